What follows belongs to an exercise in optimizing a design on an open flow for small area, a short achievable clock period and few clock cycles per item; a production flow would make more cautious choices.
At most, simulation tests tie the RTL to the original design; equivalence was not proved.
Order is by start time. A run may have started before the one above it ended, and the first run may already hold edits.
Some runs may be left out. An edit can pass the tests and still lose a function that they never use.
For runs 3 to 6 and 23 to 26, only the layout was checked, not whether the RTL still works.
The clock cells of runs 15 to 21, 23 and 25 to 42 come from the design's own scripts or RTL, not from TritonCTS.
The clock input has no modelled driver; a real chip could not lean on it and would need a root buffer or a full tree.
Power and IR drop assume default switching activity.

--- run.sh ---
#!/bin/bash
# synth_recipe.tcl (not shown) runs the flow's synth.tcl, then flattens the netlist and writes it again
# the make line also repeats each setting of config.mk as NAME=value (left out here)
make -C /OpenROAD-flow-scripts/flow DESIGN_CONFIG=/design/flow/config.mk WORK_HOME=/design/flow/orfs CLKGATE_MAP_FILE= SYNTH_SCRIPT=/design/flow/synth_recipe.tcl finish
--- design.v ---
module s_box (
    input [3:0] i_sb, output [3:0] o_sb
);
    assign o_sb[0] = (!i_sb[3]&!i_sb[2]&i_sb[1]) | (!i_sb[2]&i_sb[1]&i_sb[0]) 
    | (!i_sb[3]&i_sb[2]&!i_sb[1]) | (i_sb[2]&!i_sb[1]&i_sb[0]) | 
    (i_sb[3]&!i_sb[2]&!i_sb[1]&!i_sb[0]) | (i_sb[3]&i_sb[2]&i_sb[1]&!i_sb[0]);
    assign o_sb[1] = (!i_sb[3]&!i_sb[2]&!i_sb[0]) | (!i_sb[3]&!i_sb[1]&!i_sb[0]) | (i_sb[2]&i_sb[1]&i_sb[0]) 
| (i_sb[3]&!i_sb[2]&i_sb[0]) | (i_sb[3]&i_sb[2]&i_sb[1]);
    assign o_sb[2] = (!i_sb[3]&!i_sb[2]&!i_sb[1]) | (!i_sb[2]&!i_sb[1]&!i_sb[0]) | (!i_sb[3]&i_sb[2]&!i_sb[0]) 
| (i_sb[3]&i_sb[1]&i_sb[0]) | (i_sb[3]&i_sb[2]&i_sb[0]);
    assign o_sb[3] = (!i_sb[3]&!i_sb[2]&!i_sb[0]) | (!i_sb[3]&i_sb[1]&!i_sb[0]) | (!i_sb[3]&i_sb[2]&i_sb[0]) 
| (i_sb[3]&!i_sb[1]&!i_sb[0]) | (i_sb[3]&!i_sb[2]&i_sb[1]&i_sb[0]);
endmodule
module block_shuffle (
    input [15:0] i_bs, output [15:0] o_bs
);
    assign o_bs = {i_bs[7:4], i_bs[3:0], i_bs[15:12], i_bs[11:8]};
endmodule
module round_permutation #(
    parameter [5:0] shift = 5'b0000,
    parameter [7:0] data_length = 8'd16
)(
    input [data_length - 1:0] i_rp,  output [data_length - 1:0] o_rp
); 
assign o_rp = (i_rp << shift) | (i_rp >> (data_length - shift));
endmodule
module XOR_layer (
    input [63:0] i_xor, output [63:0] o_xor
);
    assign o_xor = {(i_xor[63:48]^i_xor[47:32]^i_xor[15:0]), (i_xor[47:32]^i_xor[15:0]),(i_xor[63:48]^i_xor[31:16]), (i_xor[63:48]^i_xor[31:16]^i_xor[15:0])};
endmodule
module permutation_layer (
    input [63:0] i_pl, output [63:0] o_pl
);
    wire [63:0] bs2rp;
    wire [63:0] rp2xor;
    genvar i;
    generate
        for (i = 0; i < 4; i = i +1 ) begin
            block_shuffle bs(.i_bs(i_pl[(16*i + 15):16*i]), .o_bs(bs2rp[(16*i + 15):16*i]));
        end
    endgenerate
            round_permutation #(.shift(1), .data_length(16)) rp0(.i_rp(bs2rp[(16*0 + 15):16*0]), .o_rp(rp2xor[15:0]));
            round_permutation #(.shift(4), .data_length(16)) rp1(.i_rp(bs2rp[(16*1 + 15):16*1]), .o_rp(rp2xor[(16 + 15):16*1]));
            round_permutation #(.shift(7), .data_length(16)) rp2(.i_rp(bs2rp[(16*2 + 15):16*2]), .o_rp(rp2xor[(16*2 + 15):16*2]));
            round_permutation #(.shift(9), .data_length(16)) rp3(.i_rp(bs2rp[(16*3 + 15):16*3]), .o_rp(rp2xor[(16*3 + 15):16*3]));
    XOR_layer xl(.i_xor(rp2xor), .o_xor(o_pl));
endmodule
module add_round_key (
    input [63:0] i_ark_msg, input [63:0] i_ark_key,
    output [63:0] o_ark_cipher
);
    wire [63:0] xor_msg_key;
    wire [63:0] sb2pl;
    assign xor_msg_key = i_ark_key ^ i_ark_msg;
    genvar j;
    generate    
    for(j=0; j < 16; j = j + 1) begin
            s_box sb(.i_sb(xor_msg_key[(4*j + 3):4*j]), .o_sb(sb2pl[(4*j + 3):4*j]));
        end
    endgenerate
    permutation_layer pl(.i_pl(sb2pl), .o_pl(o_ark_cipher));
endmodule
module key_scheduler (
    input clk, rst, input [4:0] round_counter, input [79:0] i_ks_oldkey, output [79:0] o_ks_newkey 
);
    wire [79:0] level_shift;
    wire [79:0] level_sbox;
    wire [4:0] xor_rc;
    round_permutation #(.shift(13), .data_length(80)) rp (.i_rp(i_ks_oldkey), .o_rp(level_shift));
    s_box sb(.i_sb(level_shift[3:0]), .o_sb(level_sbox[3:0]));
    assign level_sbox[79:4] = level_shift[79:4];
    assign xor_rc = level_sbox[63:59]^(round_counter -1);
    assign o_ks_newkey = {level_sbox[79:64], xor_rc, level_sbox[58:0]};
endmodule
module boron_enc (
    input  clk, rst, start, input [63:0] plain_text, input [79:0] master_key,
    output reg done, output reg [63:0] cipher_text
);
    parameter IDLE = 3'b000, ROUND = 3'b001, FINAL = 3'b010;
    reg [2:0] reg_sm_main;
    reg [4:0] reg_round_counter;
    reg [63:0] reg_plaintext;
    wire [63:0] reg_nextplaintext;
    reg [79:0] reg_key;
    wire [79:0] reg_nextkey;
    key_scheduler ks(.clk(clk), .rst(rst), .round_counter(reg_round_counter), .i_ks_oldkey(reg_key), .o_ks_newkey(reg_nextkey));
    add_round_key ark(.i_ark_msg(reg_plaintext), .i_ark_key(reg_key[63:0]), .o_ark_cipher(reg_nextplaintext));
    always @(posedge clk ) begin
        if(!rst) begin
            reg_sm_main <= IDLE;
            done <= 1'b0;
        end
        else begin
            done <= 1'b0;
            case (reg_sm_main)
                IDLE:  
                    if(start) begin
                        reg_plaintext <= plain_text;
                        reg_key <= master_key;
                        reg_sm_main <= ROUND;
                    end
                    else
                        reg_sm_main <= IDLE;
                ROUND:
                    if(reg_round_counter < 25) begin
                        reg_plaintext <= reg_nextplaintext;
                        reg_key <= reg_nextkey;
                        reg_sm_main <= ROUND;
                    end
                    else
                        reg_sm_main <= FINAL;
                FINAL:
                begin
                    cipher_text <=(reg_nextkey[63:0] ^ reg_nextplaintext);
                    done <= 1'b1;
                    reg_sm_main <= IDLE;
                end
                default:
                    reg_sm_main <= IDLE;
            endcase
        end
    end
    always @(posedge clk ) begin
        if(!rst) begin
            reg_round_counter <= 5'd0;
        end
        else if(reg_sm_main == IDLE) begin
            if(start)
                reg_round_counter <= 5'd1;
        end
        else if(reg_sm_main == ROUND && reg_round_counter < 25) begin
            reg_round_counter <= reg_round_counter + 1;
        end
    end
endmodule
--- constraint.sdc ---
create_clock -name core_clock -period 5.0 [get_ports {clk}]
set_input_delay 1.0000 -clock core_clock [delete_from_list [all_inputs] [get_ports {clk}]]
set_output_delay 1.0000 -clock core_clock [all_outputs]
set_load 0.01 [all_outputs]
--- config.mk ---
export PLATFORM = sky130hd
export DESIGN_NAME = boron_enc
export DESIGN_NICKNAME = boron_enc
export VERILOG_FILES = /design/flow/design.v
export SDC_FILE = /design/flow/constraint.sdc
export NUM_CORES = 4
export LEC_CHECK = 0
export CAP_MARGIN = 20
export CORE_MARGIN = 2
export CORE_UTILIZATION = 40
export SLEW_MARGIN = 20
==> run summary, run 1 <==
- Status: timing/DRC/antenna clean
- CP Launch Type: flop
- Worst Hold Depth: 2
- Clk sinks: 216
- Hold_sp: reg_round_counter[4]
- RR Startpoint: reg_key[56]
- Minimum hold slack: 0.510 ns
- # setup viols final: 0
- R2R setup slack: ~2.3 ns
- Slew Limit Fails: 0
- Worst Reg-to-Reg Cells: 7
- Vias in the first global route: 8321
- Met1 Track Usage GR: 26.9%
- CTS Root Cell: clkbuf_16
- Ys flop type: edfxtp_1
- Area leader, netlist: edfxtp_1
- Final Hold Fails: 0
- Core Util, Final: around 53%
- Num CTS Buffers: 26
- P_leak: about 5.3 nW
- Clock-pin slew on the worst setup and hold paths: 0.06 ns
- Sequential fraction of the synthesis area: about 53%
- NumNets Final: about 1400
- Routed wire per std cell: approximately 19 um
- Grt total ovfl: 0
- Design area: about 16000 um^2
- Die extent in y: ~180 um
- Port Buffers: approximately 210
- RSZ-0062 raised after global routing: no
- # resized after CTS: 0
- GRT met3 Usage: 3.39%
- Slew of the pin with the lowest slew margin: 0.850 ns
- Dpl ws: 1.87 ns
- Initial antenna violation count: 0
- H-Tree Depth: 1
- DRC Markers: 0
- First-pass GRT wire length: approximately 47000 um
- Vias: about 8300
- Synth top area share: between 50% and 60%
- Iteration-0 DRC Markers: 590
- Synthesized area: about 12000 um^2
- Io pins: between 200 and 250
- Crit path required time: around 5.3 ns
- Row count: 63
- CTS tree: done
- Maxcap violations: 0
- DRT antenna net count: 0
- Core area: about 30000 um^2
- CP arrival: around 3.0 ns
- Gr usage total: 19.7%
- Largest net degree at the start of global routing: approximately 150
- Pwr dens: ~500 nW/um^2
- Tcrit/Tclk final: about 55%
- Top-count cell post-synth: edfxtp_1
- CTS max path bufs: 3
- Final setup TNS: 0 ns
- Reg-to-Reg End: reg_plaintext[10]
- Syn Nets: 1169
- Die width: ~180 um
- Finished Layout Cells: roughly 1600
- Hold EP: reg_sm_main[1]
- Most Crowded Layer GR: met2
- Post-Syn Instances: about 1000
- Die area: 31700 um^2
- F_max: approximately 0.36 GHz
- Yosys reg bits: roughly 220
- Endpoint type of the worst setup path: flop
- Worst Skew: ~0.0082 ns
- Largest cells by area after synthesis: edfxtp_1 52%, xnor2_1 14%, mux2_2 6.7%
- Post-DP HPWL: approximately 23000 um
- FFs w/ async S/R, synth: 0%
- Worst min-delay path category: flop to flop
- Post-synth top cells: 208 x edfxtp_1, 191 x xnor2_1, 124 x nand2_1, 90 x o21ai_0, 74 x xor2_1
- Area Overhead vs Synth: 28.9%
- Final worst setup slack: around 2.3 ns
- Final total power: around 7.8 mW
- Tmin final: about 2.7 ns
- Antenna diodes: 0
- Gpl congestion: 0.830
- Yosys cell types: 50
- Clk Latency, worst-skew pair: approximately 0.52 ns
- Hold Buf Count CTS: 0
- Postcts setup bufs: 0
- Syn_area_per_cell: roughly 12 um^2
- DRT Wirelength: 31500 um
- Worst slew margin: 43.1%
- Post-synth EDFFs: 208
- Post-DP Area: ~15000 um^2
- Worst vdd ir: 266 uV
- Crit Path Class: flop to flop
- Max FO, Critical Path: 9
- Initial Util: between 40% and 50%
- Layout cells sized above 1: between 10% and 20%
- DR vias/cell: ~5
- Yosys warning count: 1
- First-pass DRT Iterations: 5
- Placed cell count: 1600
- GR Util met2: between 30% and 40%
-- critical path: stages (launching register included) --
cell,delay [ns]
edfxtp_1,0.40
xor2_1,0.51
nor2_1,0.11
xnor2_1,0.15
a31oi_1,0.31
xor2_1,0.40
xor2_1,0.44
o21ai_0,0.14
-- per-layer routing --
metal / part of all wire (%) / up-vias
met3: 5.6 / 52
met1: 45 / 3954
met5: 0 / -
met2: 46 / 228
li1: - / 4083
met4: 2.7 / 0
-- registers in the layout, indices dropped and copies added, names as in the netlist --
name,cells
reg_sm_main,2
reg_round_counter,5
reg_plaintext,64
reg_key,80
done,1
cipher_text,64
-- worst max path at each step --
| stage | startpoint | cells past startpoint | to | slack, ns |
|---|---|---|---|---|
| 2_1_floorplan | rst | 2 | reg_key[0] | -1.41 |
| 3_3_place_gp | rst | 4 | cipher_text[55] | 1.91 |
| 3_5_place_dp | rst | 4 | reg_key[54] | 1.87 |
| 4_1_cts | reg_key[56] | 7 | reg_plaintext[10] | 2.23 |
| 5_1_grt | reg_key[56] | 7 | reg_plaintext[10] | 1.99 |
| 6_report | reg_key[56] | 7 | reg_plaintext[10] | 2.26 |
-- layout make-up --
class,count,area (um^2)
clock inverter,17,213
sequential,216,6410
tap,390,488
timing repair buffer,217,2190
fill,2647,14100
clock buffer,29,683
inverter,4,15.0
multi-input combinational,773,5630
-- report_power, final --
part / switching, mW / internal [mW] / total (mW)
Clock: 0.750 / 1.23 / 1.98
Combinational: 1.94 / 1.36 / 3.31
Sequential: 0.128 / 2.42 / 2.54
Total: 2.82 / 5.01 / 7.83
-- placed cells by master, fill, tap and decap left out, drive strengths merged, types with 10 or more instances in the layout --
cell type | synthesis | routed
mux2 | 72 | 72
xnor2 | 205 | 205
xor2 | 82 | 82
a31oi | 10 | 10
o211ai | 15 | 15
a21oi | 21 | 21
nand2 | 124 | 124
o21ai | 101 | 101
edfxtp | 208 | 208
nor3 | 15 | 15
nand3 | 12 | 12
clkbuf | 26 | 29
clkdlybuf4s50 | 0 | 211
clkinv | 0 | 10
nor2 | 57 | 57
-- kinds of logic (layout without fill, tap and decap cells) --
family / count (synthesis) / in the layout / synth area share (%)
DFF: 216 / 216 / 52.8
and+or+nand+nor: 228 / 228 / 7.84
xor gates and xnor gates: 287 / 287 / 22.2
buffers and inverters: 31 / 267 / 0.970
adders and majority gates: 2 / 2 / 0.206
AOI/OAI and AO/OA: 180 / 180 / 8.92
muxes: 76 / 76 / 7.02
Testbench counts, summed over its fixed seeds: cycles 10,376, items 384.
==> run 2, diff against run 1 <==
--- a/design.v
+++ b/design.v
@@ -77,60 +77,32 @@
     input  clk, rst, start, input [63:0] plain_text, input [79:0] master_key,
-    output reg done, output reg [63:0] cipher_text
+    output reg done, output [63:0] cipher_text
 );
-    parameter IDLE = 3'b000, ROUND = 3'b001, FINAL = 3'b010;
-    reg [2:0] reg_sm_main;
-    reg [4:0] reg_round_counter;
-    reg [63:0] reg_plaintext;
-    wire [63:0] reg_nextplaintext;
-    reg [79:0] reg_key;
-    wire [79:0] reg_nextkey;
-    key_scheduler ks(.clk(clk), .rst(rst), .round_counter(reg_round_counter), .i_ks_oldkey(reg_key), .o_ks_newkey(reg_nextkey));
-    add_round_key ark(.i_ark_msg(reg_plaintext), .i_ark_key(reg_key[63:0]), .o_ark_cipher(reg_nextplaintext));
-    always @(posedge clk ) begin
-        if(!rst) begin
-            reg_sm_main <= IDLE;
+    reg        busy;
+    reg [4:0]  rc;           
+    reg [63:0] x;
+    reg [79:0] k;
+    wire [63:0] sp;
+    wire [79:0] k_upd;
+    add_round_key ark(.i_ark_msg(x), .i_ark_key(64'd0), .o_ark_cipher(sp));
+    key_scheduler ks(.clk(clk), .rst(rst), .round_counter(rc + 5'd1), .i_ks_oldkey(k), .o_ks_newkey(k_upd));
+    wire [79:0] k_next = busy ? k_upd : master_key;
+    wire [63:0] x_next = (busy ? sp : plain_text) ^ k_next[63:0];
+    always @(posedge clk) begin
+        x <= x_next;
+        k <= k_next;
+        rc <= busy ? rc + 5'd1 : 5'd0;
+    end
+    always @(posedge clk) begin
+        if (!rst) begin
+            busy <= 1'b0;
             done <= 1'b0;
-        end
-        else begin
-            done <= 1'b0;
-            case (reg_sm_main)
-                IDLE:  
-                    if(start) begin
-                        reg_plaintext <= plain_text;
-                        reg_key <= master_key;
-                        reg_sm_main <= ROUND;
-                    end
-                    else
-                        reg_sm_main <= IDLE;
-                ROUND:
-                    if(reg_round_counter < 25) begin
-                        reg_plaintext <= reg_nextplaintext;
-                        reg_key <= reg_nextkey;
-                        reg_sm_main <= ROUND;
-                    end
-                    else
-                        reg_sm_main <= FINAL;
-                FINAL:
-                begin
-                    cipher_text <=(reg_nextkey[63:0] ^ reg_nextplaintext);
-                    done <= 1'b1;
-                    reg_sm_main <= IDLE;
-                end
-                default:
-                    reg_sm_main <= IDLE;
-            endcase
+        end else begin
+            done <= busy && rc == 5'd24;
+            if (!busy)
+                busy <= start;
+            else if (rc == 5'd24)
+                busy <= 1'b0;
         end
     end
-    always @(posedge clk ) begin
-        if(!rst) begin
-            reg_round_counter <= 5'd0;
-        end
-        else if(reg_sm_main == IDLE) begin
-            if(start)
-                reg_round_counter <= 5'd1;
-        end
-        else if(reg_sm_main == ROUND && reg_round_counter < 25) begin
-            reg_round_counter <= reg_round_counter + 1;
-        end
-    end
+    assign cipher_text = x;
 endmodule
==> run 2 against run 1 <==
  * Synthesized area is 31% lower
  * Worst setup slack better by 0.10 ns
  * Hold slack got worse by 0.057 ns
  * Sequential share of layout area fell by 14 points
  * Synthesized cell count decreased by 14%
  * Critical endpoint is now cipher_text[7]
  * Largest cell class is now multi-input gates
==> run summary, run 2 <==
- Clock-pin slew on the worst setup and hold paths: ~0.06 ns
- Worst Reg-to-Reg Cells: 4
- DR WL met2: around 11000 um
- CP arrival: ~1.6 ns
- Area leader, netlist: dfxtp_1
- WP depth: 1
- Synth top area share: a little over a third
- Die area: between 20000 and 25000 um^2
- Largest cells by area after synthesis: dfxtp_1 36%, xnor2_1 12%, mux2_2 10%
- Hold Buf Count CTS: 0
- FF+latch area: approximately 3000 um^2
- Largest net degree at the start of global routing: between 70 and 80
- Post-Syn Instances: ~880
- Routed wire per std cell: approximately 18 um
- Most frequent cells in the layout: 211 x clkdlybuf4s50_1, 150 x dfxtp_1, 118 x xnor2_1
- H-Tree Depth: 4
- Top sig layer: met4
- Core area: 20400 um^2
- CP top delay family: buffers and inverters
- Endpoint type of the worst setup path: output port
- Crit path required time: roughly 4.0 ns
- Ys flop type: dfxtp_1
- Post-DP HPWL: roughly 19000 um
- First-pass DRT Iterations: 5
- Final Hold Fails: 0
- Maxcap violations: 0
- Yosys cell types: 57
- Port Buffers: between 200 and 250
- Met3 Wirelength: 1240 um
- Syn_area_per_cell: 9.49 um^2
- F_max: between 0.3 and 0.4 GHz
- Area Overhead vs Synth: 32.7%
- Clk sinks: 151
- CP max stage delay: 0.63 ns
- Gr usage total: between 20% and 30%
- Tmin final: between 2 and 3 ns
- Final setup TNS: 0 ns
- Die width: roughly 150 um
- CTS max path bufs: 2
- Initial Util: slightly above 40%
- Die extent in y: 149 um
- Worst Skew: roughly 0.0097 ns
- # setup viols final: 0
- Iteration-0 DRC Markers: 484
- Gpl congestion: just over 0.8
- DRC Markers: 0
- Bufs and invs on worst path: 1
- DRT Wirelength: between 20000 and 25000 um
- FFs w/ async S/R, synth: 0%
- Clk Latency, worst-skew pair: between 0.4 and 0.5 ns
- Vias in the first global route: a little over 6000
- # resized after CTS: 0
- Row count: 52
- DRT antenna net count: 0
- Yosys warning count: 1
- Largest register FFs: 80
- Layout cells sized above 1: 12.5%
- Initial antenna violation count: 1
- RSZ-0062 raised after global routing: no
- CTS Root Cell: clkbuf_16
- Fillcell total: roughly 1900
- Syn Nets: between 1000 and 1500
- Status: timing/DRC/antenna clean
- Yosys reg bits: 151
- Tcrit/Tclk final: between 50% and 60%
- Largest Register: k
- Vias: 6529
- Worst path slowest cell: clkdlybuf4s50_1
- Commonest non-fill, non-tap cell in the layout: clkdlybuf4s50_1
- Worst min-delay path category: flop to flop
- Worst Hold Depth: 1
- Synthesized area: between 8000 and 9000 um^2
- Post-synth EDFFs: 0
- Max FO, Critical Path: 9
- Postcts setup bufs: 0
- Io pins: ~210
- Worst slew margin: 38.6%
- CTS tree: done
- NumNets Final: 1187
- DR vias/cell: roughly 5
- First-pass GRT wire length: 35800 um
- Area occupied by multi-input gates: a little under 5000 um^2
- Sequential fraction of the synthesis area: between 30% and 40%
- M1 wire length: 11600 um
- Post-synth top cells: 151 x dfxtp_1, 118 x xnor2_1, 74 x mux2_2, 72 x xor2_1, 39 x nor2_1
- Top-count cell post-synth: dfxtp_1
- Grt total ovfl: 0
- Crit Path Class: flop to output port
- Crit path cell chain: clkdlybuf4s50_1
- Num CTS Buffers: 17
- CP Launch Type: flop
- Slew Limit Fails: 0
- Slew of the pin with the lowest slew margin: 0.909 ns
==> run 2: cell count changes after synthesis, sizes merged, moves of 17 or more <==
cell,previous run,this run
edfxtp,208,0
o211ai,15,36
nor2b,0,18
nor2,57,39
mux2i,4,38
buf,1,35
o21ai,101,39
xnor2,205,118
dfxtp,8,151
nand2,124,34
clkbuf,26,43
==> run 2: final timing paths <==
path / to / slack (ns) / start
hold / removal: k[79] / 0.45 / k[66]
hold reg to reg: k[79] / 0.45 / k[66]
setup / recovery: cipher_text[7] / 2.36 / x[7]
setup reg to reg: x[18] / 2.61 / busy
==> run 2: final cells by class <==
| type | count | share of cell area, % |
|---|---|---|
| multi-input cells | 634 | 44.3 |
| flip-flops and latches | 151 | 27.3 |
| repair buffers | 215 | 19.3 |
| clock buffers | 18 | 3.87 |
| well taps | 270 | 3.04 |
| clock inverters | 12 | 1.61 |
| inverters | 18 | 0.609 |
| diodes | 1 | 0.0225 |
==> run 2: per-layer routing <==
metal | up-vias | track usage, %
met5 | - | 0
met4 | 0 | 6.52
met3 | 19 | 4.48
met2 | 172 | 33.7
met1 | 3015 | 30.5
li1 | 3323 | -
==> run 2: kinds of logic after synthesis <==
group | count (synthesis) | synth area share [%]
xor+xnor | 191 | 20.1
fa+ha+maj | 3 | 0.449
mux | 112 | 14.5
simple gates | 160 | 10.0
buf+inv | 96 | 5.07
compound gates | 168 | 13.7
flops | 151 | 36.2
==> run 2: stage by stage <==
stage	cells	utilization [%]	hold WS, ns	cell area, um^2	setup WS [ns]
final	1319	54.5	0.453	11100	2.36
after global routing	1319	54.5	0.467	11100	2.30
after CTS	1318	54.5	0.455	11100	2.35
after detailed placement	1288	51.5	0.440	10500	2.61
after global placement	1288	51.5	0.437	10500	2.65
after floorplan	881	-	0.433	8360	3.09
Testbench counts for the RTL of run 2, summed over its fixed seeds: cycles 9,992, items 384.
Power of run 2 is not shown: the default activity estimate is doubtful for this run.
==> run 3, diff against run 2 <==
--- a/design.v
+++ b/design.v
@@ -1,13 +1,11 @@
 module s_box (
-    input [3:0] i_sb, output [3:0] o_sb
+    input [3:0] i_sb, output reg [3:0] o_sb
 );
-    assign o_sb[0] = (!i_sb[3]&!i_sb[2]&i_sb[1]) | (!i_sb[2]&i_sb[1]&i_sb[0]) 
-    | (!i_sb[3]&i_sb[2]&!i_sb[1]) | (i_sb[2]&!i_sb[1]&i_sb[0]) | 
-    (i_sb[3]&!i_sb[2]&!i_sb[1]&!i_sb[0]) | (i_sb[3]&i_sb[2]&i_sb[1]&!i_sb[0]);
-    assign o_sb[1] = (!i_sb[3]&!i_sb[2]&!i_sb[0]) | (!i_sb[3]&!i_sb[1]&!i_sb[0]) | (i_sb[2]&i_sb[1]&i_sb[0]) 
-| (i_sb[3]&!i_sb[2]&i_sb[0]) | (i_sb[3]&i_sb[2]&i_sb[1]);
-    assign o_sb[2] = (!i_sb[3]&!i_sb[2]&!i_sb[1]) | (!i_sb[2]&!i_sb[1]&!i_sb[0]) | (!i_sb[3]&i_sb[2]&!i_sb[0]) 
-| (i_sb[3]&i_sb[1]&i_sb[0]) | (i_sb[3]&i_sb[2]&i_sb[0]);
-    assign o_sb[3] = (!i_sb[3]&!i_sb[2]&!i_sb[0]) | (!i_sb[3]&i_sb[1]&!i_sb[0]) | (!i_sb[3]&i_sb[2]&i_sb[0]) 
-| (i_sb[3]&!i_sb[1]&!i_sb[0]) | (i_sb[3]&!i_sb[2]&i_sb[1]&i_sb[0]);
+    always @(*)
+        case (i_sb)
+            4'h0: o_sb = 4'hE; 4'h1: o_sb = 4'h4; 4'h2: o_sb = 4'hB; 4'h3: o_sb = 4'h1;
+            4'h4: o_sb = 4'h7; 4'h5: o_sb = 4'h9; 4'h6: o_sb = 4'hC; 4'h7: o_sb = 4'hA;
+            4'h8: o_sb = 4'hD; 4'h9: o_sb = 4'h2; 4'hA: o_sb = 4'h0; 4'hB: o_sb = 4'hF;
+            4'hC: o_sb = 4'h8; 4'hD: o_sb = 4'h5; 4'hE: o_sb = 4'h3; default: o_sb = 4'h6;
+        endcase
 endmodule
@@ -79,16 +77,37 @@
 );
+    localparam R = 3;
+    localparam [4:0] LAST = 25 - R;      
     reg        busy;
-    reg [4:0]  rc;           
+    reg [4:0]  c;            
     reg [63:0] x;
     reg [79:0] k;
-    wire [63:0] sp;
-    wire [79:0] k_upd;
-    add_round_key ark(.i_ark_msg(x), .i_ark_key(64'd0), .o_ark_cipher(sp));
-    key_scheduler ks(.clk(clk), .rst(rst), .round_counter(rc + 5'd1), .i_ks_oldkey(k), .o_ks_newkey(k_upd));
-    wire [79:0] k_next = busy ? k_upd : master_key;
-    wire [63:0] x_next = (busy ? sp : plain_text) ^ k_next[63:0];
+    wire [63:0] y  [0:R];
+    wire [79:0] kk [0:R];
+    wire [63:0] sp [0:R-1];
+    assign y[0]  = x;
+    assign kk[0] = k;
+    genvar t;
+    generate
+        for (t = 0; t < R; t = t + 1) begin : rnd
+            wire [63:0] s_in;
+            wire [79:0] k_in;
+            wire [4:0]  rc;
+            if (t == R - 1) begin : entry
+                assign k_in = busy ? kk[t] : master_key;
+                assign s_in = t == 0 ? (busy ? x : plain_text ^ master_key[63:0])
+                                     : ((busy ? sp[t-1] : plain_text) ^ k_in[63:0]);
+                assign rc   = busy ? c + t : 5'd0;
+            end else begin : mid
+                assign k_in = kk[t];
+                assign s_in = t == 0 ? x : (sp[t-1] ^ k_in[63:0]);
+                assign rc   = c + t;
+            end
+            add_round_key ark(.i_ark_msg(s_in), .i_ark_key(64'd0), .o_ark_cipher(sp[t]));
+            key_scheduler ks(.clk(clk), .rst(rst), .round_counter(rc + 5'd1), .i_ks_oldkey(k_in), .o_ks_newkey(kk[t+1]));
+        end
+    endgenerate
     always @(posedge clk) begin
-        x <= x_next;
-        k <= k_next;
-        rc <= busy ? rc + 5'd1 : 5'd0;
+        x <= sp[R-1] ^ kk[R][63:0];
+        k <= kk[R];
+        c <= busy ? c + R : 5'd1;
     end
@@ -99,6 +118,6 @@
         end else begin
-            done <= busy && rc == 5'd24;
+            done <= busy && c == LAST;
             if (!busy)
                 busy <= start;
-            else if (rc == 5'd24)
+            else if (c == LAST)
                 busy <= 1'b0;
==> run 3 against run 2 <==
  * Worst setup slack worse by 2.3 ns
  * Critical path depth is 17 higher
  * Sequential share of layout area is 9.5 points lower
  * Core utilization is 0.37 points higher
  * Flip-flop and latch count is 64 higher
  * Count of clock-buffer cells in the layout is 21 higher
  * Critical path type is now flop to flop
  * Largest cell class unchanged
==> run summary, run 3 <==
- Most frequent cells in the layout: 303 x xnor2_1, 297 x buf_4, 211 x clkdlybuf4s50_1
- RSZ-0062 raised after global routing: yes
- First-pass GRT wire length: between 90000 and 100000 um
- Hold EP: k[23]
- Slew Limit Fails: 0
- Tcrit/Tclk final: roughly 98%
- Crit path cell chain: xor2_2, xnor2_2, inv_1, ha_1, mux4_2, xor2_2, xnor2_1, xor2_1, a21oi_1, ha_1, or4_1, o21ai_1, nor4_2, mux2_2, xnor3_1, and2_1, mux2_2, mux2i_1
- Iteration-0 DRC Markers: roughly 1300
- Post-DP HPWL: 56200 um
- Synth top area share: 23.9%
- Yosys warning count: 2
- Area Overhead vs Synth: 35.1%
- Die extent in y: approximately 220 um
- Yosys cell types: 75
- Endpoint type of the worst setup path: flop
- Area leader, netlist: dfxtp_1
- Initial antenna violation count: 0
- Synthesized area: roughly 18000 um^2
- F_max: around 0.20 GHz
- Largest cells by area after synthesis: dfxtp_1 24%, xnor2_1 16%, mux2i_1 10%
- FF+latch area: approximately 4300 um^2
- R2R setup slack: 0.08 ns
- Post-synth EDFFs: 0
- Area occupied by multi-input gates: between 10000 and 15000 um^2
- DR vias/cell: roughly 5.3
- Io pins: 212
- CP max stage delay: 0.56 ns
- Grt total ovfl: 0
- Worst Skew: 0.0172 ns
- Reg-to-Reg End: rnd[0].ark.genblk1[14].sb.o_sb[3]
- Post-synth top cells: 330 x xnor2_1, 215 x dfxtp_1, 184 x mux2i_1, 122 x xor2_1
- RR Startpoint: rnd[0].ark.genblk1[3].sb.o_sb[3]
- CTS max path bufs: 3
- Core area: 44400 um^2
- Gpl congestion: about 0.98
- Syn Nets: 2115
- Clk Latency, worst-skew pair: ~0.58 ns
- Worst slew margin: ~46%
- Routed wire per std cell: roughly 22 um
- Layout cells sized above 1: ~23%
- Row count: between 70 and 80
- Clock-pin slew on the worst setup and hold paths: about 0.06 ns
- Final Hold Fails: 0
- Hold Buf Count CTS: 0
- Maxcap violations: 0
- Worst path slowest cell: mux4_2
- Status: timing/DRC/antenna clean
- H-Tree Depth: 1
- CP arrival: about 5.4 ns
- DRT Wirelength: just under 70000 um
- Worst Reg-to-Reg Cells: 18
- Commonest non-fill, non-tap cell in the layout: xnor2_1
- NumNets Final: between 2000 and 3000
- Worst min-delay path category: flop to flop
- Top-count cell post-synth: xnor2_1
- CTS tree: done
- Crit Path Class: flop to flop
- Die area: ~47000 um^2
- First-pass DRT Iterations: 7
- Gr usage total: between 20% and 30%
- Vias in the first global route: approximately 15000
- FFs w/ async S/R, synth: 0%
- Ys flop type: dfxtp_1
- DRT antenna net count: 0
- Antenna diodes: 0
- Final worst setup slack: 0.0837 ns
- Largest Register: k
- Syn_area_per_cell: 9.42 um^2
- CP Launch Type: flop
- Die width: approximately 220 um
- Largest register FFs: 80
- Num CTS Buffers: 28
- Max FO, Critical Path: 4
- Hold_sp: k[64]
- Slew of the pin with the lowest slew margin: 0.788 ns
- # setup viols final: 0
- DRC Markers: 0
- Dpl ws: -0.161 ns
- Initial Util: 40.6%
- Vias: 15900
- Tmin final: a little under 5 ns
- Worst Hold Depth: 2
- Sequential fraction of the synthesis area: a little under a quarter
- Crit path required time: between 5 and 6 ns
- Clk sinks: between 200 and 250
- Largest net degree at the start of global routing: 62
- Post-Syn Instances: 1914
- Yosys reg bits: about 220
- Port Buffers: approximately 210
- CTS Root Cell: clkbuf_16
- Fillcell total: between 3000 and 4000
## run 3: cell count changes in the layout (fill, tap and decap cells not counted), sizes merged, moves of 64 or more
cell and delta:
nor2 +78, buf +296, xnor2 +220, inv +101, mux2i +148, dfxtp +64
## run 3: layer usage
metal	track usage (%)	share of wire, %
met1	37.1	43
met2	43.8	44
met3	4.38	7.2
met4	14.7	6.0
met5	0	0
## run 3: repair_timing
action / in CTS / in global routing
endpoints found under the setup margin: 16 / 58
setup buffers: 0 / 8
pin swaps: 1 / 7
gates resized for setup: 11 / 72
## run 3: cells by family (layout without fill, tap and decap cells)
family,count (synthesis),in the layout,synth area share [%]
compound gates,314,314,11.6
xor+xnor,523,523,30.5
fa+ha+maj,54,54,3.75
buf+inv,165,683,3.59
flops,215,215,23.9
mux,283,283,17.2
simple gates,360,360,9.50
## run 3: final cells by class
cell class,instances,area share (%)
multi-input cells,1534,55.4
repair buffers,511,18.1
flip-flops and latches,215,17.7
clock buffers,39,3.38
well taps,592,3.04
inverters,120,1.85
clock inverters,13,0.555
## run 3: critical path: cells and delay by family, from the launching register on
family,cells,cell delay [ns]
xor+xnor,6,1.46
flops,1,0.40
buf+inv,1,0.11
simple gates,3,0.77
mux,4,1.25
compound gates,2,0.26
fa+ha+maj,2,0.57
## run 3: worst max path at each step
| stage | startpoint | end | cells past startpoint | slack [ns] |
|---|---|---|---|---|
| 2_1_floorplan | busy | rnd[0].ark.genblk1[14].sb.o_sb[3] | 18 | 0.11 |
| 3_3_place_gp | k[47] | rnd[0].ark.genblk1[0].sb.o_sb[3] | 17 | 0.006 |
| 3_5_place_dp | rnd[0].ark.genblk1[3].sb.o_sb[3] | rnd[0].ark.genblk1[2].sb.o_sb[2] | 19 | -0.16 |
| 4_1_cts | rnd[0].ark.genblk1[10].sb.o_sb[1] | rnd[0].ark.genblk1[2].sb.o_sb[2] | 18 | 0.002 |
| 5_1_grt | k[67] | rnd[0].ark.genblk1[14].sb.o_sb[3] | 18 | -0.07 |
| 6_report | rnd[0].ark.genblk1[3].sb.o_sb[3] | rnd[0].ark.genblk1[14].sb.o_sb[3] | 18 | 0.08 |
## run 3: metrics by stage
step           TNS, ns  hold slack [ns]  util (%)  cells  area [um^2]
6_report             0            0.537      54.9   3024        24400
5_1_grt         -0.371            0.571      54.9   3024        24400
4_1_cts              0            0.545      53.9   3016        24000
3_5_place_dp     -1.10            0.520      51.6   2964        22900
3_3_place_gp         0            0.501      51.6   2964        22900
2_1_floorplan        0            0.449         -   1914        18000
Power of run 3 is left out: the tool's default activity adds up to more than one toggle a clock period on the data nets, which glitch-free logic cannot reach.
==> run 4, diff against run 3 <==
--- a/design.v
+++ b/design.v
@@ -77,3 +77,3 @@
 );
-    localparam R = 3;
+    localparam R = 2;
     localparam [4:0] LAST = 25 - R;      
==> run 4 against run 3 <==
  * Synthesized cell count down 26%
  * Design area down 27%
  * Worst setup slack better by 0.36 ns
==> run summary, run 4 <==
- Sequential fraction of the synthesis area: between 30% and 40%
- Clock-pin slew on the worst setup and hold paths: around 0.06 ns
- First-pass GRT wire length: ~63000 um
- CP max stage delay: between 0.6 and 0.7 ns
- Post-synth top cells: 214 x dfxtp_1, 187 x xnor2_1, 110 x nor2_1, 108 x mux2i_1, 89 x xor2_1
- Yosys reg bits: between 200 and 250
- Ys flop type: dfxtp_1
- Crit Path Class: flop to flop
- Crit path cell chain: buf_12, mux2i_1, inv_1, xnor2_2, inv_1, ha_1, inv_1, mux4_2, xnor2_2, xnor2_2, nand2b_1, nor2_1, a311o_1
- # resized after CTS: 0
- Syn_area_per_cell: a little over 10 um^2
- Max FO, Critical Path: 58
- Hold Buf Count CTS: 0
- First-pass DRT Iterations: 7
- RSZ-0062 raised after global routing: no
- Port Buffers: about 210
- Yosys warning count: 2
- CP Launch Type: flop
- RR Startpoint: busy
- Maxcap violations: 0
- Slew of the pin with the lowest slew margin: approximately 0.92 ns
- Vias in the first global route: 10200
- Clk sinks: 214
- Initial antenna violation count: 1
- CP arrival: between 4 and 5 ns
- F_max: approximately 0.22 GHz
- Worst slew margin: 38.3%
- Area Overhead vs Synth: 24.1%
- Post-Syn Instances: ~1400
- Largest Register: k
- Slew Limit Fails: 0
- # setup viols final: 0
- Row count: between 60 and 70
- Synthesized area: approximately 14000 um^2
- Status: timing/DRC/antenna clean
- Worst Hold Depth: 1
- NumNets Final: 1811
- Postcts setup bufs: 0
- Initial Util: a little over 40%
- Tcrit/Tclk final: between 90 and 100%
- Vias: 10700
- Worst Reg-to-Reg Cells: 13
- Clk Latency, worst-skew pair: between 0.5 and 0.6 ns
- FFs w/ async S/R, synth: 0%
- Yosys cell types: approximately 80
- Hold_sp: k[52]
- Routed wire per std cell: approximately 20 um
- Tmin final: about 4.6 ns
- Iteration-0 DRC Markers: between 600 and 700
- Worst path slowest cell: dfxtp_4
- Synth top area share: between 30% and 40%
- Reg-to-Reg End: rnd[0].ark.genblk1[11].sb.o_sb[2]
- CTS max path bufs: 3
- Final setup TNS: 0 ns
- Design area: 17700 um^2
- Worst min-delay path category: flop to flop
- Post-synth EDFFs: 0
- Largest net degree at the start of global routing: roughly 60
- DR vias/cell: roughly 5.1
- Area leader, netlist: dfxtp_1
- Worst Skew: ~0.011 ns
- Crit path required time: 5.42 ns
- Gr usage total: 23.3%
- Bufs and invs on worst path: 4
- Grt total ovfl: 0
- DRC Markers: 0
- Final Hold Fails: 0
- Fillcell total: roughly 3200
- Gpl congestion: 0.904
- Die width: roughly 190 um
- Hold EP: k[78]
- Die area: approximately 37000 um^2
- CP top delay family: XOR/XNOR gates
- Layout cells sized above 1: roughly 15%
- CTS Root Cell: clkbuf_16
- Core area: 35300 um^2
- Die extent in y: 193 um
- Endpoint type of the worst setup path: flop
- Commonest non-fill, non-tap cell in the layout: dfxtp_1
- Post-DP Area: 16900 um^2
- Largest register FFs: 80
- Top-count cell post-synth: dfxtp_1
- R2R setup slack: approximately 0.44 ns
- Io pins: ~210
- H-Tree Depth: 1
- Num CTS Buffers: 26
- Most frequent cells in the layout: 213 x dfxtp_1, 211 x clkdlybuf4s50_1, 187 x xnor2_1
- Largest cells by area after synthesis: dfxtp_1 30%, xnor2_1 11%, mux2i_1 7.6%
- Syn Nets: about 1600
- DRT antenna net count: 0
- Post-DP HPWL: around 35000 um
- DRT Wirelength: between 40000 and 50000 um
- CTS tree: done
==> run 4: changes by cell type after synthesis, sizes merged, moves of 22 or more <==
cell,change
mux2i,-63
xor2,-30
xnor2,-109
inv,-31
xnor3,-26
o21ai,-27
clkbuf,-22
mux2,-22
ha,-30
o211ai,-28
==> run 4: layer usage <==
layer | routed length, um | GRT usage, %
met5 | 0 | 0
met4 | 895 | 5.46
met3 | 2900 | 3.73
met2 | 19900 | 38.1
met1 | 19800 | 32.2
==> run 4: final cells by class <==
cell class              instances  area [um^2]  area share (%)
flip-flops and latches        214         4290            24.2
multi-input cells            1077         9410            53.1
diodes                          1         2.50          0.0141
clock inverters                 9         51.3           0.290
inverters                      88          330            1.86
repair buffers                233         2290            12.9
clock buffers                  39          771            4.35
well taps                     461          577            3.26
==> run 4: metrics by stage <==
stage          util (%)  std cells  setup WS [ns]  hold WS (ns)
2_1_floorplan         -       1408          0.720         0.431
3_3_place_gp       47.8       2073          0.335         0.438
3_5_place_dp       47.8       2073          0.328         0.445
4_1_cts            50.2       2121          0.497         0.459
5_1_grt            50.2       2121          0.324         0.478
6_report           50.2       2122          0.445         0.454
==> run 4: worst max path at each step <==
stage                    from  slack [ns]  cells after the start                                end
6_report                 busy        0.44                     13  rnd[0].ark.genblk1[11].sb.o_sb[2]
4_1_cts                  busy        0.50                     13  rnd[0].ark.genblk1[11].sb.o_sb[2]
3_3_place_gp   master_key[44]        0.33                     13  rnd[0].ark.genblk1[11].sb.o_sb[2]
2_1_floorplan            busy        0.72                     19  rnd[0].ark.genblk1[12].sb.o_sb[3]
5_1_grt                  busy        0.32                     13  rnd[0].ark.genblk1[11].sb.o_sb[2]
3_5_place_dp   master_key[44]        0.33                     13  rnd[0].ark.genblk1[11].sb.o_sb[2]
==> run 4: cell families after synthesis <==
logic type	share of synthesized area, %
simple gates	9.15
buf+inv	4.06
mux	15.6
xor+xnor	28.2
flops	30.0
fa+ha+maj	2.10
compound gates	10.9
Power of run 4 is left out for the same reason.
==> run 5, diff against run 4 <==
--- a/design.v
+++ b/design.v
@@ -1,11 +1,13 @@
 module s_box (
-    input [3:0] i_sb, output reg [3:0] o_sb
+    input [3:0] i_sb, output [3:0] o_sb
 );
-    always @(*)
-        case (i_sb)
-            4'h0: o_sb = 4'hE; 4'h1: o_sb = 4'h4; 4'h2: o_sb = 4'hB; 4'h3: o_sb = 4'h1;
-            4'h4: o_sb = 4'h7; 4'h5: o_sb = 4'h9; 4'h6: o_sb = 4'hC; 4'h7: o_sb = 4'hA;
-            4'h8: o_sb = 4'hD; 4'h9: o_sb = 4'h2; 4'hA: o_sb = 4'h0; 4'hB: o_sb = 4'hF;
-            4'hC: o_sb = 4'h8; 4'hD: o_sb = 4'h5; 4'hE: o_sb = 4'h3; default: o_sb = 4'h6;
-        endcase
+    assign o_sb[0] = (!i_sb[3]&!i_sb[2]&i_sb[1]) | (!i_sb[2]&i_sb[1]&i_sb[0]) 
+    | (!i_sb[3]&i_sb[2]&!i_sb[1]) | (i_sb[2]&!i_sb[1]&i_sb[0]) | 
+    (i_sb[3]&!i_sb[2]&!i_sb[1]&!i_sb[0]) | (i_sb[3]&i_sb[2]&i_sb[1]&!i_sb[0]);
+    assign o_sb[1] = (!i_sb[3]&!i_sb[2]&!i_sb[0]) | (!i_sb[3]&!i_sb[1]&!i_sb[0]) | (i_sb[2]&i_sb[1]&i_sb[0]) 
+| (i_sb[3]&!i_sb[2]&i_sb[0]) | (i_sb[3]&i_sb[2]&i_sb[1]);
+    assign o_sb[2] = (!i_sb[3]&!i_sb[2]&!i_sb[1]) | (!i_sb[2]&!i_sb[1]&!i_sb[0]) | (!i_sb[3]&i_sb[2]&!i_sb[0]) 
+| (i_sb[3]&i_sb[1]&i_sb[0]) | (i_sb[3]&i_sb[2]&i_sb[0]);
+    assign o_sb[3] = (!i_sb[3]&!i_sb[2]&!i_sb[0]) | (!i_sb[3]&i_sb[1]&!i_sb[0]) | (!i_sb[3]&i_sb[2]&i_sb[0]) 
+| (i_sb[3]&!i_sb[1]&!i_sb[0]) | (i_sb[3]&!i_sb[2]&i_sb[1]&i_sb[0]);
 endmodule
@@ -77,3 +79,3 @@
 );
-    localparam R = 2;
+    localparam R = 3;
     localparam [4:0] LAST = 25 - R;      
==> run 5 against run 4 <==
  * Register-to-register slack worse by 0.32 ns
  * Critical path type unchanged
  * Largest cell class unchanged
  * Final cell count is 30% higher
  * Hold slack better by 0.059 ns
  * Maximum frequency is 6.5% lower
  * Still clean on timing, DRC and antenna
==> run summary, run 5 <==
- Status: timing/DRC/antenna clean
- Area leader, netlist: xnor2_1
- CP endpoint: x[12]
- Worst Skew: roughly 0.010 ns
- Die extent in y: 211 um
- Synth top area share: roughly 18%
- Final setup TNS: 0 ns
- Post-synth EDFFs: 0
- Iteration-0 DRC Markers: 1421
- Clk sinks: between 150 and 200
- CTS Root Cell: clkbuf_16
- Post-DP HPWL: roughly 56000 um
- Worst min-delay path category: flop to flop
- Row count: between 70 and 80
- Syn Nets: ~2100
- Fillcell total: ~4000
- Crit Path Class: flop to flop
- DRT Wirelength: 67200 um
- Tcrit/Tclk final: 97.5%
- Final Hold Fails: 0
- Commonest non-fill, non-tap cell in the layout: xnor2_1
- Post-Syn Instances: around 2000
- Clk Latency, worst-skew pair: 0.46 ns
- FFs w/ async S/R, synth: 0%
- Worst Hold Depth: 1
- Tmin final: around 4.9 ns
- Maxcap violations: 0
- NumNets Final: about 2400
- Largest Register: k
- Grt total ovfl: 0
- CP max stage delay: between 0.4 and 0.5 ns
- Routed wire per std cell: between 20 and 25 um
- Crit path required time: ~5.3 ns
- DRT antenna net count: 0
- Max FO, Critical Path: 11
- FF+latch area: just over 3000 um^2
- Synthesized area: 17100 um^2
- Layout cells sized above 1: around 14%
- Area occupied by multi-input gates: around 14000 um^2
- F_max: around 0.21 GHz
- Crit path cell chain: nor4b_2, a211oi_4, buf_12, xnor2_2, xnor3_1, xnor3_1, a221oi_2, buf_4, xnor2_1, xor2_1, mux2i_4, xor2_2, a311oi_1, a21oi_2, xnor2_1, xor3_1
- Slew Limit Fails: 0
- Core area: between 40000 and 50000 um^2
- CP Launch Point: x[63]
- Vias: around 16000
- Vias in the first global route: around 15000
- # setup viols final: 0
- R2R setup slack: about 0.13 ns
- Endpoint type of the worst setup path: flop
- RR Startpoint: x[63]
- CP arrival: between 5 and 6 ns
- Io pins: roughly 210
- CTS tree: done
- Die width: ~210 um
- Largest register FFs: 80
- Port Buffers: 211
- Reg-to-Reg End: x[12]
- Initial Util: 40.7%
- CTS max path bufs: 2
- Top-count cell post-synth: xnor2_1
- First-pass DRT Iterations: 6
- Core Util, Final: between 40 and 50%
- Yosys cell types: 102
- Gr usage total: a little under 30%
- Syn_area_per_cell: 8.68 um^2
- H-Tree Depth: 4
- DRC Markers: 0
- Largest cells by area after synthesis: xnor2_1 18%, dfxtp_1 18%, xor2_1 6.8%
- Hold Buf Count CTS: 0
- Die area: approximately 45000 um^2
- Largest net degree at the start of global routing: 74
- First-pass GRT wire length: roughly 95000 um
- Worst path slowest cell: a221oi_2
- Worst slew margin: between 30 and 40%
- Worst Reg-to-Reg Cells: 16
- Clock-pin slew on the worst setup and hold paths: 0.07 ns
- Area Overhead vs Synth: 22.0%
- Yosys reg bits: between 150 and 200
- Slew of the pin with the lowest slew margin: around 1 ns
- Yosys warning count: 1
- Most frequent cells in the layout: 340 x xnor2_1, 211 x clkdlybuf4s50_1, 147 x nor2_1
- Gpl congestion: approximately 1
- Sequential fraction of the synthesis area: 17.6%
- Antenna diodes: 0
- Initial antenna violation count: 1
- CP Launch Type: flop
- Num CTS Buffers: 17
- DR vias/cell: between 5 and 6
- Post-synth top cells: 347 x xnor2_1, 151 x dfxtp_1, 148 x nor2_1, 133 x xor2_1, 93 x nand2_1
- Ys flop type: dfxtp_1
[run 5: final cells by class]
class,count,share of cell area [%]
multi-input cells,1672,65.0
well taps,539,3.22
inverters,62,1.11
clock inverters,11,0.586
flip-flops and latches,151,14.5
clock buffers,20,2.28
repair buffers,296,13.3
[run 5: cells by family after synthesis]
group,count (synthesis),synth area share (%)
AND/OR/NAND/NOR,549,16.6
XOR/XNOR,569,34.9
flip-flops,151,17.6
multiplexers,135,8.42
buffers and inverters,153,3.93
adder cells (fa/ha/maj),5,0.365
AO/OA/AOI/OAI,414,18.2
[run 5: metrics by stage]
step | setup slack (ns) | instance area, um^2 | cells | hold slack (ns)
2_1_floorplan | 0.943 | 17100 | 1976 | 0.456
3_3_place_gp | -0.0487 | 20100 | 2716 | 0.489
3_5_place_dp | -0.0841 | 20100 | 2716 | 0.494
4_1_cts | 0.00716 | 20700 | 2747 | 0.513
5_1_grt | -0.0240 | 20900 | 2751 | 0.525
6_report | 0.127 | 20900 | 2751 | 0.513
[run 5: how the worst min path moves through the flow]
stage / slack, ns / to / from
2_1_floorplan: 0.46 / k[12] / k[53]
3_3_place_gp: 0.49 / k[67] / k[28]
3_5_place_dp: 0.49 / k[78] / k[39]
4_1_cts: 0.51 / k[78] / k[39]
5_1_grt: 0.52 / k[78] / k[39]
6_report: 0.51 / k[67] / k[28]
[run 5: worst max-delay path: cells and delay by family (launching register included)]
family                 cells  cell delay [ns]
XOR/XNOR                   8             2.35
AO/OA/AOI/OAI              4             0.99
flip-flops                 1             0.45
AND/OR/NAND/NOR            1             0.43
buffers and inverters      2             0.38
multiplexers               1             0.13
[run 5: layer usage]
layer	GRT usage [%]	wire, um
met1	39.2	28200
met2	47.6	30500
met3	4.46	5300
met4	13.7	3170
met5	0	0
[run 5: repair_timing]
item                                    in CTS  in global routing
pin swaps                                    0                  3
endpoints found under the setup margin       5                 30
endpoints found under the hold margin        0                  0
setup buffers                                0                  4
gates resized for setup                      1                 28
Power of run 5 is left out for the same reason.
==> run 6, diff against run 5 <==
--- a/design.v
+++ b/design.v
@@ -79,3 +79,3 @@
 );
-    localparam R = 3;
+    localparam R = 2;
     localparam [4:0] LAST = 25 - R;      
==> run 6 against run 5 <==
  * Still clean on timing, DRC and antenna
  * Register-to-register slack better by 0.95 ns
  * Via count decreased by 31%
  * Final cell count shrank 29%
  * Synthesized area decreased by 25%
  * Routed wire length shrank 35%
  * Critical path type unchanged
==> run summary, run 6 <==
- Layout cells sized above 1: 8.69%
- First-pass DRT Iterations: 5
- F_max: 0.255 GHz
- Port Buffers: 211
- Antenna diodes: 0
- Final worst setup slack: between 1 and 1.5 ns
- Post-synth EDFFs: 0
- Top-count cell post-synth: xnor2_1
- Design area: between 15000 and 20000 um^2
- # resized after CTS: 0
- Clk sinks: 150
- Status: timing/DRC/antenna clean
- Largest Register: k
- Io pins: 212
- Crit path cell chain: mux2_2, o211ai_1, xor3_1, a21oi_1, xor2_1, nor2_1, a21o_1, a221oi_2, xnor3_1
- Sequential fraction of the synthesis area: between 20% and 30%
- Iteration-0 DRC Markers: slightly below 900
- H-Tree Depth: 4
- Area leader, netlist: dfxtp_1
- Postcts setup bufs: 0
- Initial antenna violation count: 0
- Post-synth top cells: 233 x xnor2_1, 150 x dfxtp_1, 74 x xor2_1, 71 x nor2_1, 67 x mux2i_1
- Yosys reg bits: 150
- Largest net degree at the start of global routing: 67
- NumNets Final: 1688
- Die width: approximately 180 um
- CP arrival: 4.23 ns
- RSZ-0062 raised after global routing: no
- Grt total ovfl: 0
- Area Overhead vs Synth: 22.5%
- Dpl ws: 1.09 ns
- FFs w/ async S/R, synth: 0%
- CP max stage delay: 0.54 ns
- Max FO, Critical Path: 11
- CTS Root Cell: clkbuf_16
- Post-DP HPWL: around 36000 um
- DRC Markers: 0
- Maxcap violations: 0
- DRT Wirelength: 43900 um
- First-pass GRT wire length: roughly 63000 um
- Tcrit/Tclk final: 78.6%
- Yosys warning count: 1
- Final setup TNS: 0 ns
- Die extent in y: 183 um
- Num CTS Buffers: 17
- Vias: 10900
- Most frequent cells in the layout: 233 x xnor2_1, 211 x clkdlybuf4s50_1, 149 x dfxtp_1
- Tmin final: between 3 and 4 ns
- Vias in the first global route: slightly above 10000
- Worst path slowest cell: dfxtp_1
- Initial Util: a little over 40%
- Slew Limit Fails: 0
- Routed wire per std cell: about 22 um
- CTS max path bufs: 2
- CTS tree: done
- Final Hold Fails: 0
- Largest register FFs: 80
- Yosys cell types: 78
- Worst Skew: 0.0103 ns
- Crit path required time: 5.30 ns
- Hold Buf Count CTS: 0
- Row count: between 60 and 70
- Syn_area_per_cell: roughly 9.3 um^2
- DR vias/cell: 5.58
- Synth top area share: approximately a quarter
- Commonest non-fill, non-tap cell in the layout: xnor2_1
- Synthesized area: 12800 um^2
- Endpoint type of the worst setup path: flop
- Syn Nets: 1532
- Worst min-delay path category: flop to flop
- # setup viols final: 0
- Worst slew margin: 38.5%
- Crit Path Class: flop to flop
- Gr usage total: between 20 and 30%
- Largest cells by area after synthesis: dfxtp_1 23%, xnor2_1 16%, xnor3_1 6.7%
- CP Launch Type: flop
- Clk Latency, worst-skew pair: 0.44 ns
- Slew of the pin with the lowest slew margin: 0.923 ns
- Core area: roughly 32000 um^2
- Gpl congestion: between 0.9 and 1
- Die area: between 30000 and 40000 um^2
- Post-DP Area: 15100 um^2
- Core Util, Final: between 40% and 50%
- DRT antenna net count: 0
- Clock-pin slew on the worst setup and hold paths: about 0.07 ns
- Ys flop type: dfxtp_1
- Post-Syn Instances: ~1400
[run 6: cell count changes after synthesis, sizes merged, moves of 10 or more]
| cell | previous run | this run |
|---|---|---|
| and2 | 22 | 5 |
| nand2 | 93 | 45 |
| xnor2 | 375 | 236 |
| xor2 | 146 | 74 |
| o21ai | 50 | 23 |
| nor3 | 50 | 21 |
| mux2i | 81 | 68 |
| inv | 62 | 52 |
| a21oi | 95 | 39 |
| nor2 | 149 | 71 |
| nand3 | 53 | 32 |
| nand2b | 27 | 13 |
| nor3b | 21 | 8 |
[run 6: per-stage QoR]
step | hold slack, ns | cells
6_report | 0.462 | 1955
5_1_grt | 0.476 | 1955
4_1_cts | 0.467 | 1955
3_5_place_dp | 0.446 | 1923
3_3_place_gp | 0.439 | 1923
2_1_floorplan | 0.431 | 1384
[run 6: path summary, 6_finish.rpt]
check         from     to  slack (ns)  cells after the start
max          x[22]  x[11]        1.07                      9
min          k[51]  k[77]        0.46                      1
max reg2reg  x[22]  x[11]        1.07                      9
min reg2reg  k[51]  k[77]        0.46                      1
[run 6: logic make-up (layout without fill, tap and decap cells)]
kind of cell | count (synthesis) | after routing | share of synthesized area (%)
DFF | 150 | 150 | 23.4
buffers and inverters | 137 | 306 | 4.78
and+or+nand+nor | 315 | 315 | 13.4
adders and majority gates | 1 | 1 | 0.0975
muxes | 126 | 126 | 10.5
AOI/OAI and AO/OA | 297 | 297 | 18.0
xor gates and xnor gates | 358 | 358 | 29.9
[run 6: per-layer routing]
metal  share of wire (%)  vias to the layer above  GRT usage (%)
met1                  45                     5223           34.9
met2                  45                      359           40.3
li1                    -                     5263              -
met5                   0                        -              0
met4                 3.8                        0           10.9
met3                 6.2                       70           4.05
[run 6: final cells by class]
class	count	area [um^2]
clock buffers	19	453
inverters	52	195
clock inverters	13	133
multi-input cells	1097	9220
well taps	402	503
repair buffers	222	2210
fillers	2972	15800
flip-flops and latches	150	3010
[run 6: worst max-delay path, delay by kind of cell (launching register included)]
family,cells,cell delay (ns)
compound gates,4,1.34
mux,1,0.38
flops,1,0.54
simple gates,1,0.18
xor+xnor,3,1.35
Power of run 6 is left out for the same reason.
==> run 7, diff against run 6 <==
--- a/design.v
+++ b/design.v
@@ -79,37 +79,16 @@
 );
-    localparam R = 2;
-    localparam [4:0] LAST = 25 - R;      
     reg        busy;
-    reg [4:0]  c;            
+    reg [4:0]  rc;           
     reg [63:0] x;
     reg [79:0] k;
-    wire [63:0] y  [0:R];
-    wire [79:0] kk [0:R];
-    wire [63:0] sp [0:R-1];
-    assign y[0]  = x;
-    assign kk[0] = k;
-    genvar t;
-    generate
-        for (t = 0; t < R; t = t + 1) begin : rnd
-            wire [63:0] s_in;
-            wire [79:0] k_in;
-            wire [4:0]  rc;
-            if (t == R - 1) begin : entry
-                assign k_in = busy ? kk[t] : master_key;
-                assign s_in = t == 0 ? (busy ? x : plain_text ^ master_key[63:0])
-                                     : ((busy ? sp[t-1] : plain_text) ^ k_in[63:0]);
-                assign rc   = busy ? c + t : 5'd0;
-            end else begin : mid
-                assign k_in = kk[t];
-                assign s_in = t == 0 ? x : (sp[t-1] ^ k_in[63:0]);
-                assign rc   = c + t;
-            end
-            add_round_key ark(.i_ark_msg(s_in), .i_ark_key(64'd0), .o_ark_cipher(sp[t]));
-            key_scheduler ks(.clk(clk), .rst(rst), .round_counter(rc + 5'd1), .i_ks_oldkey(k_in), .o_ks_newkey(kk[t+1]));
-        end
-    endgenerate
+    wire [63:0] sp;
+    wire [79:0] k_upd;
+    add_round_key ark(.i_ark_msg(x), .i_ark_key(64'd0), .o_ark_cipher(sp));
+    key_scheduler ks(.clk(clk), .rst(rst), .round_counter(rc + 5'd1), .i_ks_oldkey(k), .o_ks_newkey(k_upd));
+    wire [79:0] k_next = busy ? k_upd : master_key;
+    wire [63:0] x_next = (busy ? sp : plain_text) ^ k_next[63:0];
     always @(posedge clk) begin
-        x <= sp[R-1] ^ kk[R][63:0];
-        k <= kk[R];
-        c <= busy ? c + R : 5'd1;
+        x <= x_next;
+        k <= k_next;
+        rc <= busy ? rc + 5'd1 : 5'd0;
     end
@@ -120,6 +99,6 @@
         end else begin
-            done <= busy && c == LAST;
+            done <= busy && rc == 5'd24;
             if (!busy)
                 busy <= start;
-            else if (c == LAST)
+            else if (rc == 5'd24)
                 busy <= 1'b0;
==> flow/run.sh (new file) <==
#!/bin/bash
# Standard layout, with the port buffers made from buf_2 cells instead of the
# cell buffer_ports picks by default.
set -euo pipefail
bash standard.sh "BUFFER_PORTS_ARGS=-buffer_cell sky130_fd_sc_hd__buf_2" finish > standard.log 2>&1
==> standard.sh (new file) <==
#!/bin/bash
# synth_recipe.tcl (not shown) runs the flow's synth.tcl, then flattens the netlist and writes it again
# the make line also repeats each setting of config.mk as NAME=value (left out here)
make -C /OpenROAD-flow-scripts/flow DESIGN_CONFIG=/design/flow/config.mk WORK_HOME=/design/flow/orfs CLKGATE_MAP_FILE= SYNTH_SCRIPT=/design/flow/synth_recipe.tcl "${@:-finish}"
removed: run.sh
==> run 7 against run 6 <==
  * Critical path depth is 8 lower
  * Synthesized area is 35% lower
  * Hold slack lost 0.011 ns
  * Count of clock-buffer cells in the layout rose by 2
  * Sequential share of layout area rose by 11 points
  * Non-clock buffer count shrank 8
  * Global-route usage shrank 4.1 points
  * Register-to-register slack better by 1.8 ns
==> run summary, run 7 <==
- Status: timing/DRC/antenna clean
- Slew Limit Fails: 0
- Postcts setup bufs: 0
- First-pass GRT wire length: 35300 um
- RR Startpoint: x[51]
- Synthesized area: ~8400 um^2
- Area Overhead vs Synth: 19.3%
- CP max stage delay: between 0.5 and 0.6 ns
- Slew of the pin with the lowest slew margin: around 0.97 ns
- Port Buffers: around 210
- Row count: 52
- Clock-pin slew on the worst setup and hold paths: about 0.060 ns
- Routed wire per std cell: roughly 18 um
- # resized after CTS: 0
- Gr usage total: 21.5%
- CTS Root Cell: clkbuf_16
- CP Launch Type: flop
- Bufs and invs on worst path: 1
- Commonest non-fill, non-tap cell in the layout: buf_2
- Crit Path Class: flop to output port
- Syn_area_per_cell: 9.49 um^2
- Io pins: around 210
- Worst path slowest cell: dfxtp_1
- Core area: between 20000 and 25000 um^2
- Synth top area share: 36.2%
- Most frequent cells in the layout: 211 x buf_2, 150 x dfxtp_1, 118 x xnor2_1
- Iteration-0 DRC Markers: ~410
- Reg-to-Reg End: x[3]
- Die extent in y: 149 um
- Die width: 149 um
- Num CTS Buffers: 17
- Vias: 6600
- Worst Reg-to-Reg Cells: 6
- Yosys warning count: 1
- Max FO, Critical Path: 8
- Top-count cell post-synth: dfxtp_1
- DRT Wirelength: 23700 um
- Maxcap violations: 0
- DR vias/cell: between 5 and 6
- Fillcell total: ~1900
- CP arrival: 1.20 ns
- Ys flop type: dfxtp_1
- Post-synth EDFFs: 0
- RSZ-0062 raised after global routing: no
- Vias in the first global route: 6121
- CTS tree: done
- Antenna diodes: 0
- Tmin final: between 2 and 2.5 ns
- R2R setup slack: approximately 2.9 ns
- First-pass DRT Iterations: 5
- Largest Register: k
- Area leader, netlist: dfxtp_1
- Worst slew margin: around 36%
- DRC Markers: 0
- F_max: approximately 0.45 GHz
- Worst Skew: ~0.0076 ns
- Final worst setup slack: 2.80 ns
- WP depth: 1
- Yosys cell types: 57
- Core Util, Final: just under 50%
- Initial antenna violation count: 0
- NumNets Final: 1186
- DRT antenna net count: 0
- CP Launch Point: x[2]
- Final setup TNS: 0 ns
- Post-Syn Instances: approximately 880
- Tcrit/Tclk final: 44.1%
- Die area: 22100 um^2
- Dpl ws: ~2.9 ns
- Initial Util: between 40 and 50%
- H-Tree Depth: 4
- CP endpoint: cipher_text[2]
- Clk Latency, worst-skew pair: between 0.4 and 0.5 ns
- FFs w/ async S/R, synth: 0%
- Syn Nets: 1031
- Gpl congestion: around 0.8
- # setup viols final: 0
- CTS max path bufs: 2
- Post-synth top cells: 151 x dfxtp_1, 118 x xnor2_1, 74 x mux2_2, 72 x xor2_1, 39 x nor2_1
- Clk sinks: 151
- Worst min-delay path category: flop to flop
- Yosys reg bits: 151
- Largest register FFs: 80
- Crit path required time: 4.00 ns
- Final Hold Fails: 0
- Crit path cell chain: buf_2
- Hold Buf Count CTS: 0
- Sequential fraction of the synthesis area: a little over a third
- Layout cells sized above 1: between 30% and 40%
- Grt total ovfl: 0
- Largest cells by area after synthesis: dfxtp_1 36%, xnor2_1 12%, mux2_2 10%
- Largest net degree at the start of global routing: 80
- Post-DP HPWL: between 15000 and 20000 um
- Endpoint type of the worst setup path: output port
- CP top delay family: flip-flops
==> run 7: routing by layer <==
layer  up-vias  global-route usage [%]  wire length (um)
li1       3322                       -                 -
met1      3055                    30.2             11200
met2       203                    33.7             10600
met3        20                    4.23              1450
met4         0                    6.10               371
met5         -                       0                 0
==> run 7: layout make-up <==
type	count	area [um^2]	share of cell area [%]
multi-input cells	634	4910	49.2
flip-flops and latches	151	3030	30.3
repair buffers	214	1080	10.8
clock buffers	21	450	4.51
well taps	270	338	3.39
clock inverters	9	103	1.03
inverters	18	67.6	0.677
==> run 7: cell families after synthesis <==
kind of cell	count (synthesis)	share of synthesized area (%)
xor+xnor	191	20.1
buf+inv	96	5.07
compound gates	168	13.7
fa+ha+maj	3	0.449
simple gates	160	10.0
mux	112	14.5
flops	151	36.2
==> run 7: worst min-delay path by stage <==
stage                from  endpoint  slack (ns)  cells after the start
floorplan           k[51]     k[64]        0.43                      1
global placement    k[63]     k[76]        0.44                      1
detailed placement  k[57]     k[70]        0.44                      1
CTS                 k[59]     k[72]        0.45                      1
global route        k[62]     k[75]        0.46                      1
finish              k[59]     k[72]        0.45                      1
==> run 7: per-stage QoR <==
step	instances	hold slack [ns]	area, um^2
finish	1317	0.451	9980
global route	1317	0.457	9980
CTS	1317	0.454	9980
detailed placement	1287	0.438	9420
global placement	1287	0.438	9420
floorplan	881	0.433	8360
Testbench counts for the RTL of run 7, summed over its fixed seeds: cycles 9,992, items 384.
Power of run 7 is not shown: the default activity estimate is doubtful for this run.
==> run 8, diff against run 7 <==
==> run.sh (new file) <==
#!/bin/bash
# synth_recipe.tcl (not shown) runs the flow's synth.tcl, then flattens the netlist and writes it again
# the make line also repeats each setting of config.mk as NAME=value (left out here)
make -C /OpenROAD-flow-scripts/flow DESIGN_CONFIG=/design/flow/config.mk WORK_HOME=/design/flow/orfs CLKGATE_MAP_FILE= SYNTH_SCRIPT=/design/flow/synth_recipe.tcl finish
--- a/config.mk
+++ b/config.mk
@@ -10,2 +10,3 @@
 export CORE_UTILIZATION = 40
+export SETUP_SLACK_MARGIN = 3.2
 export SLEW_MARGIN = 20
removed: flow/run.sh
removed: standard.sh
==> run 8 against run 7 <==
  * Synthesized cell count did not move
  * Final cell count rose by 10%
  * Synthesized area did not move
  * Count of clock-buffer cells in the layout fell by 2
  * Critical path depth rose by 6
  * First-iteration DRC count fell by 21%
  * Global-route usage rose by 3.2 points
  * Die area did not move
  * Via count rose by 10%
  * Flip-flop and latch count did not move
  * Sequential share of layout area fell by 6.3 points
  * Core utilization rose by 18 points
  * Critical path type is now flop to flop
  * Largest cell class unchanged
==> run summary, run 8 <==
- CTS tree: done
- Hold_sp: k[62]
- Core area: a little over 20000 um^2
- Num CTS Buffers: 17
- CTS max path bufs: 2
- CTS Root Cell: clkbuf_16
- Top-count cell post-synth: dfxtp_1
- # setup viols final: 0
- DRT antenna net count: 0
- Worst Reg-to-Reg Cells: 7
- Endpoint type of the worst setup path: flop
- Sequential fraction of the synthesis area: between 30% and 40%
- Tmin final: between 1.5 and 2 ns
- Worst min-delay path category: flop to flop
- Row count: 52
- Layout cells sized above 1: 43.4%
- Status: timing/DRC/antenna clean
- Io pins: between 200 and 250
- Commonest non-fill, non-tap cell in the layout: clkdlybuf4s50_1
- Maxcap violations: 0
- Vias: between 7000 and 8000
- Most frequent cells in the layout: 146 x clkdlybuf4s50_1, 100 x buf_4, 85 x buf_6
- Crit Path Class: flop to flop
- First-pass DRT Iterations: 5
- Iteration-0 DRC Markers: 322
- Syn Nets: 1031
- DR vias/cell: 5.01
- Largest cells by area after synthesis: dfxtp_1 36%, xnor2_1 12%, mux2_2 10%
- Max FO, Critical Path: 5
- Crit path required time: between 5 and 6 ns
- Post-synth EDFFs: 0
- Tcrit/Tclk final: between 30% and 40%
- Worst Hold Depth: 1
- Routed wire per std cell: slightly below 20 um
- CP arrival: roughly 2.3 ns
- Post-DP HPWL: roughly 19000 um
- CP Launch Type: flop
- Port Buffers: 211
- Gpl congestion: between 0.8 and 0.9
- Area leader, netlist: dfxtp_1
- Syn_area_per_cell: 9.49 um^2
- Hold EP: k[75]
- Synth top area share: 36.2%
- DRT Wirelength: ~28000 um
- Area Overhead vs Synth: 62.6%
- Grt total ovfl: 0
- Ys flop type: dfxtp_1
- First-pass GRT wire length: slightly above 40000 um
- Initial antenna violation count: 3
- FFs w/ async S/R, synth: 0%
- Clock-pin slew on the worst setup and hold paths: approximately 0.070 ns
- RR Startpoint: x[7]
- Synthesized area: about 8400 um^2
- Largest Register: k
- Die width: 149 um
- Worst slew margin: 62.9%
- Post-Syn Instances: about 880
- Slew Limit Fails: 0
- Largest register FFs: 80
- NumNets Final: roughly 1300
- Gr usage total: ~25%
- Die extent in y: roughly 150 um
- Worst Skew: around 0.0085 ns
- DRC Markers: 0
- Yosys cell types: 57
- Slew of the pin with the lowest slew margin: ~0.56 ns
- H-Tree Depth: 4
- RSZ-0062 raised after global routing: yes
- Yosys warning count: 1
- Die area: approximately 22000 um^2
- Clk sinks: 151
- Post-synth top cells: 151 x dfxtp_1, 118 x xnor2_1, 74 x mux2_2, 72 x xor2_1, 39 x nor2_1
- Initial Util: about two fifths
- Final Hold Fails: 0
- R2R setup slack: ~3.0 ns
- F_max: 0.510 GHz
- Clk Latency, worst-skew pair: about 0.43 ns
- Reg-to-Reg End: x[62]
- Final setup TNS: 0 ns
- Vias in the first global route: 7152
- Yosys reg bits: 151
- Largest net degree at the start of global routing: 65
[run 8: cells by family after synthesis]
family | Yosys count | share of synthesized area (%)
xor+xnor | 191 | 20.1
compound gates | 168 | 13.7
simple gates | 160 | 10.0
flops | 151 | 36.2
mux | 112 | 14.5
buf+inv | 96 | 5.07
fa+ha+maj | 3 | 0.449
[run 8: worst max path at each step]
stage / start / to / slack, ns / cells after the start
floorplan: x[46] / x[62] / 3.17 / 7
finish: x[7] / x[62] / 3.04 / 7
global placement: busy / x[60] / 2.71 / 6
global route: x[7] / x[62] / 3.00 / 7
detailed placement: busy / x[60] / 2.71 / 6
CTS: x[59] / cipher_text[59] / 2.96 / 1
[run 8: metrics by stage]
| stage | std cells | hold WS [ns] | worst slack, ns | utilization [%] | area, um^2 |
|---|---|---|---|---|---|
| after CTS | 1419 | 0.455 | 2.96 | 62.4 | 12700 |
| after global placement | 1287 | 0.441 | 2.71 | 51.5 | 10500 |
| after detailed placement | 1287 | 0.440 | 2.71 | 51.5 | 10500 |
| final | 1453 | 0.452 | 3.04 | 66.8 | 13600 |
| after floorplan | 881 | 0.433 | 3.17 | - | 8390 |
| after global routing | 1452 | 0.468 | 3.00 | 66.8 | 13600 |
[run 8: metal layers]
layer,routed length (um),share of wire [%],GRT usage [%]
met1,12600,45,33.0
met2,13300,47,40.7
met3,1480,5.3,5.61
met4,731,2.6,6.38
met5,11,0.039,0
[run 8: final cells by class]
type                            count  area [um^2]
Sequential cell                   151         3270
Clock inverter                     13          196
Multi-Input combinational cell    634         5840
Timing Repair Buffer              346         3450
Clock buffer                       19          433
Inverter                           18         67.6
Fill cell                        1583         6770
Antenna cell                        2         5.00
Tap cell                          270          338
[run 8: critical path, cell delays in order (launching register included)]
cell	delay, ns
dfxtp_4	0.36
buf_12	0.14
o211ai_1	0.25
o221ai_4	0.17
or3_4	0.35
and2_4	0.15
a221o_1	0.29
xor2_1	0.14
[run 8: timing repair]
action	4_1_cts	5_1_grt
buffers inserted	100	31
pin swaps	37	74
hold buffers	0	0
endpoints found under the setup margin	173	118
cloned	0	1
gates resized for setup	547	125
endpoints found under the hold margin	0	0
Power of run 8 is not shown: the default activity estimate is doubtful for this run.
==> run 9, diff against run 8 <==
==> flow/run.sh (new file) <==
#!/bin/bash
set -euo pipefail
here=$(pwd)
args=("PRE_GLOBAL_PLACE_TCL=$here/flow/ports.tcl")
if [[ -f flow/cts_args.txt ]]; then args+=("CTS_ARGS=$(cat flow/cts_args.txt)"); fi
if [[ -f flow/extra.txt ]]; then while read -r l; do [[ -n "$l" ]] && args+=("$l"); done < flow/extra.txt; fi
bash standard.sh "${args[@]}" finish > standard.log 2>&1
==> flow/ports.tcl (new file) <==
# Port buffers: buf_1 on the inputs, buf_2 on the outputs (which drive the
# output load), in place of the single buffer_ports call global placement makes.
rename buffer_ports std_buffer_ports
proc buffer_ports {args} {
  std_buffer_ports -inputs -buffer_cell sky130_fd_sc_hd__buf_1
  std_buffer_ports -outputs -buffer_cell sky130_fd_sc_hd__buf_2
}
==> standard.sh (new file) <==
#!/bin/bash
# synth_recipe.tcl (not shown) runs the flow's synth.tcl, then flattens the netlist and writes it again
# the make line also repeats each setting of config.mk as NAME=value (left out here)
make -C /OpenROAD-flow-scripts/flow DESIGN_CONFIG=/design/flow/config.mk WORK_HOME=/design/flow/orfs CLKGATE_MAP_FILE= SYNTH_SCRIPT=/design/flow/synth_recipe.tcl "${@:-finish}"
--- a/config.mk
+++ b/config.mk
@@ -10,3 +10,2 @@
 export CORE_UTILIZATION = 40
-export SETUP_SLACK_MARGIN = 3.2
 export SLEW_MARGIN = 20
removed: run.sh
==> run 9 against run 8 <==
  * Die area unchanged
  * Global-route usage fell by 3.5 points
  * Register-to-register slack worse by 0.29 ns
  * Routed wire length shrank 17%
  * Core utilization decreased by 18 points
==> run summary, run 9 <==
- Syn Nets: a little over 1000
- Mux contribution to synthesized area: about 15%
- Clk Latency, worst-skew pair: around 0.42 ns
- Crit path required time: 5.35 ns
- Largest net degree at the start of global routing: 55
- Adder-cell share of the synthesized area: less than 1%
- Io pins: roughly 210
- Synthesized area: between 8000 and 9000 um^2
- H-Tree Depth: 4
- Post-synth top cells: 151 x dfxtp_1, 118 x xnor2_1, 74 x mux2_2, 72 x xor2_1, 39 x nor2_1
- Die extent in y: around 150 um
- Num CTS Buffers: 17
- Sequential fraction of the synthesis area: approximately 36%
- Crit Path Class: flop to flop
- Gpl congestion: ~0.83
- DRT antenna net count: 0
- Slew Limit Fails: 0
- Clock-pin slew on the worst setup and hold paths: roughly 0.07 ns
- Area Overhead vs Synth: 18.1%
- First-pass GRT wire length: about 35000 um
- Top-count cell post-synth: dfxtp_1
- DRT Wirelength: approximately 23000 um
- CTS tree: done
- Grt total ovfl: 0
- Initial Util: about two fifths
- CP Launch Type: flop
- Iteration-0 DRC Markers: between 300 and 400
- Most frequent cells in the layout: 150 x dfxtp_1, 146 x buf_1, 118 x xnor2_1
- Worst Skew: 0.0124 ns
- Largest Register: k
- Ys flop type: dfxtp_1
- Antenna diodes: 0
- Area leader, netlist: dfxtp_1
- Maxcap violations: 0
- Largest register FFs: 80
- Final setup TNS: 0 ns
- CTS max path bufs: 2
- Die width: 149 um
- Post-DP HPWL: about 18000 um
- GRT met3 Usage: 4.39%
- Slew of the pin with the lowest slew margin: between 0.8 and 0.9 ns
- Core area: roughly 20000 um^2
- Syn_area_per_cell: approximately 9.5 um^2
- Postcts setup bufs: 0
- Worst slew margin: between 30% and 40%
- Simple-gate share of the synthesized area: about a tenth
- Synth top area share: between 30% and 40%
- Layout cells sized above 1: a little under a fifth
- Largest cells by area after synthesis: dfxtp_1 36%, xnor2_1 12%, mux2_2 10%
- Tmin final: around 2.3 ns
- Met1 Track Usage GR: 29.9%
- Fillcell total: 1969
- # setup viols final: 0
- # resized after CTS: 0
- Post-Syn Instances: 881
- DRC Markers: 0
- DR vias/cell: about 5.0
- Gr usage total: around a fifth
- RSZ-0062 raised after global routing: no
- Clk sinks: 151
- Hold Buf Count CTS: 0
- Row count: 52
- Vias: approximately 6600
- Post-Synth XOR/XNOR Area: 20.1%
- Routed wire per std cell: between 15 and 20 um
- Yosys cell types: 57
- Port Buffers: ~210
- Placed cell count: roughly 1300
- Finished Layout Cells: approximately 1300
- Final Hold Fails: 0
- Post-synth EDFFs: 0
- Max FO, Critical Path: 54
- GR Util met2: 33.2%
- Vias in the first global route: between 6000 and 7000
- Tcrit/Tclk final: between 40% and 50%
- CTS Root Cell: clkbuf_16
- FFs w/ async S/R, synth: 0%
- Largest family of logic cells by synthesized area: XOR/XNOR gates
- Yosys warning count: 1
- Die area: ~22000 um^2
- Yosys reg bits: 151
- Most Crowded Layer GR: met2
- First-pass DRT Iterations: 5
- Status: timing/DRC/antenna clean
- Worst min-delay path category: flop to flop
- F_max: between 0.4 and 0.5 GHz
- Endpoint type of the worst setup path: flop
- NumNets Final: 1187
- Compound-Gate Fraction of Synth Area: a little over an eighth
- Initial antenna violation count: 0
- Commonest non-fill, non-tap cell in the layout: dfxtp_1
- CP arrival: ~2.6 ns
## run 9: cell counts after synthesis
No cell type changed its count.
## run 9: per-stage QoR
step	cell area (um^2)	util (%)	setup slack (ns)	hold slack, ns
after floorplan	8360	-	3.09	0.433
after global placement	9250	45.4	2.87	0.434
after detailed placement	9250	45.4	2.84	0.441
after CTS	9880	48.5	2.72	0.456
after global routing	9880	48.5	2.64	0.468
final	9880	48.5	2.74	0.456
## run 9: kinds of logic (layout without fill, tap and decap cells)
| logic type | Yosys count | after routing |
|---|---|---|
| xor+xnor | 191 | 191 |
| compound gates | 168 | 168 |
| simple gates | 160 | 160 |
| flops | 151 | 151 |
| mux | 112 | 112 |
| buf+inv | 96 | 265 |
| fa+ha+maj | 3 | 3 |
## run 9: cell type report
class	instances	area, um^2	area share, %
Timing Repair Buffer	215	903	9.15
Sequential cell	151	3030	30.6
Inverter	18	67.6	0.684
Clock inverter	10	143	1.44
Clock buffer	22	484	4.90
Multi-Input combinational cell	634	4910	49.8
Tap cell	270	338	3.42
## run 9: path summary, 6_finish.rpt
kind / from / to / slack [ns] / cells past startpoint
max: busy / x[3] / 2.74 / 4
min: k[59] / k[72] / 0.46 / 1
max reg2reg: busy / x[3] / 2.74 / 4
min reg2reg: k[59] / k[72] / 0.46 / 1
## run 9: worst max-delay path, cell delays in order, from the launching register on
cell and delay (ns):
dfxtp_4 0.81, buf_4 0.56, nor2b_1 0.12, a31oi_1 0.47
xnor2_1 0.17
## run 9: metal layers
metal | vias to the layer above | wire length, um
met5 | - | 0
met2 | 198 | 10600
met4 | 0 | 276
met1 | 3027 | 11200
li1 | 3336 | -
met3 | 15 | 1380
Power of run 9 is not shown: the default activity estimate is doubtful for this run.
==> run 10, diff against run 9 <==
==> flow/cts_args.txt (new file) <==
-sink_clustering_enable -repair_clock_nets -sink_clustering_size 40 -sink_clustering_max_diameter 200 -dont_use_dummy_load
==> run 10 against run 9 <==
  * Still clean
  * Clock skew up 0.0062 ns
  * Global-route usage about the same
  * Final cell count shrank 1.1%
  * Die area stayed put
  * Flip-flop and latch count unchanged
  * Critical endpoint unchanged
  * Highest routed layer unchanged
==> run summary, run 10 <==
- Antenna diodes: 0
- First-pass GRT wire length: approximately 35000 um
- Routed wire per std cell: between 15 and 20 um
- Area occupied by multi-input gates: approximately 4900 um^2
- DRT Wirelength: ~23000 um
- # setup viols final: 0
- CTS tree: done
- CP arrival: ~2.6 ns
- FFs w/ async S/R, synth: 0%
- Max FO, Critical Path: 54
- Syn_area_per_cell: ~9.5 um^2
- Clock-pin slew on the worst setup and hold paths: ~0.060 ns
- Finished Layout Cells: 1305
- Hold Buf Count CTS: 0
- Tcrit/Tclk final: roughly 46%
- Maxcap violations: 0
- Largest Register: k
- DR vias/cell: about 5.0
- Worst slew margin: a little over a third
- Initial Util: roughly two fifths
- FF+latch area: approximately 3000 um^2
- Layout cells sized above 1: roughly 18%
- Yosys reg bits: roughly 150
- Worst Skew: between 0.015 and 0.02 ns
- Design area: 9670 um^2
- Yosys cell types: between 50 and 60
- Minimum hold slack: about 0.45 ns
- Top-count cell post-synth: dfxtp_1
- Ys flop type: dfxtp_1
- H-Tree Depth: 4
- Endpoint type of the worst setup path: flop
- Die area: 22100 um^2
- Row count: 52
- Commonest non-fill, non-tap cell in the layout: dfxtp_1
- Slew of the pin with the lowest slew margin: approximately 0.95 ns
- Sequential fraction of the synthesis area: between 30% and 40%
- CTS Root Cell: clkbuf_16
- Final setup TNS: 0 ns
- Crit Path Class: flop to flop
- Post-synth EDFFs: 0
- Tmin final: 2.28 ns
- Area leader, netlist: dfxtp_1
- F_max: roughly 0.44 GHz
- Crit path required time: 5.34 ns
- RR Startpoint: busy
- Largest cells by area after synthesis: dfxtp_1 36%, xnor2_1 12%, mux2_2 10%
- Vias in the first global route: slightly above 6000
- Post-synth top cells: 151 x dfxtp_1, 118 x xnor2_1, 74 x mux2_2, 72 x xor2_1, 39 x nor2_1
- Post-DP Area: roughly 9000 um^2
- Area Overhead vs Synth: 15.7%
- Core area: a little over 20000 um^2
- Iteration-0 DRC Markers: about 350
- Syn Nets: 1031
- Synthesized area: between 8000 and 9000 um^2
- Slew Limit Fails: 0
- Most frequent cells in the layout: 150 x dfxtp_1, 146 x buf_1, 118 x xnor2_1
- NumNets Final: between 1000 and 1500
- Vias: 6577
- Port Buffers: 211
- Worst min-delay path category: flop to flop
- CP Launch Point: busy
- Grt total ovfl: 0
- Placed cell count: ~1300
- DRC Markers: 0
- Io pins: 212
- Die extent in y: 149 um
- Post-DP HPWL: around 18000 um
- Clk Latency, worst-skew pair: approximately 0.41 ns
- CP Launch Type: flop
- Largest register FFs: 80
- CTS max path bufs: 2
- Hold_sp: k[56]
- # resized after CTS: 0
- Final Hold Fails: 0
- Post-Syn Instances: between 800 and 900
- Yosys warning count: 1
- RSZ-0062 raised after global routing: no
- First-pass DRT Iterations: 5
- Largest net degree at the start of global routing: between 50 and 60
- Status: timing/DRC/antenna clean
- Initial antenna violation count: 0
- Gr usage total: a little over a fifth
- Postcts setup bufs: 0
- Num CTS Buffers: 17
- Synth top area share: between 30 and 40%
- Fillcell total: 1987
- Clk sinks: 151
- DRT antenna net count: 0
- Gpl congestion: around 0.83
- Die width: 149 um
[run 10: cell counts after synthesis]
Identical to the previous run, type by type.
[run 10: logic make-up (layout without fill, tap and decap cells)]
family / Yosys count / count (layout) / share of synthesized area [%]
adders and majority gates: 3 / 3 / 0.449
DFF: 151 / 151 / 36.2
AOI/OAI and AO/OA: 168 / 168 / 13.7
muxes: 112 / 112 / 14.5
buffers and inverters: 96 / 250 / 5.07
and+or+nand+nor: 160 / 160 / 10.0
xor gates and xnor gates: 191 / 191 / 20.1
[run 10: final cells by class]
class / count / area share [%]
repair buffers: 215 / 9.34
multi-input cells: 634 / 50.8
flip-flops and latches: 151 / 31.3
inverters: 18 / 0.698
well taps: 270 / 3.49
clock buffers: 17 / 4.40
[run 10: worst max-delay path, cell delays in order, from the launching register on]
cell and delay [ns]:
dfxtp_4 0.82, buf_4 0.56, nor2b_1 0.13, a31oi_1 0.48, xnor2_1 0.18
[run 10: path summary, 6_finish.rpt]
path,endpoint,slack [ns],cells after the start
worst max-delay path,x[3],2.72,4
worst min-delay path,k[69],0.45,1
worst max register to register,x[3],2.72,4
worst min register to register,k[69],0.45,1
[run 10: stage by stage]
stage	util, %	setup slack [ns]
after floorplan	-	3.09
after CTS	47.5	2.74
after global routing	47.5	2.65
final	47.5	2.72
after global placement	45.4	2.87
after detailed placement	45.4	2.84
[run 10: routing by layer]
layer,routed length (um),GRT usage [%],part of all wire (%)
met4,176,4.76,0.75
met2,10800,33.6,46
met1,11300,29.8,48
met3,1240,4.45,5.3
met5,0,0,0
Power of run 10 is not shown: the default activity estimate is doubtful for this run.
==> run 11, diff against run 10 <==
--- a/config.mk
+++ b/config.mk
@@ -10,2 +10,3 @@
 export CORE_UTILIZATION = 40
+export SETUP_SLACK_MARGIN = 2.6
 export SLEW_MARGIN = 20
==> run 11 against run 10 <==
  * Count of clock-buffer cells in the layout is the same
  * Final cell count is the same
  * Register-to-register slack is essentially flat
  * Synthesized area is the same
  * Non-clock buffer count is the same
  * Synthesized cell count is the same
  * Critical path type unchanged
  * Critical endpoint unchanged
==> run summary, run 11 <==
- Initial antenna violation count: 0
- Top-count cell post-synth: dfxtp_1
- Area Overhead vs Synth: 15.7%
- CP endpoint: x[3]
- Largest net degree at the start of global routing: between 50 and 60
- Sequential fraction of the synthesis area: approximately 36%
- Synth top area share: 36.2%
- NumNets Final: between 1000 and 1500
- R2R setup slack: between 2 and 3 ns
- Reg-to-Reg End: x[3]
- Clk Latency, worst-skew pair: 0.41 ns
- Status: timing/DRC/antenna clean
- F_max: around 0.44 GHz
- Tcrit/Tclk final: approximately 46%
- Post-synth EDFFs: 0
- Final setup TNS: 0 ns
- Postcts setup bufs: 0
- Gpl congestion: 0.826
- Largest cells by area after synthesis: dfxtp_1 36%, xnor2_1 12%, mux2_2 10%
- Iteration-0 DRC Markers: approximately 350
- CP Launch Type: flop
- Hold Buf Count CTS: 0
- Commonest non-fill, non-tap cell in the layout: dfxtp_1
- DRT antenna net count: 0
- Post-Syn Instances: ~880
- CP arrival: 2.62 ns
- Port Buffers: between 200 and 250
- Layout cells sized above 1: roughly 18%
- Post-DP HPWL: about 18000 um
- Num CTS Buffers: 17
- Worst Reg-to-Reg Cells: 4
- Most frequent cells in the layout: 150 x dfxtp_1, 146 x buf_1, 118 x xnor2_1
- CTS tree: done
- Worst min-delay path category: flop to flop
- Synthesized area: between 8000 and 9000 um^2
- Yosys reg bits: around 150
- Slew Limit Fails: 0
- Crit Path Class: flop to flop
- Syn_area_per_cell: between 9 and 10 um^2
- First-pass GRT wire length: ~35000 um
- Final Hold Fails: 0
- Gr usage total: between 20% and 30%
- Io pins: about 210
- Tmin final: around 2.3 ns
- FFs w/ async S/R, synth: 0%
- Ys flop type: dfxtp_1
- Yosys cell types: 57
- Yosys warning count: 1
- CTS max path bufs: 2
- First-pass DRT Iterations: 5
- Die width: around 150 um
- Endpoint type of the worst setup path: flop
- # resized after CTS: 0
- Worst Skew: ~0.019 ns
- Worst slew margin: 35.6%
- Antenna diodes: 0
- Largest register FFs: 80
- Clk sinks: between 150 and 200
- DR vias/cell: about 5.0
- Core area: around 20000 um^2
- Syn Nets: between 1000 and 1500
- H-Tree Depth: 4
- RSZ-0062 raised after global routing: no
- Grt total ovfl: 0
- Maxcap violations: 0
- CTS Root Cell: clkbuf_16
- Area leader, netlist: dfxtp_1
- Crit path required time: between 5 and 6 ns
- Post-synth top cells: 151 x dfxtp_1, 118 x xnor2_1, 74 x mux2_2, 72 x xor2_1, 39 x nor2_1
- DRT Wirelength: 23400 um
- Routed wire per std cell: 18.0 um
- Vias: 6577
- Initial Util: 41.1%
- Row count: 52
- Clock-pin slew on the worst setup and hold paths: ~0.060 ns
- Vias in the first global route: 6082
- CP Launch Point: busy
- Max FO, Critical Path: 54
- Die area: between 20000 and 25000 um^2
- RR Startpoint: busy
- DRC Markers: 0
- Die extent in y: 149 um
- # setup viols final: 0
- Largest Register: k
- Slew of the pin with the lowest slew margin: approximately 0.95 ns
run 11: cell families (layout without fill, tap and decap cells):
| logic type | count (synthesis) | after routing | synth area share, % |
|---|---|---|---|
| muxes | 112 | 112 | 14.5 |
| DFF | 151 | 151 | 36.2 |
| and+or+nand+nor | 160 | 160 | 10.0 |
| AOI/OAI and AO/OA | 168 | 168 | 13.7 |
| adders and majority gates | 3 | 3 | 0.449 |
| xor gates and xnor gates | 191 | 191 | 20.1 |
| buffers and inverters | 96 | 250 | 5.07 |
run 11: metrics by stage:
| stage | utilization [%] | instances | setup slack, ns | hold slack, ns | cell area [um^2] |
|---|---|---|---|---|---|
| final | 47.5 | 1305 | 2.72 | 0.452 | 9670 |
| after global routing | 47.5 | 1305 | 2.65 | 0.463 | 9670 |
| after CTS | 47.5 | 1305 | 2.74 | 0.452 | 9670 |
| after detailed placement | 45.4 | 1288 | 2.84 | 0.441 | 9250 |
| after global placement | 45.4 | 1288 | 2.87 | 0.434 | 9250 |
| after floorplan | - | 881 | 3.09 | 0.433 | 8360 |
run 11: worst min-delay path by stage:
stage	startpoint	endpoint	cells past startpoint
6_report	k[56]	k[69]	1
3_3_place_gp	k[66]	k[79]	1
4_1_cts	k[56]	k[69]	1
3_5_place_dp	k[52]	k[65]	1
2_1_floorplan	k[51]	k[64]	1
5_1_grt	k[56]	k[69]	1
run 11: layer usage:
metal | track usage, % | vias to the layer above | wire length [um]
li1 | - | 3320 | -
met1 | 29.8 | 3051 | 11300
met2 | 33.6 | 198 | 10800
met3 | 4.45 | 8 | 1240
met4 | 4.76 | 0 | 176
met5 | 0 | - | 0
run 11: final cells by class:
cell class	count	area, um^2
Fill cell	1987	10700
Multi-Input combinational cell	634	4910
Sequential cell	151	3030
Timing Repair Buffer	215	903
Clock buffer	17	425
Tap cell	270	338
Inverter	18	67.6
run 11: critical path, stage by stage (launching register included):
cell and delay [ns]:
dfxtp_4 0.82, buf_4 0.56, nor2b_1 0.13, a31oi_1 0.48, xnor2_1 0.18
Power of run 11 is not shown: the default activity estimate is doubtful for this run.
==> run 12, diff against run 11 <==
--- a/config.mk
+++ b/config.mk
@@ -10,3 +10,3 @@
 export CORE_UTILIZATION = 40
-export SETUP_SLACK_MARGIN = 2.6
+export SETUP_SLACK_MARGIN = 3.0
 export SLEW_MARGIN = 20
==> run 12 against run 11 <==
  * Via count is 1.3% higher
  * Non-clock buffer count is 13 higher
  * Global-route usage is 0.40 points higher
  * Highest routed layer unchanged
  * Largest cell class unchanged
  * Final cell count is 1.0% higher
  * Count of clock-buffer cells in the layout stayed put
  * Sequential share of layout area is 1.1 points higher
  * Critical path type is now flop to output port
  * Synthesized area stayed put
  * First-iteration DRC count is 11% lower
  * Flip-flop and latch count stayed put
  * Maximum frequency is 14% higher
  * Die area stayed put
==> run summary, run 12 <==
- Post-DP HPWL: about 18000 um
- Antenna diodes: 0
- CP arrival: a little under 1 ns
- Area Overhead vs Synth: 20.6%
- # setup viols final: 0
- Layout cells sized above 1: 25.6%
- Worst slew margin: between 40% and 50%
- Worst Skew: between 0.015 and 0.02 ns
- Routed wire per std cell: roughly 18 um
- Die width: between 100 and 150 um
- CP top delay family: flip-flops
- F_max: 0.502 GHz
- Io pins: between 200 and 250
- Largest cells by area after synthesis: dfxtp_1 36%, xnor2_1 12%, mux2_2 10%
- Fillcell total: between 1500 and 2000
- Largest register FFs: 80
- Crit path required time: around 4.0 ns
- Status: timing/DRC/antenna clean
- Worst path slowest cell: dfxtp_2
- Final setup TNS: 0 ns
- CTS tree: done
- Area leader, netlist: dfxtp_1
- Post-synth EDFFs: 0
- NumNets Final: 1200
- GR Util met2: between 30% and 40%
- First-pass GRT wire length: around 36000 um
- Syn_area_per_cell: approximately 9.5 um^2
- Clock-pin slew on the worst setup and hold paths: 0.06 ns
- Core area: approximately 20000 um^2
- Yosys reg bits: roughly 150
- Top-count cell post-synth: dfxtp_1
- R2R setup slack: between 3 and 4 ns
- H-Tree Depth: 4
- Commonest non-fill, non-tap cell in the layout: buf_1
- Most Crowded Layer GR: met2
- Minimum hold slack: between 0.4 and 0.5 ns
- Num CTS Buffers: 17
- Maxcap violations: 0
- Crit path cell chain: buf_2
- Die area: about 22000 um^2
- CP Launch Type: flop
- Iteration-0 DRC Markers: ~310
- Ys flop type: dfxtp_1
- FFs w/ async S/R, synth: 0%
- Hold Buf Count CTS: 0
- Synthesized area: around 8400 um^2
- Most frequent cells in the layout: 146 x buf_1, 118 x xnor2_1, 85 x dfxtp_1
- DRT antenna net count: 0
- Max FO, Critical Path: 8
- Syn Nets: around 1000
- Initial antenna violation count: 0
- Vias in the first global route: between 6000 and 7000
- First-pass DRT Iterations: 5
- CP max stage delay: around 0.41 ns
- Vias: about 6700
- GRT met3 Usage: 4.54%
- Tcrit/Tclk final: between 30% and 40%
- Bufs and invs on worst path: 1
- Core Util, Final: between 40% and 50%
- Tmin final: ~2.0 ns
- Sequential fraction of the synthesis area: 36.2%
- Worst min-delay path category: flop to flop
- Final Hold Fails: 0
- Post-Syn Instances: 881
- Synth top area share: a little over a third
- Crit Path Class: flop to output port
- Row count: 52
- DR vias/cell: between 5 and 6
- CTS Root Cell: clkbuf_16
- Largest net degree at the start of global routing: 42
- Endpoint type of the worst setup path: output port
- DRC Markers: 0
- Yosys warning count: 1
- DRT Wirelength: roughly 24000 um
- Slew Limit Fails: 0
- Post-synth top cells: 151 x dfxtp_1, 118 x xnor2_1, 74 x mux2_2, 72 x xor2_1, 39 x nor2_1
- Gpl congestion: about 0.83
- Yosys cell types: 57
- Largest Register: k
- Slew of the pin with the lowest slew margin: just under 0.9 ns
- Met1 Track Usage GR: a little under a third
- Grt total ovfl: 0
- Gr usage total: a little over a fifth
- Clk Latency, worst-skew pair: ~0.42 ns
- Die extent in y: approximately 150 um
- Port Buffers: 211
- Clk sinks: 151
- CTS max path bufs: 2
- Initial Util: 41.1%
- RSZ-0062 raised after global routing: yes
run 12: path summary, 6_finish.rpt:
path                             from         endpoint  cells past startpoint
worst max-delay path            x[30]  cipher_text[30]                      1
worst min-delay path            k[56]            k[69]                      1
worst max register to register  x[56]            x[10]                      7
worst min register to register  k[56]            k[69]                      1
run 12: cell type report:
type / instances / area (um^2) / share of cell area (%)
flip-flops and latches: 151 / 3260 / 32.4
multi-input cells: 634 / 4940 / 49.0
clock buffers: 17 / 425 / 4.22
well taps: 270 / 338 / 3.35
repair buffers: 228 / 1050 / 10.4
inverters: 18 / 67.6 / 0.670
run 12: cell families after synthesis:
| group | synth area share [%] |
|---|---|
| muxes | 14.5 |
| DFF | 36.2 |
| buffers and inverters | 5.07 |
| AOI/OAI and AO/OA | 13.7 |
| adders and majority gates | 0.449 |
| xor gates and xnor gates | 20.1 |
| and+or+nand+nor | 10.0 |
run 12: what timing repair did:
item	in CTS	in global routing
endpoints found under the setup margin	104	50
resized for setup	105	39
setup buffers	2	11
run 12: per-stage QoR:
stage | worst slack, ns | instances | cell area [um^2]
after floorplan | 3.09 | 881 | 8360
after global placement | 2.87 | 1288 | 9250
after detailed placement | 2.84 | 1288 | 9250
after CTS | 2.91 | 1307 | 9890
after global routing | 2.96 | 1318 | 10100
final | 3.01 | 1318 | 10100
run 12: per-layer routing:
layer,share of wire [%],vias up
met5,0,-
met1,48,3108
met2,46,187
met3,5.1,14
li1,-,3351
met4,0.92,0
Power of run 12 is not shown: the default activity estimate is doubtful for this run.
==> run 13, diff against run 12 <==
--- a/config.mk
+++ b/config.mk
@@ -10,3 +10,3 @@
 export CORE_UTILIZATION = 40
-export SETUP_SLACK_MARGIN = 3.0
+export SETUP_SLACK_MARGIN = 3.2
 export SLEW_MARGIN = 20
==> run 13 against run 12 <==
  * Via count up 8.8%
  * Critical path depth unchanged
  * Worst setup slack better by 0.044 ns
  * Die area unchanged
  * Flip-flop and latch count unchanged
  * Core utilization up 9.4 points
  * Register-to-register slack better by 0.03 ns
  * Synthesized area unchanged
  * First-iteration DRC count up 31%
  * Critical path type unchanged
  * Largest cell class unchanged
==> run summary, run 13 <==
- Slew of the pin with the lowest slew margin: between 0.5 and 0.6 ns
- Clk sinks: between 150 and 200
- Gr usage total: around a quarter
- Io pins: approximately 210
- Routed wire per std cell: approximately 19 um
- Worst min-delay path category: flop to flop
- Area occupied by multi-input gates: ~5600 um^2
- Vias in the first global route: between 7000 and 8000
- Post-DP HPWL: roughly 18000 um
- Worst slew margin: around three fifths
- CTS tree: done
- Yosys warning count: 1
- Final Hold Fails: 0
- DR vias/cell: between 5 and 6
- First-pass DRT Iterations: 5
- H-Tree Depth: 4
- Largest Register: k
- Area Overhead vs Synth: 43.5%
- Top-count cell post-synth: dfxtp_1
- Vias: between 7000 and 8000
- Worst path slowest cell: dfxtp_4
- Ys flop type: dfxtp_1
- Clk Latency, worst-skew pair: about 0.42 ns
- CP max stage delay: approximately 0.41 ns
- Yosys cell types: between 50 and 60
- Area leader, netlist: dfxtp_1
- Die area: roughly 22000 um^2
- CTS Root Cell: clkbuf_16
- DRT antenna net count: 0
- Hold Buf Count CTS: 0
- Syn Nets: just over 1000
- Largest register FFs: 80
- Fillcell total: between 1500 and 2000
- Post-Syn Instances: 881
- Die extent in y: 149 um
- Final setup TNS: 0 ns
- Row count: 52
- Die width: about 150 um
- Largest net degree at the start of global routing: 82
- DRT Wirelength: approximately 27000 um
- NumNets Final: 1300
- F_max: around 0.5 GHz
- CP top delay family: flip-flops
- Bufs and invs on worst path: 1
- Initial antenna violation count: 0
- Tmin final: roughly 1.9 ns
- Syn_area_per_cell: 9.49 um^2
- Synth top area share: a little over a third
- FF+latch area: 3270 um^2
- Gpl congestion: about 0.85
- Num CTS Buffers: 17
- FFs w/ async S/R, synth: 0%
- Tcrit/Tclk final: about two fifths
- DRC Markers: 0
- Iteration-0 DRC Markers: ~400
- Post-synth top cells: 151 x dfxtp_1, 118 x xnor2_1, 74 x mux2_2, 72 x xor2_1, 39 x nor2_1
- First-pass GRT wire length: between 30000 and 40000 um
- # setup viols final: 0
- Core area: 20400 um^2
- Slew Limit Fails: 0
- Synthesized area: 8360 um^2
- Crit path cell chain: buf_6
- Layout cells sized above 1: roughly two fifths
- Crit path required time: approximately 4 ns
- Clock-pin slew on the worst setup and hold paths: approximately 0.060 ns
- Antenna diodes: 0
- Commonest non-fill, non-tap cell in the layout: buf_1
- Most frequent cells in the layout: 146 x buf_1, 99 x buf_4, 89 x xnor2_1
- CTS max path bufs: 2
- Status: timing/DRC/antenna clean
- RSZ-0062 raised after global routing: yes
- Port Buffers: roughly 210
- Worst Skew: about 0.018 ns
- Max FO, Critical Path: 6
- Endpoint type of the worst setup path: output port
- Yosys reg bits: between 150 and 200
- CP Launch Type: flop
- CP arrival: approximately 0.95 ns
- Post-synth EDFFs: 0
- Largest cells by area after synthesis: dfxtp_1 36%, xnor2_1 12%, mux2_2 10%
- Sequential fraction of the synthesis area: around 36%
- Grt total ovfl: 0
- Crit Path Class: flop to output port
- Initial Util: roughly two fifths
- Maxcap violations: 0
## run 13: cell counts after synthesis
No cell type changed its count.
## run 13: worst paths after layout
| path | cells after the start | from | endpoint | slack (ns) |
|---|---|---|---|---|
| max | 1 | x[63] | cipher_text[63] | 3.05 |
| min | 1 | k[66] | k[79] | 0.46 |
| min reg2reg | 1 | k[66] | k[79] | 0.46 |
| max reg2reg | 7 | x[47] | x[62] | 3.06 |
## run 13: repair_timing
action,CTS,global route
pin swaps,26,52
endpoints found under the hold margin,0,0
gates cloned,1,0
buffers inserted,92,22
resized for setup,248,94
endpoints found under the setup margin,106,113
## run 13: per-stage QoR
stage / setup WS, ns / hold WS [ns] / std cells / util, % / instance area (um^2)
after floorplan: 3.17 / 0.433 / 881 / - / 8390
after global placement: 2.91 / 0.438 / 1286 / 45.4 / 9250
after detailed placement: 2.89 / 0.443 / 1286 / 45.4 / 9250
after CTS: 3.05 / 0.457 / 1396 / 55.7 / 11300
after global routing: 3.00 / 0.471 / 1418 / 58.9 / 12000
final: 3.05 / 0.456 / 1418 / 58.9 / 12000
## run 13: logic make-up after synthesis
group	after synthesis	share of synthesized area (%)
simple gates	160	10.0
mux	112	14.5
flops	151	36.2
fa+ha+maj	3	0.449
compound gates	168	13.7
xor+xnor	191	20.1
buf+inv	96	5.07
## run 13: layout make-up
type | count | share of cell area, %
repair buffers | 328 | 19.3
clock buffers | 17 | 3.55
well taps | 270 | 2.82
flip-flops and latches | 151 | 27.2
inverters | 18 | 0.574
multi-input cells | 634 | 46.5
## run 13: routing by layer
metal | track usage (%) | up-vias | share of wire, %
met4 | 7.67 | 0 | 2.1
met3 | 4.39 | 31 | 5.4
met5 | 0 | - | 0
li1 | - | 3529 | -
met1 | 31.8 | 3446 | 45
met2 | 38.6 | 240 | 47
## run 13: worst register-to-register path: cells and delay by family, from the launching register on
| kind | cells | cell delay [ns] |
|---|---|---|
| AND/OR/NAND/NOR | 3 | 0.68 |
| AO/OA/AOI/OAI | 2 | 0.50 |
| buffers and inverters | 1 | 0.13 |
| flip-flops | 1 | 0.36 |
| XOR/XNOR | 1 | 0.15 |
Power of run 13 is not shown: the default activity estimate is doubtful for this run.
==> run 14, diff against run 13 <==
--- a/config.mk
+++ b/config.mk
@@ -10,3 +10,3 @@
 export CORE_UTILIZATION = 40
-export SETUP_SLACK_MARGIN = 3.2
+export SETUP_SLACK_MARGIN = 3.4
 export SLEW_MARGIN = 20
==> run 14 against run 13 <==
  * Count of clock-buffer cells in the layout is the same
  * Design area grew 12%
  * Core utilization grew 6.9 points
  * Routed wire length grew 8.0%
  * Register-to-register slack gained 0.04 ns
  * Critical path type unchanged
  * Die area is the same
  * Flip-flop and latch count is the same
  * Non-clock buffer count grew 59
  * Final cell count grew 4.2%
  * Worst setup slack lost 0.0015 ns
  * First-iteration DRC count grew 8.0%
  * Sequential share of layout area shrank 2.8 points
==> run summary, run 14 <==
- First-pass GRT wire length: between 40000 and 50000 um
- R2R setup slack: roughly 3.1 ns
- Endpoint type of the worst setup path: output port
- CP max stage delay: slightly above 0.4 ns
- Port Buffers: between 200 and 250
- Bufs and invs on worst path: 1
- Core area: approximately 20000 um^2
- Yosys warning count: 1
- Routed wire per std cell: just under 20 um
- Vias in the first global route: approximately 7500
- Syn_area_per_cell: around 9.5 um^2
- Final Hold Fails: 0
- Maxcap violations: 0
- Yosys reg bits: about 150
- DRT Wirelength: roughly 29000 um
- Die extent in y: roughly 150 um
- # setup viols final: 0
- Slew Limit Fails: 0
- Slew of the pin with the lowest slew margin: ~0.44 ns
- CP Launch Type: flop
- CP top delay family: flip-flops
- Gpl congestion: ~0.83
- Vias: around 7600
- Post-Syn Instances: 881
- Hold Buf Count CTS: 0
- Initial antenna violation count: 0
- F_max: 0.513 GHz
- CTS Root Cell: clkbuf_16
- Sequential fraction of the synthesis area: between 30% and 40%
- Clk Latency, worst-skew pair: approximately 0.42 ns
- RSZ-0062 raised after global routing: yes
- Antenna diodes: 0
- Most frequent cells in the layout: 146 x buf_1, 128 x buf_6, 100 x buf_4
- NumNets Final: roughly 1400
- Yosys cell types: 57
- CTS max path bufs: 2
- Tcrit/Tclk final: around two fifths
- FFs w/ async S/R, synth: 0%
- Num CTS Buffers: 17
- CP arrival: roughly 0.95 ns
- Top-count cell post-synth: dfxtp_1
- Largest cells by area after synthesis: dfxtp_1 36%, xnor2_1 12%, mux2_2 10%
- H-Tree Depth: 4
- Post-synth top cells: 151 x dfxtp_1, 118 x xnor2_1, 74 x mux2_2, 72 x xor2_1, 39 x nor2_1
- Post-synth EDFFs: 0
- Iteration-0 DRC Markers: between 400 and 500
- Largest Register: k
- Largest net degree at the start of global routing: 64
- Fillcell total: between 1500 and 2000
- Worst Skew: about 0.016 ns
- Row count: 52
- Syn Nets: just over 1000
- Die area: about 22000 um^2
- Synth top area share: 36.2%
- Clock-pin slew on the worst setup and hold paths: approximately 0.060 ns
- Ys flop type: dfxtp_1
- Clk sinks: 151
- Synthesized area: 8360 um^2
- Layout cells sized above 1: between 40% and 50%
- Initial Util: around two fifths
- Crit Path Class: flop to output port
- Post-DP HPWL: around 18000 um
- Grt total ovfl: 0
- DRC Markers: 0
- Worst min-delay path category: flop to flop
- First-pass DRT Iterations: 5
- DR vias/cell: 5.16
- Crit path cell chain: buf_6
- Status: timing/DRC/antenna clean
- CTS tree: done
- Area leader, netlist: dfxtp_1
- Commonest non-fill, non-tap cell in the layout: buf_1
- Gr usage total: 24.9%
- Tmin final: 1.95 ns
- DRT antenna net count: 0
- Io pins: roughly 210
- Final setup TNS: 0 ns
- Worst path slowest cell: dfxtp_4
- Largest register FFs: 80
- Worst slew margin: 70.4%
- Die width: between 100 and 150 um
- Max FO, Critical Path: 5
- Crit path required time: approximately 4.0 ns
- Area Overhead vs Synth: 60.3%
==> run 14: layout make-up <==
| class | instances | area, um^2 | area share [%] |
|---|---|---|---|
| multi-input cells | 634 | 6320 | 47.2 |
| inverters | 18 | 71.3 | 0.532 |
| clock buffers | 17 | 425 | 3.17 |
| repair buffers | 387 | 2980 | 22.2 |
| well taps | 270 | 338 | 2.52 |
| flip-flops and latches | 151 | 3270 | 24.4 |
==> run 14: cell families after synthesis <==
family / Yosys count / synth area share, %
xor+xnor: 191 / 20.1
compound gates: 168 / 13.7
simple gates: 160 / 10.0
flops: 151 / 36.2
mux: 112 / 14.5
buf+inv: 96 / 5.07
fa+ha+maj: 3 / 0.449
==> run 14: per-stage QoR <==
stage	hold WS, ns	setup WS (ns)	cells	utilization (%)	cell area [um^2]
after floorplan	0.433	3.17	881	-	8640
after global placement	0.437	2.86	1287	46.1	9380
after detailed placement	0.440	2.81	1287	46.1	9380
after CTS	0.454	3.04	1440	61.0	12400
after global routing	0.467	2.96	1477	65.8	13400
final	0.450	3.05	1477	65.8	13400
==> run 14: worst paths after layout <==
| path | from | to | cells past startpoint |
|---|---|---|---|
| min reg2reg | k[51] | k[64] | 1 |
| min | k[51] | k[64] | 1 |
| max | x[51] | cipher_text[51] | 1 |
| max reg2reg | x[24] | x[5] | 8 |
==> run 14: metal layers <==
layer / vias up / part of all wire [%] / GRT usage (%)
li1: 3651 / - / -
met1: 3656 / 43 / 32.8
met2: 278 / 48 / 41.2
met3: 35 / 6.5 / 5.12
met4: 0 / 2.4 / 7.62
met5: - / 0 / 0
==> run 14: timing repair <==
item | CTS | global route
resized for setup | 376 | 129
setup endpoints to repair | 191 | 130
pin swaps | 96 | 125
gates cloned | 1 | 0
buffers inserted | 135 | 37
Power of run 14 is not shown: the default activity estimate is doubtful for this run.
==> run 15, diff against run 14 <==
==> flow/run.sh (replaced) <==
#!/bin/bash
# Standard layout with two changes: smaller port buffers (ports.tcl) and a
# one-level clock tree (cts.tcl).
set -euo pipefail
here=$(pwd)
args=("PRE_GLOBAL_PLACE_TCL=$here/flow/ports.tcl" "PRE_CTS_TCL=$here/flow/cts.tcl")
if [[ -f flow/extra.txt ]]; then while read -r l; do [[ -n "$l" ]] && args+=("$l"); done < flow/extra.txt; fi
bash standard.sh "${args[@]}" finish > standard.log 2>&1
==> flow/cts.tcl (new file) <==
# Clock tree built here instead of by TritonCTS. The flip-flops are split into
# 2^LEAF_LEVELS groups of equal size (alternately by median x and median y);
# each group gets a clkbuf_16 leaf buffer at its centre. With ROOT_LEVELS > 0
# the leaf buffers are themselves split the same way into 2^ROOT_LEVELS groups,
# each driven by a clkbuf_16 root buffer; the clock port drives the roots (or
# the leaves). Every register sees the same number of buffers from the port.
set ::cts_leaf_levels [expr {[info exists ::env(CTS_LEAF_LEVELS)] ? $::env(CTS_LEAF_LEVELS) : 2}]
set ::cts_root_levels [expr {[info exists ::env(CTS_ROOT_LEVELS)] ? $::env(CTS_ROOT_LEVELS) : 0}]
rename clock_tree_synthesis std_clock_tree_synthesis
proc split_sinks {sinks axis levels} {
  if {$levels == 0} { return [list $sinks] }
  set sorted [lsort -integer -index $axis $sinks]
  set half [expr {[llength $sorted] / 2}]
  set out {}
  foreach part [list [lrange $sorted 0 [expr {$half - 1}]] [lrange $sorted $half end]] {
    lappend out {*}[split_sinks $part [expr {1 - $axis}] [expr {$levels - 1}]]
  }
  return $out
}
proc drive_group {block master net_in g name} {
  set sx 0; set sy 0
  foreach s $g { incr sx [lindex $s 0]; incr sy [lindex $s 1] }
  set cnt [llength $g]
  set x [expr {$sx / $cnt}]
  set y [expr {$sy / $cnt}]
  set net [odb::dbNet_create $block "clknet_$name"]
  $net setSigType CLOCK
  set buf [odb::dbInst_create $block $master "clkbuf_$name"]
  $buf setLocation $x $y
  $buf setPlacementStatus PLACED
  [$buf findITerm A] connect $net_in
  [$buf findITerm X] connect $net
  foreach s $g {
    set it [lindex $s 2]
    $it disconnect
    $it connect $net
  }
  puts "clock buffer $name: $cnt sinks"
  return [list $x $y [$buf findITerm A]]
}
proc clock_tree_synthesis {args} {
  set block [ord::get_db_block]
  set master [[ord::get_db] findMaster sky130_fd_sc_hd__clkbuf_16]
  set clk_net [$block findNet clk]
  set sinks {}
  foreach it [$clk_net getITerms] {
    set loc [[$it getInst] getLocation]
    lappend sinks [list [lindex $loc 0] [lindex $loc 1] $it]
  }
  set leaves {}
  set n 0
  foreach g [split_sinks $sinks 0 $::cts_leaf_levels] {
    lappend leaves [drive_group $block $master $clk_net $g "leaf_$n"]
    incr n
  }
  if {$::cts_root_levels > 0} {
    set n 0
    foreach g [split_sinks $leaves 0 $::cts_root_levels] {
      drive_group $block $master $clk_net $g "root_$n"
      incr n
    }
  }
  set_propagated_clock [all_clocks]
}
==> flow/extra.txt (new file) <==
CTS_LEAF_LEVELS=3
CTS_ROOT_LEVELS=1
--- a/config.mk
+++ b/config.mk
@@ -10,3 +10,3 @@
 export CORE_UTILIZATION = 40
-export SETUP_SLACK_MARGIN = 3.4
+export SETUP_SLACK_MARGIN = 3.0
 export SLEW_MARGIN = 20
removed: flow/cts_args.txt
==> run 15 against run 14 <==
  * Die area unchanged
  * Routed wire length is 18% lower
  * Via count shrank 14%
  * Synthesized cell count is the same
  * Worst setup slack gained 0.0053 ns
  * Core utilization down 18 points
  * Clock skew fell by 0.0066 ns
  * Sequential share of layout area rose by 7.7 points
  * Final cell count decreased by 12%
  * Synthesized area unchanged
  * Global-route usage fell by 4.4 points
  * Critical endpoint is now x[3]
  * Highest routed layer unchanged
==> run summary, run 15 <==
- Status: timing/DRC/antenna clean
- F_max: 0.515 GHz
- FFs w/ async S/R, synth: 0%
- Gr usage total: 20.5%
- Design area: 9710 um^2
- RSZ-0062 raised after global routing: yes
- Largest cells by area after synthesis: dfxtp_1 36%, xnor2_1 12%, mux2_2 10%
- Worst min-delay path category: flop to flop
- Worst path slowest cell: or3_4
- Ys flop type: dfxtp_1
- Crit path required time: 5.24 ns
- Final setup TNS: 0 ns
- CP max stage delay: about 0.4 ns
- Yosys warning count: 1
- Sequential fraction of the synthesis area: 36.2%
- DRC Markers: 0
- Finished Layout Cells: 1300
- Hold Buf Count CTS: 0
- Clock-pin slew on the worst setup and hold paths: 0.08 ns
- Post-DP HPWL: about 18000 um
- Endpoint type of the worst setup path: flop
- Clk Latency, worst-skew pair: around 0.31 ns
- Placed cell count: about 1300
- DR vias/cell: about 5
- Largest net degree at the start of global routing: between 40 and 50
- R2R setup slack: 3.06 ns
- Maxcap violations: 0
- Largest register FFs: 80
- Gpl congestion: between 0.8 and 0.9
- Syn Nets: 1031
- Final Hold Fails: 0
- Layout cells sized above 1: approximately 25%
- Yosys cell types: 57
- Iteration-0 DRC Markers: 350
- Die width: about 150 um
- First-pass DRT Iterations: 5
- Post-DP Area: around 9000 um^2
- DRT antenna net count: 0
- Commonest non-fill, non-tap cell in the layout: buf_1
- Crit Path Class: flop to flop
- Worst Skew: 0.00972 ns
- Worst slew margin: roughly 43%
- Synthesized area: 8360 um^2
- Antenna diodes: 0
- # setup viols final: 0
- Syn_area_per_cell: 9.49 um^2
- Fillcell total: slightly below 2000
- Die area: around 22000 um^2
- Slew Limit Fails: 0
- DRT Wirelength: 23600 um
- NumNets Final: 1182
- Routed wire per std cell: around 18 um
- Tmin final: 1.94 ns
- Synth top area share: 36.2%
- Area leader, netlist: dfxtp_1
- Post-synth top cells: 151 x dfxtp_1, 118 x xnor2_1, 74 x mux2_2, 72 x xor2_1, 39 x nor2_1
- First-pass GRT wire length: approximately 35000 um
- Largest Register: k
- Vias: about 6600
- Area Overhead vs Synth: 16.1%
- Die extent in y: ~150 um
- Slew of the pin with the lowest slew margin: 0.842 ns
- Initial antenna violation count: 0
- Yosys reg bits: about 150
- Post-Syn Instances: around 880
- CP Launch Type: flop
- Top-count cell post-synth: dfxtp_1
- Grt total ovfl: 0
- Tcrit/Tclk final: between 30% and 40%
- Crit path cell chain: a211o_1, o211a_1, or3_4, a21o_1, a31oi_2, xnor2_1
- Io pins: between 200 and 250
- Initial Util: between 40% and 50%
- Vias in the first global route: 6093
- Row count: between 50 and 60
- Core area: approximately 20000 um^2
- CP arrival: 2.18 ns
- Port Buffers: about 210
- Most frequent cells in the layout: 146 x buf_1, 115 x xnor2_1, 86 x dfxtp_1
- Post-synth EDFFs: 0
- Max FO, Critical Path: 10
[run 15: cell families (layout without fill, tap and decap cells)]
kind of cell | after synthesis | in the layout | share of synthesized area [%]
buffers and inverters | 96 | 245 | 5.07
xor gates and xnor gates | 191 | 191 | 20.1
muxes | 112 | 112 | 14.5
DFF | 151 | 151 | 36.2
adders and majority gates | 3 | 3 | 0.449
AOI/OAI and AO/OA | 168 | 168 | 13.7
and+or+nand+nor | 160 | 160 | 10.0
[run 15: critical path: cells and delay by family, from the launching register on]
| family | cells | cell delay [ns] |
|---|---|---|
| and+or+nand+nor | 1 | 0.40 |
| AOI/OAI and AO/OA | 4 | 0.93 |
| DFF | 1 | 0.39 |
| xor gates and xnor gates | 1 | 0.15 |
[run 15: path summary, 6_finish.rpt]
kind	depth (start not counted)	startpoint	to
min reg2reg	1	k[59]	k[72]
max reg2reg	6	x[48]	x[3]
min	1	k[59]	k[72]
max	6	x[48]	x[3]
[run 15: timing repair]
item | 4_1_cts | 5_1_grt
buffers inserted | 1 | 1
setup endpoints to repair | 87 | 36
cloned | 0 | 0
gates resized for setup | 47 | 38
pin swaps | 1 | 2
[run 15: final cells by class]
class	instances	area (um^2)	area share, %
inverters	18	67.6	0.696
flip-flops and latches	151	3110	32.1
repair buffers	217	938	9.67
well taps	270	338	3.48
multi-input cells	634	5000	51.5
plain buffers	10	250	2.58
[run 15: stage by stage]
| step | utilization [%] | setup slack, ns | hold WS (ns) |
|---|---|---|---|
| final | 47.7 | 3.06 | 0.461 |
| after global routing | 47.7 | 2.93 | 0.476 |
| after CTS | 47.1 | 2.96 | 0.461 |
| after detailed placement | 45.4 | 2.84 | 0.441 |
| after global placement | 45.4 | 2.87 | 0.434 |
| after floorplan | - | 3.09 | 0.433 |
[run 15: per-layer routing]
layer | up-vias | wire length, um | track usage, %
met1 | 3053 | 11200 | 29.8
met5 | - | 0 | 0
met4 | 0 | 394 | 2.90
met2 | 190 | 10700 | 33.6
li1 | 3294 | - | -
met3 | 21 | 1300 | 2.24
Power of run 15 is not shown: the default activity estimate is doubtful for this run.
==> run 16, diff against run 15 <==
--- a/config.mk
+++ b/config.mk
@@ -9,3 +9,3 @@
 export CORE_MARGIN = 2
-export CORE_UTILIZATION = 40
+export CORE_UTILIZATION = 65
 export SETUP_SLACK_MARGIN = 3.0
==> run 16 against run 15 <==
  * Still clean on timing, DRC and antenna
  * Design area is 1.1% lower
  * First-iteration DRC count rose by 28%
  * Sequential share of layout area up 0.34 points
  * Critical path type is now flop to output port
  * Critical endpoint is now cipher_text[41]
==> run summary, run 16 <==
- CP max stage delay: 0.46 ns
- Post-Synth XOR/XNOR Area: roughly 20%
- Clock-pin slew on the worst setup and hold paths: around 0.08 ns
- Status: timing/DRC/antenna clean
- Worst slew margin: 49.3%
- Sequential fraction of the synthesis area: 36.2%
- Post-DP HPWL: roughly 16000 um
- Most frequent cells in the layout: 146 x buf_1, 116 x xnor2_1, 86 x dfxtp_1
- Antenna diodes: 0
- Die area: ~14000 um^2
- Syn_area_per_cell: around 9.5 um^2
- Routed wire per std cell: 17.9 um
- RSZ-0062 raised after global routing: yes
- Gr usage total: between 20% and 30%
- DRT antenna net count: 0
- Crit path required time: around 4 ns
- Final setup TNS: 0 ns
- Top-count cell post-synth: dfxtp_1
- Slew Limit Fails: 0
- Clk Latency, worst-skew pair: 0.31 ns
- Post-Syn Instances: approximately 880
- Yosys cell types: 57
- Worst Skew: between 0.008 and 0.009 ns
- Commonest non-fill, non-tap cell in the layout: buf_1
- Area leader, netlist: dfxtp_1
- Tmin final: slightly below 2 ns
- Final Hold Fails: 0
- Ys flop type: dfxtp_1
- Post-synth EDFFs: 0
- Crit path cell chain: buf_2
- Bufs and invs on worst path: 1
- Port Buffers: between 200 and 250
- Adder-cell share of the synthesized area: less than 1%
- Grt total ovfl: 0
- Initial antenna violation count: 0
- CP top delay family: flip-flops
- Layout cells sized above 1: roughly a quarter
- Row count: 41
- Compound-Gate Fraction of Synth Area: between 10% and 20%
- Initial Util: about two thirds
- DRC Markers: 0
- Synth top area share: between 30% and 40%
- Largest Register: k
- Fillcell total: ~1000
- # setup viols final: 0
- Core Util, Final: 76.4%
- First-pass DRT Iterations: 5
- Largest family of logic cells by synthesized area: XOR/XNOR gates
- Design area: roughly 9600 um^2
- Io pins: between 200 and 250
- Dpl ws: around 2.9 ns
- First-pass GRT wire length: 32800 um
- Worst min-delay path category: flop to flop
- Area Overhead vs Synth: 14.8%
- Synthesized area: around 8400 um^2
- Iteration-0 DRC Markers: roughly 450
- R2R setup slack: just over 3 ns
- Maxcap violations: 0
- Vias in the first global route: 6175
- Gpl congestion: ~0.88
- Yosys reg bits: around 150
- Syn Nets: 1031
- Yosys warning count: 1
- DR vias/cell: about 5.6
- Worst path slowest cell: dfxtp_1
- Crit Path Class: flop to output port
- F_max: about 0.51 GHz
- Tcrit/Tclk final: just under 40%
- Die extent in y: roughly 120 um
- Largest register FFs: 80
- Endpoint type of the worst setup path: output port
- FFs w/ async S/R, synth: 0%
- Largest net degree at the start of global routing: 101
- Die width: 117 um
- NumNets Final: approximately 1200
- CP Launch Type: flop
- Largest cells by area after synthesis: dfxtp_1 36%, xnor2_1 12%, mux2_2 10%
- CP arrival: around 0.95 ns
- Post-DP Area: a little over 9000 um^2
- DRT Wirelength: ~21000 um
- Simple-gate share of the synthesized area: 10.0%
- Vias: about 6700
- Max FO, Critical Path: 8
- Mux contribution to synthesized area: about 15%
- Core area: around 13000 um^2
- Post-synth top cells: 151 x dfxtp_1, 118 x xnor2_1, 74 x mux2_2, 72 x xor2_1, 39 x nor2_1
- Final worst setup slack: 3.05 ns
- Slew of the pin with the lowest slew margin: 0.751 ns
==> run 16: final cells by class <==
type | instances | area, um^2 | area share [%]
Sequential cell | 151 | 3110 | 32.4
Timing Repair Buffer | 215 | 953 | 9.93
Inverter | 18 | 67.6 | 0.704
Multi-Input combinational cell | 634 | 5000 | 52.1
Tap cell | 172 | 215 | 2.24
Buffer | 10 | 250 | 2.61
==> run 16: cells by family after synthesis <==
group | after synthesis
muxes | 112
and+or+nand+nor | 160
DFF | 151
xor gates and xnor gates | 191
buffers and inverters | 96
adders and majority gates | 3
AOI/OAI and AO/OA | 168
==> run 16: stage by stage <==
step	instances	hold WS, ns
floorplan	881	0.433
CTS	1199	0.459
finish	1200	0.457
global placement	1188	0.437
global route	1200	0.474
detailed placement	1188	0.441
==> run 16: repair_timing <==
action | 4_1_cts | 5_1_grt
endpoints found under the setup margin | 66 | 55
cloned | 0 | 1
gates resized for setup | 34 | 52
hold buffers | 0 | 0
pin swaps | 1 | 3
buffers inserted | 1 | 0
==> run 16: worst reg2reg max path, cell delays in order, from the launching register on <==
cell      delay, ns
dfxtp_2        0.39
or2_2          0.33
o221ai_1       0.33
xor2_2         0.27
xnor2_1        0.21
a21oi_1        0.13
xor2_1         0.16
==> run 16: layer usage <==
layer,global-route usage (%),part of all wire [%],vias to the layer above
met4,4.97,1.9,0
met5,0,0,-
met3,3.60,6.8,28
met2,49.0,46,228
met1,42.0,45,3116
li1,-,-,3303
==> run 16: path summary, 6_finish.rpt <==
check,start,endpoint,cells past startpoint
setup / recovery,x[41],cipher_text[41],1
hold / removal,k[51],k[64],1
setup reg to reg,x[28],x[9],6
hold reg to reg,k[51],k[64],1
Power of run 16 is not shown: the default activity estimate is doubtful for this run.
==> run 17, diff against run 16 <==
--- a/config.mk
+++ b/config.mk
@@ -10,3 +10,3 @@
 export CORE_UTILIZATION = 65
-export SETUP_SLACK_MARGIN = 3.0
+export SETUP_SLACK_MARGIN = 3.15
 export SLEW_MARGIN = 20
==> run 17 against run 16 <==
  * Still clean on timing, DRC and antenna
  * Die area unchanged
  * Worst setup slack gained 0.072 ns
  * Synthesized area unchanged
  * Register-to-register slack improved by 0.04 ns
  * Critical path depth grew 6
  * Core utilization grew 10 points
  * Synthesized cell count stayed put
  * Hold slack better by 0.0048 ns
  * Critical path type is now flop to flop
==> run summary, run 17 <==
- Most frequent cells in the layout: 147 x buf_1, 107 x buf_4, 99 x xnor2_1
- Final Hold Fails: 0
- Row count: 41
- RSZ-0062 raised after global routing: yes
- Largest cells by area after synthesis: dfxtp_1 36%, xnor2_1 12%, mux2_2 10%
- Slew of the pin with the lowest slew margin: between 0.6 and 0.7 ns
- Worst Skew: approximately 0.0088 ns
- Core area: roughly 13000 um^2
- WP depth: 7
- DR vias/cell: 5.67
- Final setup TNS: 0 ns
- FFs w/ async S/R, synth: 0%
- Layout cells sized above 1: 35.0%
- Grt total ovfl: 0
- Vias: about 7400
- Syn_area_per_cell: about 9.5 um^2
- Largest Register: k
- R2R setup slack: around 3.1 ns
- FF+latch area: around 3300 um^2
- Post-Synth XOR/XNOR Area: about a fifth
- Area occupied by multi-input gates: 5240 um^2
- CP top delay family: XOR/XNOR gates
- Worst slew margin: 57.3%
- CP max stage delay: approximately 0.38 ns
- Routed wire per std cell: between 15 and 20 um
- NumNets Final: around 1300
- Largest family of logic cells by synthesized area: XOR/XNOR gates
- Post-synth EDFFs: 0
- Die width: ~120 um
- Design area: between 10000 and 15000 um^2
- Worst min-delay path category: flop to flop
- Yosys reg bits: about 150
- CP arrival: ~2.1 ns
- First-pass GRT wire length: between 30000 and 40000 um
- Io pins: 212
- Crit path required time: approximately 5.2 ns
- Tcrit/Tclk final: between 30 and 40%
- Commonest non-fill, non-tap cell in the layout: buf_1
- Reg-to-Reg End: x[5]
- Tmin final: 1.88 ns
- Ys flop type: dfxtp_1
- DRT antenna net count: 0
- CP Launch Point: x[24]
- Largest net degree at the start of global routing: 66
- Post-Syn Instances: slightly below 900
- Die area: about 14000 um^2
- CP Launch Type: flop
- Sequential fraction of the synthesis area: between 30% and 40%
- DRT Wirelength: ~25000 um
- Initial antenna violation count: 0
- CP endpoint: x[5]
- RR Startpoint: x[24]
- First-pass DRT Iterations: 5
- Iteration-0 DRC Markers: about 520
- Port Buffers: approximately 210
- Bufs and invs on worst path: 1
- Synthesized area: roughly 8400 um^2
- Post-DP Area: 9120 um^2
- # setup viols final: 0
- Slew Limit Fails: 0
- Gpl congestion: 0.864
- Clock-pin slew on the worst setup and hold paths: around 0.080 ns
- Crit Path Class: flop to flop
- Gr usage total: between 30% and 40%
- Max FO, Critical Path: 6
- DRC Markers: 0
- Endpoint type of the worst setup path: flop
- Initial Util: between 60% and 70%
- Post-synth top cells: 151 x dfxtp_1, 118 x xnor2_1, 74 x mux2_2, 72 x xor2_1, 39 x nor2_1
- Adder-cell share of the synthesized area: less than 1%
- Largest register FFs: 80
- Vias in the first global route: 6497
- Yosys warning count: 1
- Area Overhead vs Synth: 30.4%
- Area leader, netlist: dfxtp_1
- Maxcap violations: 0
- Fillcell total: between 600 and 700
- Die extent in y: around 120 um
- Mux contribution to synthesized area: 14.5%
- Worst path slowest cell: dfxtp_4
- F_max: about 0.53 GHz
- Worst Reg-to-Reg Cells: 7
- Status: timing/DRC/antenna clean
- Syn Nets: around 1000
- Top-count cell post-synth: dfxtp_1
- Compound-Gate Fraction of Synth Area: ~14%
- Yosys cell types: between 50 and 60
- Clk Latency, worst-skew pair: 0.31 ns
- Synth top area share: 36.2%
- Post-DP HPWL: approximately 16000 um
- Antenna diodes: 0
- Simple-gate share of the synthesized area: 10.0%
- Crit path top cell by count: xor2_1
- Crit path cell chain: or2_2, o221ai_2, xor2_1, buf_4, xnor2_1, a21oi_2, xor2_1
-- run 17: cell counts after synthesis --
No cell type changed its count.
-- run 17: what timing repair did --
item                                    in CTS  in global routing
resized for setup                          153                 75
endpoints found under the setup margin     186                101
buffers inserted                            48                 59
hold buffers                                 0                  0
pin swaps                                    4                 20
-- run 17: metrics by stage --
stage	cells	setup WS [ns]	util, %	hold slack, ns
floorplan	881	3.15	-	0.433
global placement	1189	2.90	72.6	0.439
detailed placement	1189	2.82	72.6	0.443
CTS	1247	3.08	80.3	0.462
global route	1306	3.04	86.7	0.479
finish	1306	3.12	86.7	0.461
-- run 17: how the worst min path moves through the flow --
stage	slack [ns]	depth (start not counted)	startpoint	end
2_1_floorplan	0.43	1	k[51]	k[64]
3_3_place_gp	0.44	1	k[51]	k[64]
3_5_place_dp	0.44	1	k[51]	k[64]
4_1_cts	0.46	1	k[51]	k[64]
5_1_grt	0.48	1	k[55]	k[68]
6_report	0.46	1	k[51]	k[64]
-- run 17: layout make-up --
| class | instances | share of cell area [%] |
|---|---|---|
| multi-input cells | 634 | 48.1 |
| flip-flops and latches | 151 | 30.0 |
| repair buffers | 321 | 17.0 |
| plain buffers | 10 | 2.30 |
| well taps | 172 | 1.97 |
| inverters | 18 | 0.631 |
-- run 17: cells by family (layout without fill, tap and decap cells) --
group	Yosys count	count (layout)
and+or+nand+nor	160	160
xor gates and xnor gates	191	191
muxes	112	112
AOI/OAI and AO/OA	168	168
buffers and inverters	96	349
adders and majority gates	3	3
DFF	151	151
-- run 17: layer usage --
metal	part of all wire, %	vias up	track usage [%]
li1	-	3505	-
met1	42	3493	42.7
met2	47	351	49.6
met3	7.7	57	4.52
met4	3.2	0	7.98
met5	0	-	0
Power of run 17 is not shown: the default activity estimate is doubtful for this run.
==> run 18, diff against run 17 <==
--- a/config.mk
+++ b/config.mk
@@ -9,4 +9,4 @@
 export CORE_MARGIN = 2
-export CORE_UTILIZATION = 65
-export SETUP_SLACK_MARGIN = 3.15
+export CORE_UTILIZATION = 80
+export SETUP_SLACK_MARGIN = 3.0
 export SLEW_MARGIN = 20
==> run 18 against run 17 <==
  * Flip-flop and latch count stayed put
  * First-iteration DRC count grew 110%
  * Synthesized area unchanged
  * Design area decreased by 12%
  * Clock skew fell by 0.0027 ns
  * Synthesized cell count unchanged
==> run summary, run 18 <==
- Status: timing/DRC/antenna clean
- Minimum hold slack: 0.462 ns
- Area leader, netlist: dfxtp_1
- Final worst setup slack: ~2.9 ns
- Largest register FFs: 80
- Max FO, Critical Path: 9
- Syn Nets: 1031
- Top-count cell post-synth: dfxtp_1
- Final setup TNS: 0 ns
- Tmin final: around 2.1 ns
- Gpl congestion: 0.918
- Vias: 7943
- R2R setup slack: between 2 and 3 ns
- Sequential fraction of the synthesis area: between 30% and 40%
- Die width: ~110 um
- Reg-to-Reg End: x[14]
- Hold EP: k[73]
- Clk Latency, worst-skew pair: just over 0.3 ns
- Largest cells by area after synthesis: dfxtp_1 36%, xnor2_1 12%, mux2_2 10%
- Routed wire per std cell: 24.3 um
- Worst slew margin: about half
- First-pass DRT Iterations: 6
- Slew Limit Fails: 0
- CP arrival: approximately 2.3 ns
- Yosys cell types: 57
- Worst Hold Depth: 1
- Yosys warning count: 1
- Crit path required time: roughly 5.2 ns
- Slew of the pin with the lowest slew margin: between 0.7 and 0.8 ns
- Initial antenna violation count: 0
- DRT Wirelength: approximately 28000 um
- Largest net degree at the start of global routing: slightly above 40
- DR vias/cell: roughly 6.8
- Yosys reg bits: 151
- Gr usage total: 42.3%
- Ys flop type: dfxtp_1
- Initial Util: 81.7%
- Die extent in y: between 100 and 150 um
- Worst Reg-to-Reg Cells: 6
- First-pass GRT wire length: around 38000 um
- Row count: 37
- Crit Path Class: flop to flop
- RSZ-0062 raised after global routing: no
- Io pins: about 210
- Commonest non-fill, non-tap cell in the layout: buf_1
- Final Hold Fails: 0
- Dpl ws: 2.78 ns
- Core area: approximately 10000 um^2
- Tcrit/Tclk final: a little over two fifths
- Area Overhead vs Synth: 14.9%
- DRC Markers: 0
- Grt total ovfl: 0
- Maxcap violations: 0
- Vias in the first global route: roughly 7100
- Post-DP HPWL: 16900 um
- CP Launch Type: flop
- Post-synth EDFFs: 0
- Most frequent cells in the layout: 146 x buf_1, 111 x xnor2_1, 88 x dfxtp_1
- Iteration-0 DRC Markers: around 1100
- Antenna diodes: 0
- Die area: approximately 11000 um^2
- Port Buffers: ~210
- RR Startpoint: x[60]
- Post-Syn Instances: 881
- Synthesized area: approximately 8400 um^2
- Hold_sp: k[60]
- Post-synth top cells: 151 x dfxtp_1, 118 x xnor2_1, 74 x mux2_2, 72 x xor2_1, 39 x nor2_1
- Clock-pin slew on the worst setup and hold paths: ~0.080 ns
- NumNets Final: about 1200
- DRT antenna net count: 0
- Endpoint type of the worst setup path: flop
- Syn_area_per_cell: 9.49 um^2
- Largest Register: k
- Worst Skew: around 0.0061 ns
- Synth top area share: a little over a third
- Layout cells sized above 1: roughly 26%
- FFs w/ async S/R, synth: 0%
- F_max: approximately 0.48 GHz
- Worst min-delay path category: flop to flop
- # setup viols final: 0
-- run 18: cell counts after synthesis --
No cell type changed its count.
-- run 18: worst max-delay path, cell delays in order, from the launching register on --
cell	delay [ns]
dfxtp_2	0.37
xor2_1	0.18
o211ai_1	0.47
xnor2_1	0.25
xnor2_1	0.34
mux2i_1	0.21
xnor2_1	0.16
-- run 18: layer usage --
metal	vias up	part of all wire, %	wire length (um)	GRT usage (%)
li1	3311	-	-	-
met5	-	0	0	0
met2	797	45	12900	75.0
met1	3593	34	9640	52.0
met4	0	9.1	2570	17.4
met3	242	11	3260	5.03
-- run 18: per-stage QoR --
step | util (%) | cells | area, um^2
5_1_grt | 93.9 | 1170 | 9600
3_3_place_gp | 88.8 | 1154 | 9080
6_report | 93.9 | 1170 | 9600
2_1_floorplan | - | 881 | 8360
4_1_cts | 92.2 | 1166 | 9430
3_5_place_dp | 88.8 | 1154 | 9080
-- run 18: final cells by class --
class	count	area, um^2
fillers	337	628
well taps	136	170
repair buffers	221	978
inverters	18	67.6
flip-flops and latches	151	3110
plain buffers	10	250
multi-input cells	634	5030
-- run 18: how the worst max path moves through the flow --
stage	from	to	slack (ns)	cells past startpoint
6_report	x[60]	x[14]	2.91	6
4_1_cts	x[48]	x[2]	3.00	6
2_1_floorplan	x[4]	x[62]	3.09	7
5_1_grt	x[15]	x[53]	2.89	6
3_5_place_dp	busy	x[46]	2.78	3
3_3_place_gp	busy	x[22]	2.82	3
-- run 18: cells by family (layout without fill, tap and decap cells) --
family,Yosys count,in the layout,synth area share (%)
XOR/XNOR,191,191,20.1
AO/OA/AOI/OAI,168,168,13.7
AND/OR/NAND/NOR,160,160,10.0
flip-flops,151,151,36.2
multiplexers,112,112,14.5
buffers and inverters,96,249,5.07
adder cells (fa/ha/maj),3,3,0.449
-- run 18: timing repair --
action,CTS,global route
resized for setup,44,46
buffers inserted,2,4
setup endpoints to repair,97,44
pin swaps,0,2
hold buffers,0,0
Power of run 18 is not shown: the default activity estimate is doubtful for this run.
==> run 19, diff against run 18 <==
--- a/config.mk
+++ b/config.mk
@@ -9,4 +9,4 @@
 export CORE_MARGIN = 2
-export CORE_UTILIZATION = 80
-export SETUP_SLACK_MARGIN = 3.0
+export CORE_UTILIZATION = 65
+export SETUP_SLACK_MARGIN = 3.07
 export SLEW_MARGIN = 20
==> run 19 against run 18 <==
  * Still clean
  * Synthesized cell count unchanged
  * Maximum frequency grew 9.1%
  * Global-route usage down 13 points
  * Worst setup slack better by 0.17 ns
==> run summary, run 19 <==
- DRC Markers: 0
- Grt total ovfl: 0
- Post-DP HPWL: around 16000 um
- Bufs and invs on worst path: 1
- Ys flop type: dfxtp_1
- Post-synth EDFFs: 0
- Worst path slowest cell: dfxtp_2
- Worst Skew: ~0.0086 ns
- Iteration-0 DRC Markers: 446
- Crit path required time: roughly 4.0 ns
- R2R setup slack: around 3.1 ns
- First-pass GRT wire length: around 33000 um
- Largest net degree at the start of global routing: ~100
- Reg-to-Reg End: x[62]
- Syn Nets: 1031
- Gr usage total: between 20% and 30%
- Slew Limit Fails: 0
- # setup viols final: 0
- Crit path cell chain: buf_2
- CP Launch Point: x[46]
- Yosys cell types: 57
- Die area: between 10000 and 15000 um^2
- Port Buffers: about 210
- Largest cells by area after synthesis: dfxtp_1 36%, xnor2_1 12%, mux2_2 10%
- NumNets Final: approximately 1200
- Tcrit/Tclk final: 38.3%
- CP top delay family: flip-flops
- CP max stage delay: between 0.4 and 0.5 ns
- Vias: roughly 6700
- Antenna diodes: 0
- Maxcap violations: 0
- Die extent in y: 117 um
- Yosys reg bits: 151
- RSZ-0062 raised after global routing: yes
- Initial Util: between 60% and 70%
- Top-count cell post-synth: dfxtp_1
- Clk Latency, worst-skew pair: 0.31 ns
- Crit Path Class: flop to output port
- Syn_area_per_cell: between 9 and 10 um^2
- Hold EP: k[72]
- Sequential fraction of the synthesis area: about 36%
- Vias in the first global route: 6202
- Commonest non-fill, non-tap cell in the layout: buf_1
- Io pins: approximately 210
- CP arrival: slightly above 0.9 ns
- Largest Register: k
- RR Startpoint: x[7]
- Routed wire per std cell: about 18 um
- First-pass DRT Iterations: 5
- F_max: between 0.5 and 0.6 GHz
- Core area: roughly 13000 um^2
- Clock-pin slew on the worst setup and hold paths: roughly 0.08 ns
- Post-Syn Instances: roughly 900
- Hold_sp: k[59]
- Worst min-delay path category: flop to flop
- Largest register FFs: 80
- Most frequent cells in the layout: 146 x buf_1, 116 x xnor2_1, 85 x dfxtp_1
- FFs w/ async S/R, synth: 0%
- Tmin final: 1.92 ns
- Area Overhead vs Synth: 15.8%
- Gpl congestion: roughly 0.88
- Yosys warning count: 1
- Endpoint type of the worst setup path: output port
- Final setup TNS: 0 ns
- Max FO, Critical Path: 10
- Initial antenna violation count: 0
- DRT antenna net count: 0
- Row count: 41
- Worst Reg-to-Reg Cells: 6
- Status: timing/DRC/antenna clean
- Area leader, netlist: dfxtp_1
- Final Hold Fails: 0
- DR vias/cell: around 5.6
- Worst slew margin: 48.0%
- Synthesized area: about 8400 um^2
- Worst Hold Depth: 1
- CP Launch Type: flop
- Post-synth top cells: 151 x dfxtp_1, 118 x xnor2_1, 74 x mux2_2, 72 x xor2_1, 39 x nor2_1
- Slew of the pin with the lowest slew margin: 0.770 ns
- DRT Wirelength: roughly 22000 um
- Layout cells sized above 1: approximately a quarter
- Synth top area share: between 30 and 40%
- Die width: ~120 um
[run 19: worst max-delay path by stage]
stage                                 end  slack, ns  depth (start not counted)
after floorplan                     x[62]       3.09                          7
after global placement              x[53]       2.91                          4
after detailed placement            x[53]       2.86                          4
after CTS                  cipher_text[4]       3.07                          1
after global routing                x[62]       2.99                          6
final                     cipher_text[46]       3.08                          1
[run 19: kinds of logic (layout without fill, tap and decap cells)]
| kind of cell | after synthesis | after routing | synth area share (%) |
|---|---|---|---|
| AND/OR/NAND/NOR | 160 | 160 | 10.0 |
| AO/OA/AOI/OAI | 168 | 168 | 13.7 |
| flip-flops | 151 | 151 | 36.2 |
| XOR/XNOR | 191 | 191 | 20.1 |
| multiplexers | 112 | 112 | 14.5 |
| adder cells (fa/ha/maj) | 3 | 3 | 0.449 |
| buffers and inverters | 96 | 244 | 5.07 |
[run 19: area by class of cell]
cell class | instances | area [um^2]
buffer | 10 | 250
inverter | 18 | 67.6
fill | 958 | 2890
sequential | 151 | 3170
timing repair buffer | 216 | 961
multi-input combinational | 634 | 5020
tap | 172 | 215
[run 19: timing repair]
item / in CTS / in global routing
gates cloned: 0 / 1
hold buffers: 0 / 0
pin swaps: 2 / 2
gates resized for setup: 79 / 34
setup endpoints to repair: 113 / 49
hold endpoints to repair: 0 / 0
setup buffers: 2 / 0
[run 19: per-stage QoR]
step	instance area [um^2]	util [%]	setup slack, ns	hold WS, ns	std cells
4_1_cts	9540	75.9	3.07	0.459	1200
5_1_grt	9680	77.0	2.99	0.474	1201
6_report	9680	77.0	3.08	0.458	1201
2_1_floorplan	8360	-	3.09	0.433	881
3_5_place_dp	9120	72.6	2.86	0.441	1188
3_3_place_gp	9120	72.6	2.91	0.437	1188
[run 19: per-layer routing]
| metal | vias to the layer above | part of all wire [%] | track usage (%) |
|---|---|---|---|
| li1 | 3302 | - | - |
| met4 | 0 | 2.0 | 5.20 |
| met1 | 3130 | 46 | 42.0 |
| met2 | 223 | 46 | 49.3 |
| met5 | - | 0 | 0 |
| met3 | 30 | 6.7 | 3.60 |
Power of run 19 is not shown: the default activity estimate is doubtful for this run.
==> run 20, diff against run 19 <==
--- a/design.v
+++ b/design.v
@@ -83,8 +83,6 @@
     reg [79:0] k;
-    wire [63:0] sp;
-    wire [79:0] k_upd;
-    add_round_key ark(.i_ark_msg(x), .i_ark_key(64'd0), .o_ark_cipher(sp));
-    key_scheduler ks(.clk(clk), .rst(rst), .round_counter(rc + 5'd1), .i_ks_oldkey(k), .o_ks_newkey(k_upd));
-    wire [79:0] k_next = busy ? k_upd : master_key;
-    wire [63:0] x_next = (busy ? sp : plain_text) ^ k_next[63:0];
+    wire [63:0] x_next;
+    wire [79:0] k_next;
+    boron_dp dp(.busy(busy), .rc(rc), .x(x), .k(k), .pt(plain_text), .mk(master_key),
+                .x_next(x_next), .k_next(k_next));
     always @(posedge clk) begin
@@ -108 +106,13 @@
 endmodule
+module boron_dp (
+    input busy, input [4:0] rc, input [63:0] x, input [79:0] k,
+    input [63:0] pt, input [79:0] mk,
+    output [63:0] x_next, output [79:0] k_next
+);
+    wire [63:0] sp;
+    wire [79:0] k_upd;
+    add_round_key ark(.i_ark_msg(x), .i_ark_key(64'd0), .o_ark_cipher(sp));
+    key_scheduler ks(.clk(1'b0), .rst(1'b0), .round_counter(rc + 5'd1), .i_ks_oldkey(k), .o_ks_newkey(k_upd));
+    assign k_next = busy ? k_upd : mk;
+    assign x_next = (busy ? sp : pt) ^ k_next[63:0];
+endmodule
==> flow/run.sh (replaced) <==
#!/bin/bash
# Standard layout with three changes:
#  - the design's boron_dp module (the round's next-state logic) is replaced by
#    the same function mapped by hand to cells (dp_mapped.v, from gen/mkdp.py);
#    the registers and the rest of the design go through the standard synthesis;
#  - smaller port buffers (ports.tcl);
#  - a clock tree with the same number of buffers to every register (cts.tcl).
set -euo pipefail
here=$(pwd)
python3 flow/subst.py design.v flow/dp_mapped.v > design_mapped.v 2> subst.log
args=("VERILOG_FILES=$here/design_mapped.v" "PRE_GLOBAL_PLACE_TCL=$here/flow/ports.tcl" "PRE_CTS_TCL=$here/flow/cts.tcl")
if [[ -f flow/extra.txt ]]; then while read -r l; do [[ -n "$l" ]] && args+=("$l"); done < flow/extra.txt; fi
bash standard.sh "${args[@]}" finish > standard.log 2>&1
==> flow/dp_mapped.v (new file) <==
// boron_dp mapped to sky130_fd_sc_hd cells; written by gen/mkdp.py
module boron_sbox_m (input [3:0] i, output [3:0] o);
  wire n00;
  wire n01;
  wire n02;
  wire n03;
  wire n04;
  wire n05;
  wire n06;
  wire n07;
  wire n08;
  wire n09;
  wire n10;
  wire n11;
  wire n12;
  sky130_fd_sc_hd__inv_1 g0 (.A(i[2]), .Y(n12));
  sky130_fd_sc_hd__nor2_1 g1 (.A(i[1]), .B(i[2]), .Y(n00));
  sky130_fd_sc_hd__nand2b_1 g2 (.A_N(i[0]), .B(i[3]), .Y(n01));
  sky130_fd_sc_hd__nor2_1 g3 (.A(n12), .B(i[0]), .Y(n02));
  sky130_fd_sc_hd__o21ai_1 g4 (.A1(i[3]), .A2(n02), .B1(n01), .Y(n03));
  sky130_fd_sc_hd__nand2_1 g5 (.A(n00), .B(n03), .Y(n04));
  sky130_fd_sc_hd__o21ai_1 g6 (.A1(n00), .A2(n03), .B1(n04), .Y(o[2]));
  sky130_fd_sc_hd__nor2_1 g7 (.A(i[0]), .B(i[3]), .Y(n05));
  sky130_fd_sc_hd__nor2b_1 g8 (.A(n12), .B_N(i[1]), .Y(n06));
  sky130_fd_sc_hd__and3_1 g9 (.A(n12), .B(i[0]), .C(i[3]), .X(n07));
  sky130_fd_sc_hd__nor3_1 g10 (.A(n05), .B(n06), .C(n07), .Y(n08));
  sky130_fd_sc_hd__a21oi_1 g11 (.A1(n05), .A2(n06), .B1(n08), .Y(o[1]));
  sky130_fd_sc_hd__nor2_1 g12 (.A(n00), .B(n06), .Y(n09));
  sky130_fd_sc_hd__nand2_1 g13 (.A(n01), .B(n09), .Y(n10));
  sky130_fd_sc_hd__o21ai_1 g14 (.A1(n01), .A2(n09), .B1(n10), .Y(o[0]));
  sky130_fd_sc_hd__a22oi_1 g15 (.A1(n12), .A2(i[0]), .B1(i[1]), .B2(i[3]), .Y(n11));
  sky130_fd_sc_hd__o22a_1 g16 (.A1(i[1]), .A2(n03), .B1(n07), .B2(n11), .X(o[3]));
endmodule

module boron_dp (
    input busy, input [4:0] rc, input [63:0] x, input [79:0] k,
    input [63:0] pt, input [79:0] mk,
    output [63:0] x_next, output [79:0] k_next
);
  wire [63:0] s;
  wire [3:0] ks_o;
  boron_sbox_m sb0 (.i(x[3:0]), .o(s[3:0]));
  boron_sbox_m sb1 (.i(x[7:4]), .o(s[7:4]));
  boron_sbox_m sb2 (.i(x[11:8]), .o(s[11:8]));
  boron_sbox_m sb3 (.i(x[15:12]), .o(s[15:12]));
  boron_sbox_m sb4 (.i(x[19:16]), .o(s[19:16]));
  boron_sbox_m sb5 (.i(x[23:20]), .o(s[23:20]));
  boron_sbox_m sb6 (.i(x[27:24]), .o(s[27:24]));
  boron_sbox_m sb7 (.i(x[31:28]), .o(s[31:28]));
  boron_sbox_m sb8 (.i(x[35:32]), .o(s[35:32]));
  boron_sbox_m sb9 (.i(x[39:36]), .o(s[39:36]));
  boron_sbox_m sb10 (.i(x[43:40]), .o(s[43:40]));
  boron_sbox_m sb11 (.i(x[47:44]), .o(s[47:44]));
  boron_sbox_m sb12 (.i(x[51:48]), .o(s[51:48]));
  boron_sbox_m sb13 (.i(x[55:52]), .o(s[55:52]));
  boron_sbox_m sb14 (.i(x[59:56]), .o(s[59:56]));
  boron_sbox_m sb15 (.i(x[63:60]), .o(s[63:60]));
  boron_sbox_m ksb (.i({k[70], k[69], k[68], k[67]}), .o(ks_o));
  wire kx0;
  wire kx1;
  wire kx2;
  wire kx3;
  wire kx4;
  wire p32;
  wire p16;
  wire p48;
  wire p0;
  wire p33;
  wire p17;
  wire p49;
  wire p1;
  wire p34;
  wire p18;
  wire p50;
  wire p2;
  wire p35;
  wire p19;
  wire p51;
  wire p3;
  wire p36;
  wire p20;
  wire p52;
  wire p4;
  wire p37;
  wire p21;
  wire p53;
  wire p5;
  wire p38;
  wire p22;
  wire p54;
  wire p6;
  wire p39;
  wire p23;
  wire p55;
  wire p7;
  wire p40;
  wire p24;
  wire p56;
  wire p8;
  wire p41;
  wire p25;
  wire p57;
  wire p9;
  wire p42;
  wire p26;
  wire p58;
  wire p10;
  wire p43;
  wire p27;
  wire p59;
  wire p11;
  wire p44;
  wire p28;
  wire p60;
  wire p12;
  wire p45;
  wire p29;
  wire p61;
  wire p13;
  wire p46;
  wire p30;
  wire p62;
  wire p14;
  wire p47;
  wire p31;
  wire p63;
  wire p15;
  wire mi0;
  wire mi1;
  wire mi2;
  wire mi3;
  wire mi4;
  wire mi5;
  wire mi6;
  wire mi7;
  wire mi8;
  wire mi9;
  wire mi10;
  wire mi11;
  wire mi12;
  wire mi13;
  wire mi14;
  wire mi15;
  wire mi16;
  wire mi17;
  wire mi18;
  wire mi19;
  wire mi20;
  wire mi21;
  wire mi22;
  wire mi23;
  wire mi24;
  wire mi25;
  wire mi26;
  wire mi27;
  wire mi28;
  wire mi29;
  wire mi30;
  wire mi31;
  wire mi32;
  wire mi33;
  wire mi34;
  wire mi35;
  wire mi36;
  wire mi37;
  wire mi38;
  wire mi39;
  wire mi40;
  wire mi41;
  wire mi42;
  wire mi43;
  wire mi44;
  wire mi45;
  wire mi46;
  wire mi47;
  wire mi48;
  wire mi49;
  wire mi50;
  wire mi51;
  wire mi52;
  wire mi53;
  wire mi54;
  wire mi55;
  wire mi56;
  wire mi57;
  wire mi58;
  wire mi59;
  wire mi60;
  wire mi61;
  wire mi62;
  wire mi63;
  sky130_fd_sc_hd__xor2_1 c0 (.A(k[46]), .B(rc[0]), .X(kx0));
  sky130_fd_sc_hd__xor2_1 c1 (.A(k[47]), .B(rc[1]), .X(kx1));
  sky130_fd_sc_hd__xor2_1 c2 (.A(k[48]), .B(rc[2]), .X(kx2));
  sky130_fd_sc_hd__xor2_1 c3 (.A(k[49]), .B(rc[3]), .X(kx3));
  sky130_fd_sc_hd__xor2_1 c4 (.A(k[50]), .B(rc[4]), .X(kx4));
  sky130_fd_sc_hd__mux2_1 c5 (.A0(mk[0]), .A1(ks_o[0]), .S(busy), .X(k_next[0]));
  sky130_fd_sc_hd__mux2_1 c6 (.A0(mk[1]), .A1(ks_o[1]), .S(busy), .X(k_next[1]));
  sky130_fd_sc_hd__mux2_1 c7 (.A0(mk[2]), .A1(ks_o[2]), .S(busy), .X(k_next[2]));
  sky130_fd_sc_hd__mux2_1 c8 (.A0(mk[3]), .A1(ks_o[3]), .S(busy), .X(k_next[3]));
  sky130_fd_sc_hd__mux2_1 c9 (.A0(mk[4]), .A1(k[71]), .S(busy), .X(k_next[4]));
  sky130_fd_sc_hd__mux2_1 c10 (.A0(mk[5]), .A1(k[72]), .S(busy), .X(k_next[5]));
  sky130_fd_sc_hd__mux2_1 c11 (.A0(mk[6]), .A1(k[73]), .S(busy), .X(k_next[6]));
  sky130_fd_sc_hd__mux2_1 c12 (.A0(mk[7]), .A1(k[74]), .S(busy), .X(k_next[7]));
  sky130_fd_sc_hd__mux2_1 c13 (.A0(mk[8]), .A1(k[75]), .S(busy), .X(k_next[8]));
  sky130_fd_sc_hd__mux2_1 c14 (.A0(mk[9]), .A1(k[76]), .S(busy), .X(k_next[9]));
  sky130_fd_sc_hd__mux2_1 c15 (.A0(mk[10]), .A1(k[77]), .S(busy), .X(k_next[10]));
  sky130_fd_sc_hd__mux2_1 c16 (.A0(mk[11]), .A1(k[78]), .S(busy), .X(k_next[11]));
  sky130_fd_sc_hd__mux2_1 c17 (.A0(mk[12]), .A1(k[79]), .S(busy), .X(k_next[12]));
  sky130_fd_sc_hd__mux2_1 c18 (.A0(mk[13]), .A1(k[0]), .S(busy), .X(k_next[13]));
  sky130_fd_sc_hd__mux2_1 c19 (.A0(mk[14]), .A1(k[1]), .S(busy), .X(k_next[14]));
  sky130_fd_sc_hd__mux2_1 c20 (.A0(mk[15]), .A1(k[2]), .S(busy), .X(k_next[15]));
  sky130_fd_sc_hd__mux2_1 c21 (.A0(mk[16]), .A1(k[3]), .S(busy), .X(k_next[16]));
  sky130_fd_sc_hd__mux2_1 c22 (.A0(mk[17]), .A1(k[4]), .S(busy), .X(k_next[17]));
  sky130_fd_sc_hd__mux2_1 c23 (.A0(mk[18]), .A1(k[5]), .S(busy), .X(k_next[18]));
  sky130_fd_sc_hd__mux2_1 c24 (.A0(mk[19]), .A1(k[6]), .S(busy), .X(k_next[19]));
  sky130_fd_sc_hd__mux2_1 c25 (.A0(mk[20]), .A1(k[7]), .S(busy), .X(k_next[20]));
  sky130_fd_sc_hd__mux2_1 c26 (.A0(mk[21]), .A1(k[8]), .S(busy), .X(k_next[21]));
  sky130_fd_sc_hd__mux2_1 c27 (.A0(mk[22]), .A1(k[9]), .S(busy), .X(k_next[22]));
  sky130_fd_sc_hd__mux2_1 c28 (.A0(mk[23]), .A1(k[10]), .S(busy), .X(k_next[23]));
  sky130_fd_sc_hd__mux2_1 c29 (.A0(mk[24]), .A1(k[11]), .S(busy), .X(k_next[24]));
  sky130_fd_sc_hd__mux2_1 c30 (.A0(mk[25]), .A1(k[12]), .S(busy), .X(k_next[25]));
  sky130_fd_sc_hd__mux2_1 c31 (.A0(mk[26]), .A1(k[13]), .S(busy), .X(k_next[26]));
  sky130_fd_sc_hd__mux2_1 c32 (.A0(mk[27]), .A1(k[14]), .S(busy), .X(k_next[27]));
  sky130_fd_sc_hd__mux2_1 c33 (.A0(mk[28]), .A1(k[15]), .S(busy), .X(k_next[28]));
  sky130_fd_sc_hd__mux2_1 c34 (.A0(mk[29]), .A1(k[16]), .S(busy), .X(k_next[29]));
  sky130_fd_sc_hd__mux2_1 c35 (.A0(mk[30]), .A1(k[17]), .S(busy), .X(k_next[30]));
  sky130_fd_sc_hd__mux2_1 c36 (.A0(mk[31]), .A1(k[18]), .S(busy), .X(k_next[31]));
  sky130_fd_sc_hd__mux2_1 c37 (.A0(mk[32]), .A1(k[19]), .S(busy), .X(k_next[32]));
  sky130_fd_sc_hd__mux2_1 c38 (.A0(mk[33]), .A1(k[20]), .S(busy), .X(k_next[33]));
  sky130_fd_sc_hd__mux2_1 c39 (.A0(mk[34]), .A1(k[21]), .S(busy), .X(k_next[34]));
  sky130_fd_sc_hd__mux2_1 c40 (.A0(mk[35]), .A1(k[22]), .S(busy), .X(k_next[35]));
  sky130_fd_sc_hd__mux2_1 c41 (.A0(mk[36]), .A1(k[23]), .S(busy), .X(k_next[36]));
  sky130_fd_sc_hd__mux2_1 c42 (.A0(mk[37]), .A1(k[24]), .S(busy), .X(k_next[37]));
  sky130_fd_sc_hd__mux2_1 c43 (.A0(mk[38]), .A1(k[25]), .S(busy), .X(k_next[38]));
  sky130_fd_sc_hd__mux2_1 c44 (.A0(mk[39]), .A1(k[26]), .S(busy), .X(k_next[39]));
  sky130_fd_sc_hd__mux2_1 c45 (.A0(mk[40]), .A1(k[27]), .S(busy), .X(k_next[40]));
  sky130_fd_sc_hd__mux2_1 c46 (.A0(mk[41]), .A1(k[28]), .S(busy), .X(k_next[41]));
  sky130_fd_sc_hd__mux2_1 c47 (.A0(mk[42]), .A1(k[29]), .S(busy), .X(k_next[42]));
  sky130_fd_sc_hd__mux2_1 c48 (.A0(mk[43]), .A1(k[30]), .S(busy), .X(k_next[43]));
  sky130_fd_sc_hd__mux2_1 c49 (.A0(mk[44]), .A1(k[31]), .S(busy), .X(k_next[44]));
  sky130_fd_sc_hd__mux2_1 c50 (.A0(mk[45]), .A1(k[32]), .S(busy), .X(k_next[45]));
  sky130_fd_sc_hd__mux2_1 c51 (.A0(mk[46]), .A1(k[33]), .S(busy), .X(k_next[46]));
  sky130_fd_sc_hd__mux2_1 c52 (.A0(mk[47]), .A1(k[34]), .S(busy), .X(k_next[47]));
  sky130_fd_sc_hd__mux2_1 c53 (.A0(mk[48]), .A1(k[35]), .S(busy), .X(k_next[48]));
  sky130_fd_sc_hd__mux2_1 c54 (.A0(mk[49]), .A1(k[36]), .S(busy), .X(k_next[49]));
  sky130_fd_sc_hd__mux2_1 c55 (.A0(mk[50]), .A1(k[37]), .S(busy), .X(k_next[50]));
  sky130_fd_sc_hd__mux2_1 c56 (.A0(mk[51]), .A1(k[38]), .S(busy), .X(k_next[51]));
  sky130_fd_sc_hd__mux2_1 c57 (.A0(mk[52]), .A1(k[39]), .S(busy), .X(k_next[52]));
  sky130_fd_sc_hd__mux2_1 c58 (.A0(mk[53]), .A1(k[40]), .S(busy), .X(k_next[53]));
  sky130_fd_sc_hd__mux2_1 c59 (.A0(mk[54]), .A1(k[41]), .S(busy), .X(k_next[54]));
  sky130_fd_sc_hd__mux2_1 c60 (.A0(mk[55]), .A1(k[42]), .S(busy), .X(k_next[55]));
  sky130_fd_sc_hd__mux2_1 c61 (.A0(mk[56]), .A1(k[43]), .S(busy), .X(k_next[56]));
  sky130_fd_sc_hd__mux2_1 c62 (.A0(mk[57]), .A1(k[44]), .S(busy), .X(k_next[57]));
  sky130_fd_sc_hd__mux2_1 c63 (.A0(mk[58]), .A1(k[45]), .S(busy), .X(k_next[58]));
  sky130_fd_sc_hd__mux2_1 c64 (.A0(mk[59]), .A1(kx0), .S(busy), .X(k_next[59]));
  sky130_fd_sc_hd__mux2_1 c65 (.A0(mk[60]), .A1(kx1), .S(busy), .X(k_next[60]));
  sky130_fd_sc_hd__mux2_1 c66 (.A0(mk[61]), .A1(kx2), .S(busy), .X(k_next[61]));
  sky130_fd_sc_hd__mux2_1 c67 (.A0(mk[62]), .A1(kx3), .S(busy), .X(k_next[62]));
  sky130_fd_sc_hd__mux2_1 c68 (.A0(mk[63]), .A1(kx4), .S(busy), .X(k_next[63]));
  sky130_fd_sc_hd__mux2_1 c69 (.A0(mk[64]), .A1(k[51]), .S(busy), .X(k_next[64]));
  sky130_fd_sc_hd__mux2_1 c70 (.A0(mk[65]), .A1(k[52]), .S(busy), .X(k_next[65]));
  sky130_fd_sc_hd__mux2_1 c71 (.A0(mk[66]), .A1(k[53]), .S(busy), .X(k_next[66]));
  sky130_fd_sc_hd__mux2_1 c72 (.A0(mk[67]), .A1(k[54]), .S(busy), .X(k_next[67]));
  sky130_fd_sc_hd__mux2_1 c73 (.A0(mk[68]), .A1(k[55]), .S(busy), .X(k_next[68]));
  sky130_fd_sc_hd__mux2_1 c74 (.A0(mk[69]), .A1(k[56]), .S(busy), .X(k_next[69]));
  sky130_fd_sc_hd__mux2_1 c75 (.A0(mk[70]), .A1(k[57]), .S(busy), .X(k_next[70]));
  sky130_fd_sc_hd__mux2_1 c76 (.A0(mk[71]), .A1(k[58]), .S(busy), .X(k_next[71]));
  sky130_fd_sc_hd__mux2_1 c77 (.A0(mk[72]), .A1(k[59]), .S(busy), .X(k_next[72]));
  sky130_fd_sc_hd__mux2_1 c78 (.A0(mk[73]), .A1(k[60]), .S(busy), .X(k_next[73]));
  sky130_fd_sc_hd__mux2_1 c79 (.A0(mk[74]), .A1(k[61]), .S(busy), .X(k_next[74]));
  sky130_fd_sc_hd__mux2_1 c80 (.A0(mk[75]), .A1(k[62]), .S(busy), .X(k_next[75]));
  sky130_fd_sc_hd__mux2_1 c81 (.A0(mk[76]), .A1(k[63]), .S(busy), .X(k_next[76]));
  sky130_fd_sc_hd__mux2_1 c82 (.A0(mk[77]), .A1(k[64]), .S(busy), .X(k_next[77]));
  sky130_fd_sc_hd__mux2_1 c83 (.A0(mk[78]), .A1(k[65]), .S(busy), .X(k_next[78]));
  sky130_fd_sc_hd__mux2_1 c84 (.A0(mk[79]), .A1(k[66]), .S(busy), .X(k_next[79]));
  sky130_fd_sc_hd__xor2_1 c85 (.A(s[33]), .B(s[7]), .X(p32));
  sky130_fd_sc_hd__xor2_1 c86 (.A(s[63]), .B(s[20]), .X(p16));
  sky130_fd_sc_hd__xor2_1 c87 (.A(p32), .B(s[63]), .X(p48));
  sky130_fd_sc_hd__xor2_1 c88 (.A(p16), .B(s[7]), .X(p0));
  sky130_fd_sc_hd__xor2_1 c89 (.A(s[34]), .B(s[8]), .X(p33));
  sky130_fd_sc_hd__xor2_1 c90 (.A(s[48]), .B(s[21]), .X(p17));
  sky130_fd_sc_hd__xor2_1 c91 (.A(p33), .B(s[48]), .X(p49));
  sky130_fd_sc_hd__xor2_1 c92 (.A(p17), .B(s[8]), .X(p1));
  sky130_fd_sc_hd__xor2_1 c93 (.A(s[35]), .B(s[9]), .X(p34));
  sky130_fd_sc_hd__xor2_1 c94 (.A(s[49]), .B(s[22]), .X(p18));
  sky130_fd_sc_hd__xor2_1 c95 (.A(p34), .B(s[49]), .X(p50));
  sky130_fd_sc_hd__xor2_1 c96 (.A(p18), .B(s[9]), .X(p2));
  sky130_fd_sc_hd__xor2_1 c97 (.A(s[36]), .B(s[10]), .X(p35));
  sky130_fd_sc_hd__xor2_1 c98 (.A(s[50]), .B(s[23]), .X(p19));
  sky130_fd_sc_hd__xor2_1 c99 (.A(p35), .B(s[50]), .X(p51));
  sky130_fd_sc_hd__xor2_1 c100 (.A(p19), .B(s[10]), .X(p3));
  sky130_fd_sc_hd__xor2_1 c101 (.A(s[37]), .B(s[11]), .X(p36));
  sky130_fd_sc_hd__xor2_1 c102 (.A(s[51]), .B(s[24]), .X(p20));
  sky130_fd_sc_hd__xor2_1 c103 (.A(p36), .B(s[51]), .X(p52));
  sky130_fd_sc_hd__xor2_1 c104 (.A(p20), .B(s[11]), .X(p4));
  sky130_fd_sc_hd__xor2_1 c105 (.A(s[38]), .B(s[12]), .X(p37));
  sky130_fd_sc_hd__xor2_1 c106 (.A(s[52]), .B(s[25]), .X(p21));
  sky130_fd_sc_hd__xor2_1 c107 (.A(p37), .B(s[52]), .X(p53));
  sky130_fd_sc_hd__xor2_1 c108 (.A(p21), .B(s[12]), .X(p5));
  sky130_fd_sc_hd__xor2_1 c109 (.A(s[39]), .B(s[13]), .X(p38));
  sky130_fd_sc_hd__xor2_1 c110 (.A(s[53]), .B(s[26]), .X(p22));
  sky130_fd_sc_hd__xor2_1 c111 (.A(p38), .B(s[53]), .X(p54));
  sky130_fd_sc_hd__xor2_1 c112 (.A(p22), .B(s[13]), .X(p6));
  sky130_fd_sc_hd__xor2_1 c113 (.A(s[40]), .B(s[14]), .X(p39));
  sky130_fd_sc_hd__xor2_1 c114 (.A(s[54]), .B(s[27]), .X(p23));
  sky130_fd_sc_hd__xor2_1 c115 (.A(p39), .B(s[54]), .X(p55));
  sky130_fd_sc_hd__xor2_1 c116 (.A(p23), .B(s[14]), .X(p7));
  sky130_fd_sc_hd__xor2_1 c117 (.A(s[41]), .B(s[15]), .X(p40));
  sky130_fd_sc_hd__xor2_1 c118 (.A(s[55]), .B(s[28]), .X(p24));
  sky130_fd_sc_hd__xor2_1 c119 (.A(p40), .B(s[55]), .X(p56));
  sky130_fd_sc_hd__xor2_1 c120 (.A(p24), .B(s[15]), .X(p8));
  sky130_fd_sc_hd__xor2_1 c121 (.A(s[42]), .B(s[0]), .X(p41));
  sky130_fd_sc_hd__xor2_1 c122 (.A(s[56]), .B(s[29]), .X(p25));
  sky130_fd_sc_hd__xor2_1 c123 (.A(p41), .B(s[56]), .X(p57));
  sky130_fd_sc_hd__xor2_1 c124 (.A(p25), .B(s[0]), .X(p9));
  sky130_fd_sc_hd__xor2_1 c125 (.A(s[43]), .B(s[1]), .X(p42));
  sky130_fd_sc_hd__xor2_1 c126 (.A(s[57]), .B(s[30]), .X(p26));
  sky130_fd_sc_hd__xor2_1 c127 (.A(p42), .B(s[57]), .X(p58));
  sky130_fd_sc_hd__xor2_1 c128 (.A(p26), .B(s[1]), .X(p10));
  sky130_fd_sc_hd__xor2_1 c129 (.A(s[44]), .B(s[2]), .X(p43));
  sky130_fd_sc_hd__xor2_1 c130 (.A(s[58]), .B(s[31]), .X(p27));
  sky130_fd_sc_hd__xor2_1 c131 (.A(p43), .B(s[58]), .X(p59));
  sky130_fd_sc_hd__xor2_1 c132 (.A(p27), .B(s[2]), .X(p11));
  sky130_fd_sc_hd__xor2_1 c133 (.A(s[45]), .B(s[3]), .X(p44));
  sky130_fd_sc_hd__xor2_1 c134 (.A(s[59]), .B(s[16]), .X(p28));
  sky130_fd_sc_hd__xor2_1 c135 (.A(p44), .B(s[59]), .X(p60));
  sky130_fd_sc_hd__xor2_1 c136 (.A(p28), .B(s[3]), .X(p12));
  sky130_fd_sc_hd__xor2_1 c137 (.A(s[46]), .B(s[4]), .X(p45));
  sky130_fd_sc_hd__xor2_1 c138 (.A(s[60]), .B(s[17]), .X(p29));
  sky130_fd_sc_hd__xor2_1 c139 (.A(p45), .B(s[60]), .X(p61));
  sky130_fd_sc_hd__xor2_1 c140 (.A(p29), .B(s[4]), .X(p13));
  sky130_fd_sc_hd__xor2_1 c141 (.A(s[47]), .B(s[5]), .X(p46));
  sky130_fd_sc_hd__xor2_1 c142 (.A(s[61]), .B(s[18]), .X(p30));
  sky130_fd_sc_hd__xor2_1 c143 (.A(p46), .B(s[61]), .X(p62));
  sky130_fd_sc_hd__xor2_1 c144 (.A(p30), .B(s[5]), .X(p14));
  sky130_fd_sc_hd__xor2_1 c145 (.A(s[32]), .B(s[6]), .X(p47));
  sky130_fd_sc_hd__xor2_1 c146 (.A(s[62]), .B(s[19]), .X(p31));
  sky130_fd_sc_hd__xor2_1 c147 (.A(p47), .B(s[62]), .X(p63));
  sky130_fd_sc_hd__xor2_1 c148 (.A(p31), .B(s[6]), .X(p15));
  sky130_fd_sc_hd__mux2i_1 c149 (.A0(pt[0]), .A1(p0), .S(busy), .Y(mi0));
  sky130_fd_sc_hd__xnor2_1 c150 (.A(mi0), .B(k_next[0]), .Y(x_next[0]));
  sky130_fd_sc_hd__mux2i_1 c151 (.A0(pt[1]), .A1(p1), .S(busy), .Y(mi1));
  sky130_fd_sc_hd__xnor2_1 c152 (.A(mi1), .B(k_next[1]), .Y(x_next[1]));
  sky130_fd_sc_hd__mux2i_1 c153 (.A0(pt[2]), .A1(p2), .S(busy), .Y(mi2));
  sky130_fd_sc_hd__xnor2_1 c154 (.A(mi2), .B(k_next[2]), .Y(x_next[2]));
  sky130_fd_sc_hd__mux2i_1 c155 (.A0(pt[3]), .A1(p3), .S(busy), .Y(mi3));
  sky130_fd_sc_hd__xnor2_1 c156 (.A(mi3), .B(k_next[3]), .Y(x_next[3]));
  sky130_fd_sc_hd__mux2i_1 c157 (.A0(pt[4]), .A1(p4), .S(busy), .Y(mi4));
  sky130_fd_sc_hd__xnor2_1 c158 (.A(mi4), .B(k_next[4]), .Y(x_next[4]));
  sky130_fd_sc_hd__mux2i_1 c159 (.A0(pt[5]), .A1(p5), .S(busy), .Y(mi5));
  sky130_fd_sc_hd__xnor2_1 c160 (.A(mi5), .B(k_next[5]), .Y(x_next[5]));
  sky130_fd_sc_hd__mux2i_1 c161 (.A0(pt[6]), .A1(p6), .S(busy), .Y(mi6));
  sky130_fd_sc_hd__xnor2_1 c162 (.A(mi6), .B(k_next[6]), .Y(x_next[6]));
  sky130_fd_sc_hd__mux2i_1 c163 (.A0(pt[7]), .A1(p7), .S(busy), .Y(mi7));
  sky130_fd_sc_hd__xnor2_1 c164 (.A(mi7), .B(k_next[7]), .Y(x_next[7]));
  sky130_fd_sc_hd__mux2i_1 c165 (.A0(pt[8]), .A1(p8), .S(busy), .Y(mi8));
  sky130_fd_sc_hd__xnor2_1 c166 (.A(mi8), .B(k_next[8]), .Y(x_next[8]));
  sky130_fd_sc_hd__mux2i_1 c167 (.A0(pt[9]), .A1(p9), .S(busy), .Y(mi9));
  sky130_fd_sc_hd__xnor2_1 c168 (.A(mi9), .B(k_next[9]), .Y(x_next[9]));
  sky130_fd_sc_hd__mux2i_1 c169 (.A0(pt[10]), .A1(p10), .S(busy), .Y(mi10));
  sky130_fd_sc_hd__xnor2_1 c170 (.A(mi10), .B(k_next[10]), .Y(x_next[10]));
  sky130_fd_sc_hd__mux2i_1 c171 (.A0(pt[11]), .A1(p11), .S(busy), .Y(mi11));
  sky130_fd_sc_hd__xnor2_1 c172 (.A(mi11), .B(k_next[11]), .Y(x_next[11]));
  sky130_fd_sc_hd__mux2i_1 c173 (.A0(pt[12]), .A1(p12), .S(busy), .Y(mi12));
  sky130_fd_sc_hd__xnor2_1 c174 (.A(mi12), .B(k_next[12]), .Y(x_next[12]));
  sky130_fd_sc_hd__mux2i_1 c175 (.A0(pt[13]), .A1(p13), .S(busy), .Y(mi13));
  sky130_fd_sc_hd__xnor2_1 c176 (.A(mi13), .B(k_next[13]), .Y(x_next[13]));
  sky130_fd_sc_hd__mux2i_1 c177 (.A0(pt[14]), .A1(p14), .S(busy), .Y(mi14));
  sky130_fd_sc_hd__xnor2_1 c178 (.A(mi14), .B(k_next[14]), .Y(x_next[14]));
  sky130_fd_sc_hd__mux2i_1 c179 (.A0(pt[15]), .A1(p15), .S(busy), .Y(mi15));
  sky130_fd_sc_hd__xnor2_1 c180 (.A(mi15), .B(k_next[15]), .Y(x_next[15]));
  sky130_fd_sc_hd__mux2i_1 c181 (.A0(pt[16]), .A1(p16), .S(busy), .Y(mi16));
  sky130_fd_sc_hd__xnor2_1 c182 (.A(mi16), .B(k_next[16]), .Y(x_next[16]));
  sky130_fd_sc_hd__mux2i_1 c183 (.A0(pt[17]), .A1(p17), .S(busy), .Y(mi17));
  sky130_fd_sc_hd__xnor2_1 c184 (.A(mi17), .B(k_next[17]), .Y(x_next[17]));
  sky130_fd_sc_hd__mux2i_1 c185 (.A0(pt[18]), .A1(p18), .S(busy), .Y(mi18));
  sky130_fd_sc_hd__xnor2_1 c186 (.A(mi18), .B(k_next[18]), .Y(x_next[18]));
  sky130_fd_sc_hd__mux2i_1 c187 (.A0(pt[19]), .A1(p19), .S(busy), .Y(mi19));
  sky130_fd_sc_hd__xnor2_1 c188 (.A(mi19), .B(k_next[19]), .Y(x_next[19]));
  sky130_fd_sc_hd__mux2i_1 c189 (.A0(pt[20]), .A1(p20), .S(busy), .Y(mi20));
  sky130_fd_sc_hd__xnor2_1 c190 (.A(mi20), .B(k_next[20]), .Y(x_next[20]));
  sky130_fd_sc_hd__mux2i_1 c191 (.A0(pt[21]), .A1(p21), .S(busy), .Y(mi21));
  sky130_fd_sc_hd__xnor2_1 c192 (.A(mi21), .B(k_next[21]), .Y(x_next[21]));
  sky130_fd_sc_hd__mux2i_1 c193 (.A0(pt[22]), .A1(p22), .S(busy), .Y(mi22));
  sky130_fd_sc_hd__xnor2_1 c194 (.A(mi22), .B(k_next[22]), .Y(x_next[22]));
  sky130_fd_sc_hd__mux2i_1 c195 (.A0(pt[23]), .A1(p23), .S(busy), .Y(mi23));
  sky130_fd_sc_hd__xnor2_1 c196 (.A(mi23), .B(k_next[23]), .Y(x_next[23]));
  sky130_fd_sc_hd__mux2i_1 c197 (.A0(pt[24]), .A1(p24), .S(busy), .Y(mi24));
  sky130_fd_sc_hd__xnor2_1 c198 (.A(mi24), .B(k_next[24]), .Y(x_next[24]));
  sky130_fd_sc_hd__mux2i_1 c199 (.A0(pt[25]), .A1(p25), .S(busy), .Y(mi25));
  sky130_fd_sc_hd__xnor2_1 c200 (.A(mi25), .B(k_next[25]), .Y(x_next[25]));
  sky130_fd_sc_hd__mux2i_1 c201 (.A0(pt[26]), .A1(p26), .S(busy), .Y(mi26));
  sky130_fd_sc_hd__xnor2_1 c202 (.A(mi26), .B(k_next[26]), .Y(x_next[26]));
  sky130_fd_sc_hd__mux2i_1 c203 (.A0(pt[27]), .A1(p27), .S(busy), .Y(mi27));
  sky130_fd_sc_hd__xnor2_1 c204 (.A(mi27), .B(k_next[27]), .Y(x_next[27]));
  sky130_fd_sc_hd__mux2i_1 c205 (.A0(pt[28]), .A1(p28), .S(busy), .Y(mi28));
  sky130_fd_sc_hd__xnor2_1 c206 (.A(mi28), .B(k_next[28]), .Y(x_next[28]));
  sky130_fd_sc_hd__mux2i_1 c207 (.A0(pt[29]), .A1(p29), .S(busy), .Y(mi29));
  sky130_fd_sc_hd__xnor2_1 c208 (.A(mi29), .B(k_next[29]), .Y(x_next[29]));
  sky130_fd_sc_hd__mux2i_1 c209 (.A0(pt[30]), .A1(p30), .S(busy), .Y(mi30));
  sky130_fd_sc_hd__xnor2_1 c210 (.A(mi30), .B(k_next[30]), .Y(x_next[30]));
  sky130_fd_sc_hd__mux2i_1 c211 (.A0(pt[31]), .A1(p31), .S(busy), .Y(mi31));
  sky130_fd_sc_hd__xnor2_1 c212 (.A(mi31), .B(k_next[31]), .Y(x_next[31]));
  sky130_fd_sc_hd__mux2i_1 c213 (.A0(pt[32]), .A1(p32), .S(busy), .Y(mi32));
  sky130_fd_sc_hd__xnor2_1 c214 (.A(mi32), .B(k_next[32]), .Y(x_next[32]));
  sky130_fd_sc_hd__mux2i_1 c215 (.A0(pt[33]), .A1(p33), .S(busy), .Y(mi33));
  sky130_fd_sc_hd__xnor2_1 c216 (.A(mi33), .B(k_next[33]), .Y(x_next[33]));
  sky130_fd_sc_hd__mux2i_1 c217 (.A0(pt[34]), .A1(p34), .S(busy), .Y(mi34));
  sky130_fd_sc_hd__xnor2_1 c218 (.A(mi34), .B(k_next[34]), .Y(x_next[34]));
  sky130_fd_sc_hd__mux2i_1 c219 (.A0(pt[35]), .A1(p35), .S(busy), .Y(mi35));
  sky130_fd_sc_hd__xnor2_1 c220 (.A(mi35), .B(k_next[35]), .Y(x_next[35]));
  sky130_fd_sc_hd__mux2i_1 c221 (.A0(pt[36]), .A1(p36), .S(busy), .Y(mi36));
  sky130_fd_sc_hd__xnor2_1 c222 (.A(mi36), .B(k_next[36]), .Y(x_next[36]));
  sky130_fd_sc_hd__mux2i_1 c223 (.A0(pt[37]), .A1(p37), .S(busy), .Y(mi37));
  sky130_fd_sc_hd__xnor2_1 c224 (.A(mi37), .B(k_next[37]), .Y(x_next[37]));
  sky130_fd_sc_hd__mux2i_1 c225 (.A0(pt[38]), .A1(p38), .S(busy), .Y(mi38));
  sky130_fd_sc_hd__xnor2_1 c226 (.A(mi38), .B(k_next[38]), .Y(x_next[38]));
  sky130_fd_sc_hd__mux2i_1 c227 (.A0(pt[39]), .A1(p39), .S(busy), .Y(mi39));
  sky130_fd_sc_hd__xnor2_1 c228 (.A(mi39), .B(k_next[39]), .Y(x_next[39]));
  sky130_fd_sc_hd__mux2i_1 c229 (.A0(pt[40]), .A1(p40), .S(busy), .Y(mi40));
  sky130_fd_sc_hd__xnor2_1 c230 (.A(mi40), .B(k_next[40]), .Y(x_next[40]));
  sky130_fd_sc_hd__mux2i_1 c231 (.A0(pt[41]), .A1(p41), .S(busy), .Y(mi41));
  sky130_fd_sc_hd__xnor2_1 c232 (.A(mi41), .B(k_next[41]), .Y(x_next[41]));
  sky130_fd_sc_hd__mux2i_1 c233 (.A0(pt[42]), .A1(p42), .S(busy), .Y(mi42));
  sky130_fd_sc_hd__xnor2_1 c234 (.A(mi42), .B(k_next[42]), .Y(x_next[42]));
  sky130_fd_sc_hd__mux2i_1 c235 (.A0(pt[43]), .A1(p43), .S(busy), .Y(mi43));
  sky130_fd_sc_hd__xnor2_1 c236 (.A(mi43), .B(k_next[43]), .Y(x_next[43]));
  sky130_fd_sc_hd__mux2i_1 c237 (.A0(pt[44]), .A1(p44), .S(busy), .Y(mi44));
  sky130_fd_sc_hd__xnor2_1 c238 (.A(mi44), .B(k_next[44]), .Y(x_next[44]));
  sky130_fd_sc_hd__mux2i_1 c239 (.A0(pt[45]), .A1(p45), .S(busy), .Y(mi45));
  sky130_fd_sc_hd__xnor2_1 c240 (.A(mi45), .B(k_next[45]), .Y(x_next[45]));
  sky130_fd_sc_hd__mux2i_1 c241 (.A0(pt[46]), .A1(p46), .S(busy), .Y(mi46));
  sky130_fd_sc_hd__xnor2_1 c242 (.A(mi46), .B(k_next[46]), .Y(x_next[46]));
  sky130_fd_sc_hd__mux2i_1 c243 (.A0(pt[47]), .A1(p47), .S(busy), .Y(mi47));
  sky130_fd_sc_hd__xnor2_1 c244 (.A(mi47), .B(k_next[47]), .Y(x_next[47]));
  sky130_fd_sc_hd__mux2i_1 c245 (.A0(pt[48]), .A1(p48), .S(busy), .Y(mi48));
  sky130_fd_sc_hd__xnor2_1 c246 (.A(mi48), .B(k_next[48]), .Y(x_next[48]));
  sky130_fd_sc_hd__mux2i_1 c247 (.A0(pt[49]), .A1(p49), .S(busy), .Y(mi49));
  sky130_fd_sc_hd__xnor2_1 c248 (.A(mi49), .B(k_next[49]), .Y(x_next[49]));
  sky130_fd_sc_hd__mux2i_1 c249 (.A0(pt[50]), .A1(p50), .S(busy), .Y(mi50));
  sky130_fd_sc_hd__xnor2_1 c250 (.A(mi50), .B(k_next[50]), .Y(x_next[50]));
  sky130_fd_sc_hd__mux2i_1 c251 (.A0(pt[51]), .A1(p51), .S(busy), .Y(mi51));
  sky130_fd_sc_hd__xnor2_1 c252 (.A(mi51), .B(k_next[51]), .Y(x_next[51]));
  sky130_fd_sc_hd__mux2i_1 c253 (.A0(pt[52]), .A1(p52), .S(busy), .Y(mi52));
  sky130_fd_sc_hd__xnor2_1 c254 (.A(mi52), .B(k_next[52]), .Y(x_next[52]));
  sky130_fd_sc_hd__mux2i_1 c255 (.A0(pt[53]), .A1(p53), .S(busy), .Y(mi53));
  sky130_fd_sc_hd__xnor2_1 c256 (.A(mi53), .B(k_next[53]), .Y(x_next[53]));
  sky130_fd_sc_hd__mux2i_1 c257 (.A0(pt[54]), .A1(p54), .S(busy), .Y(mi54));
  sky130_fd_sc_hd__xnor2_1 c258 (.A(mi54), .B(k_next[54]), .Y(x_next[54]));
  sky130_fd_sc_hd__mux2i_1 c259 (.A0(pt[55]), .A1(p55), .S(busy), .Y(mi55));
  sky130_fd_sc_hd__xnor2_1 c260 (.A(mi55), .B(k_next[55]), .Y(x_next[55]));
  sky130_fd_sc_hd__mux2i_1 c261 (.A0(pt[56]), .A1(p56), .S(busy), .Y(mi56));
  sky130_fd_sc_hd__xnor2_1 c262 (.A(mi56), .B(k_next[56]), .Y(x_next[56]));
  sky130_fd_sc_hd__mux2i_1 c263 (.A0(pt[57]), .A1(p57), .S(busy), .Y(mi57));
  sky130_fd_sc_hd__xnor2_1 c264 (.A(mi57), .B(k_next[57]), .Y(x_next[57]));
  sky130_fd_sc_hd__mux2i_1 c265 (.A0(pt[58]), .A1(p58), .S(busy), .Y(mi58));
  sky130_fd_sc_hd__xnor2_1 c266 (.A(mi58), .B(k_next[58]), .Y(x_next[58]));
  sky130_fd_sc_hd__mux2i_1 c267 (.A0(pt[59]), .A1(p59), .S(busy), .Y(mi59));
  sky130_fd_sc_hd__xnor2_1 c268 (.A(mi59), .B(k_next[59]), .Y(x_next[59]));
  sky130_fd_sc_hd__mux2i_1 c269 (.A0(pt[60]), .A1(p60), .S(busy), .Y(mi60));
  sky130_fd_sc_hd__xnor2_1 c270 (.A(mi60), .B(k_next[60]), .Y(x_next[60]));
  sky130_fd_sc_hd__mux2i_1 c271 (.A0(pt[61]), .A1(p61), .S(busy), .Y(mi61));
  sky130_fd_sc_hd__xnor2_1 c272 (.A(mi61), .B(k_next[61]), .Y(x_next[61]));
  sky130_fd_sc_hd__mux2i_1 c273 (.A0(pt[62]), .A1(p62), .S(busy), .Y(mi62));
  sky130_fd_sc_hd__xnor2_1 c274 (.A(mi62), .B(k_next[62]), .Y(x_next[62]));
  sky130_fd_sc_hd__mux2i_1 c275 (.A0(pt[63]), .A1(p63), .S(busy), .Y(mi63));
  sky130_fd_sc_hd__xnor2_1 c276 (.A(mi63), .B(k_next[63]), .Y(x_next[63]));
endmodule
==> flow/subst.py (new file) <==
#!/usr/bin/env python3
"""subst.py DESIGN MAPPED: prints DESIGN with its boron_dp module replaced by the
cell-level modules in MAPPED (the same function, mapped by hand)."""
import re, sys
design = open(sys.argv[1]).read()
mapped = open(sys.argv[2]).read()
out, n = re.subn(r"(?ms)^\s*module\s+boron_dp\b.*?^\s*endmodule\b", "", design)
if n != 1:
    sys.exit("boron_dp not found exactly once in " + sys.argv[1])
sys.stdout.write(out + "\n" + mapped)
--- a/config.mk
+++ b/config.mk
@@ -10,3 +10,3 @@
 export CORE_UTILIZATION = 65
-export SETUP_SLACK_MARGIN = 3.07
+export SETUP_SLACK_MARGIN = 3.0
 export SLEW_MARGIN = 20
==> run 20 against run 19 <==
  * Global-route usage increased by 2.3 points
  * Routed wire length decreased by 6.1%
  * Final cell count decreased by 7.9%
  * Synthesized cell count decreased by 16%
  * Die area decreased by 12%
  * Design area decreased by 8.1%
  * Via count decreased by 6.9%
  * Sequential share of layout area increased by 1.4 points
  * Hold slack got worse by 0.017 ns
  * Worst setup slack got worse by 0.075 ns
  * Largest cell class unchanged
==> run summary, run 20 <==
- Largest Register: k
- Slew of the pin with the lowest slew margin: about 0.56 ns
- Post-DP Area: roughly 8400 um^2
- Final Hold Fails: 0
- RSZ-0062 raised after global routing: yes
- Largest cells by area after synthesis: dfxtp_1 41%, mux2_1 12%, mux2i_1 9.0%
- DRC Markers: 0
- DRT antenna net count: 0
- NumNets Final: ~1100
- Layout cells sized above 1: around 13%
- Worst Skew: approximately 0.015 ns
- RR Startpoint: x[58]
- CP endpoint: x[12]
- Top sig layer: met5
- F_max: ~0.5 GHz
- Commonest non-fill, non-tap cell in the layout: buf_1
- Port Buffers: ~210
- Vias in the first global route: 6159
- DR WL met2: about 10000 um
- DRT Wirelength: approximately 20000 um
- Post-Synth XOR/XNOR Area: 16.0%
- Yosys cell types: 21
- Worst path slowest cell: dfxtp_1
- Largest net degree at the start of global routing: a little under 100
- Area occupied by multi-input gates: roughly 4400 um^2
- Grt total ovfl: 0
- First-pass GRT wire length: between 30000 and 40000 um
- Routed wire per std cell: roughly 19 um
- Die extent in y: ~110 um
- Post-DP HPWL: 15700 um
- Status: timing/DRC/antenna clean
- CP Launch Point: x[58]
- CP arrival: between 2 and 2.5 ns
- Area leader, netlist: dfxtp_1
- Io pins: between 200 and 250
- FFs w/ async S/R, synth: 0%
- Worst Reg-to-Reg Cells: 8
- Mux contribution to synthesized area: 21.3%
- Largest register FFs: 80
- Crit Path Class: flop to flop
- Post-synth top cells: 151 x dfxtp_1, 80 x mux2_1, 70 x xor2_1, 68 x nor2_1, 66 x mux2i_1
- Most frequent cells in the layout: 146 x buf_1, 143 x dfxtp_1, 80 x mux2_1
- Row count: 38
- Initial Util: between 60 and 70%
- Met3 Wirelength: roughly 1500 um
- Syn Nets: 886
- Compound-Gate Fraction of Synth Area: 8.55%
- Tcrit/Tclk final: 39.8%
- Die width: 110 um
- Slew Limit Fails: 0
- Final setup TNS: 0 ns
- Crit path required time: around 5.2 ns
- Iteration-0 DRC Markers: 485
- Ys flop type: dfxtp_1
- CP max stage delay: 0.39 ns
- Core area: ~11000 um^2
- Die area: between 10000 and 15000 um^2
- Synthesized area: between 7000 and 8000 um^2
- Worst min-delay path category: flop to flop
- M1 wire length: about 8100 um
- Sequential fraction of the synthesis area: 41.2%
- Hold Buf Count CTS: 0
- Clk Latency, worst-skew pair: 0.31 ns
- Area Overhead vs Synth: 21.2%
- Initial antenna violation count: 1
- Post-Syn Instances: 737
- Largest family of logic cells by synthesized area: multiplexers
- Adder-cell share of the synthesized area: less than 1%
- R2R setup slack: around 3.0 ns
- Fillcell total: about 740
- Crit path cell chain: inv_1, nor2_1, o21ai_2, o22a_1, xor2_2, xor2_1, mux2i_1, xnor2_1
- Reg-to-Reg End: x[12]
- Minimum hold slack: around 0.44 ns
- Simple-gate share of the synthesized area: between 10% and 20%
- Tmin final: between 1.5 and 2 ns
- Endpoint type of the worst setup path: flop
- First-pass DRT Iterations: 5
- Syn_area_per_cell: roughly 10 um^2
- Yosys warning count: 1
- Gr usage total: a little under a third
- Maxcap violations: 0
- # setup viols final: 0
- FF+latch area: about 3000 um^2
- Design area: ~8900 um^2
- Clock-pin slew on the worst setup and hold paths: approximately 0.07 ns
- Placed cell count: around 1100
- Yosys reg bits: 151
- Post-synth EDFFs: 0
- Synth top area share: between 40% and 50%
- Worst slew margin: ~63%
- Antenna diodes: 0
- Vias: 6226
- CP Launch Type: flop
- DR vias/cell: 5.63
- Finished Layout Cells: 1106
- Gpl congestion: slightly above 0.9
- Top-count cell post-synth: dfxtp_1
- Max FO, Critical Path: 4
run 20: cell type report:
class                      count  share of cell area, %
multi-input combinational    567                   49.5
buffer                        10                   2.81
timing repair buffer         219                   10.8
sequential                   151                   34.1
inverter                      19                  0.802
tap                          140                   1.97
run 20: worst max-delay path, delay by kind of cell (launching register included):
family / cells / cell delay (ns)
xor gates and xnor gates: 3 / 0.68
buffers and inverters: 1 / 0.10
AOI/OAI and AO/OA: 2 / 0.36
muxes: 1 / 0.17
and+or+nand+nor: 1 / 0.15
DFF: 1 / 0.39
run 20: kinds of logic (layout without fill, tap and decap cells):
logic type,Yosys count,count (layout)
muxes,146,146
DFF,151,151
buffers and inverters,19,248
xor gates and xnor gates,134,134
and+or+nand+nor,181,181
adders and majority gates,2,2
AOI/OAI and AO/OA,104,104
run 20: per-layer routing:
metal | global-route usage [%] | up-vias
li1 | - | 3004
met1 | 39.1 | 2924
met2 | 58.9 | 264
met3 | 4.17 | 32
met4 | 8.13 | 2
met5 | 0 | -
run 20: repair_timing:
action                                 4_1_cts  5_1_grt
gates resized for setup                      3       40
setup endpoints to repair                   78       25
setup buffers                                2        5
pin swaps                                    4       11
endpoints found under the hold margin        0        0
run 20: how the worst min path moves through the flow:
stage	from	end	slack [ns]	depth (start not counted)
floorplan	k[51]	k[64]	0.42	1
global placement	k[58]	k[71]	0.42	1
detailed placement	k[54]	k[67]	0.43	1
CTS	k[54]	k[67]	0.44	1
global route	k[54]	k[67]	0.46	1
finish	k[60]	k[73]	0.44	1
run 20: metrics by stage:
| step | setup slack, ns | util (%) |
|---|---|---|
| global route | 2.86 | 81.3 |
| floorplan | 2.85 | - |
| global placement | 2.89 | 76.9 |
| finish | 3.01 | 81.3 |
| detailed placement | 2.83 | 76.9 |
| CTS | 3.02 | 79.6 |
Testbench counts for the RTL of run 20, summed over its fixed seeds: cycles 9,992, items 384.
Power of run 20 is not shown: the default activity estimate is doubtful for this run.
==> run 21, diff against run 20 <==
--- a/config.mk
+++ b/config.mk
@@ -10,3 +10,3 @@
 export CORE_UTILIZATION = 65
-export SETUP_SLACK_MARGIN = 3.0
+export SETUP_SLACK_MARGIN = 3.1
 export SLEW_MARGIN = 20
==> run 21 against run 20 <==
  * First-iteration DRC count rose by 12%
  * Still clean
  * Flip-flop and latch count did not move
  * Highest routed layer unchanged
  * Routed wire length rose by 6.6%
  * Core utilization rose by 3.9 points
  * Worst setup slack improved by 0.059 ns
  * Design area rose by 4.8%
  * Global-route usage rose by 0.60 points
  * Register-to-register slack improved by 0.09 ns
  * Final cell count rose by 0.99%
  * Critical path depth fell by 7
==> run summary, run 21 <==
- Status: timing/DRC/antenna clean
- F_max: 0.518 GHz
- Final setup TNS: 0 ns
- Row count: 38
- Io pins: about 210
- First-pass DRT Iterations: 7
- Tcrit/Tclk final: between 30 and 40%
- Worst min-delay path category: flop to flop
- Sequential fraction of the synthesis area: around two fifths
- Yosys reg bits: ~150
- Most frequent cells in the layout: 146 x buf_1, 102 x dfxtp_1, 80 x mux2_1
- Vias in the first global route: approximately 6000
- Worst Reg-to-Reg Cells: 8
- DRT Wirelength: roughly 22000 um
- Gr usage total: 32.5%
- Ys flop type: dfxtp_1
- Bufs and invs on worst path: 1
- Worst Skew: 0.0119 ns
- Top-count cell post-synth: dfxtp_1
- Syn_area_per_cell: 9.95 um^2
- Initial antenna violation count: 1
- Port Buffers: between 200 and 250
- Area Overhead vs Synth: 27.0%
- Initial Util: around 67%
- CP endpoint: cipher_text[59]
- RSZ-0062 raised after global routing: yes
- Final Hold Fails: 0
- Iteration-0 DRC Markers: 544
- Largest register FFs: 80
- Max FO, Critical Path: 6
- FFs w/ async S/R, synth: 0%
- Antenna diodes: 0
- Crit path cell chain: buf_2
- Worst slew margin: a little under two thirds
- CP Launch Point: x[59]
- Gpl congestion: 0.889
- Post-synth EDFFs: 0
- CP max stage delay: between 0.4 and 0.5 ns
- Yosys cell types: 21
- Routed wire per std cell: about 20 um
- Vias: 6418
- DRT antenna net count: 0
- First-pass GRT wire length: just over 30000 um
- DR vias/cell: between 5 and 6
- CP arrival: ~0.93 ns
- Crit Path Class: flop to output port
- Hold Buf Count CTS: 0
- Largest cells by area after synthesis: dfxtp_1 41%, mux2_1 12%, mux2i_1 9.0%
- Post-DP HPWL: between 15000 and 20000 um
- Worst path slowest cell: dfxtp_1
- CP top delay family: flip-flops
- Syn Nets: 886
- Clk Latency, worst-skew pair: 0.31 ns
- # setup viols final: 0
- Die area: 12100 um^2
- Yosys warning count: 1
- Endpoint type of the worst setup path: output port
- Largest Register: k
- WP depth: 1
- Die extent in y: about 110 um
- Area leader, netlist: dfxtp_1
- DRC Markers: 0
- Post-synth top cells: 151 x dfxtp_1, 80 x mux2_1, 70 x xor2_1, 68 x nor2_1, 66 x mux2i_1
- Synth top area share: about two fifths
- Grt total ovfl: 0
- Crit path required time: roughly 4.0 ns
- RR Startpoint: x[14]
- Largest net degree at the start of global routing: 97
- Commonest non-fill, non-tap cell in the layout: buf_1
- Synthesized area: ~7300 um^2
- Reg-to-Reg End: x[54]
- NumNets Final: 1128
- Clock-pin slew on the worst setup and hold paths: roughly 0.080 ns
- Maxcap violations: 0
- Tmin final: between 1.5 and 2 ns
- Post-Syn Instances: 737
- Layout cells sized above 1: between 20% and 30%
- R2R setup slack: 3.10 ns
- Core area: around 11000 um^2
- Slew Limit Fails: 0
- Slew of the pin with the lowest slew margin: between 0.5 and 0.6 ns
- Die width: 110 um
- CP Launch Type: flop
## run 21: worst reg2reg max path, cell delays in order (launching register included)
cell	delay (ns)
dfxtp_2	0.36
inv_1	0.09
nor2b_1	0.24
nor3_1	0.10
a21oi_2	0.20
xor2_1	0.32
xor2_1	0.22
mux2i_1	0.12
xnor2_1	0.14
## run 21: kinds of logic (layout without fill, tap and decap cells)
group,after synthesis,in the layout,synth area share (%)
simple gates,181,181,11.6
flops,151,151,41.2
mux,146,146,21.3
xor+xnor,134,134,16.0
compound gates,104,104,8.55
buf+inv,19,259,0.973
fa+ha+maj,2,2,0.341
## run 21: final cells by class
type                            count  area [um^2]
Tap cell                          140          175
Fill cell                         623         1620
Sequential cell                   151         3090
Buffer                             10          250
Multi-Input combinational cell    567         4660
Inverter                           19         71.3
Timing Repair Buffer              230         1070
## run 21: timing repair
action / 4_1_cts / 5_1_grt
hold endpoints to repair: 0 / 0
endpoints found under the setup margin: 118 / 76
pin swaps: 7 / 26
cloned: 0 / 1
buffers inserted: 4 / 13
gates resized for setup: 39 / 107
## run 21: worst min path at each step
| stage | from | end | cells after the start |
|---|---|---|---|
| detailed placement | k[61] | k[74] | 1 |
| global route | k[61] | k[74] | 1 |
| global placement | k[58] | k[71] | 1 |
| floorplan | k[51] | k[64] | 1 |
| finish | k[61] | k[74] | 1 |
| CTS | k[61] | k[74] | 1 |
## run 21: metal layers
metal	track usage (%)	share of wire, %
met1	40.2	39
met2	58.4	49
met3	4.88	8.2
met4	9.82	3.8
met5	0	0.073
## run 21: metrics by stage
step                      setup WS (ns)  area, um^2  hold WS, ns  instances  util, %
final                              3.07        9310        0.443       1117     85.2
after floorplan                    2.85        7340        0.417        737        -
after detailed placement           2.82        8410        0.425       1089     76.9
after global routing               2.96        9310        0.464       1117     85.2
after global placement             2.88        8410        0.420       1089     76.9
after CTS                          3.04        8820        0.444       1103     80.6
Power of run 21 is not shown: the default activity estimate is doubtful for this run.
==> run 22, diff against run 21 <==
--- a/config.mk
+++ b/config.mk
@@ -10,3 +10,3 @@
 export CORE_UTILIZATION = 65
-export SETUP_SLACK_MARGIN = 3.1
+export SETUP_SLACK_MARGIN = 3.2
 export SLEW_MARGIN = 20
==> run 22 against run 21 <==
  * The run now fails in 5_1_grt
  * Synthesized area unchanged
  * Synthesized cell count unchanged
==> run summary, run 22 <==
- Top-count cell post-synth: dfxtp_1
- Post-DP Area: approximately 8400 um^2
- Syn_area_per_cell: around 10 um^2
- Io pins: between 200 and 250
- Sequential fraction of the synthesis area: roughly two fifths
- FFs w/ async S/R, synth: 0%
- Worst endpoint type: output port
- Post-GRT worst EP: cipher_text[59]
- Run Error: [ERROR DPL-0038] Utilization greater than 100%, impossible to legalize
- Syn Nets: slightly below 900
- Post-synth EDFFs: 0
- Yosys cell types: 21
- Adder-cell share of the synthesized area: less than 1%
- Largest family of logic cells by synthesized area: multiplexers
- Yosys warning count: 1
- Mux contribution to synthesized area: between 20% and 30%
- Port Buffers: approximately 210
- Compound-Gate Fraction of Synth Area: between 8 and 9%
- Row count: 38
- Ys flop type: dfxtp_1
- Synth top area share: a little over 40%
- Die width: between 100 and 150 um
- Largest net degree at the start of global routing: between 40 and 50
- Status: stopped before the end
- Post-DP HPWL: 15800 um
- Post-synth top cells: 151 x dfxtp_1, 80 x mux2_1, 70 x xor2_1, 68 x nor2_1, 66 x mux2i_1
- Initial Util: 67.1%
- Area leader, netlist: dfxtp_1
- Synthesized area: roughly 7300 um^2
- Yosys reg bits: about 150
- Post-Syn Instances: 737
- Largest cells by area after synthesis: dfxtp_1 41%, mux2_1 12%, mux2i_1 9.0%
- Simple-gate share of the synthesized area: 11.6%
- Gpl congestion: between 0.9 and 1
- Die extent in y: between 100 and 150 um
- Dpl ws: between 2 and 3 ns
- Post-Synth XOR/XNOR Area: around 16%
- Failing step: 5_1_grt
[run 22: cell counts after synthesis]
Identical to the previous run, type by type.
[run 22: metrics by stage]
step	std cells	util (%)
after detailed placement	1089	76.9
after global placement	1089	76.9
after CTS	1140	88.5
after floorplan	737	-
[run 22: worst max path at each step]
| stage | start | end | slack (ns) | cells after the start |
|---|---|---|---|---|
| floorplan | busy | x[10] | 2.85 | 2 |
| detailed placement | busy | x[24] | 2.84 | 3 |
| CTS | x[0] | cipher_text[0] | 3.16 | 1 |
| global placement | busy | x[18] | 2.90 | 3 |
[run 22: kinds of logic after synthesis]
group,count (synthesis)
AO/OA/AOI/OAI,104
XOR/XNOR,134
flip-flops,151
buffers and inverters,19
multiplexers,146
AND/OR/NAND/NOR,181
adder cells (fa/ha/maj),2
[run 22: what timing repair did]
| item | in CTS |
|---|---|
| pin swaps | 24 |
| hold buffers | 0 |
| hold endpoints to repair | 0 |
| setup endpoints to repair | 163 |
| setup buffers | 40 |
| gates cloned | 1 |
| gates resized for setup | 187 |
--- run 23: outline of the changes from run 22 ---
changed, not shown: flow/dp_mapped.v
--- a/design.v
+++ b/design.v
@@ -80,3 +80,3 @@
     reg        busy;
-    reg [4:0]  rc;           
+    reg [4:0]  c;            
     reg [63:0] x;
@@ -85,4 +85,4 @@
     wire [79:0] k_next;
-    boron_dp dp(.busy(busy), .rc(rc), .x(x), .k(k), .pt(plain_text), .mk(master_key),
-                .x_next(x_next), .k_next(k_next));
+    boron_dp2 dp(.busy(busy), .rc0(c), .rc1(busy ? c + 5'd1 : 5'd0), .x(x), .k(k),
+                 .pt(plain_text), .mk(master_key), .x_next(x_next), .k_next(k_next));
     always @(posedge clk) begin
@@ -90,3 +90,3 @@
         k <= k_next;
-        rc <= busy ? rc + 5'd1 : 5'd0;
+        c <= busy ? c + 5'd2 : 5'd1;
     end
@@ -97,6 +97,6 @@
         end else begin
-            done <= busy && rc == 5'd24;
+            done <= busy && c == 5'd23;
             if (!busy)
                 busy <= start;
-            else if (rc == 5'd24)
+            else if (c == 5'd23)
                 busy <= 1'b0;
@@ -106,4 +106,4 @@
 endmodule
-module boron_dp (
-    input busy, input [4:0] rc, input [63:0] x, input [79:0] k,
+module boron_dp2 (
+    input busy, input [4:0] rc0, input [4:0] rc1, input [63:0] x, input [79:0] k,
     input [63:0] pt, input [79:0] mk,
@@ -111,8 +111,11 @@
 );
-    wire [63:0] sp;
-    wire [79:0] k_upd;
-    add_round_key ark(.i_ark_msg(x), .i_ark_key(64'd0), .o_ark_cipher(sp));
-    key_scheduler ks(.clk(1'b0), .rst(1'b0), .round_counter(rc + 5'd1), .i_ks_oldkey(k), .o_ks_newkey(k_upd));
-    assign k_next = busy ? k_upd : mk;
-    assign x_next = (busy ? sp : pt) ^ k_next[63:0];
+    wire [63:0] sp0, sp1, y;
+    wire [79:0] k_upd, k1;
+    add_round_key ark0(.i_ark_msg(x), .i_ark_key(64'd0), .o_ark_cipher(sp0));
+    key_scheduler ks0(.clk(1'b0), .rst(1'b0), .round_counter(rc0 + 5'd1), .i_ks_oldkey(k), .o_ks_newkey(k_upd));
+    assign k1 = busy ? k_upd : mk;
+    assign y  = (busy ? sp0 : pt) ^ k1[63:0];
+    add_round_key ark1(.i_ark_msg(y), .i_ark_key(64'd0), .o_ark_cipher(sp1));
+    key_scheduler ks1(.clk(1'b0), .rst(1'b0), .round_counter(rc1 + 5'd1), .i_ks_oldkey(k1), .o_ks_newkey(k_next));
+    assign x_next = sp1 ^ k_next[63:0];
 endmodule
--- a/flow/run.sh
+++ b/flow/run.sh
@@ -2,4 +2,4 @@
 # Standard layout with three changes:
-#  - the design's boron_dp module (the round's next-state logic) is replaced by
-#    the same function mapped by hand to cells (dp_mapped.v, from gen/mkdp.py);
+#  - the design's boron_dp2 module (the next-state logic of two rounds) is replaced by
+#    the same function mapped by hand to cells (dp_mapped.v, from gen/mkdp2.py);
 #    the registers and the rest of the design go through the standard synthesis;
==> flow/subst.py (replaced) <==
#!/usr/bin/env python3
"""subst.py DESIGN MAPPED: prints DESIGN with its boron_dp2 module replaced by the
cell-level modules in MAPPED (the same function, mapped by hand)."""
import re, sys
design = open(sys.argv[1]).read()
mapped = open(sys.argv[2]).read()
out, n = re.subn(r"(?ms)^\s*module\s+boron_dp2\b.*?^\s*endmodule\b", "", design)
if n != 1:
    sys.exit("boron_dp2 not found exactly once in " + sys.argv[1])
sys.stdout.write(out + "\n" + mapped)
--- a/config.mk
+++ b/config.mk
@@ -10,3 +10,2 @@
 export CORE_UTILIZATION = 65
-export SETUP_SLACK_MARGIN = 3.2
 export SLEW_MARGIN = 20
==> run 23 against run 22 <==
  * The run now finishes clean
  * Synthesized cell count up 57%
  * Synthesized area up 36%
==> run summary, run 23 <==
- Status: timing/DRC/antenna clean
- Gpl congestion: ~1
- DR vias/cell: between 5 and 6
- Largest Register: k
- Worst slew margin: between 60% and 70%
- RSZ-0062 raised after global routing: no
- DRT Wirelength: between 20000 and 30000 um
- Syn_area_per_cell: 8.59 um^2
- Largest net degree at the start of global routing: ~50
- Worst path slowest cell: dfxtp_1
- Sequential fraction of the synthesis area: between 30% and 40%
- Gr usage total: 35.1%
- Post-synth EDFFs: 0
- FFs w/ async S/R, synth: 0%
- First-pass GRT wire length: 43900 um
- Port Buffers: 211
- Tmin final: ~3.5 ns
- Yosys warning count: 1
- Max FO, Critical Path: 6
- Core area: 15100 um^2
- Routed wire per std cell: around 19 um
- First-pass DRT Iterations: 5
- CP max stage delay: 0.47 ns
- Area leader, netlist: dfxtp_1
- Initial antenna violation count: 0
- Vias in the first global route: roughly 8000
- Hold Buf Count CTS: 0
- Antenna diodes: 0
- Vias: ~9000
- Tcrit/Tclk final: between 70% and 80%
- Worst min-delay path category: flop to flop
- Clock-pin slew on the worst setup and hold paths: around 0.080 ns
- Yosys reg bits: 150
- Iteration-0 DRC Markers: between 600 and 700
- Grt total ovfl: 0
- Crit path cell chain: nand2b_1, o21ai_1, o22a_1, xor2_1, xor2_1, mux2i_1, xnor2_1, nand2b_1, o21ai_1, o22a_1, xor2_1, xor2_1
- Clk Latency, worst-skew pair: roughly 0.31 ns
- Postcts setup bufs: 0
- Fillcell total: 1257
- Row count: 45
- Crit Path Class: flop to flop
- Die area: 16300 um^2
- Syn Nets: about 1300
- Layout cells sized above 1: under 10%
- NumNets Final: around 1500
- Largest register FFs: 80
- Crit path top cell by count: xor2_1
- # resized after CTS: 0
- F_max: between 0.2 and 0.3 GHz
- Initial Util: approximately 66%
- Ys flop type: dfxtp_1
- Endpoint type of the worst setup path: flop
- Final Hold Fails: 0
- Maxcap violations: 0
- Crit path required time: between 5 and 6 ns
- Most frequent cells in the layout: 203 x xor2_1, 149 x dfxtp_1, 146 x buf_1
- Slew Limit Fails: 0
- Commonest non-fill, non-tap cell in the layout: xor2_1
- Final setup TNS: 0 ns
- Yosys cell types: 24
- Die width: 128 um
- Io pins: approximately 210
- Die extent in y: around 130 um
- Largest cells by area after synthesis: dfxtp_1 30%, xor2_1 18%, mux2_1 9.0%
- # setup viols final: 0
- Top-count cell post-synth: xor2_1
- Area Overhead vs Synth: 14.2%
- Worst Skew: ~0.013 ns
- Post-Syn Instances: 1160
- CP arrival: 3.76 ns
- CP Launch Type: flop
- DRT antenna net count: 0
- Post-synth top cells: 203 x xor2_1, 150 x dfxtp_1, 137 x nor2_1, 102 x o21ai_1, 80 x mux2_1
- Synthesized area: between 9000 and 10000 um^2
- Slew of the pin with the lowest slew margin: about 0.59 ns
- Synth top area share: just over 30%
- DRC Markers: 0
- Post-DP HPWL: ~24000 um
## run 23: cell count changes after synthesis, moves of 16 or more
| cell | change |
|---|---|
| nor2b_1 | +18 |
| nor3_1 | +17 |
| inv_1 | +16 |
| o21ai_1 | +51 |
| nand2b_1 | +16 |
| nand2_1 | +34 |
| a21oi_1 | +16 |
| xor2_1 | +133 |
| a22oi_1 | +17 |
| and3_1 | +16 |
| o22a_1 | +17 |
| nor2_1 | +69 |
## run 23: cells by family after synthesis
logic type                 after synthesis  share of synthesized area (%)
AOI/OAI and AO/OA                      206                           12.6
other                                    2                         0.0754
adders and majority gates                1                          0.126
xor gates and xnor gates               267                           23.5
DFF                                    150                           30.2
muxes                                  146                           15.7
and+or+nand+nor                        352                           16.5
buffers and inverters                   36                           1.39
## run 23: worst paths after layout
| check | slack [ns] | endpoint | from | depth (start not counted) |
|---|---|---|---|---|
| hold / removal | 0.46 | k[79] | k[53] | 1 |
| setup reg to reg | 1.48 | x[16] | x[3] | 12 |
| hold reg to reg | 0.46 | k[79] | k[53] | 1 |
| setup / recovery | 1.48 | x[16] | x[3] | 12 |
## run 23: final cells by class
type / count / area, um^2 / share of cell area, %
Sequential cell: 150 / 3010 / 26.4
Tap cell: 188 / 235 / 2.07
Inverter: 35 / 131 / 1.16
Timing Repair Buffer: 215 / 928 / 8.17
Buffer: 10 / 250 / 2.20
Multi-Input combinational cell: 974 / 6820 / 60.0
## run 23: stage by stage
| stage | hold slack (ns) | cell area (um^2) | cells | setup slack [ns] | util [%] |
|---|---|---|---|---|---|
| 5_1_grt | 0.476 | 11400 | 1572 | 1.32 | 75.3 |
| 3_5_place_dp | 0.441 | 11100 | 1562 | 1.66 | 73.7 |
| 4_1_cts | 0.459 | 11400 | 1572 | 1.60 | 75.3 |
| 3_3_place_gp | 0.421 | 11100 | 1562 | 1.59 | 73.7 |
| 6_report | 0.456 | 11400 | 1572 | 1.48 | 75.3 |
| 2_1_floorplan | 0.417 | 9960 | 1160 | 0.980 | - |
## run 23: per-layer routing
layer / global-route usage, % / wire length [um] / part of all wire, %
met5: 0 / 0 / 0
met1: 46.9 / 12400 / 42
met2: 58.1 / 13400 / 45
met3: 4.30 / 2530 / 8.5
met4: 13.7 / 1330 / 4.5
## run 23: critical path: cells and delay by family, from the launching register on
| family | cells | cell delay, ns |
|---|---|---|
| xor gates and xnor gates | 5 | 1.61 |
| AOI/OAI and AO/OA | 4 | 0.84 |
| DFF | 1 | 0.47 |
| and+or+nand+nor | 2 | 0.36 |
| muxes | 1 | 0.15 |
Power of run 23 is left out: the tool's default activity adds up to more than one toggle a clock period on the data nets, which glitch-free logic cannot reach.
==> run 24, diff against run 23 <==
--- a/config.mk
+++ b/config.mk
@@ -10,2 +10,3 @@
 export CORE_UTILIZATION = 65
+export SETUP_SLACK_MARGIN = 2.2
 export SLEW_MARGIN = 20
==> run 24 against run 23 <==
  * The run now fails in 5_1_grt
  * Synthesized cell count unchanged
  * Synthesized area unchanged
==> run summary, run 24 <==
- Compound-Gate Fraction of Synth Area: approximately 13%
- Failing step: 5_1_grt
- Gpl congestion: roughly 0.97
- Syn_area_per_cell: 8.59 um^2
- Synthesized area: approximately 10000 um^2
- Largest cells by area after synthesis: dfxtp_1 30%, xor2_1 18%, mux2_1 9.0%
- Post-synth EDFFs: 0
- Run Error: [ERROR DPL-0038] Utilization greater than 100%, impossible to legalize
- Post-synth top cells: 203 x xor2_1, 150 x dfxtp_1, 137 x nor2_1, 102 x o21ai_1, 80 x mux2_1
- Io pins: between 200 and 250
- Largest net degree at the start of global routing: 31
- Sequential fraction of the synthesis area: a little under a third
- Yosys cell types: 24
- Die width: 128 um
- Worst endpoint type: register data pin
- Yosys warning count: 1
- Post-GRT worst EP: x[10]$_DFF_P_/D
- Ys flop type: dfxtp_1
- Port Buffers: between 200 and 250
- Mux contribution to synthesized area: between 10% and 20%
- Placed cell count: approximately 1600
- Status: stopped before the end
- Largest family of logic cells by synthesized area: XOR/XNOR gates
- Synth top area share: between 30% and 40%
- FFs w/ async S/R, synth: 0%
- Yosys reg bits: 150
- Post-DP Area: around 12000 um^2
- Initial Util: between 60% and 70%
- Area leader, netlist: dfxtp_1
- Post-DP HPWL: around 25000 um
- Post-Syn Instances: around 1200
- Post-Synth XOR/XNOR Area: 23.5%
- Adder-cell share of the synthesized area: less than 1%
- Die extent in y: 128 um
- Syn Nets: around 1300
- Row count: 45
- Top-count cell post-synth: xor2_1
- Simple-gate share of the synthesized area: 16.5%
## run 24: what timing repair did
item,CTS
hold buffers,0
pin swaps,151
endpoints found under the setup margin,64
buffers inserted,87
resized for setup,302
endpoints found under the hold margin,0
## run 24: worst min-delay path by stage
stage | start | end | depth (start not counted)
CTS | k[52] | k[78] | 1
detailed placement | k[51] | k[77] | 1
global placement | k[51] | k[77] | 1
floorplan | k[51] | k[77] | 1
## run 24: metrics by stage
stage               utilization (%)  hold slack, ns  setup slack (ns)
floorplan                         -           0.417              1.94
global placement               77.6           0.420              1.67
detailed placement             77.6           0.432              1.63
CTS                            92.2           0.451              2.18
## run 24: kinds of logic after synthesis
kind of cell,after synthesis
simple gates,352
fa+ha+maj,1
mux,146
other cells,2
compound gates,206
flops,150
xor+xnor,267
buf+inv,36
==> run 25, diff against run 24 <==
--- a/config.mk
+++ b/config.mk
@@ -9,4 +9,4 @@
 export CORE_MARGIN = 2
-export CORE_UTILIZATION = 65
-export SETUP_SLACK_MARGIN = 2.2
+export CORE_UTILIZATION = 50
+export SETUP_SLACK_MARGIN = 2.15
 export SLEW_MARGIN = 20
==> run 25 against run 24 <==
  * The run now finishes clean
  * Synthesized area did not move
  * Synthesized cell count unchanged
==> run summary, run 25 <==
- Grt total ovfl: 0
- Io pins: 212
- Ys flop type: dfxtp_1
- Port Buffers: ~210
- Synth top area share: 30.2%
- CP max stage delay: roughly 0.38 ns
- Hold EP: k[79]
- Crit path required time: between 5 and 6 ns
- Hold Buf Count CTS: 0
- Initial antenna violation count: 1
- Endpoint type of the worst setup path: flop
- Status: timing/DRC/antenna clean
- Vias: a little over 10000
- Bufs and invs on worst path: 3
- NumNets Final: 1674
- Crit Path Class: flop to flop
- Dpl ws: 1.66 ns
- Worst Hold Depth: 1
- FF+latch area: ~3200 um^2
- Yosys cell types: 24
- Post-synth EDFFs: 0
- Largest Register: k
- R2R setup slack: around 1.9 ns
- Max FO, Critical Path: 4
- Gpl congestion: 0.946
- Antenna diodes: 0
- FFs w/ async S/R, synth: 0%
- Yosys warning count: 1
- Reg-to-Reg End: x[60]
- Largest register FFs: 80
- Tcrit/Tclk final: 62.1%
- Worst Reg-to-Reg Cells: 14
- Core area: 19500 um^2
- Post-DP HPWL: 25900 um
- Clock-pin slew on the worst setup and hold paths: around 0.080 ns
- DRT Wirelength: between 30000 and 40000 um
- Die extent in y: approximately 150 um
- Fillcell total: roughly 1200
- DR vias/cell: around 5.7
- Post-Syn Instances: around 1200
- DRT antenna net count: 0
- Slew Limit Fails: 0
- Die area: 21100 um^2
- CP top delay family: XOR/XNOR gates
- DRC Markers: 0
- CP Launch Type: flop
- Area leader, netlist: dfxtp_1
- Routed wire per std cell: ~22 um
- Initial Util: 51.0%
- First-pass DRT Iterations: 5
- Area occupied by multi-input gates: roughly 9900 um^2
- # setup viols final: 0
- Layout cells sized above 1: between 50% and 60%
- Worst min-delay path category: flop to flop
- Clk Latency, worst-skew pair: about 0.32 ns
- Tmin final: just over 3 ns
- Largest cells by area after synthesis: dfxtp_1 30%, xor2_1 18%, mux2_1 9.0%
- Final setup TNS: 0 ns
- Syn Nets: about 1300
- Hold_sp: k[53]
- Post-synth top cells: 203 x xor2_1, 150 x dfxtp_1, 137 x nor2_1, 102 x o21ai_1, 80 x mux2_1
- Vias in the first global route: between 9000 and 10000
- Syn_area_per_cell: 8.59 um^2
- Iteration-0 DRC Markers: between 700 and 800
- Commonest non-fill, non-tap cell in the layout: buf_1
- First-pass GRT wire length: roughly 51000 um
- Final Hold Fails: 0
- Sequential fraction of the synthesis area: slightly above 30%
- Final worst setup slack: around 1.9 ns
- Worst Skew: 0.00925 ns
- Row count: 51
- RSZ-0062 raised after global routing: yes
- Die width: around 150 um
- Synthesized area: approximately 10000 um^2
- Maxcap violations: 0
- RR Startpoint: x[62]
- Placed cell count: about 1600
- Top-count cell post-synth: xor2_1
- Most frequent cells in the layout: 146 x buf_1, 126 x buf_4, 122 x xor2_1
- CP arrival: roughly 3.3 ns
- Area Overhead vs Synth: 60.1%
- Finished Layout Cells: between 1500 and 2000
- F_max: roughly 0.32 GHz
- Largest net degree at the start of global routing: 36
- Gr usage total: 31.2%
- Worst path slowest cell: dfxtp_4
- Yosys reg bits: 150
- Crit path cell chain: inv_4, nor2_2, o21ai_2, o22a_2, xor2_2, xor2_2, mux2i_2, xnor2_2, buf_4, buf_4, a22oi_1, o22a_2, xor2_4, xor2_1
run 25: cell counts after synthesis:
No cell type changed its count.
run 25: how the worst max path moves through the flow:
stage | start | end | slack [ns] | depth (start not counted)
floorplan | busy | x[32] | 1.94 | 7
global placement | x[61] | x[37] | 1.67 | 12
detailed placement | x[61] | x[53] | 1.66 | 12
CTS | x[13] | x[5] | 2.12 | 12
global route | x[62] | x[60] | 1.81 | 14
finish | x[62] | x[60] | 1.90 | 14
run 25: final cells by class:
class                      instances  share of cell area [%]
sequential                       150                    19.9
multi-input combinational        974                    62.1
buffer                            10                    1.57
inverter                          35                    1.07
timing repair buffer             355                    13.2
tap                              265                    2.08
run 25: kinds of logic after synthesis:
group,count (synthesis),synth area share [%]
simple gates,352,16.5
mux,146,15.7
buf+inv,36,1.39
compound gates,206,12.6
xor+xnor,267,23.5
fa+ha+maj,1,0.126
other cells,2,0.0754
flops,150,30.2
run 25: through the flow:
| step | util (%) | hold slack (ns) | instance area (um^2) |
|---|---|---|---|
| after global placement | 60.3 | 0.426 | 11800 |
| after floorplan | - | 0.417 | 10500 |
| after global routing | 81.7 | 0.480 | 15900 |
| after detailed placement | 60.3 | 0.429 | 11800 |
| final | 81.7 | 0.444 | 15900 |
| after CTS | 69.6 | 0.448 | 13600 |
run 25: timing repair:
action | 4_1_cts | 5_1_grt
gates resized for setup | 240 | 408
cloned | 2 | 0
pin swaps | 113 | 178
buffers inserted | 68 | 72
endpoints found under the setup margin | 64 | 64
run 25: per-layer routing:
layer,GRT usage [%],up-vias,share of wire (%)
met5,0,-,0
met4,9.56,0,4.9
met3,4.12,125,6.5
met2,53.3,475,49
met1,41.1,4908,40
li1,-,4666,-
Power of run 25 is left out for the same reason.
==> run 26, diff against run 25 <==
--- a/config.mk
+++ b/config.mk
@@ -10,3 +10,3 @@
 export CORE_UTILIZATION = 50
-export SETUP_SLACK_MARGIN = 2.15
+export SETUP_SLACK_MARGIN = 1.9
 export SLEW_MARGIN = 20
==> run 26 against run 25 <==
  * Still clean
  * Via count is 9.8% lower
  * Global-route usage is 1.8 points lower
  * Design area down 18%
  * Synthesized cell count stayed put
  * Maximum frequency is 0.37% higher
  * Hold slack better by 0.0054 ns
  * Worst setup slack improved by 0.011 ns
  * Synthesized area unchanged
  * Clock skew is 0.0048 ns higher
  * Register-to-register slack about the same
  * Sequential share of layout area grew 3.3 points
  * Core utilization fell by 15 points
==> run summary, run 26 <==
- # setup viols final: 0
- Commonest non-fill, non-tap cell in the layout: buf_1
- Top-count cell post-synth: xor2_1
- Port Buffers: around 210
- Area occupied by multi-input gates: 8020 um^2
- Post-DP Area: 11400 um^2
- GRT met3 Usage: about 3.6%
- RSZ-0062 raised after global routing: yes
- Most frequent cells in the layout: 146 x buf_1, 144 x xor2_1, 133 x nor2_1
- Vias: roughly 9200
- Initial Util: between 50% and 60%
- Post-DP HPWL: ~26000 um
- CP Launch Type: flop
- Maxcap violations: 0
- Gpl congestion: a little under 1
- Area leader, netlist: dfxtp_1
- FF+latch area: between 3000 and 4000 um^2
- Yosys reg bits: 150
- GR Util met2: 49.2%
- Worst min-delay path category: flop to flop
- Largest cells by area after synthesis: dfxtp_1 30%, xor2_1 18%, mux2_1 9.0%
- Slew Limit Fails: 0
- Iteration-0 DRC Markers: 656
- Final Hold Fails: 0
- Die area: about 21000 um^2
- Syn Nets: ~1300
- First-pass DRT Iterations: 5
- Fillcell total: between 1500 and 2000
- Status: timing/DRC/antenna clean
- Synthesized area: approximately 10000 um^2
- Post-Syn Instances: 1160
- Yosys warning count: 1
- Clock-pin slew on the worst setup and hold paths: around 0.090 ns
- Post-synth top cells: 203 x xor2_1, 150 x dfxtp_1, 137 x nor2_1, 102 x o21ai_1, 80 x mux2_1
- Max FO, Critical Path: 5
- Tcrit/Tclk final: about 62%
- Largest Register: k
- Crit path required time: around 5.2 ns
- F_max: between 0.3 and 0.4 GHz
- Largest net degree at the start of global routing: 31
- CP arrival: between 3 and 4 ns
- DRC Markers: 0
- Largest register FFs: 80
- Endpoint type of the worst setup path: flop
- DRT Wirelength: between 30000 and 40000 um
- Design area: ~13000 um^2
- Clk Latency, worst-skew pair: about 0.32 ns
- Routed wire per std cell: around 20 um
- Core Util, Final: roughly two thirds
- Crit Path Class: flop to flop
- First-pass GRT wire length: 47600 um
- Sequential fraction of the synthesis area: 30.2%
- RR Startpoint: x[49]
- CP Launch Point: x[49]
- Gr usage total: 29.3%
- Hold_sp: k[51]
- Io pins: 212
- DR vias/cell: around 5.4
- NumNets Final: between 1500 and 2000
- Most Crowded Layer GR: met2
- FFs w/ async S/R, synth: 0%
- Layout cells sized above 1: between 20% and 30%
- Tmin final: approximately 3.1 ns
- Syn_area_per_cell: between 8 and 9 um^2
- Die extent in y: between 100 and 150 um
- Worst Skew: between 0.01 and 0.015 ns
- Synth top area share: 30.2%
- Die width: between 100 and 150 um
- Initial antenna violation count: 1
- DRT antenna net count: 0
- Grt total ovfl: 0
- Core area: between 15000 and 20000 um^2
- Post-synth EDFFs: 0
- Final setup TNS: 0 ns
- Row count: a little over 50
- Ys flop type: dfxtp_1
- Area Overhead vs Synth: 31.2%
- Vias in the first global route: 8338
- Antenna diodes: 0
- Hold Buf Count CTS: 0
- Met1 Track Usage GR: 40.0%
- Yosys cell types: 24
[run 26: changes by cell type in the layout (fill, tap and decap cells not counted), moves of 30 or more]
cell / change
nor2_1: +62
dfxtp_4: -37
o21ai_1: +33
buf_4: -82
nor2_2: -32
dfxtp_1: +38
nor2_4: -30
o21ai_4: -31
[run 26: worst paths after layout]
check,end,slack (ns),depth (start not counted)
setup / recovery,x[9],1.91,15
hold / removal,k[77],0.45,1
setup reg to reg,x[9],1.91,15
hold reg to reg,k[77],0.45,1
[run 26: stage by stage]
stage                     setup slack [ns]  hold slack (ns)  instances
after global routing                  1.80            0.471       1693
after global placement                1.43            0.425       1644
after CTS                             1.83            0.453       1666
after floorplan                       1.90            0.417       1160
after detailed placement              1.44            0.432       1644
final                                 1.91            0.449       1693
[run 26: layout make-up]
cell class              count  area share (%)
plain buffers              10            1.92
multi-input cells         974            61.4
inverters                  35            1.01
repair buffers            259            9.89
flip-flops and latches    150            23.3
well taps                 265            2.54
[run 26: repair_timing]
action	CTS	global route
setup endpoints to repair	59	64
endpoints found under the hold margin	0	0
resized for setup	65	164
setup buffers	12	27
pin swaps	27	61
[run 26: logic make-up (layout without fill, tap and decap cells)]
family | after synthesis | in the layout | share of synthesized area (%)
buf+inv | 36 | 304 | 1.39
other cells | 2 | 2 | 0.0754
xor+xnor | 267 | 267 | 23.5
fa+ha+maj | 1 | 1 | 0.126
mux | 146 | 146 | 15.7
simple gates | 352 | 352 | 16.5
compound gates | 206 | 206 | 12.6
flops | 150 | 150 | 30.2
[run 26: critical path: stages, from the launching register on]
cell,delay [ns]
dfxtp_1,0.42
nor2b_2,0.26
nor3_1,0.10
a21oi_2,0.20
xor2_1,0.25
xor2_1,0.13
mux2i_1,0.33
xnor2_1,0.15
buf_4,0.15
nor2_1,0.18
nor2_1,0.11
nand2_1,0.10
o21ai_2,0.05
buf_4,0.16
xor2_2,0.19
xor2_2,0.20
[run 26: routing by layer]
layer	vias to the layer above	part of all wire, %
li1	4470	-
met1	4356	44
met2	317	47
met3	38	6.3
met4	0	2.8
met5	-	0
Power of run 26 is left out for the same reason.
==> run 27, diff against run 26 <==
--- a/design.v
+++ b/design.v
@@ -80,3 +80,3 @@
     reg        busy;
-    reg [4:0]  c;            
+    reg [4:0]  rc;           
     reg [63:0] x;
@@ -85,4 +85,4 @@
     wire [79:0] k_next;
-    boron_dp2 dp(.busy(busy), .rc0(c), .rc1(busy ? c + 5'd1 : 5'd0), .x(x), .k(k),
-                 .pt(plain_text), .mk(master_key), .x_next(x_next), .k_next(k_next));
+    boron_dp dp(.busy(busy), .rc(rc), .x(x), .k(k), .pt(plain_text), .mk(master_key),
+                .x_next(x_next), .k_next(k_next));
     always @(posedge clk) begin
@@ -90,3 +90,3 @@
         k <= k_next;
-        c <= busy ? c + 5'd2 : 5'd1;
+        rc <= busy ? rc + 5'd1 : 5'd0;
     end
@@ -97,6 +97,6 @@
         end else begin
-            done <= busy && c == 5'd23;
+            done <= busy && rc == 5'd24;
             if (!busy)
                 busy <= start;
-            else if (c == 5'd23)
+            else if (rc == 5'd24)
                 busy <= 1'b0;
@@ -106,4 +106,4 @@
 endmodule
-module boron_dp2 (
-    input busy, input [4:0] rc0, input [4:0] rc1, input [63:0] x, input [79:0] k,
+module boron_dp (
+    input busy, input [4:0] rc, input [63:0] x, input [79:0] k,
     input [63:0] pt, input [79:0] mk,
@@ -111,11 +111,8 @@
 );
-    wire [63:0] sp0, sp1, y;
-    wire [79:0] k_upd, k1;
-    add_round_key ark0(.i_ark_msg(x), .i_ark_key(64'd0), .o_ark_cipher(sp0));
-    key_scheduler ks0(.clk(1'b0), .rst(1'b0), .round_counter(rc0 + 5'd1), .i_ks_oldkey(k), .o_ks_newkey(k_upd));
-    assign k1 = busy ? k_upd : mk;
-    assign y  = (busy ? sp0 : pt) ^ k1[63:0];
-    add_round_key ark1(.i_ark_msg(y), .i_ark_key(64'd0), .o_ark_cipher(sp1));
-    key_scheduler ks1(.clk(1'b0), .rst(1'b0), .round_counter(rc1 + 5'd1), .i_ks_oldkey(k1), .o_ks_newkey(k_next));
-    assign x_next = sp1 ^ k_next[63:0];
+    wire [63:0] sp;
+    wire [79:0] k_upd;
+    add_round_key ark(.i_ark_msg(x), .i_ark_key(64'd0), .o_ark_cipher(sp));
+    key_scheduler ks(.clk(1'b0), .rst(1'b0), .round_counter(rc + 5'd1), .i_ks_oldkey(k), .o_ks_newkey(k_upd));
+    assign k_next = busy ? k_upd : mk;
+    assign x_next = (busy ? sp : pt) ^ k_next[63:0];
 endmodule
--- a/flow/run.sh
+++ b/flow/run.sh
@@ -2,4 +2,4 @@
 # Standard layout with three changes:
-#  - the design's boron_dp2 module (the next-state logic of two rounds) is replaced by
-#    the same function mapped by hand to cells (dp_mapped.v, from gen/mkdp2.py);
+#  - the design's boron_dp module (the round's next-state logic) is replaced by
+#    the same function mapped by hand to cells (dp_mapped.v, from gen/mkdp.py);
 #    the registers and the rest of the design go through the standard synthesis;
--- a/flow/cts.tcl
+++ b/flow/cts.tcl
@@ -2,3 +2,3 @@
 # 2^LEAF_LEVELS groups of equal size (alternately by median x and median y);
-# each group gets a clkbuf_16 leaf buffer at its centre. With ROOT_LEVELS > 0
+# each group gets a leaf buffer (CTS_LEAF_CELL, clkbuf_16 by default) at its centre. With ROOT_LEVELS > 0
 # the leaf buffers are themselves split the same way into 2^ROOT_LEVELS groups,
@@ -8,2 +8,3 @@
 set ::cts_root_levels [expr {[info exists ::env(CTS_ROOT_LEVELS)] ? $::env(CTS_ROOT_LEVELS) : 0}]
+set ::cts_leaf_cell [expr {[info exists ::env(CTS_LEAF_CELL)] ? $::env(CTS_LEAF_CELL) : "sky130_fd_sc_hd__clkbuf_16"}]
 rename clock_tree_synthesis std_clock_tree_synthesis
@@ -43,2 +44,3 @@
   set master [[ord::get_db] findMaster sky130_fd_sc_hd__clkbuf_16]
+  set leaf_master [[ord::get_db] findMaster $::cts_leaf_cell]
   set clk_net [$block findNet clk]
@@ -52,3 +54,3 @@
   foreach g [split_sinks $sinks 0 $::cts_leaf_levels] {
-    lappend leaves [drive_group $block $master $clk_net $g "leaf_$n"]
+    lappend leaves [drive_group $block $leaf_master $clk_net $g "leaf_$n"]
     incr n
==> flow/dp_mapped.v: back to that of run 20 <==
==> flow/subst.py (replaced) <==
#!/usr/bin/env python3
"""subst.py DESIGN MAPPED: prints DESIGN with its boron_dp module replaced by the
cell-level modules in MAPPED (the same function, mapped by hand)."""
import re, sys
design = open(sys.argv[1]).read()
mapped = open(sys.argv[2]).read()
out, n = re.subn(r"(?ms)^\s*module\s+boron_dp\b.*?^\s*endmodule\b", "", design)
if n != 1:
    sys.exit("boron_dp not found exactly once in " + sys.argv[1])
sys.stdout.write(out + "\n" + mapped)
--- a/config.mk
+++ b/config.mk
@@ -9,4 +9,4 @@
 export CORE_MARGIN = 2
-export CORE_UTILIZATION = 50
-export SETUP_SLACK_MARGIN = 1.9
+export CORE_UTILIZATION = 65
+export SETUP_SLACK_MARGIN = 2.9
 export SLEW_MARGIN = 20
==> run 27 against run 26 <==
  * Sequential share of layout area grew 11 points
  * Worst setup slack improved by 1.0 ns
  * Critical endpoint is now x[12]
  * Design area is 33% lower
  * Still clean on timing, DRC and antenna
  * Routed wire length shrank 40%
  * Final cell count decreased by 35%
  * Critical path depth down 8
  * Core utilization up 13 points
  * Die area shrank 42%
  * Register-to-register slack better by 1.0 ns
==> run summary, run 27 <==
- NumNets Final: 1112
- Port Buffers: 211
- Post-synth EDFFs: 0
- Finished Layout Cells: about 1100
- Io pins: ~210
- Crit Path Class: flop to flop
- Endpoint type of the worst setup path: flop
- DRC Markers: 0
- Die area: around 12000 um^2
- Gr usage total: 31.7%
- Maxcap violations: 0
- Status: timing/DRC/antenna clean
- Iteration-0 DRC Markers: 486
- Reg-to-Reg End: x[12]
- Hold EP: k[73]
- Worst Skew: about 0.014 ns
- Post-DP HPWL: around 16000 um
- Synthesized area: 7330 um^2
- Largest cells by area after synthesis: dfxtp_1 41%, mux2_1 12%, mux2i_1 9.0%
- Compound-Gate Fraction of Synth Area: 8.55%
- RSZ-0062 raised after global routing: yes
- Slew Limit Fails: 0
- Crit path required time: ~5.2 ns
- Core area: 10900 um^2
- Syn_area_per_cell: between 9 and 10 um^2
- Worst Hold Depth: 1
- Placed cell count: ~1100
- Design area: approximately 8700 um^2
- First-pass DRT Iterations: 5
- Adder-cell share of the synthesized area: less than 1%
- Tcrit/Tclk final: between 40% and 50%
- First-pass GRT wire length: 29700 um
- Syn Nets: ~900
- Worst slew margin: 62.5%
- Yosys cell types: 21
- # setup viols final: 0
- DRT antenna net count: 0
- Initial antenna violation count: 1
- Vias in the first global route: 6112
- Die width: approximately 110 um
- Largest net degree at the start of global routing: slightly below 100
- Top-count cell post-synth: dfxtp_1
- Gpl congestion: just over 0.9
- Ys flop type: dfxtp_1
- Post-DP Area: around 8400 um^2
- RR Startpoint: x[56]
- Final setup TNS: 0 ns
- Largest family of logic cells by synthesized area: multiplexers
- Tmin final: roughly 2 ns
- Final Hold Fails: 0
- Clock-pin slew on the worst setup and hold paths: 0.08 ns
- Post-Synth XOR/XNOR Area: ~16%
- R2R setup slack: between 2 and 3 ns
- Synth top area share: about 40%
- Grt total ovfl: 0
- Most frequent cells in the layout: 150 x dfxtp_1, 146 x buf_1, 80 x mux2_1
- Antenna diodes: 0
- Die extent in y: 110 um
- Yosys warning count: 1
- Yosys reg bits: 151
- CP Launch Type: flop
- FFs w/ async S/R, synth: 0%
- F_max: roughly 0.49 GHz
- Vias: approximately 6200
- Largest register FFs: 80
- Mux contribution to synthesized area: roughly a fifth
- CP arrival: approximately 2.2 ns
- Hold_sp: k[60]
- CP Launch Point: x[56]
- Worst Reg-to-Reg Cells: 7
- Initial Util: around two thirds
- Area leader, netlist: dfxtp_1
- Row count: 38
- Clk Latency, worst-skew pair: between 0.3 and 0.4 ns
- DR vias/cell: 5.60
- Post-Syn Instances: ~740
- Routed wire per std cell: 18.3 um
- Worst min-delay path category: flop to flop
- Commonest non-fill, non-tap cell in the layout: dfxtp_1
- Simple-gate share of the synthesized area: a little under an eighth
- Hold Buf Count CTS: 0
- DRT Wirelength: approximately 20000 um
- Max FO, Critical Path: 6
- Post-synth top cells: 151 x dfxtp_1, 80 x mux2_1, 70 x xor2_1, 68 x nor2_1, 66 x mux2i_1
- Largest Register: k
- Sequential fraction of the synthesis area: about two fifths
- Layout cells sized above 1: about 9%
- Slew of the pin with the lowest slew margin: between 0.5 and 0.6 ns
- Area Overhead vs Synth: 18.9%
==> run 27: cell types whose count changed after synthesis, sizes merged, moves of 17 or more <==
cell   change
o22a      -17
a22oi     -17
nor3      -17
nor2      -69
xor2     -133
o21ai     -51
nand2     -34
nor2b     -18
==> run 27: cells by family after synthesis <==
| kind of cell | count (synthesis) |
|---|---|
| buffers and inverters | 19 |
| AOI/OAI and AO/OA | 104 |
| adders and majority gates | 2 |
| and+or+nand+nor | 181 |
| xor gates and xnor gates | 134 |
| DFF | 151 |
| muxes | 146 |
==> run 27: timing repair <==
item,CTS,global route
gates resized for setup,0,7
setup endpoints to repair,38,6
setup buffers,1,1
pin swaps,0,4
==> run 27: through the flow <==
step,hold WS (ns),worst slack [ns],util [%]
floorplan,0.417,2.85,-
global placement,0.418,2.89,76.9
global route,0.457,2.84,79.7
CTS,0.444,2.92,79.3
finish,0.441,2.96,79.7
detailed placement,0.426,2.83,76.9
==> run 27: worst max-delay path by stage <==
stage / end / slack, ns / depth (start not counted)
3_3_place_gp: x[18] / 2.89 / 3
5_1_grt: x[11] / 2.84 / 7
2_1_floorplan: x[10] / 2.85 / 2
3_5_place_dp: x[63] / 2.83 / 3
4_1_cts: x[11] / 2.92 / 7
6_report: x[12] / 2.96 / 7
==> run 27: cell type report <==
cell class / count / area, um^2
sequential: 151 / 3030
inverter: 19 / 71.3
multi-input combinational: 567 / 4280
buffer: 10 / 250
tap: 140 / 175
timing repair buffer: 214 / 921
fill: 785 / 2210
==> run 27: worst max-delay path, cell delays in order (launching register included) <==
cell and delay, ns:
dfxtp_1 0.42, nand2b_1 0.20, o21ai_1 0.13, o22a_1 0.27, xor2_1 0.28, xor2_1 0.29, mux2i_1 0.16, xnor2_1 0.16
==> run 27: routing by layer <==
| layer | up-vias | GRT usage [%] | part of all wire, % | routed length, um |
|---|---|---|---|---|
| met4 | 2 | 8.13 | 2.7 | 541 |
| met1 | 2832 | 38.4 | 40 | 8090 |
| li1 | 2993 | - | - | - |
| met5 | - | 0 | 0.065 | 13 |
| met3 | 44 | 4.53 | 7.7 | 1560 |
| met2 | 299 | 58.7 | 49 | 9930 |
Testbench counts for the RTL of run 27, summed over its fixed seeds: cycles 9,992, items 384.
Power of run 27 is not shown: the default activity estimate is doubtful for this run.
==> run 28, diff against run 27 <==
==> flow/extra.txt (replaced) <==
CTS_LEAF_LEVELS=3
CTS_ROOT_LEVELS=1
CTS_LEAF_CELL=sky130_fd_sc_hd__clkbuf_8
--- a/config.mk
+++ b/config.mk
@@ -10,3 +10,3 @@
 export CORE_UTILIZATION = 65
-export SETUP_SLACK_MARGIN = 2.9
+export SETUP_SLACK_MARGIN = 3.0
 export SLEW_MARGIN = 20
==> run 28 against run 27 <==
  * Core utilization up 0.86 points
  * Clock skew up 0.0028 ns
  * Flip-flop and latch count stayed put
  * Maximum frequency rose by 4.5%
  * Still clean on timing, DRC and antenna
  * Critical path depth decreased by 6
  * Largest cell class unchanged
  * Critical path type is now flop to output port
  * Highest routed layer unchanged
  * Design area is 1.1% higher
  * Die area unchanged
  * First-iteration DRC count is 2.1% lower
  * Global-route usage increased by 0.17 points
  * Final cell count up 0.36%
==> run summary, run 28 <==
- Initial Util: between 60% and 70%
- Largest Register: k
- CP Launch Type: flop
- Post-synth EDFFs: 0
- Vias in the first global route: 6114
- Area leader, netlist: dfxtp_1
- Row count: 38
- Io pins: between 200 and 250
- Ys flop type: dfxtp_1
- Clock-pin slew on the worst setup and hold paths: 0.11 ns
- Fillcell total: 757
- DR vias/cell: ~5.6
- Finished Layout Cells: roughly 1100
- Gr usage total: 31.9%
- Worst Skew: around 0.017 ns
- Routed wire per std cell: 18.4 um
- Maxcap violations: 0
- Area Overhead vs Synth: 20.2%
- Post-synth top cells: 151 x dfxtp_1, 80 x mux2_1, 70 x xor2_1, 68 x nor2_1, 66 x mux2i_1
- Clk Latency, worst-skew pair: roughly 0.32 ns
- Post-DP Area: 8410 um^2
- Yosys cell types: 21
- Post-Syn Instances: between 700 and 800
- Sequential fraction of the synthesis area: between 40% and 50%
- Syn Nets: around 890
- DRT antenna net count: 0
- # setup viols final: 0
- Placed cell count: 1089
- CP top delay family: flip-flops
- R2R setup slack: 3.05 ns
- Largest net degree at the start of global routing: 97
- First-pass DRT Iterations: 6
- Tcrit/Tclk final: between 30% and 40%
- Crit path cell chain: buf_2
- Bufs and invs on worst path: 1
- Top-count cell post-synth: dfxtp_1
- Endpoint type of the worst setup path: output port
- Tmin final: around 2.0 ns
- Minimum hold slack: 0.446 ns
- NumNets Final: 1116
- Yosys reg bits: between 150 and 200
- Yosys warning count: 1
- Worst path slowest cell: dfxtp_1
- Layout cells sized above 1: about 14%
- Crit Path Class: flop to output port
- RR Startpoint: x[50]
- Iteration-0 DRC Markers: about 480
- Crit path required time: approximately 4.0 ns
- Hold EP: k[73]
- FF+latch area: just over 3000 um^2
- Largest cells by area after synthesis: dfxtp_1 41%, mux2_1 12%, mux2i_1 9.0%
- Syn_area_per_cell: approximately 10 um^2
- Worst Hold Depth: 1
- Synth top area share: between 40% and 50%
- Worst min-delay path category: flop to flop
- Synthesized area: between 7000 and 8000 um^2
- Die area: 12100 um^2
- Worst slew margin: between 60% and 70%
- Vias: 6226
- Core area: approximately 11000 um^2
- CP max stage delay: around 0.46 ns
- F_max: roughly 0.5 GHz
- Area occupied by multi-input gates: between 4000 and 5000 um^2
- Status: timing/DRC/antenna clean
- Post-DP HPWL: between 15000 and 20000 um
- Gpl congestion: 0.917
- Antenna diodes: 0
- Hold_sp: k[60]
- Grt total ovfl: 0
- Final Hold Fails: 0
- Max FO, Critical Path: 6
- Design area: 8810 um^2
- Die width: approximately 110 um
- RSZ-0062 raised after global routing: yes
- Initial antenna violation count: 1
- Largest register FFs: 80
- CP arrival: between 0.9 and 1 ns
- Die extent in y: ~110 um
- First-pass GRT wire length: between 30000 and 40000 um
- Slew Limit Fails: 0
- DRT Wirelength: a little over 20000 um
- Port Buffers: roughly 210
- Commonest non-fill, non-tap cell in the layout: buf_1
- Slew of the pin with the lowest slew margin: between 0.5 and 0.6 ns
- FFs w/ async S/R, synth: 0%
- DRC Markers: 0
- Worst Reg-to-Reg Cells: 8
- Most frequent cells in the layout: 146 x buf_1, 137 x dfxtp_1, 80 x mux2_1
- Final setup TNS: 0 ns
- Reg-to-Reg End: x[3]
-- run 28: layer usage --
layer  wire length (um)  track usage (%)  vias to the layer above
met5                 13                0                        -
met4                610             9.46                        2
met3               1610             5.00                       46
met2              10000             57.4                      315
met1               8040             39.1                     2873
li1                   -                -                     2990
-- run 28: worst max-delay path by stage --
| stage | start | slack, ns | cells after the start | endpoint |
|---|---|---|---|---|
| 6_report | x[8] | 3.04 | 1 | cipher_text[8] |
| 5_1_grt | x[2] | 2.96 | 8 | x[60] |
| 4_1_cts | x[50] | 3.01 | 8 | x[3] |
| 3_5_place_dp | busy | 2.83 | 3 | x[63] |
| 3_3_place_gp | busy | 2.89 | 3 | x[18] |
| 2_1_floorplan | busy | 2.85 | 2 | x[10] |
-- run 28: what timing repair did --
item                                    CTS  global route
gates cloned                              0             0
setup buffers                             2             4
pin swaps                                 4             9
resized for setup                         3            49
hold buffers                              0             0
endpoints found under the setup margin   79            32
-- run 28: cell families after synthesis --
family | Yosys count | share of synthesized area, %
mux | 146 | 21.3
fa+ha+maj | 2 | 0.341
buf+inv | 19 | 0.973
xor+xnor | 134 | 16.0
simple gates | 181 | 11.6
flops | 151 | 41.2
compound gates | 104 | 8.55
-- run 28: cell type report --
cell class | count | area share, %
multi-input cells | 567 | 50.0
flip-flops and latches | 151 | 34.5
plain buffers | 10 | 1.82
inverters | 19 | 0.809
repair buffers | 218 | 10.9
well taps | 140 | 1.99
-- run 28: through the flow --
stage / utilization (%) / setup slack (ns)
5_1_grt: 80.6 / 2.96
2_1_floorplan: - / 2.85
6_report: 80.6 / 3.04
3_5_place_dp: 76.9 / 2.83
3_3_place_gp: 76.9 / 2.89
4_1_cts: 78.8 / 3.01
Power of run 28 is not shown: the default activity estimate is doubtful for this run.
==> run 29, diff against run 28 <==
--- a/config.mk
+++ b/config.mk
@@ -10,3 +10,3 @@
 export CORE_UTILIZATION = 65
-export SETUP_SLACK_MARGIN = 3.0
+export SETUP_SLACK_MARGIN = 3.05
 export SLEW_MARGIN = 20
==> run 29 against run 28 <==
  * Final cell count grew 0.90%
  * Critical path depth unchanged
  * Core utilization increased by 1.9 points
  * Global-route usage barely moved
  * Routed wire length increased by 2.7%
  * Hold slack improved by 0.0043 ns
  * Die area is the same
  * First-iteration DRC count fell by 5.9%
  * Synthesized area is the same
  * Flip-flop and latch count did not move
  * Synthesized cell count stayed put
  * Critical endpoint is now cipher_text[59]
  * Largest cell class unchanged
  * Highest routed layer unchanged
==> run summary, run 29 <==
- Syn_area_per_cell: around 10 um^2
- Routed wire per std cell: between 15 and 20 um
- Post-synth top cells: 151 x dfxtp_1, 80 x mux2_1, 70 x xor2_1, 68 x nor2_1, 66 x mux2i_1
- Tcrit/Tclk final: between 30% and 40%
- Die width: 110 um
- Initial antenna violation count: 1
- Layout cells sized above 1: approximately 18%
- Tmin final: ~2 ns
- Worst min-delay path category: flop to flop
- Synthesized area: ~7300 um^2
- DR vias/cell: 5.71
- Top-count cell post-synth: dfxtp_1
- DRT Wirelength: between 20000 and 25000 um
- Clock-pin slew on the worst setup and hold paths: between 0.1 and 0.15 ns
- Antenna diodes: 0
- Clk Latency, worst-skew pair: roughly 0.32 ns
- CP Launch Type: flop
- # setup viols final: 0
- Die extent in y: ~110 um
- Status: timing/DRC/antenna clean
- Largest net degree at the start of global routing: between 90 and 100
- Largest cells by area after synthesis: dfxtp_1 41%, mux2_1 12%, mux2i_1 9.0%
- First-pass DRT Iterations: 7
- Ys flop type: dfxtp_1
- Maxcap violations: 0
- Post-DP HPWL: approximately 16000 um
- Finished Layout Cells: approximately 1100
- Port Buffers: around 210
- Gr usage total: 31.8%
- Worst Skew: around 0.017 ns
- DRC Markers: 0
- Initial Util: ~67%
- Grt total ovfl: 0
- Crit Path Class: flop to output port
- FFs w/ async S/R, synth: 0%
- Largest Register: k
- Post-Syn Instances: between 700 and 800
- First-pass GRT wire length: approximately 30000 um
- Max FO, Critical Path: 6
- CP top delay family: flip-flops
- DRT antenna net count: 0
- Commonest non-fill, non-tap cell in the layout: buf_1
- Io pins: approximately 210
- Final Hold Fails: 0
- Bufs and invs on worst path: 1
- Placed cell count: approximately 1100
- RSZ-0062 raised after global routing: yes
- Yosys warning count: 1
- CP arrival: 0.96 ns
- Die area: 12100 um^2
- Worst path slowest cell: dfxtp_1
- Vias: about 6400
- Largest register FFs: 80
- Hold Buf Count CTS: 0
- Iteration-0 DRC Markers: roughly 450
- Slew of the pin with the lowest slew margin: about 0.53 ns
- Row count: 38
- Area leader, netlist: dfxtp_1
- NumNets Final: between 1000 and 1500
- Slew Limit Fails: 0
- Most frequent cells in the layout: 146 x buf_1, 116 x dfxtp_1, 80 x mux2_1
- Yosys cell types: 21
- Sequential fraction of the synthesis area: between 40% and 50%
- Vias in the first global route: about 6000
- Worst slew margin: between 60% and 70%
- Final setup TNS: 0 ns
- CP max stage delay: between 0.4 and 0.5 ns
- Post-synth EDFFs: 0
- Core area: about 11000 um^2
- Syn Nets: 886
- Area Overhead vs Synth: 23.0%
- Gpl congestion: slightly below 0.9
- Endpoint type of the worst setup path: output port
- F_max: ~0.51 GHz
- Crit path required time: around 4.0 ns
- Synth top area share: 41.2%
- Crit path cell chain: buf_2
- Yosys reg bits: around 150
==> run 29: final timing paths <==
kind              cells past startpoint   from  slack (ns)              end
setup reg to reg                      8  x[58]        3.09            x[10]
setup / recovery                      1  x[59]        3.04  cipher_text[59]
hold / removal                        1  k[61]        0.45            k[74]
hold reg to reg                       1  k[61]        0.45            k[74]
==> run 29: kinds of logic after synthesis <==
| logic type | synth area share (%) |
|---|---|
| AOI/OAI and AO/OA | 8.55 |
| xor gates and xnor gates | 16.0 |
| adders and majority gates | 0.341 |
| buffers and inverters | 0.973 |
| DFF | 41.2 |
| muxes | 21.3 |
| and+or+nand+nor | 11.6 |
==> run 29: stage by stage <==
| stage | cell area (um^2) | hold slack, ns | setup WS, ns | utilization (%) |
|---|---|---|---|---|
| after global placement | 8410 | 0.420 | 2.88 | 76.9 |
| after floorplan | 7340 | 0.417 | 2.85 | - |
| after detailed placement | 8410 | 0.425 | 2.82 | 76.9 |
| after global routing | 9020 | 0.466 | 2.99 | 82.5 |
| after CTS | 8650 | 0.449 | 3.01 | 79.1 |
| final | 9020 | 0.450 | 3.04 | 82.5 |
==> run 29: timing repair <==
item / in CTS / in global routing
pin swaps: 6 / 17
buffers inserted: 4 / 11
resized for setup: 10 / 79
endpoints found under the setup margin: 98 / 73
hold endpoints to repair: 0 / 0
cloned: 0 / 1
==> run 29: layout make-up <==
cell class	count	area, um^2
repair buffers	228	1050
fillers	695	1920
flip-flops and latches	151	3070
inverters	19	71.3
plain buffers	10	160
well taps	140	175
multi-input cells	567	4490
==> run 29: metal layers <==
layer	global-route usage [%]	wire length, um
met1	40.0	8280
met5	0	13
met3	4.06	1690
met2	56.6	10000
met4	10.1	816
Power of run 29 is not shown: the default activity estimate is doubtful for this run.
==> run 30, diff against run 29 <==
--- a/config.mk
+++ b/config.mk
@@ -9,4 +9,4 @@
 export CORE_MARGIN = 2
-export CORE_UTILIZATION = 65
-export SETUP_SLACK_MARGIN = 3.05
+export CORE_UTILIZATION = 58
+export SETUP_SLACK_MARGIN = 3.0
 export SLEW_MARGIN = 20
==> run 30 against run 29 <==
  * Still clean
  * Synthesized area unchanged
  * Global-route usage decreased by 5.1 points
  * Final cell count increased by 2.0%
  * Routed wire length decreased by 5.9%
  * Register-to-register slack about the same
  * Hold slack got worse by 0.0086 ns
  * Design area decreased by 1.9%
  * Clock skew increased by 0.00085 ns
  * Via count decreased by 4.5%
  * Critical path depth unchanged
  * Worst setup slack got worse by 0.052 ns
  * Flip-flop and latch count unchanged
==> run summary, run 30 <==
- Slew Limit Fails: 0
- Core Util, Final: approximately 71%
- Worst min-delay path category: flop to flop
- Top-count cell post-synth: dfxtp_1
- Synth top area share: between 40% and 50%
- Final setup TNS: 0 ns
- Gr usage total: 26.7%
- Vias in the first global route: roughly 5500
- R2R setup slack: 3.08 ns
- CP arrival: approximately 1.0 ns
- Commonest non-fill, non-tap cell in the layout: buf_1
- Hold Buf Count CTS: 0
- Worst slew margin: around two thirds
- Dpl ws: roughly 2.7 ns
- Post-synth top cells: 151 x dfxtp_1, 80 x mux2_1, 70 x xor2_1, 68 x nor2_1, 66 x mux2i_1
- Reg-to-Reg End: x[6]
- Post-synth EDFFs: 0
- Row count: about 40
- Most frequent cells in the layout: 146 x buf_1, 145 x dfxtp_1, 80 x mux2_1
- RSZ-0062 raised after global routing: yes
- Syn_area_per_cell: between 9 and 10 um^2
- Status: timing/DRC/antenna clean
- Die area: approximately 14000 um^2
- DRT antenna net count: 0
- Bufs and invs on worst path: 1
- Die width: around 120 um
- First-pass GRT wire length: around 28000 um
- Hold_sp: k[65]
- Largest register FFs: 80
- Antenna diodes: 0
- Max FO, Critical Path: 6
- Crit path required time: approximately 4.0 ns
- Maxcap violations: 0
- DRT Wirelength: around 20000 um
- Largest cells by area after synthesis: dfxtp_1 41%, mux2_1 12%, mux2i_1 9.0%
- # setup viols final: 0
- Slew of the pin with the lowest slew margin: 0.515 ns
- Post-DP HPWL: about 15000 um
- Core area: between 10000 and 15000 um^2
- Tmin final: between 2 and 2.5 ns
- Clock-pin slew on the worst setup and hold paths: about 0.12 ns
- FFs w/ async S/R, synth: 0%
- DRC Markers: 0
- Synthesized area: roughly 7300 um^2
- Ys flop type: dfxtp_1
- NumNets Final: around 1100
- Worst Hold Depth: 1
- Sequential fraction of the synthesis area: about two fifths
- Crit Path Class: flop to output port
- Die extent in y: roughly 120 um
- Crit path cell chain: buf_2
- Grt total ovfl: 0
- CP Launch Type: flop
- Final worst setup slack: between 2 and 3 ns
- Yosys cell types: 21
- Largest net degree at the start of global routing: between 80 and 90
- Tcrit/Tclk final: approximately 40%
- Post-Syn Instances: 737
- Yosys warning count: 1
- Worst Reg-to-Reg Cells: 7
- Hold EP: k[78]
- Yosys reg bits: between 150 and 200
- Syn Nets: roughly 890
- Layout cells sized above 1: roughly 13%
- Iteration-0 DRC Markers: around 330
- First-pass DRT Iterations: 5
- Vias: between 6000 and 7000
- Gpl congestion: about 0.89
- Initial Util: between 50% and 60%
- CP top delay family: flip-flops
- CP max stage delay: 0.50 ns
- Largest Register: k
- F_max: around 0.50 GHz
- Routed wire per std cell: approximately 17 um
- Area leader, netlist: dfxtp_1
- RR Startpoint: x[24]
- DR vias/cell: about 5.3
- Port Buffers: between 200 and 250
- Io pins: ~210
- Fillcell total: 1049
- Final Hold Fails: 0
- Endpoint type of the worst setup path: output port
- Clk Latency, worst-skew pair: between 0.3 and 0.4 ns
- Worst path slowest cell: dfxtp_1
- Area Overhead vs Synth: 20.7%
- Worst Skew: roughly 0.018 ns
- Initial antenna violation count: 0
==> run 30: cell count changes in the layout (fill, tap and decap cells not counted), sizes merged <==
| cell | change |
|---|---|
| buf | -9 |
| clkbuf | -1 |
==> run 30: worst max path at each step <==
stage,endpoint,cells after the start,slack [ns],from
floorplan,x[10],2,2.85,busy
global placement,x[8],3,2.80,busy
detailed placement,x[24],3,2.74,busy
CTS,cipher_text[43],1,3.01,x[43]
global route,x[6],7,2.93,x[24]
finish,cipher_text[24],1,2.99,x[24]
==> run 30: logic make-up after synthesis <==
family / Yosys count / share of synthesized area [%]
flops: 151 / 41.2
simple gates: 181 / 11.6
buf+inv: 19 / 0.973
fa+ha+maj: 2 / 0.341
mux: 146 / 21.3
xor+xnor: 134 / 16.0
compound gates: 104 / 8.55
==> run 30: per-stage QoR <==
step,cells,cell area [um^2],hold slack [ns]
finish,1137,8850,0.441
detailed placement,1121,8450,0.427
global placement,1121,8450,0.418
floorplan,737,7340,0.417
global route,1137,8850,0.457
CTS,1133,8670,0.454
==> run 30: what timing repair did <==
item | 4_1_cts | 5_1_grt
pin swaps | 3 | 8
setup buffers | 2 | 4
endpoints found under the setup margin | 77 | 26
resized for setup | 5 | 34
==> run 30: cell type report <==
type / count / area [um^2] / area share [%]
multi-input combinational: 567 / 4400 / 49.7
sequential: 151 / 3030 / 34.3
timing repair buffer: 218 / 971 / 11.0
tap: 172 / 215 / 2.43
buffer: 10 / 160 / 1.81
inverter: 19 / 71.3 / 0.806
==> run 30: layer usage <==
layer  track usage, %  routed length [um]
met1             34.1                8130
met2             47.4                9570
met3             4.46                1370
met4             6.43                 546
met5                0                   0
Power of run 30 is not shown: the default activity estimate is doubtful for this run.
==> run 31, diff against run 30 <==
--- a/config.mk
+++ b/config.mk
@@ -9,3 +9,3 @@
 export CORE_MARGIN = 2
-export CORE_UTILIZATION = 58
+export CORE_UTILIZATION = 70
 export SETUP_SLACK_MARGIN = 3.0
==> run 31 against run 30 <==
  * Register-to-register slack got worse by 0.09 ns
  * Via count grew 5.3%
  * Hold slack improved by 0.011 ns
==> run summary, run 31 <==
- Status: timing/DRC/antenna clean
- CP Launch Type: flop
- Post-DP HPWL: 15600 um
- R2R setup slack: 2.99 ns
- Post-synth top cells: 151 x dfxtp_1, 80 x mux2_1, 70 x xor2_1, 68 x nor2_1, 66 x mux2i_1
- DR vias/cell: 5.79
- # setup viols final: 0
- DRC Markers: 0
- Reg-to-Reg End: x[12]
- Synthesized area: ~7300 um^2
- Bufs and invs on worst path: 0
- Vias in the first global route: 6281
- Initial Util: between 70% and 80%
- Hold Buf Count CTS: 0
- Yosys reg bits: 151
- Grt total ovfl: 0
- Die area: approximately 11000 um^2
- Largest Register: k
- Minimum hold slack: roughly 0.45 ns
- Syn_area_per_cell: roughly 10 um^2
- Gpl congestion: slightly above 0.9
- DRT antenna net count: 0
- RSZ-0062 raised after global routing: yes
- Ys flop type: dfxtp_1
- Clk Latency, worst-skew pair: around 0.31 ns
- Gr usage total: around 34%
- Initial antenna violation count: 0
- Endpoint type of the worst setup path: flop
- Most frequent cells in the layout: 146 x buf_1, 144 x dfxtp_1, 80 x mux2_1
- Row count: 37
- Slew of the pin with the lowest slew margin: 0.533 ns
- WP depth: 7
- Worst Reg-to-Reg Cells: 7
- Io pins: ~210
- Largest net degree at the start of global routing: 45
- Die width: 106 um
- Tcrit/Tclk final: 40.2%
- Crit path required time: between 5 and 6 ns
- Final Hold Fails: 0
- RR Startpoint: x[56]
- Slew Limit Fails: 0
- Routed wire per std cell: about 19 um
- Core area: ~10000 um^2
- Antenna diodes: 0
- Crit Path Class: flop to flop
- FFs w/ async S/R, synth: 0%
- Worst slew margin: about 64%
- Area leader, netlist: dfxtp_1
- Vias: approximately 6400
- CP max stage delay: between 0.4 and 0.5 ns
- Largest cells by area after synthesis: dfxtp_1 41%, mux2_1 12%, mux2i_1 9.0%
- F_max: 0.497 GHz
- First-pass DRT Iterations: 7
- Sequential fraction of the synthesis area: 41.2%
- Die extent in y: approximately 110 um
- NumNets Final: approximately 1100
- Tmin final: 2.01 ns
- CP top delay family: XOR/XNOR gates
- Top-count cell post-synth: dfxtp_1
- Hold_sp: k[51]
- Max FO, Critical Path: 6
- CP arrival: 2.22 ns
- Layout cells sized above 1: approximately 14%
- Final setup TNS: 0 ns
- Commonest non-fill, non-tap cell in the layout: buf_1
- Worst path slowest cell: dfxtp_1
- Worst min-delay path category: flop to flop
- Crit path cell chain: nand2b_1, o21ai_1, o22a_1, xor2_2, xor2_1, mux2i_1, xnor2_1
- First-pass GRT wire length: 30600 um
- DRT Wirelength: ~21000 um
- Clock-pin slew on the worst setup and hold paths: 0.12 ns
- Synth top area share: approximately two fifths
- Syn Nets: about 890
- Largest register FFs: 80
- Iteration-0 DRC Markers: 596
- Worst Skew: slightly below 0.009 ns
- Maxcap violations: 0
- Post-synth EDFFs: 0
- Hold EP: k[64]
- Port Buffers: 211
- Area Overhead vs Synth: 20.9%
- Yosys cell types: 21
- Worst Hold Depth: 1
- Yosys warning count: 1
- Post-Syn Instances: between 700 and 800
-- run 31: worst max path at each step --
stage               startpoint     to  slack (ns)
floorplan                 busy  x[10]        2.85
global placement          busy   x[8]        2.80
detailed placement        busy  x[24]        2.72
CTS                      x[57]  x[10]        2.99
global route             x[62]  x[14]        2.91
finish                   x[56]  x[12]        2.99
-- run 31: metal layers --
| layer | track usage [%] | vias to the layer above | routed length [um] |
|---|---|---|---|
| met2 | 60.9 | 352 | 10400 |
| met3 | 4.23 | 63 | 1670 |
| met1 | 41.8 | 2992 | 8070 |
| li1 | - | 2998 | - |
| met5 | 0 | - | 0 |
| met4 | 12.9 | 0 | 794 |
-- run 31: cell families after synthesis --
kind of cell,count (synthesis),synth area share [%]
AOI/OAI and AO/OA,104,8.55
xor gates and xnor gates,134,16.0
adders and majority gates,2,0.341
buffers and inverters,19,0.973
DFF,151,41.2
muxes,146,21.3
and+or+nand+nor,181,11.6
-- run 31: timing repair --
action,in CTS,in global routing
gates resized for setup,7,43
hold endpoints to repair,0,0
pin swaps,5,12
setup buffers,2,7
endpoints found under the setup margin,89,38
-- run 31: final cells by class --
class	count	area [um^2]
inverters	19	71.3
multi-input cells	567	4450
well taps	136	170
fillers	585	1360
flip-flops and latches	151	3030
plain buffers	10	160
repair buffers	223	983
-- run 31: through the flow --
step           setup slack (ns)  area (um^2)  std cells  util, %
2_1_floorplan              2.85         7340        737        -
3_3_place_gp               2.80         8400       1087     82.1
3_5_place_dp               2.72         8400       1087     82.1
4_1_cts                    2.99         8640       1099     84.4
5_1_grt                    2.91         8870       1106     86.7
6_report                   2.99         8870       1106     86.7
Power of run 31 is not shown: the default activity estimate is doubtful for this run.
==> run 32, diff against run 31 <==
==> flow/extra.txt (replaced) <==
CTS_LEAF_LEVELS=3
CTS_ROOT_LEVELS=1
CTS_LEAF_CELL=sky130_fd_sc_hd__clkbuf_8
X_FLOP_CELL=sky130_fd_sc_hd__dfxtp_2
--- a/flow/ports.tcl
+++ b/flow/ports.tcl
@@ -7 +7,9 @@
 }
+
+# The state register drives the cipher_text outputs: give its flip-flops the
+# next drive strength up (same cell type, dfxtp).
+if {[info exists ::env(X_FLOP_CELL)]} {
+  foreach inst [get_cells {x[*]$_DFF_P_}] {
+    replace_cell $inst $::env(X_FLOP_CELL)
+  }
+}
--- a/config.mk
+++ b/config.mk
@@ -9,4 +9,4 @@
 export CORE_MARGIN = 2
-export CORE_UTILIZATION = 70
-export SETUP_SLACK_MARGIN = 3.0
+export CORE_UTILIZATION = 65
+export SETUP_SLACK_MARGIN = 3.1
 export SLEW_MARGIN = 20
==> run 32 against run 31 <==
  * Synthesized cell count is the same
  * Worst setup slack gained 0.081 ns
  * Critical path depth grew 1
  * Final cell count grew 0.81%
  * Maximum frequency grew 4.2%
  * Hold slack lost 0.014 ns
  * First-iteration DRC count shrank 22%
  * Flip-flop and latch count is the same
  * Still clean on timing, DRC and antenna
==> run summary, run 32 <==
- DR vias/cell: 5.72
- Status: timing/DRC/antenna clean
- Worst Skew: around 0.018 ns
- Worst min-delay path category: flop to flop
- Grt total ovfl: 0
- Worst slew margin: 69.6%
- DRC Markers: 0
- Post-Syn Instances: about 740
- Gpl congestion: ~0.9
- Tmin final: roughly 1.9 ns
- NumNets Final: approximately 1100
- Crit Path Class: flop to flop
- Yosys cell types: 21
- Hold Buf Count CTS: 0
- DRT Wirelength: between 20000 and 25000 um
- # setup viols final: 0
- Synth top area share: between 40% and 50%
- RSZ-0062 raised after global routing: yes
- Maxcap violations: 0
- Initial Util: 67.1%
- Area leader, netlist: dfxtp_1
- Slew of the pin with the lowest slew margin: 0.457 ns
- Row count: 38
- Yosys reg bits: about 150
- Gr usage total: 31.9%
- Ys flop type: dfxtp_1
- Endpoint type of the worst setup path: flop
- Area Overhead vs Synth: 25.1%
- First-pass GRT wire length: 29900 um
- F_max: 0.518 GHz
- Clk Latency, worst-skew pair: 0.32 ns
- Most frequent cells in the layout: 146 x buf_1, 86 x dfxtp_1, 80 x mux2_1
- CP max stage delay: approximately 0.35 ns
- Largest Register: k
- Core area: between 10000 and 15000 um^2
- Clock-pin slew on the worst setup and hold paths: approximately 0.12 ns
- Vias: about 6400
- Post-synth top cells: 151 x dfxtp_1, 80 x mux2_1, 70 x xor2_1, 68 x nor2_1, 66 x mux2i_1
- Io pins: around 210
- Final setup TNS: 0 ns
- Sequential fraction of the synthesis area: 41.2%
- Slew Limit Fails: 0
- Die area: about 12000 um^2
- Initial antenna violation count: 0
- Post-DP HPWL: 15600 um
- CP arrival: between 2 and 2.5 ns
- Layout cells sized above 1: 23.9%
- Largest register FFs: 80
- Largest cells by area after synthesis: dfxtp_1 41%, mux2_1 12%, mux2i_1 9.0%
- Syn_area_per_cell: ~10 um^2
- FFs w/ async S/R, synth: 0%
- Die width: ~110 um
- First-pass DRT Iterations: 5
- Port Buffers: ~210
- Crit path required time: approximately 5.2 ns
- Vias in the first global route: between 6000 and 7000
- Top-count cell post-synth: dfxtp_1
- Largest net degree at the start of global routing: 46
- R2R setup slack: between 3 and 4 ns
- Die extent in y: 110 um
- Final Hold Fails: 0
- Tcrit/Tclk final: approximately two fifths
- Worst path slowest cell: dfxtp_2
- Max FO, Critical Path: 4
- Iteration-0 DRC Markers: around 460
- Crit path cell chain: inv_1, nor2_1, o21ai_2, o22a_1, xor2_2, xor2_2, mux2i_1, xnor2_1
- DRT antenna net count: 0
- CP Launch Type: flop
- Commonest non-fill, non-tap cell in the layout: buf_1
- Post-synth EDFFs: 0
- Routed wire per std cell: between 15 and 20 um
- Crit path top cell by count: xor2_2
- Yosys warning count: 1
- Synthesized area: between 7000 and 8000 um^2
- Syn Nets: 886
-- run 32: timing repair --
item,CTS,global route
setup buffers,1,13
pin swaps,5,19
resized for setup,16,74
setup endpoints to repair,93,58
-- run 32: worst paths after layout --
| kind | from | endpoint | cells past startpoint |
|---|---|---|---|
| worst max-delay path | x[58] | x[12] | 8 |
| worst min-delay path | k[65] | k[78] | 1 |
| worst max register to register | x[58] | x[12] | 8 |
| worst min register to register | k[65] | k[78] | 1 |
-- run 32: worst max-delay path: cells and delay by family, from the launching register on --
family	cells	cell delay, ns
flops	1	0.35
buf+inv	1	0.13
xor+xnor	3	0.61
simple gates	1	0.08
compound gates	2	0.50
mux	1	0.14
-- run 32: kinds of logic (layout without fill, tap and decap cells) --
logic type	Yosys count	after routing	synth area share (%)
mux	146	146	21.3
other cells	0	1	0
compound gates	104	104	8.55
buf+inv	19	256	0.973
simple gates	181	181	11.6
flops	151	151	41.2
fa+ha+maj	2	2	0.341
xor+xnor	134	134	16.0
-- run 32: layout make-up --
type                       count  area (um^2)
antenna                        1         2.50
fill                         684         1760
tap                          140          175
buffer                        10          160
timing repair buffer         227         1040
multi-input combinational    567         4600
sequential                   151         3130
inverter                      19         71.3
-- run 32: per-layer routing --
metal,global-route usage [%],share of wire (%),vias up
met3,4.29,7.2,60
met4,11.3,3.9,0
met2,56.2,49,288
li1,-,-,3014
met1,39.9,40,3016
met5,0,0,-
-- run 32: per-stage QoR --
stage	std cells	setup slack [ns]	util (%)	cell area, um^2	hold WS (ns)
after global placement	1090	2.72	77.6	8480	0.418
after CTS	1101	3.03	80.0	8750	0.452
after detailed placement	1090	2.63	77.6	8480	0.428
final	1115	3.07	83.9	9170	0.438
after floorplan	737	2.85	-	7340	0.417
after global routing	1114	3.02	83.9	9170	0.463
Power of run 32 is not shown: the default activity estimate is doubtful for this run.
==> run 33, diff against run 32 <==
--- a/flow/cts.tcl
+++ b/flow/cts.tcl
@@ -43,3 +43,3 @@
   set block [ord::get_db_block]
-  set master [[ord::get_db] findMaster sky130_fd_sc_hd__clkbuf_16]
+  set master [[ord::get_db] findMaster [expr {[info exists ::env(CTS_ROOT_CELL)] ? $::env(CTS_ROOT_CELL) : "sky130_fd_sc_hd__clkbuf_16"}]]
   set leaf_master [[ord::get_db] findMaster $::cts_leaf_cell]
==> flow/extra.txt (replaced) <==
CTS_LEAF_LEVELS=3
CTS_ROOT_LEVELS=1
CTS_LEAF_CELL=sky130_fd_sc_hd__clkbuf_8
CTS_ROOT_CELL=sky130_fd_sc_hd__clkbuf_8
--- a/flow/ports.tcl
+++ b/flow/ports.tcl
@@ -7,9 +7 @@
 }
-
-# The state register drives the cipher_text outputs: give its flip-flops the
-# next drive strength up (same cell type, dfxtp).
-if {[info exists ::env(X_FLOP_CELL)]} {
-  foreach inst [get_cells {x[*]$_DFF_P_}] {
-    replace_cell $inst $::env(X_FLOP_CELL)
-  }
-}
--- a/config.mk
+++ b/config.mk
@@ -10,3 +10,3 @@
 export CORE_UTILIZATION = 65
-export SETUP_SLACK_MARGIN = 3.1
+export SETUP_SLACK_MARGIN = 3.0
 export SLEW_MARGIN = 20
==> run 33 against run 32 <==
  * Sequential share of layout area rose by 0.61 points
  * Synthesized area did not move
  * Worst setup slack got worse by 0.093 ns
  * Routed wire length fell by 4.3%
  * Maximum frequency fell by 4.6%
  * Critical path depth fell by 1
  * Core utilization fell by 3.5 points
==> run summary, run 33 <==
- Sequential fraction of the synthesis area: slightly above 40%
- GRT met3 Usage: between 5 and 6%
- Port Buffers: 211
- Synthesized area: between 7000 and 8000 um^2
- Die area: between 10000 and 15000 um^2
- Tmin final: 2.02 ns
- Hold_sp: k[60]
- F_max: about 0.5 GHz
- Area leader, netlist: dfxtp_1
- Clk Latency, worst-skew pair: roughly 0.33 ns
- Vias: roughly 6200
- Layout cells sized above 1: between 10% and 20%
- DRT Wirelength: between 20000 and 25000 um
- CP Launch Type: flop
- Gpl congestion: slightly above 0.9
- Gr usage total: 31.7%
- Synth top area share: 41.2%
- Syn Nets: ~890
- Most frequent cells in the layout: 146 x buf_1, 133 x dfxtp_1, 80 x mux2_1
- Final setup TNS: 0 ns
- DRT antenna net count: 0
- Tcrit/Tclk final: 40.5%
- Worst Skew: roughly 0.011 ns
- RR Startpoint: x[59]
- Largest net degree at the start of global routing: 97
- Largest cells by area after synthesis: dfxtp_1 41%, mux2_1 12%, mux2i_1 9.0%
- Final Hold Fails: 0
- CP arrival: around 2.2 ns
- Hold Buf Count CTS: 0
- Core area: about 11000 um^2
- GR Util met2: a little under three fifths
- Met1 Track Usage GR: about two fifths
- Vias in the first global route: between 6000 and 7000
- First-pass GRT wire length: between 20000 and 30000 um
- Syn_area_per_cell: between 9 and 10 um^2
- Grt total ovfl: 0
- Yosys warning count: 1
- Post-synth EDFFs: 0
- Slew of the pin with the lowest slew margin: 0.510 ns
- DR vias/cell: about 5.6
- Routed wire per std cell: between 15 and 20 um
- Die extent in y: around 110 um
- Max FO, Critical Path: 6
- Status: timing/DRC/antenna clean
- Iteration-0 DRC Markers: 514
- Worst slew margin: between 60% and 70%
- Post-DP HPWL: approximately 16000 um
- Post-synth top cells: 151 x dfxtp_1, 80 x mux2_1, 70 x xor2_1, 68 x nor2_1, 66 x mux2i_1
- # setup viols final: 0
- Maxcap violations: 0
- Worst min-delay path category: flop to flop
- Most Crowded Layer GR: met2
- Ys flop type: dfxtp_1
- CP Launch Point: x[59]
- Largest register FFs: 80
- Worst path slowest cell: dfxtp_1
- Io pins: ~210
- RSZ-0062 raised after global routing: yes
- Initial Util: approximately 67%
- Post-Syn Instances: 737
- CP max stage delay: roughly 0.49 ns
- Clock-pin slew on the worst setup and hold paths: 0.11 ns
- Yosys reg bits: 151
- Largest Register: k
- Top-count cell post-synth: dfxtp_1
- DRC Markers: 0
- Crit Path Class: flop to flop
- Crit path required time: between 5 and 6 ns
- Row count: 38
- Die width: 110 um
- NumNets Final: between 1000 and 1500
- Antenna diodes: 0
- Commonest non-fill, non-tap cell in the layout: buf_1
- Initial antenna violation count: 1
- Area Overhead vs Synth: 19.8%
- Yosys cell types: 21
- Endpoint type of the worst setup path: flop
- Slew Limit Fails: 0
- Crit path cell chain: nand2b_1, o21ai_2, o22a_1, xor2_2, xor2_1, mux2i_1, xnor2_1
- First-pass DRT Iterations: 5
- FFs w/ async S/R, synth: 0%
[run 33: cell type report]
type | count | area (um^2)
multi-input combinational | 567 | 4390
sequential | 151 | 3050
fill | 759 | 2150
timing repair buffer | 218 | 958
tap | 140 | 175
buffer | 10 | 138
inverter | 19 | 71.3
[run 33: final timing paths]
path	to	slack, ns	cells past startpoint
worst max-delay path	x[12]	2.98	7
worst min-delay path	k[73]	0.44	1
worst max register to register	x[12]	2.98	7
worst min register to register	k[73]	0.44	1
[run 33: critical path: cells and delay by family, from the launching register on]
family	cells	cell delay (ns)
muxes	1	0.17
xor gates and xnor gates	3	0.67
and+or+nand+nor	1	0.19
DFF	1	0.49
AOI/OAI and AO/OA	2	0.39
[run 33: timing repair]
item | in CTS | in global routing
pin swaps | 4 | 9
resized for setup | 3 | 52
setup buffers | 2 | 4
setup endpoints to repair | 80 | 40
[run 33: kinds of logic after synthesis]
family | count (synthesis) | synth area share, %
buf+inv | 19 | 0.973
mux | 146 | 21.3
simple gates | 181 | 11.6
compound gates | 104 | 8.55
xor+xnor | 134 | 16.0
flops | 151 | 41.2
fa+ha+maj | 2 | 0.341
[run 33: per-stage QoR]
step	instances	util [%]	hold WS [ns]	setup slack [ns]	instance area [um^2]
floorplan	737	-	0.417	2.85	7340
global placement	1089	76.9	0.418	2.89	8410
detailed placement	1089	76.9	0.426	2.83	8410
CTS	1101	78.6	0.451	3.00	8590
global route	1105	80.3	0.467	2.93	8780
finish	1105	80.3	0.445	2.98	8780
[run 33: layer usage]
layer	wire length, um	part of all wire, %
met1	8020	39
met2	9880	49
met3	1620	8.0
met4	765	3.8
met5	13	0.064
Power of run 33 is not shown: the default activity estimate is doubtful for this run.
==> run 34, diff against run 33 <==
--- a/flow/cts.tcl
+++ b/flow/cts.tcl
@@ -43,3 +43,3 @@
   set block [ord::get_db_block]
-  set master [[ord::get_db] findMaster [expr {[info exists ::env(CTS_ROOT_CELL)] ? $::env(CTS_ROOT_CELL) : "sky130_fd_sc_hd__clkbuf_16"}]]
+  set master [[ord::get_db] findMaster sky130_fd_sc_hd__clkbuf_16]
   set leaf_master [[ord::get_db] findMaster $::cts_leaf_cell]
--- a/flow/dp_mapped.v
+++ b/flow/dp_mapped.v
@@ -34,2 +34,35 @@
 
+module boron_sbox_n (input [3:0] i, output [3:0] o);
+  wire n00;
+  wire n01;
+  wire n02;
+  wire n03;
+  wire n04;
+  wire n05;
+  wire n06;
+  wire n07;
+  wire n08;
+  wire n09;
+  wire n10;
+  wire n11;
+  wire n12;
+  sky130_fd_sc_hd__inv_1 g0 (.A(i[2]), .Y(n12));
+  sky130_fd_sc_hd__nor2_1 g1 (.A(i[1]), .B(i[2]), .Y(n00));
+  sky130_fd_sc_hd__nand2b_1 g2 (.A_N(i[0]), .B(i[3]), .Y(n01));
+  sky130_fd_sc_hd__nor2_1 g3 (.A(n12), .B(i[0]), .Y(n02));
+  sky130_fd_sc_hd__o21ai_1 g4 (.A1(i[3]), .A2(n02), .B1(n01), .Y(n03));
+  sky130_fd_sc_hd__nand2_1 g5 (.A(n00), .B(n03), .Y(n04));
+  sky130_fd_sc_hd__o21ai_1 g6 (.A1(n00), .A2(n03), .B1(n04), .Y(o[2]));
+  sky130_fd_sc_hd__nor2_1 g7 (.A(i[0]), .B(i[3]), .Y(n05));
+  sky130_fd_sc_hd__nor2b_1 g8 (.A(n12), .B_N(i[1]), .Y(n06));
+  sky130_fd_sc_hd__and3_1 g9 (.A(n12), .B(i[0]), .C(i[3]), .X(n07));
+  sky130_fd_sc_hd__nor3_1 g10 (.A(n05), .B(n06), .C(n07), .Y(n08));
+  sky130_fd_sc_hd__a21oi_1 g11 (.A1(n05), .A2(n06), .B1(n08), .Y(o[1]));
+  sky130_fd_sc_hd__nor2_1 g12 (.A(n00), .B(n06), .Y(n09));
+  sky130_fd_sc_hd__nand2_1 g13 (.A(n01), .B(n09), .Y(n10));
+  sky130_fd_sc_hd__o21ai_1 g14 (.A1(n01), .A2(n09), .B1(n10), .Y(o[0]));
+  sky130_fd_sc_hd__a22oi_1 g15 (.A1(n12), .A2(i[0]), .B1(i[1]), .B2(i[3]), .Y(n11));
+  sky130_fd_sc_hd__o22ai_1 g16 (.A1(i[1]), .A2(n03), .B1(n07), .B2(n11), .Y(o[3]));
+endmodule
+
 module boron_dp (
@@ -41,18 +74,18 @@
   wire [3:0] ks_o;
-  boron_sbox_m sb0 (.i(x[3:0]), .o(s[3:0]));
-  boron_sbox_m sb1 (.i(x[7:4]), .o(s[7:4]));
-  boron_sbox_m sb2 (.i(x[11:8]), .o(s[11:8]));
-  boron_sbox_m sb3 (.i(x[15:12]), .o(s[15:12]));
-  boron_sbox_m sb4 (.i(x[19:16]), .o(s[19:16]));
-  boron_sbox_m sb5 (.i(x[23:20]), .o(s[23:20]));
-  boron_sbox_m sb6 (.i(x[27:24]), .o(s[27:24]));
-  boron_sbox_m sb7 (.i(x[31:28]), .o(s[31:28]));
-  boron_sbox_m sb8 (.i(x[35:32]), .o(s[35:32]));
-  boron_sbox_m sb9 (.i(x[39:36]), .o(s[39:36]));
-  boron_sbox_m sb10 (.i(x[43:40]), .o(s[43:40]));
-  boron_sbox_m sb11 (.i(x[47:44]), .o(s[47:44]));
-  boron_sbox_m sb12 (.i(x[51:48]), .o(s[51:48]));
-  boron_sbox_m sb13 (.i(x[55:52]), .o(s[55:52]));
-  boron_sbox_m sb14 (.i(x[59:56]), .o(s[59:56]));
-  boron_sbox_m sb15 (.i(x[63:60]), .o(s[63:60]));
+  boron_sbox_n sb0 (.i(x[3:0]), .o(s[3:0]));
+  boron_sbox_n sb1 (.i(x[7:4]), .o(s[7:4]));
+  boron_sbox_n sb2 (.i(x[11:8]), .o(s[11:8]));
+  boron_sbox_n sb3 (.i(x[15:12]), .o(s[15:12]));
+  boron_sbox_n sb4 (.i(x[19:16]), .o(s[19:16]));
+  boron_sbox_n sb5 (.i(x[23:20]), .o(s[23:20]));
+  boron_sbox_n sb6 (.i(x[27:24]), .o(s[27:24]));
+  boron_sbox_n sb7 (.i(x[31:28]), .o(s[31:28]));
+  boron_sbox_n sb8 (.i(x[35:32]), .o(s[35:32]));
+  boron_sbox_n sb9 (.i(x[39:36]), .o(s[39:36]));
+  boron_sbox_n sb10 (.i(x[43:40]), .o(s[43:40]));
+  boron_sbox_n sb11 (.i(x[47:44]), .o(s[47:44]));
+  boron_sbox_n sb12 (.i(x[51:48]), .o(s[51:48]));
+  boron_sbox_n sb13 (.i(x[55:52]), .o(s[55:52]));
+  boron_sbox_n sb14 (.i(x[59:56]), .o(s[59:56]));
+  boron_sbox_n sb15 (.i(x[63:60]), .o(s[63:60]));
   boron_sbox_m ksb (.i({k[70], k[69], k[68], k[67]}), .o(ks_o));
@@ -276,6 +309,6 @@
   sky130_fd_sc_hd__mux2_1 c84 (.A0(mk[79]), .A1(k[66]), .S(busy), .X(k_next[79]));
-  sky130_fd_sc_hd__xor2_1 c85 (.A(s[33]), .B(s[7]), .X(p32));
-  sky130_fd_sc_hd__xor2_1 c86 (.A(s[63]), .B(s[20]), .X(p16));
-  sky130_fd_sc_hd__xor2_1 c87 (.A(p32), .B(s[63]), .X(p48));
-  sky130_fd_sc_hd__xor2_1 c88 (.A(p16), .B(s[7]), .X(p0));
+  sky130_fd_sc_hd__xnor2_1 c85 (.A(s[33]), .B(s[7]), .Y(p32));
+  sky130_fd_sc_hd__xnor2_1 c86 (.A(s[63]), .B(s[20]), .Y(p16));
+  sky130_fd_sc_hd__xnor2_1 c87 (.A(p32), .B(s[63]), .Y(p48));
+  sky130_fd_sc_hd__xnor2_1 c88 (.A(p16), .B(s[7]), .Y(p0));
   sky130_fd_sc_hd__xor2_1 c89 (.A(s[34]), .B(s[8]), .X(p33));
@@ -284,3 +317,3 @@
   sky130_fd_sc_hd__xor2_1 c92 (.A(p17), .B(s[8]), .X(p1));
-  sky130_fd_sc_hd__xor2_1 c93 (.A(s[35]), .B(s[9]), .X(p34));
+  sky130_fd_sc_hd__xnor2_1 c93 (.A(s[35]), .B(s[9]), .Y(p34));
   sky130_fd_sc_hd__xor2_1 c94 (.A(s[49]), .B(s[22]), .X(p18));
@@ -289,9 +322,9 @@
   sky130_fd_sc_hd__xor2_1 c97 (.A(s[36]), .B(s[10]), .X(p35));
-  sky130_fd_sc_hd__xor2_1 c98 (.A(s[50]), .B(s[23]), .X(p19));
+  sky130_fd_sc_hd__xnor2_1 c98 (.A(s[50]), .B(s[23]), .Y(p19));
   sky130_fd_sc_hd__xor2_1 c99 (.A(p35), .B(s[50]), .X(p51));
   sky130_fd_sc_hd__xor2_1 c100 (.A(p19), .B(s[10]), .X(p3));
-  sky130_fd_sc_hd__xor2_1 c101 (.A(s[37]), .B(s[11]), .X(p36));
-  sky130_fd_sc_hd__xor2_1 c102 (.A(s[51]), .B(s[24]), .X(p20));
-  sky130_fd_sc_hd__xor2_1 c103 (.A(p36), .B(s[51]), .X(p52));
-  sky130_fd_sc_hd__xor2_1 c104 (.A(p20), .B(s[11]), .X(p4));
+  sky130_fd_sc_hd__xnor2_1 c101 (.A(s[37]), .B(s[11]), .Y(p36));
+  sky130_fd_sc_hd__xnor2_1 c102 (.A(s[51]), .B(s[24]), .Y(p20));
+  sky130_fd_sc_hd__xnor2_1 c103 (.A(p36), .B(s[51]), .Y(p52));
+  sky130_fd_sc_hd__xnor2_1 c104 (.A(p20), .B(s[11]), .Y(p4));
   sky130_fd_sc_hd__xor2_1 c105 (.A(s[38]), .B(s[12]), .X(p37));
@@ -300,3 +333,3 @@
   sky130_fd_sc_hd__xor2_1 c108 (.A(p21), .B(s[12]), .X(p5));
-  sky130_fd_sc_hd__xor2_1 c109 (.A(s[39]), .B(s[13]), .X(p38));
+  sky130_fd_sc_hd__xnor2_1 c109 (.A(s[39]), .B(s[13]), .Y(p38));
   sky130_fd_sc_hd__xor2_1 c110 (.A(s[53]), .B(s[26]), .X(p22));
@@ -305,9 +338,9 @@
   sky130_fd_sc_hd__xor2_1 c113 (.A(s[40]), .B(s[14]), .X(p39));
-  sky130_fd_sc_hd__xor2_1 c114 (.A(s[54]), .B(s[27]), .X(p23));
+  sky130_fd_sc_hd__xnor2_1 c114 (.A(s[54]), .B(s[27]), .Y(p23));
   sky130_fd_sc_hd__xor2_1 c115 (.A(p39), .B(s[54]), .X(p55));
   sky130_fd_sc_hd__xor2_1 c116 (.A(p23), .B(s[14]), .X(p7));
-  sky130_fd_sc_hd__xor2_1 c117 (.A(s[41]), .B(s[15]), .X(p40));
-  sky130_fd_sc_hd__xor2_1 c118 (.A(s[55]), .B(s[28]), .X(p24));
-  sky130_fd_sc_hd__xor2_1 c119 (.A(p40), .B(s[55]), .X(p56));
-  sky130_fd_sc_hd__xor2_1 c120 (.A(p24), .B(s[15]), .X(p8));
+  sky130_fd_sc_hd__xnor2_1 c117 (.A(s[41]), .B(s[15]), .Y(p40));
+  sky130_fd_sc_hd__xnor2_1 c118 (.A(s[55]), .B(s[28]), .Y(p24));
+  sky130_fd_sc_hd__xnor2_1 c119 (.A(p40), .B(s[55]), .Y(p56));
+  sky130_fd_sc_hd__xnor2_1 c120 (.A(p24), .B(s[15]), .Y(p8));
   sky130_fd_sc_hd__xor2_1 c121 (.A(s[42]), .B(s[0]), .X(p41));
@@ -316,3 +349,3 @@
   sky130_fd_sc_hd__xor2_1 c124 (.A(p25), .B(s[0]), .X(p9));
-  sky130_fd_sc_hd__xor2_1 c125 (.A(s[43]), .B(s[1]), .X(p42));
+  sky130_fd_sc_hd__xnor2_1 c125 (.A(s[43]), .B(s[1]), .Y(p42));
   sky130_fd_sc_hd__xor2_1 c126 (.A(s[57]), .B(s[30]), .X(p26));
@@ -321,9 +354,9 @@
   sky130_fd_sc_hd__xor2_1 c129 (.A(s[44]), .B(s[2]), .X(p43));
-  sky130_fd_sc_hd__xor2_1 c130 (.A(s[58]), .B(s[31]), .X(p27));
+  sky130_fd_sc_hd__xnor2_1 c130 (.A(s[58]), .B(s[31]), .Y(p27));
   sky130_fd_sc_hd__xor2_1 c131 (.A(p43), .B(s[58]), .X(p59));
   sky130_fd_sc_hd__xor2_1 c132 (.A(p27), .B(s[2]), .X(p11));
-  sky130_fd_sc_hd__xor2_1 c133 (.A(s[45]), .B(s[3]), .X(p44));
-  sky130_fd_sc_hd__xor2_1 c134 (.A(s[59]), .B(s[16]), .X(p28));
-  sky130_fd_sc_hd__xor2_1 c135 (.A(p44), .B(s[59]), .X(p60));
-  sky130_fd_sc_hd__xor2_1 c136 (.A(p28), .B(s[3]), .X(p12));
+  sky130_fd_sc_hd__xnor2_1 c133 (.A(s[45]), .B(s[3]), .Y(p44));
+  sky130_fd_sc_hd__xnor2_1 c134 (.A(s[59]), .B(s[16]), .Y(p28));
+  sky130_fd_sc_hd__xnor2_1 c135 (.A(p44), .B(s[59]), .Y(p60));
+  sky130_fd_sc_hd__xnor2_1 c136 (.A(p28), .B(s[3]), .Y(p12));
   sky130_fd_sc_hd__xor2_1 c137 (.A(s[46]), .B(s[4]), .X(p45));
@@ -332,3 +365,3 @@
   sky130_fd_sc_hd__xor2_1 c140 (.A(p29), .B(s[4]), .X(p13));
-  sky130_fd_sc_hd__xor2_1 c141 (.A(s[47]), .B(s[5]), .X(p46));
+  sky130_fd_sc_hd__xnor2_1 c141 (.A(s[47]), .B(s[5]), .Y(p46));
   sky130_fd_sc_hd__xor2_1 c142 (.A(s[61]), .B(s[18]), .X(p30));
@@ -337,3 +370,3 @@
   sky130_fd_sc_hd__xor2_1 c145 (.A(s[32]), .B(s[6]), .X(p47));
-  sky130_fd_sc_hd__xor2_1 c146 (.A(s[62]), .B(s[19]), .X(p31));
+  sky130_fd_sc_hd__xnor2_1 c146 (.A(s[62]), .B(s[19]), .Y(p31));
   sky130_fd_sc_hd__xor2_1 c147 (.A(p47), .B(s[62]), .X(p63));
==> flow/extra.txt (replaced) <==
CTS_LEAF_LEVELS=3
CTS_ROOT_LEVELS=1
CTS_LEAF_CELL=sky130_fd_sc_hd__clkbuf_8
==> run 34 against run 33 <==
  * Final cell count decreased by 0.54%
  * Hold slack better by 0.0055 ns
  * Maximum frequency down 1.5%
  * First-iteration DRC count fell by 0.58%
  * Clock skew is 0.0083 ns higher
  * Synthesized area down 0.55%
  * Via count is 0.13% lower
  * Die area fell by 0.53%
==> run summary, run 34 <==
- Status: timing/DRC/antenna clean
- Worst Skew: around 0.020 ns
- Post-DP HPWL: 15500 um
- Largest Register: k
- Routed wire per std cell: around 18 um
- FFs w/ async S/R, synth: 0%
- First-pass GRT wire length: between 20000 and 30000 um
- RSZ-0062 raised after global routing: yes
- Slew of the pin with the lowest slew margin: ~0.95 ns
- Worst Reg-to-Reg Cells: 7
- Post-synth top cells: 151 x dfxtp_1, 88 x xnor2_1, 80 x mux2_1, 68 x nor2_1, 66 x mux2i_1
- Syn_area_per_cell: roughly 9.9 um^2
- Yosys cell types: 22
- Clock-pin slew on the worst setup and hold paths: about 0.11 ns
- RR Startpoint: x[5]
- Crit path required time: 5.21 ns
- Postcts setup bufs: 0
- Most frequent cells in the layout: 146 x buf_1, 145 x dfxtp_1, 86 x xnor2_1
- Ys flop type: dfxtp_1
- Worst min-delay path category: flop to flop
- Hold_sp: k[62]
- Post-Syn Instances: 737
- CP Launch Type: flop
- Die area: 12100 um^2
- Row count: 38
- First-pass DRT Iterations: 5
- Crit path top cell by count: xor2_1
- Final setup TNS: 0 ns
- Top-count cell post-synth: dfxtp_1
- Worst path slowest cell: dfxtp_1
- CP max stage delay: between 0.5 and 0.6 ns
- Worst slew margin: 36.6%
- Sequential fraction of the synthesis area: about two fifths
- Antenna diodes: 0
- Area leader, netlist: dfxtp_1
- Crit Path Class: flop to flop
- Die extent in y: 110 um
- Post-synth EDFFs: 0
- Post-DP Area: 8370 um^2
- Commonest non-fill, non-tap cell in the layout: buf_1
- Syn Nets: ~890
- Yosys reg bits: ~150
- NumNets Final: 1110
- Synth top area share: roughly 41%
- Layout cells sized above 1: 11.3%
- # setup viols final: 0
- Maxcap violations: 0
- Largest register FFs: 80
- Io pins: roughly 210
- DRC Markers: 0
- Grt total ovfl: 0
- Gr usage total: 30.6%
- Vias: a little over 6000
- Crit path cell chain: nor2b_2, nor2_1, o21ai_1, xor2_1, xor2_1, mux2i_1, xnor2_1
- Gpl congestion: just over 0.9
- Hold Buf Count CTS: 0
- Tcrit/Tclk final: approximately two fifths
- Design area: ~8700 um^2
- R2R setup slack: between 2 and 3 ns
- Clk Latency, worst-skew pair: 0.32 ns
- Largest net degree at the start of global routing: 155
- Initial Util: about two thirds
- Vias in the first global route: between 5000 and 6000
- Synthesized area: approximately 7300 um^2
- Largest cells by area after synthesis: dfxtp_1 41%, mux2_1 12%, xnor2_1 11%
- Slew Limit Fails: 0
- Port Buffers: 211
- Die width: 110 um
- CP arrival: between 2 and 2.5 ns
- Iteration-0 DRC Markers: a little over 500
- DR vias/cell: roughly 5.7
- Yosys warning count: 1
- Final Hold Fails: 0
- Area Overhead vs Synth: 18.8%
- DRT Wirelength: approximately 20000 um
- Max FO, Critical Path: 5
- Worst Hold Depth: 1
- Hold EP: k[75]
- Initial antenna violation count: 0
- DRT antenna net count: 0
- Core area: ~11000 um^2
- Reg-to-Reg End: x[61]
- F_max: 0.487 GHz
- Tmin final: 2.05 ns
- Endpoint type of the worst setup path: flop
-- run 34: metrics by stage --
stage	hold WS (ns)	worst slack (ns)	instances	util, %
finish	0.450	2.95	1099	79.6
floorplan	0.417	2.85	737	-
detailed placement	0.428	3.03	1089	76.8
CTS	0.456	3.01	1099	78.4
global route	0.472	2.90	1099	79.6
global placement	0.417	3.08	1089	76.8
-- run 34: routing by layer --
layer | track usage [%] | wire (um) | up-vias | share of wire (%)
met4 | 9.58 | 641 | 0 | 3.3
li1 | - | - | 2993 | -
met5 | 0 | 0 | - | 0
met3 | 4.68 | 1670 | 48 | 8.5
met2 | 54.7 | 9510 | 304 | 48
met1 | 37.5 | 7850 | 2885 | 40
-- run 34: area by class of cell --
class	instances	area (um^2)
sequential	151	3030
fill	768	2230
inverter	19	71.3
multi-input combinational	567	4330
tap	140	175
timing repair buffer	212	893
buffer	10	160
-- run 34: cell families (layout without fill, tap and decap cells) --
group,count (synthesis),count (layout),synth area share (%)
AO/OA/AOI/OAI,104,104,8.05
multiplexers,146,146,21.4
flip-flops,151,151,41.4
XOR/XNOR,134,134,16.1
AND/OR/NAND/NOR,181,181,11.7
adder cells (fa/ha/maj),2,2,0.343
buffers and inverters,19,241,0.978
-- run 34: what timing repair did --
action | CTS | global route
pin swaps | 0 | 6
endpoints found under the hold margin | 0 | 0
endpoints found under the setup margin | 2 | 25
resized for setup | 2 | 29
-- run 34: critical path, delay by kind of cell (launching register included) --
kind             cells  cell delay [ns]
flip-flops           1             0.51
XOR/XNOR             3             0.65
AND/OR/NAND/NOR      2             0.37
AO/OA/AOI/OAI        1             0.29
multiplexers         1             0.13
-- run 34: worst max-delay path by stage --
stage	cells past startpoint	slack, ns	to	from
6_report	7	2.95	x[61]	x[5]
3_5_place_dp	8	3.03	x[53]	x[14]
3_3_place_gp	8	3.08	x[49]	x[10]
4_1_cts	8	3.01	x[11]	x[56]
2_1_floorplan	2	2.85	x[10]	busy
5_1_grt	7	2.90	x[11]	x[56]
Power of run 34 is not shown: the default activity estimate is doubtful for this run.
==> run 35, diff against run 34 <==
--- a/config.mk
+++ b/config.mk
@@ -10,3 +10,3 @@
 export CORE_UTILIZATION = 65
-export SETUP_SLACK_MARGIN = 3.0
+export SETUP_SLACK_MARGIN = 3.05
 export SLEW_MARGIN = 20
==> run 35 against run 34 <==
  * Still clean on timing, DRC and antenna
  * Core utilization increased by 2.1 points
  * Synthesized cell count unchanged
  * Design area increased by 2.7%
  * Register-to-register slack improved by 0.10 ns
  * Synthesized area unchanged
==> run summary, run 35 <==
- Iteration-0 DRC Markers: about 320
- Antenna diodes: 0
- Status: timing/DRC/antenna clean
- Final Hold Fails: 0
- FFs w/ async S/R, synth: 0%
- Tcrit/Tclk final: roughly 39%
- First-pass DRT Iterations: 5
- Clock-pin slew on the worst setup and hold paths: 0.11 ns
- DRT Wirelength: roughly 20000 um
- Routed wire per std cell: ~18 um
- F_max: between 0.5 and 0.6 GHz
- DRC Markers: 0
- Syn_area_per_cell: ~9.9 um^2
- Largest Register: k
- Endpoint type of the worst setup path: flop
- Worst Skew: between 0.015 and 0.02 ns
- Commonest non-fill, non-tap cell in the layout: buf_1
- Syn Nets: between 800 and 900
- DR vias/cell: between 5 and 6
- Met3 Wirelength: 1510 um
- Final setup TNS: 0 ns
- Worst min-delay path category: flop to flop
- Layout cells sized above 1: roughly 17%
- Yosys warning count: 1
- Post-DP HPWL: about 15000 um
- Tmin final: between 1.5 and 2 ns
- Vias: ~6200
- CP arrival: approximately 2.2 ns
- Largest register FFs: 80
- Synthesized area: between 7000 and 8000 um^2
- Area occupied by multi-input gates: ~4500 um^2
- Initial Util: 67.0%
- Top-count cell post-synth: dfxtp_1
- FF+latch area: approximately 3100 um^2
- Max FO, Critical Path: 6
- Die extent in y: 110 um
- Top sig layer: met4
- Synth top area share: between 40% and 50%
- Largest net degree at the start of global routing: 38
- Worst slew margin: approximately two thirds
- Vias in the first global route: roughly 5900
- Yosys cell types: 22
- Maxcap violations: 0
- Ys flop type: dfxtp_1
- Row count: 38
- DRT antenna net count: 0
- Core area: approximately 11000 um^2
- Fillcell total: around 740
- Dpl ws: 2.73 ns
- # setup viols final: 0
- Io pins: 212
- DR WL met2: around 9700 um
- Post-Syn Instances: 737
- Clk Latency, worst-skew pair: about 0.32 ns
- Initial antenna violation count: 0
- Sequential fraction of the synthesis area: 41.4%
- Most frequent cells in the layout: 146 x buf_1, 122 x dfxtp_1, 83 x xnor2_1
- RSZ-0062 raised after global routing: yes
- Area leader, netlist: dfxtp_1
- Die width: between 100 and 150 um
- Port Buffers: about 210
- CP Launch Type: flop
- Post-synth top cells: 151 x dfxtp_1, 88 x xnor2_1, 80 x mux2_1, 68 x nor2_1, 66 x mux2i_1
- Gr usage total: 30.8%
- NumNets Final: 1118
- Largest cells by area after synthesis: dfxtp_1 41%, mux2_1 12%, xnor2_1 11%
- Slew Limit Fails: 0
- Grt total ovfl: 0
- Die area: 12100 um^2
- Final worst setup slack: around 3.0 ns
- M1 wire length: 8020 um
- Gpl congestion: 0.919
- Post-synth EDFFs: 0
- Crit path required time: between 5 and 6 ns
- Crit Path Class: flop to flop
- Yosys reg bits: approximately 150
- Slew of the pin with the lowest slew margin: between 0.5 and 0.6 ns
- First-pass GRT wire length: 28700 um
- Area Overhead vs Synth: 21.9%
run 35: cell counts after synthesis:
No cell type changed its count.
run 35: layout make-up:
class                      instances  area share [%]
tap                              140            1.97
buffer                            10            1.80
timing repair buffer             220            10.8
multi-input combinational        567            50.2
sequential                       151            34.4
inverter                          19           0.802
run 35: per-layer routing:
metal,up-vias,track usage (%)
met4,0,11.4
li1,3002,-
met2,287,54.1
met3,64,4.45
met1,2889,38.2
met5,-,0
run 35: path summary, 6_finish.rpt:
path	from	to	slack, ns	cells after the start
min reg2reg	k[55]	k[68]	0.45	1
min	k[55]	k[68]	0.45	1
max reg2reg	x[0]	x[59]	3.05	7
max	x[0]	x[59]	3.05	7
run 35: metrics by stage:
| stage | utilization, % | cell area (um^2) | hold WS (ns) | instances |
|---|---|---|---|---|
| floorplan | - | 7300 | 0.417 | 737 |
| global placement | 76.9 | 8370 | 0.418 | 1091 |
| detailed placement | 76.9 | 8370 | 0.426 | 1091 |
| CTS | 79.1 | 8610 | 0.451 | 1103 |
| global route | 81.7 | 8890 | 0.463 | 1107 |
| finish | 81.7 | 8890 | 0.449 | 1107 |
run 35: logic make-up (layout without fill, tap and decap cells):
group,after synthesis,after routing,synth area share (%)
muxes,146,146,21.4
and+or+nand+nor,181,181,11.7
adders and majority gates,2,2,0.343
xor gates and xnor gates,134,134,16.1
buffers and inverters,19,249,0.978
AOI/OAI and AO/OA,104,104,8.05
DFF,151,151,41.4
run 35: worst max-delay path, cell delays in order, from the launching register on:
cell and delay, ns:
dfxtp_1 0.45, nand2b_1 0.21, o21ai_1 0.14, o21ai_1 0.39, xor2_1 0.26, xor2_1 0.17, mux2i_1 0.10, xnor2_1 0.13
run 35: what timing repair did:
| item | CTS | global route |
|---|---|---|
| buffers inserted | 2 | 4 |
| endpoints found under the setup margin | 86 | 66 |
| hold buffers | 0 | 0 |
| pin swaps | 2 | 11 |
| resized for setup | 10 | 72 |
Power of run 35 is not shown: the default activity estimate is doubtful for this run.
==> run 36, diff against run 35 <==
==> flow/dp_mapped.v (replaced) <==
// boron_dp mapped to sky130_fd_sc_hd cells; written by gen/mkdp.py
module boron_sbox_m (input [3:0] i, output [3:0] o);
  wire n00;
  wire n01;
  wire n02;
  wire n03;
  wire n04;
  wire n05;
  wire n06;
  wire n07;
  wire n08;
  wire n09;
  wire n10;
  wire n11;
  wire n12;
  sky130_fd_sc_hd__inv_1 g0 (.A(i[2]), .Y(n12));
  sky130_fd_sc_hd__nor2_1 g1 (.A(i[1]), .B(i[2]), .Y(n00));
  sky130_fd_sc_hd__nand2b_1 g2 (.A_N(i[0]), .B(i[3]), .Y(n01));
  sky130_fd_sc_hd__nor2_1 g3 (.A(n12), .B(i[0]), .Y(n02));
  sky130_fd_sc_hd__o21ai_1 g4 (.A1(i[3]), .A2(n02), .B1(n01), .Y(n03));
  sky130_fd_sc_hd__nand2_1 g5 (.A(n00), .B(n03), .Y(n04));
  sky130_fd_sc_hd__o21ai_1 g6 (.A1(n00), .A2(n03), .B1(n04), .Y(o[2]));
  sky130_fd_sc_hd__nor2_1 g7 (.A(i[0]), .B(i[3]), .Y(n05));
  sky130_fd_sc_hd__nor2b_1 g8 (.A(n12), .B_N(i[1]), .Y(n06));
  sky130_fd_sc_hd__and3_1 g9 (.A(n12), .B(i[0]), .C(i[3]), .X(n07));
  sky130_fd_sc_hd__nor3_1 g10 (.A(n05), .B(n06), .C(n07), .Y(n08));
  sky130_fd_sc_hd__a21oi_1 g11 (.A1(n05), .A2(n06), .B1(n08), .Y(o[1]));
  sky130_fd_sc_hd__nor2_1 g12 (.A(n00), .B(n06), .Y(n09));
  sky130_fd_sc_hd__nand2_1 g13 (.A(n01), .B(n09), .Y(n10));
  sky130_fd_sc_hd__o21ai_1 g14 (.A1(n01), .A2(n09), .B1(n10), .Y(o[0]));
  sky130_fd_sc_hd__a22oi_1 g15 (.A1(n12), .A2(i[0]), .B1(i[1]), .B2(i[3]), .Y(n11));
  sky130_fd_sc_hd__o22a_1 g16 (.A1(i[1]), .A2(n03), .B1(n07), .B2(n11), .X(o[3]));
endmodule

module boron_sbox_n (input [3:0] i, output [3:0] o);
  wire n00;
  wire n01;
  wire n02;
  wire n03;
  wire n04;
  wire n05;
  wire n06;
  wire n07;
  wire n08;
  wire n09;
  wire n10;
  wire n11;
  wire n12;
  sky130_fd_sc_hd__inv_1 g0 (.A(i[2]), .Y(n12));
  sky130_fd_sc_hd__nor2_1 g1 (.A(i[1]), .B(i[2]), .Y(n00));
  sky130_fd_sc_hd__nand2b_1 g2 (.A_N(i[0]), .B(i[3]), .Y(n01));
  sky130_fd_sc_hd__nor2_1 g3 (.A(n12), .B(i[0]), .Y(n02));
  sky130_fd_sc_hd__o21ai_1 g4 (.A1(i[3]), .A2(n02), .B1(n01), .Y(n03));
  sky130_fd_sc_hd__nand2_1 g5 (.A(n00), .B(n03), .Y(n04));
  sky130_fd_sc_hd__o21ai_1 g6 (.A1(n00), .A2(n03), .B1(n04), .Y(o[2]));
  sky130_fd_sc_hd__nor2_1 g7 (.A(i[0]), .B(i[3]), .Y(n05));
  sky130_fd_sc_hd__nor2b_1 g8 (.A(n12), .B_N(i[1]), .Y(n06));
  sky130_fd_sc_hd__and3_1 g9 (.A(n12), .B(i[0]), .C(i[3]), .X(n07));
  sky130_fd_sc_hd__nor3_1 g10 (.A(n05), .B(n06), .C(n07), .Y(n08));
  sky130_fd_sc_hd__a21oi_1 g11 (.A1(n05), .A2(n06), .B1(n08), .Y(o[1]));
  sky130_fd_sc_hd__nor2_1 g12 (.A(n00), .B(n06), .Y(n09));
  sky130_fd_sc_hd__nand2_1 g13 (.A(n01), .B(n09), .Y(n10));
  sky130_fd_sc_hd__o21ai_1 g14 (.A1(n01), .A2(n09), .B1(n10), .Y(o[0]));
  sky130_fd_sc_hd__a22oi_1 g15 (.A1(n12), .A2(i[0]), .B1(i[1]), .B2(i[3]), .Y(n11));
  sky130_fd_sc_hd__o22ai_1 g16 (.A1(i[1]), .A2(n03), .B1(n07), .B2(n11), .Y(o[3]));
endmodule

module boron_dp (
    input busy, input [4:0] rc, input [63:0] x, input [79:0] k,
    input [63:0] pt, input [79:0] mk,
    output [63:0] x_next, output [79:0] k_next
);
  wire [63:0] s;
  wire [3:0] ks_o;
  boron_sbox_n sb0 (.i(x[3:0]), .o(s[3:0]));
  boron_sbox_n sb1 (.i(x[7:4]), .o(s[7:4]));
  boron_sbox_n sb2 (.i(x[11:8]), .o(s[11:8]));
  boron_sbox_n sb3 (.i(x[15:12]), .o(s[15:12]));
  boron_sbox_n sb4 (.i(x[19:16]), .o(s[19:16]));
  boron_sbox_n sb5 (.i(x[23:20]), .o(s[23:20]));
  boron_sbox_n sb6 (.i(x[27:24]), .o(s[27:24]));
  boron_sbox_n sb7 (.i(x[31:28]), .o(s[31:28]));
  boron_sbox_n sb8 (.i(x[35:32]), .o(s[35:32]));
  boron_sbox_n sb9 (.i(x[39:36]), .o(s[39:36]));
  boron_sbox_n sb10 (.i(x[43:40]), .o(s[43:40]));
  boron_sbox_n sb11 (.i(x[47:44]), .o(s[47:44]));
  boron_sbox_n sb12 (.i(x[51:48]), .o(s[51:48]));
  boron_sbox_n sb13 (.i(x[55:52]), .o(s[55:52]));
  boron_sbox_n sb14 (.i(x[59:56]), .o(s[59:56]));
  boron_sbox_n sb15 (.i(x[63:60]), .o(s[63:60]));
  boron_sbox_m ksb (.i({k[70], k[69], k[68], k[67]}), .o(ks_o));
  wire kx0;
  wire kx1;
  wire kx2;
  wire kx3;
  wire kx4;
  wire p32;
  wire p16;
  wire mi32;
  wire mi16;
  wire v48;
  wire wn48;
  wire ln48;
  wire v0;
  wire wn0;
  wire ln0;
  wire p33;
  wire p17;
  wire mi33;
  wire mi17;
  wire v49;
  wire wn49;
  wire ln49;
  wire v1;
  wire wn1;
  wire ln1;
  wire p34;
  wire p18;
  wire mi34;
  wire mi18;
  wire v50;
  wire wn50;
  wire ln50;
  wire v2;
  wire wn2;
  wire ln2;
  wire p35;
  wire p19;
  wire mi35;
  wire mi19;
  wire v51;
  wire wn51;
  wire ln51;
  wire v3;
  wire wn3;
  wire ln3;
  wire p36;
  wire p20;
  wire mi36;
  wire mi20;
  wire v52;
  wire wn52;
  wire ln52;
  wire v4;
  wire wn4;
  wire ln4;
  wire p37;
  wire p21;
  wire mi37;
  wire mi21;
  wire v53;
  wire wn53;
  wire ln53;
  wire v5;
  wire wn5;
  wire ln5;
  wire p38;
  wire p22;
  wire mi38;
  wire mi22;
  wire v54;
  wire wn54;
  wire ln54;
  wire v6;
  wire wn6;
  wire ln6;
  wire p39;
  wire p23;
  wire mi39;
  wire mi23;
  wire v55;
  wire wn55;
  wire ln55;
  wire v7;
  wire wn7;
  wire ln7;
  wire p40;
  wire p24;
  wire mi40;
  wire mi24;
  wire v56;
  wire wn56;
  wire ln56;
  wire v8;
  wire wn8;
  wire ln8;
  wire p41;
  wire p25;
  wire mi41;
  wire mi25;
  wire v57;
  wire wn57;
  wire ln57;
  wire v9;
  wire wn9;
  wire ln9;
  wire p42;
  wire p26;
  wire mi42;
  wire mi26;
  wire v58;
  wire wn58;
  wire ln58;
  wire v10;
  wire wn10;
  wire ln10;
  wire p43;
  wire p27;
  wire mi43;
  wire mi27;
  wire v59;
  wire wn59;
  wire ln59;
  wire v11;
  wire wn11;
  wire ln11;
  wire p44;
  wire p28;
  wire mi44;
  wire mi28;
  wire v60;
  wire wn60;
  wire ln60;
  wire v12;
  wire wn12;
  wire ln12;
  wire p45;
  wire p29;
  wire mi45;
  wire mi29;
  wire v61;
  wire wn61;
  wire ln61;
  wire v13;
  wire wn13;
  wire ln13;
  wire p46;
  wire p30;
  wire mi46;
  wire mi30;
  wire v62;
  wire wn62;
  wire ln62;
  wire v14;
  wire wn14;
  wire ln14;
  wire p47;
  wire p31;
  wire mi47;
  wire mi31;
  wire v63;
  wire wn63;
  wire ln63;
  wire v15;
  wire wn15;
  wire ln15;
  sky130_fd_sc_hd__xor2_1 c0 (.A(k[46]), .B(rc[0]), .X(kx0));
  sky130_fd_sc_hd__xor2_1 c1 (.A(k[47]), .B(rc[1]), .X(kx1));
  sky130_fd_sc_hd__xor2_1 c2 (.A(k[48]), .B(rc[2]), .X(kx2));
  sky130_fd_sc_hd__xor2_1 c3 (.A(k[49]), .B(rc[3]), .X(kx3));
  sky130_fd_sc_hd__xor2_1 c4 (.A(k[50]), .B(rc[4]), .X(kx4));
  sky130_fd_sc_hd__mux2_1 c5 (.A0(mk[0]), .A1(ks_o[0]), .S(busy), .X(k_next[0]));
  sky130_fd_sc_hd__mux2_1 c6 (.A0(mk[1]), .A1(ks_o[1]), .S(busy), .X(k_next[1]));
  sky130_fd_sc_hd__mux2_1 c7 (.A0(mk[2]), .A1(ks_o[2]), .S(busy), .X(k_next[2]));
  sky130_fd_sc_hd__mux2_1 c8 (.A0(mk[3]), .A1(ks_o[3]), .S(busy), .X(k_next[3]));
  sky130_fd_sc_hd__mux2_1 c9 (.A0(mk[4]), .A1(k[71]), .S(busy), .X(k_next[4]));
  sky130_fd_sc_hd__mux2_1 c10 (.A0(mk[5]), .A1(k[72]), .S(busy), .X(k_next[5]));
  sky130_fd_sc_hd__mux2_1 c11 (.A0(mk[6]), .A1(k[73]), .S(busy), .X(k_next[6]));
  sky130_fd_sc_hd__mux2_1 c12 (.A0(mk[7]), .A1(k[74]), .S(busy), .X(k_next[7]));
  sky130_fd_sc_hd__mux2_1 c13 (.A0(mk[8]), .A1(k[75]), .S(busy), .X(k_next[8]));
  sky130_fd_sc_hd__mux2_1 c14 (.A0(mk[9]), .A1(k[76]), .S(busy), .X(k_next[9]));
  sky130_fd_sc_hd__mux2_1 c15 (.A0(mk[10]), .A1(k[77]), .S(busy), .X(k_next[10]));
  sky130_fd_sc_hd__mux2_1 c16 (.A0(mk[11]), .A1(k[78]), .S(busy), .X(k_next[11]));
  sky130_fd_sc_hd__mux2_1 c17 (.A0(mk[12]), .A1(k[79]), .S(busy), .X(k_next[12]));
  sky130_fd_sc_hd__mux2_1 c18 (.A0(mk[13]), .A1(k[0]), .S(busy), .X(k_next[13]));
  sky130_fd_sc_hd__mux2_1 c19 (.A0(mk[14]), .A1(k[1]), .S(busy), .X(k_next[14]));
  sky130_fd_sc_hd__mux2_1 c20 (.A0(mk[15]), .A1(k[2]), .S(busy), .X(k_next[15]));
  sky130_fd_sc_hd__mux2_1 c21 (.A0(mk[16]), .A1(k[3]), .S(busy), .X(k_next[16]));
  sky130_fd_sc_hd__mux2_1 c22 (.A0(mk[17]), .A1(k[4]), .S(busy), .X(k_next[17]));
  sky130_fd_sc_hd__mux2_1 c23 (.A0(mk[18]), .A1(k[5]), .S(busy), .X(k_next[18]));
  sky130_fd_sc_hd__mux2_1 c24 (.A0(mk[19]), .A1(k[6]), .S(busy), .X(k_next[19]));
  sky130_fd_sc_hd__mux2_1 c25 (.A0(mk[20]), .A1(k[7]), .S(busy), .X(k_next[20]));
  sky130_fd_sc_hd__mux2_1 c26 (.A0(mk[21]), .A1(k[8]), .S(busy), .X(k_next[21]));
  sky130_fd_sc_hd__mux2_1 c27 (.A0(mk[22]), .A1(k[9]), .S(busy), .X(k_next[22]));
  sky130_fd_sc_hd__mux2_1 c28 (.A0(mk[23]), .A1(k[10]), .S(busy), .X(k_next[23]));
  sky130_fd_sc_hd__mux2_1 c29 (.A0(mk[24]), .A1(k[11]), .S(busy), .X(k_next[24]));
  sky130_fd_sc_hd__mux2_1 c30 (.A0(mk[25]), .A1(k[12]), .S(busy), .X(k_next[25]));
  sky130_fd_sc_hd__mux2_1 c31 (.A0(mk[26]), .A1(k[13]), .S(busy), .X(k_next[26]));
  sky130_fd_sc_hd__mux2_1 c32 (.A0(mk[27]), .A1(k[14]), .S(busy), .X(k_next[27]));
  sky130_fd_sc_hd__mux2_1 c33 (.A0(mk[28]), .A1(k[15]), .S(busy), .X(k_next[28]));
  sky130_fd_sc_hd__mux2_1 c34 (.A0(mk[29]), .A1(k[16]), .S(busy), .X(k_next[29]));
  sky130_fd_sc_hd__mux2_1 c35 (.A0(mk[30]), .A1(k[17]), .S(busy), .X(k_next[30]));
  sky130_fd_sc_hd__mux2_1 c36 (.A0(mk[31]), .A1(k[18]), .S(busy), .X(k_next[31]));
  sky130_fd_sc_hd__mux2_1 c37 (.A0(mk[32]), .A1(k[19]), .S(busy), .X(k_next[32]));
  sky130_fd_sc_hd__mux2_1 c38 (.A0(mk[33]), .A1(k[20]), .S(busy), .X(k_next[33]));
  sky130_fd_sc_hd__mux2_1 c39 (.A0(mk[34]), .A1(k[21]), .S(busy), .X(k_next[34]));
  sky130_fd_sc_hd__mux2_1 c40 (.A0(mk[35]), .A1(k[22]), .S(busy), .X(k_next[35]));
  sky130_fd_sc_hd__mux2_1 c41 (.A0(mk[36]), .A1(k[23]), .S(busy), .X(k_next[36]));
  sky130_fd_sc_hd__mux2_1 c42 (.A0(mk[37]), .A1(k[24]), .S(busy), .X(k_next[37]));
  sky130_fd_sc_hd__mux2_1 c43 (.A0(mk[38]), .A1(k[25]), .S(busy), .X(k_next[38]));
  sky130_fd_sc_hd__mux2_1 c44 (.A0(mk[39]), .A1(k[26]), .S(busy), .X(k_next[39]));
  sky130_fd_sc_hd__mux2_1 c45 (.A0(mk[40]), .A1(k[27]), .S(busy), .X(k_next[40]));
  sky130_fd_sc_hd__mux2_1 c46 (.A0(mk[41]), .A1(k[28]), .S(busy), .X(k_next[41]));
  sky130_fd_sc_hd__mux2_1 c47 (.A0(mk[42]), .A1(k[29]), .S(busy), .X(k_next[42]));
  sky130_fd_sc_hd__mux2_1 c48 (.A0(mk[43]), .A1(k[30]), .S(busy), .X(k_next[43]));
  sky130_fd_sc_hd__mux2_1 c49 (.A0(mk[44]), .A1(k[31]), .S(busy), .X(k_next[44]));
  sky130_fd_sc_hd__mux2_1 c50 (.A0(mk[45]), .A1(k[32]), .S(busy), .X(k_next[45]));
  sky130_fd_sc_hd__mux2_1 c51 (.A0(mk[46]), .A1(k[33]), .S(busy), .X(k_next[46]));
  sky130_fd_sc_hd__mux2_1 c52 (.A0(mk[47]), .A1(k[34]), .S(busy), .X(k_next[47]));
  sky130_fd_sc_hd__mux2_1 c53 (.A0(mk[48]), .A1(k[35]), .S(busy), .X(k_next[48]));
  sky130_fd_sc_hd__mux2_1 c54 (.A0(mk[49]), .A1(k[36]), .S(busy), .X(k_next[49]));
  sky130_fd_sc_hd__mux2_1 c55 (.A0(mk[50]), .A1(k[37]), .S(busy), .X(k_next[50]));
  sky130_fd_sc_hd__mux2_1 c56 (.A0(mk[51]), .A1(k[38]), .S(busy), .X(k_next[51]));
  sky130_fd_sc_hd__mux2_1 c57 (.A0(mk[52]), .A1(k[39]), .S(busy), .X(k_next[52]));
  sky130_fd_sc_hd__mux2_1 c58 (.A0(mk[53]), .A1(k[40]), .S(busy), .X(k_next[53]));
  sky130_fd_sc_hd__mux2_1 c59 (.A0(mk[54]), .A1(k[41]), .S(busy), .X(k_next[54]));
  sky130_fd_sc_hd__mux2_1 c60 (.A0(mk[55]), .A1(k[42]), .S(busy), .X(k_next[55]));
  sky130_fd_sc_hd__mux2_1 c61 (.A0(mk[56]), .A1(k[43]), .S(busy), .X(k_next[56]));
  sky130_fd_sc_hd__mux2_1 c62 (.A0(mk[57]), .A1(k[44]), .S(busy), .X(k_next[57]));
  sky130_fd_sc_hd__mux2_1 c63 (.A0(mk[58]), .A1(k[45]), .S(busy), .X(k_next[58]));
  sky130_fd_sc_hd__mux2_1 c64 (.A0(mk[59]), .A1(kx0), .S(busy), .X(k_next[59]));
  sky130_fd_sc_hd__mux2_1 c65 (.A0(mk[60]), .A1(kx1), .S(busy), .X(k_next[60]));
  sky130_fd_sc_hd__mux2_1 c66 (.A0(mk[61]), .A1(kx2), .S(busy), .X(k_next[61]));
  sky130_fd_sc_hd__mux2_1 c67 (.A0(mk[62]), .A1(kx3), .S(busy), .X(k_next[62]));
  sky130_fd_sc_hd__mux2_1 c68 (.A0(mk[63]), .A1(kx4), .S(busy), .X(k_next[63]));
  sky130_fd_sc_hd__mux2_1 c69 (.A0(mk[64]), .A1(k[51]), .S(busy), .X(k_next[64]));
  sky130_fd_sc_hd__mux2_1 c70 (.A0(mk[65]), .A1(k[52]), .S(busy), .X(k_next[65]));
  sky130_fd_sc_hd__mux2_1 c71 (.A0(mk[66]), .A1(k[53]), .S(busy), .X(k_next[66]));
  sky130_fd_sc_hd__mux2_1 c72 (.A0(mk[67]), .A1(k[54]), .S(busy), .X(k_next[67]));
  sky130_fd_sc_hd__mux2_1 c73 (.A0(mk[68]), .A1(k[55]), .S(busy), .X(k_next[68]));
  sky130_fd_sc_hd__mux2_1 c74 (.A0(mk[69]), .A1(k[56]), .S(busy), .X(k_next[69]));
  sky130_fd_sc_hd__mux2_1 c75 (.A0(mk[70]), .A1(k[57]), .S(busy), .X(k_next[70]));
  sky130_fd_sc_hd__mux2_1 c76 (.A0(mk[71]), .A1(k[58]), .S(busy), .X(k_next[71]));
  sky130_fd_sc_hd__mux2_1 c77 (.A0(mk[72]), .A1(k[59]), .S(busy), .X(k_next[72]));
  sky130_fd_sc_hd__mux2_1 c78 (.A0(mk[73]), .A1(k[60]), .S(busy), .X(k_next[73]));
  sky130_fd_sc_hd__mux2_1 c79 (.A0(mk[74]), .A1(k[61]), .S(busy), .X(k_next[74]));
  sky130_fd_sc_hd__mux2_1 c80 (.A0(mk[75]), .A1(k[62]), .S(busy), .X(k_next[75]));
  sky130_fd_sc_hd__mux2_1 c81 (.A0(mk[76]), .A1(k[63]), .S(busy), .X(k_next[76]));
  sky130_fd_sc_hd__mux2_1 c82 (.A0(mk[77]), .A1(k[64]), .S(busy), .X(k_next[77]));
  sky130_fd_sc_hd__mux2_1 c83 (.A0(mk[78]), .A1(k[65]), .S(busy), .X(k_next[78]));
  sky130_fd_sc_hd__mux2_1 c84 (.A0(mk[79]), .A1(k[66]), .S(busy), .X(k_next[79]));
  sky130_fd_sc_hd__xnor2_1 c85 (.A(s[33]), .B(s[7]), .Y(p32));
  sky130_fd_sc_hd__xnor2_1 c86 (.A(s[63]), .B(s[20]), .Y(p16));
  sky130_fd_sc_hd__mux2i_1 c87 (.A0(pt[32]), .A1(p32), .S(busy), .Y(mi32));
  sky130_fd_sc_hd__xnor2_1 c88 (.A(mi32), .B(k_next[32]), .Y(x_next[32]));
  sky130_fd_sc_hd__mux2i_1 c89 (.A0(pt[16]), .A1(p16), .S(busy), .Y(mi16));
  sky130_fd_sc_hd__xnor2_1 c90 (.A(mi16), .B(k_next[16]), .Y(x_next[16]));
  sky130_fd_sc_hd__xnor2_1 c91 (.A(s[63]), .B(k[35]), .Y(v48));
  sky130_fd_sc_hd__xnor2_1 c92 (.A(p32), .B(v48), .Y(wn48));
  sky130_fd_sc_hd__xnor2_1 c93 (.A(pt[48]), .B(mk[48]), .Y(ln48));
  sky130_fd_sc_hd__mux2i_1 c94 (.A0(ln48), .A1(wn48), .S(busy), .Y(x_next[48]));
  sky130_fd_sc_hd__xnor2_1 c95 (.A(s[7]), .B(ks_o[0]), .Y(v0));
  sky130_fd_sc_hd__xnor2_1 c96 (.A(p16), .B(v0), .Y(wn0));
  sky130_fd_sc_hd__xnor2_1 c97 (.A(pt[0]), .B(mk[0]), .Y(ln0));
  sky130_fd_sc_hd__mux2i_1 c98 (.A0(ln0), .A1(wn0), .S(busy), .Y(x_next[0]));
  sky130_fd_sc_hd__xor2_1 c99 (.A(s[34]), .B(s[8]), .X(p33));
  sky130_fd_sc_hd__xor2_1 c100 (.A(s[48]), .B(s[21]), .X(p17));
  sky130_fd_sc_hd__mux2i_1 c101 (.A0(pt[33]), .A1(p33), .S(busy), .Y(mi33));
  sky130_fd_sc_hd__xnor2_1 c102 (.A(mi33), .B(k_next[33]), .Y(x_next[33]));
  sky130_fd_sc_hd__mux2i_1 c103 (.A0(pt[17]), .A1(p17), .S(busy), .Y(mi17));
  sky130_fd_sc_hd__xnor2_1 c104 (.A(mi17), .B(k_next[17]), .Y(x_next[17]));
  sky130_fd_sc_hd__xor2_1 c105 (.A(s[48]), .B(k[36]), .X(v49));
  sky130_fd_sc_hd__xnor2_1 c106 (.A(p33), .B(v49), .Y(wn49));
  sky130_fd_sc_hd__xnor2_1 c107 (.A(pt[49]), .B(mk[49]), .Y(ln49));
  sky130_fd_sc_hd__mux2i_1 c108 (.A0(ln49), .A1(wn49), .S(busy), .Y(x_next[49]));
  sky130_fd_sc_hd__xor2_1 c109 (.A(s[8]), .B(ks_o[1]), .X(v1));
  sky130_fd_sc_hd__xnor2_1 c110 (.A(p17), .B(v1), .Y(wn1));
  sky130_fd_sc_hd__xnor2_1 c111 (.A(pt[1]), .B(mk[1]), .Y(ln1));
  sky130_fd_sc_hd__mux2i_1 c112 (.A0(ln1), .A1(wn1), .S(busy), .Y(x_next[1]));
  sky130_fd_sc_hd__xnor2_1 c113 (.A(s[35]), .B(s[9]), .Y(p34));
  sky130_fd_sc_hd__xor2_1 c114 (.A(s[49]), .B(s[22]), .X(p18));
  sky130_fd_sc_hd__mux2i_1 c115 (.A0(pt[34]), .A1(p34), .S(busy), .Y(mi34));
  sky130_fd_sc_hd__xnor2_1 c116 (.A(mi34), .B(k_next[34]), .Y(x_next[34]));
  sky130_fd_sc_hd__mux2i_1 c117 (.A0(pt[18]), .A1(p18), .S(busy), .Y(mi18));
  sky130_fd_sc_hd__xnor2_1 c118 (.A(mi18), .B(k_next[18]), .Y(x_next[18]));
  sky130_fd_sc_hd__xor2_1 c119 (.A(s[49]), .B(k[37]), .X(v50));
  sky130_fd_sc_hd__xnor2_1 c120 (.A(p34), .B(v50), .Y(wn50));
  sky130_fd_sc_hd__xnor2_1 c121 (.A(pt[50]), .B(mk[50]), .Y(ln50));
  sky130_fd_sc_hd__mux2i_1 c122 (.A0(ln50), .A1(wn50), .S(busy), .Y(x_next[50]));
  sky130_fd_sc_hd__xor2_1 c123 (.A(s[9]), .B(ks_o[2]), .X(v2));
  sky130_fd_sc_hd__xnor2_1 c124 (.A(p18), .B(v2), .Y(wn2));
  sky130_fd_sc_hd__xnor2_1 c125 (.A(pt[2]), .B(mk[2]), .Y(ln2));
  sky130_fd_sc_hd__mux2i_1 c126 (.A0(ln2), .A1(wn2), .S(busy), .Y(x_next[2]));
  sky130_fd_sc_hd__xor2_1 c127 (.A(s[36]), .B(s[10]), .X(p35));
  sky130_fd_sc_hd__xnor2_1 c128 (.A(s[50]), .B(s[23]), .Y(p19));
  sky130_fd_sc_hd__mux2i_1 c129 (.A0(pt[35]), .A1(p35), .S(busy), .Y(mi35));
  sky130_fd_sc_hd__xnor2_1 c130 (.A(mi35), .B(k_next[35]), .Y(x_next[35]));
  sky130_fd_sc_hd__mux2i_1 c131 (.A0(pt[19]), .A1(p19), .S(busy), .Y(mi19));
  sky130_fd_sc_hd__xnor2_1 c132 (.A(mi19), .B(k_next[19]), .Y(x_next[19]));
  sky130_fd_sc_hd__xor2_1 c133 (.A(s[50]), .B(k[38]), .X(v51));
  sky130_fd_sc_hd__xnor2_1 c134 (.A(p35), .B(v51), .Y(wn51));
  sky130_fd_sc_hd__xnor2_1 c135 (.A(pt[51]), .B(mk[51]), .Y(ln51));
  sky130_fd_sc_hd__mux2i_1 c136 (.A0(ln51), .A1(wn51), .S(busy), .Y(x_next[51]));
  sky130_fd_sc_hd__xor2_1 c137 (.A(s[10]), .B(ks_o[3]), .X(v3));
  sky130_fd_sc_hd__xnor2_1 c138 (.A(p19), .B(v3), .Y(wn3));
  sky130_fd_sc_hd__xnor2_1 c139 (.A(pt[3]), .B(mk[3]), .Y(ln3));
  sky130_fd_sc_hd__mux2i_1 c140 (.A0(ln3), .A1(wn3), .S(busy), .Y(x_next[3]));
  sky130_fd_sc_hd__xnor2_1 c141 (.A(s[37]), .B(s[11]), .Y(p36));
  sky130_fd_sc_hd__xnor2_1 c142 (.A(s[51]), .B(s[24]), .Y(p20));
  sky130_fd_sc_hd__mux2i_1 c143 (.A0(pt[36]), .A1(p36), .S(busy), .Y(mi36));
  sky130_fd_sc_hd__xnor2_1 c144 (.A(mi36), .B(k_next[36]), .Y(x_next[36]));
  sky130_fd_sc_hd__mux2i_1 c145 (.A0(pt[20]), .A1(p20), .S(busy), .Y(mi20));
  sky130_fd_sc_hd__xnor2_1 c146 (.A(mi20), .B(k_next[20]), .Y(x_next[20]));
  sky130_fd_sc_hd__xnor2_1 c147 (.A(s[51]), .B(k[39]), .Y(v52));
  sky130_fd_sc_hd__xnor2_1 c148 (.A(p36), .B(v52), .Y(wn52));
  sky130_fd_sc_hd__xnor2_1 c149 (.A(pt[52]), .B(mk[52]), .Y(ln52));
  sky130_fd_sc_hd__mux2i_1 c150 (.A0(ln52), .A1(wn52), .S(busy), .Y(x_next[52]));
  sky130_fd_sc_hd__xnor2_1 c151 (.A(s[11]), .B(k[71]), .Y(v4));
  sky130_fd_sc_hd__xnor2_1 c152 (.A(p20), .B(v4), .Y(wn4));
  sky130_fd_sc_hd__xnor2_1 c153 (.A(pt[4]), .B(mk[4]), .Y(ln4));
  sky130_fd_sc_hd__mux2i_1 c154 (.A0(ln4), .A1(wn4), .S(busy), .Y(x_next[4]));
  sky130_fd_sc_hd__xor2_1 c155 (.A(s[38]), .B(s[12]), .X(p37));
  sky130_fd_sc_hd__xor2_1 c156 (.A(s[52]), .B(s[25]), .X(p21));
  sky130_fd_sc_hd__mux2i_1 c157 (.A0(pt[37]), .A1(p37), .S(busy), .Y(mi37));
  sky130_fd_sc_hd__xnor2_1 c158 (.A(mi37), .B(k_next[37]), .Y(x_next[37]));
  sky130_fd_sc_hd__mux2i_1 c159 (.A0(pt[21]), .A1(p21), .S(busy), .Y(mi21));
  sky130_fd_sc_hd__xnor2_1 c160 (.A(mi21), .B(k_next[21]), .Y(x_next[21]));
  sky130_fd_sc_hd__xor2_1 c161 (.A(s[52]), .B(k[40]), .X(v53));
  sky130_fd_sc_hd__xnor2_1 c162 (.A(p37), .B(v53), .Y(wn53));
  sky130_fd_sc_hd__xnor2_1 c163 (.A(pt[53]), .B(mk[53]), .Y(ln53));
  sky130_fd_sc_hd__mux2i_1 c164 (.A0(ln53), .A1(wn53), .S(busy), .Y(x_next[53]));
  sky130_fd_sc_hd__xor2_1 c165 (.A(s[12]), .B(k[72]), .X(v5));
  sky130_fd_sc_hd__xnor2_1 c166 (.A(p21), .B(v5), .Y(wn5));
  sky130_fd_sc_hd__xnor2_1 c167 (.A(pt[5]), .B(mk[5]), .Y(ln5));
  sky130_fd_sc_hd__mux2i_1 c168 (.A0(ln5), .A1(wn5), .S(busy), .Y(x_next[5]));
  sky130_fd_sc_hd__xnor2_1 c169 (.A(s[39]), .B(s[13]), .Y(p38));
  sky130_fd_sc_hd__xor2_1 c170 (.A(s[53]), .B(s[26]), .X(p22));
  sky130_fd_sc_hd__mux2i_1 c171 (.A0(pt[38]), .A1(p38), .S(busy), .Y(mi38));
  sky130_fd_sc_hd__xnor2_1 c172 (.A(mi38), .B(k_next[38]), .Y(x_next[38]));
  sky130_fd_sc_hd__mux2i_1 c173 (.A0(pt[22]), .A1(p22), .S(busy), .Y(mi22));
  sky130_fd_sc_hd__xnor2_1 c174 (.A(mi22), .B(k_next[22]), .Y(x_next[22]));
  sky130_fd_sc_hd__xor2_1 c175 (.A(s[53]), .B(k[41]), .X(v54));
  sky130_fd_sc_hd__xnor2_1 c176 (.A(p38), .B(v54), .Y(wn54));
  sky130_fd_sc_hd__xnor2_1 c177 (.A(pt[54]), .B(mk[54]), .Y(ln54));
  sky130_fd_sc_hd__mux2i_1 c178 (.A0(ln54), .A1(wn54), .S(busy), .Y(x_next[54]));
  sky130_fd_sc_hd__xor2_1 c179 (.A(s[13]), .B(k[73]), .X(v6));
  sky130_fd_sc_hd__xnor2_1 c180 (.A(p22), .B(v6), .Y(wn6));
  sky130_fd_sc_hd__xnor2_1 c181 (.A(pt[6]), .B(mk[6]), .Y(ln6));
  sky130_fd_sc_hd__mux2i_1 c182 (.A0(ln6), .A1(wn6), .S(busy), .Y(x_next[6]));
  sky130_fd_sc_hd__xor2_1 c183 (.A(s[40]), .B(s[14]), .X(p39));
  sky130_fd_sc_hd__xnor2_1 c184 (.A(s[54]), .B(s[27]), .Y(p23));
  sky130_fd_sc_hd__mux2i_1 c185 (.A0(pt[39]), .A1(p39), .S(busy), .Y(mi39));
  sky130_fd_sc_hd__xnor2_1 c186 (.A(mi39), .B(k_next[39]), .Y(x_next[39]));
  sky130_fd_sc_hd__mux2i_1 c187 (.A0(pt[23]), .A1(p23), .S(busy), .Y(mi23));
  sky130_fd_sc_hd__xnor2_1 c188 (.A(mi23), .B(k_next[23]), .Y(x_next[23]));
  sky130_fd_sc_hd__xor2_1 c189 (.A(s[54]), .B(k[42]), .X(v55));
  sky130_fd_sc_hd__xnor2_1 c190 (.A(p39), .B(v55), .Y(wn55));
  sky130_fd_sc_hd__xnor2_1 c191 (.A(pt[55]), .B(mk[55]), .Y(ln55));
  sky130_fd_sc_hd__mux2i_1 c192 (.A0(ln55), .A1(wn55), .S(busy), .Y(x_next[55]));
  sky130_fd_sc_hd__xor2_1 c193 (.A(s[14]), .B(k[74]), .X(v7));
  sky130_fd_sc_hd__xnor2_1 c194 (.A(p23), .B(v7), .Y(wn7));
  sky130_fd_sc_hd__xnor2_1 c195 (.A(pt[7]), .B(mk[7]), .Y(ln7));
  sky130_fd_sc_hd__mux2i_1 c196 (.A0(ln7), .A1(wn7), .S(busy), .Y(x_next[7]));
  sky130_fd_sc_hd__xnor2_1 c197 (.A(s[41]), .B(s[15]), .Y(p40));
  sky130_fd_sc_hd__xnor2_1 c198 (.A(s[55]), .B(s[28]), .Y(p24));
  sky130_fd_sc_hd__mux2i_1 c199 (.A0(pt[40]), .A1(p40), .S(busy), .Y(mi40));
  sky130_fd_sc_hd__xnor2_1 c200 (.A(mi40), .B(k_next[40]), .Y(x_next[40]));
  sky130_fd_sc_hd__mux2i_1 c201 (.A0(pt[24]), .A1(p24), .S(busy), .Y(mi24));
  sky130_fd_sc_hd__xnor2_1 c202 (.A(mi24), .B(k_next[24]), .Y(x_next[24]));
  sky130_fd_sc_hd__xnor2_1 c203 (.A(s[55]), .B(k[43]), .Y(v56));
  sky130_fd_sc_hd__xnor2_1 c204 (.A(p40), .B(v56), .Y(wn56));
  sky130_fd_sc_hd__xnor2_1 c205 (.A(pt[56]), .B(mk[56]), .Y(ln56));
  sky130_fd_sc_hd__mux2i_1 c206 (.A0(ln56), .A1(wn56), .S(busy), .Y(x_next[56]));
  sky130_fd_sc_hd__xnor2_1 c207 (.A(s[15]), .B(k[75]), .Y(v8));
  sky130_fd_sc_hd__xnor2_1 c208 (.A(p24), .B(v8), .Y(wn8));
  sky130_fd_sc_hd__xnor2_1 c209 (.A(pt[8]), .B(mk[8]), .Y(ln8));
  sky130_fd_sc_hd__mux2i_1 c210 (.A0(ln8), .A1(wn8), .S(busy), .Y(x_next[8]));
  sky130_fd_sc_hd__xor2_1 c211 (.A(s[42]), .B(s[0]), .X(p41));
  sky130_fd_sc_hd__xor2_1 c212 (.A(s[56]), .B(s[29]), .X(p25));
  sky130_fd_sc_hd__mux2i_1 c213 (.A0(pt[41]), .A1(p41), .S(busy), .Y(mi41));
  sky130_fd_sc_hd__xnor2_1 c214 (.A(mi41), .B(k_next[41]), .Y(x_next[41]));
  sky130_fd_sc_hd__mux2i_1 c215 (.A0(pt[25]), .A1(p25), .S(busy), .Y(mi25));
  sky130_fd_sc_hd__xnor2_1 c216 (.A(mi25), .B(k_next[25]), .Y(x_next[25]));
  sky130_fd_sc_hd__xor2_1 c217 (.A(s[56]), .B(k[44]), .X(v57));
  sky130_fd_sc_hd__xnor2_1 c218 (.A(p41), .B(v57), .Y(wn57));
  sky130_fd_sc_hd__xnor2_1 c219 (.A(pt[57]), .B(mk[57]), .Y(ln57));
  sky130_fd_sc_hd__mux2i_1 c220 (.A0(ln57), .A1(wn57), .S(busy), .Y(x_next[57]));
  sky130_fd_sc_hd__xor2_1 c221 (.A(s[0]), .B(k[76]), .X(v9));
  sky130_fd_sc_hd__xnor2_1 c222 (.A(p25), .B(v9), .Y(wn9));
  sky130_fd_sc_hd__xnor2_1 c223 (.A(pt[9]), .B(mk[9]), .Y(ln9));
  sky130_fd_sc_hd__mux2i_1 c224 (.A0(ln9), .A1(wn9), .S(busy), .Y(x_next[9]));
  sky130_fd_sc_hd__xnor2_1 c225 (.A(s[43]), .B(s[1]), .Y(p42));
  sky130_fd_sc_hd__xor2_1 c226 (.A(s[57]), .B(s[30]), .X(p26));
  sky130_fd_sc_hd__mux2i_1 c227 (.A0(pt[42]), .A1(p42), .S(busy), .Y(mi42));
  sky130_fd_sc_hd__xnor2_1 c228 (.A(mi42), .B(k_next[42]), .Y(x_next[42]));
  sky130_fd_sc_hd__mux2i_1 c229 (.A0(pt[26]), .A1(p26), .S(busy), .Y(mi26));
  sky130_fd_sc_hd__xnor2_1 c230 (.A(mi26), .B(k_next[26]), .Y(x_next[26]));
  sky130_fd_sc_hd__xor2_1 c231 (.A(s[57]), .B(k[45]), .X(v58));
  sky130_fd_sc_hd__xnor2_1 c232 (.A(p42), .B(v58), .Y(wn58));
  sky130_fd_sc_hd__xnor2_1 c233 (.A(pt[58]), .B(mk[58]), .Y(ln58));
  sky130_fd_sc_hd__mux2i_1 c234 (.A0(ln58), .A1(wn58), .S(busy), .Y(x_next[58]));
  sky130_fd_sc_hd__xor2_1 c235 (.A(s[1]), .B(k[77]), .X(v10));
  sky130_fd_sc_hd__xnor2_1 c236 (.A(p26), .B(v10), .Y(wn10));
  sky130_fd_sc_hd__xnor2_1 c237 (.A(pt[10]), .B(mk[10]), .Y(ln10));
  sky130_fd_sc_hd__mux2i_1 c238 (.A0(ln10), .A1(wn10), .S(busy), .Y(x_next[10]));
  sky130_fd_sc_hd__xor2_1 c239 (.A(s[44]), .B(s[2]), .X(p43));
  sky130_fd_sc_hd__xnor2_1 c240 (.A(s[58]), .B(s[31]), .Y(p27));
  sky130_fd_sc_hd__mux2i_1 c241 (.A0(pt[43]), .A1(p43), .S(busy), .Y(mi43));
  sky130_fd_sc_hd__xnor2_1 c242 (.A(mi43), .B(k_next[43]), .Y(x_next[43]));
  sky130_fd_sc_hd__mux2i_1 c243 (.A0(pt[27]), .A1(p27), .S(busy), .Y(mi27));
  sky130_fd_sc_hd__xnor2_1 c244 (.A(mi27), .B(k_next[27]), .Y(x_next[27]));
  sky130_fd_sc_hd__xor2_1 c245 (.A(s[58]), .B(kx0), .X(v59));
  sky130_fd_sc_hd__xnor2_1 c246 (.A(p43), .B(v59), .Y(wn59));
  sky130_fd_sc_hd__xnor2_1 c247 (.A(pt[59]), .B(mk[59]), .Y(ln59));
  sky130_fd_sc_hd__mux2i_1 c248 (.A0(ln59), .A1(wn59), .S(busy), .Y(x_next[59]));
  sky130_fd_sc_hd__xor2_1 c249 (.A(s[2]), .B(k[78]), .X(v11));
  sky130_fd_sc_hd__xnor2_1 c250 (.A(p27), .B(v11), .Y(wn11));
  sky130_fd_sc_hd__xnor2_1 c251 (.A(pt[11]), .B(mk[11]), .Y(ln11));
  sky130_fd_sc_hd__mux2i_1 c252 (.A0(ln11), .A1(wn11), .S(busy), .Y(x_next[11]));
  sky130_fd_sc_hd__xnor2_1 c253 (.A(s[45]), .B(s[3]), .Y(p44));
  sky130_fd_sc_hd__xnor2_1 c254 (.A(s[59]), .B(s[16]), .Y(p28));
  sky130_fd_sc_hd__mux2i_1 c255 (.A0(pt[44]), .A1(p44), .S(busy), .Y(mi44));
  sky130_fd_sc_hd__xnor2_1 c256 (.A(mi44), .B(k_next[44]), .Y(x_next[44]));
  sky130_fd_sc_hd__mux2i_1 c257 (.A0(pt[28]), .A1(p28), .S(busy), .Y(mi28));
  sky130_fd_sc_hd__xnor2_1 c258 (.A(mi28), .B(k_next[28]), .Y(x_next[28]));
  sky130_fd_sc_hd__xnor2_1 c259 (.A(s[59]), .B(kx1), .Y(v60));
  sky130_fd_sc_hd__xnor2_1 c260 (.A(p44), .B(v60), .Y(wn60));
  sky130_fd_sc_hd__xnor2_1 c261 (.A(pt[60]), .B(mk[60]), .Y(ln60));
  sky130_fd_sc_hd__mux2i_1 c262 (.A0(ln60), .A1(wn60), .S(busy), .Y(x_next[60]));
  sky130_fd_sc_hd__xnor2_1 c263 (.A(s[3]), .B(k[79]), .Y(v12));
  sky130_fd_sc_hd__xnor2_1 c264 (.A(p28), .B(v12), .Y(wn12));
  sky130_fd_sc_hd__xnor2_1 c265 (.A(pt[12]), .B(mk[12]), .Y(ln12));
  sky130_fd_sc_hd__mux2i_1 c266 (.A0(ln12), .A1(wn12), .S(busy), .Y(x_next[12]));
  sky130_fd_sc_hd__xor2_1 c267 (.A(s[46]), .B(s[4]), .X(p45));
  sky130_fd_sc_hd__xor2_1 c268 (.A(s[60]), .B(s[17]), .X(p29));
  sky130_fd_sc_hd__mux2i_1 c269 (.A0(pt[45]), .A1(p45), .S(busy), .Y(mi45));
  sky130_fd_sc_hd__xnor2_1 c270 (.A(mi45), .B(k_next[45]), .Y(x_next[45]));
  sky130_fd_sc_hd__mux2i_1 c271 (.A0(pt[29]), .A1(p29), .S(busy), .Y(mi29));
  sky130_fd_sc_hd__xnor2_1 c272 (.A(mi29), .B(k_next[29]), .Y(x_next[29]));
  sky130_fd_sc_hd__xor2_1 c273 (.A(s[60]), .B(kx2), .X(v61));
  sky130_fd_sc_hd__xnor2_1 c274 (.A(p45), .B(v61), .Y(wn61));
  sky130_fd_sc_hd__xnor2_1 c275 (.A(pt[61]), .B(mk[61]), .Y(ln61));
  sky130_fd_sc_hd__mux2i_1 c276 (.A0(ln61), .A1(wn61), .S(busy), .Y(x_next[61]));
  sky130_fd_sc_hd__xor2_1 c277 (.A(s[4]), .B(k[0]), .X(v13));
  sky130_fd_sc_hd__xnor2_1 c278 (.A(p29), .B(v13), .Y(wn13));
  sky130_fd_sc_hd__xnor2_1 c279 (.A(pt[13]), .B(mk[13]), .Y(ln13));
  sky130_fd_sc_hd__mux2i_1 c280 (.A0(ln13), .A1(wn13), .S(busy), .Y(x_next[13]));
  sky130_fd_sc_hd__xnor2_1 c281 (.A(s[47]), .B(s[5]), .Y(p46));
  sky130_fd_sc_hd__xor2_1 c282 (.A(s[61]), .B(s[18]), .X(p30));
  sky130_fd_sc_hd__mux2i_1 c283 (.A0(pt[46]), .A1(p46), .S(busy), .Y(mi46));
  sky130_fd_sc_hd__xnor2_1 c284 (.A(mi46), .B(k_next[46]), .Y(x_next[46]));
  sky130_fd_sc_hd__mux2i_1 c285 (.A0(pt[30]), .A1(p30), .S(busy), .Y(mi30));
  sky130_fd_sc_hd__xnor2_1 c286 (.A(mi30), .B(k_next[30]), .Y(x_next[30]));
  sky130_fd_sc_hd__xor2_1 c287 (.A(s[61]), .B(kx3), .X(v62));
  sky130_fd_sc_hd__xnor2_1 c288 (.A(p46), .B(v62), .Y(wn62));
  sky130_fd_sc_hd__xnor2_1 c289 (.A(pt[62]), .B(mk[62]), .Y(ln62));
  sky130_fd_sc_hd__mux2i_1 c290 (.A0(ln62), .A1(wn62), .S(busy), .Y(x_next[62]));
  sky130_fd_sc_hd__xor2_1 c291 (.A(s[5]), .B(k[1]), .X(v14));
  sky130_fd_sc_hd__xnor2_1 c292 (.A(p30), .B(v14), .Y(wn14));
  sky130_fd_sc_hd__xnor2_1 c293 (.A(pt[14]), .B(mk[14]), .Y(ln14));
  sky130_fd_sc_hd__mux2i_1 c294 (.A0(ln14), .A1(wn14), .S(busy), .Y(x_next[14]));
  sky130_fd_sc_hd__xor2_1 c295 (.A(s[32]), .B(s[6]), .X(p47));
  sky130_fd_sc_hd__xnor2_1 c296 (.A(s[62]), .B(s[19]), .Y(p31));
  sky130_fd_sc_hd__mux2i_1 c297 (.A0(pt[47]), .A1(p47), .S(busy), .Y(mi47));
  sky130_fd_sc_hd__xnor2_1 c298 (.A(mi47), .B(k_next[47]), .Y(x_next[47]));
  sky130_fd_sc_hd__mux2i_1 c299 (.A0(pt[31]), .A1(p31), .S(busy), .Y(mi31));
  sky130_fd_sc_hd__xnor2_1 c300 (.A(mi31), .B(k_next[31]), .Y(x_next[31]));
  sky130_fd_sc_hd__xor2_1 c301 (.A(s[62]), .B(kx4), .X(v63));
  sky130_fd_sc_hd__xnor2_1 c302 (.A(p47), .B(v63), .Y(wn63));
  sky130_fd_sc_hd__xnor2_1 c303 (.A(pt[63]), .B(mk[63]), .Y(ln63));
  sky130_fd_sc_hd__mux2i_1 c304 (.A0(ln63), .A1(wn63), .S(busy), .Y(x_next[63]));
  sky130_fd_sc_hd__xor2_1 c305 (.A(s[6]), .B(k[2]), .X(v15));
  sky130_fd_sc_hd__xnor2_1 c306 (.A(p31), .B(v15), .Y(wn15));
  sky130_fd_sc_hd__xnor2_1 c307 (.A(pt[15]), .B(mk[15]), .Y(ln15));
  sky130_fd_sc_hd__mux2i_1 c308 (.A0(ln15), .A1(wn15), .S(busy), .Y(x_next[15]));
endmodule
--- a/config.mk
+++ b/config.mk
@@ -10,3 +10,3 @@
 export CORE_UTILIZATION = 65
-export SETUP_SLACK_MARGIN = 3.05
+export SETUP_SLACK_MARGIN = 3.0
 export SLEW_MARGIN = 20
==> run 36 against run 35 <==
  * Design area about the same
  * Still clean
  * Clock skew is 0.0015 ns higher
  * Routed wire length grew 2.5%
  * Synthesized cell count is 4.3% higher
  * Via count rose by 2.2%
==> run summary, run 36 <==
- Status: timing/DRC/antenna clean
- Tmin final: approximately 2.0 ns
- Die width: between 100 and 150 um
- Clk Latency, worst-skew pair: about 0.32 ns
- Yosys warning count: 1
- Port Buffers: around 210
- Final Hold Fails: 0
- Worst min-delay path category: flop to flop
- Post-synth EDFFs: 0
- Initial antenna violation count: 0
- CP Launch Point: x[11]
- Gpl congestion: about 0.9
- Clock-pin slew on the worst setup and hold paths: about 0.12 ns
- Row count: 39
- First-pass GRT wire length: around 31000 um
- First-pass DRT Iterations: 6
- Antenna diodes: 0
- Largest net degree at the start of global routing: 56
- CP endpoint: cipher_text[11]
- Bufs and invs on worst path: 1
- Yosys reg bits: 151
- WP depth: 1
- Worst slew margin: about 57%
- DRT antenna net count: 0
- Ys flop type: dfxtp_1
- Die area: 12500 um^2
- Area leader, netlist: dfxtp_1
- Crit path cell chain: buf_2
- Max FO, Critical Path: 6
- RSZ-0062 raised after global routing: yes
- Core area: ~11000 um^2
- Reg-to-Reg End: x[37]
- Io pins: ~210
- NumNets Final: about 1100
- Worst Reg-to-Reg Cells: 7
- DRT Wirelength: 20600 um
- CP Launch Type: flop
- Synthesized area: 7570 um^2
- Design area: ~8900 um^2
- Post-DP Area: slightly below 9000 um^2
- Worst Skew: 0.0183 ns
- Commonest non-fill, non-tap cell in the layout: dfxtp_1
- Fillcell total: between 800 and 900
- Area Overhead vs Synth: 17.3%
- Post-synth top cells: 151 x dfxtp_1, 120 x xnor2_1, 80 x mux2_1, 68 x nor2_1, 66 x mux2i_1
- Synth top area share: between 30% and 40%
- DR WL met2: about 10000 um
- M1 wire length: 8270 um
- Largest register FFs: 80
- Layout cells sized above 1: under 10%
- CP arrival: approximately 0.97 ns
- Met3 Wirelength: ~1500 um
- Largest Register: k
- CP max stage delay: roughly 0.46 ns
- Final setup TNS: 0 ns
- Yosys cell types: 22
- Vias in the first global route: roughly 6400
- Syn_area_per_cell: approximately 10 um^2
- F_max: 0.508 GHz
- Iteration-0 DRC Markers: around 460
- Initial Util: between 60% and 70%
- # setup viols final: 0
- Maxcap violations: 0
- DRC Markers: 0
- DR vias/cell: between 5 and 6
- Most frequent cells in the layout: 148 x dfxtp_1, 146 x buf_1, 120 x xnor2_1
- Top-count cell post-synth: dfxtp_1
- Sequential fraction of the synthesis area: between 30% and 40%
- Slew of the pin with the lowest slew margin: 0.645 ns
- Largest cells by area after synthesis: dfxtp_1 40%, xnor2_1 14%, mux2_1 12%
- R2R setup slack: 3.04 ns
- Die extent in y: 112 um
- Routed wire per std cell: approximately 18 um
- Grt total ovfl: 0
- Top sig layer: met4
- Post-Syn Instances: 769
- FFs w/ async S/R, synth: 0%
- Vias: ~6400
- Endpoint type of the worst setup path: output port
- RR Startpoint: x[14]
- CP top delay family: flip-flops
- Post-DP HPWL: 16300 um
- Slew Limit Fails: 0
- Syn Nets: around 920
- Tcrit/Tclk final: between 30% and 40%
- Gr usage total: a little under a third
- Hold Buf Count CTS: 0
- Worst path slowest cell: dfxtp_1
- Crit path required time: ~4.0 ns
- Crit Path Class: flop to output port
## run 36: cell types whose count changed after synthesis
cell,delta
xnor2_1,+32
## run 36: cells by family after synthesis
family / synth area share, %
fa+ha+maj: 0.330
xor+xnor: 19.2
buf+inv: 0.942
flops: 39.9
simple gates: 11.3
compound gates: 7.75
mux: 20.6
## run 36: layer usage
metal  global-route usage, %  vias up
li1                        -     3082
met1                    39.8     2950
met2                    54.7      297
met3                    3.81       53
met4                    11.4        0
met5                       0        -
## run 36: area by class of cell
type                    count  area [um^2]  area share [%]
multi-input cells         599         4520            50.9
flip-flops and latches    151         3030            34.1
repair buffers            214          925            10.4
well taps                 143          179            2.01
plain buffers              10          160            1.80
inverters                  19         71.3           0.802
## run 36: worst min-delay path by stage
| stage | start | endpoint | depth (start not counted) |
|---|---|---|---|
| detailed placement | k[66] | k[79] | 1 |
| global placement | k[51] | k[64] | 1 |
| finish | k[65] | k[78] | 1 |
| global route | k[63] | k[76] | 1 |
| floorplan | k[51] | k[64] | 1 |
| CTS | k[61] | k[74] | 1 |
## run 36: through the flow
stage / util [%] / hold slack, ns / std cells / setup slack [ns]
floorplan: - / 0.417 / 769 / 2.85
global placement: 75.8 / 0.420 / 1125 / 2.88
detailed placement: 75.8 / 0.428 / 1125 / 2.80
CTS: 77.4 / 0.461 / 1136 / 3.04
global route: 77.8 / 0.471 / 1136 / 2.95
finish: 77.8 / 0.456 / 1136 / 3.03
## run 36: timing repair
action | CTS | global route
gates resized for setup | 0 | 10
setup endpoints to repair | 40 | 14
setup buffers | 1 | 0
pin swaps | 0 | 0
Power of run 36 is not shown: the default activity estimate is doubtful for this run.
==> run 37, diff against run 36 <==
--- a/config.mk
+++ b/config.mk
@@ -10,3 +10,3 @@
 export CORE_UTILIZATION = 65
-export SETUP_SLACK_MARGIN = 3.0
+export SETUP_SLACK_MARGIN = 3.2
 export SLEW_MARGIN = 20
==> run 37 against run 36 <==
  * Clock skew is 0.0034 ns lower
  * Worst setup slack better by 0.12 ns
  * Design area rose by 15%
  * Register-to-register slack gained 0.11 ns
  * Synthesized area unchanged
  * Final cell count increased by 5.3%
  * Maximum frequency increased by 6.3%
  * Critical path type is now flop to flop
  * Critical endpoint is now x[50]
  * Largest cell class unchanged
==> run summary, run 37 <==
- Area occupied by multi-input gates: 4820 um^2
- Antenna diodes: 0
- Tmin final: about 1.9 ns
- CP Launch Type: flop
- Port Buffers: between 200 and 250
- Worst min-delay path category: flop to flop
- Clk Latency, worst-skew pair: about 0.32 ns
- Worst path slowest cell: dfxtp_2
- GR Util met2: ~64%
- Grt total ovfl: 0
- Layout cells sized above 1: between 20% and 30%
- Placed cell count: between 1000 and 1500
- DR vias/cell: 5.83
- Worst Skew: 0.0149 ns
- Yosys reg bits: about 150
- Syn_area_per_cell: a little under 10 um^2
- Crit Path Class: flop to flop
- Post-Syn Instances: about 770
- CP max stage delay: roughly 0.36 ns
- Status: timing/DRC/antenna clean
- Maxcap violations: 0
- Largest register FFs: 80
- GRT met3 Usage: under 10%
- Post-synth top cells: 151 x dfxtp_1, 120 x xnor2_1, 80 x mux2_1, 68 x nor2_1, 66 x mux2i_1
- Most frequent cells in the layout: 146 x buf_1, 111 x xnor2_1, 85 x dfxtp_1
- Io pins: between 200 and 250
- Bufs and invs on worst path: 1
- Yosys warning count: 1
- Commonest non-fill, non-tap cell in the layout: buf_1
- Core area: 11400 um^2
- Synth top area share: 39.9%
- Post-synth EDFFs: 0
- Area leader, netlist: dfxtp_1
- Iteration-0 DRC Markers: ~650
- Core Util, Final: between 80% and 90%
- Gr usage total: approximately a third
- Largest Register: k
- CP top delay family: XOR/XNOR gates
- Post-DP HPWL: ~16000 um
- Ys flop type: dfxtp_1
- Worst slew margin: 69.3%
- Largest cells by area after synthesis: dfxtp_1 40%, xnor2_1 14%, mux2_1 12%
- Hold Buf Count CTS: 0
- Finished Layout Cells: approximately 1200
- FF+latch area: around 3200 um^2
- Largest net degree at the start of global routing: 54
- Clock-pin slew on the worst setup and hold paths: 0.12 ns
- NumNets Final: 1204
- Most Crowded Layer GR: met2
- First-pass DRT Iterations: 6
- Final Hold Fails: 0
- CP arrival: approximately 2.0 ns
- Fillcell total: 530
- Met1 Track Usage GR: ~43%
- DRT antenna net count: 0
- Final setup TNS: 0 ns
- Max FO, Critical Path: 4
- Die extent in y: ~110 um
- FFs w/ async S/R, synth: 0%
- DRT Wirelength: 24400 um
- Routed wire per std cell: roughly 20 um
- Slew of the pin with the lowest slew margin: 0.461 ns
- DRC Markers: 0
- Crit path cell chain: buf_4, nor2b_1, nor3_1, a21oi_1, xnor2_1, xnor2_1, mux2i_1
- # setup viols final: 0
- Endpoint type of the worst setup path: flop
- First-pass GRT wire length: between 30000 and 40000 um
- Sequential fraction of the synthesis area: between 30 and 40%
- Initial Util: around two thirds
- Die width: 112 um
- Crit path required time: between 5 and 6 ns
- Synthesized area: 7570 um^2
- Yosys cell types: 22
- Row count: 39
- RSZ-0062 raised after global routing: yes
- Slew Limit Fails: 0
- Gpl congestion: approximately 0.87
- F_max: roughly 0.54 GHz
- Syn Nets: between 900 and 1000
- Area Overhead vs Synth: 34.9%
- Tcrit/Tclk final: between 30% and 40%
- Top-count cell post-synth: dfxtp_1
- Die area: about 13000 um^2
- Crit path top cell by count: xnor2_1
- Initial antenna violation count: 0
- Vias in the first global route: just under 7000
- Vias: approximately 7000
run 37: metrics by stage:
step / hold slack [ns] / worst slack (ns) / area [um^2]
floorplan: 0.417 / 2.85 / 7580
detailed placement: 0.429 / 2.91 / 8650
CTS: 0.446 / 3.18 / 9720
finish: 0.441 / 3.15 / 10200
global route: 0.462 / 3.10 / 10200
global placement: 0.419 / 2.97 / 8650
run 37: kinds of logic after synthesis:
logic type	after synthesis	synth area share, %
buffers and inverters	19	0.942
DFF	151	39.9
xor gates and xnor gates	166	19.2
adders and majority gates	2	0.330
and+or+nand+nor	181	11.3
AOI/OAI and AO/OA	104	7.75
muxes	146	20.6
run 37: worst paths after layout:
| kind | to | startpoint | slack [ns] | cells past startpoint |
|---|---|---|---|---|
| worst max-delay path | x[50] | x[9] | 3.15 | 7 |
| worst min-delay path | k[64] | k[51] | 0.44 | 1 |
| worst max register to register | x[50] | x[9] | 3.15 | 7 |
| worst min register to register | k[64] | k[51] | 0.44 | 1 |
run 37: layout make-up:
cell class,instances,share of cell area (%)
buffer,10,1.57
multi-input combinational,599,47.1
inverter,19,0.698
tap,143,1.75
sequential,151,31.1
timing repair buffer,274,17.7
run 37: worst reg2reg max path, stage by stage, from the launching register on:
cell	delay (ns)
dfxtp_2	0.36
buf_4	0.13
nor2b_1	0.23
nor3_1	0.09
a21oi_1	0.33
xnor2_1	0.19
xnor2_1	0.27
mux2i_1	0.13
run 37: repair_timing:
item	CTS	global route
endpoints found under the setup margin	153	121
pin swaps	0	12
buffers inserted	53	8
cloned	1	0
resized for setup	147	83
run 37: per-layer routing:
layer | share of wire (%) | routed length, um
met1 | 37 | 9160
met2 | 50 | 12300
met3 | 8.0 | 1950
met4 | 4.4 | 1070
met5 | 0 | 0
Power of run 37 is not shown: the default activity estimate is doubtful for this run.
==> run 38, diff against run 37 <==
--- a/config.mk
+++ b/config.mk
@@ -10,3 +10,3 @@
 export CORE_UTILIZATION = 65
-export SETUP_SLACK_MARGIN = 3.2
+export SETUP_SLACK_MARGIN = 3.1
 export SLEW_MARGIN = 20
==> run 38 against run 37 <==
  * Die area did not move
  * Synthesized cell count unchanged
  * Core utilization down 10 points
  * Critical endpoint is now cipher_text[57]
  * Critical path type is now flop to output port
  * Critical path depth decreased by 6
  * Final cell count is 4.8% lower
  * Hold slack better by 0.0055 ns
  * Still clean
==> run summary, run 38 <==
- NumNets Final: between 1000 and 1500
- Sequential fraction of the synthesis area: 39.9%
- Most frequent cells in the layout: 146 x buf_1, 118 x xnor2_1, 101 x dfxtp_1
- Io pins: 212
- Clk Latency, worst-skew pair: around 0.32 ns
- Hold Buf Count CTS: 0
- Antenna diodes: 0
- Top-count cell post-synth: dfxtp_1
- Vias: 6409
- First-pass DRT Iterations: 5
- Tcrit/Tclk final: a little under two fifths
- Vias in the first global route: a little over 6000
- Initial Util: 66.3%
- Largest register FFs: 80
- FFs w/ async S/R, synth: 0%
- Tmin final: 1.90 ns
- Maxcap violations: 0
- Die width: between 100 and 150 um
- Gpl congestion: between 0.8 and 0.9
- Final Hold Fails: 0
- Final setup TNS: 0 ns
- Clock-pin slew on the worst setup and hold paths: 0.11 ns
- RSZ-0062 raised after global routing: yes
- Yosys cell types: 22
- Largest Register: k
- Crit Path Class: flop to output port
- Yosys reg bits: 151
- DRT antenna net count: 0
- Worst path slowest cell: dfxtp_1
- Syn Nets: ~920
- CP Launch Type: flop
- Die extent in y: ~110 um
- # setup viols final: 0
- Port Buffers: ~210
- Post-synth EDFFs: 0
- Synthesized area: 7570 um^2
- Ys flop type: dfxtp_1
- Die area: approximately 13000 um^2
- F_max: around 0.53 GHz
- CP top delay family: flip-flops
- Slew of the pin with the lowest slew margin: just under 0.6 ns
- Synth top area share: roughly 40%
- DR vias/cell: 5.63
- Gr usage total: a little under a third
- Max FO, Critical Path: 5
- Status: timing/DRC/antenna clean
- Worst slew margin: 60.8%
- Fillcell total: ~800
- Post-DP HPWL: between 15000 and 20000 um
- Core area: 11400 um^2
- DRT Wirelength: approximately 20000 um
- Commonest non-fill, non-tap cell in the layout: buf_1
- Crit path required time: around 4.0 ns
- Area Overhead vs Synth: 19.5%
- Routed wire per std cell: between 15 and 20 um
- DRC Markers: 0
- First-pass GRT wire length: 31000 um
- Yosys warning count: 1
- Worst min-delay path category: flop to flop
- Slew Limit Fails: 0
- Grt total ovfl: 0
- Layout cells sized above 1: ~15%
- Syn_area_per_cell: slightly below 10 um^2
- Crit path cell chain: buf_2
- CP arrival: 0.90 ns
- Largest cells by area after synthesis: dfxtp_1 40%, xnor2_1 14%, mux2_1 12%
- Worst Skew: between 0.01 and 0.015 ns
- Bufs and invs on worst path: 1
- CP max stage delay: between 0.4 and 0.5 ns
- Initial antenna violation count: 0
- Area leader, netlist: dfxtp_1
- Post-Syn Instances: about 770
- Endpoint type of the worst setup path: output port
- Iteration-0 DRC Markers: about 460
- Post-synth top cells: 151 x dfxtp_1, 120 x xnor2_1, 80 x mux2_1, 68 x nor2_1, 66 x mux2i_1
- Row count: 39
- Largest net degree at the start of global routing: 38
-- run 38: cell counts after synthesis --
Identical to the previous run, type by type.
-- run 38: metrics by stage --
stage,worst slack (ns),hold slack (ns),cell area [um^2],util [%],cells
floorplan,2.85,0.417,7580,-,769
global placement,2.92,0.419,8650,75.8,1126
detailed placement,2.87,0.427,8650,75.8,1126
CTS,3.09,0.447,8880,77.7,1137
global route,3.07,0.462,9050,79.2,1138
finish,3.10,0.447,9050,79.2,1138
-- run 38: final timing paths --
| path | startpoint | endpoint | slack (ns) | depth (start not counted) |
|---|---|---|---|---|
| max | x[57] | cipher_text[57] | 3.10 | 1 |
| min reg2reg | k[51] | k[64] | 0.45 | 1 |
| min | k[51] | k[64] | 0.45 | 1 |
| max reg2reg | x[56] | x[28] | 3.17 | 6 |
-- run 38: final cells by class --
cell class              instances  area [um^2]  area share (%)
multi-input cells             599         4600            50.8
flip-flops and latches        151         3110            34.3
repair buffers                216          935            10.3
well taps                     143          179            1.98
plain buffers                  10          160            1.77
inverters                      19         71.3           0.788
-- run 38: cell families after synthesis --
family	synth area share, %
AO/OA/AOI/OAI	7.75
XOR/XNOR	19.2
adder cells (fa/ha/maj)	0.330
buffers and inverters	0.942
flip-flops	39.9
multiplexers	20.6
AND/OR/NAND/NOR	11.3
-- run 38: routing by layer --
| layer | up-vias | routed length (um) | track usage, % | share of wire [%] |
|---|---|---|---|---|
| li1 | 3088 | - | - | - |
| met1 | 3009 | 8340 | 40.5 | 41 |
| met2 | 267 | 10000 | 54.5 | 49 |
| met3 | 45 | 1420 | 3.21 | 7.0 |
| met4 | 0 | 569 | 7.72 | 2.8 |
| met5 | - | 0 | 0 | 0 |
-- run 38: what timing repair did --
action,in CTS,in global routing
setup buffers,1,1
setup endpoints to repair,107,63
gates resized for setup,31,49
cloned,0,0
pin swaps,0,2
Power of run 38 is not shown: the default activity estimate is doubtful for this run.
==> run 39, diff against run 38 <==
--- a/config.mk
+++ b/config.mk
@@ -10,3 +10,3 @@
 export CORE_UTILIZATION = 65
-export SETUP_SLACK_MARGIN = 3.1
+export SETUP_SLACK_MARGIN = 3.07
 export SLEW_MARGIN = 20
==> run 39 against run 38 <==
  * Maximum frequency shrank 0.35%
  * Clock skew grew 0.00097 ns
  * Flip-flop and latch count stayed put
  * Global-route usage grew 0.065 points
  * Synthesized cell count did not move
  * Core utilization fell by 0.58 points
  * Highest routed layer unchanged
  * Still clean on timing, DRC and antenna
  * Via count shrank 0.62%
  * Critical path type unchanged
  * Sequential share of layout area fell by 0.14 points
  * Worst setup slack got worse by 0.0068 ns
==> run summary, run 39 <==
- Status: timing/DRC/antenna clean
- Placed cell count: 1126
- Gr usage total: slightly above 30%
- CP Launch Type: flop
- Syn_area_per_cell: about 10 um^2
- Worst min-delay path category: flop to flop
- Vias: 6369
- Finished Layout Cells: around 1100
- RSZ-0062 raised after global routing: yes
- Largest register FFs: 80
- Largest Register: k
- Core area: ~11000 um^2
- Area leader, netlist: dfxtp_1
- Met1 Track Usage GR: around two fifths
- Crit path cell chain: buf_2
- Crit Path Class: flop to output port
- DR vias/cell: about 5.6
- DRT Wirelength: a little over 20000 um
- Post-DP HPWL: approximately 16000 um
- Fillcell total: 811
- Largest net degree at the start of global routing: 38
- Most frequent cells in the layout: 146 x buf_1, 120 x xnor2_1, 115 x dfxtp_1
- Commonest non-fill, non-tap cell in the layout: buf_1
- Post-Syn Instances: just under 800
- Syn Nets: 918
- Final setup TNS: 0 ns
- Post-synth top cells: 151 x dfxtp_1, 120 x xnor2_1, 80 x mux2_1, 68 x nor2_1, 66 x mux2i_1
- GRT met3 Usage: about 3.2%
- Routed wire per std cell: approximately 18 um
- Layout cells sized above 1: a little over an eighth
- Gpl congestion: roughly 0.90
- Largest cells by area after synthesis: dfxtp_1 40%, xnor2_1 14%, mux2_1 12%
- Synth top area share: between 30% and 40%
- FF+latch area: roughly 3100 um^2
- Die extent in y: ~110 um
- Clk Latency, worst-skew pair: ~0.32 ns
- Tcrit/Tclk final: approximately two fifths
- First-pass DRT Iterations: 5
- Grt total ovfl: 0
- Synthesized area: between 7000 and 8000 um^2
- Yosys warning count: 1
- GR Util met2: 54.7%
- Die width: around 110 um
- Yosys cell types: 22
- Vias in the first global route: a little over 6000
- Tmin final: 1.91 ns
- Top-count cell post-synth: dfxtp_1
- Crit path required time: roughly 4.0 ns
- FFs w/ async S/R, synth: 0%
- # setup viols final: 0
- F_max: between 0.5 and 0.6 GHz
- Area occupied by multi-input gates: ~4600 um^2
- Io pins: 212
- Maxcap violations: 0
- Bufs and invs on worst path: 1
- Final Hold Fails: 0
- Most Crowded Layer GR: met2
- Initial antenna violation count: 0
- Yosys reg bits: between 150 and 200
- Slew Limit Fails: 0
- Endpoint type of the worst setup path: output port
- Max FO, Critical Path: 5
- Initial Util: 66.3%
- CP arrival: between 0.9 and 1 ns
- NumNets Final: between 1000 and 1500
- Row count: 39
- DRC Markers: 0
- CP max stage delay: between 0.4 and 0.5 ns
- DRT antenna net count: 0
- Worst slew margin: roughly 63%
- Post-synth EDFFs: 0
- Sequential fraction of the synthesis area: approximately two fifths
- Antenna diodes: 0
- Area Overhead vs Synth: 18.6%
- CP top delay family: flip-flops
- First-pass GRT wire length: 31100 um
- Slew of the pin with the lowest slew margin: approximately 0.56 ns
- Worst Skew: ~0.014 ns
- Die area: between 10000 and 15000 um^2
- Port Buffers: between 200 and 250
- Clock-pin slew on the worst setup and hold paths: approximately 0.12 ns
- Worst path slowest cell: dfxtp_1
- Ys flop type: dfxtp_1
- Iteration-0 DRC Markers: between 400 and 500
==> run 39: cell counts after synthesis <==
Identical to the previous run, type by type.
==> run 39: per-layer routing <==
layer	share of wire (%)	wire length (um)
met5	0	0
met4	2.7	550
met3	7.4	1490
met2	49	9850
met1	41	8370
==> run 39: logic make-up (layout without fill, tap and decap cells) <==
kind of cell	after synthesis	count (layout)	synth area share (%)
compound gates	104	104	7.75
mux	146	146	20.6
buf+inv	19	245	0.942
flops	151	151	39.9
xor+xnor	166	166	19.2
simple gates	181	181	11.3
fa+ha+maj	2	2	0.330
==> run 39: worst paths after layout <==
path / start / endpoint / slack, ns / cells after the start
min reg2reg: k[51] / k[64] / 0.45 / 1
max reg2reg: x[50] / x[20] / 3.13 / 7
min: k[51] / k[64] / 0.45 / 1
max: x[57] / cipher_text[57] / 3.09 / 1
==> run 39: final cells by class <==
| class | count | share of cell area [%] |
|---|---|---|
| well taps | 143 | 1.99 |
| repair buffers | 216 | 10.4 |
| flip-flops and latches | 151 | 34.2 |
| multi-input cells | 599 | 50.8 |
| plain buffers | 10 | 1.78 |
| inverters | 19 | 0.794 |
==> run 39: what timing repair did <==
item / CTS / global route
hold buffers: 0 / 0
resized for setup: 8 / 45
setup buffers: 1 / 1
pin swaps: 0 / 2
setup endpoints to repair: 77 / 60
==> run 39: metrics by stage <==
stage | hold WS, ns | worst slack [ns] | instance area, um^2 | utilization [%]
2_1_floorplan | 0.417 | 2.85 | 7580 | -
3_3_place_gp | 0.419 | 2.92 | 8650 | 75.8
3_5_place_dp | 0.427 | 2.87 | 8650 | 75.8
4_1_cts | 0.447 | 3.07 | 8840 | 77.4
5_1_grt | 0.463 | 3.05 | 8980 | 78.7
6_report | 0.445 | 3.09 | 8980 | 78.7
Power of run 39 is not shown: the default activity estimate is doubtful for this run.
==> run 40, diff against run 39 <==
==> flow/extra.txt (replaced) <==
CTS_LEAF_LEVELS=3
CTS_ROOT_LEVELS=2
CTS_LEAF_CELL=sky130_fd_sc_hd__clkbuf_8
--- a/config.mk
+++ b/config.mk
@@ -10,3 +10,3 @@
 export CORE_UTILIZATION = 65
-export SETUP_SLACK_MARGIN = 3.07
+export SETUP_SLACK_MARGIN = 3.05
 export SLEW_MARGIN = 20
==> run 40 against run 39 <==
  * Still clean on timing, DRC and antenna
  * Design area up 0.18%
  * Routed wire length up 0.21%
  * Worst setup slack worse by 0.021 ns
  * Synthesized area unchanged
  * Clock skew about the same
  * Register-to-register slack worse by 0.05 ns
  * Maximum frequency down 1.1%
  * Critical path depth unchanged
  * Flip-flop and latch count unchanged
  * Final cell count about the same
  * Global-route usage up 0.080 points
  * Core utilization up 0.14 points
  * Highest routed layer unchanged
==> run summary, run 40 <==
- CP arrival: 0.93 ns
- Yosys cell types: 22
- Crit Path Class: flop to output port
- Bufs and invs on worst path: 1
- Yosys warning count: 1
- Sequential fraction of the synthesis area: ~40%
- Final setup TNS: 0 ns
- Port Buffers: 211
- Status: timing/DRC/antenna clean
- CP max stage delay: ~0.47 ns
- Yosys reg bits: roughly 150
- Endpoint type of the worst setup path: output port
- Clk Latency, worst-skew pair: between 0.2 and 0.3 ns
- Design area: roughly 9000 um^2
- Clock-pin slew on the worst setup and hold paths: between 0.1 and 0.15 ns
- Layout cells sized above 1: between 10 and 15%
- Maxcap violations: 0
- Post-Syn Instances: between 700 and 800
- Largest cells by area after synthesis: dfxtp_1 40%, xnor2_1 14%, mux2_1 12%
- Max FO, Critical Path: 6
- Largest net degree at the start of global routing: 38
- Post-DP HPWL: between 15000 and 20000 um
- Hold Buf Count CTS: 0
- F_max: between 0.5 and 0.6 GHz
- Core area: approximately 11000 um^2
- Gpl congestion: 0.896
- Antenna diodes: 0
- Routed wire per std cell: ~18 um
- Commonest non-fill, non-tap cell in the layout: buf_1
- Area Overhead vs Synth: 18.8%
- Grt total ovfl: 0
- Top-count cell post-synth: dfxtp_1
- Initial antenna violation count: 0
- Die area: between 10000 and 15000 um^2
- Slew Limit Fails: 0
- Worst min-delay path category: flop to flop
- Tmin final: 1.93 ns
- Largest register FFs: 80
- # setup viols final: 0
- Initial Util: between 60% and 70%
- Ys flop type: dfxtp_1
- DRC Markers: 0
- Post-DP Area: between 8000 and 9000 um^2
- Vias in the first global route: between 6000 and 7000
- Io pins: approximately 210
- Post-synth top cells: 151 x dfxtp_1, 120 x xnor2_1, 80 x mux2_1, 68 x nor2_1, 66 x mux2i_1
- Worst path slowest cell: dfxtp_1
- Gr usage total: between 30 and 40%
- Synth top area share: around two fifths
- DRT Wirelength: ~20000 um
- Worst slew margin: 64.3%
- Crit path cell chain: buf_2
- Row count: 39
- Slew of the pin with the lowest slew margin: 0.532 ns
- Largest Register: k
- RSZ-0062 raised after global routing: yes
- First-pass GRT wire length: roughly 31000 um
- DRT antenna net count: 0
- NumNets Final: roughly 1100
- Syn Nets: about 920
- CP top delay family: flip-flops
- Area leader, netlist: dfxtp_1
- Die width: 112 um
- Post-synth EDFFs: 0
- Syn_area_per_cell: 9.85 um^2
- Iteration-0 DRC Markers: between 400 and 500
- Final Hold Fails: 0
- First-pass DRT Iterations: 5
- Core Util, Final: 78.8%
- DR vias/cell: 5.61
- Tcrit/Tclk final: roughly 39%
- Most frequent cells in the layout: 146 x buf_1, 138 x dfxtp_1, 120 x xnor2_1
- Die extent in y: 112 um
- FFs w/ async S/R, synth: 0%
- Worst Skew: between 0.01 and 0.015 ns
- Crit path required time: around 4 ns
- Synthesized area: roughly 7600 um^2
- Vias: ~6400
- CP Launch Type: flop
run 40: changes by cell type in the layout (fill, tap and decap cells not counted), sizes merged:
cell | before | now
buf | 216 | 215
clkbuf | 10 | 12
run 40: logic make-up (layout without fill, tap and decap cells):
| kind of cell | after synthesis | after routing | synth area share, % |
|---|---|---|---|
| xor+xnor | 166 | 166 | 19.2 |
| mux | 146 | 146 | 20.6 |
| fa+ha+maj | 2 | 2 | 0.330 |
| compound gates | 104 | 104 | 7.75 |
| simple gates | 181 | 181 | 11.3 |
| buf+inv | 19 | 246 | 0.942 |
| flops | 151 | 151 | 39.9 |
run 40: metal layers:
metal / up-vias / global-route usage (%) / wire [um]
li1: 3096 / - / -
met1: 2985 / 40.6 / 8570
met2: 267 / 54.9 / 9910
met3: 40 / 3.54 / 1300
met4: 0 / 7.15 / 518
met5: - / 0 / 0
run 40: repair_timing:
item                                    in CTS  in global routing
gates resized for setup                      1                 29
cloned                                       0                  0
pin swaps                                    0                  0
buffers inserted                             1                  0
endpoints found under the setup margin      66                 43
run 40: worst paths after layout:
check / slack (ns) / endpoint / depth (start not counted) / from
worst max-delay path: 3.07 / cipher_text[12] / 1 / x[12]
worst min-delay path: 0.45 / k[64] / 1 / k[51]
worst max register to register: 3.08 / x[39] / 6 / x[12]
worst min register to register: 0.45 / k[64] / 1 / k[51]
run 40: through the flow:
step	setup WS (ns)	cells	hold slack [ns]
global placement	2.92	1126	0.419
floorplan	2.85	769	0.417
global route	3.04	1139	0.462
detailed placement	2.87	1126	0.427
CTS	3.05	1139	0.448
finish	3.07	1139	0.449
run 40: worst register-to-register path: cells and delay by family, from the launching register on:
family | cells | cell delay (ns)
mux | 1 | 0.17
simple gates | 1 | 0.19
xor+xnor | 2 | 0.52
flops | 1 | 0.47
compound gates | 2 | 0.47
run 40: area by class of cell:
cell class | instances | area, um^2
Buffer | 12 | 210
Fill cell | 810 | 2420
Inverter | 19 | 71.3
Multi-Input combinational cell | 599 | 4570
Sequential cell | 151 | 3040
Tap cell | 143 | 179
Timing Repair Buffer | 215 | 927
Power of run 40 is not shown: the default activity estimate is doubtful for this run.
==> run 41, diff against run 40 <==
--- a/config.mk
+++ b/config.mk
@@ -10,3 +10,3 @@
 export CORE_UTILIZATION = 65
-export SETUP_SLACK_MARGIN = 3.05
+export SETUP_SLACK_MARGIN = 3.15
 export SLEW_MARGIN = 20
==> run 41 against run 40 <==
  * Worst setup slack better by 0.092 ns
  * Hold slack better by 0.0056 ns
  * Still clean
  * Synthesized area unchanged
  * Sequential share of layout area up 0.29 points
  * First-iteration DRC count up 15%
  * Flip-flop and latch count unchanged
  * Via count up 2.2%
  * Routed wire length up 6.2%
==> run summary, run 41 <==
- Placed cell count: approximately 1100
- Yosys cell types: 22
- Synth top area share: around two fifths
- RR Startpoint: x[0]
- Hold EP: k[78]
- RSZ-0062 raised after global routing: yes
- Worst Reg-to-Reg Cells: 8
- F_max: roughly 0.54 GHz
- Final setup TNS: 0 ns
- Ys flop type: dfxtp_1
- Max FO, Critical Path: 6
- Die area: 12500 um^2
- Crit path cell chain: buf_2
- Worst path slowest cell: dfxtp_2
- Area leader, netlist: dfxtp_1
- Maxcap violations: 0
- NumNets Final: 1152
- Largest net degree at the start of global routing: between 50 and 60
- CP top delay family: flip-flops
- Die width: approximately 110 um
- Most frequent cells in the layout: 146 x buf_1, 118 x xnor2_1, 96 x dfxtp_1
- Largest Register: k
- Commonest non-fill, non-tap cell in the layout: buf_1
- Die extent in y: around 110 um
- Routed wire per std cell: 18.8 um
- Post-DP HPWL: roughly 16000 um
- Core area: roughly 11000 um^2
- First-pass DRT Iterations: 7
- Clk Latency, worst-skew pair: about 0.29 ns
- Port Buffers: between 200 and 250
- Io pins: about 210
- Largest cells by area after synthesis: dfxtp_1 40%, xnor2_1 14%, mux2_1 12%
- CP max stage delay: just under 0.4 ns
- Crit Path Class: flop to output port
- Finished Layout Cells: around 1100
- DRT Wirelength: roughly 22000 um
- Gr usage total: about a third
- Yosys reg bits: between 150 and 200
- Largest register FFs: 80
- Slew of the pin with the lowest slew margin: roughly 0.47 ns
- Yosys warning count: 1
- Endpoint type of the worst setup path: output port
- Synthesized area: 7570 um^2
- CP Launch Type: flop
- # setup viols final: 0
- Area Overhead vs Synth: 22.0%
- Tcrit/Tclk final: 36.8%
- Antenna diodes: 0
- Vias: between 6000 and 7000
- R2R setup slack: roughly 3.2 ns
- Gpl congestion: slightly below 0.9
- Crit path required time: roughly 4 ns
- Worst Hold Depth: 1
- DRT antenna net count: 0
- FFs w/ async S/R, synth: 0%
- Sequential fraction of the synthesis area: about 40%
- Post-Syn Instances: around 770
- Bufs and invs on worst path: 1
- Grt total ovfl: 0
- DR vias/cell: between 5 and 6
- Row count: 39
- Initial Util: 66.3%
- DRC Markers: 0
- Fillcell total: approximately 760
- Top-count cell post-synth: dfxtp_1
- Syn_area_per_cell: around 10 um^2
- CP arrival: 0.84 ns
- First-pass GRT wire length: between 30000 and 40000 um
- Worst min-delay path category: flop to flop
- Hold_sp: k[65]
- CP Launch Point: x[8]
- Tmin final: roughly 1.8 ns
- Reg-to-Reg End: x[43]
- Worst slew margin: between 60% and 70%
- Layout cells sized above 1: approximately 17%
- Post-synth top cells: 151 x dfxtp_1, 120 x xnor2_1, 80 x mux2_1, 68 x nor2_1, 66 x mux2i_1
- Iteration-0 DRC Markers: roughly 540
- Status: timing/DRC/antenna clean
- Post-synth EDFFs: 0
- Worst Skew: 0.0176 ns
- Final Hold Fails: 0
- Clock-pin slew on the worst setup and hold paths: around 0.12 ns
- Vias in the first global route: 6427
- Syn Nets: around 920
- Initial antenna violation count: 0
- Slew Limit Fails: 0
[run 41: changes by cell type in the layout (fill, tap and decap cells not counted), sizes merged]
cell / change
buf: +5
[run 41: cell families (layout without fill, tap and decap cells)]
| family | after synthesis | in the layout | share of synthesized area [%] |
|---|---|---|---|
| AO/OA/AOI/OAI | 104 | 104 | 7.75 |
| XOR/XNOR | 166 | 166 | 19.2 |
| adder cells (fa/ha/maj) | 2 | 2 | 0.330 |
| buffers and inverters | 19 | 251 | 0.942 |
| flip-flops | 151 | 151 | 39.9 |
| multiplexers | 146 | 146 | 20.6 |
| AND/OR/NAND/NOR | 181 | 181 | 11.3 |
[run 41: timing repair]
| action | in CTS | in global routing |
|---|---|---|
| pin swaps | 0 | 1 |
| setup buffers | 3 | 4 |
| setup endpoints to repair | 125 | 74 |
| resized for setup | 53 | 55 |
| hold buffers | 0 | 0 |
[run 41: worst max path at each step]
stage / end / cells after the start
after floorplan: x[16] / 2
after global placement: x[24] / 3
after detailed placement: x[24] / 3
after CTS: cipher_text[6] / 1
after global routing: x[17] / 7
final: cipher_text[8] / 1
[run 41: area by class of cell]
type | count | area, um^2 | area share (%)
Buffer | 12 | 210 | 2.28
Inverter | 19 | 71.3 | 0.772
Multi-Input combinational cell | 599 | 4630 | 50.1
Sequential cell | 151 | 3150 | 34.1
Tap cell | 143 | 179 | 1.94
Timing Repair Buffer | 220 | 1000 | 10.8
[run 41: per-layer routing]
layer | share of wire [%] | up-vias | GRT usage (%)
met5 | 0 | - | 0
met4 | 2.7 | 0 | 5.37
met3 | 7.3 | 51 | 4.63
met2 | 51 | 304 | 61.9
met1 | 39 | 3064 | 39.2
li1 | - | 3108 | -
[run 41: stage by stage]
step | setup WS, ns | hold slack [ns] | utilization [%] | instance area [um^2]
6_report | 3.16 | 0.454 | 80.9 | 9240
5_1_grt | 3.04 | 0.475 | 80.9 | 9240
3_3_place_gp | 2.86 | 0.418 | 75.8 | 8660
3_5_place_dp | 2.80 | 0.424 | 75.8 | 8660
2_1_floorplan | 2.85 | 0.417 | - | 7580
4_1_cts | 3.15 | 0.457 | 79.0 | 9020
Power of run 41 is not shown: the default activity estimate is doubtful for this run.
==> run 42, diff against run 41 <==
--- a/config.mk
+++ b/config.mk
@@ -10,3 +10,3 @@
 export CORE_UTILIZATION = 65
-export SETUP_SLACK_MARGIN = 3.15
+export SETUP_SLACK_MARGIN = 3.1
 export SLEW_MARGIN = 20
==> run 42 against run 41 <==
  * Still clean
  * Synthesized cell count unchanged
  * First-iteration DRC count is 15% lower
  * Final cell count fell by 0.35%
  * Worst setup slack worse by 0.043 ns
  * Critical endpoint is now cipher_text[49]
  * Largest cell class unchanged
==> run summary, run 42 <==
- Status: timing/DRC/antenna clean
- Endpoint type of the worst setup path: output port
- Die extent in y: approximately 110 um
- Area leader, netlist: dfxtp_1
- Io pins: roughly 210
- # setup viols final: 0
- Final Hold Fails: 0
- Worst Skew: between 0.01 and 0.015 ns
- Worst Hold Depth: 1
- Yosys reg bits: between 150 and 200
- Row count: 39
- Crit Path Class: flop to output port
- Gr usage total: 30.9%
- Tmin final: 1.88 ns
- Final setup TNS: 0 ns
- Clock-pin slew on the worst setup and hold paths: around 0.12 ns
- Max FO, Critical Path: 5
- RR Startpoint: x[49]
- Worst path slowest cell: dfxtp_1
- NumNets Final: approximately 1100
- CP arrival: between 0.8 and 0.9 ns
- CP max stage delay: 0.43 ns
- Largest net degree at the start of global routing: 38
- DRT antenna net count: 0
- Gpl congestion: between 0.8 and 0.9
- Tcrit/Tclk final: a little under two fifths
- Core area: around 11000 um^2
- Die area: 12500 um^2
- Hold_sp: k[51]
- Worst slew margin: about 67%
- Slew of the pin with the lowest slew margin: about 0.5 ns
- GR Util met2: between 50% and 60%
- Bufs and invs on worst path: 1
- Post-synth top cells: 151 x dfxtp_1, 120 x xnor2_1, 80 x mux2_1, 68 x nor2_1, 66 x mux2i_1
- Layout cells sized above 1: 14.9%
- Crit path cell chain: buf_2
- Antenna diodes: 0
- Post-synth EDFFs: 0
- Worst Reg-to-Reg Cells: 6
- Syn Nets: about 900
- Port Buffers: 211
- RSZ-0062 raised after global routing: yes
- Iteration-0 DRC Markers: ~450
- R2R setup slack: ~3.2 ns
- Commonest non-fill, non-tap cell in the layout: buf_1
- Crit path required time: 4.00 ns
- DRC Markers: 0
- Area Overhead vs Synth: 20.1%
- Sequential fraction of the synthesis area: roughly two fifths
- Routed wire per std cell: 17.9 um
- Hold EP: k[64]
- Synthesized area: between 7000 and 8000 um^2
- Grt total ovfl: 0
- First-pass GRT wire length: 31100 um
- CP Launch Type: flop
- CP top delay family: flip-flops
- Die width: between 100 and 150 um
- Fillcell total: 795
- Most Crowded Layer GR: met2
- Maxcap violations: 0
- FFs w/ async S/R, synth: 0%
- Clk Latency, worst-skew pair: about 0.29 ns
- Ys flop type: dfxtp_1
- Largest cells by area after synthesis: dfxtp_1 40%, xnor2_1 14%, mux2_1 12%
- Syn_area_per_cell: 9.85 um^2
- Most frequent cells in the layout: 146 x buf_1, 118 x xnor2_1, 109 x dfxtp_1
- GRT met3 Usage: 3.38%
- Hold Buf Count CTS: 0
- DRT Wirelength: between 20000 and 25000 um
- Largest register FFs: 80
- Worst min-delay path category: flop to flop
- F_max: 0.531 GHz
- Yosys warning count: 1
- Initial antenna violation count: 0
- Top-count cell post-synth: dfxtp_1
- Post-Syn Instances: ~770
- Core Util, Final: 79.6%
- Reg-to-Reg End: x[2]
- Synth top area share: around 40%
- Largest Register: k
- DR vias/cell: between 5 and 6
- First-pass DRT Iterations: 5
- Yosys cell types: 22
- Initial Util: between 60% and 70%
- Vias in the first global route: roughly 6200
- Slew Limit Fails: 0
- Vias: 6367
- Met1 Track Usage GR: around two fifths
- Post-DP HPWL: 16200 um
-- run 42: cell types whose count changed in the layout (fill, tap and decap cells not counted), sizes merged --
| cell | delta |
|---|---|
| buf | -4 |
-- run 42: kinds of logic (layout without fill, tap and decap cells) --
family	after synthesis	count (layout)	synth area share, %
compound gates	104	104	7.75
xor+xnor	166	166	19.2
buf+inv	19	247	0.942
simple gates	181	181	11.3
flops	151	151	39.9
fa+ha+maj	2	2	0.330
mux	146	146	20.6
-- run 42: layer usage --
layer | vias up | part of all wire (%) | routed length (um)
li1 | 3101 | - | -
met4 | 0 | 2.4 | 481
met3 | 38 | 7.0 | 1440
met2 | 268 | 49 | 9990
met1 | 2960 | 42 | 8480
met5 | - | 0 | 0
-- run 42: per-stage QoR --
stage	instances	hold WS [ns]	worst slack, ns	instance area, um^2
3_5_place_dp	1126	0.427	2.87	8650
4_1_cts	1139	0.448	3.09	8900
2_1_floorplan	769	0.417	2.85	7580
5_1_grt	1140	0.462	3.07	9090
3_3_place_gp	1126	0.419	2.92	8650
6_report	1140	0.446	3.12	9090
-- run 42: final cells by class --
cell class | count | area, um^2 | area share, %
plain buffers | 12 | 210 | 2.31
inverters | 19 | 71.3 | 0.784
multi-input cells | 599 | 4620 | 50.8
flip-flops and latches | 151 | 3080 | 33.9
well taps | 143 | 179 | 1.97
repair buffers | 216 | 935 | 10.3
-- run 42: what timing repair did --
item | CTS | global route
endpoints found under the setup margin | 91 | 69
setup buffers | 1 | 1
endpoints found under the hold margin | 0 | 0
gates resized for setup | 13 | 57
pin swaps | 0 | 2
gates cloned | 0 | 0
-- run 42: worst max-delay path by stage --
| stage | cells past startpoint | from | end |
|---|---|---|---|
| 6_report | 1 | x[49] | cipher_text[49] |
| 5_1_grt | 7 | x[2] | x[41] |
| 4_1_cts | 3 | busy | x[35] |
| 3_5_place_dp | 3 | busy | x[38] |
| 3_3_place_gp | 3 | busy | x[38] |
| 2_1_floorplan | 2 | busy | x[16] |
Power of run 42 is not shown: the default activity estimate is doubtful for this run.
==> run 43, diff against run 42 <==
==> flow/extra.txt (replaced) <==
CTS_LEAF_LEVELS=2
CTS_ROOT_LEVELS=0
CTS_LEAF_CELL=sky130_fd_sc_hd__clkbuf_16
--- a/config.mk
+++ b/config.mk
@@ -9,3 +9,3 @@
 export CORE_MARGIN = 2
-export CORE_UTILIZATION = 65
+export CORE_UTILIZATION = 82
 export SETUP_SLACK_MARGIN = 3.1
==> run 43 against run 42 <==
  * The run now fails in 5_1_grt
  * Synthesized cell count unchanged
  * Synthesized area unchanged
==> run summary, run 43 <==
- Yosys reg bits: approximately 150
- Die width: around 100 um
- Largest cells by area after synthesis: dfxtp_1 40%, xnor2_1 14%, mux2_1 12%
- Yosys cell types: 22
- Run Error: [ERROR GRT-0116] Global routing finished with congestion. Check the congestion regions in the DRC Viewer.
- Post-DP Area: about 8600 um^2
- Vias in the first global route: around 9800
- Status: stopped before the end
- Syn_area_per_cell: around 9.8 um^2
- First-pass GRT wire length: 58900 um
- Top-count cell post-synth: dfxtp_1
- Synth top area share: between 30% and 40%
- Ys flop type: dfxtp_1
- Post-synth EDFFs: 0
- Io pins: roughly 210
- Largest net degree at the start of global routing: 87
- Post-DP HPWL: a little under 20000 um
- Hold Buf Count CTS: 0
- Sequential fraction of the synthesis area: ~40%
- Post-synth top cells: 151 x dfxtp_1, 120 x xnor2_1, 80 x mux2_1, 68 x nor2_1, 66 x mux2i_1
- Gr usage total: 78.1%
- FFs w/ async S/R, synth: 0%
- Gpl congestion: around 0.96
- Area leader, netlist: dfxtp_1
- Grt total ovfl: 84
- Syn Nets: around 920
- Initial Util: a little over 80%
- Die extent in y: 100 um
- Row count: 35
- Failing step: 5_1_grt
- Placed cell count: between 1000 and 1500
- Yosys warning count: 1
- Synthesized area: about 7600 um^2
- Port Buffers: approximately 210
- Post-Syn Instances: around 770
-- run 43: per-stage QoR --
stage / worst slack, ns / util [%] / hold WS [ns]
floorplan: 2.85 / - / 0.417
global placement: 2.84 / 94.5 / 0.419
detailed placement: 2.75 / 94.5 / 0.435
CTS: 3.05 / 97.1 / 0.465
-- run 43: cells by family after synthesis --
family | share of synthesized area, %
adders and majority gates | 0.330
muxes | 20.6
AOI/OAI and AO/OA | 7.75
DFF | 39.9
buffers and inverters | 0.942
xor gates and xnor gates | 19.2
and+or+nand+nor | 11.3
-- run 43: worst min path at each step --
stage,startpoint,to,slack [ns]
CTS,k[51],k[64],0.46
detailed placement,k[58],k[71],0.43
global placement,k[51],k[64],0.42
floorplan,k[51],k[64],0.42
-- run 43: per-layer routing --
layer	track usage [%]	GRT overflow
met1	73.8	1
met2	98.1	42
met3	60.0	0
met4	89.5	40
met5	8.21	1
-- run 43: what timing repair did --
action / 4_1_cts
pin swaps: 2
setup buffers: 2
setup endpoints to repair: 95
resized for setup: 14

-- static timing again, ports no longer ideal --
The flow's constraints put no driver on any port. The routed layouts listed below were extracted and timed again, unchanged, in two steps.
Step 1 (the two cells are an assumption about what drives the block):
set clk [get_ports {clk}]
set_driving_cell -lib_cell sky130_fd_sc_hd__clkbuf_16 $clk
set_driving_cell -lib_cell sky130_fd_sc_hd__buf_2 [delete_from_list [all_inputs] $clk]
Step 2 adds t to the input delays and takes it off the output delays; t is the mean of the earliest and latest rising clock arrival at the registers after step 1. Input paths then give back, and output paths get back, about the clock's delay inside the block.
Slacks: ideal / step 1 / step 2; pairs: ideal / step 1.
run	t (ns)	setup WS [ns]	pins driven straight from the clock port
run 1	0.567	2.259 / 2.259 / 1.878	1
run 2	0.461	2.360 / 2.316 / 2.615	1
run 3	0.631	0.084 / 0.084 / 0.084	1
run 4	0.587	0.445 / 0.445 / 0.273	1
run 5	0.507	0.127 / 0.127 / 0.127	1
run 6	0.489	1.072 / 1.072 / 0.984	1
run 7	0.466	2.795 / 2.749 / 2.887	1
run 8	0.470	3.038 / 3.023 / 2.908	1
run 9	0.463	2.743 / 2.705 / 2.743	1
run 10	0.451	2.723 / 2.721 / 2.723	1
run 11	0.451	2.723 / 2.721 / 2.723	1
run 12	0.453	3.010 / 2.966 / 3.027	1
run 13	0.460	3.054 / 3.008 / 3.063	1
run 14	0.462	3.052 / 3.006 / 3.104	1
run 15	0.368	3.058 / 3.000 / 3.058	2
run 16	0.361	3.051 / 2.992 / 3.077	2
run 17	0.359	3.123 / 3.077 / 3.088	2
run 18	0.369	2.909 / 2.909 / 2.909	2
run 19	0.360	3.084 / 3.027 / 3.107	2
run 20	0.359	3.009 / 2.982 / 3.009	2
run 21	0.360	3.068 / 3.014 / 3.099	2
run 23	0.373	1.479 / 1.479 / 1.479	2
run 25	0.378	1.895 / 1.895 / 1.895	2
run 26	0.374	1.907 / 1.907 / 1.907	2
run 27	0.358	2.956 / 2.956 / 2.956	2
run 28	0.366	3.044 / 2.987 / 3.047	2
run 29	0.363	3.045 / 2.991 / 3.086	2
run 30	0.367	2.993 / 2.937 / 3.081	2
run 31	0.363	2.990 / 2.974 / 2.990	2
run 32	0.372	3.070 / 3.050 / 3.070	2
run 33	0.376	2.977 / 2.933 / 2.977	2
run 34	0.364	2.946 / 2.929 / 2.946	2
run 35	0.367	3.050 / 3.002 / 3.050	2
run 36	0.365	3.031 / 2.974 / 3.037	2
run 37	0.372	3.147 / 3.119 / 3.147	2
run 38	0.367	3.095 / 3.038 / 3.169	2
run 39	0.368	3.089 / 3.031 / 3.127	2
run 40	0.373	3.068 / 2.980 / 3.083	4
run 41	0.370	3.159 / 3.074 / 3.166	4
run 42	0.373	3.116 / 3.028 / 3.168	4
After both steps setup and hold are still met in every run listed. The setup slack of run 1, which loses most, moves by 0.000 ns with the drivers and by -0.381 ns with both steps.
